Background: an optimization exercise with open tools, aiming at small area. Do not read the settings as production practice.
Where RTL was checked, it was by simulation tests only, not by an equivalence proof against the original.
The runs stand in the order in which they began. Some may have run side by side, so a run need not build on the results above it, and the first need not be the original design.
Some runs may be left out. An edit can pass the tests and still lose a function that they never use.
For runs 7 and 8, only the layout was checked, not whether the RTL still works.
Power and IR drop assume default switching activity. The clock port is modelled as an ideal driver; clocking choices that lean on that would not hold on a real chip.

==> flow/design.v <==
`timescale 1ns / 1ps
module Delay_reg #(parameter WIDTH = 32)(
	input 	clk,rst,
	input 	ena,
	input 	  [WIDTH - 1:0] dat_in,
	output reg [WIDTH - 1:0] dat_out
    );
always @(posedge clk) begin
	if(rst) 			dat_out <= {WIDTH{1'b0}};
	else if (ena) 	dat_out <= dat_in;	
end
endmodule
`timescale 1ns / 1ps
module Delay2n #(parameter WIDTH = 32, D = 64, B = 6)(
	input  clk, rst, ena,
	input  [WIDTH-1:0] dat_in,	
	output [WIDTH-1:0] dat_out
);
reg [WIDTH-1:0] dat_ram [D-1:0];
reg [B-1:0]  adr_cnt;
reg 			 dat_val;
assign 	  dat_out  = (dat_val)? dat_ram[adr_cnt]: {WIDTH{1'b0}};
always@ (posedge clk)begin
	if(rst) begin
			adr_cnt <= 0;
		end
	else if (ena) begin
			dat_ram[adr_cnt]	<= dat_in;
			adr_cnt 				<= adr_cnt +1'b1;
		end		
end
always@ (posedge clk)begin
	if(rst) 								dat_val <= 1'b0;
	else if (ena & (adr_cnt == {B{1'b1}})) dat_val <= 1'b1;
end
endmodule
`timescale 1ns / 1ps
module ML_tap #(parameter WIDTH =17)(
   input 	 	[WIDTH-1:0] ML_value1, ML_value2,	
	input			[ 1:0] known_coeff,
	output reg 	[WIDTH-1:0] ML_out
    );
always @(*) begin
	case (known_coeff)
		2'b00:	ML_out = 0;					
		2'b01: 	ML_out = ML_value1;			 
		2'b10: 	ML_out = ML_value2;			 
		default: ML_out = 0;								
	endcase	
end
endmodule
`timescale 1ns / 1ps
module Multiplierless_Correlator #(parameter FBIT =7)	 
(
	input 	clk,rst,
	input 	ena,
	input 	[15:0] CR_in,				 
	output reg  [4+FBIT:0] CR_out		 
   );
localparam [255:0] SYNCH_KNOWN_COEFF = 256'h1101110211010022111102110012221020112012121110120112110110201121;
wire [3:0] Synch_known_coeff 	 [63:0];
genvar ci;
generate
   for (ci=0; ci < 64; ci = ci + 1)
   begin: coeff_rom
			assign Synch_known_coeff[ci] = SYNCH_KNOWN_COEFF[4*ci+3:4*ci];
   end
endgenerate
reg [FBIT:0]	iCR_in;		 
reg 			iena;
always @(posedge clk)
begin
	if (rst) begin
		iCR_in <= 8'd0;
		iena	 <= 1'b0;
		end
	else if(ena)	begin
		iCR_in <= CR_in[15:15-FBIT];
		iena	 <= 1'b1;
		end
	else iena	 <= 1'b0;
end
wire 	[FBIT:0] iCR_in_d64;  
Delay2n #(.WIDTH(1+FBIT), .D(64), .B(6)) RX_delay64(
	.clk(clk), 
	.rst(rst), 
	.ena(iena),
	.dat_in(iCR_in),	
	.dat_out(iCR_in_d64)
);
wire [1+FBIT:0] fir_in = iCR_in + iCR_in_d64;  
wire [1+FBIT:0] ML_value1, ML_value2;
assign ML_value1 =  fir_in >> 1;
assign ML_value2 =  fir_in;
wire [1+FBIT:0] ML_tap_out 	 [63:0];		 
genvar ML_cnt;
generate
   for (ML_cnt=0; ML_cnt < 64; ML_cnt = ML_cnt + 1) 
   begin: ML_assign
			ML_tap #(.WIDTH(2+FBIT)) ML_tap_ins(
				.ML_value1(ML_value1), 	.ML_value2(ML_value2),				 
				.known_coeff(Synch_known_coeff[ML_cnt][1:0]),				 
				.ML_out(ML_tap_out[ML_cnt])										 
				);				
   end
endgenerate	
wire [5+FBIT:0] add_out 	 [63:0];		 
assign 		add_out[0] = {{4{1'b0}},ML_tap_out[0]};
wire [4+FBIT:0] reg_out [62:0];		 
genvar cnt;
generate
   for (cnt=0; cnt < 63; cnt = cnt + 1) 
   begin: AddCmpReg_ins				
			Delay_reg #(.WIDTH(5+FBIT)) CRpc_Re_D(
					.clk(clk), 							.rst(rst),						.ena(iena),
					.dat_in( add_out[cnt][4+FBIT:0]),    		
					.dat_out(reg_out[cnt][4+FBIT:0])
					);			
			assign add_out[cnt+1] = reg_out[cnt] + {{3{1'b0}},ML_tap_out[cnt+1]};
   end
endgenerate	
always @(posedge clk)
begin
	if (rst) 		CR_out <= {(5+FBIT){1'b0}};
	else if(iena)	CR_out <= add_out[63][4+FBIT:0];
end
endmodule
==> flow/run.sh <==
#!/bin/bash
# synth_recipe.tcl (not shown) runs the flow's synth.tcl, then flattens the netlist and writes it again
# the make line also repeats each setting of config.mk as NAME=value (left out here)
make -C /OpenROAD-flow-scripts/flow DESIGN_CONFIG=/design/flow/config.mk WORK_HOME=/design/flow/orfs CLKGATE_MAP_FILE= SYNTH_SCRIPT=/design/flow/synth_recipe.tcl finish
==> flow/config.mk <==
export PLATFORM = sky130hd
export DESIGN_NAME = Multiplierless_Correlator
export DESIGN_NICKNAME = Multiplierless_Correlator
export VERILOG_FILES = /design/flow/design.v
export SDC_FILE = /design/flow/constraint.sdc
export NUM_CORES = 4
export LEC_CHECK = 0
export CAP_MARGIN = 20
export CORE_MARGIN = 2
export CORE_UTILIZATION = 40
export SLEW_MARGIN = 20
==> flow/constraint.sdc <==
create_clock -name core_clock -period 10.0 [get_ports {clk}]
set_input_delay 2.0000 -clock core_clock [delete_from_list [all_inputs] [get_ports {clk}]]
set_output_delay 2.0000 -clock core_clock [all_outputs]
set_load 0.01 [all_outputs]
==> results of run 1 <==
==> layer usage <==
metal	part of all wire [%]	wire [um]	vias up	global-route usage (%)
li1	-	-	23365	-
met5	0	0	-	0
met2	46	73100	967	30.4
met1	47	74000	23071	25.6
met4	2.2	3430	0	5.01
met3	4.9	7700	238	2.97
==> flip-flops by register name, indices dropped and copies added (netlist names), named ones only <==
| register | flops |
|---|---|
| RX_delay64.dat_ram | 512 |
| RX_delay64.dat_val | 1 |
| AddCmpReg_ins.CRpc_Re_D.dat_out | 749 |
| RX_delay64.adr_cnt | 6 |
| iena | 1 |
| iCR_in | 8 |
| CR_out | 12 |
==> worst paths after layout <==
| kind | start | endpoint | slack, ns | cells after the start |
|---|---|---|---|---|
| max | flop | AddCmpReg_ins[14].CRpc_Re_D.dat_out[8] | 2.79 | 17 |
| min | AddCmpReg_ins[25].CRpc_Re_D.dat_out[8] | AddCmpReg_ins[25].CRpc_Re_D.dat_out[8] | 0.45 | 2 |
| max reg2reg | flop | AddCmpReg_ins[14].CRpc_Re_D.dat_out[8] | 2.79 | 17 |
| min reg2reg | AddCmpReg_ins[25].CRpc_Re_D.dat_out[8] | AddCmpReg_ins[25].CRpc_Re_D.dat_out[8] | 0.45 | 2 |
==> logic make-up after synthesis <==
family / Yosys count
and+or+nand+nor: 1862
DFF: 1295
buffers and inverters: 339
xor gates and xnor gates: 185
AOI/OAI and AO/OA: 1546
adders and majority gates: 477
muxes: 508
==> critical path, delay by kind of cell, from the launching register on <==
kind                       cells  cell delay, ns
AOI/OAI and AO/OA              8            1.97
DFF                            1            0.75
xor gates and xnor gates       1            0.74
and+or+nand+nor                1            0.13
muxes                          1            0.62
adders and majority gates      3            1.23
buffers and inverters          3            1.56
==> per-stage QoR <==
stage	hold slack (ns)	util, %	setup slack (ns)	total power (W)	cell area [um^2]
6_report	0.453	44.6	2.79	0.0122	73300
5_1_grt	0.482	44.6	2.20	0.0126	73300
4_1_cts	0.455	44.6	2.71	0.0123	73300
3_5_place_dp	0.444	41.5	2.74	0.00665	68200
3_3_place_gp	0.441	41.5	2.76	0.00663	68200
2_1_floorplan	0.425	-	2.58	0.00640	65900
==> power by group through the flow <==
stage | clock network (W) | logic (W) | registers [W]
3_5_place_dp | 0 | 0.000905 | 0.00575
6_report | 0.00563 | 0.000906 | 0.00563
2_1_floorplan | 0 | 0.000662 | 0.00574
4_1_cts | 0.00575 | 0.000911 | 0.00563
5_1_grt | 0.00595 | 0.00100 | 0.00564
3_3_place_gp | 0 | 0.000892 | 0.00574
==> area by class of cell <==
cell class	instances	area (um^2)	area share, %
diodes	1	2.50	0.00341
clock buffers	194	4060	5.53
clock inverters	69	1020	1.39
inverters	48	190	0.259
multi-input cells	4578	33500	45.7
flip-flops and latches	1295	31100	42.4
well taps	2189	2740	3.74
repair buffers	75	711	0.969
==> layout by cell type, fill, tap and decap left out, types with 21 or more instances in the layout <==
cell type and instances:
sky130_fd_sc_hd__mux4_2 123, sky130_fd_sc_hd__inv_1 46, sky130_fd_sc_hd__clkbuf_16 147, sky130_fd_sc_hd__a21o_1 165, sky130_fd_sc_hd__xor2_1 99, sky130_fd_sc_hd__a31oi_1 62
sky130_fd_sc_hd__a311o_1 26, sky130_fd_sc_hd__buf_4 46, sky130_fd_sc_hd__o31ai_1 22, sky130_fd_sc_hd__clkbuf_1 27, sky130_fd_sc_hd__xnor2_1 81, sky130_fd_sc_hd__o211ai_1 63
sky130_fd_sc_hd__clkdlybuf4s50_1 21, sky130_fd_sc_hd__fa_1 47, sky130_fd_sc_hd__mux2i_1 379, sky130_fd_sc_hd__dfxtp_1 770, sky130_fd_sc_hd__and3_1 46, sky130_fd_sc_hd__a32oi_1 24
sky130_fd_sc_hd__or3_1 32, sky130_fd_sc_hd__clkinv_2 24, sky130_fd_sc_hd__a311oi_1 22, sky130_fd_sc_hd__nor4_1 63, sky130_fd_sc_hd__nand3_1 238, sky130_fd_sc_hd__nand2_1 375
sky130_fd_sc_hd__o21bai_1 88, sky130_fd_sc_hd__a211oi_1 184, sky130_fd_sc_hd__o21ai_0 298, sky130_fd_sc_hd__a22oi_1 40, sky130_fd_sc_hd__or2_2 25, sky130_fd_sc_hd__nor3_1 114
sky130_fd_sc_hd__ha_1 429, sky130_fd_sc_hd__o22ai_1 80, sky130_fd_sc_hd__edfxtp_1 512, sky130_fd_sc_hd__nor2b_1 22, sky130_fd_sc_hd__a32o_1 58, sky130_fd_sc_hd__a21oi_1 309
sky130_fd_sc_hd__nor2_1 806
==> results list, run 1 <==
- Result of the run: finished clean
- In this run the core area contains around 150 standard-cell rows.
* Setup repair after global routing missed its margin: no
- Deepest level of the CTS H-tree: 4
- Post-CTS repair changed the size of 0 cells.
- Slowest stage delay, CP: approximately 0.75 ns
- Buffers inserted during clock tree synthesis total ~140.
- Synth area leader: sky130_fd_sc_hd__dfxtp_1
* Clock root buffer: sky130_fd_sc_hd__clkbuf_16
- Standby leakage power: between 20 and 30 nW
- Port buffer count: 22
* Async S/R FF share, synth: 0%
* Routability Congestion: ~0.87
- Crit share post-route: 72.1%
- After the first detailed-routing iteration, the DRC count stood at 3538.
- The longest clock path from root to sink contains 3 buffers.
- Primary FF master, synth: sky130_fd_sc_hd__dfxtp_1
- In this run the remaining antenna-violating nets after routing total 0.
* Type of the worst min-delay path: flop to flop
* Number of instances in the placed design: 8185
* Top cells by area in the synthesized netlist: sky130_fd_sc_hd__dfxtp_1 24%, sky130_fd_sc_hd__edfxtp_1 23%, sky130_fd_sc_hd__ha_1 8.1%, sky130_fd_sc_hd__mux2i_1 5.8%, sky130_fd_sc_hd__nor2_1 4.6%
- In this run, synthesis inferred between 500 and 600 flip-flops with an integrated enable.
- Filler Cell Count: 15331
- Total half-perimeter wirelength after legalization and detailed placement: 97100 um
- Final routed wirelength across all metal layers: 158000 um
* Kind of launch point of the worst setup path: flop
* Count of TritonRoute iterations in the first routing pass: 5
- Relative to the synthesized area, the layout overhead comes to 11.2%.
- Measured against its own limit, the worst slew margin works out to ~28%.
- Final critical delay including setup and external delays: ~7.2 ns
* Worst Path Max Fanout: 43
* Number of remaining DRC errors: 0
- After synthesis, the most frequently instantiated cells are 808 x sky130_fd_sc_hd__nor2_1, 783 x sky130_fd_sc_hd__dfxtp_1, 512 x sky130_fd_sc_hd__edfxtp_1.
- Number of antenna violations at the first check in global routing: 1
- STA puts the critical path data required time at 10.65 ns.
* Number of nets in the layout: between 6000 and 7000
* Count of unique library cells instantiated by Yosys: 78
- Proportion of synthesized area in mux cells: between 10% and 20%
- Number of global-route vias before repair: roughly 46000
- The clock network accounts for ~46% of the total power.
- The clock reaches the later pin of the worst-skew pair after about 0.8 ns.
- After synthesis, the mean cell area works out to between 10 and 15 um^2.
- The number of setup buffers added after CTS is 0.
* Simple-Gate Fraction of Synth Area: between 10% and 20%
* Die Span X: approximately 410 um
* Synth warn: 4
* Endpoint arrival time on the critical path: between 7 and 8 ns
- Setup violations remaining at the end of the flow were counted as 0.
* Compound-Gate Fraction of Synth Area: between 10% and 20%
- Initial cell density of the core: around two fifths
- After detailed routing, the number of vias per cell comes to roughly 5.6.
* Sequential fraction of design power: a little under half
- Synthesis-stage register bit count: 1295
- Total count of hold-check failures in the final report: 0
- Number of placed I/O pins: 31
- Summing over every cut layer, the via total after detailed routing is approximately 48000.
* Combinational Power Share: 7.4%
- In the final timing run, aggregate negative setup slack is 0 ns.
- The max-slew violation count was 0.
* Setup Crit Path Kind: flop to flop
- Global routing consumed, over all layers together, between 10% and 20% of the routing resources.
- Detail-routed net length per standard cell: 18.7 um
* Net Sw Power: around 0.0029 W
* Least-Margin Pin Slew: ~1.1 ns
- The floorplan step defined a die boundary enclosing about 0.17 mm^2.
- Die Y-Extent: about 410 um
* Largest net degree at the start of global routing: approximately 180
- Post-synthesis adder-cell area fraction: approximately a tenth
- CTS tree: built
* Number of instances in the synthesized netlist: roughly 6200
- Core Region: 0.164 mm^2
- Parity-gate share of the synthesized area counting xor and xnor cells: about 2.5%
* Fraction of final layout cells sized beyond drive strength 1: roughly 8.0%
- Number of buffers inserted by hold repair at cts: 0
- Net Sw Frac: 23.8%
- The first global-routing pass estimated approximately 250000 um of wire.
- Fraction of synthesized cell area taken by the top area cell type: a little under a quarter
- Largest clock skew in the final design: around 0.043 ns
* GRT Residual Overflow: 0
- Max_cap viols: 0
- For this design the ratio of total power to cell area is between 150 and 200 mW/mm^2.
* Upper clock frequency limit: 139 MHz
- Critical-path cell list: buf_4 -> mux4_2 -> a22oi_1 -> a31oi_1 -> o21ai_0 -> nand2_1 -> ha_1 -> fa_4 -> xnor2_1 -> inv_4 -> buf_4 -> fa_1 -> a21o_1 -> a211o_1 -> a2111oi_2 -> o21ai_0 -> a32o_1
- Master of the slowest instance on the critical path: sky130_fd_sc_hd__dfxtp_4
- Crit end category: flop
- Largest voltage drop on the vdd net: 0.175 mV
- Fraction of the yosys area taken by sequential cells: about 47%
- By instance count, the leading cell after synthesis is sky130_fd_sc_hd__nor2_1.
- The clock net in this run drives a total of ~1300 sinks.
- Post-Synthesis Cell Area: 0.0659 mm^2
- Finished Layout Cells: 8449
* Clock slew seen by the registers of the worst setup and hold paths: roughly 0.06 ns
* Main combinational cell family by area after synthesis: compound AO/OA/AOI/OAI gates
* Cell internal power dissipation: slightly above 0.009 W
==> run 2: changes to the inputs <==
==> flow/design.v (replaced) <==
`timescale 1ns / 1ps
module Delay_reg #(parameter WIDTH = 32)(
	input 	clk,rst,
	input 	ena,
	input 	  [WIDTH - 1:0] dat_in,
	output reg [WIDTH - 1:0] dat_out
    );
always @(posedge clk) begin
	if(rst) 			dat_out <= {WIDTH{1'b0}};
	else if (ena) 	dat_out <= dat_in;	
end
endmodule
`timescale 1ns / 1ps
module Delay2n #(parameter WIDTH = 32, D = 64, B = 6)(
	input  clk, rst, ena,
	input  [WIDTH-1:0] dat_in,	
	output [WIDTH-1:0] dat_out
);
reg [WIDTH-1:0] dat_ram [D-1:0];
reg [B-1:0]  adr_cnt;
reg 			 dat_val;
assign 	  dat_out  = (dat_val)? dat_ram[adr_cnt]: {WIDTH{1'b0}};
always@ (posedge clk)begin
	if(rst) begin
			adr_cnt <= 0;
		end
	else if (ena) begin
			dat_ram[adr_cnt]	<= dat_in;
			adr_cnt 				<= adr_cnt +1'b1;
		end		
end
always@ (posedge clk)begin
	if(rst) 								dat_val <= 1'b0;
	else if (ena & (adr_cnt == {B{1'b1}})) dat_val <= 1'b1;
end
endmodule
module ML_fa (
	input a, b, c,
	output s, co
);
assign s = a ^ b ^ c;
assign co = (a & b) | (a & c) | (b & c);
endmodule
module Multiplierless_Correlator #(parameter FBIT = 7) (
	input clk, rst,
	input ena,
	input [15:0] CR_in,
	output reg [4+FBIT:0] CR_out
);
reg [7:0] iCR_in;
reg iena;
always @(posedge clk) begin
	iCR_in <= CR_in[15:8];
	iena <= ena & ~rst;
end
reg iena_n;
always @(posedge clk) iena_n <= ~ena | rst;
wire ld = iena & ~rst;
wire hd = iena_n & ~rst;
reg [7:0] x1, x2, x3, x4, x5, x6, x7, x8, x9, x10, x11, x12, x13, x14, x15, x16, x17, x18, x19, x20, x21, x22, x23, x24, x25, x26, x27, x28, x29, x30, x31, x32, x33, x34, x35, x36, x37, x38, x39, x40, x41, x42, x43, x44, x45, x46, x47, x48, x49, x50, x51, x52, x53, x54, x55, x56, x57, x58, x59, x60, x61, x62, x63, x64;
always @(posedge clk) begin
	x1 <= (iCR_in & {8{ld}}) | (x1 & {8{hd}});
	x2 <= (x1 & {8{ld}}) | (x2 & {8{hd}});
	x3 <= (x2 & {8{ld}}) | (x3 & {8{hd}});
	x4 <= (x3 & {8{ld}}) | (x4 & {8{hd}});
	x5 <= (x4 & {8{ld}}) | (x5 & {8{hd}});
	x6 <= (x5 & {8{ld}}) | (x6 & {8{hd}});
	x7 <= (x6 & {8{ld}}) | (x7 & {8{hd}});
	x8 <= (x7 & {8{ld}}) | (x8 & {8{hd}});
	x9 <= (x8 & {8{ld}}) | (x9 & {8{hd}});
	x10 <= (x9 & {8{ld}}) | (x10 & {8{hd}});
	x11 <= (x10 & {8{ld}}) | (x11 & {8{hd}});
	x12 <= (x11 & {8{ld}}) | (x12 & {8{hd}});
	x13 <= (x12 & {8{ld}}) | (x13 & {8{hd}});
	x14 <= (x13 & {8{ld}}) | (x14 & {8{hd}});
	x15 <= (x14 & {8{ld}}) | (x15 & {8{hd}});
	x16 <= (x15 & {8{ld}}) | (x16 & {8{hd}});
	x17 <= (x16 & {8{ld}}) | (x17 & {8{hd}});
	x18 <= (x17 & {8{ld}}) | (x18 & {8{hd}});
	x19 <= (x18 & {8{ld}}) | (x19 & {8{hd}});
	x20 <= (x19 & {8{ld}}) | (x20 & {8{hd}});
	x21 <= (x20 & {8{ld}}) | (x21 & {8{hd}});
	x22 <= (x21 & {8{ld}}) | (x22 & {8{hd}});
	x23 <= (x22 & {8{ld}}) | (x23 & {8{hd}});
	x24 <= (x23 & {8{ld}}) | (x24 & {8{hd}});
	x25 <= (x24 & {8{ld}}) | (x25 & {8{hd}});
	x26 <= (x25 & {8{ld}}) | (x26 & {8{hd}});
	x27 <= (x26 & {8{ld}}) | (x27 & {8{hd}});
	x28 <= (x27 & {8{ld}}) | (x28 & {8{hd}});
	x29 <= (x28 & {8{ld}}) | (x29 & {8{hd}});
	x30 <= (x29 & {8{ld}}) | (x30 & {8{hd}});
	x31 <= (x30 & {8{ld}}) | (x31 & {8{hd}});
	x32 <= (x31 & {8{ld}}) | (x32 & {8{hd}});
	x33 <= (x32 & {8{ld}}) | (x33 & {8{hd}});
	x34 <= (x33 & {8{ld}}) | (x34 & {8{hd}});
	x35 <= (x34 & {8{ld}}) | (x35 & {8{hd}});
	x36 <= (x35 & {8{ld}}) | (x36 & {8{hd}});
	x37 <= (x36 & {8{ld}}) | (x37 & {8{hd}});
	x38 <= (x37 & {8{ld}}) | (x38 & {8{hd}});
	x39 <= (x38 & {8{ld}}) | (x39 & {8{hd}});
	x40 <= (x39 & {8{ld}}) | (x40 & {8{hd}});
	x41 <= (x40 & {8{ld}}) | (x41 & {8{hd}});
	x42 <= (x41 & {8{ld}}) | (x42 & {8{hd}});
	x43 <= (x42 & {8{ld}}) | (x43 & {8{hd}});
	x44 <= (x43 & {8{ld}}) | (x44 & {8{hd}});
	x45 <= (x44 & {8{ld}}) | (x45 & {8{hd}});
	x46 <= (x45 & {8{ld}}) | (x46 & {8{hd}});
	x47 <= (x46 & {8{ld}}) | (x47 & {8{hd}});
	x48 <= (x47 & {8{ld}}) | (x48 & {8{hd}});
	x49 <= (x48 & {8{ld}}) | (x49 & {8{hd}});
	x50 <= (x49 & {8{ld}}) | (x50 & {8{hd}});
	x51 <= (x50 & {8{ld}}) | (x51 & {8{hd}});
	x52 <= (x51 & {8{ld}}) | (x52 & {8{hd}});
	x53 <= (x52 & {8{ld}}) | (x53 & {8{hd}});
	x54 <= (x53 & {8{ld}}) | (x54 & {8{hd}});
	x55 <= (x54 & {8{ld}}) | (x55 & {8{hd}});
	x56 <= (x55 & {8{ld}}) | (x56 & {8{hd}});
	x57 <= (x56 & {8{ld}}) | (x57 & {8{hd}});
	x58 <= (x57 & {8{ld}}) | (x58 & {8{hd}});
	x59 <= (x58 & {8{ld}}) | (x59 & {8{hd}});
	x60 <= (x59 & {8{ld}}) | (x60 & {8{hd}});
	x61 <= (x60 & {8{ld}}) | (x61 & {8{hd}});
	x62 <= (x61 & {8{ld}}) | (x62 & {8{hd}});
	x63 <= (x62 & {8{ld}}) | (x63 & {8{hd}});
	x64 <= (x63 & {8{ld}}) | (x64 & {8{hd}});
end
wire [8:0] fn = iCR_in + x64;
reg [8:0] f1;
reg [8:0] f2;
reg [8:0] f3;
reg [8:0] f4;
reg [8:0] f5;
reg [8:0] f6;
reg [8:0] f7;
reg [8:0] f8;
reg [8:0] f9;
reg [8:0] f10;
reg [8:0] f11;
reg [8:0] f12;
reg [8:0] f13;
reg [8:0] f14;
reg [8:0] f15;
reg [8:0] f16;
reg [8:0] f17;
reg [8:0] f18;
reg [8:0] f19;
reg [8:0] f20;
reg [8:0] f21;
reg [8:0] f22;
reg [8:0] f23;
reg [8:0] f24;
reg [8:0] f25;
reg [8:0] f26;
reg [8:0] f27;
reg [8:0] f28;
reg [8:0] f29;
reg [8:0] f30;
reg [8:0] f31;
reg [8:0] f32;
reg [8:0] f33;
reg [8:0] f34;
reg [8:0] f35;
reg [8:0] f36;
reg [8:0] f37;
reg [8:0] f38;
reg [8:0] f39;
reg [8:0] f40;
reg [8:0] f41;
reg [8:0] f42;
reg [8:0] f43;
reg [8:0] f44;
reg [8:0] f45;
reg [8:0] f46;
reg [8:0] f47;
reg [8:0] f48;
reg [8:0] f49;
reg [8:0] f50;
reg [8:0] f51;
reg [8:0] f52;
reg [8:0] f53;
reg [8:0] f54;
reg [8:0] f55;
reg [8:0] f56;
reg [8:0] f57;
reg [8:0] f58;
reg [8:0] f59;
reg [8:0] f60;
reg [8:0] f61;
reg [8:0] f62;
reg [7:0] f63;
always @(posedge clk) begin
	f1 <= (fn & {9{ld}}) | (f1 & {9{hd}});
	f2 <= (f1 & {9{ld}}) | (f2 & {9{hd}});
	f3 <= (f2 & {9{ld}}) | (f3 & {9{hd}});
	f4 <= (f3 & {9{ld}}) | (f4 & {9{hd}});
	f5 <= (f4 & {9{ld}}) | (f5 & {9{hd}});
	f6 <= (f5 & {9{ld}}) | (f6 & {9{hd}});
	f7 <= (f6 & {9{ld}}) | (f7 & {9{hd}});
	f8 <= (f7 & {9{ld}}) | (f8 & {9{hd}});
	f9 <= (f8 & {9{ld}}) | (f9 & {9{hd}});
	f10 <= (f9 & {9{ld}}) | (f10 & {9{hd}});
	f11 <= (f10 & {9{ld}}) | (f11 & {9{hd}});
	f12 <= (f11 & {9{ld}}) | (f12 & {9{hd}});
	f13 <= (f12 & {9{ld}}) | (f13 & {9{hd}});
	f14 <= (f13 & {9{ld}}) | (f14 & {9{hd}});
	f15 <= (f14 & {9{ld}}) | (f15 & {9{hd}});
	f16 <= (f15 & {9{ld}}) | (f16 & {9{hd}});
	f17 <= (f16 & {9{ld}}) | (f17 & {9{hd}});
	f18 <= (f17 & {9{ld}}) | (f18 & {9{hd}});
	f19 <= (f18 & {9{ld}}) | (f19 & {9{hd}});
	f20 <= (f19 & {9{ld}}) | (f20 & {9{hd}});
	f21 <= (f20 & {9{ld}}) | (f21 & {9{hd}});
	f22 <= (f21 & {9{ld}}) | (f22 & {9{hd}});
	f23 <= (f22 & {9{ld}}) | (f23 & {9{hd}});
	f24 <= (f23 & {9{ld}}) | (f24 & {9{hd}});
	f25 <= (f24 & {9{ld}}) | (f25 & {9{hd}});
	f26 <= (f25 & {9{ld}}) | (f26 & {9{hd}});
	f27 <= (f26 & {9{ld}}) | (f27 & {9{hd}});
	f28 <= (f27 & {9{ld}}) | (f28 & {9{hd}});
	f29 <= (f28 & {9{ld}}) | (f29 & {9{hd}});
	f30 <= (f29 & {9{ld}}) | (f30 & {9{hd}});
	f31 <= (f30 & {9{ld}}) | (f31 & {9{hd}});
	f32 <= (f31 & {9{ld}}) | (f32 & {9{hd}});
	f33 <= (f32 & {9{ld}}) | (f33 & {9{hd}});
	f34 <= (f33 & {9{ld}}) | (f34 & {9{hd}});
	f35 <= (f34 & {9{ld}}) | (f35 & {9{hd}});
	f36 <= (f35 & {9{ld}}) | (f36 & {9{hd}});
	f37 <= (f36 & {9{ld}}) | (f37 & {9{hd}});
	f38 <= (f37 & {9{ld}}) | (f38 & {9{hd}});
	f39 <= (f38 & {9{ld}}) | (f39 & {9{hd}});
	f40 <= (f39 & {9{ld}}) | (f40 & {9{hd}});
	f41 <= (f40 & {9{ld}}) | (f41 & {9{hd}});
	f42 <= (f41 & {9{ld}}) | (f42 & {9{hd}});
	f43 <= (f42 & {9{ld}}) | (f43 & {9{hd}});
	f44 <= (f43 & {9{ld}}) | (f44 & {9{hd}});
	f45 <= (f44 & {9{ld}}) | (f45 & {9{hd}});
	f46 <= (f45 & {9{ld}}) | (f46 & {9{hd}});
	f47 <= (f46 & {9{ld}}) | (f47 & {9{hd}});
	f48 <= (f47 & {9{ld}}) | (f48 & {9{hd}});
	f49 <= (f48 & {9{ld}}) | (f49 & {9{hd}});
	f50 <= (f49 & {9{ld}}) | (f50 & {9{hd}});
	f51 <= (f50 & {9{ld}}) | (f51 & {9{hd}});
	f52 <= (f51 & {9{ld}}) | (f52 & {9{hd}});
	f53 <= (f52 & {9{ld}}) | (f53 & {9{hd}});
	f54 <= (f53 & {9{ld}}) | (f54 & {9{hd}});
	f55 <= (f54 & {9{ld}}) | (f55 & {9{hd}});
	f56 <= (f55 & {9{ld}}) | (f56 & {9{hd}});
	f57 <= (f56 & {9{ld}}) | (f57 & {9{hd}});
	f58 <= (f57 & {9{ld}}) | (f58 & {9{hd}});
	f59 <= (f58 & {9{ld}}) | (f59 & {9{hd}});
	f60 <= (f59 & {9{ld}}) | (f60 & {9{hd}});
	f61 <= (f60 & {9{ld}}) | (f61 & {9{hd}});
	f62 <= (f61 & {9{ld}}) | (f62 & {9{hd}});
	f63 <= (f62[8:1] & {8{ld}}) | (f63 & {8{hd}});
end
wire t63 = iCR_in[0] & x64[0];
wire s0, c0;
wire s1, c1;
wire s2, c2;
wire s3, c3;
wire s4, c4;
wire s5, c5;
wire s6, c6;
wire s7, c7;
wire s8, c8;
wire s9, c9;
wire s10, c10;
wire s11, c11;
wire s12, c12;
wire s13, c13;
wire s14, c14;
wire s15, c15;
wire s16, c16;
wire s17, c17;
wire s18, c18;
wire s19, c19;
wire s20, c20;
wire s21, c21;
wire s22, c22;
wire s23, c23;
wire s24, c24;
wire s25, c25;
wire s26, c26;
wire s27, c27;
wire s28, c28;
wire s29, c29;
wire s30, c30;
wire s31, c31;
wire s32, c32;
wire s33, c33;
wire s34, c34;
wire s35, c35;
wire s36, c36;
wire s37, c37;
wire s38, c38;
wire s39, c39;
wire s40, c40;
wire s41, c41;
wire s42, c42;
wire s43, c43;
wire s44, c44;
wire s45, c45;
wire s46, c46;
wire s47, c47;
wire s48, c48;
wire s49, c49;
wire s50, c50;
wire s51, c51;
wire s52, c52;
wire s53, c53;
wire s54, c54;
wire s55, c55;
wire s56, c56;
wire s57, c57;
wire s58, c58;
wire s59, c59;
wire s60, c60;
wire s61, c61;
wire s62, c62;
wire s63, c63;
wire s64, c64;
wire s65, c65;
wire s66, c66;
wire s67, c67;
wire s68, c68;
wire s69, c69;
wire s70, c70;
wire s71, c71;
wire s72, c72;
wire s73, c73;
wire s74, c74;
wire s75, c75;
wire s76, c76;
wire s77, c77;
wire s78, c78;
wire s79, c79;
wire s80, c80;
wire s81, c81;
wire s82, c82;
wire s83, c83;
wire s84, c84;
wire s85, c85;
wire s86, c86;
wire s87, c87;
wire s88, c88;
wire s89, c89;
wire s90, c90;
wire s91, c91;
wire s92, c92;
wire s93, c93;
wire s94, c94;
wire s95, c95;
wire s96, c96;
wire s97, c97;
wire s98, c98;
wire s99, c99;
wire s100, c100;
wire s101, c101;
wire s102, c102;
wire s103, c103;
wire s104, c104;
wire s105, c105;
wire s106, c106;
wire s107, c107;
wire s108, c108;
wire s109, c109;
wire s110, c110;
wire s111, c111;
wire s112, c112;
wire s113, c113;
wire s114, c114;
wire s115, c115;
wire s116, c116;
wire s117, c117;
wire s118, c118;
wire s119, c119;
wire s120, c120;
wire s121, c121;
wire s122, c122;
wire s123, c123;
wire s124, c124;
wire s125, c125;
wire s126, c126;
wire s127, c127;
wire s128, c128;
wire s129, c129;
wire s130, c130;
wire s131, c131;
wire s132, c132;
wire s133, c133;
wire s134, c134;
wire s135, c135;
wire s136, c136;
wire s137, c137;
wire s138, c138;
wire s139, c139;
wire s140, c140;
wire s141, c141;
wire s142, c142;
wire s143, c143;
wire s144, c144;
wire s145, c145;
wire s146, c146;
wire s147, c147;
wire s148, c148;
wire s149, c149;
wire s150, c150;
wire s151, c151;
wire s152, c152;
wire s153, c153;
wire s154, c154;
wire s155, c155;
wire s156, c156;
wire s157, c157;
wire s158, c158;
wire s159, c159;
wire s160, c160;
wire s161, c161;
wire s162, c162;
wire s163, c163;
wire s164, c164;
wire s165, c165;
wire s166, c166;
wire s167, c167;
wire s168, c168;
wire s169, c169;
wire s170, c170;
wire s171, c171;
wire s172, c172;
wire s173, c173;
wire s174, c174;
wire s175, c175;
wire s176, c176;
wire s177, c177;
wire s178, c178;
wire s179, c179;
wire s180, c180;
wire s181, c181;
wire s182, c182;
wire s183, c183;
wire s184, c184;
wire s185, c185;
wire s186, c186;
wire s187, c187;
wire s188, c188;
wire s189, c189;
wire s190, c190;
wire s191, c191;
wire s192, c192;
wire s193, c193;
wire s194, c194;
wire s195, c195;
wire s196, c196;
wire s197, c197;
wire s198, c198;
wire s199, c199;
wire s200, c200;
wire s201, c201;
wire s202, c202;
wire s203, c203;
wire s204, c204;
wire s205, c205;
wire s206, c206;
wire s207, c207;
wire s208, c208;
wire s209, c209;
wire s210, c210;
wire s211, c211;
wire s212, c212;
wire s213, c213;
wire s214, c214;
wire s215, c215;
wire s216, c216;
wire s217, c217;
wire s218, c218;
wire s219, c219;
wire s220, c220;
wire s221, c221;
wire s222, c222;
wire s223, c223;
wire s224, c224;
wire s225, c225;
wire s226, c226;
wire s227, c227;
wire s228, c228;
wire s229, c229;
wire s230, c230;
wire s231, c231;
wire s232, c232;
wire s233, c233;
wire s234, c234;
wire s235, c235;
wire s236, c236;
wire s237, c237;
wire s238, c238;
wire s239, c239;
wire s240, c240;
wire s241, c241;
wire s242, c242;
wire s243, c243;
wire s244, c244;
wire s245, c245;
wire s246, c246;
wire s247, c247;
wire s248, c248;
wire s249, c249;
wire s250, c250;
wire s251, c251;
wire s252, c252;
wire s253, c253;
wire s254, c254;
wire s255, c255;
wire s256, c256;
wire s257, c257;
wire s258, c258;
wire s259, c259;
wire s260, c260;
wire s261, c261;
wire s262, c262;
wire s263, c263;
wire s264, c264;
wire s265, c265;
wire s266, c266;
wire s267, c267;
wire s268, c268;
wire s269, c269;
wire s270, c270;
wire s271, c271;
wire s272, c272;
wire s273, c273;
wire s274, c274;
wire s275, c275;
wire s276, c276;
wire s277, c277;
wire s278, c278;
wire s279, c279;
wire s280, c280;
wire s281, c281;
wire s282, c282;
wire s283, c283;
wire s284, c284;
wire s285, c285;
wire s286, c286;
wire s287, c287;
wire s288, c288;
wire s289, c289;
wire s290, c290;
wire s291, c291;
wire s292, c292;
wire s293, c293;
wire s294, c294;
wire s295, c295;
wire s296, c296;
wire s297, c297;
wire s298, c298;
wire s299, c299;
wire s300, c300;
wire s301, c301;
wire s302, c302;
wire s303, c303;
wire s304, c304;
wire s305, c305;
wire s306, c306;
wire s307, c307;
wire s308, c308;
wire s309, c309;
wire s310, c310;
wire s311, c311;
wire s312, c312;
wire s313, c313;
wire s314, c314;
wire s315, c315;
wire s316, c316;
wire s317, c317;
wire s318, c318;
wire s319, c319;
wire s320, c320;
wire s321, c321;
wire s322, c322;
wire s323, c323;
wire s324, c324;
wire s325, c325;
wire s326, c326;
wire s327, c327;
wire s328, c328;
wire s329, c329;
wire s330, c330;
wire s331, c331;
wire s332, c332;
wire s333, c333;
wire s334, c334;
wire s335, c335;
wire s336, c336;
wire s337, c337;
wire s338, c338;
wire s339, c339;
wire s340, c340;
wire s341, c341;
wire s342, c342;
wire s343, c343;
wire s344, c344;
wire s345, c345;
wire s346, c346;
wire s347, c347;
wire s348, c348;
wire s349, c349;
wire s350, c350;
wire s351, c351;
wire s352, c352;
wire s353, c353;
wire s354, c354;
wire s355, c355;
wire s356, c356;
wire s357, c357;
wire s358, c358;
wire s359, c359;
wire s360, c360;
wire s361, c361;
wire s362, c362;
wire s363, c363;
wire s364, c364;
wire s365, c365;
wire s366, c366;
wire s367, c367;
wire s368, c368;
wire s369, c369;
wire s370, c370;
wire s371, c371;
wire s372, c372;
wire s373, c373;
wire s374, c374;
wire s375, c375;
wire s376, c376;
wire s377, c377;
wire s378, c378;
wire s379, c379;
wire s380, c380;
wire s381, c381;
wire s382, c382;
wire s383, c383;
wire s384, c384;
ML_fa u_fa0 (.a(f1[1]), .b(f3[1]), .c(f4[1]), .s(s0), .co(c0));
ML_fa u_fa1 (.a(f5[1]), .b(f7[0]), .c(f8[1]), .s(s1), .co(c1));
ML_fa u_fa2 (.a(f9[1]), .b(f11[1]), .c(f14[0]), .s(s2), .co(c2));
ML_fa u_fa3 (.a(f15[0]), .b(f16[1]), .c(f17[1]), .s(s3), .co(c3));
ML_fa u_fa4 (.a(f18[1]), .b(f19[1]), .c(f21[0]), .s(s4), .co(c4));
ML_fa u_fa5 (.a(f22[1]), .b(f23[1]), .c(f26[1]), .s(s5), .co(c5));
ML_fa u_fa6 (.a(f27[0]), .b(f28[0]), .c(f29[0]), .s(s6), .co(c6));
ML_fa u_fa7 (.a(f30[1]), .b(f32[0]), .c(f34[1]), .s(s7), .co(c7));
ML_fa u_fa8 (.a(f35[1]), .b(f36[0]), .c(f38[1]), .s(s8), .co(c8));
ML_fa u_fa9 (.a(f39[0]), .b(f40[1]), .c(f41[0]), .s(s9), .co(c9));
ML_fa u_fa10 (.a(f42[1]), .b(f43[1]), .c(f44[1]), .s(s10), .co(c10));
ML_fa u_fa11 (.a(f46[1]), .b(f47[0]), .c(f49[1]), .s(s11), .co(c11));
ML_fa u_fa12 (.a(f50[1]), .b(f51[0]), .c(f52[1]), .s(s12), .co(c12));
ML_fa u_fa13 (.a(f53[1]), .b(f55[1]), .c(f56[1]), .s(s13), .co(c13));
ML_fa u_fa14 (.a(f58[0]), .b(f60[1]), .c(f61[1]), .s(s14), .co(c14));
ML_fa u_fa15 (.a(f62[0]), .b(f63[0]), .c(iCR_in[1]), .s(s15), .co(c15));
ML_fa u_fa16 (.a(x64[1]), .b(t63), .c(s0), .s(s16), .co(c16));
ML_fa u_fa17 (.a(s1), .b(s2), .c(s3), .s(s17), .co(c17));
ML_fa u_fa18 (.a(s4), .b(s5), .c(s6), .s(s18), .co(c18));
ML_fa u_fa19 (.a(s7), .b(s8), .c(s9), .s(s19), .co(c19));
ML_fa u_fa20 (.a(s10), .b(s11), .c(s12), .s(s20), .co(c20));
ML_fa u_fa21 (.a(s13), .b(s14), .c(s15), .s(s21), .co(c21));
ML_fa u_fa22 (.a(s16), .b(s17), .c(s18), .s(s22), .co(c22));
ML_fa u_fa23 (.a(s19), .b(s20), .c(s21), .s(s23), .co(c23));
ML_fa u_fa24 (.a(f1[2]), .b(f3[2]), .c(f4[2]), .s(s24), .co(c24));
ML_fa u_fa25 (.a(f5[2]), .b(f7[1]), .c(f8[2]), .s(s25), .co(c25));
ML_fa u_fa26 (.a(f9[2]), .b(f11[2]), .c(f14[1]), .s(s26), .co(c26));
ML_fa u_fa27 (.a(f15[1]), .b(f16[2]), .c(f17[2]), .s(s27), .co(c27));
ML_fa u_fa28 (.a(f18[2]), .b(f19[2]), .c(f21[1]), .s(s28), .co(c28));
ML_fa u_fa29 (.a(f22[2]), .b(f23[2]), .c(f26[2]), .s(s29), .co(c29));
ML_fa u_fa30 (.a(f27[1]), .b(f28[1]), .c(f29[1]), .s(s30), .co(c30));
ML_fa u_fa31 (.a(f30[2]), .b(f32[1]), .c(f34[2]), .s(s31), .co(c31));
ML_fa u_fa32 (.a(f35[2]), .b(f36[1]), .c(f38[2]), .s(s32), .co(c32));
ML_fa u_fa33 (.a(f39[1]), .b(f40[2]), .c(f41[1]), .s(s33), .co(c33));
ML_fa u_fa34 (.a(f42[2]), .b(f43[2]), .c(f44[2]), .s(s34), .co(c34));
ML_fa u_fa35 (.a(f46[2]), .b(f47[1]), .c(f49[2]), .s(s35), .co(c35));
ML_fa u_fa36 (.a(f50[2]), .b(f51[1]), .c(f52[2]), .s(s36), .co(c36));
ML_fa u_fa37 (.a(f53[2]), .b(f55[2]), .c(f56[2]), .s(s37), .co(c37));
ML_fa u_fa38 (.a(f58[1]), .b(f60[2]), .c(f61[2]), .s(s38), .co(c38));
ML_fa u_fa39 (.a(f62[1]), .b(f63[1]), .c(iCR_in[2]), .s(s39), .co(c39));
ML_fa u_fa40 (.a(x64[2]), .b(c0), .c(c1), .s(s40), .co(c40));
ML_fa u_fa41 (.a(c2), .b(c3), .c(c4), .s(s41), .co(c41));
ML_fa u_fa42 (.a(c5), .b(c6), .c(c7), .s(s42), .co(c42));
ML_fa u_fa43 (.a(c8), .b(c9), .c(c10), .s(s43), .co(c43));
ML_fa u_fa44 (.a(c11), .b(c12), .c(c13), .s(s44), .co(c44));
ML_fa u_fa45 (.a(c14), .b(c15), .c(s24), .s(s45), .co(c45));
ML_fa u_fa46 (.a(s25), .b(s26), .c(s27), .s(s46), .co(c46));
ML_fa u_fa47 (.a(s28), .b(s29), .c(s30), .s(s47), .co(c47));
ML_fa u_fa48 (.a(s31), .b(s32), .c(s33), .s(s48), .co(c48));
ML_fa u_fa49 (.a(s34), .b(s35), .c(s36), .s(s49), .co(c49));
ML_fa u_fa50 (.a(s37), .b(s38), .c(s39), .s(s50), .co(c50));
ML_fa u_fa51 (.a(c16), .b(c17), .c(c18), .s(s51), .co(c51));
ML_fa u_fa52 (.a(c19), .b(c20), .c(c21), .s(s52), .co(c52));
ML_fa u_fa53 (.a(s40), .b(s41), .c(s42), .s(s53), .co(c53));
ML_fa u_fa54 (.a(s43), .b(s44), .c(s45), .s(s54), .co(c54));
ML_fa u_fa55 (.a(s46), .b(s47), .c(s48), .s(s55), .co(c55));
ML_fa u_fa56 (.a(s49), .b(s50), .c(c22), .s(s56), .co(c56));
ML_fa u_fa57 (.a(c23), .b(s51), .c(s52), .s(s57), .co(c57));
ML_fa u_fa58 (.a(s53), .b(s54), .c(s55), .s(s58), .co(c58));
ML_fa u_fa59 (.a(s56), .b(s57), .c(s58), .s(s59), .co(c59));
ML_fa u_fa60 (.a(f1[3]), .b(f3[3]), .c(f4[3]), .s(s60), .co(c60));
ML_fa u_fa61 (.a(f5[3]), .b(f7[2]), .c(f8[3]), .s(s61), .co(c61));
ML_fa u_fa62 (.a(f9[3]), .b(f11[3]), .c(f14[2]), .s(s62), .co(c62));
ML_fa u_fa63 (.a(f15[2]), .b(f16[3]), .c(f17[3]), .s(s63), .co(c63));
ML_fa u_fa64 (.a(f18[3]), .b(f19[3]), .c(f21[2]), .s(s64), .co(c64));
ML_fa u_fa65 (.a(f22[3]), .b(f23[3]), .c(f26[3]), .s(s65), .co(c65));
ML_fa u_fa66 (.a(f27[2]), .b(f28[2]), .c(f29[2]), .s(s66), .co(c66));
ML_fa u_fa67 (.a(f30[3]), .b(f32[2]), .c(f34[3]), .s(s67), .co(c67));
ML_fa u_fa68 (.a(f35[3]), .b(f36[2]), .c(f38[3]), .s(s68), .co(c68));
ML_fa u_fa69 (.a(f39[2]), .b(f40[3]), .c(f41[2]), .s(s69), .co(c69));
ML_fa u_fa70 (.a(f42[3]), .b(f43[3]), .c(f44[3]), .s(s70), .co(c70));
ML_fa u_fa71 (.a(f46[3]), .b(f47[2]), .c(f49[3]), .s(s71), .co(c71));
ML_fa u_fa72 (.a(f50[3]), .b(f51[2]), .c(f52[3]), .s(s72), .co(c72));
ML_fa u_fa73 (.a(f53[3]), .b(f55[3]), .c(f56[3]), .s(s73), .co(c73));
ML_fa u_fa74 (.a(f58[2]), .b(f60[3]), .c(f61[3]), .s(s74), .co(c74));
ML_fa u_fa75 (.a(f62[2]), .b(f63[2]), .c(iCR_in[3]), .s(s75), .co(c75));
ML_fa u_fa76 (.a(x64[3]), .b(c24), .c(c25), .s(s76), .co(c76));
ML_fa u_fa77 (.a(c26), .b(c27), .c(c28), .s(s77), .co(c77));
ML_fa u_fa78 (.a(c29), .b(c30), .c(c31), .s(s78), .co(c78));
ML_fa u_fa79 (.a(c32), .b(c33), .c(c34), .s(s79), .co(c79));
ML_fa u_fa80 (.a(c35), .b(c36), .c(c37), .s(s80), .co(c80));
ML_fa u_fa81 (.a(c38), .b(c39), .c(s60), .s(s81), .co(c81));
ML_fa u_fa82 (.a(s61), .b(s62), .c(s63), .s(s82), .co(c82));
ML_fa u_fa83 (.a(s64), .b(s65), .c(s66), .s(s83), .co(c83));
ML_fa u_fa84 (.a(s67), .b(s68), .c(s69), .s(s84), .co(c84));
ML_fa u_fa85 (.a(s70), .b(s71), .c(s72), .s(s85), .co(c85));
ML_fa u_fa86 (.a(s73), .b(s74), .c(s75), .s(s86), .co(c86));
ML_fa u_fa87 (.a(c40), .b(c41), .c(c42), .s(s87), .co(c87));
ML_fa u_fa88 (.a(c43), .b(c44), .c(c45), .s(s88), .co(c88));
ML_fa u_fa89 (.a(c46), .b(c47), .c(c48), .s(s89), .co(c89));
ML_fa u_fa90 (.a(c49), .b(c50), .c(s76), .s(s90), .co(c90));
ML_fa u_fa91 (.a(s77), .b(s78), .c(s79), .s(s91), .co(c91));
ML_fa u_fa92 (.a(s80), .b(s81), .c(s82), .s(s92), .co(c92));
ML_fa u_fa93 (.a(s83), .b(s84), .c(s85), .s(s93), .co(c93));
ML_fa u_fa94 (.a(s86), .b(c51), .c(c52), .s(s94), .co(c94));
ML_fa u_fa95 (.a(c53), .b(s87), .c(c54), .s(s95), .co(c95));
ML_fa u_fa96 (.a(c55), .b(s88), .c(s89), .s(s96), .co(c96));
ML_fa u_fa97 (.a(s90), .b(s91), .c(s92), .s(s97), .co(c97));
ML_fa u_fa98 (.a(s93), .b(c56), .c(c57), .s(s98), .co(c98));
ML_fa u_fa99 (.a(s94), .b(c58), .c(s95), .s(s99), .co(c99));
ML_fa u_fa100 (.a(s96), .b(s97), .c(s98), .s(s100), .co(c100));
ML_fa u_fa101 (.a(c59), .b(s99), .c(s100), .s(s101), .co(c101));
ML_fa u_fa102 (.a(f1[4]), .b(f3[4]), .c(f4[4]), .s(s102), .co(c102));
ML_fa u_fa103 (.a(f5[4]), .b(f7[3]), .c(f8[4]), .s(s103), .co(c103));
ML_fa u_fa104 (.a(f9[4]), .b(f11[4]), .c(f14[3]), .s(s104), .co(c104));
ML_fa u_fa105 (.a(f15[3]), .b(f16[4]), .c(f17[4]), .s(s105), .co(c105));
ML_fa u_fa106 (.a(f18[4]), .b(f19[4]), .c(f21[3]), .s(s106), .co(c106));
ML_fa u_fa107 (.a(f22[4]), .b(f23[4]), .c(f26[4]), .s(s107), .co(c107));
ML_fa u_fa108 (.a(f27[3]), .b(f28[3]), .c(f29[3]), .s(s108), .co(c108));
ML_fa u_fa109 (.a(f30[4]), .b(f32[3]), .c(f34[4]), .s(s109), .co(c109));
ML_fa u_fa110 (.a(f35[4]), .b(f36[3]), .c(f38[4]), .s(s110), .co(c110));
ML_fa u_fa111 (.a(f39[3]), .b(f40[4]), .c(f41[3]), .s(s111), .co(c111));
ML_fa u_fa112 (.a(f42[4]), .b(f43[4]), .c(f44[4]), .s(s112), .co(c112));
ML_fa u_fa113 (.a(f46[4]), .b(f47[3]), .c(f49[4]), .s(s113), .co(c113));
ML_fa u_fa114 (.a(f50[4]), .b(f51[3]), .c(f52[4]), .s(s114), .co(c114));
ML_fa u_fa115 (.a(f53[4]), .b(f55[4]), .c(f56[4]), .s(s115), .co(c115));
ML_fa u_fa116 (.a(f58[3]), .b(f60[4]), .c(f61[4]), .s(s116), .co(c116));
ML_fa u_fa117 (.a(f62[3]), .b(f63[3]), .c(iCR_in[4]), .s(s117), .co(c117));
ML_fa u_fa118 (.a(x64[4]), .b(c60), .c(c61), .s(s118), .co(c118));
ML_fa u_fa119 (.a(c62), .b(c63), .c(c64), .s(s119), .co(c119));
ML_fa u_fa120 (.a(c65), .b(c66), .c(c67), .s(s120), .co(c120));
ML_fa u_fa121 (.a(c68), .b(c69), .c(c70), .s(s121), .co(c121));
ML_fa u_fa122 (.a(c71), .b(c72), .c(c73), .s(s122), .co(c122));
ML_fa u_fa123 (.a(c74), .b(c75), .c(s102), .s(s123), .co(c123));
ML_fa u_fa124 (.a(s103), .b(s104), .c(s105), .s(s124), .co(c124));
ML_fa u_fa125 (.a(s106), .b(s107), .c(s108), .s(s125), .co(c125));
ML_fa u_fa126 (.a(s109), .b(s110), .c(s111), .s(s126), .co(c126));
ML_fa u_fa127 (.a(s112), .b(s113), .c(s114), .s(s127), .co(c127));
ML_fa u_fa128 (.a(s115), .b(s116), .c(s117), .s(s128), .co(c128));
ML_fa u_fa129 (.a(c76), .b(c77), .c(c78), .s(s129), .co(c129));
ML_fa u_fa130 (.a(c79), .b(c80), .c(c81), .s(s130), .co(c130));
ML_fa u_fa131 (.a(c82), .b(c83), .c(c84), .s(s131), .co(c131));
ML_fa u_fa132 (.a(c85), .b(c86), .c(s118), .s(s132), .co(c132));
ML_fa u_fa133 (.a(s119), .b(s120), .c(s121), .s(s133), .co(c133));
ML_fa u_fa134 (.a(s122), .b(s123), .c(s124), .s(s134), .co(c134));
ML_fa u_fa135 (.a(s125), .b(s126), .c(s127), .s(s135), .co(c135));
ML_fa u_fa136 (.a(s128), .b(c87), .c(c88), .s(s136), .co(c136));
ML_fa u_fa137 (.a(c89), .b(c90), .c(c91), .s(s137), .co(c137));
ML_fa u_fa138 (.a(s129), .b(c92), .c(c93), .s(s138), .co(c138));
ML_fa u_fa139 (.a(s130), .b(s131), .c(s132), .s(s139), .co(c139));
ML_fa u_fa140 (.a(s133), .b(s134), .c(s135), .s(s140), .co(c140));
ML_fa u_fa141 (.a(c94), .b(c95), .c(c96), .s(s141), .co(c141));
ML_fa u_fa142 (.a(s136), .b(s137), .c(c97), .s(s142), .co(c142));
ML_fa u_fa143 (.a(s138), .b(s139), .c(s140), .s(s143), .co(c143));
ML_fa u_fa144 (.a(c98), .b(c99), .c(s141), .s(s144), .co(c144));
ML_fa u_fa145 (.a(s142), .b(s143), .c(c100), .s(s145), .co(c145));
ML_fa u_fa146 (.a(s144), .b(c101), .c(s145), .s(s146), .co(c146));
ML_fa u_fa147 (.a(f1[5]), .b(f3[5]), .c(f4[5]), .s(s147), .co(c147));
ML_fa u_fa148 (.a(f5[5]), .b(f7[4]), .c(f8[5]), .s(s148), .co(c148));
ML_fa u_fa149 (.a(f9[5]), .b(f11[5]), .c(f14[4]), .s(s149), .co(c149));
ML_fa u_fa150 (.a(f15[4]), .b(f16[5]), .c(f17[5]), .s(s150), .co(c150));
ML_fa u_fa151 (.a(f18[5]), .b(f19[5]), .c(f21[4]), .s(s151), .co(c151));
ML_fa u_fa152 (.a(f22[5]), .b(f23[5]), .c(f26[5]), .s(s152), .co(c152));
ML_fa u_fa153 (.a(f27[4]), .b(f28[4]), .c(f29[4]), .s(s153), .co(c153));
ML_fa u_fa154 (.a(f30[5]), .b(f32[4]), .c(f34[5]), .s(s154), .co(c154));
ML_fa u_fa155 (.a(f35[5]), .b(f36[4]), .c(f38[5]), .s(s155), .co(c155));
ML_fa u_fa156 (.a(f39[4]), .b(f40[5]), .c(f41[4]), .s(s156), .co(c156));
ML_fa u_fa157 (.a(f42[5]), .b(f43[5]), .c(f44[5]), .s(s157), .co(c157));
ML_fa u_fa158 (.a(f46[5]), .b(f47[4]), .c(f49[5]), .s(s158), .co(c158));
ML_fa u_fa159 (.a(f50[5]), .b(f51[4]), .c(f52[5]), .s(s159), .co(c159));
ML_fa u_fa160 (.a(f53[5]), .b(f55[5]), .c(f56[5]), .s(s160), .co(c160));
ML_fa u_fa161 (.a(f58[4]), .b(f60[5]), .c(f61[5]), .s(s161), .co(c161));
ML_fa u_fa162 (.a(f62[4]), .b(f63[4]), .c(iCR_in[5]), .s(s162), .co(c162));
ML_fa u_fa163 (.a(x64[5]), .b(c102), .c(c103), .s(s163), .co(c163));
ML_fa u_fa164 (.a(c104), .b(c105), .c(c106), .s(s164), .co(c164));
ML_fa u_fa165 (.a(c107), .b(c108), .c(c109), .s(s165), .co(c165));
ML_fa u_fa166 (.a(c110), .b(c111), .c(c112), .s(s166), .co(c166));
ML_fa u_fa167 (.a(c113), .b(c114), .c(c115), .s(s167), .co(c167));
ML_fa u_fa168 (.a(c116), .b(c117), .c(s147), .s(s168), .co(c168));
ML_fa u_fa169 (.a(s148), .b(s149), .c(s150), .s(s169), .co(c169));
ML_fa u_fa170 (.a(s151), .b(s152), .c(s153), .s(s170), .co(c170));
ML_fa u_fa171 (.a(s154), .b(s155), .c(s156), .s(s171), .co(c171));
ML_fa u_fa172 (.a(s157), .b(s158), .c(s159), .s(s172), .co(c172));
ML_fa u_fa173 (.a(s160), .b(s161), .c(s162), .s(s173), .co(c173));
ML_fa u_fa174 (.a(c118), .b(c119), .c(c120), .s(s174), .co(c174));
ML_fa u_fa175 (.a(c121), .b(c122), .c(c123), .s(s175), .co(c175));
ML_fa u_fa176 (.a(c124), .b(c125), .c(c126), .s(s176), .co(c176));
ML_fa u_fa177 (.a(c127), .b(c128), .c(s163), .s(s177), .co(c177));
ML_fa u_fa178 (.a(s164), .b(s165), .c(s166), .s(s178), .co(c178));
ML_fa u_fa179 (.a(s167), .b(s168), .c(s169), .s(s179), .co(c179));
ML_fa u_fa180 (.a(s170), .b(s171), .c(s172), .s(s180), .co(c180));
ML_fa u_fa181 (.a(s173), .b(c129), .c(c130), .s(s181), .co(c181));
ML_fa u_fa182 (.a(c131), .b(c132), .c(c133), .s(s182), .co(c182));
ML_fa u_fa183 (.a(s174), .b(c134), .c(c135), .s(s183), .co(c183));
ML_fa u_fa184 (.a(s175), .b(s176), .c(s177), .s(s184), .co(c184));
ML_fa u_fa185 (.a(s178), .b(s179), .c(s180), .s(s185), .co(c185));
ML_fa u_fa186 (.a(c136), .b(c137), .c(c138), .s(s186), .co(c186));
ML_fa u_fa187 (.a(c139), .b(s181), .c(s182), .s(s187), .co(c187));
ML_fa u_fa188 (.a(c140), .b(s183), .c(s184), .s(s188), .co(c188));
ML_fa u_fa189 (.a(s185), .b(c141), .c(c142), .s(s189), .co(c189));
ML_fa u_fa190 (.a(s186), .b(s187), .c(c143), .s(s190), .co(c190));
ML_fa u_fa191 (.a(s188), .b(c144), .c(s189), .s(s191), .co(c191));
ML_fa u_fa192 (.a(s190), .b(c145), .c(s191), .s(s192), .co(c192));
ML_fa u_fa193 (.a(f1[6]), .b(f3[6]), .c(f4[6]), .s(s193), .co(c193));
ML_fa u_fa194 (.a(f5[6]), .b(f7[5]), .c(f8[6]), .s(s194), .co(c194));
ML_fa u_fa195 (.a(f9[6]), .b(f11[6]), .c(f14[5]), .s(s195), .co(c195));
ML_fa u_fa196 (.a(f15[5]), .b(f16[6]), .c(f17[6]), .s(s196), .co(c196));
ML_fa u_fa197 (.a(f18[6]), .b(f19[6]), .c(f21[5]), .s(s197), .co(c197));
ML_fa u_fa198 (.a(f22[6]), .b(f23[6]), .c(f26[6]), .s(s198), .co(c198));
ML_fa u_fa199 (.a(f27[5]), .b(f28[5]), .c(f29[5]), .s(s199), .co(c199));
ML_fa u_fa200 (.a(f30[6]), .b(f32[5]), .c(f34[6]), .s(s200), .co(c200));
ML_fa u_fa201 (.a(f35[6]), .b(f36[5]), .c(f38[6]), .s(s201), .co(c201));
ML_fa u_fa202 (.a(f39[5]), .b(f40[6]), .c(f41[5]), .s(s202), .co(c202));
ML_fa u_fa203 (.a(f42[6]), .b(f43[6]), .c(f44[6]), .s(s203), .co(c203));
ML_fa u_fa204 (.a(f46[6]), .b(f47[5]), .c(f49[6]), .s(s204), .co(c204));
ML_fa u_fa205 (.a(f50[6]), .b(f51[5]), .c(f52[6]), .s(s205), .co(c205));
ML_fa u_fa206 (.a(f53[6]), .b(f55[6]), .c(f56[6]), .s(s206), .co(c206));
ML_fa u_fa207 (.a(f58[5]), .b(f60[6]), .c(f61[6]), .s(s207), .co(c207));
ML_fa u_fa208 (.a(f62[5]), .b(f63[5]), .c(iCR_in[6]), .s(s208), .co(c208));
ML_fa u_fa209 (.a(x64[6]), .b(c147), .c(c148), .s(s209), .co(c209));
ML_fa u_fa210 (.a(c149), .b(c150), .c(c151), .s(s210), .co(c210));
ML_fa u_fa211 (.a(c152), .b(c153), .c(c154), .s(s211), .co(c211));
ML_fa u_fa212 (.a(c155), .b(c156), .c(c157), .s(s212), .co(c212));
ML_fa u_fa213 (.a(c158), .b(c159), .c(c160), .s(s213), .co(c213));
ML_fa u_fa214 (.a(c161), .b(c162), .c(s193), .s(s214), .co(c214));
ML_fa u_fa215 (.a(s194), .b(s195), .c(s196), .s(s215), .co(c215));
ML_fa u_fa216 (.a(s197), .b(s198), .c(s199), .s(s216), .co(c216));
ML_fa u_fa217 (.a(s200), .b(s201), .c(s202), .s(s217), .co(c217));
ML_fa u_fa218 (.a(s203), .b(s204), .c(s205), .s(s218), .co(c218));
ML_fa u_fa219 (.a(s206), .b(s207), .c(s208), .s(s219), .co(c219));
ML_fa u_fa220 (.a(c163), .b(c164), .c(c165), .s(s220), .co(c220));
ML_fa u_fa221 (.a(c166), .b(c167), .c(c168), .s(s221), .co(c221));
ML_fa u_fa222 (.a(c169), .b(c170), .c(c171), .s(s222), .co(c222));
ML_fa u_fa223 (.a(c172), .b(c173), .c(s209), .s(s223), .co(c223));
ML_fa u_fa224 (.a(s210), .b(s211), .c(s212), .s(s224), .co(c224));
ML_fa u_fa225 (.a(s213), .b(s214), .c(s215), .s(s225), .co(c225));
ML_fa u_fa226 (.a(s216), .b(s217), .c(s218), .s(s226), .co(c226));
ML_fa u_fa227 (.a(s219), .b(c174), .c(c175), .s(s227), .co(c227));
ML_fa u_fa228 (.a(c176), .b(c177), .c(c178), .s(s228), .co(c228));
ML_fa u_fa229 (.a(s220), .b(c179), .c(c180), .s(s229), .co(c229));
ML_fa u_fa230 (.a(s221), .b(s222), .c(s223), .s(s230), .co(c230));
ML_fa u_fa231 (.a(s224), .b(s225), .c(s226), .s(s231), .co(c231));
ML_fa u_fa232 (.a(c181), .b(c182), .c(c183), .s(s232), .co(c232));
ML_fa u_fa233 (.a(c184), .b(s227), .c(s228), .s(s233), .co(c233));
ML_fa u_fa234 (.a(c185), .b(s229), .c(s230), .s(s234), .co(c234));
ML_fa u_fa235 (.a(s231), .b(c186), .c(c187), .s(s235), .co(c235));
ML_fa u_fa236 (.a(c188), .b(s232), .c(s233), .s(s236), .co(c236));
ML_fa u_fa237 (.a(s234), .b(c189), .c(s235), .s(s237), .co(c237));
ML_fa u_fa238 (.a(c190), .b(s236), .c(c191), .s(s238), .co(c238));
ML_fa u_fa239 (.a(s237), .b(c192), .c(s238), .s(s239), .co(c239));
ML_fa u_fa240 (.a(f1[7]), .b(f3[7]), .c(f4[7]), .s(s240), .co(c240));
ML_fa u_fa241 (.a(f5[7]), .b(f7[6]), .c(f8[7]), .s(s241), .co(c241));
ML_fa u_fa242 (.a(f9[7]), .b(f11[7]), .c(f14[6]), .s(s242), .co(c242));
ML_fa u_fa243 (.a(f15[6]), .b(f16[7]), .c(f17[7]), .s(s243), .co(c243));
ML_fa u_fa244 (.a(f18[7]), .b(f19[7]), .c(f21[6]), .s(s244), .co(c244));
ML_fa u_fa245 (.a(f22[7]), .b(f23[7]), .c(f26[7]), .s(s245), .co(c245));
ML_fa u_fa246 (.a(f27[6]), .b(f28[6]), .c(f29[6]), .s(s246), .co(c246));
ML_fa u_fa247 (.a(f30[7]), .b(f32[6]), .c(f34[7]), .s(s247), .co(c247));
ML_fa u_fa248 (.a(f35[7]), .b(f36[6]), .c(f38[7]), .s(s248), .co(c248));
ML_fa u_fa249 (.a(f39[6]), .b(f40[7]), .c(f41[6]), .s(s249), .co(c249));
ML_fa u_fa250 (.a(f42[7]), .b(f43[7]), .c(f44[7]), .s(s250), .co(c250));
ML_fa u_fa251 (.a(f46[7]), .b(f47[6]), .c(f49[7]), .s(s251), .co(c251));
ML_fa u_fa252 (.a(f50[7]), .b(f51[6]), .c(f52[7]), .s(s252), .co(c252));
ML_fa u_fa253 (.a(f53[7]), .b(f55[7]), .c(f56[7]), .s(s253), .co(c253));
ML_fa u_fa254 (.a(f58[6]), .b(f60[7]), .c(f61[7]), .s(s254), .co(c254));
ML_fa u_fa255 (.a(f62[6]), .b(f63[6]), .c(iCR_in[7]), .s(s255), .co(c255));
ML_fa u_fa256 (.a(x64[7]), .b(c193), .c(c194), .s(s256), .co(c256));
ML_fa u_fa257 (.a(c195), .b(c196), .c(c197), .s(s257), .co(c257));
ML_fa u_fa258 (.a(c198), .b(c199), .c(c200), .s(s258), .co(c258));
ML_fa u_fa259 (.a(c201), .b(c202), .c(c203), .s(s259), .co(c259));
ML_fa u_fa260 (.a(c204), .b(c205), .c(c206), .s(s260), .co(c260));
ML_fa u_fa261 (.a(c207), .b(c208), .c(s240), .s(s261), .co(c261));
ML_fa u_fa262 (.a(s241), .b(s242), .c(s243), .s(s262), .co(c262));
ML_fa u_fa263 (.a(s244), .b(s245), .c(s246), .s(s263), .co(c263));
ML_fa u_fa264 (.a(s247), .b(s248), .c(s249), .s(s264), .co(c264));
ML_fa u_fa265 (.a(s250), .b(s251), .c(s252), .s(s265), .co(c265));
ML_fa u_fa266 (.a(s253), .b(s254), .c(s255), .s(s266), .co(c266));
ML_fa u_fa267 (.a(c209), .b(c210), .c(c211), .s(s267), .co(c267));
ML_fa u_fa268 (.a(c212), .b(c213), .c(c214), .s(s268), .co(c268));
ML_fa u_fa269 (.a(c215), .b(c216), .c(c217), .s(s269), .co(c269));
ML_fa u_fa270 (.a(c218), .b(c219), .c(s256), .s(s270), .co(c270));
ML_fa u_fa271 (.a(s257), .b(s258), .c(s259), .s(s271), .co(c271));
ML_fa u_fa272 (.a(s260), .b(s261), .c(s262), .s(s272), .co(c272));
ML_fa u_fa273 (.a(s263), .b(s264), .c(s265), .s(s273), .co(c273));
ML_fa u_fa274 (.a(s266), .b(c220), .c(c221), .s(s274), .co(c274));
ML_fa u_fa275 (.a(c222), .b(c223), .c(c224), .s(s275), .co(c275));
ML_fa u_fa276 (.a(s267), .b(c225), .c(c226), .s(s276), .co(c276));
ML_fa u_fa277 (.a(s268), .b(s269), .c(s270), .s(s277), .co(c277));
ML_fa u_fa278 (.a(s271), .b(s272), .c(s273), .s(s278), .co(c278));
ML_fa u_fa279 (.a(c227), .b(c228), .c(c229), .s(s279), .co(c279));
ML_fa u_fa280 (.a(c230), .b(s274), .c(s275), .s(s280), .co(c280));
ML_fa u_fa281 (.a(c231), .b(s276), .c(s277), .s(s281), .co(c281));
ML_fa u_fa282 (.a(s278), .b(c232), .c(c233), .s(s282), .co(c282));
ML_fa u_fa283 (.a(c234), .b(s279), .c(s280), .s(s283), .co(c283));
ML_fa u_fa284 (.a(s281), .b(c235), .c(c236), .s(s284), .co(c284));
ML_fa u_fa285 (.a(s282), .b(s283), .c(c237), .s(s285), .co(c285));
ML_fa u_fa286 (.a(s284), .b(c238), .c(s285), .s(s286), .co(c286));
ML_fa u_fa287 (.a(f1[8]), .b(f3[8]), .c(f4[8]), .s(s287), .co(c287));
ML_fa u_fa288 (.a(f5[8]), .b(f7[7]), .c(f8[8]), .s(s288), .co(c288));
ML_fa u_fa289 (.a(f9[8]), .b(f11[8]), .c(f14[7]), .s(s289), .co(c289));
ML_fa u_fa290 (.a(f15[7]), .b(f16[8]), .c(f17[8]), .s(s290), .co(c290));
ML_fa u_fa291 (.a(f18[8]), .b(f19[8]), .c(f21[7]), .s(s291), .co(c291));
ML_fa u_fa292 (.a(f22[8]), .b(f23[8]), .c(f26[8]), .s(s292), .co(c292));
ML_fa u_fa293 (.a(f27[7]), .b(f28[7]), .c(f29[7]), .s(s293), .co(c293));
ML_fa u_fa294 (.a(f30[8]), .b(f32[7]), .c(f34[8]), .s(s294), .co(c294));
ML_fa u_fa295 (.a(f35[8]), .b(f36[7]), .c(f38[8]), .s(s295), .co(c295));
ML_fa u_fa296 (.a(f39[7]), .b(f40[8]), .c(f41[7]), .s(s296), .co(c296));
ML_fa u_fa297 (.a(f42[8]), .b(f43[8]), .c(f44[8]), .s(s297), .co(c297));
ML_fa u_fa298 (.a(f46[8]), .b(f47[7]), .c(f49[8]), .s(s298), .co(c298));
ML_fa u_fa299 (.a(f50[8]), .b(f51[7]), .c(f52[8]), .s(s299), .co(c299));
ML_fa u_fa300 (.a(f53[8]), .b(f55[8]), .c(f56[8]), .s(s300), .co(c300));
ML_fa u_fa301 (.a(f58[7]), .b(f60[8]), .c(f61[8]), .s(s301), .co(c301));
ML_fa u_fa302 (.a(f62[7]), .b(f63[7]), .c(c240), .s(s302), .co(c302));
ML_fa u_fa303 (.a(c241), .b(c242), .c(c243), .s(s303), .co(c303));
ML_fa u_fa304 (.a(c244), .b(c245), .c(c246), .s(s304), .co(c304));
ML_fa u_fa305 (.a(c247), .b(c248), .c(c249), .s(s305), .co(c305));
ML_fa u_fa306 (.a(c250), .b(c251), .c(c252), .s(s306), .co(c306));
ML_fa u_fa307 (.a(c253), .b(c254), .c(c255), .s(s307), .co(c307));
ML_fa u_fa308 (.a(s287), .b(s288), .c(s289), .s(s308), .co(c308));
ML_fa u_fa309 (.a(s290), .b(s291), .c(s292), .s(s309), .co(c309));
ML_fa u_fa310 (.a(s293), .b(s294), .c(s295), .s(s310), .co(c310));
ML_fa u_fa311 (.a(s296), .b(s297), .c(s298), .s(s311), .co(c311));
ML_fa u_fa312 (.a(s299), .b(s300), .c(s301), .s(s312), .co(c312));
ML_fa u_fa313 (.a(c256), .b(c257), .c(c258), .s(s313), .co(c313));
ML_fa u_fa314 (.a(c259), .b(c260), .c(c261), .s(s314), .co(c314));
ML_fa u_fa315 (.a(c262), .b(c263), .c(c264), .s(s315), .co(c315));
ML_fa u_fa316 (.a(c265), .b(c266), .c(s302), .s(s316), .co(c316));
ML_fa u_fa317 (.a(s303), .b(s304), .c(s305), .s(s317), .co(c317));
ML_fa u_fa318 (.a(s306), .b(s307), .c(s308), .s(s318), .co(c318));
ML_fa u_fa319 (.a(s309), .b(s310), .c(s311), .s(s319), .co(c319));
ML_fa u_fa320 (.a(s312), .b(c267), .c(c268), .s(s320), .co(c320));
ML_fa u_fa321 (.a(c269), .b(c270), .c(c271), .s(s321), .co(c321));
ML_fa u_fa322 (.a(s313), .b(c272), .c(c273), .s(s322), .co(c322));
ML_fa u_fa323 (.a(s314), .b(s315), .c(s316), .s(s323), .co(c323));
ML_fa u_fa324 (.a(s317), .b(s318), .c(s319), .s(s324), .co(c324));
ML_fa u_fa325 (.a(c274), .b(c275), .c(c276), .s(s325), .co(c325));
ML_fa u_fa326 (.a(c277), .b(s320), .c(s321), .s(s326), .co(c326));
ML_fa u_fa327 (.a(c278), .b(s322), .c(s323), .s(s327), .co(c327));
ML_fa u_fa328 (.a(s324), .b(c279), .c(c280), .s(s328), .co(c328));
ML_fa u_fa329 (.a(c281), .b(s325), .c(s326), .s(s329), .co(c329));
ML_fa u_fa330 (.a(s327), .b(c282), .c(c283), .s(s330), .co(c330));
ML_fa u_fa331 (.a(s328), .b(s329), .c(c284), .s(s331), .co(c331));
ML_fa u_fa332 (.a(s330), .b(c285), .c(s331), .s(s332), .co(c332));
ML_fa u_fa333 (.a(f7[8]), .b(f14[8]), .c(f15[8]), .s(s333), .co(c333));
ML_fa u_fa334 (.a(f21[8]), .b(f27[8]), .c(f28[8]), .s(s334), .co(c334));
ML_fa u_fa335 (.a(f29[8]), .b(f32[8]), .c(f36[8]), .s(s335), .co(c335));
ML_fa u_fa336 (.a(f39[8]), .b(f41[8]), .c(f47[8]), .s(s336), .co(c336));
ML_fa u_fa337 (.a(f51[8]), .b(f58[8]), .c(f62[8]), .s(s337), .co(c337));
ML_fa u_fa338 (.a(c287), .b(c288), .c(c289), .s(s338), .co(c338));
ML_fa u_fa339 (.a(c290), .b(c291), .c(c292), .s(s339), .co(c339));
ML_fa u_fa340 (.a(c293), .b(c294), .c(c295), .s(s340), .co(c340));
ML_fa u_fa341 (.a(c296), .b(c297), .c(c298), .s(s341), .co(c341));
ML_fa u_fa342 (.a(c299), .b(c300), .c(c301), .s(s342), .co(c342));
ML_fa u_fa343 (.a(s333), .b(s334), .c(s335), .s(s343), .co(c343));
ML_fa u_fa344 (.a(s336), .b(s337), .c(c302), .s(s344), .co(c344));
ML_fa u_fa345 (.a(c303), .b(c304), .c(c305), .s(s345), .co(c345));
ML_fa u_fa346 (.a(c306), .b(c307), .c(c308), .s(s346), .co(c346));
ML_fa u_fa347 (.a(c309), .b(c310), .c(c311), .s(s347), .co(c347));
ML_fa u_fa348 (.a(c312), .b(s338), .c(s339), .s(s348), .co(c348));
ML_fa u_fa349 (.a(s340), .b(s341), .c(s342), .s(s349), .co(c349));
ML_fa u_fa350 (.a(s343), .b(c313), .c(c314), .s(s350), .co(c350));
ML_fa u_fa351 (.a(c315), .b(c316), .c(c317), .s(s351), .co(c351));
ML_fa u_fa352 (.a(s344), .b(s345), .c(c318), .s(s352), .co(c352));
ML_fa u_fa353 (.a(c319), .b(s346), .c(s347), .s(s353), .co(c353));
ML_fa u_fa354 (.a(s348), .b(s349), .c(c320), .s(s354), .co(c354));
ML_fa u_fa355 (.a(c321), .b(c322), .c(c323), .s(s355), .co(c355));
ML_fa u_fa356 (.a(s350), .b(s351), .c(c324), .s(s356), .co(c356));
ML_fa u_fa357 (.a(s352), .b(s353), .c(c325), .s(s357), .co(c357));
ML_fa u_fa358 (.a(c326), .b(s354), .c(c327), .s(s358), .co(c358));
ML_fa u_fa359 (.a(s355), .b(s356), .c(c328), .s(s359), .co(c359));
ML_fa u_fa360 (.a(c329), .b(s357), .c(s358), .s(s360), .co(c360));
ML_fa u_fa361 (.a(c330), .b(s359), .c(s360), .s(s361), .co(c361));
ML_fa u_fa362 (.a(c331), .b(s361), .c(c332), .s(s362), .co(c362));
ML_fa u_fa363 (.a(c333), .b(c334), .c(c335), .s(s363), .co(c363));
ML_fa u_fa364 (.a(c336), .b(c337), .c(c338), .s(s364), .co(c364));
ML_fa u_fa365 (.a(c339), .b(c340), .c(c341), .s(s365), .co(c365));
ML_fa u_fa366 (.a(c342), .b(c343), .c(s363), .s(s366), .co(c366));
ML_fa u_fa367 (.a(c344), .b(c345), .c(c346), .s(s367), .co(c367));
ML_fa u_fa368 (.a(c347), .b(c348), .c(c349), .s(s368), .co(c368));
ML_fa u_fa369 (.a(s364), .b(s365), .c(s366), .s(s369), .co(c369));
ML_fa u_fa370 (.a(c350), .b(c351), .c(c352), .s(s370), .co(c370));
ML_fa u_fa371 (.a(c353), .b(s367), .c(s368), .s(s371), .co(c371));
ML_fa u_fa372 (.a(s369), .b(c354), .c(c355), .s(s372), .co(c372));
ML_fa u_fa373 (.a(c356), .b(s370), .c(s371), .s(s373), .co(c373));
ML_fa u_fa374 (.a(c357), .b(c358), .c(s372), .s(s374), .co(c374));
ML_fa u_fa375 (.a(s373), .b(c359), .c(c360), .s(s375), .co(c375));
ML_fa u_fa376 (.a(s374), .b(c361), .c(s375), .s(s376), .co(c376));
ML_fa u_fa377 (.a(c363), .b(c364), .c(c365), .s(s377), .co(c377));
ML_fa u_fa378 (.a(c366), .b(c367), .c(c368), .s(s378), .co(c378));
ML_fa u_fa379 (.a(s377), .b(c369), .c(c370), .s(s379), .co(c379));
ML_fa u_fa380 (.a(c371), .b(s378), .c(c372), .s(s380), .co(c380));
ML_fa u_fa381 (.a(c373), .b(s379), .c(c374), .s(s381), .co(c381));
ML_fa u_fa382 (.a(s380), .b(c375), .c(s381), .s(s382), .co(c382));
ML_fa u_fa383 (.a(c377), .b(c378), .c(c379), .s(s383), .co(c383));
ML_fa u_fa384 (.a(c380), .b(s383), .c(c381), .s(s384), .co(c384));
wire [11:0] r0 = {c382, c376, c362, s362, c286, c239, s239, c146, s146, s101, s59, s22};
wire [11:0] r1 = {s384, s382, s376, 1'b0, s332, s286, 1'b0, s192, 1'b0, 1'b0, 1'b0, s23};
wire [12:0] rc;
wire [11:0] y;
assign rc[0] = 1'b0;
assign y[0] = r0[0] ^ r1[0];
assign rc[1] = r0[0] & r1[0];
genvar gi;
generate for (gi = 1; gi < 12; gi = gi + 1) begin: rca
	ML_fa u_fa (.a(r0[gi]), .b(r1[gi]), .c(rc[gi]), .s(y[gi]), .co(rc[gi+1]));
end endgenerate
always @(posedge clk) begin
	CR_out <= (y & {12{ld}}) | (CR_out & {12{hd}});
end
endmodule
--- a/flow/config.mk
+++ b/flow/config.mk
@@ -9,3 +9,4 @@
 export CORE_MARGIN = 2
 export CORE_UTILIZATION = 40
 export SLEW_MARGIN = 20
+export SYNTH_HIERARCHICAL = 1
==> results list, run 2 <==
- Sequential cells were found to cover around 54% of the synthesized design area.
- Routability Congestion: approximately 0.86
- Setup violations remaining at the end of the flow were counted as 0.
- Setup Crit Path Kind: flop to flop
- VDD sags by at most roughly 0.14 mV.
- Max FFs per register: 12
- In this run, placement finished with an instance count of about 4000.
- STA classifies the critical path startpoint as a flop.
- Summed over all cells, the static leakage comes to 19.2 nW.
* Placed cell area: between 0.04 and 0.05 mm^2
- Antenna Violating Nets Remaining: 0
- Dividing the final minimum period by the clock period gives approximately 84%.
* Worst skew pair latency: between 0.7 and 0.8 ns
- Largest net degree at the start of global routing: 259
* Post-synthesis average cell area: ~14 um^2
* Overall fraction of global-route tracks in use: between 10% and 20%
- The root buffer cell chosen for the clock tree is sky130_fd_sc_hd__clkbuf_16.
- Filler Cell Count: ~8900
- Finished Layout Cells: 4245
- The flow ran to the end and the layout has no timing, DRC or antenna violations.
- The synthesized design contains 0 enable-type register cells.
* Fraction of final layout cells sized beyond drive strength 1: a little over 7%
- The worst pin sits at a relative slew slack of between 10% and 20%.
- After routing the design area is around 0.046 mm^2.
* Core Region: 0.102 mm^2
- Synth warn: 7
* Post-synthesis adder-cell area fraction: about 20%
- Area used by multi-input combinational logic: around 0.018 mm^2
- Number of instances in the synthesized netlist: approximately 2900
- Die Y-Extent: between 300 and 400 um
- Sequential fraction of design power: between 50% and 60%
- Total half-perimeter wirelength after legalization and detailed placement: approximately 47000 um
* Largest clock skew in the final design: between 0.06 and 0.07 ns
* Initial drt markers: around 1600
- Post-Route Hold Slack: 0.418 ns
* Drt via density: 5.35
- The tightest min-delay check is of the flop to flop type.
- Multiplexer cells account for 0% of the synthesized area.
* Max_cap viols: 0
- The synthesized netlist devotes a little under a quarter of its cell area to compound gates.
* Least-Margin Pin Slew: 1.30 ns
* Parity-gate share of the synthesized area counting xor and xnor cells: 0.0856%
- The signal on the critical path passes through fa_1 -> fa_1 -> fa_1 -> fa_1 -> fa_1 -> fa_1 -> fa_1 -> fa_1 -> fa_1 -> fa_1 -> fa_1 -> fa_1 -> fa_1 -> fa_1 -> fa_1 -> fa_1 -> fa_1 -> a22o_1.
- The library cell used most frequently in the layout, excluding fill and tap cells, is sky130_fd_sc_hd__dfxtp_1.
- Top library cells by usage in the layout, fill and taps aside: 1100 x sky130_fd_sc_hd__dfxtp_1, 1087 x sky130_fd_sc_hd__a22o_1, 397 x sky130_fd_sc_hd__fa_1, 110 x sky130_fd_sc_hd__clkbuf_16, 33 x sky130_fd_sc_hd__clkbuf_8
* CP Buf/Inv Count: 0
- Layout Area Growth over Synthesis: 12.0%
- Synth area leader: sky130_fd_sc_hd__dfxtp_1
- Upper clock frequency limit: 119 MHz
- Per report_power, the combinational group accounts for roughly 2.5% of the total.
- Number of global-route vias before repair: approximately 23000
* Placement row count: between 100 and 150
- Post-Synthesis Cell Area: between 0.04 and 0.05 mm^2
* Number of buffers inserted by hold repair at cts: 0
- Total of cells resized after clock tree synthesis: 0
* Final routed wirelength across all metal layers: ~75000 um
- Primary FF master, synth: sky130_fd_sc_hd__dfxtp_1
- Slowest stage delay, CP: between 0.5 and 0.6 ns
- Sequential cell area: 0.0220 mm^2
- Most common library cells after synthesis: 1100 x sky130_fd_sc_hd__dfxtp_1, 1087 x sky130_fd_sc_hd__a22o_1, 397 x sky130_fd_sc_hd__fa_1
- For this run, the detailed router's first-pass iteration total came to 5.
- TritonCTS built the clock tree.
* Clock Sink Count: 1100
- After routing, the total negative slack on setup checks comes to 0 ns.
* Number of nets in the layout: 3213
- Total power after layout: about 0.0088 W
- Dividing total power by cell area gives a power density of 192 mW/mm^2.
* Number of antenna violations at the first check in global routing: 0
* Master of the slowest instance on the critical path: sky130_fd_sc_hd__dfxtp_1
* Number of remaining DRC errors: 0
* CP most frequent cell: sky130_fd_sc_hd__fa_1
- Fraction of synthesized cell area taken by the top area cell type: between 50% and 60%
* Number of placed I/O pins: 31
* Total count of hold-check failures in the final report: 0
- Among all cell types in the netlist, the one instantiated most often is sky130_fd_sc_hd__dfxtp_1.
- Buffers added to address setup during post-CTS repair amount to 0.
- Net Sw Power: 0.00192 W
* Port buffer count: 22
- The kind of cell with the highest combined delay along the critical path is adder cells.
- After synthesis, the largest family of logic cells by area is compound AO/OA/AOI/OAI gates.
* Simple-Gate Fraction of Synth Area: less than 1%
- Register with the highest flop count: CR_out
- Crit end category: flop
- The clock period could shrink to between 8 and 9 ns.
- Net switching is between 20% and 30% of the power.
- Detail-routed net length per standard cell: between 15 and 20 um
* Setup repair after global routing missed its margin: no
- Share of power burned in the clock network: ~48%
- Clock-pin slew was measured on the worst setup and hold paths at 0.06 ns.
* Initial cell density of the core: about two fifths
- Die area: around 0.10 mm^2
- Antenna diode instance count: 0
* Detailed-route via count: roughly 23000
- Top cells by area in the synthesized netlist: sky130_fd_sc_hd__dfxtp_1 54%, sky130_fd_sc_hd__a22o_1 23%, sky130_fd_sc_hd__fa_1 19%, sky130_fd_sc_hd__buf_2 1.7%, sky130_fd_sc_hd__clkbuf_1 0.72%
- Global routing finished with a remaining overflow of 0.
* Worst Path Max Fanout: 4
- Counting flops with an async set or reset pin after synthesis yields a share of 0%.
- Die Span X: around 320 um
- The number of clock buffers added by TritonCTS is 110.
- Cell internal power dissipation: 0.00688 W
- CTS max path bufs: 3
- The H-tree was split into 3 levels.
* Count of unique library cells instantiated by Yosys: 33
* Required time of the worst setup path: between 10 and 15 ns
* Wire length of the first global-routing pass: approximately 130000 um
- Synthesis inferred 1100 register bits.
- The max-slew violation count came to 0.
- At the worst endpoint, the arrival time is 8.96 ns.
## run 2: cell count changes in the layout (fill, tap and decap cells not counted), moves of 184 or more
cell                       previous run  this run
sky130_fd_sc_hd__dfxtp_1            770      1100
sky130_fd_sc_hd__mux2i_1            379         0
sky130_fd_sc_hd__a211oi_1           184         0
sky130_fd_sc_hd__nor2_1             806         1
sky130_fd_sc_hd__edfxtp_1           512         0
sky130_fd_sc_hd__nand2_1            375         2
sky130_fd_sc_hd__nand3_1            238         4
sky130_fd_sc_hd__o21ai_0            298         1
sky130_fd_sc_hd__a21oi_1            309         4
sky130_fd_sc_hd__fa_1                47       397
sky130_fd_sc_hd__a22o_1               4      1087
sky130_fd_sc_hd__ha_1               429         9
## run 2: cell type report
cell class / count / share of cell area (%)
Tap cell: 1368 / 3.73
Clock inverter: 40 / 1.15
Clock buffer: 161 / 7.14
Timing Repair Buffer: 41 / 1.03
Sequential cell: 1100 / 48.0
Multi-Input combinational cell: 1532 / 38.9
Inverter: 3 / 0.0246
## run 2: Yosys stat by module (local to each module, per instance)
module	cell area [um^2]	cells	times used
Multiplierless_Correlator	33000	2478	1
ML_fa	20.0	1	396
## run 2: final timing paths
kind	slack [ns]	to	cells past startpoint	startpoint
max reg2reg	1.62	CR_out[11]	18	iCR_in[1]
max	1.62	CR_out[11]	18	iCR_in[1]
min	0.42	f3[2]	1	f2[2]
min reg2reg	0.42	f3[2]	1	f2[2]
## run 2: through the flow
stage                     setup WS (ns)  utilization (%)
final                              1.62             45.1
after global routing               1.38             45.1
after CTS                          1.56             45.1
after detailed placement           1.58             41.4
after global placement             1.69             41.4
after floorplan                    2.16                -
## run 2: cells by family after synthesis
kind of cell,after synthesis
adder cells (fa/ha/maj),406
AO/OA/AOI/OAI,1103
XOR/XNOR,4
AND/OR/NAND/NOR,14
flip-flops,1100
other,1
buffers and inverters,246
## run 2: layer usage
layer | vias to the layer above | share of wire [%] | GRT usage, %
met3 | 100 | 4.5 | 3.12
met4 | 0 | 2.1 | 4.20
met1 | 11614 | 48 | 20.8
met5 | - | 0 | 0
li1 | 10618 | - | -
met2 | 379 | 45 | 22.2
## run 2: power by group through the flow
stage | sequential [W] | clock [W] | combinational (W)
final | 0.00440 | 0.00419 | 0.000217
after global routing | 0.00440 | 0.00448 | 0.000240
after CTS | 0.00440 | 0.00430 | 0.000216
after detailed placement | 0.00450 | 0 | 0.000215
after global placement | 0.00450 | 0 | 0.000209
after floorplan | 0.00450 | 0 | 0.000164
==> run 3: changes to the inputs <==
--- a/flow/config.mk
+++ b/flow/config.mk
@@ -8,5 +8,7 @@
 export CAP_MARGIN = 20
 export CORE_MARGIN = 2
 export CORE_UTILIZATION = 40
+export CTS_BUF_LIST = sky130_fd_sc_hd__clkbuf_2 sky130_fd_sc_hd__clkbuf_4
+export CTS_CLUSTER_SIZE = 30
 export SLEW_MARGIN = 20
 export SYNTH_HIERARCHICAL = 1
==> results list, run 3 <==
- CTS max path bufs: 4
* Total power after layout: between 0.008 and 0.009 W
* Combinational Power Share: between 2 and 3%
* Number of instances in the synthesized netlist: about 2900
- For this design the total switching power over the nets is 0.00189 W.
- In this run the power density over the cells is about 180 mW/mm^2.
- Leaving out fill and tap cells, the most frequent cells in the layout are 1100 x sky130_fd_sc_hd__dfxtp_1, 1087 x sky130_fd_sc_hd__a22o_1, 413 x sky130_fd_sc_hd__clkbuf_4, 397 x sky130_fd_sc_hd__fa_1, 40 x sky130_fd_sc_hd__clkinv_1.
- The critical path is of the flop to flop type.
* Net Sw Frac: between 20% and 30%
- The register with the most flip-flops in the layout has 12 of them.
- Clock root buffer: sky130_fd_sc_hd__clkbuf_4
* Final setup violating endpoints: 0
* Initial cell density of the core: 40.3%
- Post-CTS repair changed the size of 0 cells.
* CTS tree: built
* Rel. slew slack: 25.6%
* Area used by multi-input combinational logic: ~0.018 mm^2
- Summed over its instances, the top area cell type makes up 53.8% of the synthesized netlist area.
- Worst skew pair latency: approximately 1.1 ns
- Of the total power, the clock network draws between 40% and 50%.
* Upper clock frequency limit: around 120 MHz
* Endpoint arrival time on the critical path: 9.31 ns
- For the finished layout, the period the worst path requires is between 8 and 9 ns.
- Clock Sink Count: 1100
- Summing all flip-flop and latch instances after layout gives about 0.022 mm^2.
- After clock tree synthesis, the clock-pin slew on the worst setup and hold paths is roughly 0.06 ns.
- Count of buffers added by post-CTS timing repair for setup: 0
- Filler Cell Count: between 9000 and 10000
- Commonest non-fill, non-tap cell in the layout: sky130_fd_sc_hd__dfxtp_1
* Layout Area Growth over Synthesis: 11.1%
* Routability Congestion: 0.860
- Antenna Violating Nets Remaining: 0
* Primary FF master, synth: sky130_fd_sc_hd__dfxtp_1
- In this run the vertical extent of the chip is 324 um.
- The max-slew violation count came to 0.
* Number of remaining DRC errors: 0
* Number of buffers inserted by hold repair at cts: 0
- Number of placed I/O pins: 31
- Least-Margin Pin Slew: between 1 and 1.5 ns
* Critical-path cell list: fa_1 -> fa_1 -> fa_1 -> fa_1 -> fa_1 -> fa_1 -> fa_1 -> fa_1 -> fa_1 -> fa_1 -> fa_1 -> fa_1 -> fa_1 -> fa_1 -> fa_1 -> fa_1 -> fa_1 -> a22o_1
- Across every metal layer, demand over resource in global routing totals 15.0%.
- Most common library cells after synthesis: 1100 x sky130_fd_sc_hd__dfxtp_1, 1087 x sky130_fd_sc_hd__a22o_1, 397 x sky130_fd_sc_hd__fa_1
- Setup repair after global routing missed its margin: no
- The via count of the first global-routing pass is 25038.
- Largest clock skew in the final design: 0.101 ns
- Synth warn: 7
- Kind of launch point of the worst setup path: flop
* Aggregate negative setup slack: 0 ns
- Slowest stage delay, CP: between 0.5 and 0.6 ns
* Total count of hold-check failures in the final report: 0
- STA classifies the critical path endpoint as a flop.
* Fraction of final layout cells sized beyond drive strength 1: 14.3%
* Post-synthesis average cell area: between 10 and 15 um^2
* Worst Path Max Fanout: 4
- Largest voltage drop on the vdd net: 0.0833 mV
- In this run the core area contains about 120 standard-cell rows.
- Die Span X: roughly 320 um
- The tightest min-delay check is of the flop to flop type.
* Synthesis-stage register bit count: 1100
* EDFF count, synth: 0
- The net count of the finished layout is between 3000 and 4000.
- The die covers ~0.10 mm^2.
- Detail-routed net length per standard cell: approximately 17 um
- Async S/R FF share, synth: 0%
* Total half-perimeter wirelength after legalization and detailed placement: about 47000 um
- Count of unique library cells instantiated by Yosys: 33
- Summed over all instances, the cell type with the most area after synthesis is sky130_fd_sc_hd__dfxtp_1.
- The clock tree synthesis step divided the H-tree into 5 levels.
- Master of the slowest instance on the critical path: sky130_fd_sc_hd__dfxtp_1
- The synthesized netlist occupies a cell area of 0.0409 mm^2.
* Wire length of the first global-routing pass: 129000 um
- Of the available clock period, the critical path in the final layout requires 83.3%.
- In this run the static leakage power is 19.4 nW.
* Required time of the worst setup path: about 11 ns
- Number of antenna violations at the first check in global routing: 2
- Result of the run: finished clean
* Final routed wirelength across all metal layers: approximately 76000 um
- Among all cell types in the netlist, the one instantiated most often is sky130_fd_sc_hd__dfxtp_1.
- Largest net degree at the start of global routing: about 260
- The cell that appears most often on the critical path is sky130_fd_sc_hd__fa_1.
- Sequential fraction of design power: 53.1%
* Port buffer count: 22
- TritonCTS created between 200 and 300 clock buffers.
- The core region is 0.102 mm^2.
- Initial drt markers: 1519
* Count of TritonRoute iterations in the first routing pass: 5
* Max_cap viols: 0
- Cell internal power dissipation: 0.00640 W
- The final route contains roughly 24000 vias.
- Dividing the detail-routed via count by the number of cells gives around 5.3.
- Top cells by area in the synthesized netlist: sky130_fd_sc_hd__dfxtp_1 54%, sky130_fd_sc_hd__a22o_1 23%, sky130_fd_sc_hd__fa_1 19%, sky130_fd_sc_hd__buf_2 1.7%, sky130_fd_sc_hd__clkbuf_1 0.72%
- Ranked by flip-flop count, first place goes to CR_out.
* Fraction of the yosys area taken by sequential cells: 53.8%
* GRT Residual Overflow: 0
## run 3: changes by cell type in the layout (fill, tap and decap cells not counted), sizes merged
cell      change
clkinv       +21
inv           +1
clkbuf      +252
diode         +6
bufinv        -3
clkinvlp      -4
## run 3: worst max-delay path, delay by kind of cell (launching register included)
kind            cells  cell delay (ns)
flops               1             0.54
compound gates      1             0.20
fa+ha+maj          17             7.53
## run 3: modules after synthesis, one instance, submodules excluded
module | cells inside | copies in the design | cell area [um^2]
ML_fa | 1 | 396 | 20.0
Multiplierless_Correlator | 2478 | 1 | 33000
## run 3: final timing paths
| path | startpoint | end | slack, ns | depth (start not counted) |
|---|---|---|---|---|
| hold reg to reg | f18[0] | f19[0] | 0.37 | 1 |
| setup reg to reg | iCR_in[1] | CR_out[11] | 1.67 | 18 |
| setup / recovery | iCR_in[1] | CR_out[11] | 1.67 | 18 |
| hold / removal | f18[0] | f19[0] | 0.37 | 1 |
## run 3: cell type report
| cell class | count | area share [%] |
|---|---|---|
| multi-input combinational | 1532 | 39.3 |
| tap | 1368 | 3.76 |
| timing repair buffer | 41 | 1.03 |
| clock inverter | 55 | 0.652 |
| antenna | 6 | 0.0330 |
| clock buffer | 413 | 6.82 |
| inverter | 3 | 0.0248 |
| sequential | 1100 | 48.4 |
## run 3: through the flow
step                instance area, um^2  setup slack, ns  util (%)  std cells  hold WS, ns
floorplan                         41000             2.16         -       2878        0.443
global placement                  42000             1.69      41.4       4043        0.452
detailed placement                42000             1.58      41.4       4043        0.451
CTS                               45400             1.61      44.7       4511        0.347
global route                      45500             1.44      44.8       4518        0.385
finish                            45500             1.67      44.8       4518        0.372
## run 3: cell families after synthesis
group                      after synthesis  share of synthesized area (%)
AOI/OAI and AO/OA                     1103                           23.6
xor gates and xnor gates                 4                         0.0856
adders and majority gates              406                           19.7
buffers and inverters                  246                           2.70
DFF                                   1100                           53.8
other                                    1                        0.00916
and+or+nand+nor                         14                          0.189
## run 3: per-layer routing
metal	global-route usage (%)	up-vias	share of wire, %
li1	-	11136	-
met1	20.4	11987	48
met2	22.3	443	45
met3	4.32	162	4.9
met4	6.50	0	2.4
met5	0	-	0
## run 3: power groups by stage
stage / Sequential, W / Combinational [W] / Clock (W)
finish: 0.00440 / 0.000217 / 0.00367
global route: 0.00440 / 0.000240 / 0.00407
CTS: 0.00440 / 0.000216 / 0.00383
detailed placement: 0.00450 / 0.000215 / 0
global placement: 0.00450 / 0.000209 / 0
floorplan: 0.00450 / 0.000164 / 0
==> run 4: changes to the inputs <==
--- a/flow/config.mk
+++ b/flow/config.mk
@@ -8,7 +8,7 @@
 export CAP_MARGIN = 20
 export CORE_MARGIN = 2
 export CORE_UTILIZATION = 40
-export CTS_BUF_LIST = sky130_fd_sc_hd__clkbuf_2 sky130_fd_sc_hd__clkbuf_4
-export CTS_CLUSTER_SIZE = 30
+export CTS_BUF_LIST = sky130_fd_sc_hd__clkbuf_4
+export CTS_CLUSTER_SIZE = 20
 export SLEW_MARGIN = 20
 export SYNTH_HIERARCHICAL = 1
==> results list, run 4 <==
- Top library cells by usage in the layout, fill and taps aside: 1100 x sky130_fd_sc_hd__dfxtp_1, 1087 x sky130_fd_sc_hd__a22o_1, 413 x sky130_fd_sc_hd__clkbuf_4, 397 x sky130_fd_sc_hd__fa_1, 40 x sky130_fd_sc_hd__clkinv_1
- Across every metal layer, demand over resource in global routing totals between 15 and 20%.
- Clock-pin slew was measured on the worst setup and hold paths at about 0.06 ns.
- Least-Margin Pin Slew: 1.08 ns
* Clock root buffer: sky130_fd_sc_hd__clkbuf_4
* Crit end category: flop
- The hold violation total from the final report came to 0.
* Number of antenna violations at the first check in global routing: 2
- Async S/R FF share, synth: 0%
* Wire length of the first global-routing pass: ~130000 um
- The path class of the tightest hold or removal check is flop to flop.
* Number of buffers created by CTS: 294
* Finished Layout Cells: ~4500
- Worst skew pair latency: roughly 1.1 ns
- Setup repair after global routing missed its margin: no
- The H-tree was split into 5 levels.
- Subtracting the final worst setup slack from the clock period gives roughly 8.3 ns.
- The mapped netlist covers between 0.04 and 0.05 mm^2.
* Power Density: 182 mW/mm^2
- Number of instances in the synthesized netlist: 2874
- Die Y-Extent: about 320 um
- Most common library cells after synthesis: 1100 x sky130_fd_sc_hd__dfxtp_1, 1087 x sky130_fd_sc_hd__a22o_1, 397 x sky130_fd_sc_hd__fa_1
- The synthesized design spends more area on one cell type than any other, namely sky130_fd_sc_hd__dfxtp_1.
* Standby leakage power: ~19 nW
- The initialized floorplan defines between 100 and 150 standard-cell rows.
- Summed over its instances, the top area cell type makes up roughly 54% of the synthesized netlist area.
* Largest clock skew in the final design: 0.0891 ns
- Entering global routing, the biggest net connects roughly 260 pins.
- Rel. slew slack: 28.3%
- Start point of the critical path: iCR_in[1]
- Global routing finished with a remaining overflow of 0.
* Most repeated cell in the gate-level netlist after synthesis: sky130_fd_sc_hd__dfxtp_1
- Number of buffers inserted by hold repair at cts: 0
* CTS tree: built
- Initial drt markers: ~1600
* Detail-routed net length per standard cell: about 17 um
- The run finished with no timing, DRC or antenna violations.
- The detail route stage leaves a number of antenna-violating nets equal to 0.
- The pre-antenna-repair detailed-routing pass consisted of 5 iterations.
- Buffers added to address setup during post-CTS repair amount to 0.
- Max_cap viols: 0
* Commonest non-fill, non-tap cell in the layout: sky130_fd_sc_hd__dfxtp_1
- Setup ws final: 1.67 ns
- Summing over every cut layer, the via total after detailed routing is 23707.
- Relative to the synthesized area, the layout overhead comes to 11.1%.
* Largest voltage drop on the vdd net: approximately 0.084 mV
* Number of placed I/O pins: 31
- Total of cells resized after clock tree synthesis: 0
* Total power after layout: 0.00828 W
- Primary FF master, synth: sky130_fd_sc_hd__dfxtp_1
- Endpoint arrival time on the critical path: slightly above 9 ns
- Clock Sink Count: 1100
- Number of remaining DRC errors: 0
- Routability Congestion: about 0.86
* Kind of launch point of the worst setup path: flop
* CTS max path bufs: 4
- Port buffer count: 22
- The worst register-to-register path begins at iCR_in[1].
* Synth warn: 7
- Post-Place Worst Slack: roughly 1.6 ns
* Required time of the worst setup path: around 11 ns
* EDFF count, synth: 0
* Total half-perimeter wirelength after legalization and detailed placement: approximately 47000 um
* Number of global-route vias before repair: ~25000
- Crit share post-route: about 83%
- By area the synthesized netlist is led by sky130_fd_sc_hd__dfxtp_1 54%, sky130_fd_sc_hd__a22o_1 23%, sky130_fd_sc_hd__fa_1 19%, sky130_fd_sc_hd__buf_2 1.7%, sky130_fd_sc_hd__clkbuf_1 0.72%.
- Max FFs per register: 12
- Number of max-slew violations in the final report: 0
- The synthesized netlist contains 33 unique library cells.
- A synthesized cell averages 14.2 um^2.
- Static timing analysis puts the maximum clock frequency at about 120 MHz.
* Number of nets in the layout: about 3400
- The register with the most flip-flops in the final layout is CR_out.
* Register-to-register setup slack: about 1.7 ns
- The die covers about 0.10 mm^2.
- Counting flops and latches in the post-synthesis netlist gives between 1000 and 1500.
- Adding up every negative setup slack in the final design gives 0 ns.
- Setup violations remaining at the end of the flow were counted as 0.
* Number of instances in the placed design: between 4000 and 5000
- Drt via density: approximately 5.2
- Along the worst path, the maximum fanout reaches 4.
- Cells with a size suffix above 1 make up ~14% of the layout.
* Core Region: between 0.1 and 0.15 mm^2
- For this run, the register share of the synthesized area comes to a little over half.
* Setup Crit Path Kind: flop to flop
- Hold Crit Start: f18[0]
* Initial cell density of the core: between 40% and 50%
- Final routed wirelength across all metal layers: approximately 76000 um
- Die Span X: between 300 and 400 um
## run 4: cell counts after synthesis
No cell type changed its count.
## run 4: path summary, 6_finish.rpt
kind                            depth (start not counted)    endpoint
worst min-delay path                                    1      f19[0]
worst min register to register                          1      f19[0]
worst max-delay path                                   18  CR_out[11]
worst max register to register                         18  CR_out[11]
## run 4: through the flow
stage	cell area, um^2	util [%]	hold WS (ns)
4_1_cts	45400	44.7	0.347
6_report	45500	44.8	0.383
3_5_place_dp	42000	41.4	0.451
2_1_floorplan	41000	-	0.443
3_3_place_gp	42000	41.4	0.452
5_1_grt	45500	44.8	0.385
## run 4: final cells by class
type | count | area, um^2
repair buffers | 41 | 470
multi-input cells | 1532 | 17800
fillers | 9128 | 56100
inverters | 3 | 11.3
clock buffers | 413 | 3100
flip-flops and latches | 1100 | 22000
clock inverters | 55 | 297
well taps | 1368 | 1710
diodes | 6 | 15.0
## run 4: power breakdown
group / internal [W] / switching, W / total [W] / leakage (nW)
clock: 0.00196 / 0.00171 / 0.00367 / 2.05
sequential: 0.00439 / 0.0000113 / 0.00440 / 8.86
combinational: 0.0000500 / 0.000167 / 0.000217 / 8.52
total: 0.00640 / 0.00188 / 0.00828 / 19.4
## run 4: logic make-up (layout without fill, tap and decap cells)
| family | after synthesis | in the layout | synth area share (%) |
|---|---|---|---|
| compound gates | 1103 | 1103 | 23.6 |
| xor+xnor | 4 | 4 | 0.0856 |
| fa+ha+maj | 406 | 406 | 19.7 |
| buf+inv | 246 | 512 | 2.70 |
| flops | 1100 | 1100 | 53.8 |
| other cells | 1 | 11 | 0.00916 |
| simple gates | 14 | 14 | 0.189 |
## run 4: worst max-delay path, stage by stage (launching register included)
cell	delay [ns]
sky130_fd_sc_hd__dfxtp_1	0.54
sky130_fd_sc_hd__fa_1	0.51
sky130_fd_sc_hd__fa_1	0.46
sky130_fd_sc_hd__fa_1	0.42
sky130_fd_sc_hd__fa_1	0.45
sky130_fd_sc_hd__fa_1	0.52
sky130_fd_sc_hd__fa_1	0.44
sky130_fd_sc_hd__fa_1	0.40
sky130_fd_sc_hd__fa_1	0.50
sky130_fd_sc_hd__fa_1	0.44
sky130_fd_sc_hd__fa_1	0.43
sky130_fd_sc_hd__fa_1	0.41
sky130_fd_sc_hd__fa_1	0.40
sky130_fd_sc_hd__fa_1	0.39
sky130_fd_sc_hd__fa_1	0.49
sky130_fd_sc_hd__fa_1	0.43
sky130_fd_sc_hd__fa_1	0.39
sky130_fd_sc_hd__fa_1	0.44
sky130_fd_sc_hd__a22o_1	0.20
## run 4: Yosys stat by module, one instance, submodules excluded
module                     copies in the design  area [um^2]  flip-flops and latches  cells
Multiplierless_Correlator                     1        33000                    1100   2478
ML_fa                                       396         20.0                       0      1
## run 4: metal layers
layer	track usage, %	part of all wire (%)
met1	20.4	48
met2	22.3	45
met3	4.32	4.8
met4	6.50	2.5
met5	0	0
==> run 5: changes to the inputs <==
--- a/flow/config.mk
+++ b/flow/config.mk
@@ -8,7 +8,8 @@
 export CAP_MARGIN = 20
 export CORE_MARGIN = 2
 export CORE_UTILIZATION = 40
-export CTS_BUF_LIST = sky130_fd_sc_hd__clkbuf_4
-export CTS_CLUSTER_SIZE = 20
+export CTS_BUF_LIST = sky130_fd_sc_hd__clkbuf_16
+export CTS_CLUSTER_DIAMETER = 100
+export CTS_CLUSTER_SIZE = 25
 export SLEW_MARGIN = 20
 export SYNTH_HIERARCHICAL = 1
==> results list, run 5 <==
* Placement row count: 117
- The path class of the tightest hold or removal check is flop to flop.
- GRT Residual Overflow: 0
- The routed design could run at a clock period as short as ~8.4 ns.
* Number of remaining DRC errors: 0
- Number of buffers created by CTS: 50
- Layout Area Growth over Synthesis: 6.00%
* Largest voltage drop on the vdd net: about 0.12 mV
- The floorplan step set the die height to roughly 320 um.
- Kind of launch point of the worst setup path: flop
- Crit end category: flop
- Critical-path cell list: fa_1 -> fa_1 -> fa_1 -> fa_1 -> fa_1 -> fa_1 -> fa_1 -> fa_1 -> fa_1 -> fa_1 -> fa_1 -> fa_1 -> fa_1 -> fa_1 -> fa_1 -> fa_1 -> fa_1 -> a22o_1
* Required time of the worst setup path: around 11 ns
* Rel. slew slack: between 10% and 20%
- Finished Layout Cells: 4100
- For the worst-skew pair, the clock arrives at the later sink with an insertion delay of roughly 0.65 ns.
* Die area: approximately 0.10 mm^2
- TritonCTS built the clock tree.
- Most repeated cell in the gate-level netlist after synthesis: sky130_fd_sc_hd__dfxtp_1
- Total count of hold-check failures in the final report: 0
* Master of the slowest instance on the critical path: sky130_fd_sc_hd__dfxtp_1
- The top cell types in the final layout, fill and taps aside, are 1100 x sky130_fd_sc_hd__dfxtp_1, 1087 x sky130_fd_sc_hd__a22o_1, 397 x sky130_fd_sc_hd__fa_1, 51 x sky130_fd_sc_hd__clkbuf_16, 22 x sky130_fd_sc_hd__clkdlybuf4s50_1.
- Wire length of the first global-routing pass: 122000 um
- The routed design has approximately 73000 um of wire.
- Synthesis-stage register bit count: 1100
- Setup violations remaining at the end of the flow were counted as 0.
- By area the synthesized netlist is led by sky130_fd_sc_hd__dfxtp_1 54%, sky130_fd_sc_hd__a22o_1 23%, sky130_fd_sc_hd__fa_1 19%, sky130_fd_sc_hd__buf_2 1.7%, sky130_fd_sc_hd__clkbuf_1 0.72%.
* Result of the run: finished clean
- CTS max path bufs: 3
* Commonest non-fill, non-tap cell in the layout: sky130_fd_sc_hd__dfxtp_1
- Clock Sink Count: 1100
- Number of antenna violations at the first check in global routing: 1
* Fraction of synthesized cell area taken by the top area cell type: 53.8%
* Core Region: roughly 0.10 mm^2
- Detail-routed net length per standard cell: between 15 and 20 um
* Initial drt markers: 1568
- Max-cap violations in this run came to 0.
- For the pin with the worst max-slew slack, the measured transition is around 1.2 ns.
- The count of buffers added on input and output ports is 22.
- Count of unique library cells instantiated by Yosys: 33
* Number of buffers inserted by hold repair at cts: 0
- Primary FF master, synth: sky130_fd_sc_hd__dfxtp_1
- Number of max-slew violations in the final report: 0
* Fraction of the yosys area taken by sequential cells: a little over half
- Synthesis produced ~2900 cells.
* Synth warn: 7
* Largest clock skew in the final design: between 0.03 and 0.04 ns
- Clock root buffer: sky130_fd_sc_hd__clkbuf_16
- Initial cell density of the core: around two fifths
- Power Density: about 160 mW/mm^2
- In this run, placement finished with an instance count of 4043.
* Total of cells resized after clock tree synthesis: 0
- EDFF count, synth: 0
- Standby leakage power: 18.0 nW
- Endpoint arrival time on the critical path: approximately 9 ns
* Number of nets in the layout: ~3200
* Largest net degree at the start of global routing: about 260
- The cell area that synthesis handed to floorplanning was approximately 0.04 mm^2.
- In the synthesized netlist the async set-or-reset flop fraction comes to 0%.
* Upper clock frequency limit: 119 MHz
- Drt via density: roughly 5.4
- Measured along the x axis, the die boundary spans about 320 um.
* Clock slew seen by the registers of the worst setup and hold paths: approximately 0.10 ns
- After synthesis, the mean cell area works out to about 14 um^2.
- Summed over all instances, the cell type with the most area after synthesis is sky130_fd_sc_hd__dfxtp_1.
- Most common library cells after synthesis: 1100 x sky130_fd_sc_hd__dfxtp_1, 1087 x sky130_fd_sc_hd__a22o_1, 397 x sky130_fd_sc_hd__fa_1
- In this run the worst path has a maximum fanout of 4.
* Antenna Violating Nets Remaining: 0
* CP most frequent cell: sky130_fd_sc_hd__fa_1
- Aggregate negative setup slack: 0 ns
* Setup Crit Path Kind: flop to flop
- Ranked by flip-flop count, first place goes to CR_out.
- The HPWL after detailed placement is about 47000 um.
- 31 I/O pins were placed.
- The congestion estimate from routability-driven global placement came to 0.860.
- The post-route netlist has 2.89% of its cells at a drive strength greater than 1.
- Once the clock tree was built, the setup fixing pass inserted 0 buffers.
- Antenna diode instance count: 0
* Count of TritonRoute iterations in the first routing pass: 5
- Detailed-route via count: between 20000 and 25000
- The register with the most flip-flops in the layout has 12 of them.
- Crit share post-route: a little over four fifths
- Overall fraction of global-route tracks in use: 14.1%
- Slowest stage delay, CP: between 0.5 and 0.6 ns
- Setup repair after global routing missed its margin: no
* Deepest level of the CTS H-tree: 2
* Total power after layout: 0.00687 W
* Number of global-route vias before repair: between 20000 and 25000
==> run 5: cell counts after synthesis <==
Identical to the previous run, type by type.
==> run 5: where the power goes <==
group | switching [W] | internal [W] | leakage, nW
registers | 0.0000112 | 0.00439 | 8.86
logic | 0.000167 | 0.0000500 | 8.52
clock network | 0.00133 | 0.000926 | 0.656
==> run 5: cells by family after synthesis <==
kind of cell | after synthesis | synth area share (%)
xor gates and xnor gates | 4 | 0.0856
adders and majority gates | 406 | 19.7
and+or+nand+nor | 14 | 0.189
buffers and inverters | 246 | 2.70
DFF | 1100 | 53.8
AOI/OAI and AO/OA | 1103 | 23.6
other | 1 | 0.00916
==> run 5: through the flow <==
step           hold WS, ns  instance area (um^2)  setup WS (ns)  utilization, %
6_report             0.471                 43400           1.61            42.7
4_1_cts              0.471                 43400           1.60            42.7
3_3_place_gp         0.452                 42000           1.69            41.4
5_1_grt              0.482                 43400           1.44            42.7
3_5_place_dp         0.451                 42000           1.58            41.4
2_1_floorplan        0.443                 41000           2.16               -
==> run 5: modules after synthesis, one instance, submodules excluded <==
module	times used	cells inside
Multiplierless_Correlator	1	2478
ML_fa	396	1
==> run 5: cell type report <==
cell class / count / area, um^2
timing repair buffer: 41 / 470
inverter: 3 / 11.3
tap: 1368 / 1710
sequential: 1100 / 22000
multi-input combinational: 1532 / 17800
clock inverter: 5 / 63.8
clock buffer: 51 / 1280
fill: 9114 / 58200
==> run 5: final timing paths <==
path,start,end,slack [ns],cells past startpoint
worst max-delay path,iCR_in[1],CR_out[11],1.61,18
worst min-delay path,x24[6],x25[6],0.47,1
worst max register to register,iCR_in[1],CR_out[11],1.61,18
worst min register to register,x24[6],x25[6],0.47,1
==> run 5: routing by layer <==
metal	wire, um	vias to the layer above	global-route usage [%]
li1	-	10403	-
met1	35700	11462	20.7
met2	33100	287	21.8
met3	2750	84	2.27
met4	1370	0	3.33
met5	0	-	0
==> run 5: worst max-delay path: cells and delay by family (launching register included) <==
family,cells,cell delay (ns)
AO/OA/AOI/OAI,1,0.21
adder cells (fa/ha/maj),17,7.55
flip-flops,1,0.56
==> run 6: changes to the inputs <==
--- a/flow/config.mk
+++ b/flow/config.mk
@@ -9,7 +9,7 @@
 export CORE_MARGIN = 2
 export CORE_UTILIZATION = 40
 export CTS_BUF_LIST = sky130_fd_sc_hd__clkbuf_16
-export CTS_CLUSTER_DIAMETER = 100
-export CTS_CLUSTER_SIZE = 25
+export CTS_CLUSTER_DIAMETER = 60
+export CTS_CLUSTER_SIZE = 30
 export SLEW_MARGIN = 20
 export SYNTH_HIERARCHICAL = 1
==> results list, run 6 <==
- Clock Sink Count: 1100
- Placement row count: between 100 and 150
* Fraction of the yosys area taken by sequential cells: a little over half
- Worst skew pair latency: 0.65 ns
- Setup repair after global routing left no endpoint under its margin.
* Fraction of synthesized cell area taken by the top area cell type: between 50 and 60%
- Number of instances in the placed design: slightly above 4000
- Top library cells by usage in the layout, fill and taps aside: 1100 x sky130_fd_sc_hd__dfxtp_1, 1087 x sky130_fd_sc_hd__a22o_1, 397 x sky130_fd_sc_hd__fa_1, 72 x sky130_fd_sc_hd__clkbuf_16, 22 x sky130_fd_sc_hd__clkdlybuf4s50_1
- Endpoint arrival time on the critical path: ~9.0 ns
- Least-Margin Pin Slew: 1.11 ns
* Slowest stage delay, CP: 0.55 ns
- CTS tree: built
- Leaving out filler cells and counting taps, the final layout contains ~4200.
- Entering global routing, the biggest net connects 259 pins.
- The synthesized design contains 0 enable-type register cells.
- Die area: around 0.10 mm^2
- Required time of the worst setup path: 10.53 ns
- The Yosys step of the flow raised 7 warnings.
- TritonCTS created 72 clock buffers.
* Rel. slew slack: between 20% and 30%
- Count of cells along the worst hold path: 1
- Placed cell area: between 0.04 and 0.05 mm^2
- The via count of the first global-routing pass is approximately 23000.
- Counting every instance in the synthesized netlist gives approximately 2900.
- Across the VDD grid, the largest voltage drop is roughly 0.11 mV.
- After synthesis, the cell types taking the most area are sky130_fd_sc_hd__dfxtp_1 54%, sky130_fd_sc_hd__a22o_1 23%, sky130_fd_sc_hd__fa_1 19%, sky130_fd_sc_hd__buf_2 1.7%, sky130_fd_sc_hd__clkbuf_1 0.72%.
* Number of max-slew violations in the final report: 0
* Worst r2r dst: CR_out[11]
* CTS max path bufs: 3
- After synthesis the cells add up to about 0.041 mm^2.
- Primary FF master, synth: sky130_fd_sc_hd__dfxtp_1
- In the routed design, unresolved DRC markers number 0.
- The worst hold path begins at x52[0].
* Layout Area Growth over Synthesis: 9.23%
- Register with the highest flop count: CR_out
* Fin area: between 0.04 and 0.05 mm^2
* CP most frequent cell: sky130_fd_sc_hd__fa_1
- Die Span X: 324 um
- The initial antenna violation count was 1.
- Total of cells resized after clock tree synthesis: 0
* Initial cell density of the core: 40.3%
* Detail-routed net length per standard cell: ~18 um
- By startpoint and endpoint, the worst setup path is classified as flop to flop.
- Synthesis-stage register bit count: between 1000 and 1500
- Leaving out fill and tap cells, the most frequent cell in the layout is sky130_fd_sc_hd__dfxtp_1.
* Number of placed I/O pins: 31
- Sorting the synthesized cells by how often they occur yields 1100 x sky130_fd_sc_hd__dfxtp_1, 1087 x sky130_fd_sc_hd__a22o_1, 397 x sky130_fd_sc_hd__fa_1.
- Critical-path cell list: fa_1 -> fa_1 -> fa_1 -> fa_1 -> fa_1 -> fa_1 -> fa_1 -> fa_1 -> fa_1 -> fa_1 -> fa_1 -> fa_1 -> fa_1 -> fa_1 -> fa_1 -> fa_1 -> fa_1 -> a22o_1
- In this run the worst path has a maximum fanout of 4.
* Overall fraction of global-route tracks in use: roughly 14%
- Count of TritonRoute iterations in the first routing pass: 5
- The first global-routing pass estimated approximately 120000 um of wire.
* Largest clock skew in the final design: 0.0331 ns
* Setup ws final: around 1.6 ns
* Drt via density: roughly 5.4
* Number of buffers inserted by hold repair at cts: 0
- GRT Residual Overflow: 0
- The congestion estimate from routability-driven global placement came to 0.860.
- Type of the worst min-delay path: flop to flop
* Standby leakage power: 18.7 nW
- In this run, the number of DRC markers left after iteration 0 of detailed routing was approximately 1600.
- Antenna diode instance count: 0
* Post-Place Worst Slack: roughly 1.6 ns
- Final setup violating endpoints: 0
* Result of the run: finished clean
- Most repeated cell in the gate-level netlist after synthesis: sky130_fd_sc_hd__dfxtp_1
- In this run the standard cell core region covers around 0.10 mm^2.
- Reg2Reg Depth: 18
* Max FFs per register: 12
* Master of the slowest instance on the critical path: sky130_fd_sc_hd__dfxtp_1
- Crit end category: flop
- Clock root buffer: sky130_fd_sc_hd__clkbuf_16
- The routed layout has 22451 vias.
- Clock slew seen by the registers of the worst setup and hold paths: 0.09 ns
- Counting the fill cells in the layout gives around 9000.
* Antenna Violating Nets Remaining: 0
- Register-to-register setup slack: 1.57 ns
- A synthesized cell averages about 14 um^2.
- Port buffer count: 22
- Count of unique library cells instantiated by Yosys: 33
- Fraction of final layout cells sized beyond drive strength 1: 5.41%
- After detailed routing, the total wire length is around 73000 um.
- The final layout contains 3175 nets.
- Power Density: ~180 mW/mm^2
* Synth area leader: sky130_fd_sc_hd__dfxtp_1
- Total half-perimeter wirelength after legalization and detailed placement: about 47000 um
- Kind of launch point of the worst setup path: flop
* Die Y-Extent: about 320 um
- The H-tree was split into 3 levels.
- In this run the critical register-to-register path is launched from iCR_in[1].
- Hold EP: x53[0]
- Crit share post-route: 84.3%
* Final critical delay including setup and external delays: 8.43 ns
- Summed over all failing endpoints, the final setup total negative slack is 0 ns.
* Async S/R FF share, synth: 0%
- Upper clock frequency limit: around 120 MHz
* Total count of hold-check failures in the final report: 0
- Across the run, the number of max-cap violations was 0.
* Count of buffers added by post-CTS timing repair for setup: 0
run 6: worst max-delay path: cells and delay by family (launching register included):
kind	cells	cell delay, ns
compound gates	1	0.20
fa+ha+maj	17	7.54
flops	1	0.55
run 6: modules after synthesis, one instance, submodules excluded:
module / times used / flip-flops and latches
Multiplierless_Correlator: 1 / 1100
ML_fa: 396 / 0
run 6: cell type report:
cell class / count / area (um^2) / share of cell area, %
Inverter: 3 / 11.3 / 0.0252
Clock inverter: 60 / 861 / 1.92
Multi-Input combinational cell: 1532 / 17800 / 39.9
Clock buffer: 72 / 1800 / 4.03
Timing Repair Buffer: 41 / 470 / 1.05
Tap cell: 1368 / 1710 / 3.83
Sequential cell: 1100 / 22000 / 49.2
run 6: where the power goes:
group | leakage (nW) | switching (W) | internal, W
clock | 1.28 | 0.00174 | 0.00156
sequential | 8.86 | 0.0000111 | 0.00439
combinational | 8.52 | 0.000167 | 0.0000500
run 6: cells by family after synthesis:
kind of cell | after synthesis | synth area share (%)
adders and majority gates | 406 | 19.7
and+or+nand+nor | 14 | 0.189
xor gates and xnor gates | 4 | 0.0856
other | 1 | 0.00916
AOI/OAI and AO/OA | 1103 | 23.6
buffers and inverters | 246 | 2.70
DFF | 1100 | 53.8
run 6: through the flow:
step	hold slack, ns	total power [W]	util [%]
after global routing	0.474	0.00821	44.0
after floorplan	0.443	0.00466	-
after detailed placement	0.451	0.00472	41.4
final	0.454	0.00792	44.0
after CTS	0.455	0.00801	44.0
after global placement	0.452	0.00471	41.4
run 6: per-layer routing:
metal	global-route usage [%]	vias up	wire length, um
li1	-	10540	-
met1	21.0	11498	36000
met2	21.7	311	33100
met3	2.78	102	2870
met4	3.47	0	1480
met5	0	-	0
run 6: worst max path at each step:
stage,startpoint,to,slack [ns],cells after the start
2_1_floorplan,f30[1],CR_out[11],2.16,18
3_3_place_gp,iCR_in[1],CR_out[11],1.69,18
3_5_place_dp,iCR_in[1],CR_out[11],1.58,18
4_1_cts,iCR_in[1],CR_out[11],1.55,18
5_1_grt,iCR_in[1],CR_out[11],1.41,18
6_report,iCR_in[1],CR_out[11],1.57,18
==> run 7: changes to the inputs <==
==> flow/design.v (replaced) <==
`timescale 1ns / 1ps
module Delay_reg #(parameter WIDTH = 32)(
	input 	clk,rst,
	input 	ena,
	input 	  [WIDTH - 1:0] dat_in,
	output reg [WIDTH - 1:0] dat_out
    );
always @(posedge clk) begin
	if(rst) 			dat_out <= {WIDTH{1'b0}};
	else if (ena) 	dat_out <= dat_in;	
end
endmodule
`timescale 1ns / 1ps
module Delay2n #(parameter WIDTH = 32, D = 64, B = 6)(
	input  clk, rst, ena,
	input  [WIDTH-1:0] dat_in,	
	output [WIDTH-1:0] dat_out
);
reg [WIDTH-1:0] dat_ram [D-1:0];
reg [B-1:0]  adr_cnt;
reg 			 dat_val;
assign 	  dat_out  = (dat_val)? dat_ram[adr_cnt]: {WIDTH{1'b0}};
always@ (posedge clk)begin
	if(rst) begin
			adr_cnt <= 0;
		end
	else if (ena) begin
			dat_ram[adr_cnt]	<= dat_in;
			adr_cnt 				<= adr_cnt +1'b1;
		end		
end
always@ (posedge clk)begin
	if(rst) 								dat_val <= 1'b0;
	else if (ena & (adr_cnt == {B{1'b1}})) dat_val <= 1'b1;
end
endmodule
module ML_fa (
	input a, b, c,
	output s, co
);
assign s = a ^ b ^ c;
assign co = (a & b) | (a & c) | (b & c);
endmodule
module Multiplierless_Correlator #(parameter FBIT = 7) (
	input clk, rst,
	input ena,
	input [15:0] CR_in,
	output reg [4+FBIT:0] CR_out
);
reg [7:0] iCR_in;
reg iena;
always @(posedge clk) begin
	iCR_in <= CR_in[15:8];
	iena <= ena & ~rst;
end
reg iena_n;
always @(posedge clk) iena_n <= ~ena | rst;
wire ld = iena & ~rst;
wire hd = iena_n & ~rst;
reg [7:0] x1, x2, x3, x4, x5, x6, x7, x8, x9, x10, x11, x12, x13, x14, x15, x16, x17, x18, x19, x20, x21, x22, x23, x24, x25, x26, x27, x28, x29, x30, x31, x32, x33, x34, x35, x36, x37, x38, x39, x40, x41, x42, x43, x44, x45, x46, x47, x48, x49, x50, x51, x52, x53, x54, x55, x56, x57, x58, x59, x60, x61, x62, x63, x64;
always @(posedge clk) begin
	x1 <= (iCR_in & {8{ld}}) | (x1 & {8{hd}});
	x2 <= (x1 & {8{ld}}) | (x2 & {8{hd}});
	x3 <= (x2 & {8{ld}}) | (x3 & {8{hd}});
	x4 <= (x3 & {8{ld}}) | (x4 & {8{hd}});
	x5 <= (x4 & {8{ld}}) | (x5 & {8{hd}});
	x6 <= (x5 & {8{ld}}) | (x6 & {8{hd}});
	x7 <= (x6 & {8{ld}}) | (x7 & {8{hd}});
	x8 <= (x7 & {8{ld}}) | (x8 & {8{hd}});
	x9 <= (x8 & {8{ld}}) | (x9 & {8{hd}});
	x10 <= (x9 & {8{ld}}) | (x10 & {8{hd}});
	x11 <= (x10 & {8{ld}}) | (x11 & {8{hd}});
	x12 <= (x11 & {8{ld}}) | (x12 & {8{hd}});
	x13 <= (x12 & {8{ld}}) | (x13 & {8{hd}});
	x14 <= (x13 & {8{ld}}) | (x14 & {8{hd}});
	x15 <= (x14 & {8{ld}}) | (x15 & {8{hd}});
	x16 <= (x15 & {8{ld}}) | (x16 & {8{hd}});
	x17 <= (x16 & {8{ld}}) | (x17 & {8{hd}});
	x18 <= (x17 & {8{ld}}) | (x18 & {8{hd}});
	x19 <= (x18 & {8{ld}}) | (x19 & {8{hd}});
	x20 <= (x19 & {8{ld}}) | (x20 & {8{hd}});
	x21 <= (x20 & {8{ld}}) | (x21 & {8{hd}});
	x22 <= (x21 & {8{ld}}) | (x22 & {8{hd}});
	x23 <= (x22 & {8{ld}}) | (x23 & {8{hd}});
	x24 <= (x23 & {8{ld}}) | (x24 & {8{hd}});
	x25 <= (x24 & {8{ld}}) | (x25 & {8{hd}});
	x26 <= (x25 & {8{ld}}) | (x26 & {8{hd}});
	x27 <= (x26 & {8{ld}}) | (x27 & {8{hd}});
	x28 <= (x27 & {8{ld}}) | (x28 & {8{hd}});
	x29 <= (x28 & {8{ld}}) | (x29 & {8{hd}});
	x30 <= (x29 & {8{ld}}) | (x30 & {8{hd}});
	x31 <= (x30 & {8{ld}}) | (x31 & {8{hd}});
	x32 <= (x31 & {8{ld}}) | (x32 & {8{hd}});
	x33 <= (x32 & {8{ld}}) | (x33 & {8{hd}});
	x34 <= (x33 & {8{ld}}) | (x34 & {8{hd}});
	x35 <= (x34 & {8{ld}}) | (x35 & {8{hd}});
	x36 <= (x35 & {8{ld}}) | (x36 & {8{hd}});
	x37 <= (x36 & {8{ld}}) | (x37 & {8{hd}});
	x38 <= (x37 & {8{ld}}) | (x38 & {8{hd}});
	x39 <= (x38 & {8{ld}}) | (x39 & {8{hd}});
	x40 <= (x39 & {8{ld}}) | (x40 & {8{hd}});
	x41 <= (x40 & {8{ld}}) | (x41 & {8{hd}});
	x42 <= (x41 & {8{ld}}) | (x42 & {8{hd}});
	x43 <= (x42 & {8{ld}}) | (x43 & {8{hd}});
	x44 <= (x43 & {8{ld}}) | (x44 & {8{hd}});
	x45 <= (x44 & {8{ld}}) | (x45 & {8{hd}});
	x46 <= (x45 & {8{ld}}) | (x46 & {8{hd}});
	x47 <= (x46 & {8{ld}}) | (x47 & {8{hd}});
	x48 <= (x47 & {8{ld}}) | (x48 & {8{hd}});
	x49 <= (x48 & {8{ld}}) | (x49 & {8{hd}});
	x50 <= (x49 & {8{ld}}) | (x50 & {8{hd}});
	x51 <= (x50 & {8{ld}}) | (x51 & {8{hd}});
	x52 <= (x51 & {8{ld}}) | (x52 & {8{hd}});
	x53 <= (x52 & {8{ld}}) | (x53 & {8{hd}});
	x54 <= (x53 & {8{ld}}) | (x54 & {8{hd}});
	x55 <= (x54 & {8{ld}}) | (x55 & {8{hd}});
	x56 <= (x55 & {8{ld}}) | (x56 & {8{hd}});
	x57 <= (x56 & {8{ld}}) | (x57 & {8{hd}});
	x58 <= (x57 & {8{ld}}) | (x58 & {8{hd}});
	x59 <= (x58 & {8{ld}}) | (x59 & {8{hd}});
	x60 <= (x59 & {8{ld}}) | (x60 & {8{hd}});
	x61 <= (x60 & {8{ld}}) | (x61 & {8{hd}});
	x62 <= (x61 & {8{ld}}) | (x62 & {8{hd}});
	x63 <= (x62 & {8{ld}}) | (x63 & {8{hd}});
	x64 <= (x63 & {8{ld}}) | (x64 & {8{hd}});
end
wire [8:0] fn;
wire [8:0] fc;
assign fn[0] = iCR_in[0] ^ x64[0];
assign fc[1] = iCR_in[0] & x64[0];
genvar fi;
generate for (fi = 1; fi < 8; fi = fi + 1) begin: frca
	ML_fa u_fa (.a(iCR_in[fi]), .b(x64[fi]), .c(fc[fi]), .s(fn[fi]), .co(fc[fi+1]));
end endgenerate
assign fn[8] = fc[8];
reg [8:0] f1;
reg [8:0] f2;
reg [8:0] f3;
reg [8:0] f4;
reg [8:0] f5;
reg [8:0] f6;
reg [8:0] f7;
reg [8:0] f8;
reg [8:0] f9;
reg [8:0] f10;
reg [8:0] f11;
reg [8:0] f12;
reg [8:0] f13;
reg [8:0] f14;
reg [8:0] f15;
reg [8:0] f16;
reg [8:0] f17;
reg [8:0] f18;
reg [8:0] f19;
reg [8:0] f20;
reg [8:0] f21;
reg [8:0] f22;
reg [8:0] f23;
reg [8:0] f24;
reg [8:0] f25;
reg [8:0] f26;
reg [8:0] f27;
reg [8:0] f28;
reg [8:0] f29;
reg [8:0] f30;
reg [8:0] f31;
reg [8:0] f32;
reg [8:0] f33;
reg [8:0] f34;
reg [8:0] f35;
reg [8:0] f36;
reg [8:0] f37;
reg [8:0] f38;
reg [8:0] f39;
reg [8:0] f40;
reg [8:0] f41;
reg [8:0] f42;
reg [8:0] f43;
reg [8:0] f44;
reg [8:0] f45;
reg [8:0] f46;
reg [8:0] f47;
reg [8:0] f48;
reg [8:0] f49;
reg [8:0] f50;
reg [8:0] f51;
reg [8:0] f52;
reg [8:0] f53;
reg [8:0] f54;
reg [8:0] f55;
reg [8:0] f56;
reg [8:0] f57;
reg [8:0] f58;
reg [8:0] f59;
reg [8:0] f60;
reg [8:0] f61;
reg [8:0] f62;
reg [7:0] f63;
always @(posedge clk) begin
	f1 <= (fn & {9{ld}}) | (f1 & {9{hd}});
	f2 <= (f1 & {9{ld}}) | (f2 & {9{hd}});
	f3 <= (f2 & {9{ld}}) | (f3 & {9{hd}});
	f4 <= (f3 & {9{ld}}) | (f4 & {9{hd}});
	f5 <= (f4 & {9{ld}}) | (f5 & {9{hd}});
	f6 <= (f5 & {9{ld}}) | (f6 & {9{hd}});
	f7 <= (f6 & {9{ld}}) | (f7 & {9{hd}});
	f8 <= (f7 & {9{ld}}) | (f8 & {9{hd}});
	f9 <= (f8 & {9{ld}}) | (f9 & {9{hd}});
	f10 <= (f9 & {9{ld}}) | (f10 & {9{hd}});
	f11 <= (f10 & {9{ld}}) | (f11 & {9{hd}});
	f12 <= (f11 & {9{ld}}) | (f12 & {9{hd}});
	f13 <= (f12 & {9{ld}}) | (f13 & {9{hd}});
	f14 <= (f13 & {9{ld}}) | (f14 & {9{hd}});
	f15 <= (f14 & {9{ld}}) | (f15 & {9{hd}});
	f16 <= (f15 & {9{ld}}) | (f16 & {9{hd}});
	f17 <= (f16 & {9{ld}}) | (f17 & {9{hd}});
	f18 <= (f17 & {9{ld}}) | (f18 & {9{hd}});
	f19 <= (f18 & {9{ld}}) | (f19 & {9{hd}});
	f20 <= (f19 & {9{ld}}) | (f20 & {9{hd}});
	f21 <= (f20 & {9{ld}}) | (f21 & {9{hd}});
	f22 <= (f21 & {9{ld}}) | (f22 & {9{hd}});
	f23 <= (f22 & {9{ld}}) | (f23 & {9{hd}});
	f24 <= (f23 & {9{ld}}) | (f24 & {9{hd}});
	f25 <= (f24 & {9{ld}}) | (f25 & {9{hd}});
	f26 <= (f25 & {9{ld}}) | (f26 & {9{hd}});
	f27 <= (f26 & {9{ld}}) | (f27 & {9{hd}});
	f28 <= (f27 & {9{ld}}) | (f28 & {9{hd}});
	f29 <= (f28 & {9{ld}}) | (f29 & {9{hd}});
	f30 <= (f29 & {9{ld}}) | (f30 & {9{hd}});
	f31 <= (f30 & {9{ld}}) | (f31 & {9{hd}});
	f32 <= (f31 & {9{ld}}) | (f32 & {9{hd}});
	f33 <= (f32 & {9{ld}}) | (f33 & {9{hd}});
	f34 <= (f33 & {9{ld}}) | (f34 & {9{hd}});
	f35 <= (f34 & {9{ld}}) | (f35 & {9{hd}});
	f36 <= (f35 & {9{ld}}) | (f36 & {9{hd}});
	f37 <= (f36 & {9{ld}}) | (f37 & {9{hd}});
	f38 <= (f37 & {9{ld}}) | (f38 & {9{hd}});
	f39 <= (f38 & {9{ld}}) | (f39 & {9{hd}});
	f40 <= (f39 & {9{ld}}) | (f40 & {9{hd}});
	f41 <= (f40 & {9{ld}}) | (f41 & {9{hd}});
	f42 <= (f41 & {9{ld}}) | (f42 & {9{hd}});
	f43 <= (f42 & {9{ld}}) | (f43 & {9{hd}});
	f44 <= (f43 & {9{ld}}) | (f44 & {9{hd}});
	f45 <= (f44 & {9{ld}}) | (f45 & {9{hd}});
	f46 <= (f45 & {9{ld}}) | (f46 & {9{hd}});
	f47 <= (f46 & {9{ld}}) | (f47 & {9{hd}});
	f48 <= (f47 & {9{ld}}) | (f48 & {9{hd}});
	f49 <= (f48 & {9{ld}}) | (f49 & {9{hd}});
	f50 <= (f49 & {9{ld}}) | (f50 & {9{hd}});
	f51 <= (f50 & {9{ld}}) | (f51 & {9{hd}});
	f52 <= (f51 & {9{ld}}) | (f52 & {9{hd}});
	f53 <= (f52 & {9{ld}}) | (f53 & {9{hd}});
	f54 <= (f53 & {9{ld}}) | (f54 & {9{hd}});
	f55 <= (f54 & {9{ld}}) | (f55 & {9{hd}});
	f56 <= (f55 & {9{ld}}) | (f56 & {9{hd}});
	f57 <= (f56 & {9{ld}}) | (f57 & {9{hd}});
	f58 <= (f57 & {9{ld}}) | (f58 & {9{hd}});
	f59 <= (f58 & {9{ld}}) | (f59 & {9{hd}});
	f60 <= (f59 & {9{ld}}) | (f60 & {9{hd}});
	f61 <= (f60 & {9{ld}}) | (f61 & {9{hd}});
	f62 <= (f61 & {9{ld}}) | (f62 & {9{hd}});
	f63 <= (f62[8:1] & {8{ld}}) | (f63 & {8{hd}});
end
wire s0, c0;
wire s1, c1;
wire s2, c2;
wire s3, c3;
wire s4, c4;
wire s5, c5;
wire s6, c6;
wire s7, c7;
wire s8, c8;
wire s9, c9;
wire s10, c10;
wire s11, c11;
wire s12, c12;
wire s13, c13;
wire s14, c14;
wire s15, c15;
wire s16, c16;
wire s17, c17;
wire s18, c18;
wire s19, c19;
wire s20, c20;
wire s21, c21;
wire s22, c22;
wire s23, c23;
wire s24, c24;
wire s25, c25;
wire s26, c26;
wire s27, c27;
wire s28, c28;
wire s29, c29;
wire s30, c30;
wire s31, c31;
wire s32, c32;
wire s33, c33;
wire s34, c34;
wire s35, c35;
wire s36, c36;
wire s37, c37;
wire s38, c38;
wire s39, c39;
wire s40, c40;
wire s41, c41;
wire s42, c42;
wire s43, c43;
wire s44, c44;
wire s45, c45;
wire s46, c46;
wire s47, c47;
wire s48, c48;
wire s49, c49;
wire s50, c50;
wire s51, c51;
wire s52, c52;
wire s53, c53;
wire s54, c54;
wire s55, c55;
wire s56, c56;
wire s57, c57;
wire s58, c58;
wire s59, c59;
wire s60, c60;
wire s61, c61;
wire s62, c62;
wire s63, c63;
wire s64, c64;
wire s65, c65;
wire s66, c66;
wire s67, c67;
wire s68, c68;
wire s69, c69;
wire s70, c70;
wire s71, c71;
wire s72, c72;
wire s73, c73;
wire s74, c74;
wire s75, c75;
wire s76, c76;
wire s77, c77;
wire s78, c78;
wire s79, c79;
wire s80, c80;
wire s81, c81;
wire s82, c82;
wire s83, c83;
wire s84, c84;
wire s85, c85;
wire s86, c86;
wire s87, c87;
wire s88, c88;
wire s89, c89;
wire s90, c90;
wire s91, c91;
wire s92, c92;
wire s93, c93;
wire s94, c94;
wire s95, c95;
wire s96, c96;
wire s97, c97;
wire s98, c98;
wire s99, c99;
wire s100, c100;
wire s101, c101;
wire s102, c102;
wire s103, c103;
wire s104, c104;
wire s105, c105;
wire s106, c106;
wire s107, c107;
wire s108, c108;
wire s109, c109;
wire s110, c110;
wire s111, c111;
wire s112, c112;
wire s113, c113;
wire s114, c114;
wire s115, c115;
wire s116, c116;
wire s117, c117;
wire s118, c118;
wire s119, c119;
wire s120, c120;
wire s121, c121;
wire s122, c122;
wire s123, c123;
wire s124, c124;
wire s125, c125;
wire s126, c126;
wire s127, c127;
wire s128, c128;
wire s129, c129;
wire s130, c130;
wire s131, c131;
wire s132, c132;
wire s133, c133;
wire s134, c134;
wire s135, c135;
wire s136, c136;
wire s137, c137;
wire s138, c138;
wire s139, c139;
wire s140, c140;
wire s141, c141;
wire s142, c142;
wire s143, c143;
wire s144, c144;
wire s145, c145;
wire s146, c146;
wire s147, c147;
wire s148, c148;
wire s149, c149;
wire s150, c150;
wire s151, c151;
wire s152, c152;
wire s153, c153;
wire s154, c154;
wire s155, c155;
wire s156, c156;
wire s157, c157;
wire s158, c158;
wire s159, c159;
wire s160, c160;
wire s161, c161;
wire s162, c162;
wire s163, c163;
wire s164, c164;
wire s165, c165;
wire s166, c166;
wire s167, c167;
wire s168, c168;
wire s169, c169;
wire s170, c170;
wire s171, c171;
wire s172, c172;
wire s173, c173;
wire s174, c174;
wire s175, c175;
wire s176, c176;
wire s177, c177;
wire s178, c178;
wire s179, c179;
wire s180, c180;
wire s181, c181;
wire s182, c182;
wire s183, c183;
wire s184, c184;
wire s185, c185;
wire s186, c186;
wire s187, c187;
wire s188, c188;
wire s189, c189;
wire s190, c190;
wire s191, c191;
wire s192, c192;
wire s193, c193;
wire s194, c194;
wire s195, c195;
wire s196, c196;
wire s197, c197;
wire s198, c198;
wire s199, c199;
wire s200, c200;
wire s201, c201;
wire s202, c202;
wire s203, c203;
wire s204, c204;
wire s205, c205;
wire s206, c206;
wire s207, c207;
wire s208, c208;
wire s209, c209;
wire s210, c210;
wire s211, c211;
wire s212, c212;
wire s213, c213;
wire s214, c214;
wire s215, c215;
wire s216, c216;
wire s217, c217;
wire s218, c218;
wire s219, c219;
wire s220, c220;
wire s221, c221;
wire s222, c222;
wire s223, c223;
wire s224, c224;
wire s225, c225;
wire s226, c226;
wire s227, c227;
wire s228, c228;
wire s229, c229;
wire s230, c230;
wire s231, c231;
wire s232, c232;
wire s233, c233;
wire s234, c234;
wire s235, c235;
wire s236, c236;
wire s237, c237;
wire s238, c238;
wire s239, c239;
wire s240, c240;
wire s241, c241;
wire s242, c242;
wire s243, c243;
wire s244, c244;
wire s245, c245;
wire s246, c246;
wire s247, c247;
wire s248, c248;
wire s249, c249;
wire s250, c250;
wire s251, c251;
wire s252, c252;
wire s253, c253;
wire s254, c254;
wire s255, c255;
wire s256, c256;
wire s257, c257;
wire s258, c258;
wire s259, c259;
wire s260, c260;
wire s261, c261;
wire s262, c262;
wire s263, c263;
wire s264, c264;
wire s265, c265;
wire s266, c266;
wire s267, c267;
wire s268, c268;
wire s269, c269;
wire s270, c270;
wire s271, c271;
wire s272, c272;
wire s273, c273;
wire s274, c274;
wire s275, c275;
wire s276, c276;
wire s277, c277;
wire s278, c278;
wire s279, c279;
wire s280, c280;
wire s281, c281;
wire s282, c282;
wire s283, c283;
wire s284, c284;
wire s285, c285;
wire s286, c286;
wire s287, c287;
wire s288, c288;
wire s289, c289;
wire s290, c290;
wire s291, c291;
wire s292, c292;
wire s293, c293;
wire s294, c294;
wire s295, c295;
wire s296, c296;
wire s297, c297;
wire s298, c298;
wire s299, c299;
wire s300, c300;
wire s301, c301;
wire s302, c302;
wire s303, c303;
wire s304, c304;
wire s305, c305;
wire s306, c306;
wire s307, c307;
wire s308, c308;
wire s309, c309;
wire s310, c310;
wire s311, c311;
wire s312, c312;
wire s313, c313;
wire s314, c314;
wire s315, c315;
wire s316, c316;
wire s317, c317;
wire s318, c318;
wire s319, c319;
wire s320, c320;
wire s321, c321;
wire s322, c322;
wire s323, c323;
wire s324, c324;
wire s325, c325;
wire s326, c326;
wire s327, c327;
wire s328, c328;
wire s329, c329;
wire s330, c330;
wire s331, c331;
wire s332, c332;
wire s333, c333;
wire s334, c334;
wire s335, c335;
wire s336, c336;
wire s337, c337;
wire s338, c338;
wire s339, c339;
wire s340, c340;
wire s341, c341;
wire s342, c342;
wire s343, c343;
wire s344, c344;
wire s345, c345;
wire s346, c346;
wire s347, c347;
wire s348, c348;
wire s349, c349;
wire s350, c350;
wire s351, c351;
wire s352, c352;
wire s353, c353;
wire s354, c354;
wire s355, c355;
wire s356, c356;
wire s357, c357;
wire s358, c358;
wire s359, c359;
wire s360, c360;
wire s361, c361;
wire s362, c362;
wire s363, c363;
wire s364, c364;
wire s365, c365;
wire s366, c366;
wire s367, c367;
wire s368, c368;
wire s369, c369;
wire s370, c370;
wire s371, c371;
wire s372, c372;
wire s373, c373;
wire s374, c374;
wire s375, c375;
wire s376, c376;
wire s377, c377;
ML_fa u_fa0 (.a(f1[1]), .b(f3[1]), .c(f4[1]), .s(s0), .co(c0));
ML_fa u_fa1 (.a(f5[1]), .b(f7[0]), .c(f8[1]), .s(s1), .co(c1));
ML_fa u_fa2 (.a(f9[1]), .b(f11[1]), .c(f14[0]), .s(s2), .co(c2));
ML_fa u_fa3 (.a(f15[0]), .b(f16[1]), .c(f17[1]), .s(s3), .co(c3));
ML_fa u_fa4 (.a(f18[1]), .b(f19[1]), .c(f21[0]), .s(s4), .co(c4));
ML_fa u_fa5 (.a(f22[1]), .b(f23[1]), .c(f26[1]), .s(s5), .co(c5));
ML_fa u_fa6 (.a(f27[0]), .b(f28[0]), .c(f29[0]), .s(s6), .co(c6));
ML_fa u_fa7 (.a(f30[1]), .b(f32[0]), .c(f34[1]), .s(s7), .co(c7));
ML_fa u_fa8 (.a(f35[1]), .b(f36[0]), .c(f38[1]), .s(s8), .co(c8));
ML_fa u_fa9 (.a(f39[0]), .b(f40[1]), .c(f41[0]), .s(s9), .co(c9));
ML_fa u_fa10 (.a(f42[1]), .b(f43[1]), .c(f44[1]), .s(s10), .co(c10));
ML_fa u_fa11 (.a(f46[1]), .b(f47[0]), .c(f49[1]), .s(s11), .co(c11));
ML_fa u_fa12 (.a(f50[1]), .b(f51[0]), .c(f52[1]), .s(s12), .co(c12));
ML_fa u_fa13 (.a(f53[1]), .b(f55[1]), .c(f56[1]), .s(s13), .co(c13));
ML_fa u_fa14 (.a(f58[0]), .b(f60[1]), .c(f61[1]), .s(s14), .co(c14));
ML_fa u_fa15 (.a(f62[0]), .b(f63[0]), .c(s0), .s(s15), .co(c15));
ML_fa u_fa16 (.a(s1), .b(s2), .c(s3), .s(s16), .co(c16));
ML_fa u_fa17 (.a(s4), .b(s5), .c(s6), .s(s17), .co(c17));
ML_fa u_fa18 (.a(s7), .b(s8), .c(s9), .s(s18), .co(c18));
ML_fa u_fa19 (.a(s10), .b(s11), .c(s12), .s(s19), .co(c19));
ML_fa u_fa20 (.a(s13), .b(s14), .c(fn[1]), .s(s20), .co(c20));
ML_fa u_fa21 (.a(s15), .b(s16), .c(s17), .s(s21), .co(c21));
ML_fa u_fa22 (.a(s18), .b(s19), .c(s20), .s(s22), .co(c22));
ML_fa u_fa23 (.a(f1[2]), .b(f3[2]), .c(f4[2]), .s(s23), .co(c23));
ML_fa u_fa24 (.a(f5[2]), .b(f7[1]), .c(f8[2]), .s(s24), .co(c24));
ML_fa u_fa25 (.a(f9[2]), .b(f11[2]), .c(f14[1]), .s(s25), .co(c25));
ML_fa u_fa26 (.a(f15[1]), .b(f16[2]), .c(f17[2]), .s(s26), .co(c26));
ML_fa u_fa27 (.a(f18[2]), .b(f19[2]), .c(f21[1]), .s(s27), .co(c27));
ML_fa u_fa28 (.a(f22[2]), .b(f23[2]), .c(f26[2]), .s(s28), .co(c28));
ML_fa u_fa29 (.a(f27[1]), .b(f28[1]), .c(f29[1]), .s(s29), .co(c29));
ML_fa u_fa30 (.a(f30[2]), .b(f32[1]), .c(f34[2]), .s(s30), .co(c30));
ML_fa u_fa31 (.a(f35[2]), .b(f36[1]), .c(f38[2]), .s(s31), .co(c31));
ML_fa u_fa32 (.a(f39[1]), .b(f40[2]), .c(f41[1]), .s(s32), .co(c32));
ML_fa u_fa33 (.a(f42[2]), .b(f43[2]), .c(f44[2]), .s(s33), .co(c33));
ML_fa u_fa34 (.a(f46[2]), .b(f47[1]), .c(f49[2]), .s(s34), .co(c34));
ML_fa u_fa35 (.a(f50[2]), .b(f51[1]), .c(f52[2]), .s(s35), .co(c35));
ML_fa u_fa36 (.a(f53[2]), .b(f55[2]), .c(f56[2]), .s(s36), .co(c36));
ML_fa u_fa37 (.a(f58[1]), .b(f60[2]), .c(f61[2]), .s(s37), .co(c37));
ML_fa u_fa38 (.a(f62[1]), .b(f63[1]), .c(c0), .s(s38), .co(c38));
ML_fa u_fa39 (.a(c1), .b(c2), .c(c3), .s(s39), .co(c39));
ML_fa u_fa40 (.a(c4), .b(c5), .c(c6), .s(s40), .co(c40));
ML_fa u_fa41 (.a(c7), .b(c8), .c(c9), .s(s41), .co(c41));
ML_fa u_fa42 (.a(c10), .b(c11), .c(c12), .s(s42), .co(c42));
ML_fa u_fa43 (.a(c13), .b(c14), .c(s23), .s(s43), .co(c43));
ML_fa u_fa44 (.a(s24), .b(s25), .c(s26), .s(s44), .co(c44));
ML_fa u_fa45 (.a(s27), .b(s28), .c(s29), .s(s45), .co(c45));
ML_fa u_fa46 (.a(s30), .b(s31), .c(s32), .s(s46), .co(c46));
ML_fa u_fa47 (.a(s33), .b(s34), .c(s35), .s(s47), .co(c47));
ML_fa u_fa48 (.a(s36), .b(s37), .c(c15), .s(s48), .co(c48));
ML_fa u_fa49 (.a(c16), .b(c17), .c(c18), .s(s49), .co(c49));
ML_fa u_fa50 (.a(c19), .b(s38), .c(s39), .s(s50), .co(c50));
ML_fa u_fa51 (.a(s40), .b(s41), .c(s42), .s(s51), .co(c51));
ML_fa u_fa52 (.a(c20), .b(s43), .c(s44), .s(s52), .co(c52));
ML_fa u_fa53 (.a(s45), .b(s46), .c(s47), .s(s53), .co(c53));
ML_fa u_fa54 (.a(fn[2]), .b(c21), .c(s48), .s(s54), .co(c54));
ML_fa u_fa55 (.a(s49), .b(s50), .c(s51), .s(s55), .co(c55));
ML_fa u_fa56 (.a(c22), .b(s52), .c(s53), .s(s56), .co(c56));
ML_fa u_fa57 (.a(s54), .b(s55), .c(s56), .s(s57), .co(c57));
ML_fa u_fa58 (.a(f1[3]), .b(f3[3]), .c(f4[3]), .s(s58), .co(c58));
ML_fa u_fa59 (.a(f5[3]), .b(f7[2]), .c(f8[3]), .s(s59), .co(c59));
ML_fa u_fa60 (.a(f9[3]), .b(f11[3]), .c(f14[2]), .s(s60), .co(c60));
ML_fa u_fa61 (.a(f15[2]), .b(f16[3]), .c(f17[3]), .s(s61), .co(c61));
ML_fa u_fa62 (.a(f18[3]), .b(f19[3]), .c(f21[2]), .s(s62), .co(c62));
ML_fa u_fa63 (.a(f22[3]), .b(f23[3]), .c(f26[3]), .s(s63), .co(c63));
ML_fa u_fa64 (.a(f27[2]), .b(f28[2]), .c(f29[2]), .s(s64), .co(c64));
ML_fa u_fa65 (.a(f30[3]), .b(f32[2]), .c(f34[3]), .s(s65), .co(c65));
ML_fa u_fa66 (.a(f35[3]), .b(f36[2]), .c(f38[3]), .s(s66), .co(c66));
ML_fa u_fa67 (.a(f39[2]), .b(f40[3]), .c(f41[2]), .s(s67), .co(c67));
ML_fa u_fa68 (.a(f42[3]), .b(f43[3]), .c(f44[3]), .s(s68), .co(c68));
ML_fa u_fa69 (.a(f46[3]), .b(f47[2]), .c(f49[3]), .s(s69), .co(c69));
ML_fa u_fa70 (.a(f50[3]), .b(f51[2]), .c(f52[3]), .s(s70), .co(c70));
ML_fa u_fa71 (.a(f53[3]), .b(f55[3]), .c(f56[3]), .s(s71), .co(c71));
ML_fa u_fa72 (.a(f58[2]), .b(f60[3]), .c(f61[3]), .s(s72), .co(c72));
ML_fa u_fa73 (.a(f62[2]), .b(f63[2]), .c(c23), .s(s73), .co(c73));
ML_fa u_fa74 (.a(c24), .b(c25), .c(c26), .s(s74), .co(c74));
ML_fa u_fa75 (.a(c27), .b(c28), .c(c29), .s(s75), .co(c75));
ML_fa u_fa76 (.a(c30), .b(c31), .c(c32), .s(s76), .co(c76));
ML_fa u_fa77 (.a(c33), .b(c34), .c(c35), .s(s77), .co(c77));
ML_fa u_fa78 (.a(c36), .b(c37), .c(s58), .s(s78), .co(c78));
ML_fa u_fa79 (.a(s59), .b(s60), .c(s61), .s(s79), .co(c79));
ML_fa u_fa80 (.a(s62), .b(s63), .c(s64), .s(s80), .co(c80));
ML_fa u_fa81 (.a(s65), .b(s66), .c(s67), .s(s81), .co(c81));
ML_fa u_fa82 (.a(s68), .b(s69), .c(s70), .s(s82), .co(c82));
ML_fa u_fa83 (.a(s71), .b(s72), .c(c38), .s(s83), .co(c83));
ML_fa u_fa84 (.a(c39), .b(c40), .c(c41), .s(s84), .co(c84));
ML_fa u_fa85 (.a(c42), .b(c43), .c(c44), .s(s85), .co(c85));
ML_fa u_fa86 (.a(c45), .b(c46), .c(c47), .s(s86), .co(c86));
ML_fa u_fa87 (.a(s73), .b(s74), .c(s75), .s(s87), .co(c87));
ML_fa u_fa88 (.a(s76), .b(s77), .c(s78), .s(s88), .co(c88));
ML_fa u_fa89 (.a(s79), .b(s80), .c(s81), .s(s89), .co(c89));
ML_fa u_fa90 (.a(s82), .b(c48), .c(c49), .s(s90), .co(c90));
ML_fa u_fa91 (.a(c50), .b(c51), .c(s83), .s(s91), .co(c91));
ML_fa u_fa92 (.a(s84), .b(c52), .c(c53), .s(s92), .co(c92));
ML_fa u_fa93 (.a(s85), .b(s86), .c(s87), .s(s93), .co(c93));
ML_fa u_fa94 (.a(fn[3]), .b(s88), .c(s89), .s(s94), .co(c94));
ML_fa u_fa95 (.a(c54), .b(c55), .c(s90), .s(s95), .co(c95));
ML_fa u_fa96 (.a(s91), .b(c56), .c(s92), .s(s96), .co(c96));
ML_fa u_fa97 (.a(s93), .b(s94), .c(s95), .s(s97), .co(c97));
ML_fa u_fa98 (.a(c57), .b(s96), .c(s97), .s(s98), .co(c98));
ML_fa u_fa99 (.a(f1[4]), .b(f3[4]), .c(f4[4]), .s(s99), .co(c99));
ML_fa u_fa100 (.a(f5[4]), .b(f7[3]), .c(f8[4]), .s(s100), .co(c100));
ML_fa u_fa101 (.a(f9[4]), .b(f11[4]), .c(f14[3]), .s(s101), .co(c101));
ML_fa u_fa102 (.a(f15[3]), .b(f16[4]), .c(f17[4]), .s(s102), .co(c102));
ML_fa u_fa103 (.a(f18[4]), .b(f19[4]), .c(f21[3]), .s(s103), .co(c103));
ML_fa u_fa104 (.a(f22[4]), .b(f23[4]), .c(f26[4]), .s(s104), .co(c104));
ML_fa u_fa105 (.a(f27[3]), .b(f28[3]), .c(f29[3]), .s(s105), .co(c105));
ML_fa u_fa106 (.a(f30[4]), .b(f32[3]), .c(f34[4]), .s(s106), .co(c106));
ML_fa u_fa107 (.a(f35[4]), .b(f36[3]), .c(f38[4]), .s(s107), .co(c107));
ML_fa u_fa108 (.a(f39[3]), .b(f40[4]), .c(f41[3]), .s(s108), .co(c108));
ML_fa u_fa109 (.a(f42[4]), .b(f43[4]), .c(f44[4]), .s(s109), .co(c109));
ML_fa u_fa110 (.a(f46[4]), .b(f47[3]), .c(f49[4]), .s(s110), .co(c110));
ML_fa u_fa111 (.a(f50[4]), .b(f51[3]), .c(f52[4]), .s(s111), .co(c111));
ML_fa u_fa112 (.a(f53[4]), .b(f55[4]), .c(f56[4]), .s(s112), .co(c112));
ML_fa u_fa113 (.a(f58[3]), .b(f60[4]), .c(f61[4]), .s(s113), .co(c113));
ML_fa u_fa114 (.a(f62[3]), .b(f63[3]), .c(c58), .s(s114), .co(c114));
ML_fa u_fa115 (.a(c59), .b(c60), .c(c61), .s(s115), .co(c115));
ML_fa u_fa116 (.a(c62), .b(c63), .c(c64), .s(s116), .co(c116));
ML_fa u_fa117 (.a(c65), .b(c66), .c(c67), .s(s117), .co(c117));
ML_fa u_fa118 (.a(c68), .b(c69), .c(c70), .s(s118), .co(c118));
ML_fa u_fa119 (.a(c71), .b(c72), .c(s99), .s(s119), .co(c119));
ML_fa u_fa120 (.a(s100), .b(s101), .c(s102), .s(s120), .co(c120));
ML_fa u_fa121 (.a(s103), .b(s104), .c(s105), .s(s121), .co(c121));
ML_fa u_fa122 (.a(s106), .b(s107), .c(s108), .s(s122), .co(c122));
ML_fa u_fa123 (.a(s109), .b(s110), .c(s111), .s(s123), .co(c123));
ML_fa u_fa124 (.a(s112), .b(s113), .c(c73), .s(s124), .co(c124));
ML_fa u_fa125 (.a(c74), .b(c75), .c(c76), .s(s125), .co(c125));
ML_fa u_fa126 (.a(c77), .b(c78), .c(c79), .s(s126), .co(c126));
ML_fa u_fa127 (.a(c80), .b(c81), .c(c82), .s(s127), .co(c127));
ML_fa u_fa128 (.a(s114), .b(s115), .c(s116), .s(s128), .co(c128));
ML_fa u_fa129 (.a(s117), .b(s118), .c(s119), .s(s129), .co(c129));
ML_fa u_fa130 (.a(s120), .b(s121), .c(s122), .s(s130), .co(c130));
ML_fa u_fa131 (.a(s123), .b(c83), .c(c84), .s(s131), .co(c131));
ML_fa u_fa132 (.a(c85), .b(c86), .c(c87), .s(s132), .co(c132));
ML_fa u_fa133 (.a(s124), .b(s125), .c(c88), .s(s133), .co(c133));
ML_fa u_fa134 (.a(c89), .b(s126), .c(s127), .s(s134), .co(c134));
ML_fa u_fa135 (.a(s128), .b(s129), .c(s130), .s(s135), .co(c135));
ML_fa u_fa136 (.a(c90), .b(c91), .c(s131), .s(s136), .co(c136));
ML_fa u_fa137 (.a(c92), .b(c93), .c(s132), .s(s137), .co(c137));
ML_fa u_fa138 (.a(c94), .b(s133), .c(s134), .s(s138), .co(c138));
ML_fa u_fa139 (.a(fn[4]), .b(s135), .c(c95), .s(s139), .co(c139));
ML_fa u_fa140 (.a(s136), .b(c96), .c(s137), .s(s140), .co(c140));
ML_fa u_fa141 (.a(s138), .b(c97), .c(s139), .s(s141), .co(c141));
ML_fa u_fa142 (.a(s140), .b(c98), .c(s141), .s(s142), .co(c142));
ML_fa u_fa143 (.a(f1[5]), .b(f3[5]), .c(f4[5]), .s(s143), .co(c143));
ML_fa u_fa144 (.a(f5[5]), .b(f7[4]), .c(f8[5]), .s(s144), .co(c144));
ML_fa u_fa145 (.a(f9[5]), .b(f11[5]), .c(f14[4]), .s(s145), .co(c145));
ML_fa u_fa146 (.a(f15[4]), .b(f16[5]), .c(f17[5]), .s(s146), .co(c146));
ML_fa u_fa147 (.a(f18[5]), .b(f19[5]), .c(f21[4]), .s(s147), .co(c147));
ML_fa u_fa148 (.a(f22[5]), .b(f23[5]), .c(f26[5]), .s(s148), .co(c148));
ML_fa u_fa149 (.a(f27[4]), .b(f28[4]), .c(f29[4]), .s(s149), .co(c149));
ML_fa u_fa150 (.a(f30[5]), .b(f32[4]), .c(f34[5]), .s(s150), .co(c150));
ML_fa u_fa151 (.a(f35[5]), .b(f36[4]), .c(f38[5]), .s(s151), .co(c151));
ML_fa u_fa152 (.a(f39[4]), .b(f40[5]), .c(f41[4]), .s(s152), .co(c152));
ML_fa u_fa153 (.a(f42[5]), .b(f43[5]), .c(f44[5]), .s(s153), .co(c153));
ML_fa u_fa154 (.a(f46[5]), .b(f47[4]), .c(f49[5]), .s(s154), .co(c154));
ML_fa u_fa155 (.a(f50[5]), .b(f51[4]), .c(f52[5]), .s(s155), .co(c155));
ML_fa u_fa156 (.a(f53[5]), .b(f55[5]), .c(f56[5]), .s(s156), .co(c156));
ML_fa u_fa157 (.a(f58[4]), .b(f60[5]), .c(f61[5]), .s(s157), .co(c157));
ML_fa u_fa158 (.a(f62[4]), .b(f63[4]), .c(c99), .s(s158), .co(c158));
ML_fa u_fa159 (.a(c100), .b(c101), .c(c102), .s(s159), .co(c159));
ML_fa u_fa160 (.a(c103), .b(c104), .c(c105), .s(s160), .co(c160));
ML_fa u_fa161 (.a(c106), .b(c107), .c(c108), .s(s161), .co(c161));
ML_fa u_fa162 (.a(c109), .b(c110), .c(c111), .s(s162), .co(c162));
ML_fa u_fa163 (.a(c112), .b(c113), .c(s143), .s(s163), .co(c163));
ML_fa u_fa164 (.a(s144), .b(s145), .c(s146), .s(s164), .co(c164));
ML_fa u_fa165 (.a(s147), .b(s148), .c(s149), .s(s165), .co(c165));
ML_fa u_fa166 (.a(s150), .b(s151), .c(s152), .s(s166), .co(c166));
ML_fa u_fa167 (.a(s153), .b(s154), .c(s155), .s(s167), .co(c167));
ML_fa u_fa168 (.a(s156), .b(s157), .c(c114), .s(s168), .co(c168));
ML_fa u_fa169 (.a(c115), .b(c116), .c(c117), .s(s169), .co(c169));
ML_fa u_fa170 (.a(c118), .b(c119), .c(c120), .s(s170), .co(c170));
ML_fa u_fa171 (.a(c121), .b(c122), .c(c123), .s(s171), .co(c171));
ML_fa u_fa172 (.a(s158), .b(s159), .c(s160), .s(s172), .co(c172));
ML_fa u_fa173 (.a(s161), .b(s162), .c(s163), .s(s173), .co(c173));
ML_fa u_fa174 (.a(s164), .b(s165), .c(s166), .s(s174), .co(c174));
ML_fa u_fa175 (.a(s167), .b(c124), .c(c125), .s(s175), .co(c175));
ML_fa u_fa176 (.a(c126), .b(c127), .c(c128), .s(s176), .co(c176));
ML_fa u_fa177 (.a(s168), .b(s169), .c(c129), .s(s177), .co(c177));
ML_fa u_fa178 (.a(c130), .b(s170), .c(s171), .s(s178), .co(c178));
ML_fa u_fa179 (.a(s172), .b(s173), .c(s174), .s(s179), .co(c179));
ML_fa u_fa180 (.a(c131), .b(c132), .c(s175), .s(s180), .co(c180));
ML_fa u_fa181 (.a(c133), .b(c134), .c(s176), .s(s181), .co(c181));
ML_fa u_fa182 (.a(c135), .b(s177), .c(s178), .s(s182), .co(c182));
ML_fa u_fa183 (.a(s179), .b(c136), .c(c137), .s(s183), .co(c183));
ML_fa u_fa184 (.a(s180), .b(c138), .c(s181), .s(s184), .co(c184));
ML_fa u_fa185 (.a(fn[5]), .b(s182), .c(c139), .s(s185), .co(c185));
ML_fa u_fa186 (.a(c140), .b(s183), .c(s184), .s(s186), .co(c186));
ML_fa u_fa187 (.a(c141), .b(s185), .c(s186), .s(s187), .co(c187));
ML_fa u_fa188 (.a(f1[6]), .b(f3[6]), .c(f4[6]), .s(s188), .co(c188));
ML_fa u_fa189 (.a(f5[6]), .b(f7[5]), .c(f8[6]), .s(s189), .co(c189));
ML_fa u_fa190 (.a(f9[6]), .b(f11[6]), .c(f14[5]), .s(s190), .co(c190));
ML_fa u_fa191 (.a(f15[5]), .b(f16[6]), .c(f17[6]), .s(s191), .co(c191));
ML_fa u_fa192 (.a(f18[6]), .b(f19[6]), .c(f21[5]), .s(s192), .co(c192));
ML_fa u_fa193 (.a(f22[6]), .b(f23[6]), .c(f26[6]), .s(s193), .co(c193));
ML_fa u_fa194 (.a(f27[5]), .b(f28[5]), .c(f29[5]), .s(s194), .co(c194));
ML_fa u_fa195 (.a(f30[6]), .b(f32[5]), .c(f34[6]), .s(s195), .co(c195));
ML_fa u_fa196 (.a(f35[6]), .b(f36[5]), .c(f38[6]), .s(s196), .co(c196));
ML_fa u_fa197 (.a(f39[5]), .b(f40[6]), .c(f41[5]), .s(s197), .co(c197));
ML_fa u_fa198 (.a(f42[6]), .b(f43[6]), .c(f44[6]), .s(s198), .co(c198));
ML_fa u_fa199 (.a(f46[6]), .b(f47[5]), .c(f49[6]), .s(s199), .co(c199));
ML_fa u_fa200 (.a(f50[6]), .b(f51[5]), .c(f52[6]), .s(s200), .co(c200));
ML_fa u_fa201 (.a(f53[6]), .b(f55[6]), .c(f56[6]), .s(s201), .co(c201));
ML_fa u_fa202 (.a(f58[5]), .b(f60[6]), .c(f61[6]), .s(s202), .co(c202));
ML_fa u_fa203 (.a(f62[5]), .b(f63[5]), .c(c143), .s(s203), .co(c203));
ML_fa u_fa204 (.a(c144), .b(c145), .c(c146), .s(s204), .co(c204));
ML_fa u_fa205 (.a(c147), .b(c148), .c(c149), .s(s205), .co(c205));
ML_fa u_fa206 (.a(c150), .b(c151), .c(c152), .s(s206), .co(c206));
ML_fa u_fa207 (.a(c153), .b(c154), .c(c155), .s(s207), .co(c207));
ML_fa u_fa208 (.a(c156), .b(c157), .c(s188), .s(s208), .co(c208));
ML_fa u_fa209 (.a(s189), .b(s190), .c(s191), .s(s209), .co(c209));
ML_fa u_fa210 (.a(s192), .b(s193), .c(s194), .s(s210), .co(c210));
ML_fa u_fa211 (.a(s195), .b(s196), .c(s197), .s(s211), .co(c211));
ML_fa u_fa212 (.a(s198), .b(s199), .c(s200), .s(s212), .co(c212));
ML_fa u_fa213 (.a(s201), .b(s202), .c(c158), .s(s213), .co(c213));
ML_fa u_fa214 (.a(c159), .b(c160), .c(c161), .s(s214), .co(c214));
ML_fa u_fa215 (.a(c162), .b(c163), .c(c164), .s(s215), .co(c215));
ML_fa u_fa216 (.a(c165), .b(c166), .c(c167), .s(s216), .co(c216));
ML_fa u_fa217 (.a(s203), .b(s204), .c(s205), .s(s217), .co(c217));
ML_fa u_fa218 (.a(s206), .b(s207), .c(s208), .s(s218), .co(c218));
ML_fa u_fa219 (.a(s209), .b(s210), .c(s211), .s(s219), .co(c219));
ML_fa u_fa220 (.a(s212), .b(c168), .c(c169), .s(s220), .co(c220));
ML_fa u_fa221 (.a(c170), .b(c171), .c(c172), .s(s221), .co(c221));
ML_fa u_fa222 (.a(s213), .b(s214), .c(c173), .s(s222), .co(c222));
ML_fa u_fa223 (.a(c174), .b(s215), .c(s216), .s(s223), .co(c223));
ML_fa u_fa224 (.a(s217), .b(s218), .c(s219), .s(s224), .co(c224));
ML_fa u_fa225 (.a(c175), .b(c176), .c(s220), .s(s225), .co(c225));
ML_fa u_fa226 (.a(c177), .b(c178), .c(s221), .s(s226), .co(c226));
ML_fa u_fa227 (.a(c179), .b(s222), .c(s223), .s(s227), .co(c227));
ML_fa u_fa228 (.a(s224), .b(c180), .c(c181), .s(s228), .co(c228));
ML_fa u_fa229 (.a(s225), .b(c182), .c(s226), .s(s229), .co(c229));
ML_fa u_fa230 (.a(s227), .b(c183), .c(c184), .s(s230), .co(c230));
ML_fa u_fa231 (.a(s228), .b(s229), .c(fn[6]), .s(s231), .co(c231));
ML_fa u_fa232 (.a(c185), .b(c186), .c(s230), .s(s232), .co(c232));
ML_fa u_fa233 (.a(s231), .b(c187), .c(s232), .s(s233), .co(c233));
ML_fa u_fa234 (.a(f1[7]), .b(f3[7]), .c(f4[7]), .s(s234), .co(c234));
ML_fa u_fa235 (.a(f5[7]), .b(f7[6]), .c(f8[7]), .s(s235), .co(c235));
ML_fa u_fa236 (.a(f9[7]), .b(f11[7]), .c(f14[6]), .s(s236), .co(c236));
ML_fa u_fa237 (.a(f15[6]), .b(f16[7]), .c(f17[7]), .s(s237), .co(c237));
ML_fa u_fa238 (.a(f18[7]), .b(f19[7]), .c(f21[6]), .s(s238), .co(c238));
ML_fa u_fa239 (.a(f22[7]), .b(f23[7]), .c(f26[7]), .s(s239), .co(c239));
ML_fa u_fa240 (.a(f27[6]), .b(f28[6]), .c(f29[6]), .s(s240), .co(c240));
ML_fa u_fa241 (.a(f30[7]), .b(f32[6]), .c(f34[7]), .s(s241), .co(c241));
ML_fa u_fa242 (.a(f35[7]), .b(f36[6]), .c(f38[7]), .s(s242), .co(c242));
ML_fa u_fa243 (.a(f39[6]), .b(f40[7]), .c(f41[6]), .s(s243), .co(c243));
ML_fa u_fa244 (.a(f42[7]), .b(f43[7]), .c(f44[7]), .s(s244), .co(c244));
ML_fa u_fa245 (.a(f46[7]), .b(f47[6]), .c(f49[7]), .s(s245), .co(c245));
ML_fa u_fa246 (.a(f50[7]), .b(f51[6]), .c(f52[7]), .s(s246), .co(c246));
ML_fa u_fa247 (.a(f53[7]), .b(f55[7]), .c(f56[7]), .s(s247), .co(c247));
ML_fa u_fa248 (.a(f58[6]), .b(f60[7]), .c(f61[7]), .s(s248), .co(c248));
ML_fa u_fa249 (.a(f62[6]), .b(f63[6]), .c(c188), .s(s249), .co(c249));
ML_fa u_fa250 (.a(c189), .b(c190), .c(c191), .s(s250), .co(c250));
ML_fa u_fa251 (.a(c192), .b(c193), .c(c194), .s(s251), .co(c251));
ML_fa u_fa252 (.a(c195), .b(c196), .c(c197), .s(s252), .co(c252));
ML_fa u_fa253 (.a(c198), .b(c199), .c(c200), .s(s253), .co(c253));
ML_fa u_fa254 (.a(c201), .b(c202), .c(s234), .s(s254), .co(c254));
ML_fa u_fa255 (.a(s235), .b(s236), .c(s237), .s(s255), .co(c255));
ML_fa u_fa256 (.a(s238), .b(s239), .c(s240), .s(s256), .co(c256));
ML_fa u_fa257 (.a(s241), .b(s242), .c(s243), .s(s257), .co(c257));
ML_fa u_fa258 (.a(s244), .b(s245), .c(s246), .s(s258), .co(c258));
ML_fa u_fa259 (.a(s247), .b(s248), .c(c203), .s(s259), .co(c259));
ML_fa u_fa260 (.a(c204), .b(c205), .c(c206), .s(s260), .co(c260));
ML_fa u_fa261 (.a(c207), .b(c208), .c(c209), .s(s261), .co(c261));
ML_fa u_fa262 (.a(c210), .b(c211), .c(c212), .s(s262), .co(c262));
ML_fa u_fa263 (.a(s249), .b(s250), .c(s251), .s(s263), .co(c263));
ML_fa u_fa264 (.a(s252), .b(s253), .c(s254), .s(s264), .co(c264));
ML_fa u_fa265 (.a(s255), .b(s256), .c(s257), .s(s265), .co(c265));
ML_fa u_fa266 (.a(s258), .b(c213), .c(c214), .s(s266), .co(c266));
ML_fa u_fa267 (.a(c215), .b(c216), .c(c217), .s(s267), .co(c267));
ML_fa u_fa268 (.a(s259), .b(s260), .c(c218), .s(s268), .co(c268));
ML_fa u_fa269 (.a(c219), .b(s261), .c(s262), .s(s269), .co(c269));
ML_fa u_fa270 (.a(s263), .b(s264), .c(s265), .s(s270), .co(c270));
ML_fa u_fa271 (.a(c220), .b(c221), .c(s266), .s(s271), .co(c271));
ML_fa u_fa272 (.a(c222), .b(c223), .c(s267), .s(s272), .co(c272));
ML_fa u_fa273 (.a(c224), .b(s268), .c(s269), .s(s273), .co(c273));
ML_fa u_fa274 (.a(s270), .b(c225), .c(c226), .s(s274), .co(c274));
ML_fa u_fa275 (.a(s271), .b(c227), .c(s272), .s(s275), .co(c275));
ML_fa u_fa276 (.a(s273), .b(c228), .c(c229), .s(s276), .co(c276));
ML_fa u_fa277 (.a(s274), .b(s275), .c(c230), .s(s277), .co(c277));
ML_fa u_fa278 (.a(s276), .b(c231), .c(fn[7]), .s(s278), .co(c278));
ML_fa u_fa279 (.a(c232), .b(s277), .c(s278), .s(s279), .co(c279));
ML_fa u_fa280 (.a(f1[8]), .b(f3[8]), .c(f4[8]), .s(s280), .co(c280));
ML_fa u_fa281 (.a(f5[8]), .b(f7[7]), .c(f8[8]), .s(s281), .co(c281));
ML_fa u_fa282 (.a(f9[8]), .b(f11[8]), .c(f14[7]), .s(s282), .co(c282));
ML_fa u_fa283 (.a(f15[7]), .b(f16[8]), .c(f17[8]), .s(s283), .co(c283));
ML_fa u_fa284 (.a(f18[8]), .b(f19[8]), .c(f21[7]), .s(s284), .co(c284));
ML_fa u_fa285 (.a(f22[8]), .b(f23[8]), .c(f26[8]), .s(s285), .co(c285));
ML_fa u_fa286 (.a(f27[7]), .b(f28[7]), .c(f29[7]), .s(s286), .co(c286));
ML_fa u_fa287 (.a(f30[8]), .b(f32[7]), .c(f34[8]), .s(s287), .co(c287));
ML_fa u_fa288 (.a(f35[8]), .b(f36[7]), .c(f38[8]), .s(s288), .co(c288));
ML_fa u_fa289 (.a(f39[7]), .b(f40[8]), .c(f41[7]), .s(s289), .co(c289));
ML_fa u_fa290 (.a(f42[8]), .b(f43[8]), .c(f44[8]), .s(s290), .co(c290));
ML_fa u_fa291 (.a(f46[8]), .b(f47[7]), .c(f49[8]), .s(s291), .co(c291));
ML_fa u_fa292 (.a(f50[8]), .b(f51[7]), .c(f52[8]), .s(s292), .co(c292));
ML_fa u_fa293 (.a(f53[8]), .b(f55[8]), .c(f56[8]), .s(s293), .co(c293));
ML_fa u_fa294 (.a(f58[7]), .b(f60[8]), .c(f61[8]), .s(s294), .co(c294));
ML_fa u_fa295 (.a(f62[7]), .b(f63[7]), .c(c234), .s(s295), .co(c295));
ML_fa u_fa296 (.a(c235), .b(c236), .c(c237), .s(s296), .co(c296));
ML_fa u_fa297 (.a(c238), .b(c239), .c(c240), .s(s297), .co(c297));
ML_fa u_fa298 (.a(c241), .b(c242), .c(c243), .s(s298), .co(c298));
ML_fa u_fa299 (.a(c244), .b(c245), .c(c246), .s(s299), .co(c299));
ML_fa u_fa300 (.a(c247), .b(c248), .c(s280), .s(s300), .co(c300));
ML_fa u_fa301 (.a(s281), .b(s282), .c(s283), .s(s301), .co(c301));
ML_fa u_fa302 (.a(s284), .b(s285), .c(s286), .s(s302), .co(c302));
ML_fa u_fa303 (.a(s287), .b(s288), .c(s289), .s(s303), .co(c303));
ML_fa u_fa304 (.a(s290), .b(s291), .c(s292), .s(s304), .co(c304));
ML_fa u_fa305 (.a(s293), .b(s294), .c(c249), .s(s305), .co(c305));
ML_fa u_fa306 (.a(c250), .b(c251), .c(c252), .s(s306), .co(c306));
ML_fa u_fa307 (.a(c253), .b(c254), .c(c255), .s(s307), .co(c307));
ML_fa u_fa308 (.a(c256), .b(c257), .c(c258), .s(s308), .co(c308));
ML_fa u_fa309 (.a(s295), .b(s296), .c(s297), .s(s309), .co(c309));
ML_fa u_fa310 (.a(s298), .b(s299), .c(s300), .s(s310), .co(c310));
ML_fa u_fa311 (.a(s301), .b(s302), .c(s303), .s(s311), .co(c311));
ML_fa u_fa312 (.a(s304), .b(c259), .c(c260), .s(s312), .co(c312));
ML_fa u_fa313 (.a(c261), .b(c262), .c(c263), .s(s313), .co(c313));
ML_fa u_fa314 (.a(s305), .b(s306), .c(c264), .s(s314), .co(c314));
ML_fa u_fa315 (.a(c265), .b(s307), .c(s308), .s(s315), .co(c315));
ML_fa u_fa316 (.a(s309), .b(s310), .c(s311), .s(s316), .co(c316));
ML_fa u_fa317 (.a(c266), .b(c267), .c(s312), .s(s317), .co(c317));
ML_fa u_fa318 (.a(c268), .b(c269), .c(s313), .s(s318), .co(c318));
ML_fa u_fa319 (.a(c270), .b(s314), .c(s315), .s(s319), .co(c319));
ML_fa u_fa320 (.a(s316), .b(c271), .c(c272), .s(s320), .co(c320));
ML_fa u_fa321 (.a(s317), .b(c273), .c(s318), .s(s321), .co(c321));
ML_fa u_fa322 (.a(s319), .b(c274), .c(c275), .s(s322), .co(c322));
ML_fa u_fa323 (.a(s320), .b(s321), .c(c276), .s(s323), .co(c323));
ML_fa u_fa324 (.a(s322), .b(c277), .c(s323), .s(s324), .co(c324));
ML_fa u_fa325 (.a(c278), .b(fn[8]), .c(s324), .s(s325), .co(c325));
ML_fa u_fa326 (.a(f7[8]), .b(f14[8]), .c(f15[8]), .s(s326), .co(c326));
ML_fa u_fa327 (.a(f21[8]), .b(f27[8]), .c(f28[8]), .s(s327), .co(c327));
ML_fa u_fa328 (.a(f29[8]), .b(f32[8]), .c(f36[8]), .s(s328), .co(c328));
ML_fa u_fa329 (.a(f39[8]), .b(f41[8]), .c(f47[8]), .s(s329), .co(c329));
ML_fa u_fa330 (.a(f51[8]), .b(f58[8]), .c(f62[8]), .s(s330), .co(c330));
ML_fa u_fa331 (.a(c280), .b(c281), .c(c282), .s(s331), .co(c331));
ML_fa u_fa332 (.a(c283), .b(c284), .c(c285), .s(s332), .co(c332));
ML_fa u_fa333 (.a(c286), .b(c287), .c(c288), .s(s333), .co(c333));
ML_fa u_fa334 (.a(c289), .b(c290), .c(c291), .s(s334), .co(c334));
ML_fa u_fa335 (.a(c292), .b(c293), .c(c294), .s(s335), .co(c335));
ML_fa u_fa336 (.a(s326), .b(s327), .c(s328), .s(s336), .co(c336));
ML_fa u_fa337 (.a(s329), .b(s330), .c(c295), .s(s337), .co(c337));
ML_fa u_fa338 (.a(c296), .b(c297), .c(c298), .s(s338), .co(c338));
ML_fa u_fa339 (.a(c299), .b(c300), .c(c301), .s(s339), .co(c339));
ML_fa u_fa340 (.a(c302), .b(c303), .c(c304), .s(s340), .co(c340));
ML_fa u_fa341 (.a(s331), .b(s332), .c(s333), .s(s341), .co(c341));
ML_fa u_fa342 (.a(s334), .b(s335), .c(s336), .s(s342), .co(c342));
ML_fa u_fa343 (.a(c305), .b(c306), .c(c307), .s(s343), .co(c343));
ML_fa u_fa344 (.a(c308), .b(c309), .c(s337), .s(s344), .co(c344));
ML_fa u_fa345 (.a(s338), .b(c310), .c(c311), .s(s345), .co(c345));
ML_fa u_fa346 (.a(s339), .b(s340), .c(s341), .s(s346), .co(c346));
ML_fa u_fa347 (.a(s342), .b(c312), .c(c313), .s(s347), .co(c347));
ML_fa u_fa348 (.a(c314), .b(c315), .c(s343), .s(s348), .co(c348));
ML_fa u_fa349 (.a(s344), .b(c316), .c(s345), .s(s349), .co(c349));
ML_fa u_fa350 (.a(s346), .b(c317), .c(c318), .s(s350), .co(c350));
ML_fa u_fa351 (.a(s347), .b(c319), .c(s348), .s(s351), .co(c351));
ML_fa u_fa352 (.a(s349), .b(c320), .c(c321), .s(s352), .co(c352));
ML_fa u_fa353 (.a(s350), .b(s351), .c(c322), .s(s353), .co(c353));
ML_fa u_fa354 (.a(s352), .b(c323), .c(s353), .s(s354), .co(c354));
ML_fa u_fa355 (.a(c324), .b(s354), .c(c325), .s(s355), .co(c355));
ML_fa u_fa356 (.a(c326), .b(c327), .c(c328), .s(s356), .co(c356));
ML_fa u_fa357 (.a(c329), .b(c330), .c(c331), .s(s357), .co(c357));
ML_fa u_fa358 (.a(c332), .b(c333), .c(c334), .s(s358), .co(c358));
ML_fa u_fa359 (.a(c335), .b(c336), .c(s356), .s(s359), .co(c359));
ML_fa u_fa360 (.a(c337), .b(c338), .c(c339), .s(s360), .co(c360));
ML_fa u_fa361 (.a(c340), .b(c341), .c(s357), .s(s361), .co(c361));
ML_fa u_fa362 (.a(s358), .b(c342), .c(s359), .s(s362), .co(c362));
ML_fa u_fa363 (.a(c343), .b(c344), .c(c345), .s(s363), .co(c363));
ML_fa u_fa364 (.a(c346), .b(s360), .c(s361), .s(s364), .co(c364));
ML_fa u_fa365 (.a(s362), .b(c347), .c(c348), .s(s365), .co(c365));
ML_fa u_fa366 (.a(c349), .b(s363), .c(s364), .s(s366), .co(c366));
ML_fa u_fa367 (.a(c350), .b(c351), .c(s365), .s(s367), .co(c367));
ML_fa u_fa368 (.a(s366), .b(c352), .c(s367), .s(s368), .co(c368));
ML_fa u_fa369 (.a(c353), .b(s368), .c(c354), .s(s369), .co(c369));
ML_fa u_fa370 (.a(c356), .b(c357), .c(c358), .s(s370), .co(c370));
ML_fa u_fa371 (.a(c359), .b(c360), .c(c361), .s(s371), .co(c371));
ML_fa u_fa372 (.a(s370), .b(c362), .c(c363), .s(s372), .co(c372));
ML_fa u_fa373 (.a(c364), .b(s371), .c(c365), .s(s373), .co(c373));
ML_fa u_fa374 (.a(c366), .b(s372), .c(c367), .s(s374), .co(c374));
ML_fa u_fa375 (.a(s373), .b(c368), .c(s374), .s(s375), .co(c375));
ML_fa u_fa376 (.a(c370), .b(c371), .c(c372), .s(s376), .co(c376));
ML_fa u_fa377 (.a(c373), .b(s376), .c(c374), .s(s377), .co(c377));
wire [11:0] r0 = {c375, c369, c355, s355, c279, c233, s233, c142, s142, s98, s57, s21};
wire [11:0] r1 = {s377, s375, s369, 1'b0, s325, s279, 1'b0, s187, 1'b0, 1'b0, 1'b0, s22};
wire [12:0] rc;
wire [11:0] y;
assign rc[0] = 1'b0;
assign y[0] = r0[0] ^ r1[0];
assign rc[1] = r0[0] & r1[0];
genvar gi;
generate for (gi = 1; gi < 12; gi = gi + 1) begin: rca
	ML_fa u_fa (.a(r0[gi]), .b(r1[gi]), .c(rc[gi]), .s(y[gi]), .co(rc[gi+1]));
end endgenerate
always @(posedge clk) begin
	CR_out <= (y & {12{ld}}) | (CR_out & {12{hd}});
end
endmodule
--- a/flow/config.mk
+++ b/flow/config.mk
@@ -9,7 +9,7 @@
 export CORE_MARGIN = 2
 export CORE_UTILIZATION = 40
 export CTS_BUF_LIST = sky130_fd_sc_hd__clkbuf_16
-export CTS_CLUSTER_DIAMETER = 60
-export CTS_CLUSTER_SIZE = 30
+export CTS_CLUSTER_DIAMETER = 120
+export CTS_CLUSTER_SIZE = 32
 export SLEW_MARGIN = 20
 export SYNTH_HIERARCHICAL = 1
==> results list, run 7 <==
* Synth area leader: sky130_fd_sc_hd__dfxtp_1
- Family with the most delay on the worst path: adder cells
- Timing would allow up to 117 MHz.
- After synthesis the cells add up to between 0.04 and 0.05 mm^2.
- Standby leakage power: 17.3 nW
- Number of buffers inserted by hold repair at cts: 0
* Largest voltage drop on the vdd net: 0.0968 mV
- Result of the run: finished clean
- The max-slew violation count came to 0.
* Detail-routed net length per standard cell: 16.0 um
- Yosys mapped a number of flops with a built-in enable equal to 0.
- Sequential cell area: approximately 0.022 mm^2
- Kind of launch point of the worst setup path: flop
* Number of remaining DRC errors: 0
- The worst hold path was traced through 2 stages.
- Sequential fraction of design power: between 60% and 70%
* Setup repair after global routing missed its margin: no
- sky130_fd_sc_hd__dfxtp_1 is the most common cell in the netlist.
- Total half-perimeter wirelength after legalization and detailed placement: between 50000 and 60000 um
- Power Density: about 150 mW/mm^2
- The congestion estimate from routability-driven global placement came to between 0.7 and 0.8.
- Count of buffers added by post-CTS timing repair for setup: 0
* Setup Crit Path Kind: flop to flop
- Clock skew on the completed layout was measured at approximately 0.034 ns.
- Rel. slew slack: roughly 22%
* Final routed wirelength across all metal layers: ~84000 um
- The initial antenna violation count came to 0.
* Die area: 0.113 mm^2
- Summed over all nets, the switching power comes to 0.00156 W.
* Number of nets in the layout: 4194
- Core Region: 0.109 mm^2
* Number of global-route vias before repair: between 20000 and 30000
- Total count of hold-check failures in the final report: 0
- In this run the vertical extent of the chip is roughly 340 um.
- The longest clock path from root to sink contains 3 buffers.
- Critical-path cell list: fa_1 -> fa_1 -> fa_1 -> fa_1 -> fa_1 -> fa_1 -> fa_1 -> fa_1 -> fa_1 -> fa_1 -> fa_1 -> fa_1 -> fa_1 -> fa_1 -> fa_1 -> fa_1 -> fa_1 -> a22oi_1 -> nor2_1
* Antenna Violating Nets Remaining: 0
- Before CTS, the worst setup slack after placement is between 1 and 1.5 ns.
- At the pin with the least slew margin, the transition time is around 1.2 ns.
* Crit end category: flop
- CP Buf/Inv Count: 0
* Placement row count: ~120
- Of the total power, combinational logic draws 4.2%.
- Reg2Reg Depth: 19
- Drt via density: about 5.3
- Initial drt markers: roughly 2500
- Top library cells by usage in the layout, fill and taps aside: 1098 x sky130_fd_sc_hd__dfxtp_1, 1090 x sky130_fd_sc_hd__a22oi_1, 1090 x sky130_fd_sc_hd__nor2_1, 396 x sky130_fd_sc_hd__fa_1, 40 x sky130_fd_sc_hd__clkbuf_16
- In this run the worst hold path is classified as flop to flop.
- At the worst endpoint, the required time is about 11 ns.
- Count of unique library cells instantiated by Yosys: 12
- Entering global routing, the biggest net connects 253 pins.
- Share of power burned in the clock network: a little under a third
- Fraction of the yosys area taken by sequential cells: between 40 and 50%
* GRT Residual Overflow: 0
- Top cells by area in the synthesized netlist: sky130_fd_sc_hd__dfxtp_1 50%, sky130_fd_sc_hd__a22oi_1 19%, sky130_fd_sc_hd__fa_1 18%, sky130_fd_sc_hd__nor2_1 9.3%, sky130_fd_sc_hd__buf_2 2.9%
* Aggregate negative setup slack: 0 ns
- A synthesized cell averages about 11 um^2.
- Slowest stage delay, CP: about 0.55 ns
- Wire length of the first global-routing pass: ~140000 um
* Worst Path Max Fanout: 3
* Commonest non-fill, non-tap cell in the layout: sky130_fd_sc_hd__dfxtp_1
- The number of antenna diodes in the final layout is 0.
- Cell internal power dissipation: just over 0.005 W
- CTS saw between 1000 and 1500 sinks.
* Final critical delay including setup and external delays: 8.57 ns
- Fraction of synthesized cell area taken by the top area cell type: approximately half
- Counting buffers and inverters, the worst setup path is 19 cells deep.
* Endpoint arrival time on the critical path: ~9 ns
- Synth warn: 7
- CP most frequent cell: sky130_fd_sc_hd__fa_1
- Number of instances in the synthesized netlist: around 4000
* Deepest level of the CTS H-tree: 2
- Relative to the synthesized area, the layout overhead comes to 3.61%.
* Port buffer count: 22
- Max-cap violations in this run came to 0.
* Setup ws final: approximately 1.4 ns
- For this configuration, the core starts out at a cell density of around two fifths.
* Crit share post-route: between 80% and 90%
- Setup violations remaining at the end of the flow were counted as 0.
* Clock root buffer: sky130_fd_sc_hd__clkbuf_16
* Register with the highest flop count: CR_out
- Most common library cells after synthesis: 1100 x sky130_fd_sc_hd__dfxtp_1, 1090 x sky130_fd_sc_hd__a22oi_1, 1090 x sky130_fd_sc_hd__nor2_1
- 31 I/O pins were placed.
- Clock-pin slew was measured on the worst setup and hold paths at between 0.1 and 0.15 ns.
- Before antenna repair, the detailed router went through 5 iterations.
- Number of buffers created by CTS: 40
* Total of cells resized after clock tree synthesis: 0
- On the critical path, the stage with the largest delay is an instance of sky130_fd_sc_hd__fa_1.
* Overall fraction of global-route tracks in use: between 10 and 15%
- Net Sw Frac: between 20% and 30%
* Synthesis-stage register bit count: 1100
- The routed layout has approximately 28000 vias.
* Area used by multi-input combinational logic: 0.0203 mm^2
- Async S/R FF share, synth: 0%
- Max FFs per register: 12
- Of the cells placed in the final design, the portion with a size suffix greater than 1 is approximately 2.0%.
- Counting the fill cells in the layout gives around 10000.
- Die Span X: between 300 and 400 um
* Primary FF master, synth: sky130_fd_sc_hd__dfxtp_1
- At the later pin of the worst-skew pair, clock insertion delay measures around 0.66 ns.
* CTS tree: built
[run 7: area by class of cell]
cell class,count,share of cell area (%)
repair buffers,50,1.18
multi-input cells,2584,44.3
flip-flops and latches,1100,48.2
clock buffers,40,2.19
inverters,1,0.00821
well taps,1476,4.04
clock inverters,4,0.107
[run 7: power by group through the flow]
stage	Combinational (W)	Clock, W	Sequential [W]
floorplan	0.000234	0	0.00450
global placement	0.000281	0	0.00450
detailed placement	0.000280	0	0.00450
CTS	0.000280	0.00217	0.00440
global route	0.000310	0.00231	0.00441
finish	0.000282	0.00205	0.00440
[run 7: through the flow]
stage / util, % / hold slack [ns] / cells / power, W / cell area, um^2
2_1_floorplan: - / 0.463 / 4048 / 0.00473 / 44100
3_3_place_gp: 40.9 / 0.467 / 5209 / 0.00478 / 44600
3_5_place_dp: 40.9 / 0.479 / 5209 / 0.00478 / 44600
4_1_cts: 41.8 / 0.479 / 5253 / 0.00685 / 45700
5_1_grt: 41.9 / 0.518 / 5255 / 0.00702 / 45700
6_report: 41.9 / 0.487 / 5255 / 0.00674 / 45700
[run 7: final timing paths]
| check | start | end | slack [ns] |
|---|---|---|---|
| min reg2reg | f45[2] | f46[2] | 0.49 |
| max | f7[0] | CR_out[11] | 1.43 |
| min | f45[2] | f46[2] | 0.49 |
| max reg2reg | f7[0] | CR_out[11] | 1.43 |
[run 7: per-module statistics from Yosys (local to each module, per instance)]
| module | flip-flops and latches | cells |
|---|---|---|
| Multiplierless_Correlator | 1100 | 3648 |
| ML_fa | 0 | 1 |
[run 7: per-layer routing]
metal / vias to the layer above / part of all wire (%) / global-route usage (%)
met1: 13871 / 48 / 21.4
met5: - / 0 / 0
met3: 58 / 3.1 / 2.19
met4: 0 / 1.4 / 2.82
met2: 273 / 47 / 23.8
li1: 13550 / - / -
[run 7: tightest hold or removal path, stage by stage, from the launching register on]
cell and delay [ns]:
sky130_fd_sc_hd__dfxtp_1 0.35, sky130_fd_sc_hd__a22oi_1 0.06, sky130_fd_sc_hd__nor2_1 0.08
[run 7: logic make-up (layout without fill, tap and decap cells)]
group / count (synthesis) / in the layout / share of synthesized area, %
AND/OR/NAND/NOR: 1091 / 1091 / 9.29
AO/OA/AOI/OAI: 1090 / 1090 / 18.5
adder cells (fa/ha/maj): 398 / 398 / 18.0
other: 1 / 5 / 0.00850
flip-flops: 1100 / 1100 / 49.9
buffers and inverters: 364 / 95 / 4.24
==> run 8: changes to the inputs <==
--- a/flow/config.mk
+++ b/flow/config.mk
@@ -9,7 +9,7 @@
 export CORE_MARGIN = 2
 export CORE_UTILIZATION = 40
 export CTS_BUF_LIST = sky130_fd_sc_hd__clkbuf_16
-export CTS_CLUSTER_DIAMETER = 120
-export CTS_CLUSTER_SIZE = 32
+export CTS_CLUSTER_DIAMETER = 100
+export CTS_CLUSTER_SIZE = 28
 export SLEW_MARGIN = 20
 export SYNTH_HIERARCHICAL = 1
==> results list, run 8 <==
- Result of the run: finished clean
- CTS max path bufs: 3
* Port buffer count: 22
- CTS tree: built
* Number of antenna violations at the first check in global routing: 0
- Largest clock skew in the final design: between 0.03 and 0.04 ns
- CP Buf/Inv Count: 0
* Total count of hold-check failures in the final report: 0
- Least-Margin Pin Slew: 1.17 ns
* Fraction of the yosys area taken by sequential cells: around half
- CP most frequent cell: sky130_fd_sc_hd__fa_1
- The max-slew violation count is 0.
* Number of buffers created by CTS: between 40 and 50
- Drt via density: approximately 5.3
- Final setup violating endpoints: 0
- Share of the core filled with cells: ~42%
- The root buffer cell chosen for the clock tree is sky130_fd_sc_hd__clkbuf_16.
* Routability Congestion: roughly 0.78
- The first routing iteration left 2598 violations.
* GRT Residual Overflow: 0
- After synthesis the netlist holds a flip-flop and latch count of between 1000 and 1500.
- Count of buffers added by post-CTS timing repair for setup: 0
- Detail-routed net length per standard cell: approximately 16 um
- The worst register-to-register path has a depth of 19.
* Final routed wirelength across all metal layers: around 84000 um
* Rel. slew slack: between 20% and 30%
- Across the run, the number of max-cap violations was 0.
- Antenna Violating Nets Remaining: 0
* Clock Sink Count: 1100
* EDFF count, synth: 0
- Kind of launch point of the worst setup path: flop
- CTS built an H-tree with a depth of 2.
- Max FFs per register: 12
* Top library cells by usage in the layout, fill and taps aside: 1098 x sky130_fd_sc_hd__dfxtp_1, 1090 x sky130_fd_sc_hd__a22oi_1, 1090 x sky130_fd_sc_hd__nor2_1, 396 x sky130_fd_sc_hd__fa_1, 48 x sky130_fd_sc_hd__clkbuf_16
* Setup repair after global routing missed its margin: no
* Primary FF master, synth: sky130_fd_sc_hd__dfxtp_1
- Of the cells placed in the final design, the portion with a size suffix greater than 1 is approximately 2.4%.
- Antenna diode instance count: 0
- The library cell used most frequently in the layout, excluding fill and tap cells, is sky130_fd_sc_hd__dfxtp_1.
- Sorting the synthesized cells by area gives the leading types as sky130_fd_sc_hd__dfxtp_1 50%, sky130_fd_sc_hd__a22oi_1 19%, sky130_fd_sc_hd__fa_1 18%, sky130_fd_sc_hd__nor2_1 9.3%, sky130_fd_sc_hd__buf_2 2.9%.
- Data arrives at the worst endpoint at between 9 and 10 ns.
* Synth area leader: sky130_fd_sc_hd__dfxtp_1
- During synthesis, Yosys emitted a total of 7 warnings.
- The die is 336 um wide.
- The netlist uses 12 different library cells.
- Proportion of synthesized area in mux cells: 0%
* Register with the highest flop count: CR_out
- Slowest stage delay, CP: about 0.55 ns
* Simple-Gate Fraction of Synth Area: a little under a tenth
* Largest net degree at the start of global routing: 253
* Number of nets in the layout: roughly 4200
- Averaged over all synthesized cells, the footprint is between 10 and 15 um^2.
- The worst path uses between 80% and 90% of the clock period.
* Detailed-route via count: ~28000
- Clock slew seen by the registers of the worst setup and hold paths: about 0.11 ns
- Row generation in the floorplan step produced about 120 rows.
- For this design the ratio of total power to cell area is 151 mW/mm^2.
* Post-synthesis adder-cell area fraction: between 10% and 20%
- The count of cells in the finished layout, fillers not included, comes to 5271.
- Family with the most delay on the worst path: adder cells
- For the worst setup path, the data required time is about 11 ns.
- Clock latency on the worst-skew pair, taken at its later pin, is around 0.67 ns.
- The critical path is of the flop to flop type.
- In this run the number of cells on the critical path is 19.
- Total of cells resized after clock tree synthesis: 0
- Crit end category: flop
* Async S/R FF share, synth: 0%
- Critical-path cell list: fa_1 -> fa_1 -> fa_1 -> fa_1 -> fa_1 -> fa_1 -> fa_1 -> fa_1 -> fa_1 -> fa_1 -> fa_1 -> fa_1 -> fa_1 -> fa_1 -> fa_1 -> fa_1 -> fa_1 -> a22oi_1 -> nor2_1
- Final critical delay including setup and external delays: between 8 and 9 ns
- The min-delay analysis places its worst path in the category flop to flop.
- From bottom edge to top edge, the die measures between 300 and 400 um.
- The synthesized netlist devotes roughly 19% of its cell area to compound gates.
- Main combinational cell family by area after synthesis: compound AO/OA/AOI/OAI gates
- Including well taps, the total number of placed cells is around 5200.
- The first detailed-routing pass ran for 6 iterations.
- Largest voltage drop on the vdd net: approximately 0.099 mV
- Number of instances in the synthesized netlist: between 4000 and 5000
* Total half-perimeter wirelength after legalization and detailed placement: 52400 um
- The area growth from synthesis to layout is 4.23%.
* Worst Path Max Fanout: 3
- For this run, design rule violations remaining after detail routing come to 0.
* Count of cells along the worst hold path: 2
- Post-Synthesis Cell Area: approximately 0.044 mm^2
- Most common library cells after synthesis: 1100 x sky130_fd_sc_hd__dfxtp_1, 1090 x sky130_fd_sc_hd__a22oi_1, 1090 x sky130_fd_sc_hd__nor2_1
* Master of the slowest instance on the critical path: sky130_fd_sc_hd__fa_1
* Wire length of the first global-routing pass: 140000 um
* Number of buffers inserted by hold repair at cts: 0
- Initial cell density of the core: about two fifths
* Standby leakage power: about 17 nW
- Number of placed I/O pins: 31
- After routing, the total negative slack on setup checks comes to 0 ns.
- Upper clock frequency limit: ~120 MHz
- Core Region: roughly 0.11 mm^2
- For this run, the total global-route usage over all layers was measured as around 15%.
- Parity-gate share of the synthesized area counting xor and xnor cells: 0%
- sky130_fd_sc_hd__dfxtp_1 is the most common cell in the netlist.
- The die covers between 0.1 and 0.15 mm^2.
* Number of global-route vias before repair: about 26000
- Fraction of synthesized cell area taken by the top area cell type: around 50%
run 8: cell counts after synthesis:
No cell type changed its count.
run 8: tightest hold or removal path, cell delays in order (launching register included):
cell and delay (ns):
sky130_fd_sc_hd__dfxtp_1 0.34, sky130_fd_sc_hd__a22oi_1 0.06, sky130_fd_sc_hd__nor2_1 0.07
run 8: power by group:
group / internal (W) / leakage (nW) / switching, W
registers: 0.00439 / 8.86 / 0.0000142
clock network: 0.000891 / 0.654 / 0.00138
logic: 0.0000523 / 7.90 / 0.000229
run 8: Yosys stat by module (local to each module, per instance):
module	cells	area (um^2)
Multiplierless_Correlator	3648	36200
ML_fa	1	20.0
run 8: path summary, 6_finish.rpt:
| path | start | to | slack (ns) |
|---|---|---|---|
| worst min register to register | x2[5] | x3[5] | 0.47 |
| worst min-delay path | x2[5] | x3[5] | 0.47 |
| worst max-delay path | f7[0] | CR_out[11] | 1.44 |
| worst max register to register | f7[0] | CR_out[11] | 1.44 |
run 8: area by class of cell:
type | instances | area, um^2
fillers | 10361 | 63200
flip-flops and latches | 1100 | 22000
multi-input cells | 2584 | 20300
well taps | 1476 | 1850
clock buffers | 48 | 1200
repair buffers | 50 | 538
clock inverters | 12 | 125
inverters | 1 | 3.75
run 8: cells by family (layout without fill, tap and decap cells):
logic type | count (synthesis) | after routing
DFF | 1100 | 1100
and+or+nand+nor | 1091 | 1091
AOI/OAI and AO/OA | 1090 | 1090
adders and majority gates | 398 | 398
buffers and inverters | 364 | 111
other | 1 | 5
run 8: stage by stage:
stage / worst slack [ns] / hold slack (ns) / power (W) / cell area, um^2
2_1_floorplan: 2.07 / 0.463 / 0.00473 / 44100
3_3_place_gp: 1.47 / 0.467 / 0.00478 / 44600
3_5_place_dp: 1.44 / 0.479 / 0.00478 / 44600
4_1_cts: 1.40 / 0.476 / 0.00706 / 45900
5_1_grt: 1.21 / 0.497 / 0.00725 / 46000
6_report: 1.44 / 0.473 / 0.00696 / 46000
run 8: per-layer routing:
layer  vias to the layer above  global-route usage (%)  share of wire [%]
met1                     13908                    21.5                 48
met2                       306                    23.8                 48
met4                         0                    3.22                1.7
li1                      13567                       -                  -
met5                         -                       0                  0
met3                        72                    1.97                3.1
==> run 9: changes to the inputs <==
--- a/flow/design.v
+++ b/flow/design.v
@@ -1,14 +1,9 @@
-`timescale 1ns / 1ps
-module Delay_reg #(parameter WIDTH = 32)(
-	input 	clk,rst,
-	input 	ena,
-	input 	  [WIDTH - 1:0] dat_in,
-	output reg [WIDTH - 1:0] dat_out
-    );
-always @(posedge clk) begin
-	if(rst) 			dat_out <= {WIDTH{1'b0}};
-	else if (ena) 	dat_out <= dat_in;	
-end
+module ML_hold #(parameter W = 8) (
+	input ld, hd,
+	input [W-1:0] a, q,
+	output [W-1:0] d
+);
+assign d = (a & {W{ld}}) | (q & {W{hd}});
 endmodule
 `timescale 1ns / 1ps
 module Delay2n #(parameter WIDTH = 32, D = 64, B = 6)(
@@ -53,76 +48,74 @@
 	iCR_in <= CR_in[15:8];
 	iena <= ena & ~rst;
 end
-reg iena_n;
-always @(posedge clk) iena_n <= ~ena | rst;
 wire ld = iena & ~rst;
-wire hd = iena_n & ~rst;
+wire hd = ~iena & ~rst;
 reg [7:0] x1, x2, x3, x4, x5, x6, x7, x8, x9, x10, x11, x12, x13, x14, x15, x16, x17, x18, x19, x20, x21, x22, x23, x24, x25, x26, x27, x28, x29, x30, x31, x32, x33, x34, x35, x36, x37, x38, x39, x40, x41, x42, x43, x44, x45, x46, x47, x48, x49, x50, x51, x52, x53, x54, x55, x56, x57, x58, x59, x60, x61, x62, x63, x64;
 always @(posedge clk) begin
-	x1 <= (iCR_in & {8{ld}}) | (x1 & {8{hd}});
-	x2 <= (x1 & {8{ld}}) | (x2 & {8{hd}});
-	x3 <= (x2 & {8{ld}}) | (x3 & {8{hd}});
-	x4 <= (x3 & {8{ld}}) | (x4 & {8{hd}});
-	x5 <= (x4 & {8{ld}}) | (x5 & {8{hd}});
-	x6 <= (x5 & {8{ld}}) | (x6 & {8{hd}});
-	x7 <= (x6 & {8{ld}}) | (x7 & {8{hd}});
-	x8 <= (x7 & {8{ld}}) | (x8 & {8{hd}});
-	x9 <= (x8 & {8{ld}}) | (x9 & {8{hd}});
-	x10 <= (x9 & {8{ld}}) | (x10 & {8{hd}});
-	x11 <= (x10 & {8{ld}}) | (x11 & {8{hd}});
-	x12 <= (x11 & {8{ld}}) | (x12 & {8{hd}});
-	x13 <= (x12 & {8{ld}}) | (x13 & {8{hd}});
-	x14 <= (x13 & {8{ld}}) | (x14 & {8{hd}});
-	x15 <= (x14 & {8{ld}}) | (x15 & {8{hd}});
-	x16 <= (x15 & {8{ld}}) | (x16 & {8{hd}});
-	x17 <= (x16 & {8{ld}}) | (x17 & {8{hd}});
-	x18 <= (x17 & {8{ld}}) | (x18 & {8{hd}});
-	x19 <= (x18 & {8{ld}}) | (x19 & {8{hd}});
-	x20 <= (x19 & {8{ld}}) | (x20 & {8{hd}});
-	x21 <= (x20 & {8{ld}}) | (x21 & {8{hd}});
-	x22 <= (x21 & {8{ld}}) | (x22 & {8{hd}});
-	x23 <= (x22 & {8{ld}}) | (x23 & {8{hd}});
-	x24 <= (x23 & {8{ld}}) | (x24 & {8{hd}});
-	x25 <= (x24 & {8{ld}}) | (x25 & {8{hd}});
-	x26 <= (x25 & {8{ld}}) | (x26 & {8{hd}});
-	x27 <= (x26 & {8{ld}}) | (x27 & {8{hd}});
-	x28 <= (x27 & {8{ld}}) | (x28 & {8{hd}});
-	x29 <= (x28 & {8{ld}}) | (x29 & {8{hd}});
-	x30 <= (x29 & {8{ld}}) | (x30 & {8{hd}});
-	x31 <= (x30 & {8{ld}}) | (x31 & {8{hd}});
-	x32 <= (x31 & {8{ld}}) | (x32 & {8{hd}});
-	x33 <= (x32 & {8{ld}}) | (x33 & {8{hd}});
-	x34 <= (x33 & {8{ld}}) | (x34 & {8{hd}});
-	x35 <= (x34 & {8{ld}}) | (x35 & {8{hd}});
-	x36 <= (x35 & {8{ld}}) | (x36 & {8{hd}});
-	x37 <= (x36 & {8{ld}}) | (x37 & {8{hd}});
-	x38 <= (x37 & {8{ld}}) | (x38 & {8{hd}});
-	x39 <= (x38 & {8{ld}}) | (x39 & {8{hd}});
-	x40 <= (x39 & {8{ld}}) | (x40 & {8{hd}});
-	x41 <= (x40 & {8{ld}}) | (x41 & {8{hd}});
-	x42 <= (x41 & {8{ld}}) | (x42 & {8{hd}});
-	x43 <= (x42 & {8{ld}}) | (x43 & {8{hd}});
-	x44 <= (x43 & {8{ld}}) | (x44 & {8{hd}});
-	x45 <= (x44 & {8{ld}}) | (x45 & {8{hd}});
-	x46 <= (x45 & {8{ld}}) | (x46 & {8{hd}});
-	x47 <= (x46 & {8{ld}}) | (x47 & {8{hd}});
-	x48 <= (x47 & {8{ld}}) | (x48 & {8{hd}});
-	x49 <= (x48 & {8{ld}}) | (x49 & {8{hd}});
-	x50 <= (x49 & {8{ld}}) | (x50 & {8{hd}});
-	x51 <= (x50 & {8{ld}}) | (x51 & {8{hd}});
-	x52 <= (x51 & {8{ld}}) | (x52 & {8{hd}});
-	x53 <= (x52 & {8{ld}}) | (x53 & {8{hd}});
-	x54 <= (x53 & {8{ld}}) | (x54 & {8{hd}});
-	x55 <= (x54 & {8{ld}}) | (x55 & {8{hd}});
-	x56 <= (x55 & {8{ld}}) | (x56 & {8{hd}});
-	x57 <= (x56 & {8{ld}}) | (x57 & {8{hd}});
-	x58 <= (x57 & {8{ld}}) | (x58 & {8{hd}});
-	x59 <= (x58 & {8{ld}}) | (x59 & {8{hd}});
-	x60 <= (x59 & {8{ld}}) | (x60 & {8{hd}});
-	x61 <= (x60 & {8{ld}}) | (x61 & {8{hd}});
-	x62 <= (x61 & {8{ld}}) | (x62 & {8{hd}});
-	x63 <= (x62 & {8{ld}}) | (x63 & {8{hd}});
-	x64 <= (x63 & {8{ld}}) | (x64 & {8{hd}});
+	x1 <= x1_d;
+	x2 <= x2_d;
+	x3 <= x3_d;
+	x4 <= x4_d;
+	x5 <= x5_d;
+	x6 <= x6_d;
+	x7 <= x7_d;
+	x8 <= x8_d;
+	x9 <= x9_d;
+	x10 <= x10_d;
+	x11 <= x11_d;
+	x12 <= x12_d;
+	x13 <= x13_d;
+	x14 <= x14_d;
+	x15 <= x15_d;
+	x16 <= x16_d;
+	x17 <= x17_d;
+	x18 <= x18_d;
+	x19 <= x19_d;
+	x20 <= x20_d;
+	x21 <= x21_d;
+	x22 <= x22_d;
+	x23 <= x23_d;
+	x24 <= x24_d;
+	x25 <= x25_d;
+	x26 <= x26_d;
+	x27 <= x27_d;
+	x28 <= x28_d;
+	x29 <= x29_d;
+	x30 <= x30_d;
+	x31 <= x31_d;
+	x32 <= x32_d;
+	x33 <= x33_d;
+	x34 <= x34_d;
+	x35 <= x35_d;
+	x36 <= x36_d;
+	x37 <= x37_d;
+	x38 <= x38_d;
+	x39 <= x39_d;
+	x40 <= x40_d;
+	x41 <= x41_d;
+	x42 <= x42_d;
+	x43 <= x43_d;
+	x44 <= x44_d;
+	x45 <= x45_d;
+	x46 <= x46_d;
+	x47 <= x47_d;
+	x48 <= x48_d;
+	x49 <= x49_d;
+	x50 <= x50_d;
+	x51 <= x51_d;
+	x52 <= x52_d;
+	x53 <= x53_d;
+	x54 <= x54_d;
+	x55 <= x55_d;
+	x56 <= x56_d;
+	x57 <= x57_d;
+	x58 <= x58_d;
+	x59 <= x59_d;
+	x60 <= x60_d;
+	x61 <= x61_d;
+	x62 <= x62_d;
+	x63 <= x63_d;
+	x64 <= x64_d;
 end
 wire [8:0] fn;
 wire [8:0] fc;
@@ -197,69 +190,69 @@
 reg [8:0] f62;
 reg [7:0] f63;
 always @(posedge clk) begin
-	f1 <= (fn & {9{ld}}) | (f1 & {9{hd}});
-	f2 <= (f1 & {9{ld}}) | (f2 & {9{hd}});
-	f3 <= (f2 & {9{ld}}) | (f3 & {9{hd}});
-	f4 <= (f3 & {9{ld}}) | (f4 & {9{hd}});
-	f5 <= (f4 & {9{ld}}) | (f5 & {9{hd}});
-	f6 <= (f5 & {9{ld}}) | (f6 & {9{hd}});
-	f7 <= (f6 & {9{ld}}) | (f7 & {9{hd}});
-	f8 <= (f7 & {9{ld}}) | (f8 & {9{hd}});
-	f9 <= (f8 & {9{ld}}) | (f9 & {9{hd}});
-	f10 <= (f9 & {9{ld}}) | (f10 & {9{hd}});
-	f11 <= (f10 & {9{ld}}) | (f11 & {9{hd}});
-	f12 <= (f11 & {9{ld}}) | (f12 & {9{hd}});
-	f13 <= (f12 & {9{ld}}) | (f13 & {9{hd}});
-	f14 <= (f13 & {9{ld}}) | (f14 & {9{hd}});
-	f15 <= (f14 & {9{ld}}) | (f15 & {9{hd}});
-	f16 <= (f15 & {9{ld}}) | (f16 & {9{hd}});
-	f17 <= (f16 & {9{ld}}) | (f17 & {9{hd}});
-	f18 <= (f17 & {9{ld}}) | (f18 & {9{hd}});
-	f19 <= (f18 & {9{ld}}) | (f19 & {9{hd}});
-	f20 <= (f19 & {9{ld}}) | (f20 & {9{hd}});
-	f21 <= (f20 & {9{ld}}) | (f21 & {9{hd}});
-	f22 <= (f21 & {9{ld}}) | (f22 & {9{hd}});
-	f23 <= (f22 & {9{ld}}) | (f23 & {9{hd}});
-	f24 <= (f23 & {9{ld}}) | (f24 & {9{hd}});
-	f25 <= (f24 & {9{ld}}) | (f25 & {9{hd}});
-	f26 <= (f25 & {9{ld}}) | (f26 & {9{hd}});
-	f27 <= (f26 & {9{ld}}) | (f27 & {9{hd}});
-	f28 <= (f27 & {9{ld}}) | (f28 & {9{hd}});
-	f29 <= (f28 & {9{ld}}) | (f29 & {9{hd}});
-	f30 <= (f29 & {9{ld}}) | (f30 & {9{hd}});
-	f31 <= (f30 & {9{ld}}) | (f31 & {9{hd}});
-	f32 <= (f31 & {9{ld}}) | (f32 & {9{hd}});
-	f33 <= (f32 & {9{ld}}) | (f33 & {9{hd}});
-	f34 <= (f33 & {9{ld}}) | (f34 & {9{hd}});
-	f35 <= (f34 & {9{ld}}) | (f35 & {9{hd}});
-	f36 <= (f35 & {9{ld}}) | (f36 & {9{hd}});
-	f37 <= (f36 & {9{ld}}) | (f37 & {9{hd}});
-	f38 <= (f37 & {9{ld}}) | (f38 & {9{hd}});
-	f39 <= (f38 & {9{ld}}) | (f39 & {9{hd}});
-	f40 <= (f39 & {9{ld}}) | (f40 & {9{hd}});
-	f41 <= (f40 & {9{ld}}) | (f41 & {9{hd}});
-	f42 <= (f41 & {9{ld}}) | (f42 & {9{hd}});
-	f43 <= (f42 & {9{ld}}) | (f43 & {9{hd}});
-	f44 <= (f43 & {9{ld}}) | (f44 & {9{hd}});
-	f45 <= (f44 & {9{ld}}) | (f45 & {9{hd}});
-	f46 <= (f45 & {9{ld}}) | (f46 & {9{hd}});
-	f47 <= (f46 & {9{ld}}) | (f47 & {9{hd}});
-	f48 <= (f47 & {9{ld}}) | (f48 & {9{hd}});
-	f49 <= (f48 & {9{ld}}) | (f49 & {9{hd}});
-	f50 <= (f49 & {9{ld}}) | (f50 & {9{hd}});
-	f51 <= (f50 & {9{ld}}) | (f51 & {9{hd}});
-	f52 <= (f51 & {9{ld}}) | (f52 & {9{hd}});
-	f53 <= (f52 & {9{ld}}) | (f53 & {9{hd}});
-	f54 <= (f53 & {9{ld}}) | (f54 & {9{hd}});
-	f55 <= (f54 & {9{ld}}) | (f55 & {9{hd}});
-	f56 <= (f55 & {9{ld}}) | (f56 & {9{hd}});
-	f57 <= (f56 & {9{ld}}) | (f57 & {9{hd}});
-	f58 <= (f57 & {9{ld}}) | (f58 & {9{hd}});
-	f59 <= (f58 & {9{ld}}) | (f59 & {9{hd}});
-	f60 <= (f59 & {9{ld}}) | (f60 & {9{hd}});
-	f61 <= (f60 & {9{ld}}) | (f61 & {9{hd}});
-	f62 <= (f61 & {9{ld}}) | (f62 & {9{hd}});
-	f63 <= (f62[8:1] & {8{ld}}) | (f63 & {8{hd}});
+	f1 <= f1_d;
+	f2 <= f2_d;
+	f3 <= f3_d;
+	f4 <= f4_d;
+	f5 <= f5_d;
+	f6 <= f6_d;
+	f7 <= f7_d;
+	f8 <= f8_d;
+	f9 <= f9_d;
+	f10 <= f10_d;
+	f11 <= f11_d;
+	f12 <= f12_d;
+	f13 <= f13_d;
+	f14 <= f14_d;
+	f15 <= f15_d;
+	f16 <= f16_d;
+	f17 <= f17_d;
+	f18 <= f18_d;
+	f19 <= f19_d;
+	f20 <= f20_d;
+	f21 <= f21_d;
+	f22 <= f22_d;
+	f23 <= f23_d;
+	f24 <= f24_d;
+	f25 <= f25_d;
+	f26 <= f26_d;
+	f27 <= f27_d;
+	f28 <= f28_d;
+	f29 <= f29_d;
+	f30 <= f30_d;
+	f31 <= f31_d;
+	f32 <= f32_d;
+	f33 <= f33_d;
+	f34 <= f34_d;
+	f35 <= f35_d;
+	f36 <= f36_d;
+	f37 <= f37_d;
+	f38 <= f38_d;
+	f39 <= f39_d;
+	f40 <= f40_d;
+	f41 <= f41_d;
+	f42 <= f42_d;
+	f43 <= f43_d;
+	f44 <= f44_d;
+	f45 <= f45_d;
+	f46 <= f46_d;
+	f47 <= f47_d;
+	f48 <= f48_d;
+	f49 <= f49_d;
+	f50 <= f50_d;
+	f51 <= f51_d;
+	f52 <= f52_d;
+	f53 <= f53_d;
+	f54 <= f54_d;
+	f55 <= f55_d;
+	f56 <= f56_d;
+	f57 <= f57_d;
+	f58 <= f58_d;
+	f59 <= f59_d;
+	f60 <= f60_d;
+	f61 <= f61_d;
+	f62 <= f62_d;
+	f63 <= f63_d;
 end
 wire s0, c0;
 wire s1, c1;
@@ -1029,6 +1022,262 @@
 	ML_fa u_fa (.a(r0[gi]), .b(r1[gi]), .c(rc[gi]), .s(y[gi]), .co(rc[gi+1]));
 end endgenerate
 always @(posedge clk) begin
-	CR_out <= (y & {12{ld}}) | (CR_out & {12{hd}});
+	CR_out <= CR_out_d;
 end
+wire [7:0] x1_d;
+ML_hold #(.W(8)) u_x1_hold (.ld(ld), .hd(hd), .a(iCR_in), .q(x1), .d(x1_d));
+wire [7:0] x2_d;
+ML_hold #(.W(8)) u_x2_hold (.ld(ld), .hd(hd), .a(x1), .q(x2), .d(x2_d));
+wire [7:0] x3_d;
+ML_hold #(.W(8)) u_x3_hold (.ld(ld), .hd(hd), .a(x2), .q(x3), .d(x3_d));
+wire [7:0] x4_d;
+ML_hold #(.W(8)) u_x4_hold (.ld(ld), .hd(hd), .a(x3), .q(x4), .d(x4_d));
+wire [7:0] x5_d;
+ML_hold #(.W(8)) u_x5_hold (.ld(ld), .hd(hd), .a(x4), .q(x5), .d(x5_d));
+wire [7:0] x6_d;
+ML_hold #(.W(8)) u_x6_hold (.ld(ld), .hd(hd), .a(x5), .q(x6), .d(x6_d));
+wire [7:0] x7_d;
+ML_hold #(.W(8)) u_x7_hold (.ld(ld), .hd(hd), .a(x6), .q(x7), .d(x7_d));
+wire [7:0] x8_d;
+ML_hold #(.W(8)) u_x8_hold (.ld(ld), .hd(hd), .a(x7), .q(x8), .d(x8_d));
+wire [7:0] x9_d;
+ML_hold #(.W(8)) u_x9_hold (.ld(ld), .hd(hd), .a(x8), .q(x9), .d(x9_d));
+wire [7:0] x10_d;
+ML_hold #(.W(8)) u_x10_hold (.ld(ld), .hd(hd), .a(x9), .q(x10), .d(x10_d));
+wire [7:0] x11_d;
+ML_hold #(.W(8)) u_x11_hold (.ld(ld), .hd(hd), .a(x10), .q(x11), .d(x11_d));
+wire [7:0] x12_d;
+ML_hold #(.W(8)) u_x12_hold (.ld(ld), .hd(hd), .a(x11), .q(x12), .d(x12_d));
+wire [7:0] x13_d;
+ML_hold #(.W(8)) u_x13_hold (.ld(ld), .hd(hd), .a(x12), .q(x13), .d(x13_d));
+wire [7:0] x14_d;
+ML_hold #(.W(8)) u_x14_hold (.ld(ld), .hd(hd), .a(x13), .q(x14), .d(x14_d));
+wire [7:0] x15_d;
+ML_hold #(.W(8)) u_x15_hold (.ld(ld), .hd(hd), .a(x14), .q(x15), .d(x15_d));
+wire [7:0] x16_d;
+ML_hold #(.W(8)) u_x16_hold (.ld(ld), .hd(hd), .a(x15), .q(x16), .d(x16_d));
+wire [7:0] x17_d;
+ML_hold #(.W(8)) u_x17_hold (.ld(ld), .hd(hd), .a(x16), .q(x17), .d(x17_d));
+wire [7:0] x18_d;
+ML_hold #(.W(8)) u_x18_hold (.ld(ld), .hd(hd), .a(x17), .q(x18), .d(x18_d));
+wire [7:0] x19_d;
+ML_hold #(.W(8)) u_x19_hold (.ld(ld), .hd(hd), .a(x18), .q(x19), .d(x19_d));
+wire [7:0] x20_d;
+ML_hold #(.W(8)) u_x20_hold (.ld(ld), .hd(hd), .a(x19), .q(x20), .d(x20_d));
+wire [7:0] x21_d;
+ML_hold #(.W(8)) u_x21_hold (.ld(ld), .hd(hd), .a(x20), .q(x21), .d(x21_d));
+wire [7:0] x22_d;
+ML_hold #(.W(8)) u_x22_hold (.ld(ld), .hd(hd), .a(x21), .q(x22), .d(x22_d));
+wire [7:0] x23_d;
+ML_hold #(.W(8)) u_x23_hold (.ld(ld), .hd(hd), .a(x22), .q(x23), .d(x23_d));
+wire [7:0] x24_d;
+ML_hold #(.W(8)) u_x24_hold (.ld(ld), .hd(hd), .a(x23), .q(x24), .d(x24_d));
+wire [7:0] x25_d;
+ML_hold #(.W(8)) u_x25_hold (.ld(ld), .hd(hd), .a(x24), .q(x25), .d(x25_d));
+wire [7:0] x26_d;
+ML_hold #(.W(8)) u_x26_hold (.ld(ld), .hd(hd), .a(x25), .q(x26), .d(x26_d));
+wire [7:0] x27_d;
+ML_hold #(.W(8)) u_x27_hold (.ld(ld), .hd(hd), .a(x26), .q(x27), .d(x27_d));
+wire [7:0] x28_d;
+ML_hold #(.W(8)) u_x28_hold (.ld(ld), .hd(hd), .a(x27), .q(x28), .d(x28_d));
+wire [7:0] x29_d;
+ML_hold #(.W(8)) u_x29_hold (.ld(ld), .hd(hd), .a(x28), .q(x29), .d(x29_d));
+wire [7:0] x30_d;
+ML_hold #(.W(8)) u_x30_hold (.ld(ld), .hd(hd), .a(x29), .q(x30), .d(x30_d));
+wire [7:0] x31_d;
+ML_hold #(.W(8)) u_x31_hold (.ld(ld), .hd(hd), .a(x30), .q(x31), .d(x31_d));
+wire [7:0] x32_d;
+ML_hold #(.W(8)) u_x32_hold (.ld(ld), .hd(hd), .a(x31), .q(x32), .d(x32_d));
+wire [7:0] x33_d;
+ML_hold #(.W(8)) u_x33_hold (.ld(ld), .hd(hd), .a(x32), .q(x33), .d(x33_d));
+wire [7:0] x34_d;
+ML_hold #(.W(8)) u_x34_hold (.ld(ld), .hd(hd), .a(x33), .q(x34), .d(x34_d));
+wire [7:0] x35_d;
+ML_hold #(.W(8)) u_x35_hold (.ld(ld), .hd(hd), .a(x34), .q(x35), .d(x35_d));
+wire [7:0] x36_d;
+ML_hold #(.W(8)) u_x36_hold (.ld(ld), .hd(hd), .a(x35), .q(x36), .d(x36_d));
+wire [7:0] x37_d;
+ML_hold #(.W(8)) u_x37_hold (.ld(ld), .hd(hd), .a(x36), .q(x37), .d(x37_d));
+wire [7:0] x38_d;
+ML_hold #(.W(8)) u_x38_hold (.ld(ld), .hd(hd), .a(x37), .q(x38), .d(x38_d));
+wire [7:0] x39_d;
+ML_hold #(.W(8)) u_x39_hold (.ld(ld), .hd(hd), .a(x38), .q(x39), .d(x39_d));
+wire [7:0] x40_d;
+ML_hold #(.W(8)) u_x40_hold (.ld(ld), .hd(hd), .a(x39), .q(x40), .d(x40_d));
+wire [7:0] x41_d;
+ML_hold #(.W(8)) u_x41_hold (.ld(ld), .hd(hd), .a(x40), .q(x41), .d(x41_d));
+wire [7:0] x42_d;
+ML_hold #(.W(8)) u_x42_hold (.ld(ld), .hd(hd), .a(x41), .q(x42), .d(x42_d));
+wire [7:0] x43_d;
+ML_hold #(.W(8)) u_x43_hold (.ld(ld), .hd(hd), .a(x42), .q(x43), .d(x43_d));
+wire [7:0] x44_d;
+ML_hold #(.W(8)) u_x44_hold (.ld(ld), .hd(hd), .a(x43), .q(x44), .d(x44_d));
+wire [7:0] x45_d;
+ML_hold #(.W(8)) u_x45_hold (.ld(ld), .hd(hd), .a(x44), .q(x45), .d(x45_d));
+wire [7:0] x46_d;
+ML_hold #(.W(8)) u_x46_hold (.ld(ld), .hd(hd), .a(x45), .q(x46), .d(x46_d));
+wire [7:0] x47_d;
+ML_hold #(.W(8)) u_x47_hold (.ld(ld), .hd(hd), .a(x46), .q(x47), .d(x47_d));
+wire [7:0] x48_d;
+ML_hold #(.W(8)) u_x48_hold (.ld(ld), .hd(hd), .a(x47), .q(x48), .d(x48_d));
+wire [7:0] x49_d;
+ML_hold #(.W(8)) u_x49_hold (.ld(ld), .hd(hd), .a(x48), .q(x49), .d(x49_d));
+wire [7:0] x50_d;
+ML_hold #(.W(8)) u_x50_hold (.ld(ld), .hd(hd), .a(x49), .q(x50), .d(x50_d));
+wire [7:0] x51_d;
+ML_hold #(.W(8)) u_x51_hold (.ld(ld), .hd(hd), .a(x50), .q(x51), .d(x51_d));
+wire [7:0] x52_d;
+ML_hold #(.W(8)) u_x52_hold (.ld(ld), .hd(hd), .a(x51), .q(x52), .d(x52_d));
+wire [7:0] x53_d;
+ML_hold #(.W(8)) u_x53_hold (.ld(ld), .hd(hd), .a(x52), .q(x53), .d(x53_d));
+wire [7:0] x54_d;
+ML_hold #(.W(8)) u_x54_hold (.ld(ld), .hd(hd), .a(x53), .q(x54), .d(x54_d));
+wire [7:0] x55_d;
+ML_hold #(.W(8)) u_x55_hold (.ld(ld), .hd(hd), .a(x54), .q(x55), .d(x55_d));
+wire [7:0] x56_d;
+ML_hold #(.W(8)) u_x56_hold (.ld(ld), .hd(hd), .a(x55), .q(x56), .d(x56_d));
+wire [7:0] x57_d;
+ML_hold #(.W(8)) u_x57_hold (.ld(ld), .hd(hd), .a(x56), .q(x57), .d(x57_d));
+wire [7:0] x58_d;
+ML_hold #(.W(8)) u_x58_hold (.ld(ld), .hd(hd), .a(x57), .q(x58), .d(x58_d));
+wire [7:0] x59_d;
+ML_hold #(.W(8)) u_x59_hold (.ld(ld), .hd(hd), .a(x58), .q(x59), .d(x59_d));
+wire [7:0] x60_d;
+ML_hold #(.W(8)) u_x60_hold (.ld(ld), .hd(hd), .a(x59), .q(x60), .d(x60_d));
+wire [7:0] x61_d;
+ML_hold #(.W(8)) u_x61_hold (.ld(ld), .hd(hd), .a(x60), .q(x61), .d(x61_d));
+wire [7:0] x62_d;
+ML_hold #(.W(8)) u_x62_hold (.ld(ld), .hd(hd), .a(x61), .q(x62), .d(x62_d));
+wire [7:0] x63_d;
+ML_hold #(.W(8)) u_x63_hold (.ld(ld), .hd(hd), .a(x62), .q(x63), .d(x63_d));
+wire [7:0] x64_d;
+ML_hold #(.W(8)) u_x64_hold (.ld(ld), .hd(hd), .a(x63), .q(x64), .d(x64_d));
+wire [8:0] f1_d;
+ML_hold #(.W(9)) u_f1_hold (.ld(ld), .hd(hd), .a(fn), .q(f1), .d(f1_d));
+wire [8:0] f2_d;
+ML_hold #(.W(9)) u_f2_hold (.ld(ld), .hd(hd), .a(f1), .q(f2), .d(f2_d));
+wire [8:0] f3_d;
+ML_hold #(.W(9)) u_f3_hold (.ld(ld), .hd(hd), .a(f2), .q(f3), .d(f3_d));
+wire [8:0] f4_d;
+ML_hold #(.W(9)) u_f4_hold (.ld(ld), .hd(hd), .a(f3), .q(f4), .d(f4_d));
+wire [8:0] f5_d;
+ML_hold #(.W(9)) u_f5_hold (.ld(ld), .hd(hd), .a(f4), .q(f5), .d(f5_d));
+wire [8:0] f6_d;
+ML_hold #(.W(9)) u_f6_hold (.ld(ld), .hd(hd), .a(f5), .q(f6), .d(f6_d));
+wire [8:0] f7_d;
+ML_hold #(.W(9)) u_f7_hold (.ld(ld), .hd(hd), .a(f6), .q(f7), .d(f7_d));
+wire [8:0] f8_d;
+ML_hold #(.W(9)) u_f8_hold (.ld(ld), .hd(hd), .a(f7), .q(f8), .d(f8_d));
+wire [8:0] f9_d;
+ML_hold #(.W(9)) u_f9_hold (.ld(ld), .hd(hd), .a(f8), .q(f9), .d(f9_d));
+wire [8:0] f10_d;
+ML_hold #(.W(9)) u_f10_hold (.ld(ld), .hd(hd), .a(f9), .q(f10), .d(f10_d));
+wire [8:0] f11_d;
+ML_hold #(.W(9)) u_f11_hold (.ld(ld), .hd(hd), .a(f10), .q(f11), .d(f11_d));
+wire [8:0] f12_d;
+ML_hold #(.W(9)) u_f12_hold (.ld(ld), .hd(hd), .a(f11), .q(f12), .d(f12_d));
+wire [8:0] f13_d;
+ML_hold #(.W(9)) u_f13_hold (.ld(ld), .hd(hd), .a(f12), .q(f13), .d(f13_d));
+wire [8:0] f14_d;
+ML_hold #(.W(9)) u_f14_hold (.ld(ld), .hd(hd), .a(f13), .q(f14), .d(f14_d));
+wire [8:0] f15_d;
+ML_hold #(.W(9)) u_f15_hold (.ld(ld), .hd(hd), .a(f14), .q(f15), .d(f15_d));
+wire [8:0] f16_d;
+ML_hold #(.W(9)) u_f16_hold (.ld(ld), .hd(hd), .a(f15), .q(f16), .d(f16_d));
+wire [8:0] f17_d;
+ML_hold #(.W(9)) u_f17_hold (.ld(ld), .hd(hd), .a(f16), .q(f17), .d(f17_d));
+wire [8:0] f18_d;
+ML_hold #(.W(9)) u_f18_hold (.ld(ld), .hd(hd), .a(f17), .q(f18), .d(f18_d));
+wire [8:0] f19_d;
+ML_hold #(.W(9)) u_f19_hold (.ld(ld), .hd(hd), .a(f18), .q(f19), .d(f19_d));
+wire [8:0] f20_d;
+ML_hold #(.W(9)) u_f20_hold (.ld(ld), .hd(hd), .a(f19), .q(f20), .d(f20_d));
+wire [8:0] f21_d;
+ML_hold #(.W(9)) u_f21_hold (.ld(ld), .hd(hd), .a(f20), .q(f21), .d(f21_d));
+wire [8:0] f22_d;
+ML_hold #(.W(9)) u_f22_hold (.ld(ld), .hd(hd), .a(f21), .q(f22), .d(f22_d));
+wire [8:0] f23_d;
+ML_hold #(.W(9)) u_f23_hold (.ld(ld), .hd(hd), .a(f22), .q(f23), .d(f23_d));
+wire [8:0] f24_d;
+ML_hold #(.W(9)) u_f24_hold (.ld(ld), .hd(hd), .a(f23), .q(f24), .d(f24_d));
+wire [8:0] f25_d;
+ML_hold #(.W(9)) u_f25_hold (.ld(ld), .hd(hd), .a(f24), .q(f25), .d(f25_d));
+wire [8:0] f26_d;
+ML_hold #(.W(9)) u_f26_hold (.ld(ld), .hd(hd), .a(f25), .q(f26), .d(f26_d));
+wire [8:0] f27_d;
+ML_hold #(.W(9)) u_f27_hold (.ld(ld), .hd(hd), .a(f26), .q(f27), .d(f27_d));
+wire [8:0] f28_d;
+ML_hold #(.W(9)) u_f28_hold (.ld(ld), .hd(hd), .a(f27), .q(f28), .d(f28_d));
+wire [8:0] f29_d;
+ML_hold #(.W(9)) u_f29_hold (.ld(ld), .hd(hd), .a(f28), .q(f29), .d(f29_d));
+wire [8:0] f30_d;
+ML_hold #(.W(9)) u_f30_hold (.ld(ld), .hd(hd), .a(f29), .q(f30), .d(f30_d));
+wire [8:0] f31_d;
+ML_hold #(.W(9)) u_f31_hold (.ld(ld), .hd(hd), .a(f30), .q(f31), .d(f31_d));
+wire [8:0] f32_d;
+ML_hold #(.W(9)) u_f32_hold (.ld(ld), .hd(hd), .a(f31), .q(f32), .d(f32_d));
+wire [8:0] f33_d;
+ML_hold #(.W(9)) u_f33_hold (.ld(ld), .hd(hd), .a(f32), .q(f33), .d(f33_d));
+wire [8:0] f34_d;
+ML_hold #(.W(9)) u_f34_hold (.ld(ld), .hd(hd), .a(f33), .q(f34), .d(f34_d));
+wire [8:0] f35_d;
+ML_hold #(.W(9)) u_f35_hold (.ld(ld), .hd(hd), .a(f34), .q(f35), .d(f35_d));
+wire [8:0] f36_d;
+ML_hold #(.W(9)) u_f36_hold (.ld(ld), .hd(hd), .a(f35), .q(f36), .d(f36_d));
+wire [8:0] f37_d;
+ML_hold #(.W(9)) u_f37_hold (.ld(ld), .hd(hd), .a(f36), .q(f37), .d(f37_d));
+wire [8:0] f38_d;
+ML_hold #(.W(9)) u_f38_hold (.ld(ld), .hd(hd), .a(f37), .q(f38), .d(f38_d));
+wire [8:0] f39_d;
+ML_hold #(.W(9)) u_f39_hold (.ld(ld), .hd(hd), .a(f38), .q(f39), .d(f39_d));
+wire [8:0] f40_d;
+ML_hold #(.W(9)) u_f40_hold (.ld(ld), .hd(hd), .a(f39), .q(f40), .d(f40_d));
+wire [8:0] f41_d;
+ML_hold #(.W(9)) u_f41_hold (.ld(ld), .hd(hd), .a(f40), .q(f41), .d(f41_d));
+wire [8:0] f42_d;
+ML_hold #(.W(9)) u_f42_hold (.ld(ld), .hd(hd), .a(f41), .q(f42), .d(f42_d));
+wire [8:0] f43_d;
+ML_hold #(.W(9)) u_f43_hold (.ld(ld), .hd(hd), .a(f42), .q(f43), .d(f43_d));
+wire [8:0] f44_d;
+ML_hold #(.W(9)) u_f44_hold (.ld(ld), .hd(hd), .a(f43), .q(f44), .d(f44_d));
+wire [8:0] f45_d;
+ML_hold #(.W(9)) u_f45_hold (.ld(ld), .hd(hd), .a(f44), .q(f45), .d(f45_d));
+wire [8:0] f46_d;
+ML_hold #(.W(9)) u_f46_hold (.ld(ld), .hd(hd), .a(f45), .q(f46), .d(f46_d));
+wire [8:0] f47_d;
+ML_hold #(.W(9)) u_f47_hold (.ld(ld), .hd(hd), .a(f46), .q(f47), .d(f47_d));
+wire [8:0] f48_d;
+ML_hold #(.W(9)) u_f48_hold (.ld(ld), .hd(hd), .a(f47), .q(f48), .d(f48_d));
+wire [8:0] f49_d;
+ML_hold #(.W(9)) u_f49_hold (.ld(ld), .hd(hd), .a(f48), .q(f49), .d(f49_d));
+wire [8:0] f50_d;
+ML_hold #(.W(9)) u_f50_hold (.ld(ld), .hd(hd), .a(f49), .q(f50), .d(f50_d));
+wire [8:0] f51_d;
+ML_hold #(.W(9)) u_f51_hold (.ld(ld), .hd(hd), .a(f50), .q(f51), .d(f51_d));
+wire [8:0] f52_d;
+ML_hold #(.W(9)) u_f52_hold (.ld(ld), .hd(hd), .a(f51), .q(f52), .d(f52_d));
+wire [8:0] f53_d;
+ML_hold #(.W(9)) u_f53_hold (.ld(ld), .hd(hd), .a(f52), .q(f53), .d(f53_d));
+wire [8:0] f54_d;
+ML_hold #(.W(9)) u_f54_hold (.ld(ld), .hd(hd), .a(f53), .q(f54), .d(f54_d));
+wire [8:0] f55_d;
+ML_hold #(.W(9)) u_f55_hold (.ld(ld), .hd(hd), .a(f54), .q(f55), .d(f55_d));
+wire [8:0] f56_d;
+ML_hold #(.W(9)) u_f56_hold (.ld(ld), .hd(hd), .a(f55), .q(f56), .d(f56_d));
+wire [8:0] f57_d;
+ML_hold #(.W(9)) u_f57_hold (.ld(ld), .hd(hd), .a(f56), .q(f57), .d(f57_d));
+wire [8:0] f58_d;
+ML_hold #(.W(9)) u_f58_hold (.ld(ld), .hd(hd), .a(f57), .q(f58), .d(f58_d));
+wire [8:0] f59_d;
+ML_hold #(.W(9)) u_f59_hold (.ld(ld), .hd(hd), .a(f58), .q(f59), .d(f59_d));
+wire [8:0] f60_d;
+ML_hold #(.W(9)) u_f60_hold (.ld(ld), .hd(hd), .a(f59), .q(f60), .d(f60_d));
+wire [8:0] f61_d;
+ML_hold #(.W(9)) u_f61_hold (.ld(ld), .hd(hd), .a(f60), .q(f61), .d(f61_d));
+wire [8:0] f62_d;
+ML_hold #(.W(9)) u_f62_hold (.ld(ld), .hd(hd), .a(f61), .q(f62), .d(f62_d));
+wire [7:0] f63_d;
+ML_hold #(.W(8)) u_f63_hold (.ld(ld), .hd(hd), .a(f62[8:1]), .q(f63), .d(f63_d));
+wire [11:0] CR_out_d;
+ML_hold #(.W(12)) u_CR_out_hold (.ld(ld), .hd(hd), .a(y), .q(CR_out), .d(CR_out_d));
 endmodule
==> results list, run 9 <==
- Least-Margin Pin Slew: 1.24 ns
* Total half-perimeter wirelength after legalization and detailed placement: between 40000 and 50000 um
* Filler Cell Count: 9452
* Sequential fraction of design power: 64.7%
* Endpoint arrival time on the critical path: ~9 ns
- Synthesis-stage register bit count: ~1100
- Number of buffers inserted by hold repair at cts: 0
- In this run the clock root is driven by a sky130_fd_sc_hd__clkbuf_16.
- Count of cells along the worst hold path: 1
* Antenna diode instance count: 0
* Most common library cells after synthesis: 1099 x sky130_fd_sc_hd__dfxtp_1, 1088 x sky130_fd_sc_hd__a22o_1, 396 x sky130_fd_sc_hd__fa_1
- The clock network accounts for roughly 32% of the total power.
- Max FFs per register: 12
- Entering global routing, the biggest net connects 276 pins.
- Setup total negative slack on the finished layout was measured at 0 ns.
* Number of remaining DRC errors: 0
* Die area: between 0.1 and 0.15 mm^2
- Synth warn: 7
* Net Sw Frac: between 20% and 30%
- The max-slew violation count came to 0.
* Final routed wirelength across all metal layers: 71400 um
- The congestion estimate from routability-driven global placement came to ~0.95.
* Number of buffers created by CTS: 46
- Synth area leader: sky130_fd_sc_hd__dfxtp_1
* Most repeated cell in the gate-level netlist after synthesis: sky130_fd_sc_hd__dfxtp_1
* Wire length of the first global-routing pass: 120000 um
* Number of nets in the layout: 3095
- The first detailed-routing pass ran for 5 iterations.
* Async S/R FF share, synth: 0%
- Summed over all cells, the static leakage comes to around 18 nW.
- Upper clock frequency limit: 118 MHz
- Top library cells by usage in the layout, fill and taps aside: 1099 x sky130_fd_sc_hd__dfxtp_1, 1088 x sky130_fd_sc_hd__a22o_1, 396 x sky130_fd_sc_hd__fa_1, 47 x sky130_fd_sc_hd__clkbuf_16, 22 x sky130_fd_sc_hd__clkdlybuf4s50_1
- Counting cells, the worst reg-to-reg path comes to 18.
- Antenna Violating Nets Remaining: 0
* Finished Layout Cells: roughly 4100
- Initial drt markers: ~1700
* Detailed-route via count: 21572
- Once the clock tree was built, the resizer swapped 0 gates to a different size.
- The via count of the first global-routing pass is about 22000.
- The run finished with no timing, DRC or antenna violations.
- Number of instances in the synthesized netlist: between 2000 and 3000
* Register with the highest flop count: CR_out
- 31 I/O pins were placed.
- Number of antenna violations at the first check in global routing: 0
* Setup Crit Path Kind: flop to flop
- CTS max path bufs: 3
- Rel. slew slack: around 17%
- Largest clock skew in the final design: between 0.04 and 0.05 ns
- The smallest clock period supported by the final layout is computed as approximately 8.5 ns.
- After synthesis, the largest area contributor takes up about 52% of total cell area.
- Data on the critical path is required at its endpoint by between 10 and 15 ns.
- Drt via density: about 5.3
- Among all flip-flop cells after synthesis, the most frequent one is sky130_fd_sc_hd__dfxtp_1.
- Top cells by area in the synthesized netlist: sky130_fd_sc_hd__dfxtp_1 52%, sky130_fd_sc_hd__a22o_1 22%, sky130_fd_sc_hd__fa_1 19%, sky130_fd_sc_hd__buf_6 6.8%, sky130_fd_sc_hd__ha_1 0.059%
* Clock Sink Count: about 1100
* Kind of launch point of the worst setup path: flop
- Largest voltage drop on the vdd net: about 0.14 mV
- EDFF count, synth: 0
- After clock tree synthesis, the clock-pin slew on the worst setup and hold paths is approximately 0.10 ns.
- Counting tap cells, the placed design contains a total of 4020 instances.
* Overall fraction of global-route tracks in use: between 10% and 20%
- Setup repair after global routing missed its margin: no
- Count of unique library cells instantiated by Yosys: 9
- Deepest level of the CTS H-tree: 2
- Of all nets on the critical path, the largest fanout is 3.
- Total count of hold-check failures in the final report: 0
* Die Span X: about 330 um
* Max_cap viols: 0
- Core Region: 0.105 mm^2
* Type of the worst min-delay path: flop to flop
- Post-Synthesis Cell Area: 0.0424 mm^2
- The initial utilization of the core area, before any placement, comes to between 40% and 50%.
- Total power after layout: ~0.0068 W
- Port buffer count: 22
- Setup violations remaining at the end of the flow were counted as 0.
- Post-synthesis average cell area: 14.9 um^2
* Combinational Power Share: approximately 3.0%
- Fraction of final layout cells sized beyond drive strength 1: approximately 2.6%
- Count of buffers added by post-CTS timing repair for setup: 0
- The worst setup path is captured at a flop.
- Fraction of the yosys area taken by sequential cells: 51.9%
- Detail-routed net length per standard cell: about 18 um
- The later pin in the worst-skew pair is clocked with a latency of about 0.64 ns.
- Compared with the post-synthesis result, the final layout area differs by 1.35%.
* Net Sw Power: roughly 0.0015 W
- Cells fill 40.8% of the core in the end.
* Die Y-Extent: 330 um
- GRT Residual Overflow: 0
- Power Density: ~160 mW/mm^2
* Crit share post-route: between 80% and 90%
- Commonest non-fill, non-tap cell in the layout: sky130_fd_sc_hd__dfxtp_1
* Placement row count: around 120
- CTS tree: built
* Cell internal power dissipation: 0.00529 W
run 9: cell types whose count changed in the layout (fill, tap and decap cells not counted), moves of 2 or more:
cell	delta
sky130_fd_sc_hd__a22o_1	+1088
sky130_fd_sc_hd__a22o_2	+2
sky130_fd_sc_hd__a22oi_1	-1090
sky130_fd_sc_hd__buf_12	+3
sky130_fd_sc_hd__buf_4	-17
sky130_fd_sc_hd__clkinv_2	-3
sky130_fd_sc_hd__clkinv_8	-3
sky130_fd_sc_hd__dfxtp_4	-2
sky130_fd_sc_hd__nor2_1	-1090
run 9: layout make-up:
class | instances | area (um^2) | share of cell area (%)
flip-flops and latches | 1099 | 22000 | 51.2
multi-input cells | 1496 | 17600 | 40.8
well taps | 1391 | 1740 | 4.05
clock buffers | 47 | 1180 | 2.74
repair buffers | 35 | 438 | 1.02
clock inverters | 6 | 68.8 | 0.160
run 9: cell families after synthesis:
kind of cell             share of synthesized area [%]
AND/OR/NAND/NOR                                 0.0383
adder cells (fa/ha/maj)                           18.8
buffers and inverters                             6.80
flip-flops                                        51.9
AO/OA/AOI/OAI                                     22.5
other                                          0.00884
run 9: per-stage QoR:
stage          worst slack (ns)  hold WS (ns)  cell area (um^2)
6_report                   1.50         0.462             43000
5_1_grt                    1.24         0.490             43000
4_1_cts                    1.42         0.456             42900
3_5_place_dp               1.46         0.454             41700
3_3_place_gp               1.52         0.453             41700
2_1_floorplan              2.05         0.440             42400
run 9: per-layer routing:
metal / wire length (um) / up-vias / track usage, %
met1: 34500 / 11102 / 19.0
li1: - / 10229 / -
met2: 33800 / 177 / 21.4
met4: 1400 / 0 / 3.07
met3: 1720 / 64 / 1.82
met5: 0 / - / 0
run 9: final timing paths:
path / from / end / slack [ns]
worst max register to register: f5[1] / CR_out[11] / 1.50
worst max-delay path: f5[1] / CR_out[11] / 1.50
worst min-delay path: f59[8] / f60[8] / 0.46
worst min register to register: f59[8] / f60[8] / 0.46
run 9: critical path, stage by stage, from the launching register on:
cell	delay, ns
sky130_fd_sc_hd__dfxtp_1	0.36
sky130_fd_sc_hd__fa_1	0.53
sky130_fd_sc_hd__fa_1	0.47
sky130_fd_sc_hd__fa_1	0.53
sky130_fd_sc_hd__fa_1	0.48
sky130_fd_sc_hd__fa_1	0.50
sky130_fd_sc_hd__fa_1	0.41
sky130_fd_sc_hd__fa_1	0.54
sky130_fd_sc_hd__fa_1	0.44
sky130_fd_sc_hd__fa_1	0.46
sky130_fd_sc_hd__fa_1	0.41
sky130_fd_sc_hd__fa_1	0.39
sky130_fd_sc_hd__fa_1	0.42
sky130_fd_sc_hd__fa_1	0.39
sky130_fd_sc_hd__fa_1	0.38
sky130_fd_sc_hd__fa_1	0.42
sky130_fd_sc_hd__fa_1	0.43
sky130_fd_sc_hd__fa_1	0.53
sky130_fd_sc_hd__a22o_2	0.29
run 9: Yosys stat by module, one instance, submodules excluded, excerpt:
module                     cells  copies in the design  flip-flops and latches  area (um^2)
Multiplierless_Correlator   1105                     1                    1099        22000
ML_fa                          1                   396                       0         20.0
run 9: power by group through the flow:
| stage | clock network (W) | logic, W | registers [W] |
|---|---|---|---|
| after floorplan | 0 | 0.000268 | 0.00449 |
| after CTS | 0.00229 | 0.000209 | 0.00439 |
| after detailed placement | 0 | 0.000208 | 0.00449 |
| after global routing | 0.00243 | 0.000229 | 0.00440 |
| final | 0.00219 | 0.000206 | 0.00439 |
| after global placement | 0 | 0.000203 | 0.00449 |
==> run 10: changes to the inputs <==
--- a/flow/config.mk
+++ b/flow/config.mk
@@ -7,7 +7,7 @@
 export LEC_CHECK = 0
 export CAP_MARGIN = 20
 export CORE_MARGIN = 2
-export CORE_UTILIZATION = 40
+export CORE_UTILIZATION = 60
 export CTS_BUF_LIST = sky130_fd_sc_hd__clkbuf_16
 export CTS_CLUSTER_DIAMETER = 100
 export CTS_CLUSTER_SIZE = 28
==> results list, run 10 <==
* Number of placed I/O pins: 31
* Count of unique library cells instantiated by Yosys: 9
- Register-to-register setup slack: between 1.5 and 2 ns
- STA classifies the critical path startpoint as a flop.
- CTS tree: built
* Setup ws final: approximately 1.5 ns
* Area used by multi-input combinational logic: roughly 0.018 mm^2
* Drt via density: slightly below 6
- The max-slew violation count came to 0.
* Synthesis-stage register bit count: 1099
- Net Sw Power: 0.00146 W
- Die area: approximately 0.073 mm^2
- The tree is rooted in a sky130_fd_sc_hd__clkbuf_16.
* Filler Cell Count: between 5000 and 6000
* Die Y-Extent: approximately 270 um
- STA puts the critical path data required time at ~11 ns.
* Sequential fraction of design power: about two thirds
* Standby leakage power: 17.8 nW
- The total overflow left after global routing is 0.
* Antenna diode instance count: 0
- Top library cells by usage in the layout, fill and taps aside: 1099 x sky130_fd_sc_hd__dfxtp_1, 1088 x sky130_fd_sc_hd__a22o_1, 396 x sky130_fd_sc_hd__fa_1, 45 x sky130_fd_sc_hd__clkbuf_16, 22 x sky130_fd_sc_hd__clkdlybuf4s50_1
- The via count of the first global-routing pass came to 21787.
- Timing would allow up to around 120 MHz.
- Result of the run: finished clean
* Largest voltage drop on the vdd net: around 0.14 mV
- Entering global routing, the biggest net connects about 210 pins.
- Routability Congestion: between 0.8 and 0.9
- Fraction of synthesized cell area taken by the top area cell type: about half
- Number of instances in the synthesized netlist: around 2800
- Fraction of final layout cells sized beyond drive strength 1: between 2 and 2.5%
* Met2 capacity usage during global routing: around 34%
- Number of buffers inserted by hold repair at cts: 0
- Setup violations remaining at the end of the flow were counted as 0.
- Total count of hold-check failures in the final report: 0
- Most repeated cell in the gate-level netlist after synthesis: sky130_fd_sc_hd__dfxtp_1
- Global routing used under 10% of the available met3 tracks.
* Master of the slowest instance on the critical path: sky130_fd_sc_hd__fa_1
- Detailed-route via count: 21563
- For the pin with the worst max-slew slack, the measured transition is approximately 1.1 ns.
- Primary FF master, synth: sky130_fd_sc_hd__dfxtp_1
- Number of buffers created by CTS: 45
* Startpoint of the lowest-slack register-to-register path: f7[0]
- Largest clock skew in the final design: 0.0191 ns
- Placement row count: 97
- The register with the most flip-flops in the layout has 12 of them.
* Critical-path cell list: fa_1 -> fa_1 -> fa_1 -> fa_1 -> fa_1 -> fa_1 -> fa_1 -> fa_1 -> fa_1 -> fa_1 -> fa_1 -> fa_1 -> fa_1 -> fa_1 -> fa_1 -> fa_1 -> fa_1 -> a22o_2
- Crit share post-route: a little over four fifths
- Worst skew pair latency: roughly 0.62 ns
* Endpoint arrival time on the critical path: about 9 ns
- EDFF count, synth: 0
- Clock-pin slew was measured on the worst setup and hold paths at about 0.1 ns.
* Initial drt markers: around 1600
- Antenna Violating Nets Remaining: 0
- In this run the post-CTS setup repair buffer count came out at 0.
- For this run, global-route usage on met1 was measured as between 20% and 30%.
- The initial antenna violation count came to 0.
* Share of power burned in the clock network: between 30% and 40%
* Total half-perimeter wirelength after legalization and detailed placement: 48600 um
- A synthesized cell averages roughly 15 um^2.
- At the end of the flow the core is filled with cells to 60.4%.
- The net count of the finished layout is a little over 3000.
- Overall fraction of global-route tracks in use: between 20 and 25%
* Layout Area Growth over Synthesis: -0.195%
- The final layout contains routed wiring with a total length of approximately 74000 um.
- After global routing, the most crowded layer is met2.
* Wire length of the first global-routing pass: 121000 um
* Post-Synthesis Cell Area: 0.0424 mm^2
- In this run, post-CTS repair resized a total of 0 instances.
- Clock Sink Count: between 1000 and 1500
- The clock passes through at most 3 buffers.
- The number of buffers and inverters on the critical path is 0.
- Async S/R FF share, synth: 0%
* Aggregate negative setup slack: 0 ns
- Hold Crit Start: x33[2]
- Fraction of the yosys area taken by sequential cells: about half
- Power Density: 158 mW/mm^2
* Register with the highest flop count: CR_out
- Synth area leader: sky130_fd_sc_hd__dfxtp_1
- Start point of the critical path: f7[0]
- Timing analysis after detailed placement gives a worst setup slack of between 1 and 1.5 ns.
* Number of remaining DRC errors: 0
- Synth warn: 7
* Top cells by area in the synthesized netlist: sky130_fd_sc_hd__dfxtp_1 52%, sky130_fd_sc_hd__a22o_1 22%, sky130_fd_sc_hd__fa_1 19%, sky130_fd_sc_hd__buf_6 6.8%, sky130_fd_sc_hd__ha_1 0.059%
* Net Sw Frac: between 20% and 30%
- The count of buffers added on input and output ports is 22.
- The worst setup path is of the flop to flop kind.
* Slowest stage delay, CP: roughly 0.55 ns
- The tightest min-delay check is of the flop to flop type.
- Combinational Power Share: 3.1%
- The die is about 270 um wide.
- Leaving out fill and tap cells, the most frequent cell in the layout is sky130_fd_sc_hd__dfxtp_1.
- In the final routed layout, each cell accounts on average for about 20 um.
- Final critical delay including setup and external delays: about 8.5 ns
- Max-cap violations in this run came to 0.
* Crit end category: flop
* Setup repair after global routing missed its margin: no
* Initial cell density of the core: between 60 and 70%
- Deepest level of the CTS H-tree: 2
* Cell internal power dissipation: about 0.0052 W
- Core Region: around 0.07 mm^2
- Count of TritonRoute iterations in the first routing pass: 7
* Family with the most delay on the worst path: adder cells
- The sequential cells in the finished layout cover a total of approximately 0.022 mm^2.
- Rel. slew slack: between 20% and 30%
- Among the stages of the critical path, the cell type that occurs most often is sky130_fd_sc_hd__fa_1.
- Worst Path Max Fanout: 3
* Most common library cells after synthesis: 1099 x sky130_fd_sc_hd__dfxtp_1, 1088 x sky130_fd_sc_hd__a22o_1, 396 x sky130_fd_sc_hd__fa_1
[run 10: changes by cell type in the layout (fill, tap and decap cells not counted), sizes merged]
cell and change:
clkinvlp +1, clkinv +1, buf +3, inv -5, clkbuf -2
[run 10: stage by stage]
| stage | cell area, um^2 | total power [W] | std cells | hold WS (ns) |
|---|---|---|---|---|
| 2_1_floorplan | 42400 | 0.00476 | 2851 | 0.440 |
| 3_3_place_gp | 41200 | 0.00469 | 3573 | 0.453 |
| 3_5_place_dp | 41200 | 0.00470 | 3573 | 0.454 |
| 4_1_cts | 42300 | 0.00679 | 3621 | 0.484 |
| 5_1_grt | 42300 | 0.00696 | 3621 | 0.493 |
| 6_report | 42300 | 0.00671 | 3621 | 0.480 |
[run 10: final timing paths]
| path | end | depth (start not counted) |
|---|---|---|
| setup reg to reg | CR_out[11] | 18 |
| hold reg to reg | x33[2] | 1 |
| setup / recovery | CR_out[11] | 18 |
| hold / removal | x33[2] | 1 |
[run 10: power by group through the flow]
stage	sequential [W]	combinational, W	clock [W]
after detailed placement	0.00449	0.000206	0
after CTS	0.00439	0.000207	0.00219
final	0.00439	0.000206	0.00211
after global placement	0.00449	0.000201	0
after floorplan	0.00449	0.000268	0
after global routing	0.00440	0.000226	0.00233
[run 10: layout make-up]
cell class                 count  area share, %
multi-input combinational   1496           41.5
sequential                  1099           52.0
clock inverter                 3         0.0650
clock buffer                  45           2.66
timing repair buffer          38           1.04
tap                          940           2.78
[run 10: cells by family after synthesis]
kind of cell / after synthesis / synth area share (%)
and+or+nand+nor: 3 / 0.0383
DFF: 1099 / 51.9
buffers and inverters: 256 / 6.80
adders and majority gates: 398 / 18.8
AOI/OAI and AO/OA: 1090 / 22.5
other: 1 / 0.00884
[run 10: metal layers]
layer,part of all wire [%],up-vias
met5,0,-
met4,2.0,0
met3,2.7,70
met2,49,216
met1,47,11043
li1,-,10234
[run 10: modules after synthesis (local to each module, per instance), a selection]
module	cells	area [um^2]
Multiplierless_Correlator	1105	22000
ML_fa	1	20.0
==> run 11: changes to the inputs <==
--- a/flow/config.mk
+++ b/flow/config.mk
@@ -7,9 +7,9 @@
 export LEC_CHECK = 0
 export CAP_MARGIN = 20
 export CORE_MARGIN = 2
-export CORE_UTILIZATION = 60
+export CORE_UTILIZATION = 70
 export CTS_BUF_LIST = sky130_fd_sc_hd__clkbuf_16
-export CTS_CLUSTER_DIAMETER = 100
-export CTS_CLUSTER_SIZE = 28
+export CTS_CLUSTER_DIAMETER = 80
+export CTS_CLUSTER_SIZE = 32
 export SLEW_MARGIN = 20
 export SYNTH_HIERARCHICAL = 1
==> results list, run 11 <==
- Total of cells resized after clock tree synthesis: 0
- Worst Path Max Fanout: 3
* Most common library cells after synthesis: 1099 x sky130_fd_sc_hd__dfxtp_1, 1088 x sky130_fd_sc_hd__a22o_1, 396 x sky130_fd_sc_hd__fa_1
- Setup repair after global routing missed its margin: no
- Die area: 0.0626 mm^2
- The worst setup path is captured at a flop.
- The total area inside the core boundary comes to 0.0601 mm^2.
- Of the total power, registers draw 64.6%.
- At the end of routability-driven placement, the weighted congestion stood at 0.829.
- Upper clock frequency limit: around 120 MHz
- In the synthesized netlist the async set-or-reset flop fraction comes to 0%.
- The area growth from synthesis to layout is -0.295%.
- Max FFs per register: 12
- The worst pin sits at a relative slew slack of 20.8%.
- Number of antenna violations at the first check in global routing: 1
- Fin area: 0.0423 mm^2
- Largest voltage drop on the vdd net: 0.162 mV
- Largest net degree at the start of global routing: 265
- Port buffer count: 22
- The library cell used most frequently in the layout, excluding fill and tap cells, is sky130_fd_sc_hd__dfxtp_1.
* Number of max-slew violations in the final report: 0
* Combinational Power Share: 2.9%
* Cell internal power dissipation: 0.00533 W
- Number of instances in the synthesized netlist: between 2000 and 3000
- Endpoint arrival time on the critical path: 9.03 ns
- CTS tree: built
- Number of buffers created by CTS: 43
* Synth warn: 7
- In the final layout, the share of cells above drive strength 1 is between 2 and 3%.
- The worst setup path is launched from a flop.
- Measured along the x axis, the die boundary spans 250 um.
- The number of antenna diodes in the final layout is 0.
- The floorplan has 90 rows.
- Number of global-route vias before repair: roughly 22000
- The die is 250 um tall.
- Top cells by area in the synthesized netlist: sky130_fd_sc_hd__dfxtp_1 52%, sky130_fd_sc_hd__a22o_1 22%, sky130_fd_sc_hd__fa_1 19%, sky130_fd_sc_hd__buf_6 6.8%, sky130_fd_sc_hd__ha_1 0.059%
- Power Density: 161 mW/mm^2
- Crit share post-route: 85.1%
- In the final design database the tool counted ~3100 nets.
- In this run the static leakage power is between 15 and 20 nW.
- The final route contains 21717 vias.
- The clock period could shrink to approximately 8.5 ns.
- Detail-routed net length per standard cell: roughly 20 um
- Count of unique library cells instantiated by Yosys: 9
* Largest clock skew in the final design: ~0.023 ns
- Net Sw Frac: between 20 and 25%
- For this run, design rule violations remaining after detail routing come to 0.
* Post-Place Worst Slack: ~1.5 ns
* Count of TritonRoute iterations in the first routing pass: 5
* Number of placed I/O pins: 31
- The clock net in this run drives a total of ~1100 sinks.
- Count of buffers added by post-CTS timing repair for setup: 0
- Required time of the worst setup path: about 11 ns
- Type of the worst min-delay path: flop to flop
* CTS max path bufs: 3
- Least-Margin Pin Slew: roughly 1.2 ns
- Most repeated cell in the gate-level netlist after synthesis: sky130_fd_sc_hd__dfxtp_1
- Initial cell density of the core: between 70% and 80%
* Antenna Violating Nets Remaining: 0
- Post-Synthesis Cell Area: roughly 0.042 mm^2
- The H-tree generated during clock tree synthesis spans 2 levels.
* Fraction of the yosys area taken by sequential cells: 51.9%
* Register-to-register setup slack: between 1 and 1.5 ns
- The run finished with no timing, DRC or antenna violations.
- Primary FF master, synth: sky130_fd_sc_hd__dfxtp_1
- Global routing finished with a remaining overflow of 0.
- Setup Crit Path Kind: flop to flop
- Post-synthesis average cell area: about 15 um^2
- Overall fraction of global-route tracks in use: a little under a quarter
* Placed cell area: between 0.04 and 0.05 mm^2
* Max_cap viols: 0
* Synth area leader: sky130_fd_sc_hd__dfxtp_1
- Initial drt markers: roughly 1700
- Clock slew seen by the registers of the worst setup and hold paths: 0.11 ns
- Fraction of synthesized cell area taken by the top area cell type: between 50% and 60%
- Across all setup checks in the final design, the least slack found is 1.49 ns.
* Worst skew pair latency: a little over 0.6 ns
- Synthesis inferred 1099 register bits.
* Number of buffers inserted by hold repair at cts: 0
* EDFF count, synth: 0
* Aggregate negative setup slack: 0 ns
* Drt via density: roughly 6.3
- After detailed routing, the total wire length is roughly 70000 um.
- Once detailed placement completed, the half-perimeter wirelength came to between 40000 and 50000 um.
- Total count of hold-check failures in the final report: 0
* Register with the highest flop count: CR_out
- The cell sitting at the root of the clock tree is a sky130_fd_sc_hd__clkbuf_16.
- Final setup violating endpoints: 0
- Net Sw Power: 0.00147 W
* Share of power burned in the clock network: 32.5%
- Finished Layout Cells: 3474
- Wire length of the first global-routing pass: between 100000 and 150000 um
- Number of instances in the placed design: between 3000 and 4000
- In the layout the commonest cells are 1099 x sky130_fd_sc_hd__dfxtp_1, 1088 x sky130_fd_sc_hd__a22o_1, 396 x sky130_fd_sc_hd__fa_1, 45 x sky130_fd_sc_hd__clkbuf_16, 22 x sky130_fd_sc_hd__clkdlybuf4s50_1.
[run 11: logic make-up after synthesis]
| family | after synthesis | synth area share, % |
|---|---|---|
| adders and majority gates | 398 | 18.8 |
| buffers and inverters | 256 | 6.80 |
| other | 1 | 0.00884 |
| DFF | 1099 | 51.9 |
| and+or+nand+nor | 3 | 0.0383 |
| AOI/OAI and AO/OA | 1090 | 22.5 |
[run 11: power groups by stage]
stage                     sequential, W  clock, W  combinational, W
after floorplan                 0.00449         0          0.000268
after global placement          0.00449         0          0.000193
after detailed placement        0.00449         0          0.000198
after CTS                       0.00439   0.00228          0.000199
after global routing            0.00440   0.00242          0.000219
final                           0.00439   0.00221          0.000198
[run 11: per-module statistics from Yosys, one instance, submodules excluded, excerpt]
module                     times used  area [um^2]  cells
ML_fa                             396         20.0      1
Multiplierless_Correlator           1        22000   1105
[run 11: area by class of cell]
| class | instances | area (um^2) |
|---|---|---|
| Timing Repair Buffer | 35 | 418 |
| Multi-Input combinational cell | 1496 | 17600 |
| Fill cell | 4114 | 17900 |
| Clock inverter | 17 | 205 |
| Clock buffer | 45 | 1130 |
| Sequential cell | 1099 | 22000 |
| Tap cell | 782 | 978 |
[run 11: path summary, 6_finish.rpt]
path / start / end / cells after the start
worst max-delay path: f7[0] / CR_out[11] / 18
worst min-delay path: x51[0] / x51[0] / 1
worst max register to register: f7[0] / CR_out[11] / 18
worst min register to register: x51[0] / x51[0] / 1
[run 11: metrics by stage]
stage	power (W)	hold WS, ns	utilization [%]
final	0.00680	0.480	70.3
after global routing	0.00704	0.494	70.3
after CTS	0.00687	0.480	70.3
after detailed placement	0.00469	0.454	68.1
after global placement	0.00469	0.452	68.1
after floorplan	0.00476	0.440	-
[run 11: critical path, cell delays in order, from the launching register on]
cell and delay [ns]:
sky130_fd_sc_hd__dfxtp_1 0.42, sky130_fd_sc_hd__fa_1 0.47, sky130_fd_sc_hd__fa_1 0.50, sky130_fd_sc_hd__fa_1 0.52, sky130_fd_sc_hd__fa_1 0.47, sky130_fd_sc_hd__fa_1 0.52, sky130_fd_sc_hd__fa_1 0.41, sky130_fd_sc_hd__fa_1 0.54
sky130_fd_sc_hd__fa_1 0.44, sky130_fd_sc_hd__fa_1 0.44, sky130_fd_sc_hd__fa_1 0.39, sky130_fd_sc_hd__fa_1 0.39, sky130_fd_sc_hd__fa_1 0.46, sky130_fd_sc_hd__fa_1 0.42, sky130_fd_sc_hd__fa_1 0.40, sky130_fd_sc_hd__fa_1 0.42
sky130_fd_sc_hd__fa_1 0.41, sky130_fd_sc_hd__fa_1 0.51, sky130_fd_sc_hd__a22o_2 0.29
[run 11: routing by layer]
metal / GRT usage [%] / up-vias / part of all wire [%]
met2: 36.0 / 264 / 47
met3: 2.90 / 88 / 3.2
li1: - / 10228 / -
met4: 7.66 / 2 / 3.3
met1: 33.9 / 11135 / 47
met5: 0 / - / 0.024
==> run 12: changes to the inputs <==
==> flow/config.mk (replaced) <==
export PLATFORM = sky130hd
export DESIGN_NAME = Multiplierless_Correlator
export DESIGN_NICKNAME = Multiplierless_Correlator
export VERILOG_FILES = /design/flow/design.v
export SDC_FILE = /design/flow/constraint.sdc
export NUM_CORES = 4
export LEC_CHECK = 0
export CAP_MARGIN = 0
export CORE_MARGIN = 2
export CORE_UTILIZATION = 60
export CTS_BUF_LIST = sky130_fd_sc_hd__clkbuf_16
export CTS_CLUSTER_DIAMETER = 100
export CTS_CLUSTER_SIZE = 28
export PLACE_DENSITY = 0.8
export SLEW_MARGIN = 0
export SYNTH_HIERARCHICAL = 1
==> results list, run 12 <==
- Result of the run: finished clean
- Setup repair after global routing missed its margin: no
- The register with the most flip-flops in the layout has 12 of them.
- The initial antenna violation count is 0.
- Number of buffers inserted by hold repair at cts: 0
- Cells with a size suffix above 1 make up around 2.7% of the layout.
* Antenna diode instance count: 0
- Total count of hold-check failures in the final report: 0
- Number of buffers created by CTS: 45
- Leaving out fill and tap cells, the most frequent cells in the layout are 1099 x sky130_fd_sc_hd__dfxtp_1, 1088 x sky130_fd_sc_hd__a22o_1, 396 x sky130_fd_sc_hd__fa_1, 46 x sky130_fd_sc_hd__clkbuf_16, 22 x sky130_fd_sc_hd__clkdlybuf4s50_1.
* CTS tree: built
- After detailed routing, the average wire length per cell comes to 19.7 um.
- For the pin with the worst max-slew slack, the measured transition is 1.18 ns.
- Rel. slew slack: 20.8%
* Die area: ~0.073 mm^2
* Total half-perimeter wirelength after legalization and detailed placement: roughly 48000 um
- Among cell families on the critical path, the largest total delay comes from adder cells.
- Worst skew pair latency: 0.63 ns
* CP Buf/Inv Count: 0
* Power Density: 159 mW/mm^2
- The via count of the first global-routing pass was approximately 22000.
* Drt via density: approximately 6.1
* Number of placed I/O pins: 31
* Register with the highest flop count: CR_out
- Count of unique library cells instantiated by Yosys: 9
- On the worst path, the slowest cell contributes a delay of around 0.54 ns.
* Most repeated cell in the gate-level netlist after synthesis: sky130_fd_sc_hd__dfxtp_1
* Required time of the worst setup path: 10.52 ns
* Number of nets in the layout: about 3100
* Crit share post-route: between 80% and 90%
* Standby leakage power: about 18 nW
- Across the run, the number of max-cap violations was 0.
* Largest voltage drop on the vdd net: between 0.1 and 0.15 mV
- Initial drt markers: around 1700
* Routability Congestion: around 0.90
- Ranked by total cell area, the synthesized netlist is headed by sky130_fd_sc_hd__dfxtp_1 52%, sky130_fd_sc_hd__a22o_1 22%, sky130_fd_sc_hd__fa_1 19%, sky130_fd_sc_hd__buf_6 6.8%, sky130_fd_sc_hd__ha_1 0.059%.
- For this configuration, the core starts out at a cell density of about 61%.
- Antenna Violating Nets Remaining: 0
* Largest clock skew in the final design: 0.0356 ns
* Total power after layout: 0.00672 W
- After detailed routing, the total wire length is between 70000 and 80000 um.
- A synthesized cell averages ~15 um^2.
- Fraction of synthesized cell area taken by the top area cell type: just over 50%
- Fraction of the yosys area taken by sequential cells: approximately half
* Type of the worst min-delay path: flop to flop
- For this run, the number of Yosys warnings is 7.
- Placement row count: between 90 and 100
- Async S/R FF share, synth: 0%
* Overall fraction of global-route tracks in use: 19.8%
- The tree is rooted in a sky130_fd_sc_hd__clkbuf_16.
- Largest net degree at the start of global routing: about 250
* Final setup violating endpoints: 0
* GRT Residual Overflow: 0
- Kind of launch point of the worst setup path: flop
* Most common library cells after synthesis: 1099 x sky130_fd_sc_hd__dfxtp_1, 1088 x sky130_fd_sc_hd__a22o_1, 396 x sky130_fd_sc_hd__fa_1
- sky130_fd_sc_hd__dfxtp_1 takes more of the synthesized area than any other cell.
* Aggregate negative setup slack: 0 ns
* Detailed-route via count: around 22000
* Synthesis-stage register bit count: approximately 1100
* Setup Crit Path Kind: flop to flop
* Die Y-Extent: around 270 um
- Port buffer count: 22
- For this design, the slowest cell found on the critical path is sky130_fd_sc_hd__fa_1.
* Crit end category: flop
- EDFF count, synth: 0
- Post-Place Worst Slack: around 1.6 ns
* Number of instances in the synthesized netlist: approximately 2800
- The library cell used most frequently in the layout, excluding fill and tap cells, is sky130_fd_sc_hd__dfxtp_1.
- Number of max-slew violations in the final report: 0
- Among all flip-flop cells after synthesis, the most frequent one is sky130_fd_sc_hd__dfxtp_1.
- Post-Synthesis Cell Area: 0.0424 mm^2
- Clock slew seen by the registers of the worst setup and hold paths: about 0.10 ns
- Counting along the longest clock path gives a buffer depth of 3.
- In this run the standard cell core region covers about 0.07 mm^2.
* Worst Path Max Fanout: 3
- Layout Area Growth over Synthesis: -0.0678%
- The filler cells instantiated in the layout total approximately 5200.
* Deepest level of the CTS H-tree: 2
- Endpoint arrival time on the critical path: between 9 and 10 ns
- Timing would allow up to ~120 MHz.
- Wire length of the first global-routing pass: about 120000 um
- Clock Sink Count: approximately 1100
- In this run, post-CTS repair resized a total of 0 instances.
* Setup ws final: between 1 and 1.5 ns
* Count of buffers added by post-CTS timing repair for setup: 0
* CP most frequent cell: sky130_fd_sc_hd__fa_1
- Die Span X: roughly 270 um
- After layout, the minimum clock period comes to around 8.5 ns.
- The signal on the critical path passes through fa_1 -> fa_1 -> fa_1 -> fa_1 -> fa_1 -> fa_1 -> fa_1 -> fa_1 -> fa_1 -> fa_1 -> fa_1 -> fa_1 -> fa_1 -> fa_1 -> fa_1 -> fa_1 -> fa_1 -> a22o_2.
- For this run, design rule violations remaining after detail routing come to 0.
- Count of TritonRoute iterations in the first routing pass: 5
-- run 12: cell counts after synthesis --
No cell type changed its count.
-- run 12: path summary, 6_finish.rpt --
kind | start | end | slack, ns | cells past startpoint
max | f7[0] | CR_out[11] | 1.50 | 18
min reg2reg | x16[6] | x17[6] | 0.47 | 1
min | x16[6] | x17[6] | 0.47 | 1
max reg2reg | f7[0] | CR_out[11] | 1.50 | 18
-- run 12: modules after synthesis, one instance, submodules excluded, a selection --
| module | cells inside | times used | flops+latches | cell area, um^2 |
|---|---|---|---|---|
| Multiplierless_Correlator | 1105 | 1 | 1099 | 22000 |
| ML_fa | 1 | 396 | 0 | 20.0 |
-- run 12: area by class of cell --
| cell class | count | area, um^2 | share of cell area, % |
|---|---|---|---|
| well taps | 940 | 1180 | 2.78 |
| clock buffers | 46 | 1150 | 2.72 |
| multi-input cells | 1496 | 17600 | 41.4 |
| flip-flops and latches | 1099 | 22000 | 51.9 |
| clock inverters | 5 | 61.3 | 0.145 |
| repair buffers | 39 | 435 | 1.03 |
-- run 12: worst register-to-register path: stages (launching register included) --
cell                      delay (ns)
sky130_fd_sc_hd__dfxtp_1        0.43
sky130_fd_sc_hd__fa_1           0.47
sky130_fd_sc_hd__fa_1           0.49
sky130_fd_sc_hd__fa_1           0.53
sky130_fd_sc_hd__fa_1           0.47
sky130_fd_sc_hd__fa_1           0.54
sky130_fd_sc_hd__fa_1           0.43
sky130_fd_sc_hd__fa_1           0.41
sky130_fd_sc_hd__fa_1           0.50
sky130_fd_sc_hd__fa_1           0.44
sky130_fd_sc_hd__fa_1           0.43
sky130_fd_sc_hd__fa_1           0.43
sky130_fd_sc_hd__fa_1           0.44
sky130_fd_sc_hd__fa_1           0.41
sky130_fd_sc_hd__fa_1           0.39
sky130_fd_sc_hd__fa_1           0.42
sky130_fd_sc_hd__fa_1           0.44
sky130_fd_sc_hd__fa_1           0.46
sky130_fd_sc_hd__a22o_2         0.26
-- run 12: metal layers --
layer / vias up / share of wire [%] / track usage, %
li1: 10228 / - / -
met1: 11253 / 45 / 27.6
met2: 338 / 48 / 31.7
met3: 121 / 3.6 / 3.13
met4: 0 / 3.7 / 7.27
met5: - / 0 / 0
-- run 12: cell families (layout without fill, tap and decap cells) --
kind of cell	count (synthesis)	after routing	share of synthesized area, %
and+or+nand+nor	3	3	0.0383
buffers and inverters	256	90	6.80
other	1	5	0.00884
DFF	1099	1099	51.9
AOI/OAI and AO/OA	1090	1090	22.5
adders and majority gates	398	398	18.8
-- run 12: stage by stage --
stage	instances	hold slack, ns	utilization (%)	instance area [um^2]
6_report	3625	0.467	60.5	42400
3_3_place_gp	3574	0.452	58.8	41200
2_1_floorplan	2851	0.440	-	42400
4_1_cts	3625	0.470	60.5	42400
3_5_place_dp	3574	0.454	58.8	41200
5_1_grt	3625	0.486	60.5	42400
-- run 12: where the power goes --
part | leakage, nW | switching (W) | total, W | internal [W]
Clock | 0.598 | 0.00128 | 0.00212 | 0.000842
Sequential | 8.85 | 0.00000860 | 0.00439 | 0.00438
Combinational | 8.38 | 0.000160 | 0.000207 | 0.0000470
==> run 13: changes to the inputs <==
--- a/flow/config.mk
+++ b/flow/config.mk
@@ -9,8 +9,7 @@
 export CORE_MARGIN = 2
 export CORE_UTILIZATION = 60
 export CTS_BUF_LIST = sky130_fd_sc_hd__clkbuf_16
-export CTS_CLUSTER_DIAMETER = 100
-export CTS_CLUSTER_SIZE = 28
-export PLACE_DENSITY = 0.8
+export CTS_CLUSTER_DIAMETER = 110
+export CTS_CLUSTER_SIZE = 30
 export SLEW_MARGIN = 0
 export SYNTH_HIERARCHICAL = 1
==> results list, run 13 <==
- Wire length of the first global-routing pass: between 100000 and 150000 um
- Synthesis-stage register bit count: about 1100
* Endpoint arrival time on the critical path: roughly 9.0 ns
* Fin area: approximately 0.042 mm^2
* Filler Cell Count: 5478
- Post-CTS repair changed the size of 0 cells.
- Master of the slowest instance on the critical path: sky130_fd_sc_hd__fa_1
* Aggregate negative setup slack: 0 ns
- Number of nets in the layout: ~3100
* GRT Residual Overflow: 0
- The hold violation total from the final report came to 0.
- Post-synthesis average cell area: about 15 um^2
* Result of the run: finished clean
- After floorplanning, the core was divided into 97 placement rows.
- Register with the highest flop count: CR_out
* Post-Place Worst Slack: around 1.5 ns
- For this block, the via count after detailed routing is 21588.
* Synth area leader: sky130_fd_sc_hd__dfxtp_1
- TritonCTS built the clock tree.
- CTS saw between 1000 and 1500 sinks.
- Sequential cells account for roughly two thirds of the total power.
- Derived from the worst setup path, the maximum achievable clock frequency is about 120 MHz.
- The most common cell in the synthesized netlist is sky130_fd_sc_hd__dfxtp_1.
- The via count of the first global-routing pass is 21742.
- Global routing used between 20% and 30% of the available tracks across all layers.
* Setup ws final: 1.53 ns
* Required time of the worst setup path: between 10 and 15 ns
* Post-Route Hold Slack: 0.481 ns
* Setup repair after global routing missed its margin: no
- Top cells by area in the synthesized netlist: sky130_fd_sc_hd__dfxtp_1 52%, sky130_fd_sc_hd__a22o_1 22%, sky130_fd_sc_hd__fa_1 19%, sky130_fd_sc_hd__buf_6 6.8%, sky130_fd_sc_hd__ha_1 0.059%
- The worst hold path belongs to the class flop to flop.
- Using the TritonRoute via totals, the vias-per-cell ratio works out to approximately 6.0.
* Die area: 0.0728 mm^2
- Clock-pin slew was measured on the worst setup and hold paths at roughly 0.11 ns.
- Layout Area Growth over Synthesis: -0.227%
- Commonest non-fill, non-tap cell in the layout: sky130_fd_sc_hd__dfxtp_1
* Die Span X: 270 um
* Clock root buffer: sky130_fd_sc_hd__clkbuf_16
- Max FFs per register: 12
- Number of max-slew violations in the final report: 0
- Headroom to the max-slew limit came out at between 30% and 40%.
- Largest voltage drop on the vdd net: about 0.16 mV
- Total half-perimeter wirelength after legalization and detailed placement: roughly 49000 um
- 0 antenna diodes ended up in the layout.
- Crit end category: flop
- After detailed routing, the average wire length per cell comes to roughly 20 um.
- Initial cell density of the core: around three fifths
- Most common library cells after synthesis: 1099 x sky130_fd_sc_hd__dfxtp_1, 1088 x sky130_fd_sc_hd__a22o_1, 396 x sky130_fd_sc_hd__fa_1
- Share of power burned in the clock network: a little under a third
- Fraction of synthesized cell area taken by the top area cell type: between 50% and 60%
* Final setup violating endpoints: 0
* Primary FF master, synth: sky130_fd_sc_hd__dfxtp_1
- The netlist uses 9 different library cells.
- In the finished design, the share of the clock period the worst path needs comes to 84.7%.
- CP most frequent cell: sky130_fd_sc_hd__fa_1
- The synthesized design contains 0 enable-type register cells.
* Largest clock skew in the final design: around 0.022 ns
- Number of instances in the synthesized netlist: around 2800
- Number of placed I/O pins: 31
- Walking the worst path, the cells encountered are fa_1 -> fa_1 -> fa_1 -> fa_1 -> fa_1 -> fa_1 -> fa_1 -> fa_1 -> fa_1 -> fa_1 -> fa_1 -> fa_1 -> fa_1 -> fa_1 -> fa_1 -> fa_1 -> fa_1 -> a22o_2.
* Largest net degree at the start of global routing: 214
- Net Sw Power: between 0.001 and 0.0015 W
* Cell internal power dissipation: 0.00525 W
* Standby leakage power: ~18 nW
- Antenna Violating Nets Remaining: 0
- CTS max path bufs: 3
- The worst path in the final design needs a cycle of between 8 and 9 ns, including I/O delays and setup.
- Buffers added to address setup during post-CTS repair amount to 0.
- Least-Margin Pin Slew: around 1.0 ns
- Port buffer count: 22
* Deepest level of the CTS H-tree: 2
- Net Sw Frac: between 20 and 25%
- Max-cap violations in this run came to 0.
- Number of antenna violations at the first check in global routing: 0
- In this run, CTS created clock tree buffers numbering 42.
- Number of remaining DRC errors: 0
* Number of buffers inserted by hold repair at cts: 0
- In this run the power density over the cells is 158 mW/mm^2.
- The congestion estimate from routability-driven global placement came to about 0.84.
- Worst Path Max Fanout: 3
- Slowest stage delay, CP: 0.55 ns
* Core Region: between 0.07 and 0.08 mm^2
- Fraction of the yosys area taken by sequential cells: approximately 52%
- Count of TritonRoute iterations in the first routing pass: 7
- Combinational logic is responsible for slightly above 3% of the overall power.
- Once placement finished, the instance area stood at a little over 0.04 mm^2.
- Synth warn: 7
- In this run, the number of DRC markers left after iteration 0 of detailed routing was approximately 1600.
- Fraction of final layout cells sized beyond drive strength 1: around 2.5%
- Leaving out fill and tap cells, the most frequent cells in the layout are 1099 x sky130_fd_sc_hd__dfxtp_1, 1088 x sky130_fd_sc_hd__a22o_1, 396 x sky130_fd_sc_hd__fa_1, 45 x sky130_fd_sc_hd__clkbuf_16, 22 x sky130_fd_sc_hd__clkdlybuf4s50_1.
- The mapped netlist covers roughly 0.042 mm^2.
- STA classifies the critical path startpoint as a flop.
- Clock latency on the worst-skew pair, taken at its later pin, is between 0.6 and 0.7 ns.
* Async S/R FF share, synth: 0%
- Die Y-Extent: ~270 um
- Final routed wirelength across all metal layers: 73500 um
* Setup Crit Path Kind: flop to flop
==> run 13: cell count changes in the layout (fill, tap and decap cells not counted) <==
cell                        delta
sky130_fd_sc_hd__inv_8         -1
sky130_fd_sc_hd__buf_12        +1
sky130_fd_sc_hd__clkbuf_16     -1
sky130_fd_sc_hd__inv_16        -1
sky130_fd_sc_hd__buf_4         -2
sky130_fd_sc_hd__clkinv_8      -1
==> run 13: per-module statistics from Yosys (local to each module, per instance), excerpt <==
module,flops+latches,times used
Multiplierless_Correlator,1099,1
ML_fa,0,396
==> run 13: cell families after synthesis <==
| logic type | synth area share, % |
|---|---|
| fa+ha+maj | 18.8 |
| buf+inv | 6.80 |
| simple gates | 0.0383 |
| other cells | 0.00884 |
| flops | 51.9 |
| compound gates | 22.5 |
==> run 13: final timing paths <==
path / startpoint / endpoint / slack (ns) / cells after the start
max: f7[0] / CR_out[11] / 1.53 / 18
min: x20[2] / x20[2] / 0.48 / 1
max reg2reg: f7[0] / CR_out[11] / 1.53 / 18
min reg2reg: x20[2] / x20[2] / 0.48 / 1
==> run 13: layout make-up <==
| type | count | area, um^2 | area share, % |
|---|---|---|---|
| tap | 940 | 1180 | 2.78 |
| timing repair buffer | 38 | 440 | 1.04 |
| clock inverter | 2 | 13.8 | 0.0325 |
| multi-input combinational | 1496 | 17600 | 41.5 |
| clock buffer | 45 | 1130 | 2.66 |
| sequential | 1099 | 22000 | 52.0 |
==> run 13: power groups by stage <==
stage               registers, W  logic [W]  clock network, W
floorplan                0.00449   0.000268                 0
global placement         0.00449   0.000201                 0
detailed placement       0.00449   0.000206                 0
CTS                      0.00439   0.000207           0.00217
global route             0.00440   0.000226           0.00231
finish                   0.00439   0.000205           0.00209
==> run 13: stage by stage <==
stage / util (%) / total power (W) / instances
after floorplan: - / 0.00476 / 2851
after global placement: 58.8 / 0.00469 / 3573
after detailed placement: 58.8 / 0.00470 / 3573
after CTS: 60.4 / 0.00677 / 3620
after global routing: 60.4 / 0.00694 / 3620
final: 60.4 / 0.00669 / 3620
==> run 13: critical path, delay by kind of cell (launching register included) <==
| kind | cells | cell delay (ns) |
|---|---|---|
| adders and majority gates | 17 | 7.67 |
| DFF | 1 | 0.42 |
| AOI/OAI and AO/OA | 1 | 0.28 |
==> run 13: layer usage <==
metal	vias to the layer above	part of all wire, %	GRT usage, %	wire [um]
li1	10244	-	-	-
met1	11062	47	29.2	34400
met2	211	48	33.2	35500
met3	71	2.5	2.38	1870
met4	0	2.3	5.04	1670
met5	-	0	0	0
==> run 14: changes to the inputs <==
==> flow/flow/run.sh (new file) <==
#!/bin/bash
# The standard layout (standard.sh), with the smallest buffer on the ports and
# clock tree settings: clkbuf_16 leaves, clkbuf_8 root, no dummy loads.
set -euo pipefail
bash standard.sh "BUFFER_PORTS_ARGS=-buffer_cell sky130_fd_sc_hd__buf_1" \
  "CTS_ARGS=-sink_clustering_enable -repair_clock_nets -sink_clustering_size 30 -sink_clustering_max_diameter 110 -buf_list sky130_fd_sc_hd__clkbuf_16 -root_buf sky130_fd_sc_hd__clkbuf_8 -dont_use_dummy_load" \
  finish > standard_flow.log 2>&1
==> flow/standard.sh (new file) <==
#!/bin/bash
# synth_recipe.tcl (not shown) runs the flow's synth.tcl, then flattens the netlist and writes it again
# the make line also repeats each setting of config.mk as NAME=value (left out here)
make -C /OpenROAD-flow-scripts/flow DESIGN_CONFIG=/design/flow/config.mk WORK_HOME=/design/flow/orfs CLKGATE_MAP_FILE= SYNTH_SCRIPT=/design/flow/synth_recipe.tcl "${@:-finish}"
removed: flow/run.sh
==> results list, run 14 <==
- Clock root buffer: sky130_fd_sc_hd__clkbuf_8
- Clock-pin slew was measured on the worst setup and hold paths at 0.11 ns.
- The worst register-to-register path begins at f7[0].
- The area growth from synthesis to layout is -0.930%.
* Proportion of synthesized area in mux cells: 0%
* Total of cells resized after clock tree synthesis: 0
* Die Span X: 270 um
- Using the TritonRoute via totals, the vias-per-cell ratio works out to 5.99.
- Compound-Gate Fraction of Synth Area: 22.5%
- Rel. slew slack: between 20 and 30%
- No sink is reached through more buffers than the 3 on the longest clock path.
- Number of instances in the synthesized netlist: ~2800
- Required time of the worst setup path: about 11 ns
* Parity-gate share of the synthesized area counting xor and xnor cells: 0%
- Largest net degree at the start of global routing: approximately 230
* Max_cap viols: 0
* Crit share post-route: between 80 and 90%
* Largest voltage drop on the vdd net: ~0.15 mV
* Initial drt markers: approximately 1700
* Overall fraction of global-route tracks in use: 20.1%
- Cell internal power dissipation: just over 0.005 W
- Once detail routing completed, the nets flagged for antenna violations numbered 0.
- The largest individual stage delay along the critical path comes from the cell sky130_fd_sc_hd__fa_1.
* Type of the worst min-delay path: flop to flop
- Among the stages of the critical path, the cell type that occurs most often is sky130_fd_sc_hd__fa_1.
- Setup violations remaining at the end of the flow were counted as 0.
- Simple-Gate Fraction of Synth Area: less than 1%
- During synthesis, Yosys emitted a total of 7 warnings.
- By area, the combinational part of the netlist is dominated by compound AO/OA/AOI/OAI gates.
* Top library cells by usage in the layout, fill and taps aside: 1099 x sky130_fd_sc_hd__dfxtp_1, 1088 x sky130_fd_sc_hd__a22o_1, 396 x sky130_fd_sc_hd__fa_1, 37 x sky130_fd_sc_hd__clkbuf_16, 22 x sky130_fd_sc_hd__buf_1
- Combinational Power Share: under 10%
* Net Sw Power: approximately 0.0014 W
- Counting flops with an async set or reset pin after synthesis yields a share of 0%.
- Yosys instantiated no cell more often than sky130_fd_sc_hd__dfxtp_1.
* Port buffer count: 22
- Count of unique library cells instantiated by Yosys: 9
* Kind of launch point of the worst setup path: flop
* Result of the run: finished clean
* GRT Residual Overflow: 0
- Number of nets in the layout: slightly above 3000
- Power Density: about 160 mW/mm^2
- The max-slew violation count is 0.
* Most common library cells after synthesis: 1099 x sky130_fd_sc_hd__dfxtp_1, 1088 x sky130_fd_sc_hd__a22o_1, 396 x sky130_fd_sc_hd__fa_1
- After Yosys synthesis, full adders, half adders and majority gates account for 18.8% of the synthesized area.
- Synth area leader: sky130_fd_sc_hd__dfxtp_1
- For the final database, setup skew stands at around 0.09 ns.
- Excluding fillers, the count of instances in the completed layout stands at between 3000 and 4000.
- Counting the fill cells in the layout gives 5460.
- After synthesis the netlist holds a flip-flop and latch count of ~1100.
- The first global-routing pass estimated roughly 120000 um of wire.
- Primary FF master, synth: sky130_fd_sc_hd__dfxtp_1
- The most critical setup path has its startpoint at f7[0].
* Hold Crit Start: f57[5]
- The hold violation total from the final report is 0.
* Detailed-route via count: 21670
- The die covers roughly 0.073 mm^2.
- Summing every instance area after synthesis gives between 0.04 and 0.05 mm^2.
* Endpoint arrival time on the critical path: between 9 and 10 ns
* Worst skew pair latency: 0.76 ns
- Worst Path Max Fanout: 3
* Fraction of the yosys area taken by sequential cells: around half
* Total power after layout: between 0.006 and 0.007 W
- The number of hold buffers added after CTS was 0.
* Share of power burned in the clock network: around 30%
- Number of instances in the placed design: about 3600
- Setup Crit Path Kind: flop to flop
- Counting flops per register, the top entry is CR_out.
- Number of global-route vias before repair: approximately 22000
- Summing all non-filler instances in the final layout gives an area of 0.0420 mm^2.
- Count of buffers added by post-CTS timing repair for setup: 0
- For the finished layout, the period the worst path requires is roughly 8.5 ns.
* Fraction of final layout cells sized beyond drive strength 1: 2.35%
- Routability-driven placement finished with a final weighted congestion of around 0.84.
- Initial cell density of the core: 60.6%
* Family with the most delay on the worst path: adder cells
- Clock Sink Count: about 1100
- TritonCTS built the clock tree.
- Fraction of synthesized cell area taken by the top area cell type: 51.9%
- Static timing analysis puts the maximum clock frequency at ~120 MHz.
* Aggregate negative setup slack: 0 ns
- Commonest non-fill, non-tap cell in the layout: sky130_fd_sc_hd__dfxtp_1
- Critical-path cell list: fa_1 -> fa_1 -> fa_1 -> fa_1 -> fa_1 -> fa_1 -> fa_1 -> fa_1 -> fa_1 -> fa_1 -> fa_1 -> fa_1 -> fa_1 -> fa_1 -> fa_1 -> fa_1 -> fa_1 -> a22o_2
- Summed over all cells, the static leakage comes to approximately 18 nW.
* Detail-routed net length per standard cell: ~20 um
* Core Region: roughly 0.070 mm^2
- STA classifies the critical path endpoint as a flop.
- In this run the vertical extent of the chip is ~270 um.
* Placed cell area: between 0.04 and 0.05 mm^2
- Least-Margin Pin Slew: about 1.1 ns
- Number of buffers created by CTS: 42
- Share of the core filled with cells: 60.0%
- Number of antenna violations at the first check in global routing: 1
* Count of TritonRoute iterations in the first routing pass: 7
* Final routed wirelength across all metal layers: around 72000 um
- Total half-perimeter wirelength after legalization and detailed placement: ~48000 um
* EDFF count, synth: 0
- Slowest stage delay, CP: 0.58 ns
- After detailed routing, the number of remaining DRC violations is 0.
- Setup repair after global routing left no endpoint under its margin.
- Placement row count: 97
* Net Sw Frac: 21.6%
- Max FFs per register: 12
* Sequential fraction of design power: roughly two thirds
- Together, buffers and inverters on the worst path number 0.
- Post-synthesis average cell area: 14.9 um^2
- Top cells by area in the synthesized netlist: sky130_fd_sc_hd__dfxtp_1 52%, sky130_fd_sc_hd__a22o_1 22%, sky130_fd_sc_hd__fa_1 19%, sky130_fd_sc_hd__buf_6 6.8%, sky130_fd_sc_hd__ha_1 0.059%
* Number of placed I/O pins: 31
- Deepest level of the CTS H-tree: 2
-- run 14: cell counts after synthesis --
No cell type changed its count.
-- run 14: worst reg2reg max path, cell delays in order (launching register included) --
cell and delay, ns:
sky130_fd_sc_hd__dfxtp_1 0.42, sky130_fd_sc_hd__fa_1 0.48, sky130_fd_sc_hd__fa_1 0.49, sky130_fd_sc_hd__fa_1 0.52, sky130_fd_sc_hd__fa_1 0.47, sky130_fd_sc_hd__fa_1 0.58
sky130_fd_sc_hd__fa_1 0.46, sky130_fd_sc_hd__fa_1 0.41, sky130_fd_sc_hd__fa_1 0.50, sky130_fd_sc_hd__fa_1 0.44, sky130_fd_sc_hd__fa_1 0.41, sky130_fd_sc_hd__fa_1 0.39
sky130_fd_sc_hd__fa_1 0.39, sky130_fd_sc_hd__fa_1 0.40, sky130_fd_sc_hd__fa_1 0.40, sky130_fd_sc_hd__fa_1 0.40, sky130_fd_sc_hd__fa_1 0.39, sky130_fd_sc_hd__fa_1 0.52
sky130_fd_sc_hd__a22o_2 0.28
-- run 14: power by group through the flow --
stage          registers [W]  clock network [W]  logic [W]
2_1_floorplan        0.00449                  0   0.000268
3_3_place_gp         0.00449                  0   0.000192
3_5_place_dp         0.00449                  0   0.000197
4_1_cts              0.00439            0.00204   0.000198
5_1_grt              0.00440            0.00219   0.000218
6_report             0.00439            0.00196   0.000197
-- run 14: final timing paths --
| kind | depth (start not counted) | slack (ns) | endpoint |
|---|---|---|---|
| max reg2reg | 18 | 1.53 | CR_out[11] |
| min reg2reg | 1 | 0.43 | f58[5] |
| min | 1 | 0.43 | f58[5] |
| max | 18 | 1.53 | CR_out[11] |
-- run 14: per-stage QoR --
step | worst slack [ns] | hold slack (ns)
after floorplan | 2.05 | 0.440
final | 1.53 | 0.426
after global placement | 1.50 | 0.451
after global routing | 1.27 | 0.443
after CTS | 1.42 | 0.417
after detailed placement | 1.47 | 0.454
-- run 14: cells by family (layout without fill, tap and decap cells) --
group           after synthesis  in the layout
fa+ha+maj                   398            398
compound gates             1090           1090
other cells                   1              6
buf+inv                     256             81
flops                      1099           1099
simple gates                  3              3
-- run 14: metal layers --
layer | share of wire, % | up-vias | global-route usage [%]
met5 | 0 | - | 0
met4 | 2.1 | 0 | 4.53
met3 | 2.4 | 72 | 2.28
met2 | 46 | 193 | 31.6
met1 | 49 | 11170 | 30.3
li1 | - | 10235 | -
-- run 14: cell type report --
| type | instances | area, um^2 | share of cell area [%] |
|---|---|---|---|
| diodes | 1 | 2.50 | 0.00596 |
| clock buffers | 42 | 995 | 2.37 |
| multi-input cells | 1496 | 17600 | 41.8 |
| flip-flops and latches | 1099 | 22000 | 52.4 |
| well taps | 940 | 1180 | 2.80 |
| repair buffers | 39 | 285 | 0.679 |
-- run 14: modules after synthesis, one instance, submodules excluded, a selection --
module	cell area (um^2)	copies in the design	flops+latches
Multiplierless_Correlator	22000	1	1099
ML_fa	20.0	396	0
==> run 15: changes to the inputs <==
==> flow/flow/run.sh (replaced) <==
#!/bin/bash
# The standard layout (standard.sh), with the smallest buffer on the ports.
set -euo pipefail
bash standard.sh "BUFFER_PORTS_ARGS=-buffer_cell sky130_fd_sc_hd__buf_1" finish > standard_flow.log 2>&1
==> results list, run 15 <==
- Result of the run: finished clean
- After detailed routing, the number of remaining DRC violations is 0.
* Total half-perimeter wirelength after legalization and detailed placement: about 48000 um
* Post-Place Worst Slack: between 1 and 1.5 ns
- The worst-case IR drop observed on VDD is 0.160 mV.
- Of the post-synthesis cell area, the dominant cell type holds roughly 52%.
* Fin area: around 0.042 mm^2
* Deepest level of the CTS H-tree: 2
- For the worst setup path, the data arrival time is between 8 and 9 ns.
- Initial cell density of the core: between 60 and 70%
* Wire length of the first global-routing pass: 121000 um
- The layout has between 5000 and 6000 filler cells.
* Antenna diode instance count: 0
- The hold violation total from the final report is 0.
- Max_cap viols: 0
- The worst path meets setup with roughly 1.6 ns of slack.
- Largest net degree at the start of global routing: between 200 and 250
- Setup repair after global routing left no endpoint under its margin.
- Averaged over all synthesized cells, the footprint is roughly 15 um^2.
* Fraction of final layout cells sized beyond drive strength 1: 2.50%
- The die is roughly 270 um wide.
- After clock tree synthesis, the flow added hold-fix buffers numbering 0.
- Most repeated cell in the gate-level netlist after synthesis: sky130_fd_sc_hd__dfxtp_1
* Hold EP: x29[0]
- Sequential elements use between 50% and 60% of the synthesized area.
- Post-CTS timing repair inserted 0 buffers for setup.
* Max FFs per register: 12
- Largest clock skew in the final design: about 0.021 ns
- After detailed routing, the number of vias per cell comes to 5.98.
- Once placement finished, the instance area stood at 0.0410 mm^2.
* Synth area leader: sky130_fd_sc_hd__dfxtp_1
- Placement row count: between 90 and 100
* Share of the core filled with cells: around 60%
- Clock tree synthesis found a total of between 1000 and 1500 sinks.
* Reg2Reg Depth: 18
* Port buffer count: 22
* Initial drt markers: 1733
* EDFF count, synth: 0
- CTS tree: built
* GRT Residual Overflow: 0
- After floorplanning, the core was sized to cover approximately 0.07 mm^2.
- Register-to-register setup slack: between 1.5 and 2 ns
- Static timing analysis puts the maximum clock frequency at 118 MHz.
- The startpoint identified for the worst hold timing path is x29[0].
* Crit share post-route: 84.5%
- More flip-flops sit in one register than any other, and that register is CR_out.
* Count of unique library cells instantiated by Yosys: 9
* Finished Layout Cells: roughly 3600
- Overall fraction of global-route tracks in use: roughly a fifth
- After clock tree synthesis, the clock-pin slew on the worst setup and hold paths is between 0.1 and 0.15 ns.
* Kind of launch point of the worst setup path: flop
- In this run the deepest clock path goes through 3 buffers.
- Required time of the worst setup path: 10.53 ns
- Final critical delay including setup and external delays: between 8 and 9 ns
* Number of buffers created by CTS: 42
- The worst register-to-register path ends at CR_out[11].
- Final setup violating endpoints: 0
- Routability Congestion: approximately 0.84
- The initial antenna violation count came to 0.
* Aggregate negative setup slack: 0 ns
- Async S/R FF share, synth: 0%
* Number of placed I/O pins: 31
- Detailed-route via count: approximately 22000
* Detail-routed net length per standard cell: roughly 20 um
- For this run, the number of Yosys warnings is 7.
- In this run the tightest slew margin relative to its limit is between 20% and 30%.
- Of all nets on the critical path, the largest fanout is 3.
- In the final layout, the multi-input gates occupy between 0.015 and 0.02 mm^2.
* Final routed wirelength across all metal layers: about 73000 um
- Power Density: roughly 160 mW/mm^2
* Number of nets in the layout: 3095
- Across the whole layout, storage elements account for roughly 0.022 mm^2.
- Ranked by instance count, the synthesized netlist is headed by 1099 x sky130_fd_sc_hd__dfxtp_1, 1088 x sky130_fd_sc_hd__a22o_1, 396 x sky130_fd_sc_hd__fa_1.
* Top cells by area in the synthesized netlist: sky130_fd_sc_hd__dfxtp_1 52%, sky130_fd_sc_hd__a22o_1 22%, sky130_fd_sc_hd__fa_1 19%, sky130_fd_sc_hd__buf_6 6.8%, sky130_fd_sc_hd__ha_1 0.059%
* Antenna Violating Nets Remaining: 0
* Number of instances in the placed design: around 3600
* Count of TritonRoute iterations in the first routing pass: 5
- Setup Crit Path Kind: flop to flop
* Top library cells by usage in the layout, fill and taps aside: 1099 x sky130_fd_sc_hd__dfxtp_1, 1088 x sky130_fd_sc_hd__a22o_1, 396 x sky130_fd_sc_hd__fa_1, 42 x sky130_fd_sc_hd__clkbuf_16, 22 x sky130_fd_sc_hd__buf_1
- In this run, post-CTS repair resized a total of 0 instances.
* Type of the worst min-delay path: flop to flop
- The clock reaches the later pin of the worst-skew pair after between 0.6 and 0.7 ns.
- Count of cells along the worst hold path: 1
- Primary FF master, synth: sky130_fd_sc_hd__dfxtp_1
- Number of max-slew violations in the final report: 0
* Commonest non-fill, non-tap cell in the layout: sky130_fd_sc_hd__dfxtp_1
* Post-Synthesis Cell Area: 0.0424 mm^2
- Standby leakage power: 17.7 nW
- Number of global-route vias before repair: 21849
* Startpoint of the lowest-slack register-to-register path: f7[0]
* Layout Area Growth over Synthesis: -0.634%
- Die area: 0.0728 mm^2
- Crit end category: flop
- Counting every instance in the synthesized netlist gives roughly 2800.
- Die Y-Extent: 270 um
- Least-Margin Pin Slew: 1.13 ns
* Clock root buffer: sky130_fd_sc_hd__clkbuf_16
- Synthesis-stage register bit count: between 1000 and 1500
[run 15: layout make-up]
class,count,share of cell area [%]
tap,940,2.79
multi-input combinational,1496,41.7
sequential,1099,52.2
clock buffer,42,2.49
clock inverter,5,0.169
timing repair buffer,39,0.677
[run 15: how the worst max path moves through the flow]
| stage | startpoint | end | slack (ns) | cells after the start |
|---|---|---|---|---|
| 3_3_place_gp | f7[0] | CR_out[11] | 1.50 | 18 |
| 6_report | f7[0] | CR_out[11] | 1.55 | 18 |
| 4_1_cts | f7[0] | CR_out[11] | 1.45 | 18 |
| 2_1_floorplan | f5[1] | CR_out[11] | 2.05 | 18 |
| 3_5_place_dp | f7[0] | CR_out[11] | 1.47 | 18 |
| 5_1_grt | f47[0] | CR_out[11] | 1.30 | 18 |
[run 15: cells by family after synthesis]
logic type      share of synthesized area [%]
compound gates                           22.5
fa+ha+maj                                18.8
buf+inv                                  6.80
flops                                    51.9
other cells                           0.00884
simple gates                           0.0383
[run 15: Yosys stat by module (local to each module, per instance), a selection]
module                     flops+latches  cell area, um^2  times used
ML_fa                                  0             20.0         396
Multiplierless_Correlator           1099            22000           1
[run 15: layer usage]
metal	vias up	wire [um]	global-route usage, %
li1	10239	-	-
met1	11158	35800	30.3
met2	189	33600	31.6
met3	70	1710	2.24
met4	0	1540	4.59
met5	-	0	0
[run 15: worst max-delay path, stage by stage, from the launching register on]
cell and delay (ns):
sky130_fd_sc_hd__dfxtp_1 0.42, sky130_fd_sc_hd__fa_1 0.48, sky130_fd_sc_hd__fa_1 0.49, sky130_fd_sc_hd__fa_1 0.52, sky130_fd_sc_hd__fa_1 0.47, sky130_fd_sc_hd__fa_1 0.57
sky130_fd_sc_hd__fa_1 0.46, sky130_fd_sc_hd__fa_1 0.41, sky130_fd_sc_hd__fa_1 0.49, sky130_fd_sc_hd__fa_1 0.44, sky130_fd_sc_hd__fa_1 0.41, sky130_fd_sc_hd__fa_1 0.39
sky130_fd_sc_hd__fa_1 0.39, sky130_fd_sc_hd__fa_1 0.40, sky130_fd_sc_hd__fa_1 0.40, sky130_fd_sc_hd__fa_1 0.41, sky130_fd_sc_hd__fa_1 0.39, sky130_fd_sc_hd__fa_1 0.52
sky130_fd_sc_hd__a22o_2 0.28
[run 15: where the power goes]
part           switching (W)  internal [W]
Sequential        0.00000815       0.00438
Combinational       0.000158     0.0000387
Clock                0.00130      0.000779
Total                0.00146       0.00520
[run 15: metrics by stage]
| step | total power, W | hold slack (ns) |
|---|---|---|
| 2_1_floorplan | 0.00476 | 0.440 |
| 3_3_place_gp | 0.00468 | 0.451 |
| 3_5_place_dp | 0.00469 | 0.454 |
| 4_1_cts | 0.00674 | 0.481 |
| 5_1_grt | 0.00692 | 0.494 |
| 6_report | 0.00667 | 0.480 |
==> run 16: changes to the inputs <==
--- a/flow/design.v
+++ b/flow/design.v
@@ -1008,19 +1008,34 @@
 ML_fa u_fa373 (.a(c364), .b(s371), .c(c365), .s(s373), .co(c373));
 ML_fa u_fa374 (.a(c366), .b(s372), .c(c367), .s(s374), .co(c374));
 ML_fa u_fa375 (.a(s373), .b(c368), .c(s374), .s(s375), .co(c375));
-ML_fa u_fa376 (.a(c370), .b(c371), .c(c372), .s(s376), .co(c376));
-ML_fa u_fa377 (.a(c373), .b(s376), .c(c374), .s(s377), .co(c377));
+assign s376 = c370 ^ c371 ^ c372;
+assign s377 = c373 ^ s376 ^ c374;
 wire [11:0] r0 = {c375, c369, c355, s355, c279, c233, s233, c142, s142, s98, s57, s21};
 wire [11:0] r1 = {s377, s375, s369, 1'b0, s325, s279, 1'b0, s187, 1'b0, 1'b0, 1'b0, s22};
-wire [12:0] rc;
 wire [11:0] y;
-assign rc[0] = 1'b0;
-assign y[0] = r0[0] ^ r1[0];
-assign rc[1] = r0[0] & r1[0];
-genvar gi;
-generate for (gi = 1; gi < 12; gi = gi + 1) begin: rca
-	ML_fa u_fa (.a(r0[gi]), .b(r1[gi]), .c(rc[gi]), .s(y[gi]), .co(rc[gi+1]));
-end endgenerate
+assign y[0] = s21 ^ s22;
+wire yc0 = s21 & s22;
+assign y[1] = s57 ^ yc0;
+wire yc1 = s57 & yc0;
+assign y[2] = s98 ^ yc1;
+wire yc2 = s98 & yc1;
+assign y[3] = s142 ^ yc2;
+wire yc3 = s142 & yc2;
+wire yc4;
+ML_fa u_yfa4 (.a(c142), .b(s187), .c(yc3), .s(y[4]), .co(yc4));
+assign y[5] = s233 ^ yc4;
+wire yc5 = s233 & yc4;
+wire yc6;
+ML_fa u_yfa6 (.a(c233), .b(s279), .c(yc5), .s(y[6]), .co(yc6));
+wire yc7;
+ML_fa u_yfa7 (.a(c279), .b(s325), .c(yc6), .s(y[7]), .co(yc7));
+assign y[8] = s355 ^ yc7;
+wire yc8 = s355 & yc7;
+wire yc9;
+ML_fa u_yfa9 (.a(c355), .b(s369), .c(yc8), .s(y[9]), .co(yc9));
+wire yc10;
+ML_fa u_yfa10 (.a(c369), .b(s375), .c(yc9), .s(y[10]), .co(yc10));
+assign y[11] = c375 ^ s377 ^ yc10;
 always @(posedge clk) begin
 	CR_out <= CR_out_d;
 end
==> flow/flow/run.sh (replaced) <==
#!/bin/bash
# The standard layout (standard.sh), with the smallest buffer on the ports and
# clock tree settings: clkbuf_16 leaves, clkbuf_8 root, no dummy loads.
set -euo pipefail
bash standard.sh "BUFFER_PORTS_ARGS=-buffer_cell sky130_fd_sc_hd__buf_1" \
  "CTS_ARGS=-sink_clustering_enable -repair_clock_nets -sink_clustering_size 30 -sink_clustering_max_diameter 110 -buf_list sky130_fd_sc_hd__clkbuf_16 -root_buf sky130_fd_sc_hd__clkbuf_8 -dont_use_dummy_load" \
  finish > standard_flow.log 2>&1
==> results list, run 16 <==
- Largest voltage drop on the vdd net: roughly 0.12 mV
- CTS max path bufs: 3
* Routability Congestion: between 0.8 and 0.9
- Sorting the synthesized cells by how often they occur yields 1099 x sky130_fd_sc_hd__dfxtp_1, 1088 x sky130_fd_sc_hd__a22o_1, 388 x sky130_fd_sc_hd__fa_1.
* Max_cap viols: 0
* Clock Sink Count: between 1000 and 1500
- Largest net degree at the start of global routing: around 250
- Port buffer count: 22
* Overall fraction of global-route tracks in use: about a fifth
- Count of cells along the worst hold path: 1
* GRT Residual Overflow: 0
- The worst path meets setup with around 2 ns of slack.
- Setup violations remaining at the end of the flow were counted as 0.
* Startpoint of the lowest-slack register-to-register path: iCR_in[0]
* Upper clock frequency limit: 125 MHz
- The via count of the first global-routing pass came to ~21000.
- Main combinational cell family by area after synthesis: compound AO/OA/AOI/OAI gates
- Primary FF master, synth: sky130_fd_sc_hd__dfxtp_1
- Aggregate negative setup slack: 0 ns
- The synthesized design spends more area on one cell type than any other, namely sky130_fd_sc_hd__dfxtp_1.
- Clock-pin slew was measured on the worst setup and hold paths at between 0.1 and 0.15 ns.
- Register with the highest flop count: CR_out
- The worst setup path is launched from a flop.
* Largest clock skew in the final design: between 0.07 and 0.08 ns
* Least-Margin Pin Slew: about 1.1 ns
- Max FFs per register: 12
- Commonest non-fill, non-tap cell in the layout: sky130_fd_sc_hd__dfxtp_1
- In this run the most critical hold path is launched from f48[7].
* Post-synthesis adder-cell area fraction: around 19%
- After technology mapping, the gate count stands at roughly 2800.
- Measured in cells, the most critical reg-to-reg path has a length of 19.
* Number of placed I/O pins: 31
- After clock tree synthesis, the setup repair step added 0 buffers.
- The synthesized netlist devotes less than 1% of its cell area to XOR and XNOR gates.
* Layout Area Growth over Synthesis: -0.942%
* Async S/R FF share, synth: 0%
- Of the cells placed in the final design, the portion with a size suffix greater than 1 is approximately 2.3%.
- After synthesis, the netlist uses 10 different library cells.
* Number of buffers inserted by hold repair at cts: 0
- Number of nets in the layout: just over 3000
* Total power after layout: around 0.0065 W
* Number of remaining DRC errors: 0
* Worst r2r dst: CR_out[11]
- Sequential cells account for about two thirds of the total power.
* Total of cells resized after clock tree synthesis: 0
* Net Sw Power: 0.00140 W
- Internal power comes to between 0.005 and 0.006 W.
* Share of power burned in the clock network: between 20 and 30%
- Endpoint arrival time on the critical path: about 8.6 ns
* Final routed wirelength across all metal layers: 70000 um
- The first global-routing pass estimated 117000 um of wire.
* Post-Synthesis Cell Area: around 0.042 mm^2
- Synthesis-stage register bit count: between 1000 and 1500
* Clock root buffer: sky130_fd_sc_hd__clkbuf_8
- Placement row count: 97
- Result of the run: finished clean
- Number of buffers created by CTS: 42
- The max-slew violation count is 0.
* Most repeated cell in the gate-level netlist after synthesis: sky130_fd_sc_hd__dfxtp_1
* Die Y-Extent: 270 um
- The die is approximately 270 um wide.
* Total half-perimeter wirelength after legalization and detailed placement: roughly 45000 um
* Fin area: approximately 0.042 mm^2
- Of the available clock period, the critical path in the final layout requires about four fifths.
* Antenna Violating Nets Remaining: 0
- Power Density: roughly 160 mW/mm^2
* Share of the core filled with cells: between 50% and 60%
* Fraction of the yosys area taken by sequential cells: 51.9%
* Compound-Gate Fraction of Synth Area: a little under a quarter
- Hold EP: f49[7]
- Die area: ~0.073 mm^2
- Total count of hold-check failures in the final report: 0
- Synth warn: 7
* Initial drt markers: about 1700
- Of the total power, the share spent switching nets is between 20% and 30%.
- In this run the register-to-register setup slack is a little under 2 ns.
- A synthesized cell averages approximately 15 um^2.
- EDFF count, synth: 0
- Summed over its instances, the top area cell type makes up 51.9% of the synthesized netlist area.
- The core region is around 0.070 mm^2.
* Sequential cell area: roughly 0.022 mm^2
- Standby leakage power: 17.7 nW
- The pre-antenna-repair detailed-routing pass consisted of 5 iterations.
- Simple-Gate Fraction of Synth Area: 0.0384%
- Setup Crit Path Kind: flop to flop
- Top cells by area in the synthesized netlist: sky130_fd_sc_hd__dfxtp_1 52%, sky130_fd_sc_hd__a22o_1 22%, sky130_fd_sc_hd__fa_1 18%, sky130_fd_sc_hd__buf_6 6.8%, sky130_fd_sc_hd__ha_1 0.21%
* Detailed-route via count: ~21000
* Proportion of synthesized area in mux cells: 0%
* Deepest level of the CTS H-tree: 2
- Worst skew pair latency: 0.74 ns
* Drt via density: about 6
- Required time of the worst setup path: 10.57 ns
- Rel. slew slack: 24.3%
- The layout has around 5500 filler cells.
* CTS tree: built
- Of all nets on the critical path, the largest fanout is 2.
- The multi-input combinational cells in the finished layout cover a total of between 0.015 and 0.02 mm^2.
- Before CTS, the worst setup slack after placement is 2.04 ns.
* Top library cells by usage in the layout, fill and taps aside: 1099 x sky130_fd_sc_hd__dfxtp_1, 1088 x sky130_fd_sc_hd__a22o_1, 388 x sky130_fd_sc_hd__fa_1, 37 x sky130_fd_sc_hd__clkbuf_16, 22 x sky130_fd_sc_hd__buf_1
* Placed cell area: slightly above 0.04 mm^2
- Number of antenna violations at the first check in global routing: 1
- Setup repair after global routing left no endpoint under its margin.
* Detail-routed net length per standard cell: 19.4 um
- After layout, the minimum clock period comes to ~8 ns.
- For this configuration, the core starts out at a cell density of between 60% and 70%.
- Combinational Power Share: under 10%
- The path class of the tightest hold or removal check is flop to flop.
- Crit end category: flop
## run 16: how the worst max path moves through the flow
stage / from / depth (start not counted) / slack [ns] / to
3_3_place_gp: f7[0] / 19 / 2.07 / CR_out[11]
3_5_place_dp: iCR_in[0] / 19 / 2.04 / CR_out[11]
5_1_grt: iCR_in[0] / 19 / 1.74 / CR_out[11]
6_report: iCR_in[0] / 19 / 1.99 / CR_out[11]
4_1_cts: iCR_in[0] / 19 / 1.93 / CR_out[11]
2_1_floorplan: rst / 2 / 2.62 / CR_out[0]
## run 16: logic make-up (layout without fill, tap and decap cells)
logic type	count (synthesis)	after routing
other	0	1
AOI/OAI and AO/OA	1090	1090
xor gates and xnor gates	4	4
adders and majority gates	395	395
buffers and inverters	256	79
DFF	1099	1099
and+or+nand+nor	3	3
## run 16: through the flow
step | hold WS, ns | std cells
after floorplan | 0.440 | 2847
after global placement | 0.451 | 3568
after detailed placement | 0.454 | 3568
after CTS | 0.433 | 3610
after global routing | 0.441 | 3611
final | 0.442 | 3611
## run 16: power by group through the flow
| stage | logic, W | registers (W) | clock network, W |
|---|---|---|---|
| 2_1_floorplan | 0.000261 | 0.00449 | 0 |
| 3_3_place_gp | 0.000179 | 0.00449 | 0 |
| 3_5_place_dp | 0.000183 | 0.00449 | 0 |
| 4_1_cts | 0.000184 | 0.00439 | 0.00204 |
| 5_1_grt | 0.000202 | 0.00439 | 0.00219 |
| 6_report | 0.000183 | 0.00439 | 0.00195 |
## run 16: Yosys stat by module, one instance, submodules excluded, excerpt
module                     times used  cells  flip-flops and latches
ML_fa                             388      1                       0
Multiplierless_Correlator           1   1113                    1099
## run 16: worst max-delay path, stage by stage (launching register included)
cell                      delay (ns)
sky130_fd_sc_hd__dfxtp_1        0.34
sky130_fd_sc_hd__ha_1           0.21
sky130_fd_sc_hd__fa_1           0.61
sky130_fd_sc_hd__fa_1           0.47
sky130_fd_sc_hd__fa_1           0.41
sky130_fd_sc_hd__fa_1           0.45
sky130_fd_sc_hd__fa_1           0.43
sky130_fd_sc_hd__fa_1           0.44
sky130_fd_sc_hd__fa_1           0.48
sky130_fd_sc_hd__fa_1           0.54
sky130_fd_sc_hd__fa_1           0.42
sky130_fd_sc_hd__ha_1           0.22
sky130_fd_sc_hd__fa_1           0.45
sky130_fd_sc_hd__fa_1           0.41
sky130_fd_sc_hd__ha_1           0.21
sky130_fd_sc_hd__fa_1           0.43
sky130_fd_sc_hd__fa_1           0.42
sky130_fd_sc_hd__xnor2_1        0.15
sky130_fd_sc_hd__xnor3_1        0.48
sky130_fd_sc_hd__a22o_2         0.28
## run 16: layout make-up
cell class | instances | share of cell area (%)
clock buffer | 42 | 2.37
tap | 940 | 2.80
timing repair buffer | 37 | 0.704
sequential | 1099 | 52.4
antenna | 1 | 0.00596
multi-input combinational | 1492 | 41.7
## run 16: metal layers
| layer | routed length [um] | up-vias | part of all wire, % | GRT usage, % |
|---|---|---|---|---|
| met4 | 1300 | 0 | 1.9 | 4.17 |
| li1 | - | 10223 | - | - |
| met2 | 32800 | 204 | 47 | 30.4 |
| met3 | 1890 | 69 | 2.7 | 2.54 |
| met1 | 34000 | 10911 | 49 | 29.1 |
| met5 | 0 | - | 0 | 0 |
==> run 17: changes to the inputs <==
==> flow/flow/run.sh (replaced) <==
#!/bin/bash
# The standard layout (standard.sh), with the smallest buffer on the ports and
# clock tree settings: clkbuf_16 leaves, clkbuf_8 root and tree buffers, no dummy loads.
set -euo pipefail
bash standard.sh "BUFFER_PORTS_ARGS=-buffer_cell sky130_fd_sc_hd__buf_1" \
  "CTS_ARGS=-sink_clustering_enable -repair_clock_nets -sink_clustering_size 30 -sink_clustering_max_diameter 110 -buf_list sky130_fd_sc_hd__clkbuf_16 -root_buf sky130_fd_sc_hd__clkbuf_8 -tree_buf sky130_fd_sc_hd__clkbuf_8 -dont_use_dummy_load" \
  finish > standard_flow.log 2>&1
==> results list, run 17 <==
- Fraction of synthesized cell area taken by the top area cell type: 51.9%
- Setup repair after global routing left no endpoint under its margin.
- Crit share post-route: between 80 and 90%
- Wire length of the first global-routing pass: between 100000 and 150000 um
- Post-synthesis average cell area: 14.9 um^2
* Die Span X: about 270 um
- Of all flip-flops after synthesis, the portion carrying an async set or reset was 0%.
- At the later pin of the worst-skew pair, clock insertion delay measures roughly 0.74 ns.
- Layout Area Growth over Synthesis: -0.942%
* Commonest non-fill, non-tap cell in the layout: sky130_fd_sc_hd__dfxtp_1
* Largest voltage drop on the vdd net: approximately 0.12 mV
- Upper clock frequency limit: between 100 and 150 MHz
* Result of the run: finished clean
* Port buffer count: 22
- Before antenna repair, the detailed router went through 5 iterations.
* Filler Cell Count: approximately 5500
- Power Density: around 160 mW/mm^2
- Summing over every cut layer, the via total after detailed routing is roughly 21000.
- Net Sw Frac: between 20% and 30%
* Number of global-route vias before repair: 21456
* Initial cell density of the core: around three fifths
- Synthesis-stage register bit count: roughly 1100
* Net Sw Power: around 0.0014 W
* Detail-routed net length per standard cell: just under 20 um
* EDFF count, synth: 0
- Required time of the worst setup path: roughly 11 ns
* Number of buffers inserted by hold repair at cts: 0
* Type of the worst min-delay path: flop to flop
* Number of max-slew violations in the final report: 0
* Setup Crit Path Kind: flop to flop
* Final critical delay including setup and external delays: around 8 ns
- Largest clock skew in the final design: 0.0759 ns
- The H-tree was split into 2 levels.
* Least-Margin Pin Slew: approximately 1.1 ns
- The region available for standard cell placement spans around 0.070 mm^2.
- The largest individual stage delay along the critical path comes from the cell sky130_fd_sc_hd__fa_1.
- Top cells by area in the synthesized netlist: sky130_fd_sc_hd__dfxtp_1 52%, sky130_fd_sc_hd__a22o_1 22%, sky130_fd_sc_hd__fa_1 18%, sky130_fd_sc_hd__buf_6 6.8%, sky130_fd_sc_hd__ha_1 0.21%
- Synth warn: 7
- Slowest stage delay, CP: 0.61 ns
* Area used by multi-input combinational logic: 0.0175 mm^2
- The floorplan step set the die height to roughly 270 um.
- Initial drt markers: 1675
* Cell internal power dissipation: ~0.005 W
- Fraction of final layout cells sized beyond drive strength 1: 2.28%
- The analysis attributes to cell leakage a power of about 18 nW.
* Fraction of the yosys area taken by sequential cells: approximately 52%
- Entering global routing, the biggest net connects between 200 and 250 pins.
- Crit end category: flop
- Global routing finished with a remaining overflow of 0.
- Count of unique library cells instantiated by Yosys: 10
- Number of antenna violations at the first check in global routing: 1
- Setup violations remaining at the end of the flow were counted as 0.
* Most common library cells after synthesis: 1099 x sky130_fd_sc_hd__dfxtp_1, 1088 x sky130_fd_sc_hd__a22o_1, 388 x sky130_fd_sc_hd__fa_1
- sky130_fd_sc_hd__dfxtp_1 takes more of the synthesized area than any other cell.
- Combinational Power Share: approximately 2.8%
* Drt via density: roughly 5.9
* Top library cells by usage in the layout, fill and taps aside: 1099 x sky130_fd_sc_hd__dfxtp_1, 1088 x sky130_fd_sc_hd__a22o_1, 388 x sky130_fd_sc_hd__fa_1, 37 x sky130_fd_sc_hd__clkbuf_16, 22 x sky130_fd_sc_hd__buf_1
- Clock Sink Count: 1099
- Most repeated cell in the gate-level netlist after synthesis: sky130_fd_sc_hd__dfxtp_1
- Detailed placement finished with a half-perimeter wire length of between 40000 and 50000 um.
- In the synthesized netlist the dominant register cell turns out to be sky130_fd_sc_hd__dfxtp_1.
- After routing, the total negative slack on setup checks comes to 0 ns.
* Max FFs per register: 12
- Critical-path cell list: ha_1 -> fa_1 -> fa_1 -> fa_1 -> fa_1 -> fa_1 -> fa_1 -> fa_1 -> fa_1 -> fa_1 -> ha_1 -> fa_1 -> fa_1 -> ha_1 -> fa_1 -> fa_1 -> xnor2_1 -> xnor3_1 -> a22o_2
* Max_cap viols: 0
* Post-Synthesis Cell Area: between 0.04 and 0.05 mm^2
- Die area: 0.0728 mm^2
* Sequential fraction of design power: 67.3%
- Number of placed I/O pins: 31
* Sequential cell area: approximately 0.022 mm^2
- CP most frequent cell: sky130_fd_sc_hd__fa_1
* Total of cells resized after clock tree synthesis: 0
- Global routing used approximately a fifth of the available tracks across all layers.
* Endpoint arrival time on the critical path: between 8 and 9 ns
- Of all nets on the critical path, the largest fanout is 2.
- TritonCTS built the clock tree.
- Final routed wirelength across all metal layers: between 60000 and 70000 um
* Total count of hold-check failures in the final report: 0
- For this run, design rule violations remaining after detail routing come to 0.
- Share of power burned in the clock network: 29.9%
* Routability Congestion: about 0.87
- Placement row count: between 90 and 100
- Count of buffers added by post-CTS timing repair for setup: 0
- Number of buffers created by CTS: 42
* Number of nets in the layout: roughly 3100
* Antenna Violating Nets Remaining: 0
- Measured on the finished design, the core utilization comes to between 50 and 60%.
- Clock slew seen by the registers of the worst setup and hold paths: between 0.1 and 0.15 ns
- Rel. slew slack: between 20% and 30%
- The cell sitting at the root of the clock tree is a sky130_fd_sc_hd__clkbuf_8.
- Register with the highest flop count: CR_out
- Number of instances in the synthesized netlist: about 2800
* CTS max path bufs: 3
- Kind of launch point of the worst setup path: flop
## run 17: per-module statistics from Yosys, one instance, submodules excluded, a selection
module	cells inside	flops+latches	area, um^2	times used
ML_fa	1	0	20.0	388
Multiplierless_Correlator	1113	1099	22200	1
## run 17: cell families after synthesis
group | Yosys count | synth area share, %
adders and majority gates | 395 | 18.5
xor gates and xnor gates | 4 | 0.148
DFF | 1099 | 51.9
AOI/OAI and AO/OA | 1090 | 22.5
and+or+nand+nor | 3 | 0.0384
buffers and inverters | 256 | 6.80
## run 17: path summary, 6_finish.rpt
kind | to | from | cells after the start | slack, ns
worst max-delay path | CR_out[11] | iCR_in[0] | 19 | 1.99
worst min-delay path | f49[7] | f48[7] | 1 | 0.44
worst max register to register | CR_out[11] | iCR_in[0] | 19 | 1.99
worst min register to register | f49[7] | f48[7] | 1 | 0.44
## run 17: final cells by class
class                      count  share of cell area [%]
multi-input combinational   1492                    41.7
tap                          940                    2.80
sequential                  1099                    52.4
antenna                        1                 0.00596
clock buffer                  42                    2.37
timing repair buffer          37                   0.704
## run 17: power by group through the flow
stage	Combinational, W	Clock (W)	Sequential, W
detailed placement	0.000183	0	0.00449
global route	0.000202	0.00219	0.00439
global placement	0.000179	0	0.00449
floorplan	0.000261	0	0.00449
CTS	0.000184	0.00204	0.00439
finish	0.000183	0.00195	0.00439
## run 17: layer usage
metal  part of all wire [%]  global-route usage (%)  vias up
met5                      0                       0        -
met4                    1.9                    4.17        0
met3                    2.7                    2.54       69
met2                     47                    30.4      204
met1                     49                    29.1    10911
li1                       -                       -    10223
## run 17: critical path, delay by kind of cell, from the launching register on
family | cells | cell delay (ns)
adder cells (fa/ha/maj) | 16 | 6.60
XOR/XNOR | 2 | 0.63
flip-flops | 1 | 0.34
AO/OA/AOI/OAI | 1 | 0.28
## run 17: per-stage QoR
stage	hold WS (ns)	worst slack [ns]	cells	total power, W	area [um^2]
floorplan	0.440	2.62	2847	0.00475	42400
global placement	0.451	2.07	3568	0.00467	41000
detailed placement	0.454	2.04	3568	0.00467	41000
CTS	0.433	1.93	3610	0.00661	42000
global route	0.441	1.74	3611	0.00679	42000
finish	0.442	1.99	3611	0.00653	42000
==> run 18: changes to the inputs <==
==> flow/flow/run.sh (replaced) <==
#!/bin/bash
# The standard layout (standard.sh), with the smallest buffer on the ports and
# clock tree settings: clkbuf_16 leaves, clkbuf_8 root, no dummy loads.
set -euo pipefail
bash standard.sh "BUFFER_PORTS_ARGS=-buffer_cell sky130_fd_sc_hd__buf_1" \
  "CTS_ARGS=-sink_clustering_enable -repair_clock_nets -sink_clustering_size 33 -sink_clustering_max_diameter 80 -buf_list sky130_fd_sc_hd__clkbuf_16 -root_buf sky130_fd_sc_hd__clkbuf_8 -dont_use_dummy_load" \
  finish > standard_flow.log 2>&1
--- a/flow/config.mk
+++ b/flow/config.mk
@@ -11,5 +11,6 @@
 export CTS_BUF_LIST = sky130_fd_sc_hd__clkbuf_16
 export CTS_CLUSTER_DIAMETER = 110
 export CTS_CLUSTER_SIZE = 30
+export PLACE_DENSITY = 0.9
 export SLEW_MARGIN = 0
 export SYNTH_HIERARCHICAL = 1
==> results list, run 18 <==
- In this run, post-CTS repair resized a total of 0 instances.
* Largest clock skew in the final design: about 0.19 ns
- Endpoint arrival time on the critical path: 8.76 ns
- Dividing the detail-routed via count by the number of cells gives between 6 and 7.
- Number of nets in the layout: between 3000 and 4000
- For the pin with the worst max-slew slack, the measured transition is ~1.3 ns.
* Clock slew seen by the registers of the worst setup and hold paths: about 0.12 ns
* Largest voltage drop on the vdd net: 0.151 mV
- Counting I/O delays and the setup requirement, the final critical path takes just over 8 ns.
- Setup violations remaining at the end of the flow were counted as 0.
* Synth area leader: sky130_fd_sc_hd__dfxtp_1
- Deepest level of the CTS H-tree: 2
- Core Region: ~0.070 mm^2
* Async S/R FF share, synth: 0%
- Synthesis-stage register bit count: roughly 1100
- Synth warn: 7
- Adding up every negative setup slack in the final design gives 0 ns.
- Fraction of synthesized cell area taken by the top area cell type: about half
- Setup repair after global routing left no endpoint under its margin.
- Number of buffers inserted by hold repair at cts: 0
* Antenna Violating Nets Remaining: 0
- Largest net degree at the start of global routing: slightly below 300
* Detail-routed net length per standard cell: 21.1 um
- Result of the run: finished clean
- Crit end category: flop
- Wire length of the first global-routing pass: between 100000 and 150000 um
* Primary FF master, synth: sky130_fd_sc_hd__dfxtp_1
* Max_cap viols: 0
* Most repeated cell in the gate-level netlist after synthesis: sky130_fd_sc_hd__dfxtp_1
- CTS tree: built
* Rel. slew slack: approximately an eighth
* Number of placed I/O pins: 31
* Most common library cells after synthesis: 1099 x sky130_fd_sc_hd__dfxtp_1, 1088 x sky130_fd_sc_hd__a22o_1, 388 x sky130_fd_sc_hd__fa_1
* CTS max path bufs: 3
- Counting distinct cell types in the post-synthesis netlist gives 10.
- Post-synthesis average cell area: ~15 um^2
- The wire-length estimate of the detail-placed layout is ~49000 um.
- Placement row count: 97
- Number of global-route vias before repair: between 20000 and 25000
* Port buffer count: 22
- Placed cell area: around 0.04 mm^2
* Final routed wirelength across all metal layers: between 70000 and 80000 um
- The floorplan step defined a die boundary enclosing 0.0728 mm^2.
- Power Density: 156 mW/mm^2
* Max FFs per register: 12
- Crit share post-route: between 80% and 90%
- The hold violation total from the final report was 0.
- The worst hold path belongs to the class flop to flop.
- The floorplan step set the die width to approximately 270 um.
- Setup Crit Path Kind: flop to flop
* Fraction of final layout cells sized beyond drive strength 1: between 2 and 2.5%
- The number of setup buffers added after CTS is 0.
- Synthesis handed over a netlist of approximately 2800 instances.
- The initial antenna violation count came to 1.
- Along the worst path, the maximum fanout reaches 3.
- Fin area: between 0.04 and 0.05 mm^2
- Global routing finished with a remaining overflow of 0.
- The first TritonRoute pass finished after 5 iterations.
* Register with the highest flop count: CR_out
* Fraction of the yosys area taken by sequential cells: between 50 and 60%
- For the worst-skew pair, the clock arrives at the later sink with an insertion delay of ~0.79 ns.
- Number of buffers created by CTS: 42
- For this design the static power due to leakage is around 18 nW.
- Top cells by area in the synthesized netlist: sky130_fd_sc_hd__dfxtp_1 52%, sky130_fd_sc_hd__a22o_1 22%, sky130_fd_sc_hd__fa_1 18%, sky130_fd_sc_hd__buf_6 6.8%, sky130_fd_sc_hd__ha_1 0.21%
- Clock root buffer: sky130_fd_sc_hd__clkbuf_8
- The max-slew violation count came to 0.
- Post-Synthesis Cell Area: 0.0424 mm^2
- Kind of launch point of the worst setup path: flop
- STA puts the critical path data required time at 10.61 ns.
- Timing would allow up to approximately 120 MHz.
- Clock tree synthesis found a total of between 1000 and 1500 sinks.
- In the global route stage, overall resource usage came out at 20.8%.
- Initial cell density of the core: between 60% and 70%
- From bottom edge to top edge, the die measures 270 um.
- In this run, the number of DRC markers left after iteration 0 of detailed routing was roughly 1900.
- Number of remaining DRC errors: 0
- Routability-driven placement finished with a final weighted congestion of 0.905.
* EDFF count, synth: 0
* Detailed-route via count: 22597
* Commonest non-fill, non-tap cell in the layout: sky130_fd_sc_hd__dfxtp_1
- Layout Area Growth over Synthesis: -1.04%
- Top library cells by usage in the layout, fill and taps aside: 1099 x sky130_fd_sc_hd__dfxtp_1, 1088 x sky130_fd_sc_hd__a22o_1, 388 x sky130_fd_sc_hd__fa_1, 37 x sky130_fd_sc_hd__clkbuf_16, 22 x sky130_fd_sc_hd__buf_1
-- run 18: path summary, 6_finish.rpt --
check | startpoint | to | slack (ns) | cells past startpoint
setup reg to reg | f9[1] | CR_out[11] | 1.85 | 19
hold reg to reg | x31[5] | x32[5] | 0.31 | 1
setup / recovery | f9[1] | CR_out[11] | 1.85 | 19
hold / removal | x31[5] | x32[5] | 0.31 | 1
-- run 18: kinds of logic after synthesis --
group,synth area share (%)
XOR/XNOR,0.148
flip-flops,51.9
buffers and inverters,6.80
AO/OA/AOI/OAI,22.5
adder cells (fa/ha/maj),18.5
AND/OR/NAND/NOR,0.0384
-- run 18: final cells by class --
class	instances	area [um^2]
clock buffers	42	995
fillers	4965	28100
repair buffers	33	253
flip-flops and latches	1099	22000
multi-input cells	1492	17500
well taps	940	1180
diodes	1	2.50
-- run 18: modules after synthesis (local to each module, per instance), a selection --
| module | cells inside | cell area [um^2] | times used |
|---|---|---|---|
| ML_fa | 1 | 20.0 | 388 |
| Multiplierless_Correlator | 1113 | 22200 | 1 |
-- run 18: stage by stage --
stage / std cells / setup slack, ns / hold slack [ns] / power [W] / utilization, %
2_1_floorplan: 2847 / 2.62 / 0.440 / 0.00475 / -
3_3_place_gp: 3564 / 2.09 / 0.450 / 0.00466 / 58.4
3_5_place_dp: 3564 / 2.00 / 0.454 / 0.00467 / 58.4
4_1_cts: 3606 / 1.86 / 0.298 / 0.00655 / 59.9
5_1_grt: 3607 / 1.62 / 0.318 / 0.00671 / 59.9
6_report: 3607 / 1.85 / 0.309 / 0.00652 / 59.9
-- run 18: worst max-delay path, cell delays in order, from the launching register on --
cell                      delay [ns]
sky130_fd_sc_hd__dfxtp_1        0.36
sky130_fd_sc_hd__fa_1           0.52
sky130_fd_sc_hd__fa_1           0.46
sky130_fd_sc_hd__fa_1           0.52
sky130_fd_sc_hd__fa_1           0.47
sky130_fd_sc_hd__fa_1           0.48
sky130_fd_sc_hd__fa_1           0.42
sky130_fd_sc_hd__fa_1           0.57
sky130_fd_sc_hd__fa_1           0.43
sky130_fd_sc_hd__ha_1           0.23
sky130_fd_sc_hd__fa_1           0.41
sky130_fd_sc_hd__ha_1           0.24
sky130_fd_sc_hd__fa_1           0.40
sky130_fd_sc_hd__fa_1           0.39
sky130_fd_sc_hd__ha_1           0.20
sky130_fd_sc_hd__fa_1           0.45
sky130_fd_sc_hd__fa_1           0.44
sky130_fd_sc_hd__xnor2_1        0.21
sky130_fd_sc_hd__xnor3_1        0.48
sky130_fd_sc_hd__a22o_2         0.27
-- run 18: metal layers --
metal / vias up / global-route usage (%) / part of all wire, %
li1: 10213 / - / -
met1: 11688 / 27.4 / 42
met2: 510 / 34.9 / 50
met3: 186 / 2.78 / 4.0
met4: 0 / 8.77 / 4.3
met5: - / 0 / 0
-- run 18: power by group --
group	switching (W)	internal, W	total [W]
clock network	0.00125	0.000708	0.00195
registers	0.00000735	0.00438	0.00439
logic	0.000149	0.0000315	0.000180
total	0.00140	0.00512	0.00652

-- re-timing with driven ports --
No port has a modelled driver above. Below, the same layouts with a new extraction and two added sets of constraints. Step 1 sets driving cells, clkbuf_16 on the clock port and buf_2 on the other inputs (assumed; they add their load-dependent delay and slew). Step 2 times the ports against the registers' clock, not the clock port: input delays grow and output delays shrink by t, the midpoint of the rising clock arrivals with the driver on. a / b / c = ideal / step 1 / step 2; a / b = the first two.
| run | t (ns) | setup WS [ns] | worst setup path at the end | pins driven straight from the clock port |
|---|---|---|---|---|
| run 1 | 0.837 | 2.788 / 2.788 / 2.788 | register to register | 1 |
| run 2 | 0.737 | 1.624 / 1.624 / 1.624 | register to register | 1 |
| run 3 | 1.124 | 1.667 / 1.667 / 1.667 | register to register | 1 |
| run 4 | 1.121 | 1.667 / 1.667 / 1.667 | register to register | 1 |
| run 5 | 0.698 | 1.609 / 1.609 / 1.609 | register to register | 1 |
| run 6 | 0.704 | 1.571 / 1.571 / 1.571 | register to register | 1 |
| run 7 | 0.718 | 1.434 / 1.434 / 1.434 | register to register | 1 |
| run 8 | 0.714 | 1.441 / 1.442 / 1.442 | register to register | 1 |
| run 9 | 0.679 | 1.504 / 1.504 / 1.504 | register to register | 1 |
| run 10 | 0.679 | 1.520 / 1.520 / 1.520 | register to register | 1 |
| run 11 | 0.673 | 1.489 / 1.489 / 1.489 | register to register | 1 |
| run 12 | 0.675 | 1.499 / 1.499 / 1.499 | register to register | 1 |
| run 13 | 0.672 | 1.530 / 1.530 / 1.530 | register to register | 1 |
| run 14 | 0.778 | 1.527 / 1.527 / 1.527 | register to register | 1 |
| run 15 | 0.688 | 1.555 / 1.555 / 1.555 | register to register | 1 |
| run 16 | 0.762 | 1.988 / 1.988 / 1.988 | register to register | 1 |
| run 17 | 0.762 | 1.988 / 1.988 / 1.988 | register to register | 1 |
| run 18 | 0.736 | 1.853 / 1.853 / 1.853 | register to register | 1 |
After both steps setup and hold are still met in every run listed.
